This is an optimization exercise on Yosys and OpenROAD, whose aim is small area, not a production implementation. RTL that was checked went through simulation tests only; none was proved equivalent to the original. The runs stand in the order in which they began. Some may have run side by side, so a run need not build on the results above it, and the first need not be the original design. Not every run is shown, and edits may drop behaviour that the tests do not exercise. For runs 1 to 3, only the layout was checked, not whether the RTL still works. Power and IR drop assume default switching activity.

==> design/flow/design.v <==
module NV_soDLA_CACC_CALC_int8(  
  input         reset,  
  input         nvdla_core_clk,  
  input  [4:0]  cfg_truncate,  
  input  [21:0] in_data,  
  input  [33:0] in_op,  
  input         in_op_valid,  
  input         in_sel,  
  input         in_valid,  
  output [31:0] out_final_data,  
  output        out_final_sat,  
  output        out_final_valid,  
  output [33:0] out_partial_data,  
  output        out_partial_valid  
);
  reg  i_sat_vld;  
  reg [31:0] _RAND_0;
  reg  i_sat_sel;  
  reg [31:0] _RAND_1;
  reg [34:0] i_sum_pd;  
  reg [63:0] _RAND_2;
  wire [21:0] _T_34;  
  wire [33:0] _T_36;  
  wire [33:0] _T_37;  
  wire [33:0] _GEN_5;  
  wire [34:0] _T_38;  
  wire [34:0] _T_39;  
  wire  _GEN_0;  
  wire  i_sum_sign;  
  wire  i_sum_msb;  
  wire  _T_42;  
  wire  _T_43;  
  wire [32:0] _T_47;  
  wire [32:0] _T_48;  
  wire [32:0] i_sat_bits;  
  wire [33:0] i_sat_pd;  
  wire [33:0] i_pre_sft_pd;  
  wire [49:0] _T_57;  
  wire [49:0] _T_58;  
  wire [49:0] i_pre_sft_pd_pack;  
  wire [49:0] _T_59;  
  wire [33:0] i_sft_pd;  
  wire  i_guide;  
  wire [14:0] i_stick;  
  wire [1:0] _T_62;  
  wire [1:0] _T_63;  
  wire  _T_65;  
  wire  _T_66;  
  wire  _T_67;  
  wire  _T_71;  
  wire  _T_72;  
  wire  _T_73;  
  wire [30:0] _T_75;  
  wire  _T_88;  
  wire  _T_91;  
  wire  _T_92;  
  wire  i_point5;  
  wire [31:0] _T_76;  
  wire [31:0] _T_77;  
  wire  _T_79;  
  wire  _T_80;  
  wire  i_sft_need_sat;  
  wire [31:0] i_sft_max;  
  wire [31:0] _T_94;  
  wire [31:0] _GEN_6;  
  wire [32:0] _T_95;  
  wire [31:0] i_pos_pd;  
  wire [31:0] i_final_result;  
  wire  _T_96;  
  wire  i_partial_vld;  
  wire  i_final_vld;  
  reg  _T_99;  
  reg [31:0] _RAND_3;
  reg [33:0] _T_101;  
  reg [63:0] _RAND_4;
  reg  _T_104;  
  reg [31:0] _RAND_5;
  wire  _T_105;  
  reg  _T_108;  
  reg [31:0] _RAND_6;
  reg [31:0] _T_110;  
  reg [31:0] _RAND_7;
  assign _T_34 = $signed(in_data);  
  assign _T_36 = in_op_valid ? in_op : 34'h0;  
  assign _T_37 = $signed(_T_36);  
  assign _GEN_5 = {{12{_T_34[21]}},_T_34};  
  assign _T_38 = $signed(_GEN_5) + $signed(_T_37);  
  assign _T_39 = $unsigned(_T_38);  
  assign _GEN_0 = in_valid ? in_sel : i_sat_sel;  
  assign i_sum_sign = i_sum_pd[34];  
  assign i_sum_msb = i_sum_pd[33];  
  assign _T_42 = i_sum_sign ^ i_sum_msb;  
  assign _T_43 = ~ i_sum_sign;  
  assign _T_47 = _T_43 ? 33'h1ffffffff : 33'h0;  
  assign _T_48 = i_sum_pd[32:0];  
  assign i_sat_bits = _T_42 ? _T_47 : _T_48;  
  assign i_sat_pd = {i_sum_sign,i_sat_bits};  
  assign i_pre_sft_pd = i_sat_sel ? i_sat_pd : 34'h0;  
  assign _T_57 = {i_pre_sft_pd,16'h0};  
  assign _T_58 = $signed(_T_57);  
  assign i_pre_sft_pd_pack = $signed(_T_58) >>> cfg_truncate;  
  assign _T_59 = $unsigned(i_pre_sft_pd_pack);  
  assign i_sft_pd = _T_59[49:16];  
  assign i_guide = _T_59[15];  
  assign i_stick = _T_59[14:0];  
  assign _T_62 = i_sft_pd[32:31];  
  assign _T_63 = ~ _T_62;  
  assign _T_65 = _T_63 == 2'h0;  
  assign _T_66 = ~ _T_65;  
  assign _T_67 = i_sum_sign & _T_66;  
  assign _T_71 = _T_62 != 2'h0;  
  assign _T_72 = _T_43 & _T_71;  
  assign _T_73 = _T_67 | _T_72;  
  assign _T_75 = i_sft_pd[30:0];  
  assign _T_88 = i_sat_sel & i_guide;  
  assign _T_91 = i_stick != 15'h0;  
  assign _T_92 = _T_43 | _T_91;  
  assign i_point5 = _T_88 & _T_92;  
  assign _T_76 = {_T_75,i_point5};  
  assign _T_77 = ~ _T_76;  
  assign _T_79 = _T_77 == 32'h0;  
  assign _T_80 = _T_43 & _T_79;  
  assign i_sft_need_sat = _T_73 | _T_80;  
  assign i_sft_max = i_sum_sign ? 32'h80000000 : 32'h7fffffff;  
  assign _T_94 = i_sft_pd[31:0];  
  assign _GEN_6 = {{31'd0}, i_point5};  
  assign _T_95 = _T_94 + _GEN_6;  
  assign i_pos_pd = _T_94 + _GEN_6;  
  assign i_final_result = i_sft_need_sat ? i_sft_max : i_pos_pd;  
  assign _T_96 = ~ i_sat_sel;  
  assign i_partial_vld = i_sat_vld & _T_96;  
  assign i_final_vld = i_sat_vld & i_sat_sel;  
  assign _T_105 = i_final_vld & i_sft_need_sat;  
  assign out_final_data = _T_110;  
  assign out_final_sat = _T_108;  
  assign out_final_valid = _T_104;  
  assign out_partial_data = _T_101;  
  assign out_partial_valid = _T_99;  
  always @(posedge nvdla_core_clk) begin
    if (reset) begin
      i_sat_vld <= 1'h0;
    end else begin
      i_sat_vld <= in_valid;
    end
    if (reset) begin
      i_sat_sel <= 1'h0;
    end else begin
      if (in_valid) begin
        i_sat_sel <= in_sel;
      end
    end
    if (in_valid) begin
      i_sum_pd <= _T_39;
    end
    if (reset) begin
      _T_99 <= 1'h0;
    end else begin
      _T_99 <= i_partial_vld;
    end
    if (i_partial_vld) begin
      _T_101 <= i_sat_pd;
    end
    if (reset) begin
      _T_104 <= 1'h0;
    end else begin
      _T_104 <= i_final_vld;
    end
    if (reset) begin
      _T_108 <= 1'h0;
    end else begin
      _T_108 <= _T_105;
    end
    if (i_final_vld) begin
      if (i_sft_need_sat) begin
        if (i_sum_sign) begin
          _T_110 <= 32'h80000000;
        end else begin
          _T_110 <= 32'h7fffffff;
        end
      end else begin
        _T_110 <= i_pos_pd;
      end
    end
  end
endmodule
module NV_soDLA_CACC_calculator_for_check(  
  input           nvdla_core_clk,  
  input           nvdla_core_rstn,  
  input  [1087:0] abuf_rd_data,  
  output          abuf_wr_en,  
  output [5:0]    abuf_wr_addr,  
  output [1087:0] abuf_wr_data,  
  output          dlv_valid,  
  output          dlv_mask,  
  output [1023:0] dlv_data,  
  output [1:0]    dlv_pd,  
  input           accu_ctrl_valid,  
  input  [12:0]   accu_ctrl_pd,  
  input           accu_ctrl_ram_valid,  
  input  [4:0]    cfg_truncate,  
  input  [21:0]   mac_a2accu_data0,  
  input  [21:0]   mac_a2accu_data1,  
  input  [21:0]   mac_a2accu_data2,  
  input  [21:0]   mac_a2accu_data3,  
  input  [21:0]   mac_a2accu_data4,  
  input  [21:0]   mac_a2accu_data5,  
  input  [21:0]   mac_a2accu_data6,  
  input  [21:0]   mac_a2accu_data7,  
  input  [21:0]   mac_a2accu_data8,  
  input  [21:0]   mac_a2accu_data9,  
  input  [21:0]   mac_a2accu_data10,  
  input  [21:0]   mac_a2accu_data11,  
  input  [21:0]   mac_a2accu_data12,  
  input  [21:0]   mac_a2accu_data13,  
  input  [21:0]   mac_a2accu_data14,  
  input  [21:0]   mac_a2accu_data15,  
  input  [15:0]   mac_a2accu_mask,  
  input           mac_a2accu_mode, 
  input           mac_a2accu_pvld,  
  input  [21:0]   mac_b2accu_data0,  
  input  [21:0]   mac_b2accu_data1,  
  input  [21:0]   mac_b2accu_data2,  
  input  [21:0]   mac_b2accu_data3,  
  input  [21:0]   mac_b2accu_data4,  
  input  [21:0]   mac_b2accu_data5,  
  input  [21:0]   mac_b2accu_data6,  
  input  [21:0]   mac_b2accu_data7,  
  input  [21:0]   mac_b2accu_data8,  
  input  [21:0]   mac_b2accu_data9,  
  input  [21:0]   mac_b2accu_data10,  
  input  [21:0]   mac_b2accu_data11,  
  input  [21:0]   mac_b2accu_data12,  
  input  [21:0]   mac_b2accu_data13,  
  input  [21:0]   mac_b2accu_data14,  
  input  [21:0]   mac_b2accu_data15,  
  input  [15:0]   mac_b2accu_mask,  
  input           mac_b2accu_mode, 
  input           mac_b2accu_pvld,  
  output [31:0]   dp2reg_sat_count  
);
  wire  NV_soDLA_CACC_CALC_int8_reset;  
  wire  NV_soDLA_CACC_CALC_int8_nvdla_core_clk;  
  wire [4:0] NV_soDLA_CACC_CALC_int8_cfg_truncate;  
  wire [21:0] NV_soDLA_CACC_CALC_int8_in_data;  
  wire [33:0] NV_soDLA_CACC_CALC_int8_in_op;  
  wire  NV_soDLA_CACC_CALC_int8_in_op_valid;  
  wire  NV_soDLA_CACC_CALC_int8_in_sel;  
  wire  NV_soDLA_CACC_CALC_int8_in_valid;  
  wire [31:0] NV_soDLA_CACC_CALC_int8_out_final_data;  
  wire  NV_soDLA_CACC_CALC_int8_out_final_sat;  
  wire  NV_soDLA_CACC_CALC_int8_out_final_valid;  
  wire [33:0] NV_soDLA_CACC_CALC_int8_out_partial_data;  
  wire  NV_soDLA_CACC_CALC_int8_out_partial_valid;  
  wire  NV_soDLA_CACC_CALC_int8_1_reset;  
  wire  NV_soDLA_CACC_CALC_int8_1_nvdla_core_clk;  
  wire [4:0] NV_soDLA_CACC_CALC_int8_1_cfg_truncate;  
  wire [21:0] NV_soDLA_CACC_CALC_int8_1_in_data;  
  wire [33:0] NV_soDLA_CACC_CALC_int8_1_in_op;  
  wire  NV_soDLA_CACC_CALC_int8_1_in_op_valid;  
  wire  NV_soDLA_CACC_CALC_int8_1_in_sel;  
  wire  NV_soDLA_CACC_CALC_int8_1_in_valid;  
  wire [31:0] NV_soDLA_CACC_CALC_int8_1_out_final_data;  
  wire  NV_soDLA_CACC_CALC_int8_1_out_final_sat;  
  wire  NV_soDLA_CACC_CALC_int8_1_out_final_valid;  
  wire [33:0] NV_soDLA_CACC_CALC_int8_1_out_partial_data;  
  wire  NV_soDLA_CACC_CALC_int8_1_out_partial_valid;  
  wire  NV_soDLA_CACC_CALC_int8_2_reset;  
  wire  NV_soDLA_CACC_CALC_int8_2_nvdla_core_clk;  
  wire [4:0] NV_soDLA_CACC_CALC_int8_2_cfg_truncate;  
  wire [21:0] NV_soDLA_CACC_CALC_int8_2_in_data;  
  wire [33:0] NV_soDLA_CACC_CALC_int8_2_in_op;  
  wire  NV_soDLA_CACC_CALC_int8_2_in_op_valid;  
  wire  NV_soDLA_CACC_CALC_int8_2_in_sel;  
  wire  NV_soDLA_CACC_CALC_int8_2_in_valid;  
  wire [31:0] NV_soDLA_CACC_CALC_int8_2_out_final_data;  
  wire  NV_soDLA_CACC_CALC_int8_2_out_final_sat;  
  wire  NV_soDLA_CACC_CALC_int8_2_out_final_valid;  
  wire [33:0] NV_soDLA_CACC_CALC_int8_2_out_partial_data;  
  wire  NV_soDLA_CACC_CALC_int8_2_out_partial_valid;  
  wire  NV_soDLA_CACC_CALC_int8_3_reset;  
  wire  NV_soDLA_CACC_CALC_int8_3_nvdla_core_clk;  
  wire [4:0] NV_soDLA_CACC_CALC_int8_3_cfg_truncate;  
  wire [21:0] NV_soDLA_CACC_CALC_int8_3_in_data;  
  wire [33:0] NV_soDLA_CACC_CALC_int8_3_in_op;  
  wire  NV_soDLA_CACC_CALC_int8_3_in_op_valid;  
  wire  NV_soDLA_CACC_CALC_int8_3_in_sel;  
  wire  NV_soDLA_CACC_CALC_int8_3_in_valid;  
  wire [31:0] NV_soDLA_CACC_CALC_int8_3_out_final_data;  
  wire  NV_soDLA_CACC_CALC_int8_3_out_final_sat;  
  wire  NV_soDLA_CACC_CALC_int8_3_out_final_valid;  
  wire [33:0] NV_soDLA_CACC_CALC_int8_3_out_partial_data;  
  wire  NV_soDLA_CACC_CALC_int8_3_out_partial_valid;  
  wire  NV_soDLA_CACC_CALC_int8_4_reset;  
  wire  NV_soDLA_CACC_CALC_int8_4_nvdla_core_clk;  
  wire [4:0] NV_soDLA_CACC_CALC_int8_4_cfg_truncate;  
  wire [21:0] NV_soDLA_CACC_CALC_int8_4_in_data;  
  wire [33:0] NV_soDLA_CACC_CALC_int8_4_in_op;  
  wire  NV_soDLA_CACC_CALC_int8_4_in_op_valid;  
  wire  NV_soDLA_CACC_CALC_int8_4_in_sel;  
  wire  NV_soDLA_CACC_CALC_int8_4_in_valid;  
  wire [31:0] NV_soDLA_CACC_CALC_int8_4_out_final_data;  
  wire  NV_soDLA_CACC_CALC_int8_4_out_final_sat;  
  wire  NV_soDLA_CACC_CALC_int8_4_out_final_valid;  
  wire [33:0] NV_soDLA_CACC_CALC_int8_4_out_partial_data;  
  wire  NV_soDLA_CACC_CALC_int8_4_out_partial_valid;  
  wire  NV_soDLA_CACC_CALC_int8_5_reset;  
  wire  NV_soDLA_CACC_CALC_int8_5_nvdla_core_clk;  
  wire [4:0] NV_soDLA_CACC_CALC_int8_5_cfg_truncate;  
  wire [21:0] NV_soDLA_CACC_CALC_int8_5_in_data;  
  wire [33:0] NV_soDLA_CACC_CALC_int8_5_in_op;  
  wire  NV_soDLA_CACC_CALC_int8_5_in_op_valid;  
  wire  NV_soDLA_CACC_CALC_int8_5_in_sel;  
  wire  NV_soDLA_CACC_CALC_int8_5_in_valid;  
  wire [31:0] NV_soDLA_CACC_CALC_int8_5_out_final_data;  
  wire  NV_soDLA_CACC_CALC_int8_5_out_final_sat;  
  wire  NV_soDLA_CACC_CALC_int8_5_out_final_valid;  
  wire [33:0] NV_soDLA_CACC_CALC_int8_5_out_partial_data;  
  wire  NV_soDLA_CACC_CALC_int8_5_out_partial_valid;  
  wire  NV_soDLA_CACC_CALC_int8_6_reset;  
  wire  NV_soDLA_CACC_CALC_int8_6_nvdla_core_clk;  
  wire [4:0] NV_soDLA_CACC_CALC_int8_6_cfg_truncate;  
  wire [21:0] NV_soDLA_CACC_CALC_int8_6_in_data;  
  wire [33:0] NV_soDLA_CACC_CALC_int8_6_in_op;  
  wire  NV_soDLA_CACC_CALC_int8_6_in_op_valid;  
  wire  NV_soDLA_CACC_CALC_int8_6_in_sel;  
  wire  NV_soDLA_CACC_CALC_int8_6_in_valid;  
  wire [31:0] NV_soDLA_CACC_CALC_int8_6_out_final_data;  
  wire  NV_soDLA_CACC_CALC_int8_6_out_final_sat;  
  wire  NV_soDLA_CACC_CALC_int8_6_out_final_valid;  
  wire [33:0] NV_soDLA_CACC_CALC_int8_6_out_partial_data;  
  wire  NV_soDLA_CACC_CALC_int8_6_out_partial_valid;  
  wire  NV_soDLA_CACC_CALC_int8_7_reset;  
  wire  NV_soDLA_CACC_CALC_int8_7_nvdla_core_clk;  
  wire [4:0] NV_soDLA_CACC_CALC_int8_7_cfg_truncate;  
  wire [21:0] NV_soDLA_CACC_CALC_int8_7_in_data;  
  wire [33:0] NV_soDLA_CACC_CALC_int8_7_in_op;  
  wire  NV_soDLA_CACC_CALC_int8_7_in_op_valid;  
  wire  NV_soDLA_CACC_CALC_int8_7_in_sel;  
  wire  NV_soDLA_CACC_CALC_int8_7_in_valid;  
  wire [31:0] NV_soDLA_CACC_CALC_int8_7_out_final_data;  
  wire  NV_soDLA_CACC_CALC_int8_7_out_final_sat;  
  wire  NV_soDLA_CACC_CALC_int8_7_out_final_valid;  
  wire [33:0] NV_soDLA_CACC_CALC_int8_7_out_partial_data;  
  wire  NV_soDLA_CACC_CALC_int8_7_out_partial_valid;  
  wire  NV_soDLA_CACC_CALC_int8_8_reset;  
  wire  NV_soDLA_CACC_CALC_int8_8_nvdla_core_clk;  
  wire [4:0] NV_soDLA_CACC_CALC_int8_8_cfg_truncate;  
  wire [21:0] NV_soDLA_CACC_CALC_int8_8_in_data;  
  wire [33:0] NV_soDLA_CACC_CALC_int8_8_in_op;  
  wire  NV_soDLA_CACC_CALC_int8_8_in_op_valid;  
  wire  NV_soDLA_CACC_CALC_int8_8_in_sel;  
  wire  NV_soDLA_CACC_CALC_int8_8_in_valid;  
  wire [31:0] NV_soDLA_CACC_CALC_int8_8_out_final_data;  
  wire  NV_soDLA_CACC_CALC_int8_8_out_final_sat;  
  wire  NV_soDLA_CACC_CALC_int8_8_out_final_valid;  
  wire [33:0] NV_soDLA_CACC_CALC_int8_8_out_partial_data;  
  wire  NV_soDLA_CACC_CALC_int8_8_out_partial_valid;  
  wire  NV_soDLA_CACC_CALC_int8_9_reset;  
  wire  NV_soDLA_CACC_CALC_int8_9_nvdla_core_clk;  
  wire [4:0] NV_soDLA_CACC_CALC_int8_9_cfg_truncate;  
  wire [21:0] NV_soDLA_CACC_CALC_int8_9_in_data;  
  wire [33:0] NV_soDLA_CACC_CALC_int8_9_in_op;  
  wire  NV_soDLA_CACC_CALC_int8_9_in_op_valid;  
  wire  NV_soDLA_CACC_CALC_int8_9_in_sel;  
  wire  NV_soDLA_CACC_CALC_int8_9_in_valid;  
  wire [31:0] NV_soDLA_CACC_CALC_int8_9_out_final_data;  
  wire  NV_soDLA_CACC_CALC_int8_9_out_final_sat;  
  wire  NV_soDLA_CACC_CALC_int8_9_out_final_valid;  
  wire [33:0] NV_soDLA_CACC_CALC_int8_9_out_partial_data;  
  wire  NV_soDLA_CACC_CALC_int8_9_out_partial_valid;  
  wire  NV_soDLA_CACC_CALC_int8_10_reset;  
  wire  NV_soDLA_CACC_CALC_int8_10_nvdla_core_clk;  
  wire [4:0] NV_soDLA_CACC_CALC_int8_10_cfg_truncate;  
  wire [21:0] NV_soDLA_CACC_CALC_int8_10_in_data;  
  wire [33:0] NV_soDLA_CACC_CALC_int8_10_in_op;  
  wire  NV_soDLA_CACC_CALC_int8_10_in_op_valid;  
  wire  NV_soDLA_CACC_CALC_int8_10_in_sel;  
  wire  NV_soDLA_CACC_CALC_int8_10_in_valid;  
  wire [31:0] NV_soDLA_CACC_CALC_int8_10_out_final_data;  
  wire  NV_soDLA_CACC_CALC_int8_10_out_final_sat;  
  wire  NV_soDLA_CACC_CALC_int8_10_out_final_valid;  
  wire [33:0] NV_soDLA_CACC_CALC_int8_10_out_partial_data;  
  wire  NV_soDLA_CACC_CALC_int8_10_out_partial_valid;  
  wire  NV_soDLA_CACC_CALC_int8_11_reset;  
  wire  NV_soDLA_CACC_CALC_int8_11_nvdla_core_clk;  
  wire [4:0] NV_soDLA_CACC_CALC_int8_11_cfg_truncate;  
  wire [21:0] NV_soDLA_CACC_CALC_int8_11_in_data;  
  wire [33:0] NV_soDLA_CACC_CALC_int8_11_in_op;  
  wire  NV_soDLA_CACC_CALC_int8_11_in_op_valid;  
  wire  NV_soDLA_CACC_CALC_int8_11_in_sel;  
  wire  NV_soDLA_CACC_CALC_int8_11_in_valid;  
  wire [31:0] NV_soDLA_CACC_CALC_int8_11_out_final_data;  
  wire  NV_soDLA_CACC_CALC_int8_11_out_final_sat;  
  wire  NV_soDLA_CACC_CALC_int8_11_out_final_valid;  
  wire [33:0] NV_soDLA_CACC_CALC_int8_11_out_partial_data;  
  wire  NV_soDLA_CACC_CALC_int8_11_out_partial_valid;  
  wire  NV_soDLA_CACC_CALC_int8_12_reset;  
  wire  NV_soDLA_CACC_CALC_int8_12_nvdla_core_clk;  
  wire [4:0] NV_soDLA_CACC_CALC_int8_12_cfg_truncate;  
  wire [21:0] NV_soDLA_CACC_CALC_int8_12_in_data;  
  wire [33:0] NV_soDLA_CACC_CALC_int8_12_in_op;  
  wire  NV_soDLA_CACC_CALC_int8_12_in_op_valid;  
  wire  NV_soDLA_CACC_CALC_int8_12_in_sel;  
  wire  NV_soDLA_CACC_CALC_int8_12_in_valid;  
  wire [31:0] NV_soDLA_CACC_CALC_int8_12_out_final_data;  
  wire  NV_soDLA_CACC_CALC_int8_12_out_final_sat;  
  wire  NV_soDLA_CACC_CALC_int8_12_out_final_valid;  
  wire [33:0] NV_soDLA_CACC_CALC_int8_12_out_partial_data;  
  wire  NV_soDLA_CACC_CALC_int8_12_out_partial_valid;  
  wire  NV_soDLA_CACC_CALC_int8_13_reset;  
  wire  NV_soDLA_CACC_CALC_int8_13_nvdla_core_clk;  
  wire [4:0] NV_soDLA_CACC_CALC_int8_13_cfg_truncate;  
  wire [21:0] NV_soDLA_CACC_CALC_int8_13_in_data;  
  wire [33:0] NV_soDLA_CACC_CALC_int8_13_in_op;  
  wire  NV_soDLA_CACC_CALC_int8_13_in_op_valid;  
  wire  NV_soDLA_CACC_CALC_int8_13_in_sel;  
  wire  NV_soDLA_CACC_CALC_int8_13_in_valid;  
  wire [31:0] NV_soDLA_CACC_CALC_int8_13_out_final_data;  
  wire  NV_soDLA_CACC_CALC_int8_13_out_final_sat;  
  wire  NV_soDLA_CACC_CALC_int8_13_out_final_valid;  
  wire [33:0] NV_soDLA_CACC_CALC_int8_13_out_partial_data;  
  wire  NV_soDLA_CACC_CALC_int8_13_out_partial_valid;  
  wire  NV_soDLA_CACC_CALC_int8_14_reset;  
  wire  NV_soDLA_CACC_CALC_int8_14_nvdla_core_clk;  
  wire [4:0] NV_soDLA_CACC_CALC_int8_14_cfg_truncate;  
  wire [21:0] NV_soDLA_CACC_CALC_int8_14_in_data;  
  wire [33:0] NV_soDLA_CACC_CALC_int8_14_in_op;  
  wire  NV_soDLA_CACC_CALC_int8_14_in_op_valid;  
  wire  NV_soDLA_CACC_CALC_int8_14_in_sel;  
  wire  NV_soDLA_CACC_CALC_int8_14_in_valid;  
  wire [31:0] NV_soDLA_CACC_CALC_int8_14_out_final_data;  
  wire  NV_soDLA_CACC_CALC_int8_14_out_final_sat;  
  wire  NV_soDLA_CACC_CALC_int8_14_out_final_valid;  
  wire [33:0] NV_soDLA_CACC_CALC_int8_14_out_partial_data;  
  wire  NV_soDLA_CACC_CALC_int8_14_out_partial_valid;  
  wire  NV_soDLA_CACC_CALC_int8_15_reset;  
  wire  NV_soDLA_CACC_CALC_int8_15_nvdla_core_clk;  
  wire [4:0] NV_soDLA_CACC_CALC_int8_15_cfg_truncate;  
  wire [21:0] NV_soDLA_CACC_CALC_int8_15_in_data;  
  wire [33:0] NV_soDLA_CACC_CALC_int8_15_in_op;  
  wire  NV_soDLA_CACC_CALC_int8_15_in_op_valid;  
  wire  NV_soDLA_CACC_CALC_int8_15_in_sel;  
  wire  NV_soDLA_CACC_CALC_int8_15_in_valid;  
  wire [31:0] NV_soDLA_CACC_CALC_int8_15_out_final_data;  
  wire  NV_soDLA_CACC_CALC_int8_15_out_final_sat;  
  wire  NV_soDLA_CACC_CALC_int8_15_out_final_valid;  
  wire [33:0] NV_soDLA_CACC_CALC_int8_15_out_partial_data;  
  wire  NV_soDLA_CACC_CALC_int8_15_out_partial_valid;  
  wire  NV_soDLA_CACC_CALC_int8_16_reset;  
  wire  NV_soDLA_CACC_CALC_int8_16_nvdla_core_clk;  
  wire [4:0] NV_soDLA_CACC_CALC_int8_16_cfg_truncate;  
  wire [21:0] NV_soDLA_CACC_CALC_int8_16_in_data;  
  wire [33:0] NV_soDLA_CACC_CALC_int8_16_in_op;  
  wire  NV_soDLA_CACC_CALC_int8_16_in_op_valid;  
  wire  NV_soDLA_CACC_CALC_int8_16_in_sel;  
  wire  NV_soDLA_CACC_CALC_int8_16_in_valid;  
  wire [31:0] NV_soDLA_CACC_CALC_int8_16_out_final_data;  
  wire  NV_soDLA_CACC_CALC_int8_16_out_final_sat;  
  wire  NV_soDLA_CACC_CALC_int8_16_out_final_valid;  
  wire [33:0] NV_soDLA_CACC_CALC_int8_16_out_partial_data;  
  wire  NV_soDLA_CACC_CALC_int8_16_out_partial_valid;  
  wire  NV_soDLA_CACC_CALC_int8_17_reset;  
  wire  NV_soDLA_CACC_CALC_int8_17_nvdla_core_clk;  
  wire [4:0] NV_soDLA_CACC_CALC_int8_17_cfg_truncate;  
  wire [21:0] NV_soDLA_CACC_CALC_int8_17_in_data;  
  wire [33:0] NV_soDLA_CACC_CALC_int8_17_in_op;  
  wire  NV_soDLA_CACC_CALC_int8_17_in_op_valid;  
  wire  NV_soDLA_CACC_CALC_int8_17_in_sel;  
  wire  NV_soDLA_CACC_CALC_int8_17_in_valid;  
  wire [31:0] NV_soDLA_CACC_CALC_int8_17_out_final_data;  
  wire  NV_soDLA_CACC_CALC_int8_17_out_final_sat;  
  wire  NV_soDLA_CACC_CALC_int8_17_out_final_valid;  
  wire [33:0] NV_soDLA_CACC_CALC_int8_17_out_partial_data;  
  wire  NV_soDLA_CACC_CALC_int8_17_out_partial_valid;  
  wire  NV_soDLA_CACC_CALC_int8_18_reset;  
  wire  NV_soDLA_CACC_CALC_int8_18_nvdla_core_clk;  
  wire [4:0] NV_soDLA_CACC_CALC_int8_18_cfg_truncate;  
  wire [21:0] NV_soDLA_CACC_CALC_int8_18_in_data;  
  wire [33:0] NV_soDLA_CACC_CALC_int8_18_in_op;  
  wire  NV_soDLA_CACC_CALC_int8_18_in_op_valid;  
  wire  NV_soDLA_CACC_CALC_int8_18_in_sel;  
  wire  NV_soDLA_CACC_CALC_int8_18_in_valid;  
  wire [31:0] NV_soDLA_CACC_CALC_int8_18_out_final_data;  
  wire  NV_soDLA_CACC_CALC_int8_18_out_final_sat;  
  wire  NV_soDLA_CACC_CALC_int8_18_out_final_valid;  
  wire [33:0] NV_soDLA_CACC_CALC_int8_18_out_partial_data;  
  wire  NV_soDLA_CACC_CALC_int8_18_out_partial_valid;  
  wire  NV_soDLA_CACC_CALC_int8_19_reset;  
  wire  NV_soDLA_CACC_CALC_int8_19_nvdla_core_clk;  
  wire [4:0] NV_soDLA_CACC_CALC_int8_19_cfg_truncate;  
  wire [21:0] NV_soDLA_CACC_CALC_int8_19_in_data;  
  wire [33:0] NV_soDLA_CACC_CALC_int8_19_in_op;  
  wire  NV_soDLA_CACC_CALC_int8_19_in_op_valid;  
  wire  NV_soDLA_CACC_CALC_int8_19_in_sel;  
  wire  NV_soDLA_CACC_CALC_int8_19_in_valid;  
  wire [31:0] NV_soDLA_CACC_CALC_int8_19_out_final_data;  
  wire  NV_soDLA_CACC_CALC_int8_19_out_final_sat;  
  wire  NV_soDLA_CACC_CALC_int8_19_out_final_valid;  
  wire [33:0] NV_soDLA_CACC_CALC_int8_19_out_partial_data;  
  wire  NV_soDLA_CACC_CALC_int8_19_out_partial_valid;  
  wire  NV_soDLA_CACC_CALC_int8_20_reset;  
  wire  NV_soDLA_CACC_CALC_int8_20_nvdla_core_clk;  
  wire [4:0] NV_soDLA_CACC_CALC_int8_20_cfg_truncate;  
  wire [21:0] NV_soDLA_CACC_CALC_int8_20_in_data;  
  wire [33:0] NV_soDLA_CACC_CALC_int8_20_in_op;  
  wire  NV_soDLA_CACC_CALC_int8_20_in_op_valid;  
  wire  NV_soDLA_CACC_CALC_int8_20_in_sel;  
  wire  NV_soDLA_CACC_CALC_int8_20_in_valid;  
  wire [31:0] NV_soDLA_CACC_CALC_int8_20_out_final_data;  
  wire  NV_soDLA_CACC_CALC_int8_20_out_final_sat;  
  wire  NV_soDLA_CACC_CALC_int8_20_out_final_valid;  
  wire [33:0] NV_soDLA_CACC_CALC_int8_20_out_partial_data;  
  wire  NV_soDLA_CACC_CALC_int8_20_out_partial_valid;  
  wire  NV_soDLA_CACC_CALC_int8_21_reset;  
  wire  NV_soDLA_CACC_CALC_int8_21_nvdla_core_clk;  
  wire [4:0] NV_soDLA_CACC_CALC_int8_21_cfg_truncate;  
  wire [21:0] NV_soDLA_CACC_CALC_int8_21_in_data;  
  wire [33:0] NV_soDLA_CACC_CALC_int8_21_in_op;  
  wire  NV_soDLA_CACC_CALC_int8_21_in_op_valid;  
  wire  NV_soDLA_CACC_CALC_int8_21_in_sel;  
  wire  NV_soDLA_CACC_CALC_int8_21_in_valid;  
  wire [31:0] NV_soDLA_CACC_CALC_int8_21_out_final_data;  
  wire  NV_soDLA_CACC_CALC_int8_21_out_final_sat;  
  wire  NV_soDLA_CACC_CALC_int8_21_out_final_valid;  
  wire [33:0] NV_soDLA_CACC_CALC_int8_21_out_partial_data;  
  wire  NV_soDLA_CACC_CALC_int8_21_out_partial_valid;  
  wire  NV_soDLA_CACC_CALC_int8_22_reset;  
  wire  NV_soDLA_CACC_CALC_int8_22_nvdla_core_clk;  
  wire [4:0] NV_soDLA_CACC_CALC_int8_22_cfg_truncate;  
  wire [21:0] NV_soDLA_CACC_CALC_int8_22_in_data;  
  wire [33:0] NV_soDLA_CACC_CALC_int8_22_in_op;  
  wire  NV_soDLA_CACC_CALC_int8_22_in_op_valid;  
  wire  NV_soDLA_CACC_CALC_int8_22_in_sel;  
  wire  NV_soDLA_CACC_CALC_int8_22_in_valid;  
  wire [31:0] NV_soDLA_CACC_CALC_int8_22_out_final_data;  
  wire  NV_soDLA_CACC_CALC_int8_22_out_final_sat;  
  wire  NV_soDLA_CACC_CALC_int8_22_out_final_valid;  
  wire [33:0] NV_soDLA_CACC_CALC_int8_22_out_partial_data;  
  wire  NV_soDLA_CACC_CALC_int8_22_out_partial_valid;  
  wire  NV_soDLA_CACC_CALC_int8_23_reset;  
  wire  NV_soDLA_CACC_CALC_int8_23_nvdla_core_clk;  
  wire [4:0] NV_soDLA_CACC_CALC_int8_23_cfg_truncate;  
  wire [21:0] NV_soDLA_CACC_CALC_int8_23_in_data;  
  wire [33:0] NV_soDLA_CACC_CALC_int8_23_in_op;  
  wire  NV_soDLA_CACC_CALC_int8_23_in_op_valid;  
  wire  NV_soDLA_CACC_CALC_int8_23_in_sel;  
  wire  NV_soDLA_CACC_CALC_int8_23_in_valid;  
  wire [31:0] NV_soDLA_CACC_CALC_int8_23_out_final_data;  
  wire  NV_soDLA_CACC_CALC_int8_23_out_final_sat;  
  wire  NV_soDLA_CACC_CALC_int8_23_out_final_valid;  
  wire [33:0] NV_soDLA_CACC_CALC_int8_23_out_partial_data;  
  wire  NV_soDLA_CACC_CALC_int8_23_out_partial_valid;  
  wire  NV_soDLA_CACC_CALC_int8_24_reset;  
  wire  NV_soDLA_CACC_CALC_int8_24_nvdla_core_clk;  
  wire [4:0] NV_soDLA_CACC_CALC_int8_24_cfg_truncate;  
  wire [21:0] NV_soDLA_CACC_CALC_int8_24_in_data;  
  wire [33:0] NV_soDLA_CACC_CALC_int8_24_in_op;  
  wire  NV_soDLA_CACC_CALC_int8_24_in_op_valid;  
  wire  NV_soDLA_CACC_CALC_int8_24_in_sel;  
  wire  NV_soDLA_CACC_CALC_int8_24_in_valid;  
  wire [31:0] NV_soDLA_CACC_CALC_int8_24_out_final_data;  
  wire  NV_soDLA_CACC_CALC_int8_24_out_final_sat;  
  wire  NV_soDLA_CACC_CALC_int8_24_out_final_valid;  
  wire [33:0] NV_soDLA_CACC_CALC_int8_24_out_partial_data;  
  wire  NV_soDLA_CACC_CALC_int8_24_out_partial_valid;  
  wire  NV_soDLA_CACC_CALC_int8_25_reset;  
  wire  NV_soDLA_CACC_CALC_int8_25_nvdla_core_clk;  
  wire [4:0] NV_soDLA_CACC_CALC_int8_25_cfg_truncate;  
  wire [21:0] NV_soDLA_CACC_CALC_int8_25_in_data;  
  wire [33:0] NV_soDLA_CACC_CALC_int8_25_in_op;  
  wire  NV_soDLA_CACC_CALC_int8_25_in_op_valid;  
  wire  NV_soDLA_CACC_CALC_int8_25_in_sel;  
  wire  NV_soDLA_CACC_CALC_int8_25_in_valid;  
  wire [31:0] NV_soDLA_CACC_CALC_int8_25_out_final_data;  
  wire  NV_soDLA_CACC_CALC_int8_25_out_final_sat;  
  wire  NV_soDLA_CACC_CALC_int8_25_out_final_valid;  
  wire [33:0] NV_soDLA_CACC_CALC_int8_25_out_partial_data;  
  wire  NV_soDLA_CACC_CALC_int8_25_out_partial_valid;  
  wire  NV_soDLA_CACC_CALC_int8_26_reset;  
  wire  NV_soDLA_CACC_CALC_int8_26_nvdla_core_clk;  
  wire [4:0] NV_soDLA_CACC_CALC_int8_26_cfg_truncate;  
  wire [21:0] NV_soDLA_CACC_CALC_int8_26_in_data;  
  wire [33:0] NV_soDLA_CACC_CALC_int8_26_in_op;  
  wire  NV_soDLA_CACC_CALC_int8_26_in_op_valid;  
  wire  NV_soDLA_CACC_CALC_int8_26_in_sel;  
  wire  NV_soDLA_CACC_CALC_int8_26_in_valid;  
  wire [31:0] NV_soDLA_CACC_CALC_int8_26_out_final_data;  
  wire  NV_soDLA_CACC_CALC_int8_26_out_final_sat;  
  wire  NV_soDLA_CACC_CALC_int8_26_out_final_valid;  
  wire [33:0] NV_soDLA_CACC_CALC_int8_26_out_partial_data;  
  wire  NV_soDLA_CACC_CALC_int8_26_out_partial_valid;  
  wire  NV_soDLA_CACC_CALC_int8_27_reset;  
  wire  NV_soDLA_CACC_CALC_int8_27_nvdla_core_clk;  
  wire [4:0] NV_soDLA_CACC_CALC_int8_27_cfg_truncate;  
  wire [21:0] NV_soDLA_CACC_CALC_int8_27_in_data;  
  wire [33:0] NV_soDLA_CACC_CALC_int8_27_in_op;  
  wire  NV_soDLA_CACC_CALC_int8_27_in_op_valid;  
  wire  NV_soDLA_CACC_CALC_int8_27_in_sel;  
  wire  NV_soDLA_CACC_CALC_int8_27_in_valid;  
  wire [31:0] NV_soDLA_CACC_CALC_int8_27_out_final_data;  
  wire  NV_soDLA_CACC_CALC_int8_27_out_final_sat;  
  wire  NV_soDLA_CACC_CALC_int8_27_out_final_valid;  
  wire [33:0] NV_soDLA_CACC_CALC_int8_27_out_partial_data;  
  wire  NV_soDLA_CACC_CALC_int8_27_out_partial_valid;  
  wire  NV_soDLA_CACC_CALC_int8_28_reset;  
  wire  NV_soDLA_CACC_CALC_int8_28_nvdla_core_clk;  
  wire [4:0] NV_soDLA_CACC_CALC_int8_28_cfg_truncate;  
  wire [21:0] NV_soDLA_CACC_CALC_int8_28_in_data;  
  wire [33:0] NV_soDLA_CACC_CALC_int8_28_in_op;  
  wire  NV_soDLA_CACC_CALC_int8_28_in_op_valid;  
  wire  NV_soDLA_CACC_CALC_int8_28_in_sel;  
  wire  NV_soDLA_CACC_CALC_int8_28_in_valid;  
  wire [31:0] NV_soDLA_CACC_CALC_int8_28_out_final_data;  
  wire  NV_soDLA_CACC_CALC_int8_28_out_final_sat;  
  wire  NV_soDLA_CACC_CALC_int8_28_out_final_valid;  
  wire [33:0] NV_soDLA_CACC_CALC_int8_28_out_partial_data;  
  wire  NV_soDLA_CACC_CALC_int8_28_out_partial_valid;  
  wire  NV_soDLA_CACC_CALC_int8_29_reset;  
  wire  NV_soDLA_CACC_CALC_int8_29_nvdla_core_clk;  
  wire [4:0] NV_soDLA_CACC_CALC_int8_29_cfg_truncate;  
  wire [21:0] NV_soDLA_CACC_CALC_int8_29_in_data;  
  wire [33:0] NV_soDLA_CACC_CALC_int8_29_in_op;  
  wire  NV_soDLA_CACC_CALC_int8_29_in_op_valid;  
  wire  NV_soDLA_CACC_CALC_int8_29_in_sel;  
  wire  NV_soDLA_CACC_CALC_int8_29_in_valid;  
  wire [31:0] NV_soDLA_CACC_CALC_int8_29_out_final_data;  
  wire  NV_soDLA_CACC_CALC_int8_29_out_final_sat;  
  wire  NV_soDLA_CACC_CALC_int8_29_out_final_valid;  
  wire [33:0] NV_soDLA_CACC_CALC_int8_29_out_partial_data;  
  wire  NV_soDLA_CACC_CALC_int8_29_out_partial_valid;  
  wire  NV_soDLA_CACC_CALC_int8_30_reset;  
  wire  NV_soDLA_CACC_CALC_int8_30_nvdla_core_clk;  
  wire [4:0] NV_soDLA_CACC_CALC_int8_30_cfg_truncate;  
  wire [21:0] NV_soDLA_CACC_CALC_int8_30_in_data;  
  wire [33:0] NV_soDLA_CACC_CALC_int8_30_in_op;  
  wire  NV_soDLA_CACC_CALC_int8_30_in_op_valid;  
  wire  NV_soDLA_CACC_CALC_int8_30_in_sel;  
  wire  NV_soDLA_CACC_CALC_int8_30_in_valid;  
  wire [31:0] NV_soDLA_CACC_CALC_int8_30_out_final_data;  
  wire  NV_soDLA_CACC_CALC_int8_30_out_final_sat;  
  wire  NV_soDLA_CACC_CALC_int8_30_out_final_valid;  
  wire [33:0] NV_soDLA_CACC_CALC_int8_30_out_partial_data;  
  wire  NV_soDLA_CACC_CALC_int8_30_out_partial_valid;  
  wire  NV_soDLA_CACC_CALC_int8_31_reset;  
  wire  NV_soDLA_CACC_CALC_int8_31_nvdla_core_clk;  
  wire [4:0] NV_soDLA_CACC_CALC_int8_31_cfg_truncate;  
  wire [21:0] NV_soDLA_CACC_CALC_int8_31_in_data;  
  wire [33:0] NV_soDLA_CACC_CALC_int8_31_in_op;  
  wire  NV_soDLA_CACC_CALC_int8_31_in_op_valid;  
  wire  NV_soDLA_CACC_CALC_int8_31_in_sel;  
  wire  NV_soDLA_CACC_CALC_int8_31_in_valid;  
  wire [31:0] NV_soDLA_CACC_CALC_int8_31_out_final_data;  
  wire  NV_soDLA_CACC_CALC_int8_31_out_final_sat;  
  wire  NV_soDLA_CACC_CALC_int8_31_out_final_valid;  
  wire [33:0] NV_soDLA_CACC_CALC_int8_31_out_partial_data;  
  wire  NV_soDLA_CACC_CALC_int8_31_out_partial_valid;  
  wire  _T_134;  
  reg [12:0] accu_ctrl_pd_d1;  
  reg [31:0] _RAND_0;
  wire [12:0] _GEN_0;  
  wire  calc_valid_in;  
  reg  _T_209;  
  reg [31:0] _RAND_1;
  reg  _T_211;  
  reg [31:0] _RAND_2;
  reg  calc_valid;  
  reg [31:0] _RAND_3;
  wire [5:0] calc_addr;  
  wire  calc_stripe_end;  
  wire  calc_channel_end;  
  wire  calc_layer_end;  
  wire  calc_in_mask_0;  
  wire  calc_in_mask_16;  
  wire  calc_in_mask_1;  
  wire  calc_in_mask_17;  
  wire  calc_in_mask_2;  
  wire  calc_in_mask_18;  
  wire  calc_in_mask_3;  
  wire  calc_in_mask_19;  
  wire  calc_in_mask_4;  
  wire  calc_in_mask_20;  
  wire  calc_in_mask_5;  
  wire  calc_in_mask_21;  
  wire  calc_in_mask_6;  
  wire  calc_in_mask_22;  
  wire  calc_in_mask_7;  
  wire  calc_in_mask_23;  
  wire  calc_in_mask_8;  
  wire  calc_in_mask_24;  
  wire  calc_in_mask_9;  
  wire  calc_in_mask_25;  
  wire  calc_in_mask_10;  
  wire  calc_in_mask_26;  
  wire  calc_in_mask_11;  
  wire  calc_in_mask_27;  
  wire  calc_in_mask_12;  
  wire  calc_in_mask_28;  
  wire  calc_in_mask_13;  
  wire  calc_in_mask_29;  
  wire  calc_in_mask_14;  
  wire  calc_in_mask_30;  
  wire  calc_in_mask_15;  
  wire  calc_in_mask_31;  
  wire  calc_dlv_valid;  
  wire  _T_425;  
  wire  calc_wr_en;  
  reg  _T_615;  
  reg [31:0] _RAND_4;
  reg  _T_622;  
  reg [31:0] _RAND_5;
  reg  calc_wr_en_out;  
  reg [31:0] _RAND_6;
  reg [5:0] _T_629;  
  reg [31:0] _RAND_7;
  reg [5:0] calc_addr_out;  
  reg [31:0] _RAND_8;
  wire [5:0] _GEN_4;  
  wire [5:0] _GEN_5;  
  reg  _T_636;  
  reg [31:0] _RAND_9;
  reg  calc_dlv_valid_out;  
  reg [31:0] _RAND_10;
  reg  _T_643;  
  reg [31:0] _RAND_11;
  reg  calc_stripe_end_out;  
  reg [31:0] _RAND_12;
  reg  _T_650;  
  reg [31:0] _RAND_13;
  reg  calc_layer_end_out;  
  reg [31:0] _RAND_14;
  wire  _GEN_6;  
  wire  _GEN_7;  
  wire  _GEN_8;  
  wire  _GEN_9;  
  wire  calc_pout_vld_0;  
  wire [33:0] calc_pout_sum_0;  
  wire [33:0] calc_pout_0;  
  wire  calc_pout_vld_1;  
  wire [33:0] calc_pout_sum_1;  
  wire [33:0] calc_pout_1;  
  wire  calc_pout_vld_2;  
  wire [33:0] calc_pout_sum_2;  
  wire [33:0] calc_pout_2;  
  wire  calc_pout_vld_3;  
  wire [33:0] calc_pout_sum_3;  
  wire [33:0] calc_pout_3;  
  wire  calc_pout_vld_4;  
  wire [33:0] calc_pout_sum_4;  
  wire [33:0] calc_pout_4;  
  wire  calc_pout_vld_5;  
  wire [33:0] calc_pout_sum_5;  
  wire [33:0] calc_pout_5;  
  wire  calc_pout_vld_6;  
  wire [33:0] calc_pout_sum_6;  
  wire [33:0] calc_pout_6;  
  wire  calc_pout_vld_7;  
  wire [33:0] calc_pout_sum_7;  
  wire [33:0] calc_pout_7;  
  wire  calc_pout_vld_8;  
  wire [33:0] calc_pout_sum_8;  
  wire [33:0] calc_pout_8;  
  wire  calc_pout_vld_9;  
  wire [33:0] calc_pout_sum_9;  
  wire [33:0] calc_pout_9;  
  wire  calc_pout_vld_10;  
  wire [33:0] calc_pout_sum_10;  
  wire [33:0] calc_pout_10;  
  wire  calc_pout_vld_11;  
  wire [33:0] calc_pout_sum_11;  
  wire [33:0] calc_pout_11;  
  wire  calc_pout_vld_12;  
  wire [33:0] calc_pout_sum_12;  
  wire [33:0] calc_pout_12;  
  wire  calc_pout_vld_13;  
  wire [33:0] calc_pout_sum_13;  
  wire [33:0] calc_pout_13;  
  wire  calc_pout_vld_14;  
  wire [33:0] calc_pout_sum_14;  
  wire [33:0] calc_pout_14;  
  wire  calc_pout_vld_15;  
  wire [33:0] calc_pout_sum_15;  
  wire [33:0] calc_pout_15;  
  wire  calc_pout_vld_16;  
  wire [33:0] calc_pout_sum_16;  
  wire [33:0] calc_pout_16;  
  wire  calc_pout_vld_17;  
  wire [33:0] calc_pout_sum_17;  
  wire [33:0] calc_pout_17;  
  wire  calc_pout_vld_18;  
  wire [33:0] calc_pout_sum_18;  
  wire [33:0] calc_pout_18;  
  wire  calc_pout_vld_19;  
  wire [33:0] calc_pout_sum_19;  
  wire [33:0] calc_pout_19;  
  wire  calc_pout_vld_20;  
  wire [33:0] calc_pout_sum_20;  
  wire [33:0] calc_pout_20;  
  wire  calc_pout_vld_21;  
  wire [33:0] calc_pout_sum_21;  
  wire [33:0] calc_pout_21;  
  wire  calc_pout_vld_22;  
  wire [33:0] calc_pout_sum_22;  
  wire [33:0] calc_pout_22;  
  wire  calc_pout_vld_23;  
  wire [33:0] calc_pout_sum_23;  
  wire [33:0] calc_pout_23;  
  wire  calc_pout_vld_24;  
  wire [33:0] calc_pout_sum_24;  
  wire [33:0] calc_pout_24;  
  wire  calc_pout_vld_25;  
  wire [33:0] calc_pout_sum_25;  
  wire [33:0] calc_pout_25;  
  wire  calc_pout_vld_26;  
  wire [33:0] calc_pout_sum_26;  
  wire [33:0] calc_pout_26;  
  wire  calc_pout_vld_27;  
  wire [33:0] calc_pout_sum_27;  
  wire [33:0] calc_pout_27;  
  wire  calc_pout_vld_28;  
  wire [33:0] calc_pout_sum_28;  
  wire [33:0] calc_pout_28;  
  wire  calc_pout_vld_29;  
  wire [33:0] calc_pout_sum_29;  
  wire [33:0] calc_pout_29;  
  wire  calc_pout_vld_30;  
  wire [33:0] calc_pout_sum_30;  
  wire [33:0] calc_pout_30;  
  wire  calc_pout_vld_31;  
  wire [33:0] calc_pout_sum_31;  
  wire [33:0] calc_pout_31;  
  wire  calc_fout_vld_0;  
  wire [31:0] calc_fout_sum_0;  
  wire [31:0] calc_fout_0;  
  wire  calc_fout_vld_1;  
  wire [31:0] calc_fout_sum_1;  
  wire [31:0] calc_fout_1;  
  wire  calc_fout_vld_2;  
  wire [31:0] calc_fout_sum_2;  
  wire [31:0] calc_fout_2;  
  wire  calc_fout_vld_3;  
  wire [31:0] calc_fout_sum_3;  
  wire [31:0] calc_fout_3;  
  wire  calc_fout_vld_4;  
  wire [31:0] calc_fout_sum_4;  
  wire [31:0] calc_fout_4;  
  wire  calc_fout_vld_5;  
  wire [31:0] calc_fout_sum_5;  
  wire [31:0] calc_fout_5;  
  wire  calc_fout_vld_6;  
  wire [31:0] calc_fout_sum_6;  
  wire [31:0] calc_fout_6;  
  wire  calc_fout_vld_7;  
  wire [31:0] calc_fout_sum_7;  
  wire [31:0] calc_fout_7;  
  wire  calc_fout_vld_8;  
  wire [31:0] calc_fout_sum_8;  
  wire [31:0] calc_fout_8;  
  wire  calc_fout_vld_9;  
  wire [31:0] calc_fout_sum_9;  
  wire [31:0] calc_fout_9;  
  wire  calc_fout_vld_10;  
  wire [31:0] calc_fout_sum_10;  
  wire [31:0] calc_fout_10;  
  wire  calc_fout_vld_11;  
  wire [31:0] calc_fout_sum_11;  
  wire [31:0] calc_fout_11;  
  wire  calc_fout_vld_12;  
  wire [31:0] calc_fout_sum_12;  
  wire [31:0] calc_fout_12;  
  wire  calc_fout_vld_13;  
  wire [31:0] calc_fout_sum_13;  
  wire [31:0] calc_fout_13;  
  wire  calc_fout_vld_14;  
  wire [31:0] calc_fout_sum_14;  
  wire [31:0] calc_fout_14;  
  wire  calc_fout_vld_15;  
  wire [31:0] calc_fout_sum_15;  
  wire [31:0] calc_fout_15;  
  wire  calc_fout_vld_16;  
  wire [31:0] calc_fout_sum_16;  
  wire [31:0] calc_fout_16;  
  wire  calc_fout_vld_17;  
  wire [31:0] calc_fout_sum_17;  
  wire [31:0] calc_fout_17;  
  wire  calc_fout_vld_18;  
  wire [31:0] calc_fout_sum_18;  
  wire [31:0] calc_fout_18;  
  wire  calc_fout_vld_19;  
  wire [31:0] calc_fout_sum_19;  
  wire [31:0] calc_fout_19;  
  wire  calc_fout_vld_20;  
  wire [31:0] calc_fout_sum_20;  
  wire [31:0] calc_fout_20;  
  wire  calc_fout_vld_21;  
  wire [31:0] calc_fout_sum_21;  
  wire [31:0] calc_fout_21;  
  wire  calc_fout_vld_22;  
  wire [31:0] calc_fout_sum_22;  
  wire [31:0] calc_fout_22;  
  wire  calc_fout_vld_23;  
  wire [31:0] calc_fout_sum_23;  
  wire [31:0] calc_fout_23;  
  wire  calc_fout_vld_24;  
  wire [31:0] calc_fout_sum_24;  
  wire [31:0] calc_fout_24;  
  wire  calc_fout_vld_25;  
  wire [31:0] calc_fout_sum_25;  
  wire [31:0] calc_fout_25;  
  wire  calc_fout_vld_26;  
  wire [31:0] calc_fout_sum_26;  
  wire [31:0] calc_fout_26;  
  wire  calc_fout_vld_27;  
  wire [31:0] calc_fout_sum_27;  
  wire [31:0] calc_fout_27;  
  wire  calc_fout_vld_28;  
  wire [31:0] calc_fout_sum_28;  
  wire [31:0] calc_fout_28;  
  wire  calc_fout_vld_29;  
  wire [31:0] calc_fout_sum_29;  
  wire [31:0] calc_fout_29;  
  wire  calc_fout_vld_30;  
  wire [31:0] calc_fout_sum_30;  
  wire [31:0] calc_fout_30;  
  wire  calc_fout_vld_31;  
  wire [31:0] calc_fout_sum_31;  
  wire [31:0] calc_fout_31;  
  reg  _T_793;  
  reg [31:0] _RAND_15;
  reg [5:0] _T_795;  
  reg [31:0] _RAND_16;
  wire [271:0] _T_802;  
  wire [543:0] _T_810;  
  wire [271:0] _T_817;  
  wire [1087:0] _T_826;  
  reg [1087:0] _T_828;  
  reg [1087:0] _RAND_17;
  wire [255:0] _T_835;  
  wire [511:0] _T_843;  
  wire [255:0] _T_850;  
  wire [1023:0] _T_859;  
  reg [1023:0] _T_861;  
  reg [1023:0] _RAND_18;
  reg  _T_864;  
  reg [31:0] _RAND_19;
  reg  _T_867;  
  reg [31:0] _RAND_20;
  reg  dlv_stripe_end;  
  reg [31:0] _RAND_21;
  wire  _GEN_77;  
  reg  dlv_layer_end;  
  reg [31:0] _RAND_22;
  wire  _GEN_78;  
  reg  dlv_sat_vld_d1;  
  reg [31:0] _RAND_23;
  reg  dlv_sat_end_d1;  
  reg [31:0] _RAND_24;
  reg  dlv_sat_bit_d1_0;  
  reg [31:0] _RAND_25;
  reg  dlv_sat_bit_d1_1;  
  reg [31:0] _RAND_26;
  reg  dlv_sat_bit_d1_2;  
  reg [31:0] _RAND_27;
  reg  dlv_sat_bit_d1_3;  
  reg [31:0] _RAND_28;
  reg  dlv_sat_bit_d1_4;  
  reg [31:0] _RAND_29;
  reg  dlv_sat_bit_d1_5;  
  reg [31:0] _RAND_30;
  reg  dlv_sat_bit_d1_6;  
  reg [31:0] _RAND_31;
  reg  dlv_sat_bit_d1_7;  
  reg [31:0] _RAND_32;
  reg  dlv_sat_bit_d1_8;  
  reg [31:0] _RAND_33;
  reg  dlv_sat_bit_d1_9;  
  reg [31:0] _RAND_34;
  reg  dlv_sat_bit_d1_10;  
  reg [31:0] _RAND_35;
  reg  dlv_sat_bit_d1_11;  
  reg [31:0] _RAND_36;
  reg  dlv_sat_bit_d1_12;  
  reg [31:0] _RAND_37;
  reg  dlv_sat_bit_d1_13;  
  reg [31:0] _RAND_38;
  reg  dlv_sat_bit_d1_14;  
  reg [31:0] _RAND_39;
  reg  dlv_sat_bit_d1_15;  
  reg [31:0] _RAND_40;
  reg  dlv_sat_bit_d1_16;  
  reg [31:0] _RAND_41;
  reg  dlv_sat_bit_d1_17;  
  reg [31:0] _RAND_42;
  reg  dlv_sat_bit_d1_18;  
  reg [31:0] _RAND_43;
  reg  dlv_sat_bit_d1_19;  
  reg [31:0] _RAND_44;
  reg  dlv_sat_bit_d1_20;  
  reg [31:0] _RAND_45;
  reg  dlv_sat_bit_d1_21;  
  reg [31:0] _RAND_46;
  reg  dlv_sat_bit_d1_22;  
  reg [31:0] _RAND_47;
  reg  dlv_sat_bit_d1_23;  
  reg [31:0] _RAND_48;
  reg  dlv_sat_bit_d1_24;  
  reg [31:0] _RAND_49;
  reg  dlv_sat_bit_d1_25;  
  reg [31:0] _RAND_50;
  reg  dlv_sat_bit_d1_26;  
  reg [31:0] _RAND_51;
  reg  dlv_sat_bit_d1_27;  
  reg [31:0] _RAND_52;
  reg  dlv_sat_bit_d1_28;  
  reg [31:0] _RAND_53;
  reg  dlv_sat_bit_d1_29;  
  reg [31:0] _RAND_54;
  reg  dlv_sat_bit_d1_30;  
  reg [31:0] _RAND_55;
  reg  dlv_sat_bit_d1_31;  
  reg [31:0] _RAND_56;
  reg  dlv_sat_clr_d1;  
  reg [31:0] _RAND_57;
  wire  dlv_sat_end;  
  wire  _T_1117;  
  wire  _T_1118;  
  wire  dlv_sat_clr;  
  wire  _GEN_79;  
  wire  calc_fout_sat_0;  
  wire  _GEN_80;  
  wire  calc_fout_sat_1;  
  wire  _GEN_81;  
  wire  calc_fout_sat_2;  
  wire  _GEN_82;  
  wire  calc_fout_sat_3;  
  wire  _GEN_83;  
  wire  calc_fout_sat_4;  
  wire  _GEN_84;  
  wire  calc_fout_sat_5;  
  wire  _GEN_85;  
  wire  calc_fout_sat_6;  
  wire  _GEN_86;  
  wire  calc_fout_sat_7;  
  wire  _GEN_87;  
  wire  calc_fout_sat_8;  
  wire  _GEN_88;  
  wire  calc_fout_sat_9;  
  wire  _GEN_89;  
  wire  calc_fout_sat_10;  
  wire  _GEN_90;  
  wire  calc_fout_sat_11;  
  wire  _GEN_91;  
  wire  calc_fout_sat_12;  
  wire  _GEN_92;  
  wire  calc_fout_sat_13;  
  wire  _GEN_93;  
  wire  calc_fout_sat_14;  
  wire  _GEN_94;  
  wire  calc_fout_sat_15;  
  wire  _GEN_95;  
  wire  calc_fout_sat_16;  
  wire  _GEN_96;  
  wire  calc_fout_sat_17;  
  wire  _GEN_97;  
  wire  calc_fout_sat_18;  
  wire  _GEN_98;  
  wire  calc_fout_sat_19;  
  wire  _GEN_99;  
  wire  calc_fout_sat_20;  
  wire  _GEN_100;  
  wire  calc_fout_sat_21;  
  wire  _GEN_101;  
  wire  calc_fout_sat_22;  
  wire  _GEN_102;  
  wire  calc_fout_sat_23;  
  wire  _GEN_103;  
  wire  calc_fout_sat_24;  
  wire  _GEN_104;  
  wire  calc_fout_sat_25;  
  wire  _GEN_105;  
  wire  calc_fout_sat_26;  
  wire  _GEN_106;  
  wire  calc_fout_sat_27;  
  wire  _GEN_107;  
  wire  calc_fout_sat_28;  
  wire  _GEN_108;  
  wire  calc_fout_sat_29;  
  wire  _GEN_109;  
  wire  calc_fout_sat_30;  
  wire  _GEN_110;  
  wire  calc_fout_sat_31;  
  wire  _GEN_111;  
  wire [1:0] _T_1157;  
  wire [1:0] _GEN_113;  
  wire [2:0] _T_1158;  
  wire [2:0] _GEN_114;  
  wire [3:0] _T_1159;  
  wire [3:0] _GEN_115;  
  wire [4:0] _T_1160;  
  wire [4:0] _GEN_116;  
  wire [5:0] _T_1161;  
  wire [5:0] _GEN_117;  
  wire [6:0] _T_1162;  
  wire [6:0] _GEN_118;  
  wire [7:0] _T_1163;  
  wire [7:0] _GEN_119;  
  wire [8:0] _T_1164;  
  wire [8:0] _GEN_120;  
  wire [9:0] _T_1165;  
  wire [9:0] _GEN_121;  
  wire [10:0] _T_1166;  
  wire [10:0] _GEN_122;  
  wire [11:0] _T_1167;  
  wire [11:0] _GEN_123;  
  wire [12:0] _T_1168;  
  wire [12:0] _GEN_124;  
  wire [13:0] _T_1169;  
  wire [13:0] _GEN_125;  
  wire [14:0] _T_1170;  
  wire [14:0] _GEN_126;  
  wire [15:0] _T_1171;  
  wire [15:0] _GEN_127;  
  wire [16:0] _T_1172;  
  wire [16:0] _GEN_128;  
  wire [17:0] _T_1173;  
  wire [17:0] _GEN_129;  
  wire [18:0] _T_1174;  
  wire [18:0] _GEN_130;  
  wire [19:0] _T_1175;  
  wire [19:0] _GEN_131;  
  wire [20:0] _T_1176;  
  wire [20:0] _GEN_132;  
  wire [21:0] _T_1177;  
  wire [21:0] _GEN_133;  
  wire [22:0] _T_1178;  
  wire [22:0] _GEN_134;  
  wire [23:0] _T_1179;  
  wire [23:0] _GEN_135;  
  wire [24:0] _T_1180;  
  wire [24:0] _GEN_136;  
  wire [25:0] _T_1181;  
  wire [25:0] _GEN_137;  
  wire [26:0] _T_1182;  
  wire [26:0] _GEN_138;  
  wire [27:0] _T_1183;  
  wire [27:0] _GEN_139;  
  wire [28:0] _T_1184;  
  wire [28:0] _GEN_140;  
  wire [29:0] _T_1185;  
  wire [29:0] _GEN_141;  
  wire [30:0] _T_1186;  
  wire [30:0] _GEN_142;  
  wire [31:0] sat_sum;  
  reg [31:0] sat_count;  
  reg [31:0] _RAND_58;
  wire [32:0] _T_1189;  
  wire [31:0] sat_count_inc;  
  wire  sat_carry;  
  wire [55:0] _T_1192;  
  wire [31:0] _T_1198;  
  wire [55:0] sat_count_w;  
  wire  _T_1200;  
  wire  _T_1201;  
  wire  sat_reg_en;  
  wire [55:0] _GEN_112;  
  NV_soDLA_CACC_CALC_int8 NV_soDLA_CACC_CALC_int8 (  
    .reset(NV_soDLA_CACC_CALC_int8_reset),
    .nvdla_core_clk(NV_soDLA_CACC_CALC_int8_nvdla_core_clk),
    .cfg_truncate(NV_soDLA_CACC_CALC_int8_cfg_truncate),
    .in_data(NV_soDLA_CACC_CALC_int8_in_data),
    .in_op(NV_soDLA_CACC_CALC_int8_in_op),
    .in_op_valid(NV_soDLA_CACC_CALC_int8_in_op_valid),
    .in_sel(NV_soDLA_CACC_CALC_int8_in_sel),
    .in_valid(NV_soDLA_CACC_CALC_int8_in_valid),
    .out_final_data(NV_soDLA_CACC_CALC_int8_out_final_data),
    .out_final_sat(NV_soDLA_CACC_CALC_int8_out_final_sat),
    .out_final_valid(NV_soDLA_CACC_CALC_int8_out_final_valid),
    .out_partial_data(NV_soDLA_CACC_CALC_int8_out_partial_data),
    .out_partial_valid(NV_soDLA_CACC_CALC_int8_out_partial_valid)
  );
  NV_soDLA_CACC_CALC_int8 NV_soDLA_CACC_CALC_int8_1 (  
    .reset(NV_soDLA_CACC_CALC_int8_1_reset),
    .nvdla_core_clk(NV_soDLA_CACC_CALC_int8_1_nvdla_core_clk),
    .cfg_truncate(NV_soDLA_CACC_CALC_int8_1_cfg_truncate),
    .in_data(NV_soDLA_CACC_CALC_int8_1_in_data),
    .in_op(NV_soDLA_CACC_CALC_int8_1_in_op),
    .in_op_valid(NV_soDLA_CACC_CALC_int8_1_in_op_valid),
    .in_sel(NV_soDLA_CACC_CALC_int8_1_in_sel),
    .in_valid(NV_soDLA_CACC_CALC_int8_1_in_valid),
    .out_final_data(NV_soDLA_CACC_CALC_int8_1_out_final_data),
    .out_final_sat(NV_soDLA_CACC_CALC_int8_1_out_final_sat),
    .out_final_valid(NV_soDLA_CACC_CALC_int8_1_out_final_valid),
    .out_partial_data(NV_soDLA_CACC_CALC_int8_1_out_partial_data),
    .out_partial_valid(NV_soDLA_CACC_CALC_int8_1_out_partial_valid)
  );
  NV_soDLA_CACC_CALC_int8 NV_soDLA_CACC_CALC_int8_2 (  
    .reset(NV_soDLA_CACC_CALC_int8_2_reset),
    .nvdla_core_clk(NV_soDLA_CACC_CALC_int8_2_nvdla_core_clk),
    .cfg_truncate(NV_soDLA_CACC_CALC_int8_2_cfg_truncate),
    .in_data(NV_soDLA_CACC_CALC_int8_2_in_data),
    .in_op(NV_soDLA_CACC_CALC_int8_2_in_op),
    .in_op_valid(NV_soDLA_CACC_CALC_int8_2_in_op_valid),
    .in_sel(NV_soDLA_CACC_CALC_int8_2_in_sel),
    .in_valid(NV_soDLA_CACC_CALC_int8_2_in_valid),
    .out_final_data(NV_soDLA_CACC_CALC_int8_2_out_final_data),
    .out_final_sat(NV_soDLA_CACC_CALC_int8_2_out_final_sat),
    .out_final_valid(NV_soDLA_CACC_CALC_int8_2_out_final_valid),
    .out_partial_data(NV_soDLA_CACC_CALC_int8_2_out_partial_data),
    .out_partial_valid(NV_soDLA_CACC_CALC_int8_2_out_partial_valid)
  );
  NV_soDLA_CACC_CALC_int8 NV_soDLA_CACC_CALC_int8_3 (  
    .reset(NV_soDLA_CACC_CALC_int8_3_reset),
    .nvdla_core_clk(NV_soDLA_CACC_CALC_int8_3_nvdla_core_clk),
    .cfg_truncate(NV_soDLA_CACC_CALC_int8_3_cfg_truncate),
    .in_data(NV_soDLA_CACC_CALC_int8_3_in_data),
    .in_op(NV_soDLA_CACC_CALC_int8_3_in_op),
    .in_op_valid(NV_soDLA_CACC_CALC_int8_3_in_op_valid),
    .in_sel(NV_soDLA_CACC_CALC_int8_3_in_sel),
    .in_valid(NV_soDLA_CACC_CALC_int8_3_in_valid),
    .out_final_data(NV_soDLA_CACC_CALC_int8_3_out_final_data),
    .out_final_sat(NV_soDLA_CACC_CALC_int8_3_out_final_sat),
    .out_final_valid(NV_soDLA_CACC_CALC_int8_3_out_final_valid),
    .out_partial_data(NV_soDLA_CACC_CALC_int8_3_out_partial_data),
    .out_partial_valid(NV_soDLA_CACC_CALC_int8_3_out_partial_valid)
  );
  NV_soDLA_CACC_CALC_int8 NV_soDLA_CACC_CALC_int8_4 (  
    .reset(NV_soDLA_CACC_CALC_int8_4_reset),
    .nvdla_core_clk(NV_soDLA_CACC_CALC_int8_4_nvdla_core_clk),
    .cfg_truncate(NV_soDLA_CACC_CALC_int8_4_cfg_truncate),
    .in_data(NV_soDLA_CACC_CALC_int8_4_in_data),
    .in_op(NV_soDLA_CACC_CALC_int8_4_in_op),
    .in_op_valid(NV_soDLA_CACC_CALC_int8_4_in_op_valid),
    .in_sel(NV_soDLA_CACC_CALC_int8_4_in_sel),
    .in_valid(NV_soDLA_CACC_CALC_int8_4_in_valid),
    .out_final_data(NV_soDLA_CACC_CALC_int8_4_out_final_data),
    .out_final_sat(NV_soDLA_CACC_CALC_int8_4_out_final_sat),
    .out_final_valid(NV_soDLA_CACC_CALC_int8_4_out_final_valid),
    .out_partial_data(NV_soDLA_CACC_CALC_int8_4_out_partial_data),
    .out_partial_valid(NV_soDLA_CACC_CALC_int8_4_out_partial_valid)
  );
  NV_soDLA_CACC_CALC_int8 NV_soDLA_CACC_CALC_int8_5 (  
    .reset(NV_soDLA_CACC_CALC_int8_5_reset),
    .nvdla_core_clk(NV_soDLA_CACC_CALC_int8_5_nvdla_core_clk),
    .cfg_truncate(NV_soDLA_CACC_CALC_int8_5_cfg_truncate),
    .in_data(NV_soDLA_CACC_CALC_int8_5_in_data),
    .in_op(NV_soDLA_CACC_CALC_int8_5_in_op),
    .in_op_valid(NV_soDLA_CACC_CALC_int8_5_in_op_valid),
    .in_sel(NV_soDLA_CACC_CALC_int8_5_in_sel),
    .in_valid(NV_soDLA_CACC_CALC_int8_5_in_valid),
    .out_final_data(NV_soDLA_CACC_CALC_int8_5_out_final_data),
    .out_final_sat(NV_soDLA_CACC_CALC_int8_5_out_final_sat),
    .out_final_valid(NV_soDLA_CACC_CALC_int8_5_out_final_valid),
    .out_partial_data(NV_soDLA_CACC_CALC_int8_5_out_partial_data),
    .out_partial_valid(NV_soDLA_CACC_CALC_int8_5_out_partial_valid)
  );
  NV_soDLA_CACC_CALC_int8 NV_soDLA_CACC_CALC_int8_6 (  
    .reset(NV_soDLA_CACC_CALC_int8_6_reset),
    .nvdla_core_clk(NV_soDLA_CACC_CALC_int8_6_nvdla_core_clk),
    .cfg_truncate(NV_soDLA_CACC_CALC_int8_6_cfg_truncate),
    .in_data(NV_soDLA_CACC_CALC_int8_6_in_data),
    .in_op(NV_soDLA_CACC_CALC_int8_6_in_op),
    .in_op_valid(NV_soDLA_CACC_CALC_int8_6_in_op_valid),
    .in_sel(NV_soDLA_CACC_CALC_int8_6_in_sel),
    .in_valid(NV_soDLA_CACC_CALC_int8_6_in_valid),
    .out_final_data(NV_soDLA_CACC_CALC_int8_6_out_final_data),
    .out_final_sat(NV_soDLA_CACC_CALC_int8_6_out_final_sat),
    .out_final_valid(NV_soDLA_CACC_CALC_int8_6_out_final_valid),
    .out_partial_data(NV_soDLA_CACC_CALC_int8_6_out_partial_data),
    .out_partial_valid(NV_soDLA_CACC_CALC_int8_6_out_partial_valid)
  );
  NV_soDLA_CACC_CALC_int8 NV_soDLA_CACC_CALC_int8_7 (  
    .reset(NV_soDLA_CACC_CALC_int8_7_reset),
    .nvdla_core_clk(NV_soDLA_CACC_CALC_int8_7_nvdla_core_clk),
    .cfg_truncate(NV_soDLA_CACC_CALC_int8_7_cfg_truncate),
    .in_data(NV_soDLA_CACC_CALC_int8_7_in_data),
    .in_op(NV_soDLA_CACC_CALC_int8_7_in_op),
    .in_op_valid(NV_soDLA_CACC_CALC_int8_7_in_op_valid),
    .in_sel(NV_soDLA_CACC_CALC_int8_7_in_sel),
    .in_valid(NV_soDLA_CACC_CALC_int8_7_in_valid),
    .out_final_data(NV_soDLA_CACC_CALC_int8_7_out_final_data),
    .out_final_sat(NV_soDLA_CACC_CALC_int8_7_out_final_sat),
    .out_final_valid(NV_soDLA_CACC_CALC_int8_7_out_final_valid),
    .out_partial_data(NV_soDLA_CACC_CALC_int8_7_out_partial_data),
    .out_partial_valid(NV_soDLA_CACC_CALC_int8_7_out_partial_valid)
  );
  NV_soDLA_CACC_CALC_int8 NV_soDLA_CACC_CALC_int8_8 (  
    .reset(NV_soDLA_CACC_CALC_int8_8_reset),
    .nvdla_core_clk(NV_soDLA_CACC_CALC_int8_8_nvdla_core_clk),
    .cfg_truncate(NV_soDLA_CACC_CALC_int8_8_cfg_truncate),
    .in_data(NV_soDLA_CACC_CALC_int8_8_in_data),
    .in_op(NV_soDLA_CACC_CALC_int8_8_in_op),
    .in_op_valid(NV_soDLA_CACC_CALC_int8_8_in_op_valid),
    .in_sel(NV_soDLA_CACC_CALC_int8_8_in_sel),
    .in_valid(NV_soDLA_CACC_CALC_int8_8_in_valid),
    .out_final_data(NV_soDLA_CACC_CALC_int8_8_out_final_data),
    .out_final_sat(NV_soDLA_CACC_CALC_int8_8_out_final_sat),
    .out_final_valid(NV_soDLA_CACC_CALC_int8_8_out_final_valid),
    .out_partial_data(NV_soDLA_CACC_CALC_int8_8_out_partial_data),
    .out_partial_valid(NV_soDLA_CACC_CALC_int8_8_out_partial_valid)
  );
  NV_soDLA_CACC_CALC_int8 NV_soDLA_CACC_CALC_int8_9 (  
    .reset(NV_soDLA_CACC_CALC_int8_9_reset),
    .nvdla_core_clk(NV_soDLA_CACC_CALC_int8_9_nvdla_core_clk),
    .cfg_truncate(NV_soDLA_CACC_CALC_int8_9_cfg_truncate),
    .in_data(NV_soDLA_CACC_CALC_int8_9_in_data),
    .in_op(NV_soDLA_CACC_CALC_int8_9_in_op),
    .in_op_valid(NV_soDLA_CACC_CALC_int8_9_in_op_valid),
    .in_sel(NV_soDLA_CACC_CALC_int8_9_in_sel),
    .in_valid(NV_soDLA_CACC_CALC_int8_9_in_valid),
    .out_final_data(NV_soDLA_CACC_CALC_int8_9_out_final_data),
    .out_final_sat(NV_soDLA_CACC_CALC_int8_9_out_final_sat),
    .out_final_valid(NV_soDLA_CACC_CALC_int8_9_out_final_valid),
    .out_partial_data(NV_soDLA_CACC_CALC_int8_9_out_partial_data),
    .out_partial_valid(NV_soDLA_CACC_CALC_int8_9_out_partial_valid)
  );
  NV_soDLA_CACC_CALC_int8 NV_soDLA_CACC_CALC_int8_10 (  
    .reset(NV_soDLA_CACC_CALC_int8_10_reset),
    .nvdla_core_clk(NV_soDLA_CACC_CALC_int8_10_nvdla_core_clk),
    .cfg_truncate(NV_soDLA_CACC_CALC_int8_10_cfg_truncate),
    .in_data(NV_soDLA_CACC_CALC_int8_10_in_data),
    .in_op(NV_soDLA_CACC_CALC_int8_10_in_op),
    .in_op_valid(NV_soDLA_CACC_CALC_int8_10_in_op_valid),
    .in_sel(NV_soDLA_CACC_CALC_int8_10_in_sel),
    .in_valid(NV_soDLA_CACC_CALC_int8_10_in_valid),
    .out_final_data(NV_soDLA_CACC_CALC_int8_10_out_final_data),
    .out_final_sat(NV_soDLA_CACC_CALC_int8_10_out_final_sat),
    .out_final_valid(NV_soDLA_CACC_CALC_int8_10_out_final_valid),
    .out_partial_data(NV_soDLA_CACC_CALC_int8_10_out_partial_data),
    .out_partial_valid(NV_soDLA_CACC_CALC_int8_10_out_partial_valid)
  );
  NV_soDLA_CACC_CALC_int8 NV_soDLA_CACC_CALC_int8_11 (  
    .reset(NV_soDLA_CACC_CALC_int8_11_reset),
    .nvdla_core_clk(NV_soDLA_CACC_CALC_int8_11_nvdla_core_clk),
    .cfg_truncate(NV_soDLA_CACC_CALC_int8_11_cfg_truncate),
    .in_data(NV_soDLA_CACC_CALC_int8_11_in_data),
    .in_op(NV_soDLA_CACC_CALC_int8_11_in_op),
    .in_op_valid(NV_soDLA_CACC_CALC_int8_11_in_op_valid),
    .in_sel(NV_soDLA_CACC_CALC_int8_11_in_sel),
    .in_valid(NV_soDLA_CACC_CALC_int8_11_in_valid),
    .out_final_data(NV_soDLA_CACC_CALC_int8_11_out_final_data),
    .out_final_sat(NV_soDLA_CACC_CALC_int8_11_out_final_sat),
    .out_final_valid(NV_soDLA_CACC_CALC_int8_11_out_final_valid),
    .out_partial_data(NV_soDLA_CACC_CALC_int8_11_out_partial_data),
    .out_partial_valid(NV_soDLA_CACC_CALC_int8_11_out_partial_valid)
  );
  NV_soDLA_CACC_CALC_int8 NV_soDLA_CACC_CALC_int8_12 (  
    .reset(NV_soDLA_CACC_CALC_int8_12_reset),
    .nvdla_core_clk(NV_soDLA_CACC_CALC_int8_12_nvdla_core_clk),
    .cfg_truncate(NV_soDLA_CACC_CALC_int8_12_cfg_truncate),
    .in_data(NV_soDLA_CACC_CALC_int8_12_in_data),
    .in_op(NV_soDLA_CACC_CALC_int8_12_in_op),
    .in_op_valid(NV_soDLA_CACC_CALC_int8_12_in_op_valid),
    .in_sel(NV_soDLA_CACC_CALC_int8_12_in_sel),
    .in_valid(NV_soDLA_CACC_CALC_int8_12_in_valid),
    .out_final_data(NV_soDLA_CACC_CALC_int8_12_out_final_data),
    .out_final_sat(NV_soDLA_CACC_CALC_int8_12_out_final_sat),
    .out_final_valid(NV_soDLA_CACC_CALC_int8_12_out_final_valid),
    .out_partial_data(NV_soDLA_CACC_CALC_int8_12_out_partial_data),
    .out_partial_valid(NV_soDLA_CACC_CALC_int8_12_out_partial_valid)
  );
  NV_soDLA_CACC_CALC_int8 NV_soDLA_CACC_CALC_int8_13 (  
    .reset(NV_soDLA_CACC_CALC_int8_13_reset),
    .nvdla_core_clk(NV_soDLA_CACC_CALC_int8_13_nvdla_core_clk),
    .cfg_truncate(NV_soDLA_CACC_CALC_int8_13_cfg_truncate),
    .in_data(NV_soDLA_CACC_CALC_int8_13_in_data),
    .in_op(NV_soDLA_CACC_CALC_int8_13_in_op),
    .in_op_valid(NV_soDLA_CACC_CALC_int8_13_in_op_valid),
    .in_sel(NV_soDLA_CACC_CALC_int8_13_in_sel),
    .in_valid(NV_soDLA_CACC_CALC_int8_13_in_valid),
    .out_final_data(NV_soDLA_CACC_CALC_int8_13_out_final_data),
    .out_final_sat(NV_soDLA_CACC_CALC_int8_13_out_final_sat),
    .out_final_valid(NV_soDLA_CACC_CALC_int8_13_out_final_valid),
    .out_partial_data(NV_soDLA_CACC_CALC_int8_13_out_partial_data),
    .out_partial_valid(NV_soDLA_CACC_CALC_int8_13_out_partial_valid)
  );
  NV_soDLA_CACC_CALC_int8 NV_soDLA_CACC_CALC_int8_14 (  
    .reset(NV_soDLA_CACC_CALC_int8_14_reset),
    .nvdla_core_clk(NV_soDLA_CACC_CALC_int8_14_nvdla_core_clk),
    .cfg_truncate(NV_soDLA_CACC_CALC_int8_14_cfg_truncate),
    .in_data(NV_soDLA_CACC_CALC_int8_14_in_data),
    .in_op(NV_soDLA_CACC_CALC_int8_14_in_op),
    .in_op_valid(NV_soDLA_CACC_CALC_int8_14_in_op_valid),
    .in_sel(NV_soDLA_CACC_CALC_int8_14_in_sel),
    .in_valid(NV_soDLA_CACC_CALC_int8_14_in_valid),
    .out_final_data(NV_soDLA_CACC_CALC_int8_14_out_final_data),
    .out_final_sat(NV_soDLA_CACC_CALC_int8_14_out_final_sat),
    .out_final_valid(NV_soDLA_CACC_CALC_int8_14_out_final_valid),
    .out_partial_data(NV_soDLA_CACC_CALC_int8_14_out_partial_data),
    .out_partial_valid(NV_soDLA_CACC_CALC_int8_14_out_partial_valid)
  );
  NV_soDLA_CACC_CALC_int8 NV_soDLA_CACC_CALC_int8_15 (  
    .reset(NV_soDLA_CACC_CALC_int8_15_reset),
    .nvdla_core_clk(NV_soDLA_CACC_CALC_int8_15_nvdla_core_clk),
    .cfg_truncate(NV_soDLA_CACC_CALC_int8_15_cfg_truncate),
    .in_data(NV_soDLA_CACC_CALC_int8_15_in_data),
    .in_op(NV_soDLA_CACC_CALC_int8_15_in_op),
    .in_op_valid(NV_soDLA_CACC_CALC_int8_15_in_op_valid),
    .in_sel(NV_soDLA_CACC_CALC_int8_15_in_sel),
    .in_valid(NV_soDLA_CACC_CALC_int8_15_in_valid),
    .out_final_data(NV_soDLA_CACC_CALC_int8_15_out_final_data),
    .out_final_sat(NV_soDLA_CACC_CALC_int8_15_out_final_sat),
    .out_final_valid(NV_soDLA_CACC_CALC_int8_15_out_final_valid),
    .out_partial_data(NV_soDLA_CACC_CALC_int8_15_out_partial_data),
    .out_partial_valid(NV_soDLA_CACC_CALC_int8_15_out_partial_valid)
  );
  NV_soDLA_CACC_CALC_int8 NV_soDLA_CACC_CALC_int8_16 (  
    .reset(NV_soDLA_CACC_CALC_int8_16_reset),
    .nvdla_core_clk(NV_soDLA_CACC_CALC_int8_16_nvdla_core_clk),
    .cfg_truncate(NV_soDLA_CACC_CALC_int8_16_cfg_truncate),
    .in_data(NV_soDLA_CACC_CALC_int8_16_in_data),
    .in_op(NV_soDLA_CACC_CALC_int8_16_in_op),
    .in_op_valid(NV_soDLA_CACC_CALC_int8_16_in_op_valid),
    .in_sel(NV_soDLA_CACC_CALC_int8_16_in_sel),
    .in_valid(NV_soDLA_CACC_CALC_int8_16_in_valid),
    .out_final_data(NV_soDLA_CACC_CALC_int8_16_out_final_data),
    .out_final_sat(NV_soDLA_CACC_CALC_int8_16_out_final_sat),
    .out_final_valid(NV_soDLA_CACC_CALC_int8_16_out_final_valid),
    .out_partial_data(NV_soDLA_CACC_CALC_int8_16_out_partial_data),
    .out_partial_valid(NV_soDLA_CACC_CALC_int8_16_out_partial_valid)
  );
  NV_soDLA_CACC_CALC_int8 NV_soDLA_CACC_CALC_int8_17 (  
    .reset(NV_soDLA_CACC_CALC_int8_17_reset),
    .nvdla_core_clk(NV_soDLA_CACC_CALC_int8_17_nvdla_core_clk),
    .cfg_truncate(NV_soDLA_CACC_CALC_int8_17_cfg_truncate),
    .in_data(NV_soDLA_CACC_CALC_int8_17_in_data),
    .in_op(NV_soDLA_CACC_CALC_int8_17_in_op),
    .in_op_valid(NV_soDLA_CACC_CALC_int8_17_in_op_valid),
    .in_sel(NV_soDLA_CACC_CALC_int8_17_in_sel),
    .in_valid(NV_soDLA_CACC_CALC_int8_17_in_valid),
    .out_final_data(NV_soDLA_CACC_CALC_int8_17_out_final_data),
    .out_final_sat(NV_soDLA_CACC_CALC_int8_17_out_final_sat),
    .out_final_valid(NV_soDLA_CACC_CALC_int8_17_out_final_valid),
    .out_partial_data(NV_soDLA_CACC_CALC_int8_17_out_partial_data),
    .out_partial_valid(NV_soDLA_CACC_CALC_int8_17_out_partial_valid)
  );
  NV_soDLA_CACC_CALC_int8 NV_soDLA_CACC_CALC_int8_18 (  
    .reset(NV_soDLA_CACC_CALC_int8_18_reset),
    .nvdla_core_clk(NV_soDLA_CACC_CALC_int8_18_nvdla_core_clk),
    .cfg_truncate(NV_soDLA_CACC_CALC_int8_18_cfg_truncate),
    .in_data(NV_soDLA_CACC_CALC_int8_18_in_data),
    .in_op(NV_soDLA_CACC_CALC_int8_18_in_op),
    .in_op_valid(NV_soDLA_CACC_CALC_int8_18_in_op_valid),
    .in_sel(NV_soDLA_CACC_CALC_int8_18_in_sel),
    .in_valid(NV_soDLA_CACC_CALC_int8_18_in_valid),
    .out_final_data(NV_soDLA_CACC_CALC_int8_18_out_final_data),
    .out_final_sat(NV_soDLA_CACC_CALC_int8_18_out_final_sat),
    .out_final_valid(NV_soDLA_CACC_CALC_int8_18_out_final_valid),
    .out_partial_data(NV_soDLA_CACC_CALC_int8_18_out_partial_data),
    .out_partial_valid(NV_soDLA_CACC_CALC_int8_18_out_partial_valid)
  );
  NV_soDLA_CACC_CALC_int8 NV_soDLA_CACC_CALC_int8_19 (  
    .reset(NV_soDLA_CACC_CALC_int8_19_reset),
    .nvdla_core_clk(NV_soDLA_CACC_CALC_int8_19_nvdla_core_clk),
    .cfg_truncate(NV_soDLA_CACC_CALC_int8_19_cfg_truncate),
    .in_data(NV_soDLA_CACC_CALC_int8_19_in_data),
    .in_op(NV_soDLA_CACC_CALC_int8_19_in_op),
    .in_op_valid(NV_soDLA_CACC_CALC_int8_19_in_op_valid),
    .in_sel(NV_soDLA_CACC_CALC_int8_19_in_sel),
    .in_valid(NV_soDLA_CACC_CALC_int8_19_in_valid),
    .out_final_data(NV_soDLA_CACC_CALC_int8_19_out_final_data),
    .out_final_sat(NV_soDLA_CACC_CALC_int8_19_out_final_sat),
    .out_final_valid(NV_soDLA_CACC_CALC_int8_19_out_final_valid),
    .out_partial_data(NV_soDLA_CACC_CALC_int8_19_out_partial_data),
    .out_partial_valid(NV_soDLA_CACC_CALC_int8_19_out_partial_valid)
  );
  NV_soDLA_CACC_CALC_int8 NV_soDLA_CACC_CALC_int8_20 (  
    .reset(NV_soDLA_CACC_CALC_int8_20_reset),
    .nvdla_core_clk(NV_soDLA_CACC_CALC_int8_20_nvdla_core_clk),
    .cfg_truncate(NV_soDLA_CACC_CALC_int8_20_cfg_truncate),
    .in_data(NV_soDLA_CACC_CALC_int8_20_in_data),
    .in_op(NV_soDLA_CACC_CALC_int8_20_in_op),
    .in_op_valid(NV_soDLA_CACC_CALC_int8_20_in_op_valid),
    .in_sel(NV_soDLA_CACC_CALC_int8_20_in_sel),
    .in_valid(NV_soDLA_CACC_CALC_int8_20_in_valid),
    .out_final_data(NV_soDLA_CACC_CALC_int8_20_out_final_data),
    .out_final_sat(NV_soDLA_CACC_CALC_int8_20_out_final_sat),
    .out_final_valid(NV_soDLA_CACC_CALC_int8_20_out_final_valid),
    .out_partial_data(NV_soDLA_CACC_CALC_int8_20_out_partial_data),
    .out_partial_valid(NV_soDLA_CACC_CALC_int8_20_out_partial_valid)
  );
  NV_soDLA_CACC_CALC_int8 NV_soDLA_CACC_CALC_int8_21 (  
    .reset(NV_soDLA_CACC_CALC_int8_21_reset),
    .nvdla_core_clk(NV_soDLA_CACC_CALC_int8_21_nvdla_core_clk),
    .cfg_truncate(NV_soDLA_CACC_CALC_int8_21_cfg_truncate),
    .in_data(NV_soDLA_CACC_CALC_int8_21_in_data),
    .in_op(NV_soDLA_CACC_CALC_int8_21_in_op),
    .in_op_valid(NV_soDLA_CACC_CALC_int8_21_in_op_valid),
    .in_sel(NV_soDLA_CACC_CALC_int8_21_in_sel),
    .in_valid(NV_soDLA_CACC_CALC_int8_21_in_valid),
    .out_final_data(NV_soDLA_CACC_CALC_int8_21_out_final_data),
    .out_final_sat(NV_soDLA_CACC_CALC_int8_21_out_final_sat),
    .out_final_valid(NV_soDLA_CACC_CALC_int8_21_out_final_valid),
    .out_partial_data(NV_soDLA_CACC_CALC_int8_21_out_partial_data),
    .out_partial_valid(NV_soDLA_CACC_CALC_int8_21_out_partial_valid)
  );
  NV_soDLA_CACC_CALC_int8 NV_soDLA_CACC_CALC_int8_22 (  
    .reset(NV_soDLA_CACC_CALC_int8_22_reset),
    .nvdla_core_clk(NV_soDLA_CACC_CALC_int8_22_nvdla_core_clk),
    .cfg_truncate(NV_soDLA_CACC_CALC_int8_22_cfg_truncate),
    .in_data(NV_soDLA_CACC_CALC_int8_22_in_data),
    .in_op(NV_soDLA_CACC_CALC_int8_22_in_op),
    .in_op_valid(NV_soDLA_CACC_CALC_int8_22_in_op_valid),
    .in_sel(NV_soDLA_CACC_CALC_int8_22_in_sel),
    .in_valid(NV_soDLA_CACC_CALC_int8_22_in_valid),
    .out_final_data(NV_soDLA_CACC_CALC_int8_22_out_final_data),
    .out_final_sat(NV_soDLA_CACC_CALC_int8_22_out_final_sat),
    .out_final_valid(NV_soDLA_CACC_CALC_int8_22_out_final_valid),
    .out_partial_data(NV_soDLA_CACC_CALC_int8_22_out_partial_data),
    .out_partial_valid(NV_soDLA_CACC_CALC_int8_22_out_partial_valid)
  );
  NV_soDLA_CACC_CALC_int8 NV_soDLA_CACC_CALC_int8_23 (  
    .reset(NV_soDLA_CACC_CALC_int8_23_reset),
    .nvdla_core_clk(NV_soDLA_CACC_CALC_int8_23_nvdla_core_clk),
    .cfg_truncate(NV_soDLA_CACC_CALC_int8_23_cfg_truncate),
    .in_data(NV_soDLA_CACC_CALC_int8_23_in_data),
    .in_op(NV_soDLA_CACC_CALC_int8_23_in_op),
    .in_op_valid(NV_soDLA_CACC_CALC_int8_23_in_op_valid),
    .in_sel(NV_soDLA_CACC_CALC_int8_23_in_sel),
    .in_valid(NV_soDLA_CACC_CALC_int8_23_in_valid),
    .out_final_data(NV_soDLA_CACC_CALC_int8_23_out_final_data),
    .out_final_sat(NV_soDLA_CACC_CALC_int8_23_out_final_sat),
    .out_final_valid(NV_soDLA_CACC_CALC_int8_23_out_final_valid),
    .out_partial_data(NV_soDLA_CACC_CALC_int8_23_out_partial_data),
    .out_partial_valid(NV_soDLA_CACC_CALC_int8_23_out_partial_valid)
  );
  NV_soDLA_CACC_CALC_int8 NV_soDLA_CACC_CALC_int8_24 (  
    .reset(NV_soDLA_CACC_CALC_int8_24_reset),
    .nvdla_core_clk(NV_soDLA_CACC_CALC_int8_24_nvdla_core_clk),
    .cfg_truncate(NV_soDLA_CACC_CALC_int8_24_cfg_truncate),
    .in_data(NV_soDLA_CACC_CALC_int8_24_in_data),
    .in_op(NV_soDLA_CACC_CALC_int8_24_in_op),
    .in_op_valid(NV_soDLA_CACC_CALC_int8_24_in_op_valid),
    .in_sel(NV_soDLA_CACC_CALC_int8_24_in_sel),
    .in_valid(NV_soDLA_CACC_CALC_int8_24_in_valid),
    .out_final_data(NV_soDLA_CACC_CALC_int8_24_out_final_data),
    .out_final_sat(NV_soDLA_CACC_CALC_int8_24_out_final_sat),
    .out_final_valid(NV_soDLA_CACC_CALC_int8_24_out_final_valid),
    .out_partial_data(NV_soDLA_CACC_CALC_int8_24_out_partial_data),
    .out_partial_valid(NV_soDLA_CACC_CALC_int8_24_out_partial_valid)
  );
  NV_soDLA_CACC_CALC_int8 NV_soDLA_CACC_CALC_int8_25 (  
    .reset(NV_soDLA_CACC_CALC_int8_25_reset),
    .nvdla_core_clk(NV_soDLA_CACC_CALC_int8_25_nvdla_core_clk),
    .cfg_truncate(NV_soDLA_CACC_CALC_int8_25_cfg_truncate),
    .in_data(NV_soDLA_CACC_CALC_int8_25_in_data),
    .in_op(NV_soDLA_CACC_CALC_int8_25_in_op),
    .in_op_valid(NV_soDLA_CACC_CALC_int8_25_in_op_valid),
    .in_sel(NV_soDLA_CACC_CALC_int8_25_in_sel),
    .in_valid(NV_soDLA_CACC_CALC_int8_25_in_valid),
    .out_final_data(NV_soDLA_CACC_CALC_int8_25_out_final_data),
    .out_final_sat(NV_soDLA_CACC_CALC_int8_25_out_final_sat),
    .out_final_valid(NV_soDLA_CACC_CALC_int8_25_out_final_valid),
    .out_partial_data(NV_soDLA_CACC_CALC_int8_25_out_partial_data),
    .out_partial_valid(NV_soDLA_CACC_CALC_int8_25_out_partial_valid)
  );
  NV_soDLA_CACC_CALC_int8 NV_soDLA_CACC_CALC_int8_26 (  
    .reset(NV_soDLA_CACC_CALC_int8_26_reset),
    .nvdla_core_clk(NV_soDLA_CACC_CALC_int8_26_nvdla_core_clk),
    .cfg_truncate(NV_soDLA_CACC_CALC_int8_26_cfg_truncate),
    .in_data(NV_soDLA_CACC_CALC_int8_26_in_data),
    .in_op(NV_soDLA_CACC_CALC_int8_26_in_op),
    .in_op_valid(NV_soDLA_CACC_CALC_int8_26_in_op_valid),
    .in_sel(NV_soDLA_CACC_CALC_int8_26_in_sel),
    .in_valid(NV_soDLA_CACC_CALC_int8_26_in_valid),
    .out_final_data(NV_soDLA_CACC_CALC_int8_26_out_final_data),
    .out_final_sat(NV_soDLA_CACC_CALC_int8_26_out_final_sat),
    .out_final_valid(NV_soDLA_CACC_CALC_int8_26_out_final_valid),
    .out_partial_data(NV_soDLA_CACC_CALC_int8_26_out_partial_data),
    .out_partial_valid(NV_soDLA_CACC_CALC_int8_26_out_partial_valid)
  );
  NV_soDLA_CACC_CALC_int8 NV_soDLA_CACC_CALC_int8_27 (  
    .reset(NV_soDLA_CACC_CALC_int8_27_reset),
    .nvdla_core_clk(NV_soDLA_CACC_CALC_int8_27_nvdla_core_clk),
    .cfg_truncate(NV_soDLA_CACC_CALC_int8_27_cfg_truncate),
    .in_data(NV_soDLA_CACC_CALC_int8_27_in_data),
    .in_op(NV_soDLA_CACC_CALC_int8_27_in_op),
    .in_op_valid(NV_soDLA_CACC_CALC_int8_27_in_op_valid),
    .in_sel(NV_soDLA_CACC_CALC_int8_27_in_sel),
    .in_valid(NV_soDLA_CACC_CALC_int8_27_in_valid),
    .out_final_data(NV_soDLA_CACC_CALC_int8_27_out_final_data),
    .out_final_sat(NV_soDLA_CACC_CALC_int8_27_out_final_sat),
    .out_final_valid(NV_soDLA_CACC_CALC_int8_27_out_final_valid),
    .out_partial_data(NV_soDLA_CACC_CALC_int8_27_out_partial_data),
    .out_partial_valid(NV_soDLA_CACC_CALC_int8_27_out_partial_valid)
  );
  NV_soDLA_CACC_CALC_int8 NV_soDLA_CACC_CALC_int8_28 (  
    .reset(NV_soDLA_CACC_CALC_int8_28_reset),
    .nvdla_core_clk(NV_soDLA_CACC_CALC_int8_28_nvdla_core_clk),
    .cfg_truncate(NV_soDLA_CACC_CALC_int8_28_cfg_truncate),
    .in_data(NV_soDLA_CACC_CALC_int8_28_in_data),
    .in_op(NV_soDLA_CACC_CALC_int8_28_in_op),
    .in_op_valid(NV_soDLA_CACC_CALC_int8_28_in_op_valid),
    .in_sel(NV_soDLA_CACC_CALC_int8_28_in_sel),
    .in_valid(NV_soDLA_CACC_CALC_int8_28_in_valid),
    .out_final_data(NV_soDLA_CACC_CALC_int8_28_out_final_data),
    .out_final_sat(NV_soDLA_CACC_CALC_int8_28_out_final_sat),
    .out_final_valid(NV_soDLA_CACC_CALC_int8_28_out_final_valid),
    .out_partial_data(NV_soDLA_CACC_CALC_int8_28_out_partial_data),
    .out_partial_valid(NV_soDLA_CACC_CALC_int8_28_out_partial_valid)
  );
  NV_soDLA_CACC_CALC_int8 NV_soDLA_CACC_CALC_int8_29 (  
    .reset(NV_soDLA_CACC_CALC_int8_29_reset),
    .nvdla_core_clk(NV_soDLA_CACC_CALC_int8_29_nvdla_core_clk),
    .cfg_truncate(NV_soDLA_CACC_CALC_int8_29_cfg_truncate),
    .in_data(NV_soDLA_CACC_CALC_int8_29_in_data),
    .in_op(NV_soDLA_CACC_CALC_int8_29_in_op),
    .in_op_valid(NV_soDLA_CACC_CALC_int8_29_in_op_valid),
    .in_sel(NV_soDLA_CACC_CALC_int8_29_in_sel),
    .in_valid(NV_soDLA_CACC_CALC_int8_29_in_valid),
    .out_final_data(NV_soDLA_CACC_CALC_int8_29_out_final_data),
    .out_final_sat(NV_soDLA_CACC_CALC_int8_29_out_final_sat),
    .out_final_valid(NV_soDLA_CACC_CALC_int8_29_out_final_valid),
    .out_partial_data(NV_soDLA_CACC_CALC_int8_29_out_partial_data),
    .out_partial_valid(NV_soDLA_CACC_CALC_int8_29_out_partial_valid)
  );
  NV_soDLA_CACC_CALC_int8 NV_soDLA_CACC_CALC_int8_30 (  
    .reset(NV_soDLA_CACC_CALC_int8_30_reset),
    .nvdla_core_clk(NV_soDLA_CACC_CALC_int8_30_nvdla_core_clk),
    .cfg_truncate(NV_soDLA_CACC_CALC_int8_30_cfg_truncate),
    .in_data(NV_soDLA_CACC_CALC_int8_30_in_data),
    .in_op(NV_soDLA_CACC_CALC_int8_30_in_op),
    .in_op_valid(NV_soDLA_CACC_CALC_int8_30_in_op_valid),
    .in_sel(NV_soDLA_CACC_CALC_int8_30_in_sel),
    .in_valid(NV_soDLA_CACC_CALC_int8_30_in_valid),
    .out_final_data(NV_soDLA_CACC_CALC_int8_30_out_final_data),
    .out_final_sat(NV_soDLA_CACC_CALC_int8_30_out_final_sat),
    .out_final_valid(NV_soDLA_CACC_CALC_int8_30_out_final_valid),
    .out_partial_data(NV_soDLA_CACC_CALC_int8_30_out_partial_data),
    .out_partial_valid(NV_soDLA_CACC_CALC_int8_30_out_partial_valid)
  );
  NV_soDLA_CACC_CALC_int8 NV_soDLA_CACC_CALC_int8_31 (  
    .reset(NV_soDLA_CACC_CALC_int8_31_reset),
    .nvdla_core_clk(NV_soDLA_CACC_CALC_int8_31_nvdla_core_clk),
    .cfg_truncate(NV_soDLA_CACC_CALC_int8_31_cfg_truncate),
    .in_data(NV_soDLA_CACC_CALC_int8_31_in_data),
    .in_op(NV_soDLA_CACC_CALC_int8_31_in_op),
    .in_op_valid(NV_soDLA_CACC_CALC_int8_31_in_op_valid),
    .in_sel(NV_soDLA_CACC_CALC_int8_31_in_sel),
    .in_valid(NV_soDLA_CACC_CALC_int8_31_in_valid),
    .out_final_data(NV_soDLA_CACC_CALC_int8_31_out_final_data),
    .out_final_sat(NV_soDLA_CACC_CALC_int8_31_out_final_sat),
    .out_final_valid(NV_soDLA_CACC_CALC_int8_31_out_final_valid),
    .out_partial_data(NV_soDLA_CACC_CALC_int8_31_out_partial_data),
    .out_partial_valid(NV_soDLA_CACC_CALC_int8_31_out_partial_valid)
  );
  assign _T_134 = nvdla_core_rstn == 1'h0;  
  assign _GEN_0 = accu_ctrl_valid ? accu_ctrl_pd : accu_ctrl_pd_d1;  
  assign calc_valid_in = mac_b2accu_pvld | mac_a2accu_pvld;  
  assign calc_addr = accu_ctrl_pd_d1[5:0];  
  assign calc_stripe_end = accu_ctrl_pd_d1[9];  
  assign calc_channel_end = accu_ctrl_pd_d1[10];  
  assign calc_layer_end = accu_ctrl_pd_d1[11];  
  assign calc_in_mask_0 = mac_a2accu_mask[0];  
  assign calc_in_mask_16 = mac_b2accu_mask[0];  
  assign calc_in_mask_1 = mac_a2accu_mask[1];  
  assign calc_in_mask_17 = mac_b2accu_mask[1];  
  assign calc_in_mask_2 = mac_a2accu_mask[2];  
  assign calc_in_mask_18 = mac_b2accu_mask[2];  
  assign calc_in_mask_3 = mac_a2accu_mask[3];  
  assign calc_in_mask_19 = mac_b2accu_mask[3];  
  assign calc_in_mask_4 = mac_a2accu_mask[4];  
  assign calc_in_mask_20 = mac_b2accu_mask[4];  
  assign calc_in_mask_5 = mac_a2accu_mask[5];  
  assign calc_in_mask_21 = mac_b2accu_mask[5];  
  assign calc_in_mask_6 = mac_a2accu_mask[6];  
  assign calc_in_mask_22 = mac_b2accu_mask[6];  
  assign calc_in_mask_7 = mac_a2accu_mask[7];  
  assign calc_in_mask_23 = mac_b2accu_mask[7];  
  assign calc_in_mask_8 = mac_a2accu_mask[8];  
  assign calc_in_mask_24 = mac_b2accu_mask[8];  
  assign calc_in_mask_9 = mac_a2accu_mask[9];  
  assign calc_in_mask_25 = mac_b2accu_mask[9];  
  assign calc_in_mask_10 = mac_a2accu_mask[10];  
  assign calc_in_mask_26 = mac_b2accu_mask[10];  
  assign calc_in_mask_11 = mac_a2accu_mask[11];  
  assign calc_in_mask_27 = mac_b2accu_mask[11];  
  assign calc_in_mask_12 = mac_a2accu_mask[12];  
  assign calc_in_mask_28 = mac_b2accu_mask[12];  
  assign calc_in_mask_13 = mac_a2accu_mask[13];  
  assign calc_in_mask_29 = mac_b2accu_mask[13];  
  assign calc_in_mask_14 = mac_a2accu_mask[14];  
  assign calc_in_mask_30 = mac_b2accu_mask[14];  
  assign calc_in_mask_15 = mac_a2accu_mask[15];  
  assign calc_in_mask_31 = mac_b2accu_mask[15];  
  assign calc_dlv_valid = calc_valid & calc_channel_end;  
  assign _T_425 = ~ calc_channel_end;  
  assign calc_wr_en = calc_valid & _T_425;  
  assign _GEN_4 = calc_valid ? calc_addr : _T_629;  
  assign _GEN_5 = _T_615 ? _T_629 : calc_addr_out;  
  assign _GEN_6 = calc_dlv_valid ? calc_stripe_end : _T_643;  
  assign _GEN_7 = calc_dlv_valid ? calc_layer_end : _T_650;  
  assign _GEN_8 = _T_636 ? _T_643 : calc_stripe_end_out;  
  assign _GEN_9 = _T_636 ? _T_650 : calc_layer_end_out;  
  assign calc_pout_vld_0 = NV_soDLA_CACC_CALC_int8_out_partial_valid;  
  assign calc_pout_sum_0 = NV_soDLA_CACC_CALC_int8_out_partial_data;  
  assign calc_pout_0 = calc_pout_vld_0 ? calc_pout_sum_0 : 34'h0;  
  assign calc_pout_vld_1 = NV_soDLA_CACC_CALC_int8_1_out_partial_valid;  
  assign calc_pout_sum_1 = NV_soDLA_CACC_CALC_int8_1_out_partial_data;  
  assign calc_pout_1 = calc_pout_vld_1 ? calc_pout_sum_1 : 34'h0;  
  assign calc_pout_vld_2 = NV_soDLA_CACC_CALC_int8_2_out_partial_valid;  
  assign calc_pout_sum_2 = NV_soDLA_CACC_CALC_int8_2_out_partial_data;  
  assign calc_pout_2 = calc_pout_vld_2 ? calc_pout_sum_2 : 34'h0;  
  assign calc_pout_vld_3 = NV_soDLA_CACC_CALC_int8_3_out_partial_valid;  
  assign calc_pout_sum_3 = NV_soDLA_CACC_CALC_int8_3_out_partial_data;  
  assign calc_pout_3 = calc_pout_vld_3 ? calc_pout_sum_3 : 34'h0;  
  assign calc_pout_vld_4 = NV_soDLA_CACC_CALC_int8_4_out_partial_valid;  
  assign calc_pout_sum_4 = NV_soDLA_CACC_CALC_int8_4_out_partial_data;  
  assign calc_pout_4 = calc_pout_vld_4 ? calc_pout_sum_4 : 34'h0;  
  assign calc_pout_vld_5 = NV_soDLA_CACC_CALC_int8_5_out_partial_valid;  
  assign calc_pout_sum_5 = NV_soDLA_CACC_CALC_int8_5_out_partial_data;  
  assign calc_pout_5 = calc_pout_vld_5 ? calc_pout_sum_5 : 34'h0;  
  assign calc_pout_vld_6 = NV_soDLA_CACC_CALC_int8_6_out_partial_valid;  
  assign calc_pout_sum_6 = NV_soDLA_CACC_CALC_int8_6_out_partial_data;  
  assign calc_pout_6 = calc_pout_vld_6 ? calc_pout_sum_6 : 34'h0;  
  assign calc_pout_vld_7 = NV_soDLA_CACC_CALC_int8_7_out_partial_valid;  
  assign calc_pout_sum_7 = NV_soDLA_CACC_CALC_int8_7_out_partial_data;  
  assign calc_pout_7 = calc_pout_vld_7 ? calc_pout_sum_7 : 34'h0;  
  assign calc_pout_vld_8 = NV_soDLA_CACC_CALC_int8_8_out_partial_valid;  
  assign calc_pout_sum_8 = NV_soDLA_CACC_CALC_int8_8_out_partial_data;  
  assign calc_pout_8 = calc_pout_vld_8 ? calc_pout_sum_8 : 34'h0;  
  assign calc_pout_vld_9 = NV_soDLA_CACC_CALC_int8_9_out_partial_valid;  
  assign calc_pout_sum_9 = NV_soDLA_CACC_CALC_int8_9_out_partial_data;  
  assign calc_pout_9 = calc_pout_vld_9 ? calc_pout_sum_9 : 34'h0;  
  assign calc_pout_vld_10 = NV_soDLA_CACC_CALC_int8_10_out_partial_valid;  
  assign calc_pout_sum_10 = NV_soDLA_CACC_CALC_int8_10_out_partial_data;  
  assign calc_pout_10 = calc_pout_vld_10 ? calc_pout_sum_10 : 34'h0;  
  assign calc_pout_vld_11 = NV_soDLA_CACC_CALC_int8_11_out_partial_valid;  
  assign calc_pout_sum_11 = NV_soDLA_CACC_CALC_int8_11_out_partial_data;  
  assign calc_pout_11 = calc_pout_vld_11 ? calc_pout_sum_11 : 34'h0;  
  assign calc_pout_vld_12 = NV_soDLA_CACC_CALC_int8_12_out_partial_valid;  
  assign calc_pout_sum_12 = NV_soDLA_CACC_CALC_int8_12_out_partial_data;  
  assign calc_pout_12 = calc_pout_vld_12 ? calc_pout_sum_12 : 34'h0;  
  assign calc_pout_vld_13 = NV_soDLA_CACC_CALC_int8_13_out_partial_valid;  
  assign calc_pout_sum_13 = NV_soDLA_CACC_CALC_int8_13_out_partial_data;  
  assign calc_pout_13 = calc_pout_vld_13 ? calc_pout_sum_13 : 34'h0;  
  assign calc_pout_vld_14 = NV_soDLA_CACC_CALC_int8_14_out_partial_valid;  
  assign calc_pout_sum_14 = NV_soDLA_CACC_CALC_int8_14_out_partial_data;  
  assign calc_pout_14 = calc_pout_vld_14 ? calc_pout_sum_14 : 34'h0;  
  assign calc_pout_vld_15 = NV_soDLA_CACC_CALC_int8_15_out_partial_valid;  
  assign calc_pout_sum_15 = NV_soDLA_CACC_CALC_int8_15_out_partial_data;  
  assign calc_pout_15 = calc_pout_vld_15 ? calc_pout_sum_15 : 34'h0;  
  assign calc_pout_vld_16 = NV_soDLA_CACC_CALC_int8_16_out_partial_valid;  
  assign calc_pout_sum_16 = NV_soDLA_CACC_CALC_int8_16_out_partial_data;  
  assign calc_pout_16 = calc_pout_vld_16 ? calc_pout_sum_16 : 34'h0;  
  assign calc_pout_vld_17 = NV_soDLA_CACC_CALC_int8_17_out_partial_valid;  
  assign calc_pout_sum_17 = NV_soDLA_CACC_CALC_int8_17_out_partial_data;  
  assign calc_pout_17 = calc_pout_vld_17 ? calc_pout_sum_17 : 34'h0;  
  assign calc_pout_vld_18 = NV_soDLA_CACC_CALC_int8_18_out_partial_valid;  
  assign calc_pout_sum_18 = NV_soDLA_CACC_CALC_int8_18_out_partial_data;  
  assign calc_pout_18 = calc_pout_vld_18 ? calc_pout_sum_18 : 34'h0;  
  assign calc_pout_vld_19 = NV_soDLA_CACC_CALC_int8_19_out_partial_valid;  
  assign calc_pout_sum_19 = NV_soDLA_CACC_CALC_int8_19_out_partial_data;  
  assign calc_pout_19 = calc_pout_vld_19 ? calc_pout_sum_19 : 34'h0;  
  assign calc_pout_vld_20 = NV_soDLA_CACC_CALC_int8_20_out_partial_valid;  
  assign calc_pout_sum_20 = NV_soDLA_CACC_CALC_int8_20_out_partial_data;  
  assign calc_pout_20 = calc_pout_vld_20 ? calc_pout_sum_20 : 34'h0;  
  assign calc_pout_vld_21 = NV_soDLA_CACC_CALC_int8_21_out_partial_valid;  
  assign calc_pout_sum_21 = NV_soDLA_CACC_CALC_int8_21_out_partial_data;  
  assign calc_pout_21 = calc_pout_vld_21 ? calc_pout_sum_21 : 34'h0;  
  assign calc_pout_vld_22 = NV_soDLA_CACC_CALC_int8_22_out_partial_valid;  
  assign calc_pout_sum_22 = NV_soDLA_CACC_CALC_int8_22_out_partial_data;  
  assign calc_pout_22 = calc_pout_vld_22 ? calc_pout_sum_22 : 34'h0;  
  assign calc_pout_vld_23 = NV_soDLA_CACC_CALC_int8_23_out_partial_valid;  
  assign calc_pout_sum_23 = NV_soDLA_CACC_CALC_int8_23_out_partial_data;  
  assign calc_pout_23 = calc_pout_vld_23 ? calc_pout_sum_23 : 34'h0;  
  assign calc_pout_vld_24 = NV_soDLA_CACC_CALC_int8_24_out_partial_valid;  
  assign calc_pout_sum_24 = NV_soDLA_CACC_CALC_int8_24_out_partial_data;  
  assign calc_pout_24 = calc_pout_vld_24 ? calc_pout_sum_24 : 34'h0;  
  assign calc_pout_vld_25 = NV_soDLA_CACC_CALC_int8_25_out_partial_valid;  
  assign calc_pout_sum_25 = NV_soDLA_CACC_CALC_int8_25_out_partial_data;  
  assign calc_pout_25 = calc_pout_vld_25 ? calc_pout_sum_25 : 34'h0;  
  assign calc_pout_vld_26 = NV_soDLA_CACC_CALC_int8_26_out_partial_valid;  
  assign calc_pout_sum_26 = NV_soDLA_CACC_CALC_int8_26_out_partial_data;  
  assign calc_pout_26 = calc_pout_vld_26 ? calc_pout_sum_26 : 34'h0;  
  assign calc_pout_vld_27 = NV_soDLA_CACC_CALC_int8_27_out_partial_valid;  
  assign calc_pout_sum_27 = NV_soDLA_CACC_CALC_int8_27_out_partial_data;  
  assign calc_pout_27 = calc_pout_vld_27 ? calc_pout_sum_27 : 34'h0;  
  assign calc_pout_vld_28 = NV_soDLA_CACC_CALC_int8_28_out_partial_valid;  
  assign calc_pout_sum_28 = NV_soDLA_CACC_CALC_int8_28_out_partial_data;  
  assign calc_pout_28 = calc_pout_vld_28 ? calc_pout_sum_28 : 34'h0;  
  assign calc_pout_vld_29 = NV_soDLA_CACC_CALC_int8_29_out_partial_valid;  
  assign calc_pout_sum_29 = NV_soDLA_CACC_CALC_int8_29_out_partial_data;  
  assign calc_pout_29 = calc_pout_vld_29 ? calc_pout_sum_29 : 34'h0;  
  assign calc_pout_vld_30 = NV_soDLA_CACC_CALC_int8_30_out_partial_valid;  
  assign calc_pout_sum_30 = NV_soDLA_CACC_CALC_int8_30_out_partial_data;  
  assign calc_pout_30 = calc_pout_vld_30 ? calc_pout_sum_30 : 34'h0;  
  assign calc_pout_vld_31 = NV_soDLA_CACC_CALC_int8_31_out_partial_valid;  
  assign calc_pout_sum_31 = NV_soDLA_CACC_CALC_int8_31_out_partial_data;  
  assign calc_pout_31 = calc_pout_vld_31 ? calc_pout_sum_31 : 34'h0;  
  assign calc_fout_vld_0 = NV_soDLA_CACC_CALC_int8_out_final_valid;  
  assign calc_fout_sum_0 = NV_soDLA_CACC_CALC_int8_out_final_data;  
  assign calc_fout_0 = calc_fout_vld_0 ? calc_fout_sum_0 : 32'h0;  
  assign calc_fout_vld_1 = NV_soDLA_CACC_CALC_int8_1_out_final_valid;  
  assign calc_fout_sum_1 = NV_soDLA_CACC_CALC_int8_1_out_final_data;  
  assign calc_fout_1 = calc_fout_vld_1 ? calc_fout_sum_1 : 32'h0;  
  assign calc_fout_vld_2 = NV_soDLA_CACC_CALC_int8_2_out_final_valid;  
  assign calc_fout_sum_2 = NV_soDLA_CACC_CALC_int8_2_out_final_data;  
  assign calc_fout_2 = calc_fout_vld_2 ? calc_fout_sum_2 : 32'h0;  
  assign calc_fout_vld_3 = NV_soDLA_CACC_CALC_int8_3_out_final_valid;  
  assign calc_fout_sum_3 = NV_soDLA_CACC_CALC_int8_3_out_final_data;  
  assign calc_fout_3 = calc_fout_vld_3 ? calc_fout_sum_3 : 32'h0;  
  assign calc_fout_vld_4 = NV_soDLA_CACC_CALC_int8_4_out_final_valid;  
  assign calc_fout_sum_4 = NV_soDLA_CACC_CALC_int8_4_out_final_data;  
  assign calc_fout_4 = calc_fout_vld_4 ? calc_fout_sum_4 : 32'h0;  
  assign calc_fout_vld_5 = NV_soDLA_CACC_CALC_int8_5_out_final_valid;  
  assign calc_fout_sum_5 = NV_soDLA_CACC_CALC_int8_5_out_final_data;  
  assign calc_fout_5 = calc_fout_vld_5 ? calc_fout_sum_5 : 32'h0;  
  assign calc_fout_vld_6 = NV_soDLA_CACC_CALC_int8_6_out_final_valid;  
  assign calc_fout_sum_6 = NV_soDLA_CACC_CALC_int8_6_out_final_data;  
  assign calc_fout_6 = calc_fout_vld_6 ? calc_fout_sum_6 : 32'h0;  
  assign calc_fout_vld_7 = NV_soDLA_CACC_CALC_int8_7_out_final_valid;  
  assign calc_fout_sum_7 = NV_soDLA_CACC_CALC_int8_7_out_final_data;  
  assign calc_fout_7 = calc_fout_vld_7 ? calc_fout_sum_7 : 32'h0;  
  assign calc_fout_vld_8 = NV_soDLA_CACC_CALC_int8_8_out_final_valid;  
  assign calc_fout_sum_8 = NV_soDLA_CACC_CALC_int8_8_out_final_data;  
  assign calc_fout_8 = calc_fout_vld_8 ? calc_fout_sum_8 : 32'h0;  
  assign calc_fout_vld_9 = NV_soDLA_CACC_CALC_int8_9_out_final_valid;  
  assign calc_fout_sum_9 = NV_soDLA_CACC_CALC_int8_9_out_final_data;  
  assign calc_fout_9 = calc_fout_vld_9 ? calc_fout_sum_9 : 32'h0;  
  assign calc_fout_vld_10 = NV_soDLA_CACC_CALC_int8_10_out_final_valid;  
  assign calc_fout_sum_10 = NV_soDLA_CACC_CALC_int8_10_out_final_data;  
  assign calc_fout_10 = calc_fout_vld_10 ? calc_fout_sum_10 : 32'h0;  
  assign calc_fout_vld_11 = NV_soDLA_CACC_CALC_int8_11_out_final_valid;  
  assign calc_fout_sum_11 = NV_soDLA_CACC_CALC_int8_11_out_final_data;  
  assign calc_fout_11 = calc_fout_vld_11 ? calc_fout_sum_11 : 32'h0;  
  assign calc_fout_vld_12 = NV_soDLA_CACC_CALC_int8_12_out_final_valid;  
  assign calc_fout_sum_12 = NV_soDLA_CACC_CALC_int8_12_out_final_data;  
  assign calc_fout_12 = calc_fout_vld_12 ? calc_fout_sum_12 : 32'h0;  
  assign calc_fout_vld_13 = NV_soDLA_CACC_CALC_int8_13_out_final_valid;  
  assign calc_fout_sum_13 = NV_soDLA_CACC_CALC_int8_13_out_final_data;  
  assign calc_fout_13 = calc_fout_vld_13 ? calc_fout_sum_13 : 32'h0;  
  assign calc_fout_vld_14 = NV_soDLA_CACC_CALC_int8_14_out_final_valid;  
  assign calc_fout_sum_14 = NV_soDLA_CACC_CALC_int8_14_out_final_data;  
  assign calc_fout_14 = calc_fout_vld_14 ? calc_fout_sum_14 : 32'h0;  
  assign calc_fout_vld_15 = NV_soDLA_CACC_CALC_int8_15_out_final_valid;  
  assign calc_fout_sum_15 = NV_soDLA_CACC_CALC_int8_15_out_final_data;  
  assign calc_fout_15 = calc_fout_vld_15 ? calc_fout_sum_15 : 32'h0;  
  assign calc_fout_vld_16 = NV_soDLA_CACC_CALC_int8_16_out_final_valid;  
  assign calc_fout_sum_16 = NV_soDLA_CACC_CALC_int8_16_out_final_data;  
  assign calc_fout_16 = calc_fout_vld_16 ? calc_fout_sum_16 : 32'h0;  
  assign calc_fout_vld_17 = NV_soDLA_CACC_CALC_int8_17_out_final_valid;  
  assign calc_fout_sum_17 = NV_soDLA_CACC_CALC_int8_17_out_final_data;  
  assign calc_fout_17 = calc_fout_vld_17 ? calc_fout_sum_17 : 32'h0;  
  assign calc_fout_vld_18 = NV_soDLA_CACC_CALC_int8_18_out_final_valid;  
  assign calc_fout_sum_18 = NV_soDLA_CACC_CALC_int8_18_out_final_data;  
  assign calc_fout_18 = calc_fout_vld_18 ? calc_fout_sum_18 : 32'h0;  
  assign calc_fout_vld_19 = NV_soDLA_CACC_CALC_int8_19_out_final_valid;  
  assign calc_fout_sum_19 = NV_soDLA_CACC_CALC_int8_19_out_final_data;  
  assign calc_fout_19 = calc_fout_vld_19 ? calc_fout_sum_19 : 32'h0;  
  assign calc_fout_vld_20 = NV_soDLA_CACC_CALC_int8_20_out_final_valid;  
  assign calc_fout_sum_20 = NV_soDLA_CACC_CALC_int8_20_out_final_data;  
  assign calc_fout_20 = calc_fout_vld_20 ? calc_fout_sum_20 : 32'h0;  
  assign calc_fout_vld_21 = NV_soDLA_CACC_CALC_int8_21_out_final_valid;  
  assign calc_fout_sum_21 = NV_soDLA_CACC_CALC_int8_21_out_final_data;  
  assign calc_fout_21 = calc_fout_vld_21 ? calc_fout_sum_21 : 32'h0;  
  assign calc_fout_vld_22 = NV_soDLA_CACC_CALC_int8_22_out_final_valid;  
  assign calc_fout_sum_22 = NV_soDLA_CACC_CALC_int8_22_out_final_data;  
  assign calc_fout_22 = calc_fout_vld_22 ? calc_fout_sum_22 : 32'h0;  
  assign calc_fout_vld_23 = NV_soDLA_CACC_CALC_int8_23_out_final_valid;  
  assign calc_fout_sum_23 = NV_soDLA_CACC_CALC_int8_23_out_final_data;  
  assign calc_fout_23 = calc_fout_vld_23 ? calc_fout_sum_23 : 32'h0;  
  assign calc_fout_vld_24 = NV_soDLA_CACC_CALC_int8_24_out_final_valid;  
  assign calc_fout_sum_24 = NV_soDLA_CACC_CALC_int8_24_out_final_data;  
  assign calc_fout_24 = calc_fout_vld_24 ? calc_fout_sum_24 : 32'h0;  
  assign calc_fout_vld_25 = NV_soDLA_CACC_CALC_int8_25_out_final_valid;  
  assign calc_fout_sum_25 = NV_soDLA_CACC_CALC_int8_25_out_final_data;  
  assign calc_fout_25 = calc_fout_vld_25 ? calc_fout_sum_25 : 32'h0;  
  assign calc_fout_vld_26 = NV_soDLA_CACC_CALC_int8_26_out_final_valid;  
  assign calc_fout_sum_26 = NV_soDLA_CACC_CALC_int8_26_out_final_data;  
  assign calc_fout_26 = calc_fout_vld_26 ? calc_fout_sum_26 : 32'h0;  
  assign calc_fout_vld_27 = NV_soDLA_CACC_CALC_int8_27_out_final_valid;  
  assign calc_fout_sum_27 = NV_soDLA_CACC_CALC_int8_27_out_final_data;  
  assign calc_fout_27 = calc_fout_vld_27 ? calc_fout_sum_27 : 32'h0;  
  assign calc_fout_vld_28 = NV_soDLA_CACC_CALC_int8_28_out_final_valid;  
  assign calc_fout_sum_28 = NV_soDLA_CACC_CALC_int8_28_out_final_data;  
  assign calc_fout_28 = calc_fout_vld_28 ? calc_fout_sum_28 : 32'h0;  
  assign calc_fout_vld_29 = NV_soDLA_CACC_CALC_int8_29_out_final_valid;  
  assign calc_fout_sum_29 = NV_soDLA_CACC_CALC_int8_29_out_final_data;  
  assign calc_fout_29 = calc_fout_vld_29 ? calc_fout_sum_29 : 32'h0;  
  assign calc_fout_vld_30 = NV_soDLA_CACC_CALC_int8_30_out_final_valid;  
  assign calc_fout_sum_30 = NV_soDLA_CACC_CALC_int8_30_out_final_data;  
  assign calc_fout_30 = calc_fout_vld_30 ? calc_fout_sum_30 : 32'h0;  
  assign calc_fout_vld_31 = NV_soDLA_CACC_CALC_int8_31_out_final_valid;  
  assign calc_fout_sum_31 = NV_soDLA_CACC_CALC_int8_31_out_final_data;  
  assign calc_fout_31 = calc_fout_vld_31 ? calc_fout_sum_31 : 32'h0;  
  assign _T_802 = {calc_pout_7,calc_pout_6,calc_pout_5,calc_pout_4,calc_pout_3,calc_pout_2,calc_pout_1,calc_pout_0};  
  assign _T_810 = {calc_pout_15,calc_pout_14,calc_pout_13,calc_pout_12,calc_pout_11,calc_pout_10,calc_pout_9,calc_pout_8,_T_802};  
  assign _T_817 = {calc_pout_23,calc_pout_22,calc_pout_21,calc_pout_20,calc_pout_19,calc_pout_18,calc_pout_17,calc_pout_16};  
  assign _T_826 = {calc_pout_31,calc_pout_30,calc_pout_29,calc_pout_28,calc_pout_27,calc_pout_26,calc_pout_25,calc_pout_24,_T_817,_T_810};  
  assign _T_835 = {calc_fout_7,calc_fout_6,calc_fout_5,calc_fout_4,calc_fout_3,calc_fout_2,calc_fout_1,calc_fout_0};  
  assign _T_843 = {calc_fout_15,calc_fout_14,calc_fout_13,calc_fout_12,calc_fout_11,calc_fout_10,calc_fout_9,calc_fout_8,_T_835};  
  assign _T_850 = {calc_fout_23,calc_fout_22,calc_fout_21,calc_fout_20,calc_fout_19,calc_fout_18,calc_fout_17,calc_fout_16};  
  assign _T_859 = {calc_fout_31,calc_fout_30,calc_fout_29,calc_fout_28,calc_fout_27,calc_fout_26,calc_fout_25,calc_fout_24,_T_850,_T_843};  
  assign _GEN_77 = calc_dlv_valid_out ? calc_stripe_end_out : dlv_stripe_end;  
  assign _GEN_78 = calc_dlv_valid_out ? calc_layer_end_out : dlv_layer_end;  
  assign dlv_sat_end = calc_layer_end_out & calc_stripe_end_out;  
  assign _T_1117 = ~ dlv_sat_end;  
  assign _T_1118 = calc_dlv_valid_out & _T_1117;  
  assign dlv_sat_clr = _T_1118 & dlv_sat_end_d1;  
  assign _GEN_79 = calc_dlv_valid_out ? dlv_sat_end : dlv_sat_end_d1;  
  assign calc_fout_sat_0 = NV_soDLA_CACC_CALC_int8_out_final_sat;  
  assign _GEN_80 = calc_dlv_valid_out ? calc_fout_sat_0 : dlv_sat_bit_d1_0;  
  assign calc_fout_sat_1 = NV_soDLA_CACC_CALC_int8_1_out_final_sat;  
  assign _GEN_81 = calc_dlv_valid_out ? calc_fout_sat_1 : dlv_sat_bit_d1_1;  
  assign calc_fout_sat_2 = NV_soDLA_CACC_CALC_int8_2_out_final_sat;  
  assign _GEN_82 = calc_dlv_valid_out ? calc_fout_sat_2 : dlv_sat_bit_d1_2;  
  assign calc_fout_sat_3 = NV_soDLA_CACC_CALC_int8_3_out_final_sat;  
  assign _GEN_83 = calc_dlv_valid_out ? calc_fout_sat_3 : dlv_sat_bit_d1_3;  
  assign calc_fout_sat_4 = NV_soDLA_CACC_CALC_int8_4_out_final_sat;  
  assign _GEN_84 = calc_dlv_valid_out ? calc_fout_sat_4 : dlv_sat_bit_d1_4;  
  assign calc_fout_sat_5 = NV_soDLA_CACC_CALC_int8_5_out_final_sat;  
  assign _GEN_85 = calc_dlv_valid_out ? calc_fout_sat_5 : dlv_sat_bit_d1_5;  
  assign calc_fout_sat_6 = NV_soDLA_CACC_CALC_int8_6_out_final_sat;  
  assign _GEN_86 = calc_dlv_valid_out ? calc_fout_sat_6 : dlv_sat_bit_d1_6;  
  assign calc_fout_sat_7 = NV_soDLA_CACC_CALC_int8_7_out_final_sat;  
  assign _GEN_87 = calc_dlv_valid_out ? calc_fout_sat_7 : dlv_sat_bit_d1_7;  
  assign calc_fout_sat_8 = NV_soDLA_CACC_CALC_int8_8_out_final_sat;  
  assign _GEN_88 = calc_dlv_valid_out ? calc_fout_sat_8 : dlv_sat_bit_d1_8;  
  assign calc_fout_sat_9 = NV_soDLA_CACC_CALC_int8_9_out_final_sat;  
  assign _GEN_89 = calc_dlv_valid_out ? calc_fout_sat_9 : dlv_sat_bit_d1_9;  
  assign calc_fout_sat_10 = NV_soDLA_CACC_CALC_int8_10_out_final_sat;  
  assign _GEN_90 = calc_dlv_valid_out ? calc_fout_sat_10 : dlv_sat_bit_d1_10;  
  assign calc_fout_sat_11 = NV_soDLA_CACC_CALC_int8_11_out_final_sat;  
  assign _GEN_91 = calc_dlv_valid_out ? calc_fout_sat_11 : dlv_sat_bit_d1_11;  
  assign calc_fout_sat_12 = NV_soDLA_CACC_CALC_int8_12_out_final_sat;  
  assign _GEN_92 = calc_dlv_valid_out ? calc_fout_sat_12 : dlv_sat_bit_d1_12;  
  assign calc_fout_sat_13 = NV_soDLA_CACC_CALC_int8_13_out_final_sat;  
  assign _GEN_93 = calc_dlv_valid_out ? calc_fout_sat_13 : dlv_sat_bit_d1_13;  
  assign calc_fout_sat_14 = NV_soDLA_CACC_CALC_int8_14_out_final_sat;  
  assign _GEN_94 = calc_dlv_valid_out ? calc_fout_sat_14 : dlv_sat_bit_d1_14;  
  assign calc_fout_sat_15 = NV_soDLA_CACC_CALC_int8_15_out_final_sat;  
  assign _GEN_95 = calc_dlv_valid_out ? calc_fout_sat_15 : dlv_sat_bit_d1_15;  
  assign calc_fout_sat_16 = NV_soDLA_CACC_CALC_int8_16_out_final_sat;  
  assign _GEN_96 = calc_dlv_valid_out ? calc_fout_sat_16 : dlv_sat_bit_d1_16;  
  assign calc_fout_sat_17 = NV_soDLA_CACC_CALC_int8_17_out_final_sat;  
  assign _GEN_97 = calc_dlv_valid_out ? calc_fout_sat_17 : dlv_sat_bit_d1_17;  
  assign calc_fout_sat_18 = NV_soDLA_CACC_CALC_int8_18_out_final_sat;  
  assign _GEN_98 = calc_dlv_valid_out ? calc_fout_sat_18 : dlv_sat_bit_d1_18;  
  assign calc_fout_sat_19 = NV_soDLA_CACC_CALC_int8_19_out_final_sat;  
  assign _GEN_99 = calc_dlv_valid_out ? calc_fout_sat_19 : dlv_sat_bit_d1_19;  
  assign calc_fout_sat_20 = NV_soDLA_CACC_CALC_int8_20_out_final_sat;  
  assign _GEN_100 = calc_dlv_valid_out ? calc_fout_sat_20 : dlv_sat_bit_d1_20;  
  assign calc_fout_sat_21 = NV_soDLA_CACC_CALC_int8_21_out_final_sat;  
  assign _GEN_101 = calc_dlv_valid_out ? calc_fout_sat_21 : dlv_sat_bit_d1_21;  
  assign calc_fout_sat_22 = NV_soDLA_CACC_CALC_int8_22_out_final_sat;  
  assign _GEN_102 = calc_dlv_valid_out ? calc_fout_sat_22 : dlv_sat_bit_d1_22;  
  assign calc_fout_sat_23 = NV_soDLA_CACC_CALC_int8_23_out_final_sat;  
  assign _GEN_103 = calc_dlv_valid_out ? calc_fout_sat_23 : dlv_sat_bit_d1_23;  
  assign calc_fout_sat_24 = NV_soDLA_CACC_CALC_int8_24_out_final_sat;  
  assign _GEN_104 = calc_dlv_valid_out ? calc_fout_sat_24 : dlv_sat_bit_d1_24;  
  assign calc_fout_sat_25 = NV_soDLA_CACC_CALC_int8_25_out_final_sat;  
  assign _GEN_105 = calc_dlv_valid_out ? calc_fout_sat_25 : dlv_sat_bit_d1_25;  
  assign calc_fout_sat_26 = NV_soDLA_CACC_CALC_int8_26_out_final_sat;  
  assign _GEN_106 = calc_dlv_valid_out ? calc_fout_sat_26 : dlv_sat_bit_d1_26;  
  assign calc_fout_sat_27 = NV_soDLA_CACC_CALC_int8_27_out_final_sat;  
  assign _GEN_107 = calc_dlv_valid_out ? calc_fout_sat_27 : dlv_sat_bit_d1_27;  
  assign calc_fout_sat_28 = NV_soDLA_CACC_CALC_int8_28_out_final_sat;  
  assign _GEN_108 = calc_dlv_valid_out ? calc_fout_sat_28 : dlv_sat_bit_d1_28;  
  assign calc_fout_sat_29 = NV_soDLA_CACC_CALC_int8_29_out_final_sat;  
  assign _GEN_109 = calc_dlv_valid_out ? calc_fout_sat_29 : dlv_sat_bit_d1_29;  
  assign calc_fout_sat_30 = NV_soDLA_CACC_CALC_int8_30_out_final_sat;  
  assign _GEN_110 = calc_dlv_valid_out ? calc_fout_sat_30 : dlv_sat_bit_d1_30;  
  assign calc_fout_sat_31 = NV_soDLA_CACC_CALC_int8_31_out_final_sat;  
  assign _GEN_111 = calc_dlv_valid_out ? calc_fout_sat_31 : dlv_sat_bit_d1_31;  
  assign _T_1157 = dlv_sat_bit_d1_0 + dlv_sat_bit_d1_1;  
  assign _GEN_113 = {{1'd0}, dlv_sat_bit_d1_2};  
  assign _T_1158 = _T_1157 + _GEN_113;  
  assign _GEN_114 = {{2'd0}, dlv_sat_bit_d1_3};  
  assign _T_1159 = _T_1158 + _GEN_114;  
  assign _GEN_115 = {{3'd0}, dlv_sat_bit_d1_4};  
  assign _T_1160 = _T_1159 + _GEN_115;  
  assign _GEN_116 = {{4'd0}, dlv_sat_bit_d1_5};  
  assign _T_1161 = _T_1160 + _GEN_116;  
  assign _GEN_117 = {{5'd0}, dlv_sat_bit_d1_6};  
  assign _T_1162 = _T_1161 + _GEN_117;  
  assign _GEN_118 = {{6'd0}, dlv_sat_bit_d1_7};  
  assign _T_1163 = _T_1162 + _GEN_118;  
  assign _GEN_119 = {{7'd0}, dlv_sat_bit_d1_8};  
  assign _T_1164 = _T_1163 + _GEN_119;  
  assign _GEN_120 = {{8'd0}, dlv_sat_bit_d1_9};  
  assign _T_1165 = _T_1164 + _GEN_120;  
  assign _GEN_121 = {{9'd0}, dlv_sat_bit_d1_10};  
  assign _T_1166 = _T_1165 + _GEN_121;  
  assign _GEN_122 = {{10'd0}, dlv_sat_bit_d1_11};  
  assign _T_1167 = _T_1166 + _GEN_122;  
  assign _GEN_123 = {{11'd0}, dlv_sat_bit_d1_12};  
  assign _T_1168 = _T_1167 + _GEN_123;  
  assign _GEN_124 = {{12'd0}, dlv_sat_bit_d1_13};  
  assign _T_1169 = _T_1168 + _GEN_124;  
  assign _GEN_125 = {{13'd0}, dlv_sat_bit_d1_14};  
  assign _T_1170 = _T_1169 + _GEN_125;  
  assign _GEN_126 = {{14'd0}, dlv_sat_bit_d1_15};  
  assign _T_1171 = _T_1170 + _GEN_126;  
  assign _GEN_127 = {{15'd0}, dlv_sat_bit_d1_16};  
  assign _T_1172 = _T_1171 + _GEN_127;  
  assign _GEN_128 = {{16'd0}, dlv_sat_bit_d1_17};  
  assign _T_1173 = _T_1172 + _GEN_128;  
  assign _GEN_129 = {{17'd0}, dlv_sat_bit_d1_18};  
  assign _T_1174 = _T_1173 + _GEN_129;  
  assign _GEN_130 = {{18'd0}, dlv_sat_bit_d1_19};  
  assign _T_1175 = _T_1174 + _GEN_130;  
  assign _GEN_131 = {{19'd0}, dlv_sat_bit_d1_20};  
  assign _T_1176 = _T_1175 + _GEN_131;  
  assign _GEN_132 = {{20'd0}, dlv_sat_bit_d1_21};  
  assign _T_1177 = _T_1176 + _GEN_132;  
  assign _GEN_133 = {{21'd0}, dlv_sat_bit_d1_22};  
  assign _T_1178 = _T_1177 + _GEN_133;  
  assign _GEN_134 = {{22'd0}, dlv_sat_bit_d1_23};  
  assign _T_1179 = _T_1178 + _GEN_134;  
  assign _GEN_135 = {{23'd0}, dlv_sat_bit_d1_24};  
  assign _T_1180 = _T_1179 + _GEN_135;  
  assign _GEN_136 = {{24'd0}, dlv_sat_bit_d1_25};  
  assign _T_1181 = _T_1180 + _GEN_136;  
  assign _GEN_137 = {{25'd0}, dlv_sat_bit_d1_26};  
  assign _T_1182 = _T_1181 + _GEN_137;  
  assign _GEN_138 = {{26'd0}, dlv_sat_bit_d1_27};  
  assign _T_1183 = _T_1182 + _GEN_138;  
  assign _GEN_139 = {{27'd0}, dlv_sat_bit_d1_28};  
  assign _T_1184 = _T_1183 + _GEN_139;  
  assign _GEN_140 = {{28'd0}, dlv_sat_bit_d1_29};  
  assign _T_1185 = _T_1184 + _GEN_140;  
  assign _GEN_141 = {{29'd0}, dlv_sat_bit_d1_30};  
  assign _T_1186 = _T_1185 + _GEN_141;  
  assign _GEN_142 = {{30'd0}, dlv_sat_bit_d1_31};  
  assign sat_sum = _T_1186 + _GEN_142;  
  assign _T_1189 = sat_count + sat_sum;  
  assign sat_count_inc = _T_1189[31:0];  
  assign sat_carry = _T_1189[32];  
  assign _T_1192 = {24'h0,sat_sum};  
  assign _T_1198 = sat_carry ? 32'hffffffff : sat_count_inc;  
  assign sat_count_w = dlv_sat_clr_d1 ? _T_1192 : {{24'd0}, _T_1198};  
  assign _T_1200 = sat_sum != 32'h0;  
  assign _T_1201 = _T_1200 | dlv_sat_clr_d1;  
  assign sat_reg_en = dlv_sat_vld_d1 & _T_1201;  
  assign _GEN_112 = sat_reg_en ? sat_count_w : {{24'd0}, sat_count};  
  assign abuf_wr_en = _T_793;  
  assign abuf_wr_addr = _T_795;  
  assign abuf_wr_data = _T_828;  
  assign dlv_valid = _T_864;  
  assign dlv_mask = _T_867;  
  assign dlv_data = _T_861;  
  assign dlv_pd = {dlv_layer_end,dlv_stripe_end};  
  assign dp2reg_sat_count = sat_count;  
  assign NV_soDLA_CACC_CALC_int8_reset = nvdla_core_rstn == 1'h0;  
  assign NV_soDLA_CACC_CALC_int8_nvdla_core_clk = nvdla_core_clk;  
  assign NV_soDLA_CACC_CALC_int8_cfg_truncate = cfg_truncate;  
  assign NV_soDLA_CACC_CALC_int8_in_data = mac_a2accu_data0;  
  assign NV_soDLA_CACC_CALC_int8_in_op = abuf_rd_data[33:0];  
  assign NV_soDLA_CACC_CALC_int8_in_op_valid = calc_in_mask_0 & accu_ctrl_ram_valid;  
  assign NV_soDLA_CACC_CALC_int8_in_sel = calc_valid & calc_channel_end;  
  assign NV_soDLA_CACC_CALC_int8_in_valid = mac_a2accu_mask[0];  
  assign NV_soDLA_CACC_CALC_int8_1_reset = nvdla_core_rstn == 1'h0;  
  assign NV_soDLA_CACC_CALC_int8_1_nvdla_core_clk = nvdla_core_clk;  
  assign NV_soDLA_CACC_CALC_int8_1_cfg_truncate = cfg_truncate;  
  assign NV_soDLA_CACC_CALC_int8_1_in_data = mac_a2accu_data1;  
  assign NV_soDLA_CACC_CALC_int8_1_in_op = abuf_rd_data[67:34];  
  assign NV_soDLA_CACC_CALC_int8_1_in_op_valid = calc_in_mask_1 & accu_ctrl_ram_valid;  
  assign NV_soDLA_CACC_CALC_int8_1_in_sel = calc_valid & calc_channel_end;  
  assign NV_soDLA_CACC_CALC_int8_1_in_valid = mac_a2accu_mask[1];  
  assign NV_soDLA_CACC_CALC_int8_2_reset = nvdla_core_rstn == 1'h0;  
  assign NV_soDLA_CACC_CALC_int8_2_nvdla_core_clk = nvdla_core_clk;  
  assign NV_soDLA_CACC_CALC_int8_2_cfg_truncate = cfg_truncate;  
  assign NV_soDLA_CACC_CALC_int8_2_in_data = mac_a2accu_data2;  
  assign NV_soDLA_CACC_CALC_int8_2_in_op = abuf_rd_data[101:68];  
  assign NV_soDLA_CACC_CALC_int8_2_in_op_valid = calc_in_mask_2 & accu_ctrl_ram_valid;  
  assign NV_soDLA_CACC_CALC_int8_2_in_sel = calc_valid & calc_channel_end;  
  assign NV_soDLA_CACC_CALC_int8_2_in_valid = mac_a2accu_mask[2];  
  assign NV_soDLA_CACC_CALC_int8_3_reset = nvdla_core_rstn == 1'h0;  
  assign NV_soDLA_CACC_CALC_int8_3_nvdla_core_clk = nvdla_core_clk;  
  assign NV_soDLA_CACC_CALC_int8_3_cfg_truncate = cfg_truncate;  
  assign NV_soDLA_CACC_CALC_int8_3_in_data = mac_a2accu_data3;  
  assign NV_soDLA_CACC_CALC_int8_3_in_op = abuf_rd_data[135:102];  
  assign NV_soDLA_CACC_CALC_int8_3_in_op_valid = calc_in_mask_3 & accu_ctrl_ram_valid;  
  assign NV_soDLA_CACC_CALC_int8_3_in_sel = calc_valid & calc_channel_end;  
  assign NV_soDLA_CACC_CALC_int8_3_in_valid = mac_a2accu_mask[3];  
  assign NV_soDLA_CACC_CALC_int8_4_reset = nvdla_core_rstn == 1'h0;  
  assign NV_soDLA_CACC_CALC_int8_4_nvdla_core_clk = nvdla_core_clk;  
  assign NV_soDLA_CACC_CALC_int8_4_cfg_truncate = cfg_truncate;  
  assign NV_soDLA_CACC_CALC_int8_4_in_data = mac_a2accu_data4;  
  assign NV_soDLA_CACC_CALC_int8_4_in_op = abuf_rd_data[169:136];  
  assign NV_soDLA_CACC_CALC_int8_4_in_op_valid = calc_in_mask_4 & accu_ctrl_ram_valid;  
  assign NV_soDLA_CACC_CALC_int8_4_in_sel = calc_valid & calc_channel_end;  
  assign NV_soDLA_CACC_CALC_int8_4_in_valid = mac_a2accu_mask[4];  
  assign NV_soDLA_CACC_CALC_int8_5_reset = nvdla_core_rstn == 1'h0;  
  assign NV_soDLA_CACC_CALC_int8_5_nvdla_core_clk = nvdla_core_clk;  
  assign NV_soDLA_CACC_CALC_int8_5_cfg_truncate = cfg_truncate;  
  assign NV_soDLA_CACC_CALC_int8_5_in_data = mac_a2accu_data5;  
  assign NV_soDLA_CACC_CALC_int8_5_in_op = abuf_rd_data[203:170];  
  assign NV_soDLA_CACC_CALC_int8_5_in_op_valid = calc_in_mask_5 & accu_ctrl_ram_valid;  
  assign NV_soDLA_CACC_CALC_int8_5_in_sel = calc_valid & calc_channel_end;  
  assign NV_soDLA_CACC_CALC_int8_5_in_valid = mac_a2accu_mask[5];  
  assign NV_soDLA_CACC_CALC_int8_6_reset = nvdla_core_rstn == 1'h0;  
  assign NV_soDLA_CACC_CALC_int8_6_nvdla_core_clk = nvdla_core_clk;  
  assign NV_soDLA_CACC_CALC_int8_6_cfg_truncate = cfg_truncate;  
  assign NV_soDLA_CACC_CALC_int8_6_in_data = mac_a2accu_data6;  
  assign NV_soDLA_CACC_CALC_int8_6_in_op = abuf_rd_data[237:204];  
  assign NV_soDLA_CACC_CALC_int8_6_in_op_valid = calc_in_mask_6 & accu_ctrl_ram_valid;  
  assign NV_soDLA_CACC_CALC_int8_6_in_sel = calc_valid & calc_channel_end;  
  assign NV_soDLA_CACC_CALC_int8_6_in_valid = mac_a2accu_mask[6];  
  assign NV_soDLA_CACC_CALC_int8_7_reset = nvdla_core_rstn == 1'h0;  
  assign NV_soDLA_CACC_CALC_int8_7_nvdla_core_clk = nvdla_core_clk;  
  assign NV_soDLA_CACC_CALC_int8_7_cfg_truncate = cfg_truncate;  
  assign NV_soDLA_CACC_CALC_int8_7_in_data = mac_a2accu_data7;  
  assign NV_soDLA_CACC_CALC_int8_7_in_op = abuf_rd_data[271:238];  
  assign NV_soDLA_CACC_CALC_int8_7_in_op_valid = calc_in_mask_7 & accu_ctrl_ram_valid;  
  assign NV_soDLA_CACC_CALC_int8_7_in_sel = calc_valid & calc_channel_end;  
  assign NV_soDLA_CACC_CALC_int8_7_in_valid = mac_a2accu_mask[7];  
  assign NV_soDLA_CACC_CALC_int8_8_reset = nvdla_core_rstn == 1'h0;  
  assign NV_soDLA_CACC_CALC_int8_8_nvdla_core_clk = nvdla_core_clk;  
  assign NV_soDLA_CACC_CALC_int8_8_cfg_truncate = cfg_truncate;  
  assign NV_soDLA_CACC_CALC_int8_8_in_data = mac_a2accu_data8;  
  assign NV_soDLA_CACC_CALC_int8_8_in_op = abuf_rd_data[305:272];  
  assign NV_soDLA_CACC_CALC_int8_8_in_op_valid = calc_in_mask_8 & accu_ctrl_ram_valid;  
  assign NV_soDLA_CACC_CALC_int8_8_in_sel = calc_valid & calc_channel_end;  
  assign NV_soDLA_CACC_CALC_int8_8_in_valid = mac_a2accu_mask[8];  
  assign NV_soDLA_CACC_CALC_int8_9_reset = nvdla_core_rstn == 1'h0;  
  assign NV_soDLA_CACC_CALC_int8_9_nvdla_core_clk = nvdla_core_clk;  
  assign NV_soDLA_CACC_CALC_int8_9_cfg_truncate = cfg_truncate;  
  assign NV_soDLA_CACC_CALC_int8_9_in_data = mac_a2accu_data9;  
  assign NV_soDLA_CACC_CALC_int8_9_in_op = abuf_rd_data[339:306];  
  assign NV_soDLA_CACC_CALC_int8_9_in_op_valid = calc_in_mask_9 & accu_ctrl_ram_valid;  
  assign NV_soDLA_CACC_CALC_int8_9_in_sel = calc_valid & calc_channel_end;  
  assign NV_soDLA_CACC_CALC_int8_9_in_valid = mac_a2accu_mask[9];  
  assign NV_soDLA_CACC_CALC_int8_10_reset = nvdla_core_rstn == 1'h0;  
  assign NV_soDLA_CACC_CALC_int8_10_nvdla_core_clk = nvdla_core_clk;  
  assign NV_soDLA_CACC_CALC_int8_10_cfg_truncate = cfg_truncate;  
  assign NV_soDLA_CACC_CALC_int8_10_in_data = mac_a2accu_data10;  
  assign NV_soDLA_CACC_CALC_int8_10_in_op = abuf_rd_data[373:340];  
  assign NV_soDLA_CACC_CALC_int8_10_in_op_valid = calc_in_mask_10 & accu_ctrl_ram_valid;  
  assign NV_soDLA_CACC_CALC_int8_10_in_sel = calc_valid & calc_channel_end;  
  assign NV_soDLA_CACC_CALC_int8_10_in_valid = mac_a2accu_mask[10];  
  assign NV_soDLA_CACC_CALC_int8_11_reset = nvdla_core_rstn == 1'h0;  
  assign NV_soDLA_CACC_CALC_int8_11_nvdla_core_clk = nvdla_core_clk;  
  assign NV_soDLA_CACC_CALC_int8_11_cfg_truncate = cfg_truncate;  
  assign NV_soDLA_CACC_CALC_int8_11_in_data = mac_a2accu_data11;  
  assign NV_soDLA_CACC_CALC_int8_11_in_op = abuf_rd_data[407:374];  
  assign NV_soDLA_CACC_CALC_int8_11_in_op_valid = calc_in_mask_11 & accu_ctrl_ram_valid;  
  assign NV_soDLA_CACC_CALC_int8_11_in_sel = calc_valid & calc_channel_end;  
  assign NV_soDLA_CACC_CALC_int8_11_in_valid = mac_a2accu_mask[11];  
  assign NV_soDLA_CACC_CALC_int8_12_reset = nvdla_core_rstn == 1'h0;  
  assign NV_soDLA_CACC_CALC_int8_12_nvdla_core_clk = nvdla_core_clk;  
  assign NV_soDLA_CACC_CALC_int8_12_cfg_truncate = cfg_truncate;  
  assign NV_soDLA_CACC_CALC_int8_12_in_data = mac_a2accu_data12;  
  assign NV_soDLA_CACC_CALC_int8_12_in_op = abuf_rd_data[441:408];  
  assign NV_soDLA_CACC_CALC_int8_12_in_op_valid = calc_in_mask_12 & accu_ctrl_ram_valid;  
  assign NV_soDLA_CACC_CALC_int8_12_in_sel = calc_valid & calc_channel_end;  
  assign NV_soDLA_CACC_CALC_int8_12_in_valid = mac_a2accu_mask[12];  
  assign NV_soDLA_CACC_CALC_int8_13_reset = nvdla_core_rstn == 1'h0;  
  assign NV_soDLA_CACC_CALC_int8_13_nvdla_core_clk = nvdla_core_clk;  
  assign NV_soDLA_CACC_CALC_int8_13_cfg_truncate = cfg_truncate;  
  assign NV_soDLA_CACC_CALC_int8_13_in_data = mac_a2accu_data13;  
  assign NV_soDLA_CACC_CALC_int8_13_in_op = abuf_rd_data[475:442];  
  assign NV_soDLA_CACC_CALC_int8_13_in_op_valid = calc_in_mask_13 & accu_ctrl_ram_valid;  
  assign NV_soDLA_CACC_CALC_int8_13_in_sel = calc_valid & calc_channel_end;  
  assign NV_soDLA_CACC_CALC_int8_13_in_valid = mac_a2accu_mask[13];  
  assign NV_soDLA_CACC_CALC_int8_14_reset = nvdla_core_rstn == 1'h0;  
  assign NV_soDLA_CACC_CALC_int8_14_nvdla_core_clk = nvdla_core_clk;  
  assign NV_soDLA_CACC_CALC_int8_14_cfg_truncate = cfg_truncate;  
  assign NV_soDLA_CACC_CALC_int8_14_in_data = mac_a2accu_data14;  
  assign NV_soDLA_CACC_CALC_int8_14_in_op = abuf_rd_data[509:476];  
  assign NV_soDLA_CACC_CALC_int8_14_in_op_valid = calc_in_mask_14 & accu_ctrl_ram_valid;  
  assign NV_soDLA_CACC_CALC_int8_14_in_sel = calc_valid & calc_channel_end;  
  assign NV_soDLA_CACC_CALC_int8_14_in_valid = mac_a2accu_mask[14];  
  assign NV_soDLA_CACC_CALC_int8_15_reset = nvdla_core_rstn == 1'h0;  
  assign NV_soDLA_CACC_CALC_int8_15_nvdla_core_clk = nvdla_core_clk;  
  assign NV_soDLA_CACC_CALC_int8_15_cfg_truncate = cfg_truncate;  
  assign NV_soDLA_CACC_CALC_int8_15_in_data = mac_a2accu_data15;  
  assign NV_soDLA_CACC_CALC_int8_15_in_op = abuf_rd_data[543:510];  
  assign NV_soDLA_CACC_CALC_int8_15_in_op_valid = calc_in_mask_15 & accu_ctrl_ram_valid;  
  assign NV_soDLA_CACC_CALC_int8_15_in_sel = calc_valid & calc_channel_end;  
  assign NV_soDLA_CACC_CALC_int8_15_in_valid = mac_a2accu_mask[15];  
  assign NV_soDLA_CACC_CALC_int8_16_reset = nvdla_core_rstn == 1'h0;  
  assign NV_soDLA_CACC_CALC_int8_16_nvdla_core_clk = nvdla_core_clk;  
  assign NV_soDLA_CACC_CALC_int8_16_cfg_truncate = cfg_truncate;  
  assign NV_soDLA_CACC_CALC_int8_16_in_data = mac_b2accu_data0;  
  assign NV_soDLA_CACC_CALC_int8_16_in_op = abuf_rd_data[577:544];  
  assign NV_soDLA_CACC_CALC_int8_16_in_op_valid = calc_in_mask_16 & accu_ctrl_ram_valid;  
  assign NV_soDLA_CACC_CALC_int8_16_in_sel = calc_valid & calc_channel_end;  
  assign NV_soDLA_CACC_CALC_int8_16_in_valid = mac_b2accu_mask[0];  
  assign NV_soDLA_CACC_CALC_int8_17_reset = nvdla_core_rstn == 1'h0;  
  assign NV_soDLA_CACC_CALC_int8_17_nvdla_core_clk = nvdla_core_clk;  
  assign NV_soDLA_CACC_CALC_int8_17_cfg_truncate = cfg_truncate;  
  assign NV_soDLA_CACC_CALC_int8_17_in_data = mac_b2accu_data1;  
  assign NV_soDLA_CACC_CALC_int8_17_in_op = abuf_rd_data[611:578];  
  assign NV_soDLA_CACC_CALC_int8_17_in_op_valid = calc_in_mask_17 & accu_ctrl_ram_valid;  
  assign NV_soDLA_CACC_CALC_int8_17_in_sel = calc_valid & calc_channel_end;  
  assign NV_soDLA_CACC_CALC_int8_17_in_valid = mac_b2accu_mask[1];  
  assign NV_soDLA_CACC_CALC_int8_18_reset = nvdla_core_rstn == 1'h0;  
  assign NV_soDLA_CACC_CALC_int8_18_nvdla_core_clk = nvdla_core_clk;  
  assign NV_soDLA_CACC_CALC_int8_18_cfg_truncate = cfg_truncate;  
  assign NV_soDLA_CACC_CALC_int8_18_in_data = mac_b2accu_data2;  
  assign NV_soDLA_CACC_CALC_int8_18_in_op = abuf_rd_data[645:612];  
  assign NV_soDLA_CACC_CALC_int8_18_in_op_valid = calc_in_mask_18 & accu_ctrl_ram_valid;  
  assign NV_soDLA_CACC_CALC_int8_18_in_sel = calc_valid & calc_channel_end;  
  assign NV_soDLA_CACC_CALC_int8_18_in_valid = mac_b2accu_mask[2];  
  assign NV_soDLA_CACC_CALC_int8_19_reset = nvdla_core_rstn == 1'h0;  
  assign NV_soDLA_CACC_CALC_int8_19_nvdla_core_clk = nvdla_core_clk;  
  assign NV_soDLA_CACC_CALC_int8_19_cfg_truncate = cfg_truncate;  
  assign NV_soDLA_CACC_CALC_int8_19_in_data = mac_b2accu_data3;  
  assign NV_soDLA_CACC_CALC_int8_19_in_op = abuf_rd_data[679:646];  
  assign NV_soDLA_CACC_CALC_int8_19_in_op_valid = calc_in_mask_19 & accu_ctrl_ram_valid;  
  assign NV_soDLA_CACC_CALC_int8_19_in_sel = calc_valid & calc_channel_end;  
  assign NV_soDLA_CACC_CALC_int8_19_in_valid = mac_b2accu_mask[3];  
  assign NV_soDLA_CACC_CALC_int8_20_reset = nvdla_core_rstn == 1'h0;  
  assign NV_soDLA_CACC_CALC_int8_20_nvdla_core_clk = nvdla_core_clk;  
  assign NV_soDLA_CACC_CALC_int8_20_cfg_truncate = cfg_truncate;  
  assign NV_soDLA_CACC_CALC_int8_20_in_data = mac_b2accu_data4;  
  assign NV_soDLA_CACC_CALC_int8_20_in_op = abuf_rd_data[713:680];  
  assign NV_soDLA_CACC_CALC_int8_20_in_op_valid = calc_in_mask_20 & accu_ctrl_ram_valid;  
  assign NV_soDLA_CACC_CALC_int8_20_in_sel = calc_valid & calc_channel_end;  
  assign NV_soDLA_CACC_CALC_int8_20_in_valid = mac_b2accu_mask[4];  
  assign NV_soDLA_CACC_CALC_int8_21_reset = nvdla_core_rstn == 1'h0;  
  assign NV_soDLA_CACC_CALC_int8_21_nvdla_core_clk = nvdla_core_clk;  
  assign NV_soDLA_CACC_CALC_int8_21_cfg_truncate = cfg_truncate;  
  assign NV_soDLA_CACC_CALC_int8_21_in_data = mac_b2accu_data5;  
  assign NV_soDLA_CACC_CALC_int8_21_in_op = abuf_rd_data[747:714];  
  assign NV_soDLA_CACC_CALC_int8_21_in_op_valid = calc_in_mask_21 & accu_ctrl_ram_valid;  
  assign NV_soDLA_CACC_CALC_int8_21_in_sel = calc_valid & calc_channel_end;  
  assign NV_soDLA_CACC_CALC_int8_21_in_valid = mac_b2accu_mask[5];  
  assign NV_soDLA_CACC_CALC_int8_22_reset = nvdla_core_rstn == 1'h0;  
  assign NV_soDLA_CACC_CALC_int8_22_nvdla_core_clk = nvdla_core_clk;  
  assign NV_soDLA_CACC_CALC_int8_22_cfg_truncate = cfg_truncate;  
  assign NV_soDLA_CACC_CALC_int8_22_in_data = mac_b2accu_data6;  
  assign NV_soDLA_CACC_CALC_int8_22_in_op = abuf_rd_data[781:748];  
  assign NV_soDLA_CACC_CALC_int8_22_in_op_valid = calc_in_mask_22 & accu_ctrl_ram_valid;  
  assign NV_soDLA_CACC_CALC_int8_22_in_sel = calc_valid & calc_channel_end;  
  assign NV_soDLA_CACC_CALC_int8_22_in_valid = mac_b2accu_mask[6];  
  assign NV_soDLA_CACC_CALC_int8_23_reset = nvdla_core_rstn == 1'h0;  
  assign NV_soDLA_CACC_CALC_int8_23_nvdla_core_clk = nvdla_core_clk;  
  assign NV_soDLA_CACC_CALC_int8_23_cfg_truncate = cfg_truncate;  
  assign NV_soDLA_CACC_CALC_int8_23_in_data = mac_b2accu_data7;  
  assign NV_soDLA_CACC_CALC_int8_23_in_op = abuf_rd_data[815:782];  
  assign NV_soDLA_CACC_CALC_int8_23_in_op_valid = calc_in_mask_23 & accu_ctrl_ram_valid;  
  assign NV_soDLA_CACC_CALC_int8_23_in_sel = calc_valid & calc_channel_end;  
  assign NV_soDLA_CACC_CALC_int8_23_in_valid = mac_b2accu_mask[7];  
  assign NV_soDLA_CACC_CALC_int8_24_reset = nvdla_core_rstn == 1'h0;  
  assign NV_soDLA_CACC_CALC_int8_24_nvdla_core_clk = nvdla_core_clk;  
  assign NV_soDLA_CACC_CALC_int8_24_cfg_truncate = cfg_truncate;  
  assign NV_soDLA_CACC_CALC_int8_24_in_data = mac_b2accu_data8;  
  assign NV_soDLA_CACC_CALC_int8_24_in_op = abuf_rd_data[849:816];  
  assign NV_soDLA_CACC_CALC_int8_24_in_op_valid = calc_in_mask_24 & accu_ctrl_ram_valid;  
  assign NV_soDLA_CACC_CALC_int8_24_in_sel = calc_valid & calc_channel_end;  
  assign NV_soDLA_CACC_CALC_int8_24_in_valid = mac_b2accu_mask[8];  
  assign NV_soDLA_CACC_CALC_int8_25_reset = nvdla_core_rstn == 1'h0;  
  assign NV_soDLA_CACC_CALC_int8_25_nvdla_core_clk = nvdla_core_clk;  
  assign NV_soDLA_CACC_CALC_int8_25_cfg_truncate = cfg_truncate;  
  assign NV_soDLA_CACC_CALC_int8_25_in_data = mac_b2accu_data9;  
  assign NV_soDLA_CACC_CALC_int8_25_in_op = abuf_rd_data[883:850];  
  assign NV_soDLA_CACC_CALC_int8_25_in_op_valid = calc_in_mask_25 & accu_ctrl_ram_valid;  
  assign NV_soDLA_CACC_CALC_int8_25_in_sel = calc_valid & calc_channel_end;  
  assign NV_soDLA_CACC_CALC_int8_25_in_valid = mac_b2accu_mask[9];  
  assign NV_soDLA_CACC_CALC_int8_26_reset = nvdla_core_rstn == 1'h0;  
  assign NV_soDLA_CACC_CALC_int8_26_nvdla_core_clk = nvdla_core_clk;  
  assign NV_soDLA_CACC_CALC_int8_26_cfg_truncate = cfg_truncate;  
  assign NV_soDLA_CACC_CALC_int8_26_in_data = mac_b2accu_data10;  
  assign NV_soDLA_CACC_CALC_int8_26_in_op = abuf_rd_data[917:884];  
  assign NV_soDLA_CACC_CALC_int8_26_in_op_valid = calc_in_mask_26 & accu_ctrl_ram_valid;  
  assign NV_soDLA_CACC_CALC_int8_26_in_sel = calc_valid & calc_channel_end;  
  assign NV_soDLA_CACC_CALC_int8_26_in_valid = mac_b2accu_mask[10];  
  assign NV_soDLA_CACC_CALC_int8_27_reset = nvdla_core_rstn == 1'h0;  
  assign NV_soDLA_CACC_CALC_int8_27_nvdla_core_clk = nvdla_core_clk;  
  assign NV_soDLA_CACC_CALC_int8_27_cfg_truncate = cfg_truncate;  
  assign NV_soDLA_CACC_CALC_int8_27_in_data = mac_b2accu_data11;  
  assign NV_soDLA_CACC_CALC_int8_27_in_op = abuf_rd_data[951:918];  
  assign NV_soDLA_CACC_CALC_int8_27_in_op_valid = calc_in_mask_27 & accu_ctrl_ram_valid;  
  assign NV_soDLA_CACC_CALC_int8_27_in_sel = calc_valid & calc_channel_end;  
  assign NV_soDLA_CACC_CALC_int8_27_in_valid = mac_b2accu_mask[11];  
  assign NV_soDLA_CACC_CALC_int8_28_reset = nvdla_core_rstn == 1'h0;  
  assign NV_soDLA_CACC_CALC_int8_28_nvdla_core_clk = nvdla_core_clk;  
  assign NV_soDLA_CACC_CALC_int8_28_cfg_truncate = cfg_truncate;  
  assign NV_soDLA_CACC_CALC_int8_28_in_data = mac_b2accu_data12;  
  assign NV_soDLA_CACC_CALC_int8_28_in_op = abuf_rd_data[985:952];  
  assign NV_soDLA_CACC_CALC_int8_28_in_op_valid = calc_in_mask_28 & accu_ctrl_ram_valid;  
  assign NV_soDLA_CACC_CALC_int8_28_in_sel = calc_valid & calc_channel_end;  
  assign NV_soDLA_CACC_CALC_int8_28_in_valid = mac_b2accu_mask[12];  
  assign NV_soDLA_CACC_CALC_int8_29_reset = nvdla_core_rstn == 1'h0;  
  assign NV_soDLA_CACC_CALC_int8_29_nvdla_core_clk = nvdla_core_clk;  
  assign NV_soDLA_CACC_CALC_int8_29_cfg_truncate = cfg_truncate;  
  assign NV_soDLA_CACC_CALC_int8_29_in_data = mac_b2accu_data13;  
  assign NV_soDLA_CACC_CALC_int8_29_in_op = abuf_rd_data[1019:986];  
  assign NV_soDLA_CACC_CALC_int8_29_in_op_valid = calc_in_mask_29 & accu_ctrl_ram_valid;  
  assign NV_soDLA_CACC_CALC_int8_29_in_sel = calc_valid & calc_channel_end;  
  assign NV_soDLA_CACC_CALC_int8_29_in_valid = mac_b2accu_mask[13];  
  assign NV_soDLA_CACC_CALC_int8_30_reset = nvdla_core_rstn == 1'h0;  
  assign NV_soDLA_CACC_CALC_int8_30_nvdla_core_clk = nvdla_core_clk;  
  assign NV_soDLA_CACC_CALC_int8_30_cfg_truncate = cfg_truncate;  
  assign NV_soDLA_CACC_CALC_int8_30_in_data = mac_b2accu_data14;  
  assign NV_soDLA_CACC_CALC_int8_30_in_op = abuf_rd_data[1053:1020];  
  assign NV_soDLA_CACC_CALC_int8_30_in_op_valid = calc_in_mask_30 & accu_ctrl_ram_valid;  
  assign NV_soDLA_CACC_CALC_int8_30_in_sel = calc_valid & calc_channel_end;  
  assign NV_soDLA_CACC_CALC_int8_30_in_valid = mac_b2accu_mask[14];  
  assign NV_soDLA_CACC_CALC_int8_31_reset = nvdla_core_rstn == 1'h0;  
  assign NV_soDLA_CACC_CALC_int8_31_nvdla_core_clk = nvdla_core_clk;  
  assign NV_soDLA_CACC_CALC_int8_31_cfg_truncate = cfg_truncate;  
  assign NV_soDLA_CACC_CALC_int8_31_in_data = mac_b2accu_data15;  
  assign NV_soDLA_CACC_CALC_int8_31_in_op = abuf_rd_data[1087:1054];  
  assign NV_soDLA_CACC_CALC_int8_31_in_op_valid = calc_in_mask_31 & accu_ctrl_ram_valid;  
  assign NV_soDLA_CACC_CALC_int8_31_in_sel = calc_valid & calc_channel_end;  
  assign NV_soDLA_CACC_CALC_int8_31_in_valid = mac_b2accu_mask[15];  
  always @(posedge nvdla_core_clk) begin
    if (_T_134) begin
      accu_ctrl_pd_d1 <= 13'h0;
    end else begin
      if (accu_ctrl_valid) begin
        accu_ctrl_pd_d1 <= accu_ctrl_pd;
      end
    end
    if (_T_134) begin
      _T_209 <= 1'h0;
    end else begin
      _T_209 <= calc_valid_in;
    end
    if (_T_134) begin
      _T_211 <= 1'h0;
    end else begin
      _T_211 <= _T_209;
    end
    if (_T_134) begin
      calc_valid <= 1'h0;
    end else begin
      calc_valid <= _T_211;
    end
    if (_T_134) begin
      _T_615 <= 1'h0;
    end else begin
      _T_615 <= calc_valid;
    end
    if (_T_134) begin
      _T_622 <= 1'h0;
    end else begin
      _T_622 <= calc_wr_en;
    end
    if (_T_134) begin
      calc_wr_en_out <= 1'h0;
    end else begin
      calc_wr_en_out <= _T_622;
    end
    if (_T_134) begin
      _T_629 <= 6'h0;
    end else begin
      if (calc_valid) begin
        _T_629 <= calc_addr;
      end
    end
    if (_T_134) begin
      calc_addr_out <= 6'h0;
    end else begin
      if (_T_615) begin
        calc_addr_out <= _T_629;
      end
    end
    if (_T_134) begin
      _T_636 <= 1'h0;
    end else begin
      _T_636 <= calc_dlv_valid;
    end
    if (_T_134) begin
      calc_dlv_valid_out <= 1'h0;
    end else begin
      calc_dlv_valid_out <= _T_636;
    end
    if (_T_134) begin
      _T_643 <= 1'h0;
    end else begin
      if (calc_dlv_valid) begin
        _T_643 <= calc_stripe_end;
      end
    end
    if (_T_134) begin
      calc_stripe_end_out <= 1'h0;
    end else begin
      if (_T_636) begin
        calc_stripe_end_out <= _T_643;
      end
    end
    if (_T_134) begin
      _T_650 <= 1'h0;
    end else begin
      if (calc_dlv_valid) begin
        _T_650 <= calc_layer_end;
      end
    end
    if (_T_134) begin
      calc_layer_end_out <= 1'h0;
    end else begin
      if (_T_636) begin
        calc_layer_end_out <= _T_650;
      end
    end
    if (_T_134) begin
      _T_793 <= 1'h0;
    end else begin
      _T_793 <= calc_wr_en_out;
    end
    if (calc_wr_en_out) begin
      _T_795 <= calc_addr_out;
    end
    if (calc_wr_en_out) begin
      _T_828 <= _T_826;
    end
    if (calc_dlv_valid_out) begin
      _T_861 <= _T_859;
    end
    if (_T_134) begin
      _T_864 <= 1'h0;
    end else begin
      _T_864 <= calc_dlv_valid_out;
    end
    if (_T_134) begin
      _T_867 <= 1'h0;
    end else begin
      _T_867 <= calc_dlv_valid_out;
    end
    if (_T_134) begin
      dlv_stripe_end <= 1'h0;
    end else begin
      if (calc_dlv_valid_out) begin
        dlv_stripe_end <= calc_stripe_end_out;
      end
    end
    if (_T_134) begin
      dlv_layer_end <= 1'h0;
    end else begin
      if (calc_dlv_valid_out) begin
        dlv_layer_end <= calc_layer_end_out;
      end
    end
    if (_T_134) begin
      dlv_sat_vld_d1 <= 1'h0;
    end else begin
      dlv_sat_vld_d1 <= calc_dlv_valid_out;
    end
    if (_T_134) begin
      dlv_sat_end_d1 <= 1'h1;
    end else begin
      if (calc_dlv_valid_out) begin
        dlv_sat_end_d1 <= dlv_sat_end;
      end
    end
    if (_T_134) begin
      dlv_sat_bit_d1_0 <= 1'h0;
    end else begin
      if (calc_dlv_valid_out) begin
        dlv_sat_bit_d1_0 <= calc_fout_sat_0;
      end
    end
    if (_T_134) begin
      dlv_sat_bit_d1_1 <= 1'h0;
    end else begin
      if (calc_dlv_valid_out) begin
        dlv_sat_bit_d1_1 <= calc_fout_sat_1;
      end
    end
    if (_T_134) begin
      dlv_sat_bit_d1_2 <= 1'h0;
    end else begin
      if (calc_dlv_valid_out) begin
        dlv_sat_bit_d1_2 <= calc_fout_sat_2;
      end
    end
    if (_T_134) begin
      dlv_sat_bit_d1_3 <= 1'h0;
    end else begin
      if (calc_dlv_valid_out) begin
        dlv_sat_bit_d1_3 <= calc_fout_sat_3;
      end
    end
    if (_T_134) begin
      dlv_sat_bit_d1_4 <= 1'h0;
    end else begin
      if (calc_dlv_valid_out) begin
        dlv_sat_bit_d1_4 <= calc_fout_sat_4;
      end
    end
    if (_T_134) begin
      dlv_sat_bit_d1_5 <= 1'h0;
    end else begin
      if (calc_dlv_valid_out) begin
        dlv_sat_bit_d1_5 <= calc_fout_sat_5;
      end
    end
    if (_T_134) begin
      dlv_sat_bit_d1_6 <= 1'h0;
    end else begin
      if (calc_dlv_valid_out) begin
        dlv_sat_bit_d1_6 <= calc_fout_sat_6;
      end
    end
    if (_T_134) begin
      dlv_sat_bit_d1_7 <= 1'h0;
    end else begin
      if (calc_dlv_valid_out) begin
        dlv_sat_bit_d1_7 <= calc_fout_sat_7;
      end
    end
    if (_T_134) begin
      dlv_sat_bit_d1_8 <= 1'h0;
    end else begin
      if (calc_dlv_valid_out) begin
        dlv_sat_bit_d1_8 <= calc_fout_sat_8;
      end
    end
    if (_T_134) begin
      dlv_sat_bit_d1_9 <= 1'h0;
    end else begin
      if (calc_dlv_valid_out) begin
        dlv_sat_bit_d1_9 <= calc_fout_sat_9;
      end
    end
    if (_T_134) begin
      dlv_sat_bit_d1_10 <= 1'h0;
    end else begin
      if (calc_dlv_valid_out) begin
        dlv_sat_bit_d1_10 <= calc_fout_sat_10;
      end
    end
    if (_T_134) begin
      dlv_sat_bit_d1_11 <= 1'h0;
    end else begin
      if (calc_dlv_valid_out) begin
        dlv_sat_bit_d1_11 <= calc_fout_sat_11;
      end
    end
    if (_T_134) begin
      dlv_sat_bit_d1_12 <= 1'h0;
    end else begin
      if (calc_dlv_valid_out) begin
        dlv_sat_bit_d1_12 <= calc_fout_sat_12;
      end
    end
    if (_T_134) begin
      dlv_sat_bit_d1_13 <= 1'h0;
    end else begin
      if (calc_dlv_valid_out) begin
        dlv_sat_bit_d1_13 <= calc_fout_sat_13;
      end
    end
    if (_T_134) begin
      dlv_sat_bit_d1_14 <= 1'h0;
    end else begin
      if (calc_dlv_valid_out) begin
        dlv_sat_bit_d1_14 <= calc_fout_sat_14;
      end
    end
    if (_T_134) begin
      dlv_sat_bit_d1_15 <= 1'h0;
    end else begin
      if (calc_dlv_valid_out) begin
        dlv_sat_bit_d1_15 <= calc_fout_sat_15;
      end
    end
    if (_T_134) begin
      dlv_sat_bit_d1_16 <= 1'h0;
    end else begin
      if (calc_dlv_valid_out) begin
        dlv_sat_bit_d1_16 <= calc_fout_sat_16;
      end
    end
    if (_T_134) begin
      dlv_sat_bit_d1_17 <= 1'h0;
    end else begin
      if (calc_dlv_valid_out) begin
        dlv_sat_bit_d1_17 <= calc_fout_sat_17;
      end
    end
    if (_T_134) begin
      dlv_sat_bit_d1_18 <= 1'h0;
    end else begin
      if (calc_dlv_valid_out) begin
        dlv_sat_bit_d1_18 <= calc_fout_sat_18;
      end
    end
    if (_T_134) begin
      dlv_sat_bit_d1_19 <= 1'h0;
    end else begin
      if (calc_dlv_valid_out) begin
        dlv_sat_bit_d1_19 <= calc_fout_sat_19;
      end
    end
    if (_T_134) begin
      dlv_sat_bit_d1_20 <= 1'h0;
    end else begin
      if (calc_dlv_valid_out) begin
        dlv_sat_bit_d1_20 <= calc_fout_sat_20;
      end
    end
    if (_T_134) begin
      dlv_sat_bit_d1_21 <= 1'h0;
    end else begin
      if (calc_dlv_valid_out) begin
        dlv_sat_bit_d1_21 <= calc_fout_sat_21;
      end
    end
    if (_T_134) begin
      dlv_sat_bit_d1_22 <= 1'h0;
    end else begin
      if (calc_dlv_valid_out) begin
        dlv_sat_bit_d1_22 <= calc_fout_sat_22;
      end
    end
    if (_T_134) begin
      dlv_sat_bit_d1_23 <= 1'h0;
    end else begin
      if (calc_dlv_valid_out) begin
        dlv_sat_bit_d1_23 <= calc_fout_sat_23;
      end
    end
    if (_T_134) begin
      dlv_sat_bit_d1_24 <= 1'h0;
    end else begin
      if (calc_dlv_valid_out) begin
        dlv_sat_bit_d1_24 <= calc_fout_sat_24;
      end
    end
    if (_T_134) begin
      dlv_sat_bit_d1_25 <= 1'h0;
    end else begin
      if (calc_dlv_valid_out) begin
        dlv_sat_bit_d1_25 <= calc_fout_sat_25;
      end
    end
    if (_T_134) begin
      dlv_sat_bit_d1_26 <= 1'h0;
    end else begin
      if (calc_dlv_valid_out) begin
        dlv_sat_bit_d1_26 <= calc_fout_sat_26;
      end
    end
    if (_T_134) begin
      dlv_sat_bit_d1_27 <= 1'h0;
    end else begin
      if (calc_dlv_valid_out) begin
        dlv_sat_bit_d1_27 <= calc_fout_sat_27;
      end
    end
    if (_T_134) begin
      dlv_sat_bit_d1_28 <= 1'h0;
    end else begin
      if (calc_dlv_valid_out) begin
        dlv_sat_bit_d1_28 <= calc_fout_sat_28;
      end
    end
    if (_T_134) begin
      dlv_sat_bit_d1_29 <= 1'h0;
    end else begin
      if (calc_dlv_valid_out) begin
        dlv_sat_bit_d1_29 <= calc_fout_sat_29;
      end
    end
    if (_T_134) begin
      dlv_sat_bit_d1_30 <= 1'h0;
    end else begin
      if (calc_dlv_valid_out) begin
        dlv_sat_bit_d1_30 <= calc_fout_sat_30;
      end
    end
    if (_T_134) begin
      dlv_sat_bit_d1_31 <= 1'h0;
    end else begin
      if (calc_dlv_valid_out) begin
        dlv_sat_bit_d1_31 <= calc_fout_sat_31;
      end
    end
    if (_T_134) begin
      dlv_sat_clr_d1 <= 1'h0;
    end else begin
      dlv_sat_clr_d1 <= dlv_sat_clr;
    end
    if (_T_134) begin
      sat_count <= 32'h0;
    end else begin
      sat_count <= _GEN_112[31:0];
    end
  end
endmodule
==> design/flow/run.sh <==
#!/bin/bash
# synth_recipe.tcl (not shown) runs the flow's synth.tcl, then flattens the netlist and writes it again
# the make line also repeats each setting of config.mk as NAME=value (left out here)
make -C /OpenROAD-flow-scripts/flow DESIGN_CONFIG=/design/flow/config.mk WORK_HOME=/design/flow/orfs CLKGATE_MAP_FILE= SYNTH_SCRIPT=/design/flow/synth_recipe.tcl finish
==> design/flow/config.mk <==
export PLATFORM = sky130hd
export DESIGN_NAME = NV_soDLA_CACC_calculator_for_check
export DESIGN_NICKNAME = NV_soDLA_CACC_calculator_for_check
export VERILOG_FILES = /design/flow/design.v
export SDC_FILE = /design/flow/constraint.sdc
export NUM_CORES = 8
export LEC_CHECK = 0
export CAP_MARGIN = 20
export CORE_AREA = 10 10 1390 1390
export DIE_AREA = 0 0 1400 1400
export PLACE_DENSITY = 0.35
export SLEW_MARGIN = 20
==> design/flow/constraint.sdc <==
create_clock -name core_clock -period 10.0 [get_ports {nvdla_core_clk}]
set_input_delay 2.0000 -clock core_clock [delete_from_list [all_inputs] [get_ports {nvdla_core_clk}]]
set_output_delay 2.0000 -clock core_clock [all_outputs]
set_load 0.01 [all_outputs]
==> flow_summary_export.csv, run 1 <==
group,metric,value,unit
critical_path,crit_arrival,8.74,ns
pwr,p_leak,0.1640,uW
synth,netlist_area,0.3783,mm2
synth,synth_top_area_share,42.47,%
pwr,ir_worst_vdd,0.0001576,V
sta,rsz0062_at_grt,"no",
hold_path,hold_start,"_T_622",
routing,wl,2895000,um
critical_path,cp-start-kind,"flip-flop",
sta,setup_viol,0,
die,rows,507,
critical_path,r2r-start,"NV_soDLA_CACC_CALC_int8_17.i_sum_pd[34]",
sta,finalClockSkew,0.1295,ns
clock_tree,cts_resized,0,
sta,tns,0,ns
routing,vias_per_cell,5.098,
synth,synth_area_leaders,"edfxtp_1, mux4_2, and2_1",
sta,fin_crit_sh,78.50,%
critical_path,critPathKind,"flip-flop to flip-flop",
die,die_width,1400,um
clock_tree,numCtsBuffers,741,
sta,hold_violations,0,
clock_tree,cts_buffer_depth,5,
routing,dr.pass1.iters,7,
global_route,gr-usage-all-layers,28.10,%
synth,syn_avg_cell_area,10.64,um2
synth,netlist_instances,35550,
finish,final_cells,66070,
placed_design,dp_cells,63190,
clock_tree,htreeDepth,6,
die,die_y,1400,um
placed_design,post-dp-hpwl,2427000,um
clock_tree,cts-hold-fix-buffers,0,
synth,yosysMostFrequentCell,"edfxtp_1",
clock_tree,post_cts_buffers,0,
outcome,outcome,"finished clean",
placed_design,gp_congestion,0.9792,
routing,drc,0,
synth,dominantRegCellSynth,"edfxtp_1",
finish,nNetsFinal,41840,
critical_path,r2r_slack,2.15,ns
clock_tree,cts.sinks,5613,
sta,period_needed,7.850,ns
synth,ys_ff_latch,5613,
die,die_area,1.960,mm2
die,pin_count,4005,
global_route,grt_pass1_vias,317300,
routing,drt_iter0_drc,42640,
synth,async_reset_ff_share,0,%
critical_path,worstPathMaxFanout,35,
global_route,grt_max_degree,146,
die,start_util,19.88,%
synth,synth_top_area_cell,"edfxtp_1",
sta,tightest_slew,1.393,ns
critical_path,r2r_end,"NV_soDLA_CACC_CALC_int8_17._T_110[29]",
critical_path,rr_worst_depth,20,
clock_tree,cts_tree,"done",
die,fp.coreArea,1.902,mm2
synth,ys_seq_area_share,43.86,%
pwr,power_density,153.6,mW/mm2
sta,fmaxAchievable,127.4,MHz
hold_path,hold_depth,1,
global_route,grt.overflow.total,0,
clock_tree,cts.clk_slew.worst_paths,0.06,ns
synth,synth-edff-count,5350,
routing,ant_nets,0,
finish,top_register,"_T_828",
hold_path,hp-class,"flip-flop to flip-flop",
sta,slew_viol_final,0,
hold_path,holdPathEnd,"calc_wr_en_out",
synth,yosys-top-cells-count,"edfxtp_1, o21ai_0, and2_1",
clock_tree,clockRootBuffer,"clkbuf_16",
routing,dr_total_vias,336800,
placed_design,numPortBuffers,3998,
finish,largestRegisters,"_T_828 (1088), _T_861 (1024)",
sta,maxSlewHeadroom,6.486,%
clock_tree,clk_latency,1.26,ns
synth,yosysUniqueCellTypes,154,
critical_path,crit_required,10.89,ns
synth,yosys_warnings,2,
finish,layout-drive-gt1-share,10.49,%
global_route,grt_pass1_wl,3621000,um
run,maxCapViolCount,0,
critical_path,cp-end-kind,"flip-flop",
global_route,antenna_found_initial,1086,
finish,area_growth,25.84,%
routing,wl_per_cell,43.82,um
finish,largest_reg_flops,1088,
==> metal layers <==
layer | track usage (%) | share of wire, % | vias to the layer above
met5 | 0 | 0.077 | -
met4 | 17.84 | 7.3 | 340
met3 | 7.650 | 8.4 | 3325
met2 | 41.01 | 42 | 16890
met1 | 36.60 | 42 | 173500
li1 | - | - | 142700
==> where the power goes <==
part / internal, uW / leakage, uW / switching [uW]
clock: 16100 / 0.0120 / 12100
sequential: 27100 / 0.0489 / 2320
combinational: 5500 / 0.103 / 9930
==> stage by stage <==
step           worst slack, ns  power [uW]  instance area [um2]  hold slack, ns  util, %
4_1_cts                  2.124       73460               471800          0.4115    24.80
3_5_place_dp             1.062       44920               446900          0.4170    23.49
3_3_place_gp            0.9063       44930               446500          0.4128    23.47
2_1_floorplan           0.9167       36600               378300          0.4076        -
5_1_grt                  1.775       75390               475000          0.4451    24.97
6_report                 2.150       73110               476000          0.4311    25.02
==> cell type report <==
type                            instances  area [um2]
Fill cell                          201800     1426000
Multi-Input combinational cell      26630      197500
Sequential cell                      5613      166000
Timing Repair Buffer                 5094       49780
Tap cell                            25200       31520
Clock buffer                          890       19290
Clock inverter                        467        5654
Antenna cell                         1492        3734
Inverter                              684        2605
==> kinds of logic (layout without fill, tap and decap cells) <==
kind of cell	Yosys count	after routing	share of synthesized area, %
adder cells (fa/ha/maj)	2463	2463	7.440
AO/OA/AOI/OAI	8667	8667	14.73
multiplexers	2311	2311	9.884
buffers and inverters	3302	7135	4.221
XOR/XNOR	1781	1781	4.124
flip-flops	5613	5613	43.86
other	0	1492	0
AND/OR/NAND/NOR	11410	11410	15.74
==> worst max-delay path, cell delays in order (launching register included) <==
cell	delay [ns]
edfxtp_1	0.42
buf_4	0.30
inv_2	0.55
buf_4	0.52
maj3_1	0.42
nor2_1	0.07
o41ai_1	0.43
nor3_1	0.12
o221ai_1	0.28
a21oi_1	0.14
o41ai_1	0.76
ha_1	0.33
inv_1	0.05
a31oi_1	0.23
o211ai_1	0.26
or3_1	0.49
or4b_2	0.79
nor3_1	0.51
o311a_1	0.23
buf_4	0.30
o21ai_0	0.18
==> cell usage in the layout, fill, tap and decap left out, drive strengths merged, types with 604 or more instances in the layout <==
| cell type | Yosys | routed |
|---|---|---|
| mux2i | 914 | 914 |
| nor3 | 641 | 641 |
| inv | 653 | 703 |
| xnor2 | 1177 | 1177 |
| and3 | 1358 | 1358 |
| edfxtp | 5350 | 5350 |
| buf | 1016 | 1197 |
| diode | 0 | 1492 |
| maj3 | 1241 | 1241 |
| and2 | 2459 | 2459 |
| o21ai | 2671 | 2671 |
| mux4 | 1060 | 1060 |
| clkdlybuf4s50 | 1 | 3894 |
| xor2 | 604 | 604 |
| a21oi | 1927 | 1927 |
| nor2 | 2149 | 2149 |
| nand3 | 723 | 723 |
| ha | 1165 | 1165 |
| clkbuf | 1597 | 893 |
| nand2 | 2375 | 2375 |
==> how the worst max path moves through the flow <==
stage	cells after the start	slack (ns)	endpoint	start
3_3_place_gp	14	0.91	NV_soDLA_CACC_CALC_int8_7._T_110[22]	cfg_truncate[1]
3_5_place_dp	22	1.06	NV_soDLA_CACC_CALC_int8_11._T_110[28]	cfg_truncate[2]
5_1_grt	25	1.77	sat_count[20]	dlv_sat_bit_d1_0
2_1_floorplan	38	0.92	NV_soDLA_CACC_CALC_int8_17._T_110[10]	cfg_truncate[0]
6_report	20	2.15	NV_soDLA_CACC_CALC_int8_17._T_110[29]	NV_soDLA_CACC_CALC_int8_17.i_sum_pd[34]
4_1_cts	25	2.12	sat_count[9]	dlv_sat_bit_d1_0
==> run 2: changes to the inputs <==
==> design/flow/design.v (replaced) <==
module NV_soDLA_CACC_calculator_for_check(
  input           nvdla_core_clk,
  input           nvdla_core_rstn,
  input  [1087:0] abuf_rd_data,
  output          abuf_wr_en,
  output [5:0]    abuf_wr_addr,
  output [1087:0] abuf_wr_data,
  output          dlv_valid,
  output          dlv_mask,
  output [1023:0] dlv_data,
  output [1:0]    dlv_pd,
  input           accu_ctrl_valid,
  input  [12:0]   accu_ctrl_pd,
  input           accu_ctrl_ram_valid,
  input  [4:0]    cfg_truncate,
  input  [21:0]   mac_a2accu_data0,
  input  [21:0]   mac_a2accu_data1,
  input  [21:0]   mac_a2accu_data2,
  input  [21:0]   mac_a2accu_data3,
  input  [21:0]   mac_a2accu_data4,
  input  [21:0]   mac_a2accu_data5,
  input  [21:0]   mac_a2accu_data6,
  input  [21:0]   mac_a2accu_data7,
  input  [21:0]   mac_a2accu_data8,
  input  [21:0]   mac_a2accu_data9,
  input  [21:0]   mac_a2accu_data10,
  input  [21:0]   mac_a2accu_data11,
  input  [21:0]   mac_a2accu_data12,
  input  [21:0]   mac_a2accu_data13,
  input  [21:0]   mac_a2accu_data14,
  input  [21:0]   mac_a2accu_data15,
  input  [15:0]   mac_a2accu_mask,
  input           mac_a2accu_mode,
  input           mac_a2accu_pvld,
  input  [21:0]   mac_b2accu_data0,
  input  [21:0]   mac_b2accu_data1,
  input  [21:0]   mac_b2accu_data2,
  input  [21:0]   mac_b2accu_data3,
  input  [21:0]   mac_b2accu_data4,
  input  [21:0]   mac_b2accu_data5,
  input  [21:0]   mac_b2accu_data6,
  input  [21:0]   mac_b2accu_data7,
  input  [21:0]   mac_b2accu_data8,
  input  [21:0]   mac_b2accu_data9,
  input  [21:0]   mac_b2accu_data10,
  input  [21:0]   mac_b2accu_data11,
  input  [21:0]   mac_b2accu_data12,
  input  [21:0]   mac_b2accu_data13,
  input  [21:0]   mac_b2accu_data14,
  input  [21:0]   mac_b2accu_data15,
  input  [15:0]   mac_b2accu_mask,
  input           mac_b2accu_mode,
  input           mac_b2accu_pvld,
  output [31:0]   dp2reg_sat_count
);
  wire [703:0] in_data = {mac_b2accu_data15,mac_b2accu_data14,mac_b2accu_data13,mac_b2accu_data12,mac_b2accu_data11,mac_b2accu_data10,mac_b2accu_data9,mac_b2accu_data8,mac_b2accu_data7,mac_b2accu_data6,mac_b2accu_data5,mac_b2accu_data4,mac_b2accu_data3,mac_b2accu_data2,mac_b2accu_data1,mac_b2accu_data0,mac_a2accu_data15,mac_a2accu_data14,mac_a2accu_data13,mac_a2accu_data12,mac_a2accu_data11,mac_a2accu_data10,mac_a2accu_data9,mac_a2accu_data8,mac_a2accu_data7,mac_a2accu_data6,mac_a2accu_data5,mac_a2accu_data4,mac_a2accu_data3,mac_a2accu_data2,mac_a2accu_data1,mac_a2accu_data0};
  wire [31:0] in_mask = {mac_b2accu_mask, mac_a2accu_mask};
  wire        rst = ~nvdla_core_rstn;
  reg  [5:0]  ctl_addr;
  reg         ctl_stripe_end, ctl_channel_end, ctl_layer_end;
  always @(posedge nvdla_core_clk) begin
    if (rst) begin
      ctl_addr <= 6'h0; ctl_stripe_end <= 1'b0; ctl_channel_end <= 1'b0; ctl_layer_end <= 1'b0;
    end else if (accu_ctrl_valid) begin
      ctl_addr <= accu_ctrl_pd[5:0];
      ctl_stripe_end <= accu_ctrl_pd[9];
      ctl_channel_end <= accu_ctrl_pd[10];
      ctl_layer_end <= accu_ctrl_pd[11];
    end
  end
  reg v1, v2, calc_valid;
  reg wr1, wr2, wr3, dl1, dl2, dl3;
  always @(posedge nvdla_core_clk) begin
    if (rst) begin
      v1 <= 1'b0; v2 <= 1'b0; calc_valid <= 1'b0;
      wr1 <= 1'b0; wr2 <= 1'b0; wr3 <= 1'b0;
      dl1 <= 1'b0; dl2 <= 1'b0; dl3 <= 1'b0;
    end else begin
      v1 <= mac_a2accu_pvld | mac_b2accu_pvld;
      v2 <= v1;
      calc_valid <= v2;
      wr1 <= calc_valid & ~ctl_channel_end;
      wr2 <= wr1;
      wr3 <= wr2;
      dl1 <= calc_valid & ctl_channel_end;
      dl2 <= dl1;
      dl3 <= dl2;
    end
  end
  reg [5:0] f1, f2, f3;
  always @(posedge nvdla_core_clk) begin
    f1 <= {ctl_addr[5:2], ctl_channel_end ? {ctl_layer_end, ctl_stripe_end} : ctl_addr[1:0]};
    f2 <= f1;
    f3 <= f2;
  end
  reg [4:0] t2, t3;
  always @(posedge nvdla_core_clk) begin
    t2 <= cfg_truncate;
    t3 <= t2;
  end
  reg  [1087:0] r1, r2, r3;
  wire [1087:0] s0;
  wire [1023:0] fdata;
  wire [31:0]   fsat;
  genvar gi;
  generate
    for (gi = 0; gi < 32; gi = gi + 1) begin : lane
      wire        m   = in_mask[gi];
      wire [21:0] d   = m ? in_data[22*gi +: 22] : 22'h0;
      wire [33:0] op  = (m & accu_ctrl_ram_valid) ? abuf_rd_data[34*gi +: 34] : 34'h0;
      wire [34:0] sum = {{13{d[21]}}, d} + {op[33], op};
      assign s0[34*gi +: 34] = (sum[34] ^ sum[33]) ? {sum[34], {33{~sum[34]}}} : sum[33:0];
      wire [33:0] x = r3[34*gi +: 34];
      wire        sg = x[33];
      wire [49:0] pre = $signed({x, 16'h0}) >>> t3;
      wire [33:0] sft = pre[49:16];
      wire        guide = pre[15];
      wire [14:0] stick = pre[14:0];
      wire        p5 = guide & (~sg | (stick != 15'h0));
      wire        ns = (sg & (sft[32:31] != 2'b11)) | (~sg & (sft[32:31] != 2'b00)) |
                       (~sg & ({sft[30:0], p5} == 32'hffffffff));
      wire [31:0] pos = sft[31:0] + {31'h0, p5};
      assign fdata[32*gi +: 32] = ns ? (sg ? 32'h80000000 : 32'h7fffffff) : pos;
      assign fsat[gi] = ns;
    end
  endgenerate
  always @(posedge nvdla_core_clk) begin
    r1 <= s0;
    r2 <= r1;
    r3 <= r2;
  end
  reg        prev_end;
  reg [31:0] sat_count;
  wire       cur_end = f3[1] & f3[0];
  wire       sat_clr = ~cur_end & prev_end;
  reg  [5:0] sat_sum;
  integer k;
  always @(*) begin
    sat_sum = 6'h0;
    for (k = 0; k < 32; k = k + 1) sat_sum = sat_sum + {5'h0, fsat[k]};
  end
  wire [32:0] sat_add = {1'b0, sat_count} + {27'h0, sat_sum};
  always @(posedge nvdla_core_clk) begin
    if (rst) begin
      prev_end <= 1'b1;
      sat_count <= 32'h0;
    end else if (dl3) begin
      prev_end <= cur_end;
      sat_count <= sat_clr ? {26'h0, sat_sum} : (sat_add[32] ? 32'hffffffff : sat_add[31:0]);
    end
  end
  assign abuf_wr_en = wr3;
  assign abuf_wr_addr = f3;
  assign abuf_wr_data = r3;
  assign dlv_valid = dl3;
  assign dlv_mask = dl3;
  assign dlv_data = fdata;
  assign dlv_pd = f3[1:0];
  assign dp2reg_sat_count = sat_count;
endmodule
--- a/design/flow/config.mk
+++ b/design/flow/config.mk
@@ -7,6 +7,6 @@
 export LEC_CHECK = 0
 export CAP_MARGIN = 20
-export CORE_AREA = 10 10 1390 1390
-export DIE_AREA = 0 0 1400 1400
-export PLACE_DENSITY = 0.35
+export CORE_AREA = 10 10 750 750
+export DIE_AREA = 0 0 760 760
+export PLACE_DENSITY = 0.65
 export SLEW_MARGIN = 20
==> run 2 against run 1 <==
  * The flow now stops in I/O pin placement (3_2_place_iop)
  * Synthesized cell count down 22%
  * Area after synthesis decreased by 34%
==> flow_summary_export.csv, run 2 <==
group,metric,value,unit
synth,synth-edff-count,0,
outcome,error_line,"[ERROR PPL-0024] Number of IO pins (4005) exceeds maximum number of available positions (2758). Increase the die perimeter from 3040.00um to 5446.80um.",
synth,async_reset_ff_share,0,%
die,die_y,760,um
synth,netlist_area,0.2506,mm2
synth,synth_top_area_share,26.71,%
synth,synth_area_leaders,"dfxtp_1, mux4_2, ha_1",
synth,yosys_warnings,1,
synth,ys_ff_latch,3343,
die,start_util,45.96,%
synth,yosysUniqueCellTypes,159,
outcome,outcome,"aborted with a tool error",
outcome,lastStage,"I/O pin placement (3_2_place_iop)",
synth,netlist_instances,27900,
die,rows,271,
synth,yosysMostFrequentCell,"dfxtp_1",
die,die_width,760,um
synth,ys_seq_area_share,26.71,%
synth,yosys-top-cells-count,"dfxtp_1, o21ai_0, nand2_1",
synth,synth_top_area_cell,"dfxtp_1",
synth,dominantRegCellSynth,"dfxtp_1",
synth,syn_avg_cell_area,8.980,um2
[run 2: cell types whose count changed after synthesis, moves of 201 or more]
cell,previous run,this run
maj3_1,1239,209
edfxtp_1,5350,0
mux4_2,907,1196
clkbuf_1,1573,850
mux2i_1,914,713
and2_1,2446,868
nor2_1,2148,1611
dfxtp_1,263,3343
[run 2: logic make-up after synthesis]
| group | Yosys count | synth area share, % |
|---|---|---|
| AND/OR/NAND/NOR | 8657 | 17.59 |
| buffers and inverters | 2515 | 5.639 |
| multiplexers | 2606 | 18.15 |
| AO/OA/AOI/OAI | 7520 | 18.41 |
| flip-flops | 3343 | 26.71 |
| adder cells (fa/ha/maj) | 1431 | 7.108 |
| XOR/XNOR | 1830 | 6.397 |
==> run 3: changes to the inputs <==
--- a/design/flow/design.v
+++ b/design/flow/design.v
@@ -99,6 +99,28 @@
     t3 <= t2;
   end
-  reg  [1087:0] r1, r2, r3;
-  wire [1087:0] s0;
+  reg a1s, b1s, c1s, c2s, e1s, e2s;
+  integer ti;
+  always @(*) begin
+    ti = t3;
+    a1s = (ti >= 18); if (a1s) ti = ti - 18;
+    b1s = (ti >= 9);  if (b1s) ti = ti - 9;
+    c1s = (ti >= 3) && (ti < 6);
+    c2s = (ti >= 6);
+    e1s = (ti % 3) == 1;
+    e2s = (ti % 3) == 2;
+  end
+  wire sa0 = ~a1s, sa1 = a1s, sb0 = ~b1s, sb1 = b1s;
+  wire sc0 = ~(c1s | c2s), sc1 = c1s, sc2 = c2s, sc0n = c1s | c2s;
+  wire se0n = e1s | e2s, se1n = ~e1s, se2n = ~e2s;
+  wire st0 = (t3 == 5'd0), st1 = (t3 == 5'd1), st2 = (t3 == 5'd2);
+  wire [29:0] sw;
+  genvar gw;
+  generate for (gw = 0; gw < 30; gw = gw + 1) begin : swin
+    assign sw[gw] = ({1'b0, t3} >= gw + 2) && ({1'b0, t3} <= gw + 16);
+  end endgenerate
+  reg  [1183:0] r1;
+  reg  [1087:0] r2, r3;
+  wire [1183:0] q0;
+  wire [1087:0] q1;
   wire [1023:0] fdata;
   wire [31:0]   fsat;
@@ -106,26 +128,15 @@
   generate
     for (gi = 0; gi < 32; gi = gi + 1) begin : lane
-      wire        m   = in_mask[gi];
-      wire [21:0] d   = m ? in_data[22*gi +: 22] : 22'h0;
-      wire [33:0] op  = (m & accu_ctrl_ram_valid) ? abuf_rd_data[34*gi +: 34] : 34'h0;
-      wire [34:0] sum = {{13{d[21]}}, d} + {op[33], op};
-      assign s0[34*gi +: 34] = (sum[34] ^ sum[33]) ? {sum[34], {33{~sum[34]}}} : sum[33:0];
-      wire [33:0] x = r3[34*gi +: 34];
-      wire        sg = x[33];
-      wire [49:0] pre = $signed({x, 16'h0}) >>> t3;
-      wire [33:0] sft = pre[49:16];
-      wire        guide = pre[15];
-      wire [14:0] stick = pre[14:0];
-      wire        p5 = guide & (~sg | (stick != 15'h0));
-      wire        ns = (sg & (sft[32:31] != 2'b11)) | (~sg & (sft[32:31] != 2'b00)) |
-                       (~sg & ({sft[30:0], p5} == 32'hffffffff));
-      wire [31:0] pos = sft[31:0] + {31'h0, p5};
-      assign fdata[32*gi +: 32] = ns ? (sg ? 32'h80000000 : 32'h7fffffff) : pos;
-      assign fsat[gi] = ns;
+      cacc_lane_in  u_in  (.d(in_data[22*gi +: 22]), .op(abuf_rd_data[34*gi +: 34]), .m(in_mask[gi]),
+                           .mr(in_mask[gi] & accu_ctrl_ram_valid), .q(q0[37*gi +: 37]));
+      cacc_lane_s2  u_s2  (.q(r1[37*gi +: 37]), .y(q1[34*gi +: 34]));
+      cacc_lane_fin u_fin (.x(r3[34*gi +: 34]), .a0(sa0), .a1(sa1), .b0(sb0), .b1(sb1),
+                           .c0(sc0), .c1(sc1), .c2(sc2), .c0n(sc0n), .e0n(se0n), .e1n(se1n), .e2n(se2n),
+                           .t0(st0), .t1(st1), .t2(st2), .w(sw), .f(fdata[32*gi +: 32]), .ns(fsat[gi]));
     end
   endgenerate
   always @(posedge nvdla_core_clk) begin
-    r1 <= s0;
-    r2 <= r1;
+    r1 <= q0;
+    r2 <= q1;
     r3 <= r2;
   end
@@ -159,2 +170,446 @@
   assign dp2reg_sat_count = sat_count;
 endmodule
+module cacc_lane_in (
+  input [21:0] d,
+  input [33:0] op,
+  input m,
+  input mr,
+  output [36:0] q
+);
+  wire [20:0] dn;
+  wire [21:0] on;
+  wire [9:0] cn0;
+  wire [9:0] cn11;
+  k_nand2 u1 (.a(m), .b(d[0]), .y(dn[0]));
+  k_nand2 u2 (.a(m), .b(d[1]), .y(dn[1]));
+  k_nand2 u3 (.a(m), .b(d[2]), .y(dn[2]));
+  k_nand2 u4 (.a(m), .b(d[3]), .y(dn[3]));
+  k_nand2 u5 (.a(m), .b(d[4]), .y(dn[4]));
+  k_nand2 u6 (.a(m), .b(d[5]), .y(dn[5]));
+  k_nand2 u7 (.a(m), .b(d[6]), .y(dn[6]));
+  k_nand2 u8 (.a(m), .b(d[7]), .y(dn[7]));
+  k_nand2 u9 (.a(m), .b(d[8]), .y(dn[8]));
+  k_nand2 u10 (.a(m), .b(d[9]), .y(dn[9]));
+  k_nand2 u11 (.a(m), .b(d[10]), .y(dn[10]));
+  k_nand2 u12 (.a(m), .b(d[11]), .y(dn[11]));
+  k_nand2 u13 (.a(m), .b(d[12]), .y(dn[12]));
+  k_nand2 u14 (.a(m), .b(d[13]), .y(dn[13]));
+  k_nand2 u15 (.a(m), .b(d[14]), .y(dn[14]));
+  k_nand2 u16 (.a(m), .b(d[15]), .y(dn[15]));
+  k_nand2 u17 (.a(m), .b(d[16]), .y(dn[16]));
+  k_nand2 u18 (.a(m), .b(d[17]), .y(dn[17]));
+  k_nand2 u19 (.a(m), .b(d[18]), .y(dn[18]));
+  k_nand2 u20 (.a(m), .b(d[19]), .y(dn[19]));
+  k_nand2 u21 (.a(m), .b(d[20]), .y(dn[20]));
+  k_nand2 u22 (.a(m), .b(d[21]), .y(q[36]));
+  k_nand2 u23 (.a(mr), .b(op[0]), .y(on[0]));
+  k_nand2 u24 (.a(mr), .b(op[1]), .y(on[1]));
+  k_nand2 u25 (.a(mr), .b(op[2]), .y(on[2]));
+  k_nand2 u26 (.a(mr), .b(op[3]), .y(on[3]));
+  k_nand2 u27 (.a(mr), .b(op[4]), .y(on[4]));
+  k_nand2 u28 (.a(mr), .b(op[5]), .y(on[5]));
+  k_nand2 u29 (.a(mr), .b(op[6]), .y(on[6]));
+  k_nand2 u30 (.a(mr), .b(op[7]), .y(on[7]));
+  k_nand2 u31 (.a(mr), .b(op[8]), .y(on[8]));
+  k_nand2 u32 (.a(mr), .b(op[9]), .y(on[9]));
+  k_nand2 u33 (.a(mr), .b(op[10]), .y(on[10]));
+  k_nand2 u34 (.a(mr), .b(op[11]), .y(on[11]));
+  k_nand2 u35 (.a(mr), .b(op[12]), .y(on[12]));
+  k_nand2 u36 (.a(mr), .b(op[13]), .y(on[13]));
+  k_nand2 u37 (.a(mr), .b(op[14]), .y(on[14]));
+  k_nand2 u38 (.a(mr), .b(op[15]), .y(on[15]));
+  k_nand2 u39 (.a(mr), .b(op[16]), .y(on[16]));
+  k_nand2 u40 (.a(mr), .b(op[17]), .y(on[17]));
+  k_nand2 u41 (.a(mr), .b(op[18]), .y(on[18]));
+  k_nand2 u42 (.a(mr), .b(op[19]), .y(on[19]));
+  k_nand2 u43 (.a(mr), .b(op[20]), .y(on[20]));
+  k_nand2 u44 (.a(mr), .b(op[21]), .y(on[21]));
+  k_nand2 u45 (.a(mr), .b(op[22]), .y(q[24]));
+  k_nand2 u46 (.a(mr), .b(op[23]), .y(q[25]));
+  k_nand2 u47 (.a(mr), .b(op[24]), .y(q[26]));
+  k_nand2 u48 (.a(mr), .b(op[25]), .y(q[27]));
+  k_nand2 u49 (.a(mr), .b(op[26]), .y(q[28]));
+  k_nand2 u50 (.a(mr), .b(op[27]), .y(q[29]));
+  k_nand2 u51 (.a(mr), .b(op[28]), .y(q[30]));
+  k_nand2 u52 (.a(mr), .b(op[29]), .y(q[31]));
+  k_nand2 u53 (.a(mr), .b(op[30]), .y(q[32]));
+  k_nand2 u54 (.a(mr), .b(op[31]), .y(q[33]));
+  k_nand2 u55 (.a(mr), .b(op[32]), .y(q[34]));
+  k_nand2 u56 (.a(mr), .b(op[33]), .y(q[35]));
+  k_xnor2 u57 (.a(dn[0]), .b(on[0]), .y(q[0]));
+  k_or2 u58 (.a(dn[0]), .b(on[0]), .y(cn0[0]));
+  k_fa u59 (.a(dn[1]), .b(on[1]), .ci(cn0[0]), .s(q[1]), .co(cn0[1]));
+  k_fa u60 (.a(dn[2]), .b(on[2]), .ci(cn0[1]), .s(q[2]), .co(cn0[2]));
+  k_fa u61 (.a(dn[3]), .b(on[3]), .ci(cn0[2]), .s(q[3]), .co(cn0[3]));
+  k_fa u62 (.a(dn[4]), .b(on[4]), .ci(cn0[3]), .s(q[4]), .co(cn0[4]));
+  k_fa u63 (.a(dn[5]), .b(on[5]), .ci(cn0[4]), .s(q[5]), .co(cn0[5]));
+  k_fa u64 (.a(dn[6]), .b(on[6]), .ci(cn0[5]), .s(q[6]), .co(cn0[6]));
+  k_fa u65 (.a(dn[7]), .b(on[7]), .ci(cn0[6]), .s(q[7]), .co(cn0[7]));
+  k_fa u66 (.a(dn[8]), .b(on[8]), .ci(cn0[7]), .s(q[8]), .co(cn0[8]));
+  k_fa u67 (.a(dn[9]), .b(on[9]), .ci(cn0[8]), .s(q[9]), .co(cn0[9]));
+  k_fa u68 (.a(dn[10]), .b(on[10]), .ci(cn0[9]), .s(q[10]), .co(q[11]));
+  k_xnor2 u69 (.a(dn[11]), .b(on[11]), .y(q[12]));
+  k_or2 u70 (.a(dn[11]), .b(on[11]), .y(cn11[0]));
+  k_fa u71 (.a(dn[12]), .b(on[12]), .ci(cn11[0]), .s(q[13]), .co(cn11[1]));
+  k_fa u72 (.a(dn[13]), .b(on[13]), .ci(cn11[1]), .s(q[14]), .co(cn11[2]));
+  k_fa u73 (.a(dn[14]), .b(on[14]), .ci(cn11[2]), .s(q[15]), .co(cn11[3]));
+  k_fa u74 (.a(dn[15]), .b(on[15]), .ci(cn11[3]), .s(q[16]), .co(cn11[4]));
+  k_fa u75 (.a(dn[16]), .b(on[16]), .ci(cn11[4]), .s(q[17]), .co(cn11[5]));
+  k_fa u76 (.a(dn[17]), .b(on[17]), .ci(cn11[5]), .s(q[18]), .co(cn11[6]));
+  k_fa u77 (.a(dn[18]), .b(on[18]), .ci(cn11[6]), .s(q[19]), .co(cn11[7]));
+  k_fa u78 (.a(dn[19]), .b(on[19]), .ci(cn11[7]), .s(q[20]), .co(cn11[8]));
+  k_fa u79 (.a(dn[20]), .b(on[20]), .ci(cn11[8]), .s(q[21]), .co(cn11[9]));
+  k_fa u80 (.a(q[36]), .b(on[21]), .ci(cn11[9]), .s(q[22]), .co(q[23]));
+endmodule
+module cacc_lane_s2 (
+  input [36:0] q,
+  output [33:0] y
+);
+  wire [11:0] kn;
+  wire [10:0] mn;
+  wire u;
+  wire usn;
+  wire decn;
+  wire [12:0] hn;
+  wire [12:0] hc;
+  wire ovf;
+  wire qs;
+  assign kn[0] = q[11];
+  k_xnor2 u1 (.a(q[12]), .b(kn[0]), .y(mn[0]));
+  k_or2 u2 (.a(q[12]), .b(kn[0]), .y(kn[1]));
+  k_xnor2 u3 (.a(q[13]), .b(kn[1]), .y(mn[1]));
+  k_or2 u4 (.a(q[13]), .b(kn[1]), .y(kn[2]));
+  k_xnor2 u5 (.a(q[14]), .b(kn[2]), .y(mn[2]));
+  k_or2 u6 (.a(q[14]), .b(kn[2]), .y(kn[3]));
+  k_xnor2 u7 (.a(q[15]), .b(kn[3]), .y(mn[3]));
+  k_or2 u8 (.a(q[15]), .b(kn[3]), .y(kn[4]));
+  k_xnor2 u9 (.a(q[16]), .b(kn[4]), .y(mn[4]));
+  k_or2 u10 (.a(q[16]), .b(kn[4]), .y(kn[5]));
+  k_xnor2 u11 (.a(q[17]), .b(kn[5]), .y(mn[5]));
+  k_or2 u12 (.a(q[17]), .b(kn[5]), .y(kn[6]));
+  k_xnor2 u13 (.a(q[18]), .b(kn[6]), .y(mn[6]));
+  k_or2 u14 (.a(q[18]), .b(kn[6]), .y(kn[7]));
+  k_xnor2 u15 (.a(q[19]), .b(kn[7]), .y(mn[7]));
+  k_or2 u16 (.a(q[19]), .b(kn[7]), .y(kn[8]));
+  k_xnor2 u17 (.a(q[20]), .b(kn[8]), .y(mn[8]));
+  k_or2 u18 (.a(q[20]), .b(kn[8]), .y(kn[9]));
+  k_xnor2 u19 (.a(q[21]), .b(kn[9]), .y(mn[9]));
+  k_or2 u20 (.a(q[21]), .b(kn[9]), .y(kn[10]));
+  k_xnor2 u21 (.a(q[22]), .b(kn[10]), .y(mn[10]));
+  k_or2 u22 (.a(q[22]), .b(kn[10]), .y(kn[11]));
+  k_nand2 u23 (.a(q[23]), .b(kn[11]), .y(u));
+  k_xor2 u24 (.a(u), .b(q[36]), .y(usn));
+  k_or2 u25 (.a(u), .b(q[36]), .y(decn));
+  k_xnor2 u26 (.a(q[24]), .b(usn), .y(hn[0]));
+  k_or2 u27 (.a(q[24]), .b(usn), .y(hc[1]));
+  k_fa u28 (.a(q[25]), .b(decn), .ci(hc[1]), .s(hn[1]), .co(hc[2]));
+  k_fa u29 (.a(q[26]), .b(decn), .ci(hc[2]), .s(hn[2]), .co(hc[3]));
+  k_fa u30 (.a(q[27]), .b(decn), .ci(hc[3]), .s(hn[3]), .co(hc[4]));
+  k_fa u31 (.a(q[28]), .b(decn), .ci(hc[4]), .s(hn[4]), .co(hc[5]));
+  k_fa u32 (.a(q[29]), .b(decn), .ci(hc[5]), .s(hn[5]), .co(hc[6]));
+  k_fa u33 (.a(q[30]), .b(decn), .ci(hc[6]), .s(hn[6]), .co(hc[7]));
+  k_fa u34 (.a(q[31]), .b(decn), .ci(hc[7]), .s(hn[7]), .co(hc[8]));
+  k_fa u35 (.a(q[32]), .b(decn), .ci(hc[8]), .s(hn[8]), .co(hc[9]));
+  k_fa u36 (.a(q[33]), .b(decn), .ci(hc[9]), .s(hn[9]), .co(hc[10]));
+  k_fa u37 (.a(q[34]), .b(decn), .ci(hc[10]), .s(hn[10]), .co(hc[11]));
+  k_fa u38 (.a(q[35]), .b(decn), .ci(hc[11]), .s(hn[11]), .co(hc[12]));
+  k_xor3 u39 (.a(q[35]), .b(decn), .c(hc[12]), .y(hn[12]));
+  k_xor2 u40 (.a(hn[12]), .b(hn[11]), .y(ovf));
+  k_nand2 u41 (.a(ovf), .b(hn[12]), .y(qs));
+  k_o21ai u42 (.a1(ovf), .a2(q[0]), .b1(qs), .y(y[0]));
+  k_o21ai u43 (.a1(ovf), .a2(q[1]), .b1(qs), .y(y[1]));
+  k_o21ai u44 (.a1(ovf), .a2(q[2]), .b1(qs), .y(y[2]));
+  k_o21ai u45 (.a1(ovf), .a2(q[3]), .b1(qs), .y(y[3]));
+  k_o21ai u46 (.a1(ovf), .a2(q[4]), .b1(qs), .y(y[4]));
+  k_o21ai u47 (.a1(ovf), .a2(q[5]), .b1(qs), .y(y[5]));
+  k_o21ai u48 (.a1(ovf), .a2(q[6]), .b1(qs), .y(y[6]));
+  k_o21ai u49 (.a1(ovf), .a2(q[7]), .b1(qs), .y(y[7]));
+  k_o21ai u50 (.a1(ovf), .a2(q[8]), .b1(qs), .y(y[8]));
+  k_o21ai u51 (.a1(ovf), .a2(q[9]), .b1(qs), .y(y[9]));
+  k_o21ai u52 (.a1(ovf), .a2(q[10]), .b1(qs), .y(y[10]));
+  k_o21ai u53 (.a1(ovf), .a2(mn[0]), .b1(qs), .y(y[11]));
+  k_o21ai u54 (.a1(ovf), .a2(mn[1]), .b1(qs), .y(y[12]));
+  k_o21ai u55 (.a1(ovf), .a2(mn[2]), .b1(qs), .y(y[13]));
+  k_o21ai u56 (.a1(ovf), .a2(mn[3]), .b1(qs), .y(y[14]));
+  k_o21ai u57 (.a1(ovf), .a2(mn[4]), .b1(qs), .y(y[15]));
+  k_o21ai u58 (.a1(ovf), .a2(mn[5]), .b1(qs), .y(y[16]));
+  k_o21ai u59 (.a1(ovf), .a2(mn[6]), .b1(qs), .y(y[17]));
+  k_o21ai u60 (.a1(ovf), .a2(mn[7]), .b1(qs), .y(y[18]));
+  k_o21ai u61 (.a1(ovf), .a2(mn[8]), .b1(qs), .y(y[19]));
+  k_o21ai u62 (.a1(ovf), .a2(mn[9]), .b1(qs), .y(y[20]));
+  k_o21ai u63 (.a1(ovf), .a2(mn[10]), .b1(qs), .y(y[21]));
+  k_o21ai u64 (.a1(ovf), .a2(hn[0]), .b1(qs), .y(y[22]));
+  k_o21ai u65 (.a1(ovf), .a2(hn[1]), .b1(qs), .y(y[23]));
+  k_o21ai u66 (.a1(ovf), .a2(hn[2]), .b1(qs), .y(y[24]));
+  k_o21ai u67 (.a1(ovf), .a2(hn[3]), .b1(qs), .y(y[25]));
+  k_o21ai u68 (.a1(ovf), .a2(hn[4]), .b1(qs), .y(y[26]));
+  k_o21ai u69 (.a1(ovf), .a2(hn[5]), .b1(qs), .y(y[27]));
+  k_o21ai u70 (.a1(ovf), .a2(hn[6]), .b1(qs), .y(y[28]));
+  k_o21ai u71 (.a1(ovf), .a2(hn[7]), .b1(qs), .y(y[29]));
+  k_o21ai u72 (.a1(ovf), .a2(hn[8]), .b1(qs), .y(y[30]));
+  k_o21ai u73 (.a1(ovf), .a2(hn[9]), .b1(qs), .y(y[31]));
+  k_o21ai u74 (.a1(ovf), .a2(hn[10]), .b1(qs), .y(y[32]));
+  k_inv u75 (.a(hn[12]), .y(y[33]));
+endmodule
+module cacc_lane_fin (
+  input [33:0] x,
+  input a0,
+  input a1,
+  input b0,
+  input b1,
+  input c0,
+  input c1,
+  input c2,
+  input c0n,
+  input e0n,
+  input e1n,
+  input e2n,
+  input t0,
+  input t1,
+  input t2,
+  input [29:0] w,
+  output [31:0] f,
+  output ns
+);
+  wire sn;
+  wire k1;
+  wire k2;
+  wire k3;
+  wire e0g;
+  wire e1g;
+  wire e2g;
+  wire p5;
+  wire cy0;
+  wire nns;
+  wire y31g;
+  wire pk0;
+  wire [34:0] z1n;
+  wire [34:0] z2;
+  wire [34:0] z3n;
+  wire [32:0] y;
+  wire [9:0] sq;
+  wire [2:0] sp;
+  wire [32:0] cy;
+  k_inv u1 (.a(x[33]), .y(sn));
+  k_nand2 u2 (.a(a1), .b(sn), .y(k1));
+  k_nand2 u3 (.a(b1), .b(x[33]), .y(k2));
+  k_or2 u4 (.a(c0), .b(x[33]), .y(k3));
+  k_nand2 u5 (.a(a1), .b(x[17]), .y(z1n[0]));
+  k_o22ai u6 (.a1(a1), .a2(x[0]), .b1(a0), .b2(x[18]), .y(z1n[1]));
+  k_o22ai u7 (.a1(a1), .a2(x[1]), .b1(a0), .b2(x[19]), .y(z1n[2]));
+  k_o22ai u8 (.a1(a1), .a2(x[2]), .b1(a0), .b2(x[20]), .y(z1n[3]));
+  k_o22ai u9 (.a1(a1), .a2(x[3]), .b1(a0), .b2(x[21]), .y(z1n[4]));
+  k_o22ai u10 (.a1(a1), .a2(x[4]), .b1(a0), .b2(x[22]), .y(z1n[5]));
+  k_o22ai u11 (.a1(a1), .a2(x[5]), .b1(a0), .b2(x[23]), .y(z1n[6]));
+  k_o22ai u12 (.a1(a1), .a2(x[6]), .b1(a0), .b2(x[24]), .y(z1n[7]));
+  k_o22ai u13 (.a1(a1), .a2(x[7]), .b1(a0), .b2(x[25]), .y(z1n[8]));
+  k_o22ai u14 (.a1(a1), .a2(x[8]), .b1(a0), .b2(x[26]), .y(z1n[9]));
+  k_o22ai u15 (.a1(a1), .a2(x[9]), .b1(a0), .b2(x[27]), .y(z1n[10]));
+  k_o22ai u16 (.a1(a1), .a2(x[10]), .b1(a0), .b2(x[28]), .y(z1n[11]));
+  k_o22ai u17 (.a1(a1), .a2(x[11]), .b1(a0), .b2(x[29]), .y(z1n[12]));
+  k_o22ai u18 (.a1(a1), .a2(x[12]), .b1(a0), .b2(x[30]), .y(z1n[13]));
+  k_o22ai u19 (.a1(a1), .a2(x[13]), .b1(a0), .b2(x[31]), .y(z1n[14]));
+  k_o22ai u20 (.a1(a1), .a2(x[14]), .b1(a0), .b2(x[32]), .y(z1n[15]));
+  k_o22ai u21 (.a1(a1), .a2(x[15]), .b1(a0), .b2(x[33]), .y(z1n[16]));
+  k_o21ai u22 (.a1(a1), .a2(x[16]), .b1(k1), .y(z1n[17]));
+  k_o21ai u23 (.a1(a1), .a2(x[17]), .b1(k1), .y(z1n[18]));
+  k_o21ai u24 (.a1(a1), .a2(x[18]), .b1(k1), .y(z1n[19]));
+  k_o21ai u25 (.a1(a1), .a2(x[19]), .b1(k1), .y(z1n[20]));
+  k_o21ai u26 (.a1(a1), .a2(x[20]), .b1(k1), .y(z1n[21]));
+  k_o21ai u27 (.a1(a1), .a2(x[21]), .b1(k1), .y(z1n[22]));
+  k_o21ai u28 (.a1(a1), .a2(x[22]), .b1(k1), .y(z1n[23]));
+  k_o21ai u29 (.a1(a1), .a2(x[23]), .b1(k1), .y(z1n[24]));
+  k_o21ai u30 (.a1(a1), .a2(x[24]), .b1(k1), .y(z1n[25]));
+  k_o21ai u31 (.a1(a1), .a2(x[25]), .b1(k1), .y(z1n[26]));
+  k_o21ai u32 (.a1(a1), .a2(x[26]), .b1(k1), .y(z1n[27]));
+  k_o21ai u33 (.a1(a1), .a2(x[27]), .b1(k1), .y(z1n[28]));
+  k_o21ai u34 (.a1(a1), .a2(x[28]), .b1(k1), .y(z1n[29]));
+  k_o21ai u35 (.a1(a1), .a2(x[29]), .b1(k1), .y(z1n[30]));
+  k_o21ai u36 (.a1(a1), .a2(x[30]), .b1(k1), .y(z1n[31]));
+  k_o21ai u37 (.a1(a1), .a2(x[31]), .b1(k1), .y(z1n[32]));
+  k_o21ai u38 (.a1(a1), .a2(x[32]), .b1(k1), .y(z1n[33]));
+  k_o21ai u39 (.a1(a1), .a2(x[33]), .b1(k1), .y(z1n[34]));
+  k_o22ai u40 (.a1(b1), .a2(z1n[0]), .b1(b0), .b2(z1n[9]), .y(z2[0]));
+  k_o22ai u41 (.a1(b1), .a2(z1n[1]), .b1(b0), .b2(z1n[10]), .y(z2[1]));
+  k_o22ai u42 (.a1(b1), .a2(z1n[2]), .b1(b0), .b2(z1n[11]), .y(z2[2]));
+  k_o22ai u43 (.a1(b1), .a2(z1n[3]), .b1(b0), .b2(z1n[12]), .y(z2[3]));
+  k_o22ai u44 (.a1(b1), .a2(z1n[4]), .b1(b0), .b2(z1n[13]), .y(z2[4]));
+  k_o22ai u45 (.a1(b1), .a2(z1n[5]), .b1(b0), .b2(z1n[14]), .y(z2[5]));
+  k_o22ai u46 (.a1(b1), .a2(z1n[6]), .b1(b0), .b2(z1n[15]), .y(z2[6]));
+  k_o22ai u47 (.a1(b1), .a2(z1n[7]), .b1(b0), .b2(z1n[16]), .y(z2[7]));
+  k_o22ai u48 (.a1(b1), .a2(z1n[8]), .b1(b0), .b2(z1n[17]), .y(z2[8]));
+  k_o22ai u49 (.a1(b1), .a2(z1n[9]), .b1(b0), .b2(z1n[18]), .y(z2[9]));
+  k_o22ai u50 (.a1(b1), .a2(z1n[10]), .b1(b0), .b2(z1n[19]), .y(z2[10]));
+  k_o22ai u51 (.a1(b1), .a2(z1n[11]), .b1(b0), .b2(z1n[20]), .y(z2[11]));
+  k_o22ai u52 (.a1(b1), .a2(z1n[12]), .b1(b0), .b2(z1n[21]), .y(z2[12]));
+  k_o22ai u53 (.a1(b1), .a2(z1n[13]), .b1(b0), .b2(z1n[22]), .y(z2[13]));
+  k_o22ai u54 (.a1(b1), .a2(z1n[14]), .b1(b0), .b2(z1n[23]), .y(z2[14]));
+  k_o22ai u55 (.a1(b1), .a2(z1n[15]), .b1(b0), .b2(z1n[24]), .y(z2[15]));
+  k_o22ai u56 (.a1(b1), .a2(z1n[16]), .b1(b0), .b2(z1n[25]), .y(z2[16]));
+  k_o22ai u57 (.a1(b1), .a2(z1n[17]), .b1(b0), .b2(z1n[26]), .y(z2[17]));
+  k_o22ai u58 (.a1(b1), .a2(z1n[18]), .b1(b0), .b2(z1n[27]), .y(z2[18]));
+  k_o22ai u59 (.a1(b1), .a2(z1n[19]), .b1(b0), .b2(z1n[28]), .y(z2[19]));
+  k_o22ai u60 (.a1(b1), .a2(z1n[20]), .b1(b0), .b2(z1n[29]), .y(z2[20]));
+  k_o22ai u61 (.a1(b1), .a2(z1n[21]), .b1(b0), .b2(z1n[30]), .y(z2[21]));
+  k_o22ai u62 (.a1(b1), .a2(z1n[22]), .b1(b0), .b2(z1n[31]), .y(z2[22]));
+  k_o22ai u63 (.a1(b1), .a2(z1n[23]), .b1(b0), .b2(z1n[32]), .y(z2[23]));
+  k_o22ai u64 (.a1(b1), .a2(z1n[24]), .b1(b0), .b2(z1n[33]), .y(z2[24]));
+  k_o22ai u65 (.a1(b1), .a2(z1n[25]), .b1(b0), .b2(z1n[34]), .y(z2[25]));
+  k_o21ai u66 (.a1(b1), .a2(z1n[26]), .b1(k2), .y(z2[26]));
+  k_o21ai u67 (.a1(b1), .a2(z1n[27]), .b1(k2), .y(z2[27]));
+  k_o21ai u68 (.a1(b1), .a2(z1n[28]), .b1(k2), .y(z2[28]));
+  k_o21ai u69 (.a1(b1), .a2(z1n[29]), .b1(k2), .y(z2[29]));
+  k_o21ai u70 (.a1(b1), .a2(z1n[30]), .b1(k2), .y(z2[30]));
+  k_o21ai u71 (.a1(b1), .a2(z1n[31]), .b1(k2), .y(z2[31]));
+  k_o21ai u72 (.a1(b1), .a2(z1n[32]), .b1(k2), .y(z2[32]));
+  k_o21ai u73 (.a1(b1), .a2(z1n[33]), .b1(k2), .y(z2[33]));
+  k_o21ai u74 (.a1(b1), .a2(z1n[34]), .b1(k2), .y(z2[34]));
+  k_a222oi u75 (.a1(c0), .a2(z2[0]), .b1(c1), .b2(z2[3]), .c1(c2), .c2(z2[6]), .y(z3n[0]));
+  k_a222oi u76 (.a1(c0), .a2(z2[1]), .b1(c1), .b2(z2[4]), .c1(c2), .c2(z2[7]), .y(z3n[1]));
+  k_a222oi u77 (.a1(c0), .a2(z2[2]), .b1(c1), .b2(z2[5]), .c1(c2), .c2(z2[8]), .y(z3n[2]));
+  k_a222oi u78 (.a1(c0), .a2(z2[3]), .b1(c1), .b2(z2[6]), .c1(c2), .c2(z2[9]), .y(z3n[3]));
+  k_a222oi u79 (.a1(c0), .a2(z2[4]), .b1(c1), .b2(z2[7]), .c1(c2), .c2(z2[10]), .y(z3n[4]));
+  k_a222oi u80 (.a1(c0), .a2(z2[5]), .b1(c1), .b2(z2[8]), .c1(c2), .c2(z2[11]), .y(z3n[5]));
+  k_a222oi u81 (.a1(c0), .a2(z2[6]), .b1(c1), .b2(z2[9]), .c1(c2), .c2(z2[12]), .y(z3n[6]));
+  k_a222oi u82 (.a1(c0), .a2(z2[7]), .b1(c1), .b2(z2[10]), .c1(c2), .c2(z2[13]), .y(z3n[7]));
+  k_a222oi u83 (.a1(c0), .a2(z2[8]), .b1(c1), .b2(z2[11]), .c1(c2), .c2(z2[14]), .y(z3n[8]));
+  k_a222oi u84 (.a1(c0), .a2(z2[9]), .b1(c1), .b2(z2[12]), .c1(c2), .c2(z2[15]), .y(z3n[9]));
+  k_a222oi u85 (.a1(c0), .a2(z2[10]), .b1(c1), .b2(z2[13]), .c1(c2), .c2(z2[16]), .y(z3n[10]));
+  k_a222oi u86 (.a1(c0), .a2(z2[11]), .b1(c1), .b2(z2[14]), .c1(c2), .c2(z2[17]), .y(z3n[11]));
+  k_a222oi u87 (.a1(c0), .a2(z2[12]), .b1(c1), .b2(z2[15]), .c1(c2), .c2(z2[18]), .y(z3n[12]));
+  k_a222oi u88 (.a1(c0), .a2(z2[13]), .b1(c1), .b2(z2[16]), .c1(c2), .c2(z2[19]), .y(z3n[13]));
+  k_a222oi u89 (.a1(c0), .a2(z2[14]), .b1(c1), .b2(z2[17]), .c1(c2), .c2(z2[20]), .y(z3n[14]));
+  k_a222oi u90 (.a1(c0), .a2(z2[15]), .b1(c1), .b2(z2[18]), .c1(c2), .c2(z2[21]), .y(z3n[15]));
+  k_a222oi u91 (.a1(c0), .a2(z2[16]), .b1(c1), .b2(z2[19]), .c1(c2), .c2(z2[22]), .y(z3n[16]));
+  k_a222oi u92 (.a1(c0), .a2(z2[17]), .b1(c1), .b2(z2[20]), .c1(c2), .c2(z2[23]), .y(z3n[17]));
+  k_a222oi u93 (.a1(c0), .a2(z2[18]), .b1(c1), .b2(z2[21]), .c1(c2), .c2(z2[24]), .y(z3n[18]));
+  k_a222oi u94 (.a1(c0), .a2(z2[19]), .b1(c1), .b2(z2[22]), .c1(c2), .c2(z2[25]), .y(z3n[19]));
+  k_a222oi u95 (.a1(c0), .a2(z2[20]), .b1(c1), .b2(z2[23]), .c1(c2), .c2(z2[26]), .y(z3n[20]));
+  k_a222oi u96 (.a1(c0), .a2(z2[21]), .b1(c1), .b2(z2[24]), .c1(c2), .c2(z2[27]), .y(z3n[21]));
+  k_a222oi u97 (.a1(c0), .a2(z2[22]), .b1(c1), .b2(z2[25]), .c1(c2), .c2(z2[28]), .y(z3n[22]));
+  k_a222oi u98 (.a1(c0), .a2(z2[23]), .b1(c1), .b2(z2[26]), .c1(c2), .c2(z2[29]), .y(z3n[23]));
+  k_a222oi u99 (.a1(c0), .a2(z2[24]), .b1(c1), .b2(z2[27]), .c1(c2), .c2(z2[30]), .y(z3n[24]));
+  k_a222oi u100 (.a1(c0), .a2(z2[25]), .b1(c1), .b2(z2[28]), .c1(c2), .c2(z2[31]), .y(z3n[25]));
+  k_a222oi u101 (.a1(c0), .a2(z2[26]), .b1(c1), .b2(z2[29]), .c1(c2), .c2(z2[32]), .y(z3n[26]));
+  k_a222oi u102 (.a1(c0), .a2(z2[27]), .b1(c1), .b2(z2[30]), .c1(c2), .c2(z2[33]), .y(z3n[27]));
+  k_a222oi u103 (.a1(c0), .a2(z2[28]), .b1(c1), .b2(z2[31]), .c1(c2), .c2(z2[34]), .y(z3n[28]));
+  k_a222oi u104 (.a1(c0), .a2(z2[29]), .b1(c1), .b2(z2[32]), .c1(c2), .c2(x[33]), .y(z3n[29]));
+  k_a222oi u105 (.a1(c0), .a2(z2[30]), .b1(c1), .b2(z2[33]), .c1(c2), .c2(x[33]), .y(z3n[30]));
+  k_a222oi u106 (.a1(c0), .a2(z2[31]), .b1(c1), .b2(z2[34]), .c1(c2), .c2(x[33]), .y(z3n[31]));
+  k_o21ai u107 (.a1(c0n), .a2(z2[32]), .b1(k3), .y(z3n[32]));
+  k_o21ai u108 (.a1(c0n), .a2(z2[33]), .b1(k3), .y(z3n[33]));
+  k_o21ai u109 (.a1(c0n), .a2(z2[34]), .b1(k3), .y(z3n[34]));
+  k_nor2 u110 (.a(e0n), .b(ns), .y(e0g));
+  k_nor2 u111 (.a(e1n), .b(ns), .y(e1g));
+  k_nor2 u112 (.a(e2n), .b(ns), .y(e2g));
+  k_a222oi u113 (.a1(e0g), .a2(z3n[0]), .b1(e1g), .b2(z3n[1]), .c1(e2g), .c2(z3n[2]), .y(y[0]));
+  k_a222oi u114 (.a1(e0g), .a2(z3n[1]), .b1(e1g), .b2(z3n[2]), .c1(e2g), .c2(z3n[3]), .y(y[1]));
+  k_a222oi u115 (.a1(e0g), .a2(z3n[2]), .b1(e1g), .b2(z3n[3]), .c1(e2g), .c2(z3n[4]), .y(y[2]));
+  k_a222oi u116 (.a1(e0g), .a2(z3n[3]), .b1(e1g), .b2(z3n[4]), .c1(e2g), .c2(z3n[5]), .y(y[3]));
+  k_a222oi u117 (.a1(e0g), .a2(z3n[4]), .b1(e1g), .b2(z3n[5]), .c1(e2g), .c2(z3n[6]), .y(y[4]));
+  k_a222oi u118 (.a1(e0g), .a2(z3n[5]), .b1(e1g), .b2(z3n[6]), .c1(e2g), .c2(z3n[7]), .y(y[5]));
+  k_a222oi u119 (.a1(e0g), .a2(z3n[6]), .b1(e1g), .b2(z3n[7]), .c1(e2g), .c2(z3n[8]), .y(y[6]));
+  k_a222oi u120 (.a1(e0g), .a2(z3n[7]), .b1(e1g), .b2(z3n[8]), .c1(e2g), .c2(z3n[9]), .y(y[7]));
+  k_a222oi u121 (.a1(e0g), .a2(z3n[8]), .b1(e1g), .b2(z3n[9]), .c1(e2g), .c2(z3n[10]), .y(y[8]));
+  k_a222oi u122 (.a1(e0g), .a2(z3n[9]), .b1(e1g), .b2(z3n[10]), .c1(e2g), .c2(z3n[11]), .y(y[9]));
+  k_a222oi u123 (.a1(e0g), .a2(z3n[10]), .b1(e1g), .b2(z3n[11]), .c1(e2g), .c2(z3n[12]), .y(y[10]));
+  k_a222oi u124 (.a1(e0g), .a2(z3n[11]), .b1(e1g), .b2(z3n[12]), .c1(e2g), .c2(z3n[13]), .y(y[11]));
+  k_a222oi u125 (.a1(e0g), .a2(z3n[12]), .b1(e1g), .b2(z3n[13]), .c1(e2g), .c2(z3n[14]), .y(y[12]));
+  k_a222oi u126 (.a1(e0g), .a2(z3n[13]), .b1(e1g), .b2(z3n[14]), .c1(e2g), .c2(z3n[15]), .y(y[13]));
+  k_a222oi u127 (.a1(e0g), .a2(z3n[14]), .b1(e1g), .b2(z3n[15]), .c1(e2g), .c2(z3n[16]), .y(y[14]));
+  k_a222oi u128 (.a1(e0g), .a2(z3n[15]), .b1(e1g), .b2(z3n[16]), .c1(e2g), .c2(z3n[17]), .y(y[15]));
+  k_a222oi u129 (.a1(e0g), .a2(z3n[16]), .b1(e1g), .b2(z3n[17]), .c1(e2g), .c2(z3n[18]), .y(y[16]));
+  k_a222oi u130 (.a1(e0g), .a2(z3n[17]), .b1(e1g), .b2(z3n[18]), .c1(e2g), .c2(z3n[19]), .y(y[17]));
+  k_a222oi u131 (.a1(e0g), .a2(z3n[18]), .b1(e1g), .b2(z3n[19]), .c1(e2g), .c2(z3n[20]), .y(y[18]));
+  k_a222oi u132 (.a1(e0g), .a2(z3n[19]), .b1(e1g), .b2(z3n[20]), .c1(e2g), .c2(z3n[21]), .y(y[19]));
+  k_a222oi u133 (.a1(e0g), .a2(z3n[20]), .b1(e1g), .b2(z3n[21]), .c1(e2g), .c2(z3n[22]), .y(y[20]));
+  k_a222oi u134 (.a1(e0g), .a2(z3n[21]), .b1(e1g), .b2(z3n[22]), .c1(e2g), .c2(z3n[23]), .y(y[21]));
+  k_a222oi u135 (.a1(e0g), .a2(z3n[22]), .b1(e1g), .b2(z3n[23]), .c1(e2g), .c2(z3n[24]), .y(y[22]));
+  k_a222oi u136 (.a1(e0g), .a2(z3n[23]), .b1(e1g), .b2(z3n[24]), .c1(e2g), .c2(z3n[25]), .y(y[23]));
+  k_a222oi u137 (.a1(e0g), .a2(z3n[24]), .b1(e1g), .b2(z3n[25]), .c1(e2g), .c2(z3n[26]), .y(y[24]));
+  k_a222oi u138 (.a1(e0g), .a2(z3n[25]), .b1(e1g), .b2(z3n[26]), .c1(e2g), .c2(z3n[27]), .y(y[25]));
+  k_a222oi u139 (.a1(e0g), .a2(z3n[26]), .b1(e1g), .b2(z3n[27]), .c1(e2g), .c2(z3n[28]), .y(y[26]));
+  k_a222oi u140 (.a1(e0g), .a2(z3n[27]), .b1(e1g), .b2(z3n[28]), .c1(e2g), .c2(z3n[29]), .y(y[27]));
+  k_a222oi u141 (.a1(e0g), .a2(z3n[28]), .b1(e1g), .b2(z3n[29]), .c1(e2g), .c2(z3n[30]), .y(y[28]));
+  k_a222oi u142 (.a1(e0g), .a2(z3n[29]), .b1(e1g), .b2(z3n[30]), .c1(e2g), .c2(z3n[31]), .y(y[29]));
+  k_a222oi u143 (.a1(e0g), .a2(z3n[30]), .b1(e1g), .b2(z3n[31]), .c1(e2g), .c2(z3n[32]), .y(y[30]));
+  k_a222oi u144 (.a1(e0g), .a2(z3n[31]), .b1(e1g), .b2(z3n[32]), .c1(e2g), .c2(z3n[33]), .y(y[31]));
+  k_a222oi u145 (.a1(e0g), .a2(z3n[32]), .b1(e1g), .b2(z3n[33]), .c1(e2g), .c2(z3n[34]), .y(y[32]));
+  k_a222oi u146 (.a1(x[0]), .a2(w[0]), .b1(x[1]), .b2(w[1]), .c1(x[2]), .c2(w[2]), .y(sq[0]));
+  k_a222oi u147 (.a1(x[3]), .a2(w[3]), .b1(x[4]), .b2(w[4]), .c1(x[5]), .c2(w[5]), .y(sq[1]));
+  k_a222oi u148 (.a1(x[6]), .a2(w[6]), .b1(x[7]), .b2(w[7]), .c1(x[8]), .c2(w[8]), .y(sq[2]));
+  k_a222oi u149 (.a1(x[9]), .a2(w[9]), .b1(x[10]), .b2(w[10]), .c1(x[11]), .c2(w[11]), .y(sq[3]));
+  k_a222oi u150 (.a1(x[12]), .a2(w[12]), .b1(x[13]), .b2(w[13]), .c1(x[14]), .c2(w[14]), .y(sq[4]));
+  k_a222oi u151 (.a1(x[15]), .a2(w[15]), .b1(x[16]), .b2(w[16]), .c1(x[17]), .c2(w[17]), .y(sq[5]));
+  k_a222oi u152 (.a1(x[18]), .a2(w[18]), .b1(x[19]), .b2(w[19]), .c1(x[20]), .c2(w[20]), .y(sq[6]));
+  k_a222oi u153 (.a1(x[21]), .a2(w[21]), .b1(x[22]), .b2(w[22]), .c1(x[23]), .c2(w[23]), .y(sq[7]));
+  k_a222oi u154 (.a1(x[24]), .a2(w[24]), .b1(x[25]), .b2(w[25]), .c1(x[26]), .c2(w[26]), .y(sq[8]));
+  k_a222oi u155 (.a1(x[27]), .a2(w[27]), .b1(x[28]), .b2(w[28]), .c1(x[29]), .c2(w[29]), .y(sq[9]));
+  k_nand4 u156 (.a(sq[0]), .b(sq[1]), .c(sq[2]), .d(sq[3]), .y(sp[0]));
+  k_nand4 u157 (.a(sq[4]), .b(sq[5]), .c(sq[6]), .d(sq[7]), .y(sp[1]));
+  k_nand3 u158 (.a(sq[8]), .b(sq[9]), .c(x[33]), .y(sp[2]));
+  k_o31a u159 (.a1(sp[0]), .a2(sp[1]), .a3(sp[2]), .b1(y[0]), .y(p5));
+  cacc_lane_fg u160 (.x(x), .t0(t0), .t1(t1), .t2(t2), .p5(p5), .ns(ns), .cy0(cy0));
+  k_inv u161 (.a(ns), .y(nns));
+  assign cy[0] = cy0;
+  k_ha u162 (.a(y[1]), .b(cy[0]), .s(f[0]), .co(cy[1]));
+  k_ha u163 (.a(y[2]), .b(cy[1]), .s(f[1]), .co(cy[2]));
+  k_ha u164 (.a(y[3]), .b(cy[2]), .s(f[2]), .co(cy[3]));
+  k_ha u165 (.a(y[4]), .b(cy[3]), .s(f[3]), .co(cy[4]));
+  k_ha u166 (.a(y[5]), .b(cy[4]), .s(f[4]), .co(cy[5]));
+  k_ha u167 (.a(y[6]), .b(cy[5]), .s(f[5]), .co(cy[6]));
+  k_ha u168 (.a(y[7]), .b(cy[6]), .s(f[6]), .co(cy[7]));
+  k_ha u169 (.a(y[8]), .b(cy[7]), .s(f[7]), .co(cy[8]));
+  k_ha u170 (.a(y[9]), .b(cy[8]), .s(f[8]), .co(cy[9]));
+  k_ha u171 (.a(y[10]), .b(cy[9]), .s(f[9]), .co(cy[10]));
+  k_ha u172 (.a(y[11]), .b(cy[10]), .s(f[10]), .co(cy[11]));
+  k_ha u173 (.a(y[12]), .b(cy[11]), .s(f[11]), .co(cy[12]));
+  k_ha u174 (.a(y[13]), .b(cy[12]), .s(f[12]), .co(cy[13]));
+  k_ha u175 (.a(y[14]), .b(cy[13]), .s(f[13]), .co(cy[14]));
+  k_ha u176 (.a(y[15]), .b(cy[14]), .s(f[14]), .co(cy[15]));
+  k_xor2 u177 (.a(y[16]), .b(cy[15]), .y(f[15]));
+  k_ha u178 (.a(y[17]), .b(cy[16]), .s(f[16]), .co(cy[17]));
+  k_ha u179 (.a(y[18]), .b(cy[17]), .s(f[17]), .co(cy[18]));
+  k_ha u180 (.a(y[19]), .b(cy[18]), .s(f[18]), .co(cy[19]));
+  k_ha u181 (.a(y[20]), .b(cy[19]), .s(f[19]), .co(cy[20]));
+  k_ha u182 (.a(y[21]), .b(cy[20]), .s(f[20]), .co(cy[21]));
+  k_ha u183 (.a(y[22]), .b(cy[21]), .s(f[21]), .co(cy[22]));
+  k_ha u184 (.a(y[23]), .b(cy[22]), .s(f[22]), .co(cy[23]));
+  k_ha u185 (.a(y[24]), .b(cy[23]), .s(f[23]), .co(cy[24]));
+  k_ha u186 (.a(y[25]), .b(cy[24]), .s(f[24]), .co(cy[25]));
+  k_ha u187 (.a(y[26]), .b(cy[25]), .s(f[25]), .co(cy[26]));
+  k_ha u188 (.a(y[27]), .b(cy[26]), .s(f[26]), .co(cy[27]));
+  k_ha u189 (.a(y[28]), .b(cy[27]), .s(f[27]), .co(cy[28]));
+  k_ha u190 (.a(y[29]), .b(cy[28]), .s(f[28]), .co(cy[29]));
+  k_ha u191 (.a(y[30]), .b(cy[29]), .s(f[29]), .co(cy[30]));
+  k_ha u192 (.a(y[31]), .b(cy[30]), .s(f[30]), .co(cy[31]));
+  k_and2 u193 (.a(y[32]), .b(nns), .y(y31g));
+  k_xor2 u194 (.a(y31g), .b(cy[31]), .y(f[31]));
+  cacc_and16 u195 (.a(y[16:1]), .y(pk0));
+  k_and2 u196 (.a(cy0), .b(pk0), .y(cy[16]));
+endmodule
+module cacc_lane_fg (input [33:0] x, input t0, input t1, input t2, input p5, output ns, output cy0);
+  wire s = x[33];
+  wire ovf = (t0 & ~((x[33] == x[32]) & (x[32] == x[31]))) | (t1 & (x[33] ^ x[32]));
+  wire a31 = &x[31:1];
+  wire cc = ~s & ((t1 & a31 & x[0]) | (t2 & a31 & x[32]));
+  assign ns = ovf | cc;
+  assign cy0 = ns ? s : p5;
+endmodule
+module cacc_and16 (input [15:0] a, output y); assign y = &a; endmodule
+module k_inv (input a, output y); assign y = ~a; endmodule
+module k_nand2 (input a, input b, output y); assign y = ~(a & b); endmodule
+module k_nor2 (input a, input b, output y); assign y = ~(a | b); endmodule
+module k_or2 (input a, input b, output y); assign y = a | b; endmodule
+module k_and2 (input a, input b, output y); assign y = a & b; endmodule
+module k_xor2 (input a, input b, output y); assign y = a ^ b; endmodule
+module k_xnor2 (input a, input b, output y); assign y = ~(a ^ b); endmodule
+module k_nand3 (input a, input b, input c, output y); assign y = ~(a & b & c); endmodule
+module k_nand4 (input a, input b, input c, input d, output y); assign y = ~(a & b & c & d); endmodule
+module k_o21ai (input a1, input a2, input b1, output y); assign y = ~((a1 | a2) & b1); endmodule
+module k_o22ai (input a1, input a2, input b1, input b2, output y); assign y = ~((a1 | a2) & (b1 | b2)); endmodule
+module k_o31a (input a1, input a2, input a3, input b1, output y); assign y = (a1 | a2 | a3) & b1; endmodule
+module k_a222oi (input a1, input a2, input b1, input b2, input c1, input c2, output y); assign y = ~((a1 & a2) | (b1 & b2) | (c1 & c2)); endmodule
+module k_ha (input a, input b, output s, output co); assign s = a ^ b; assign co = a & b; endmodule
+module k_fa (input a, input b, input ci, output s, output co); assign s = a ^ b ^ ci; assign co = (a & b) | (ci & (a ^ b)); endmodule
+module k_xor3 (input a, input b, input c, output y); assign y = a ^ b ^ c; endmodule
--- a/design/flow/config.mk
+++ b/design/flow/config.mk
@@ -7,6 +7,7 @@
 export LEC_CHECK = 0
 export CAP_MARGIN = 20
-export CORE_AREA = 10 10 750 750
-export DIE_AREA = 0 0 760 760
-export PLACE_DENSITY = 0.65
+export CORE_AREA = 10 10 1890 250
+export DIE_AREA = 0 0 1900 260
+export PLACE_DENSITY = 0.62
 export SLEW_MARGIN = 20
+export SYNTH_HIERARCHICAL = 1
==> run 3 against run 2 <==
  * The run fails in global routing (5_1_grt)
  * Area after synthesis down 30%
  * Synthesized cell count is 41% lower
==> flow_summary_export.csv, run 3 <==
group,metric,value,unit
synth,async_reset_ff_share,0,%
global_route,grt_pass1_wl,2086000,um
outcome,outcome,"aborted with a tool error",
clock_tree,cts.sinks,3439,
global_route,grt_pass1_vias,206000,
outcome,error_line,"[ERROR GRT-0116] Global routing finished with congestion. Check the congestion regions in the DRC Viewer.",
die,start_util,39.23,%
placed_design,place_area,0.2564,mm2
synth,yosys_warnings,7,
placed_design,gp_congestion,1.513,
die,die_width,1900,um
global_route,grt_max_degree,133,
synth,yosysMostFrequentCell,"dfxtp_1",
die,pin_count,4005,
global_route,gr-usage-all-layers,63.02,%
die,rows,87,
clock_tree,cts_buffer_depth,5,
clock_tree,cts-hold-fix-buffers,0,
synth,yosysUniqueCellTypes,114,
synth,ys_ff_latch,3439,
global_route,grt.overflow.total,164,
synth,dominantRegCellSynth,"dfxtp_1",
synth,yosys-top-cells-count,"dfxtp_1, a222oi_1, nand2_1",
placed_design,numPortBuffers,3998,
die,die_y,260,um
placed_design,place_ws,-8.771,ns
synth,synth_top_area_cell,"dfxtp_1",
outcome,lastStage,"global routing (5_1_grt)",
synth,netlist_area,0.1745,mm2
synth,ys_seq_area_share,39.46,%
synth,synth_top_area_share,39.46,%
clock_tree,numCtsBuffers,225,
synth,synth_area_leaders,"dfxtp_1, a222oi_1, fa_1",
synth,syn_avg_cell_area,10.51,um2
placed_design,post-dp-hpwl,1353000,um
synth,synth-edff-count,0,
clock_tree,clockRootBuffer,"clkbuf_16",
synth,netlist_instances,16600,
clock_tree,htreeDepth,4,
run 3: cell count changes after synthesis, moves of 642 or more:
| cell | previous run | this run |
|---|---|---|
| mux4_2 | 1196 | 0 |
| mux2i_1 | 713 | 17 |
| o22ai_1 | 48 | 1355 |
| xor2_1 | 780 | 138 |
| o21ai_0 | 2472 | 67 |
| fa_1 | 57 | 1017 |
| nor2_1 | 1611 | 300 |
| a222oi_1 | 0 | 2400 |
| and3_1 | 1305 | 24 |
| and2_1 | 868 | 113 |
| clkbuf_1 | 850 | 50 |
| a21oi_1 | 2071 | 91 |
| a21o_1 | 672 | 13 |
| o21ai_1 | 42 | 2023 |
run 3: per-module statistics from Yosys (local to each module, per instance), excerpt:
module,cells inside,flip-flops and latches,times used
cacc_lane_fg,21,0,32
cacc_and16,5,0,32
k_xor3,1,0,32
k_ha,1,0,960
k_a222oi,1,0,2400
k_xnor2,1,0,448
k_xor2,1,0,128
k_o22ai,1,0,1344
k_or2,1,0,512
k_and2,1,0,64
k_nand3,1,0,32
k_nor2,1,0,96
k_inv,1,0,96
k_nand2,1,0,1952
run 3: worst min path at each step:
stage                         end  startpoint  slack, ns
after floorplan             t3[1]       t2[1]       0.31
after global placement    r3[151]     r2[151]       0.31
after detailed placement  r3[209]     r2[209]       0.31
after CTS                 r3[670]     r2[670]       0.27
run 3: logic make-up after synthesis:
kind of cell / share of synthesized area [%]
compound gates: 26.77
buf+inv: 0.5701
xor+xnor: 3.573
mux: 0.1592
simple gates: 10.65
fa+ha+maj: 18.81
flops: 39.46
run 3: layer usage:
metal	track usage, %	GRT overflow
met4	28.49	0
met5	46.14	7
met1	73.65	61
met2	67.31	0
met3	63.02	96
run 3: power by group through the flow:
| stage | clock network (uW) | logic (uW) | registers (uW) |
|---|---|---|---|
| 4_1_cts | 10900 | 107000 | 20300 |
| 3_3_place_gp | 0 | 103000 | 20600 |
| 2_1_floorplan | 0 | 39000 | 19100 |
| 3_5_place_dp | 0 | 103000 | 20600 |
run 3: through the flow:
step	cells	utilization [%]	hold WS (ns)
floorplan	16600	-	0.3095
detailed placement	29870	57.66	0.3121
CTS	30410	60.17	0.2718
global placement	29870	57.65	0.3095
run 3: timing repair:
action / CTS
cloned: 14
setup endpoints to repair: 1056
setup buffers: 124
gates resized for setup: 669
endpoints found under the hold margin: 0
pin swaps: 258
==> run 4: changes to the inputs <==
--- a/design/flow/design.v
+++ b/design/flow/design.v
@@ -99,19 +99,46 @@
     t3 <= t2;
   end
-  reg a1s, b1s, c1s, c2s, e1s, e2s;
-  integer ti;
-  always @(*) begin
-    ti = t3;
-    a1s = (ti >= 18); if (a1s) ti = ti - 18;
-    b1s = (ti >= 9);  if (b1s) ti = ti - 9;
-    c1s = (ti >= 3) && (ti < 6);
-    c2s = (ti >= 6);
-    e1s = (ti % 3) == 1;
-    e2s = (ti % 3) == 2;
+  reg [8:0] dsel;   
+  always @(posedge nvdla_core_clk) begin
+    case (t2)
+      5'd0: dsel <= 9'b001000000;
+      5'd1: dsel <= 9'b010010000;
+      5'd2: dsel <= 9'b100100000;
+      5'd3: dsel <= 9'b000000100;
+      5'd4: dsel <= 9'b000010100;
+      5'd5: dsel <= 9'b000100100;
+      5'd6: dsel <= 9'b000001000;
+      5'd7: dsel <= 9'b000011000;
+      5'd8: dsel <= 9'b000101000;
+      5'd9: dsel <= 9'b000000010;
+      5'd10: dsel <= 9'b000010010;
+      5'd11: dsel <= 9'b000100010;
+      5'd12: dsel <= 9'b000000110;
+      5'd13: dsel <= 9'b000010110;
+      5'd14: dsel <= 9'b000100110;
+      5'd15: dsel <= 9'b000001010;
+      5'd16: dsel <= 9'b000011010;
+      5'd17: dsel <= 9'b000101010;
+      5'd18: dsel <= 9'b000000001;
+      5'd19: dsel <= 9'b000010001;
+      5'd20: dsel <= 9'b000100001;
+      5'd21: dsel <= 9'b000000101;
+      5'd22: dsel <= 9'b000010101;
+      5'd23: dsel <= 9'b000100101;
+      5'd24: dsel <= 9'b000001001;
+      5'd25: dsel <= 9'b000011001;
+      5'd26: dsel <= 9'b000101001;
+      5'd27: dsel <= 9'b000000011;
+      5'd28: dsel <= 9'b000010011;
+      5'd29: dsel <= 9'b000100011;
+      5'd30: dsel <= 9'b000000111;
+      5'd31: dsel <= 9'b000010111;
+    endcase
   end
+  wire a1s = dsel[0], b1s = dsel[1], c1s = dsel[2], c2s = dsel[3], e1s = dsel[4], e2s = dsel[5];
   wire sa0 = ~a1s, sa1 = a1s, sb0 = ~b1s, sb1 = b1s;
   wire sc0 = ~(c1s | c2s), sc1 = c1s, sc2 = c2s, sc0n = c1s | c2s;
   wire se0n = e1s | e2s, se1n = ~e1s, se2n = ~e2s;
-  wire st0 = (t3 == 5'd0), st1 = (t3 == 5'd1), st2 = (t3 == 5'd2);
+  wire st0 = dsel[6], st1 = dsel[7], st2 = dsel[8];
   wire [29:0] sw;
   genvar gw;
@@ -383,5 +410,4 @@
   wire nns;
   wire y31g;
-  wire pk0;
   wire [34:0] z1n;
   wire [34:0] z2;
@@ -391,4 +417,5 @@
   wire [2:0] sp;
   wire [32:0] cy;
+  wire [2:0] pk;
   k_inv u1 (.a(x[33]), .y(sn));
   k_nand2 u2 (.a(a1), .b(sn), .y(k1));
@@ -560,5 +587,5 @@
   k_ha u167 (.a(y[6]), .b(cy[5]), .s(f[5]), .co(cy[6]));
   k_ha u168 (.a(y[7]), .b(cy[6]), .s(f[6]), .co(cy[7]));
-  k_ha u169 (.a(y[8]), .b(cy[7]), .s(f[7]), .co(cy[8]));
+  k_xor2 u169 (.a(y[8]), .b(cy[7]), .y(f[7]));
   k_ha u170 (.a(y[9]), .b(cy[8]), .s(f[8]), .co(cy[9]));
   k_ha u171 (.a(y[10]), .b(cy[9]), .s(f[9]), .co(cy[10]));
@@ -576,5 +603,5 @@
   k_ha u183 (.a(y[22]), .b(cy[21]), .s(f[21]), .co(cy[22]));
   k_ha u184 (.a(y[23]), .b(cy[22]), .s(f[22]), .co(cy[23]));
-  k_ha u185 (.a(y[24]), .b(cy[23]), .s(f[23]), .co(cy[24]));
+  k_xor2 u185 (.a(y[24]), .b(cy[23]), .y(f[23]));
   k_ha u186 (.a(y[25]), .b(cy[24]), .s(f[24]), .co(cy[25]));
   k_ha u187 (.a(y[26]), .b(cy[25]), .s(f[25]), .co(cy[26]));
@@ -586,6 +613,10 @@
   k_and2 u193 (.a(y[32]), .b(nns), .y(y31g));
   k_xor2 u194 (.a(y31g), .b(cy[31]), .y(f[31]));
-  cacc_and16 u195 (.a(y[16:1]), .y(pk0));
-  k_and2 u196 (.a(cy0), .b(pk0), .y(cy[16]));
+  cacc_and8 u195 (.a(y[8:1]), .y(pk[0]));
+  k_and2 u196 (.a(cy[0]), .b(pk[0]), .y(cy[8]));
+  cacc_and8 u197 (.a(y[16:9]), .y(pk[1]));
+  k_and2 u198 (.a(cy[8]), .b(pk[1]), .y(cy[16]));
+  cacc_and8 u199 (.a(y[24:17]), .y(pk[2]));
+  k_and2 u200 (.a(cy[16]), .b(pk[2]), .y(cy[24]));
 endmodule
 module cacc_lane_fg (input [33:0] x, input t0, input t1, input t2, input p5, output ns, output cy0);
@@ -597,5 +628,5 @@
   assign cy0 = ns ? s : p5;
 endmodule
-module cacc_and16 (input [15:0] a, output y); assign y = &a; endmodule
+module cacc_and8 (input [7:0] a, output y); assign y = &a; endmodule
 module k_inv (input a, output y); assign y = ~a; endmodule
 module k_nand2 (input a, input b, output y); assign y = ~(a & b); endmodule
==> design/flow/flow/run.sh (new file) <==
#!/bin/bash
# Layout flow: the standard ORFS flow (standard.sh, unchanged synthesis, floorplan, power grid
# and tap cells), with these changes to how the layout is made:
#  - no timing-driven upsizing at floorplan (the netlist has no wires yet, so it only grows cells)
#  - port buffers use the smallest buffer cell (repair_design upsizes where a port needs more drive)
#  - pins one routing track apart (the default is two), so that a compact die holds all 4005 ports
#  - clock tree: larger sink clusters (25 flip-flops per leaf buffer) and no dummy loads
#  - power/area recovery (downsizing of non-critical cells) after global routing
# Every tool's output goes to a log in this folder (make's output here, each ORFS step's full
# log under orfs/logs/).
set -euo pipefail
W=$(pwd)
EXTRA=(
  "REMOVE_ABC_BUFFERS=1"
  "BUFFER_PORTS_ARGS=-buffer_cell sky130_fd_sc_hd__buf_1"
  "RECOVER_POWER=100"
  "PLACE_PINS_ARGS=-min_distance 1 -min_distance_in_tracks"
  "CTS_ARGS=-sink_clustering_enable -repair_clock_nets -dont_use_dummy_load -sink_clustering_size 25 -sink_clustering_max_diameter 100"
)
bash "$W/standard.sh" "${EXTRA[@]}" finish > "$W/flow_make.log" 2>&1
==> design/flow/standard.sh (new file) <==
#!/bin/bash
# synth_recipe.tcl (not shown) runs the flow's synth.tcl, then flattens the netlist and writes it again
# the make line also repeats each setting of config.mk as NAME=value (left out here)
make -C /OpenROAD-flow-scripts/flow DESIGN_CONFIG=/design/flow/config.mk WORK_HOME=/design/flow/orfs CLKGATE_MAP_FILE= SYNTH_SCRIPT=/design/flow/synth_recipe.tcl "${@:-finish}"
--- a/design/flow/config.mk
+++ b/design/flow/config.mk
@@ -7,7 +7,9 @@
 export LEC_CHECK = 0
 export CAP_MARGIN = 20
-export CORE_AREA = 10 10 1890 250
-export DIE_AREA = 0 0 1900 260
-export PLACE_DENSITY = 0.62
+export CELL_PAD_IN_SITES_DETAIL_PLACEMENT = 1
+export CELL_PAD_IN_SITES_GLOBAL_PLACEMENT = 1
+export CORE_AREA = 10 10 810 810
+export DIE_AREA = 0 0 820 820
+export PLACE_DENSITY = 0.5
 export SLEW_MARGIN = 20
 export SYNTH_HIERARCHICAL = 1
removed: design/flow/run.sh
==> run 4 against run 3 <==
  * The layout now fails its checks (antenna rules, capacitance limit, slew limit)
  * Area after synthesis shrank 2.1%
  * Synthesized cell count shrank 2.7%
==> flow_summary_export.csv, run 4 <==
group,metric,value,unit
finish,nFillCells,73680,
synth,syn_avg_cell_area,10.58,um2
pwr,power_density,248.8,mW/mm2
synth,async_reset_ff_share,0,%
synth,netlist_area,0.1709,mm2
finish,top_register,"r1",
pwr,seqPwrFrac,39.8,%
sta,hold_violations,0,
pwr,ir_worst_vdd,0.0001369,V
routing,vias_per_cell,6.240,
sta,setup_viol,0,
sta,tightest_slew,3.163,ns
clock_tree,cts_buffer_depth,4,
clock_tree,htreeDepth,4,
pwr,comb_power_share,44.5,%
finish,area_growth,21.18,%
critical_path,cpLargestDelayFamily,"simple AND/OR/NAND/NOR gates",
placed_design,place_area,0.2012,mm2
die,rows,293,
hold_path,hp-class,"flip-flop to flip-flop",
die,die_area,0.6724,mm2
critical_path,crit_required,8.00,ns
die,pin_count,4005,
critical_path,cpMostUsedCell,"ha_1",
critical_path,critical_path.slowest_cell,"clkbuf_1",
sta,fin_crit_sh,99.07,%
global_route,gr-usage-all-layers,37.12,%
sta,maxSlewHeadroom,-110.9,%
clock_tree,cts_resized,0,
global_route,grt.overflow.total,0,
clock_tree,cts_tree,"done",
clock_tree,clockRootBuffer,"clkbuf_16",
critical_path,crit_arrival,7.91,ns
synth,yosys_warnings,7,
placed_design,gp_congestion,1.020,
routing,dr_total_vias,185100,
critical_path,worstPathMaxFanout,16,
finish,final_area,0.2071,mm2
critical_path,critPathKind,"flip-flop to output pin",
outcome,so_faults,"antenna rules, capacitance limit, slew limit",
critical_path,slowest_delay,0.85,ns
die,die_width,820,um
clock_tree,cts.clk_slew.worst_paths,0.10,ns
finish,final_cells,29670,
routing,drc,0,
routing,wl_per_cell,44.33,um
synth,synth_top_area_cell,"dfxtp_1",
global_route,grt_pass1_wl,1708000,um
pwr,intPower,26060,uW
clock_tree,cts-hold-fix-buffers,0,
finish,final_common_cell,"dfxtp_1",
routing,drt_iter0_drc,37340,
critical_path,worst-path-buf-inv,2,
die,start_util,26.82,%
sta,period_needed,9.907,ns
placed_design,post-dp-hpwl,1043000,um
clock_tree,post_cts_buffers,0,
pwr,p_leak,0.06982,uW
synth,ys_ff_latch,3448,
placed_design,numPortBuffers,3998,
pwr,p_sw_share,49.41,%
synth,ys_seq_area_share,40.40,%
synth,yosysUniqueCellTypes,69,
finish,nNetsFinal,24510,
routing,wl,1315000,um
placed_design,dp_cells,28940,
finish,largest_reg_flops,1184,
synth,synth_area_leaders,"dfxtp_1, a222oi_1, fa_1",
global_route,grt_max_degree,181,
clock_tree,clk_latency,1.03,ns
finish,layout-drive-gt1-share,3.484,%
clock_tree,numCtsBuffers,191,
global_route,antenna_found_initial,604,
critical_path,cp-end-kind,"output pin",
routing,dr.pass1.iters,17,
critical_path,worstPathCellList,"and2_0 > nand2_1 > nand3_1 > nand2_4 > clkbuf_1 > a222oi_1 > nand4_1 > o31a_1 > a31o_1 > and2_1 > and2_1 > ha_1 > ha_1 > ha_1 > ha_1 > ha_1 > ha_1 > ha_1 > xor2_1 > clkbuf_1",
critical_path,cp-start-kind,"flip-flop",
sta,fmaxAchievable,100.9,MHz
sta,finalClockSkew,0.1250,ns
clock_tree,cts.sinks,3448,
synth,synth-edff-count,0,
routing,ant_nets,2,
synth,yosys-top-cells-count,"dfxtp_1, a222oi_1, nand2_1",
global_route,grt_pass1_vias,177400,
outcome,outcome,"finished with violations",
pwr,power.switching,25460,uW
finish,mostFrequentLayoutCells,"dfxtp_1, buf_1, a222oi_1",
synth,synth_top_area_share,40.40,%
pwr,power.clock.fraction,15.8,%
die,fp.coreArea,0.6372,mm2
finish,largestRegisters,"r1 (1184), r2 (1088), r3 (1088)",
die,die_y,820,um
synth,dominantRegCellSynth,"dfxtp_1",
synth,yosysMostFrequentCell,"dfxtp_1",
synth,netlist_instances,16150,
sta,slew_viol_final,212,
run,maxCapViolCount,11,
run 4: cell types whose count changed after synthesis, moves of 41 or more:
cell,delta
nand2_1,-76
xor2_1,+58
a21oi_1,-71
and2_1,+64
nand4_1,+61
ha_1,-83
o21ai_0,-41
run 4: cell type report:
class                           count  area, um2  area share, %
Multi-Input combinational cell  12470     101900          49.22
Sequential cell                  3448      69050          33.35
Timing Repair Buffer             4418      18680          9.022
Tap cell                         8407      10520          5.080
Clock buffer                      191       4780          2.308
Antenna cell                      535       1339         0.6465
Inverter                          197      777.0         0.3752
run 4: cells by family (layout without fill, tap and decap cells):
family	Yosys count	after routing	synth area share, %
buffers and inverters	230	4806	0.5155
adders and majority gates	1930	1930	18.60
DFF	3448	3448	40.40
and+or+nand+nor	3810	3810	10.48
muxes	16	16	0.09519
other	0	535	0
xor gates and xnor gates	680	680	3.767
AOI/OAI and AO/OA	6035	6035	26.15
run 4: worst paths after layout:
check	from	endpoint	slack [ns]	depth (start not counted)
worst min-delay path	r2[715]	r3[715]	0.24	0
worst min register to register	r2[715]	r3[715]	0.24	0
worst max-delay path	t3[1]	dlv_data[183]	0.09	20
worst max register to register	r1[48]	r2[46]	0.35	29
run 4: modules after synthesis, one instance, submodules excluded, a selection:
module	cell area (um2)	cells inside	flip-flops and latches
k_a222oi	10.01	1	0
k_or2	6.256	1	0
cacc_and8	16.27	3	0
k_nand4	6.256	1	0
k_nor2	3.754	1	0
k_xnor2	8.758	1	0
run 4: routing by layer:
metal | global-route usage (%) | share of wire [%] | wire [um]
met3 | 14.89 | 12 | 154900
met5 | 2.214 | 0.22 | 2872
met4 | 34.98 | 12 | 153200
met1 | 40.54 | 34 | 452600
met2 | 54.41 | 42 | 551600
run 4: metrics by stage:
stage          power [uW]  worst slack [ns]  hold slack (ns)  util [%]   TNS, ns
3_3_place_gp        42390            0.6256           0.3097     31.55         0
3_5_place_dp        42450            0.5529           0.3132     31.57         0
2_1_floorplan       29760            -81.03           0.3096         -         -
6_report            51520           0.09329           0.2399     32.50         0
4_1_cts             50620            0.1761           0.2460     32.32         0
5_1_grt             52810          -0.01119           0.2432     32.41  -0.01119
run 4: power groups by stage:
| stage | Clock [uW] | Combinational (uW) | Sequential [uW] |
|---|---|---|---|
| after floorplan | 0 | 10400 | 19400 |
| after global placement | 0 | 21800 | 20600 |
| after detailed placement | 0 | 21800 | 20600 |
| after CTS | 8340 | 22000 | 20300 |
| after global routing | 8790 | 23400 | 20600 |
| final | 8130 | 22900 | 20500 |
==> run 5: changes to the inputs <==
--- a/design/flow/flow/run.sh
+++ b/design/flow/flow/run.sh
@@ -6,5 +6,4 @@
 #  - pins one routing track apart (the default is two), so that a compact die holds all 4005 ports
 #  - clock tree: larger sink clusters (25 flip-flops per leaf buffer) and no dummy loads
-#  - power/area recovery (downsizing of non-critical cells) after global routing
 # Every tool's output goes to a log in this folder (make's output here, each ORFS step's full
 # log under orfs/logs/).
@@ -14,5 +13,4 @@
   "REMOVE_ABC_BUFFERS=1"
   "BUFFER_PORTS_ARGS=-buffer_cell sky130_fd_sc_hd__buf_1"
-  "RECOVER_POWER=100"
   "PLACE_PINS_ARGS=-min_distance 1 -min_distance_in_tracks"
   "CTS_ARGS=-sink_clustering_enable -repair_clock_nets -dont_use_dummy_load -sink_clustering_size 25 -sink_clustering_max_diameter 100"
==> run 5 against run 4 <==
  * Now clean on timing, DRC and antenna
  * Count of clock-buffer cells in the layout unchanged
  * First-iteration DRC count increased by 0.70%
  * Critical endpoint is now dlv_data[926]
  * Sequential cell count unchanged
  * Area after synthesis unchanged
  * Critical path type unchanged
  * Via count increased by 0.18%
==> flow_summary_export.csv, run 5 <==
group,metric,value,unit
synth,netlist_area,0.1709,mm2
placed_design,gp_congestion,1.020,
critical_path,critPathLaunch,"dsel[0]",
critical_path,r2r-start,"r1[233]",
die,die_area,0.6724,mm2
placed_design,post-dp-hpwl,1043000,um
die,die_width,820,um
placed_design,numPortBuffers,3998,
clock_tree,numCtsBuffers,191,
critical_path,worstPathCellList,"inv_8 > buf_12 > o22ai_1 > o22ai_1 > a222oi_1 > a222oi_1 > nand4_1 > nor2_1 > and2_1 > and2_1 > ha_1 > ha_1 > ha_1 > ha_1 > ha_1 > ha_1 > ha_1 > buf_1",
synth,synth_area_leaders,"dfxtp_1, a222oi_1, fa_1",
routing,dr_total_vias,185500,
sta,tns,0,ns
pwr,p_leak,0.07022,uW
routing,wl_met3,154400,um
synth,netlist_instances,16150,
synth,yosysMostFrequentCell,"dfxtp_1",
critical_path,r2r_end,"r2[206]",
sta,fmaxAchievable,103.0,MHz
synth,yosysUniqueCellTypes,69,
critical_path,rr_worst_depth,30,
finish,layout-drive-gt1-share,3.913,%
synth,yosys-top-cells-count,"dfxtp_1, a222oi_1, nand2_1",
routing,ant_nets,0,
finish,largestRegisters,"r1 (1184), r2 (1088), r3 (1088)",
die,start_util,26.82,%
pwr,ir_worst_vdd,0.0001367,V
clock_tree,cts.clk_slew.worst_paths,0.08,ns
placed_design,dp_cells,28940,
clock_tree,clk_latency,1.01,ns
global_route,grt_pass1_vias,177400,
critical_path,critPathCapture,"dlv_data[926]",
outcome,outcome,"finished clean",
critical_path,critPathKind,"flip-flop to output pin",
global_route,gr-usage-all-layers,37.12,%
synth,synth_top_area_cell,"dfxtp_1",
pwr,p_sw_share,49.44,%
finish,final_area,0.2074,mm2
global_route,grt_pass1_wl,1708000,um
finish,mostFrequentLayoutCells,"buf_1, dfxtp_1, a222oi_1",
clock_tree,cts_buffer_depth,4,
pwr,intPower,26190,uW
synth,synth-edff-count,0,
clock_tree,cts.sinks,3448,
routing,top_layer,"met5",
critical_path,cp-start-kind,"flip-flop",
pwr,seqPwrFrac,39.6,%
sta,fin_crit_sh,97.06,%
finish,nNetsFinal,24510,
die,rows,293,
sta,whs,0.2406,ns
sta,maxSlewHeadroom,9.341,%
synth,async_reset_ff_share,0,%
placed_design,place_ws,0.5529,ns
critical_path,cpMostUsedCell,"ha_1",
synth,synth_top_area_share,40.40,%
sta,tightest_slew,1.365,ns
routing,wl_met1,454600,um
routing,wl,1317000,um
sta,finalWorstSetupSlack,0.2936,ns
finish,nFillCells,73610,
finish,final_common_cell,"buf_1",
die,die_y,820,um
die,pin_count,4005,
synth,ys_ff_latch,3448,
synth,ys_seq_area_share,40.40,%
critical_path,slowest_delay,1.00,ns
die,fp.coreArea,0.6372,mm2
clock_tree,post_cts_buffers,0,
clock_tree,clockRootBuffer,"clkbuf_16",
clock_tree,cts-hold-fix-buffers,0,
run,maxCapViolCount,0,
routing,wl_met2,553200,um
critical_path,critical_path.slowest_cell,"dfxtp_4",
synth,dominantRegCellSynth,"dfxtp_1",
pwr,power.clock.fraction,15.7,%
sta,rsz0062_at_grt,"no",
routing,drt_iter0_drc,37610,
critical_path,cp-end-kind,"output pin",
routing,dr.pass1.iters,20,
pwr,comb_power_share,44.7,%
sta,setup_viol,0,
synth,yosys_warnings,7,
placed_design,place_area,0.2012,mm2
hold_path,hold_depth,0,
critical_path,crit_required,8.00,ns
global_route,grt.overflow.total,0,
critical_path,r2r_slack,0.60,ns
critical_path,crit_arrival,7.71,ns
pwr,power_density,249.7,mW/mm2
sta,slew_viol_final,0,
sta,period_needed,9.706,ns
pwr,power.switching,25610,uW
sta,finalClockSkew,0.1190,ns
synth,syn_avg_cell_area,10.58,um2
routing,drc,0,
global_route,grt_max_degree,181,
global_route,antenna_found_initial,604,
finish,final_cells,29640,
finish,top_register,"r1",
routing,wl_per_cell,44.43,um
sta,hold_violations,0,
hold_path,hp-class,"flip-flop to flip-flop",
finish,area_growth,21.39,%
clock_tree,cts_tree,"done",
clock_tree,cts_resized,0,
routing,vias_per_cell,6.257,
critical_path,worstPathMaxFanout,111,
finish,largest_reg_flops,1184,
clock_tree,htreeDepth,4,
run 5: changes by cell type in the layout (fill, tap and decap cells not counted), sizes merged:
cell / change
buf: +1221
diode: -29
clkbuf: -1221
run 5: power groups by stage:
| stage | Sequential [uW] | Combinational, uW | Clock [uW] |
|---|---|---|---|
| after floorplan | 19400 | 10400 | 0 |
| after global placement | 20600 | 21800 | 0 |
| after detailed placement | 20600 | 21800 | 0 |
| after CTS | 20300 | 22000 | 8340 |
| after global routing | 20600 | 23700 | 8790 |
| final | 20500 | 23200 | 8140 |
run 5: final cells by class:
| class | count | area, um2 | area share (%) |
|---|---|---|---|
| Antenna cell | 506 | 1266 | 0.6104 |
| Clock buffer | 191 | 4780 | 2.304 |
| Inverter | 197 | 777.0 | 0.3746 |
| Multi-Input combinational cell | 12470 | 102000 | 49.17 |
| Sequential cell | 3448 | 69050 | 33.29 |
| Tap cell | 8407 | 10520 | 5.071 |
| Timing Repair Buffer | 4418 | 19040 | 9.181 |
run 5: worst min path at each step:
| stage | start | end | slack, ns |
|---|---|---|---|
| after floorplan | f1[0] | f2[0] | 0.31 |
| after global routing | r2[715] | r3[715] | 0.24 |
| after CTS | r2[715] | r3[715] | 0.25 |
| after global placement | r2[419] | r3[419] | 0.31 |
| after detailed placement | r2[226] | r3[226] | 0.31 |
| final | r2[715] | r3[715] | 0.24 |
run 5: worst max-delay path, delay by kind of cell, from the launching register on:
family / cells / cell delay, ns
AO/OA/AOI/OAI: 4 / 1.87
buffers and inverters: 3 / 1.70
adder cells (fa/ha/maj): 7 / 1.36
flip-flops: 1 / 1.00
AND/OR/NAND/NOR: 4 / 0.70
run 5: cells by family (layout without fill, tap and decap cells):
| kind of cell | Yosys count | after routing | share of synthesized area [%] |
|---|---|---|---|
| adders and majority gates | 1930 | 1930 | 18.60 |
| other | 0 | 506 | 0 |
| AOI/OAI and AO/OA | 6035 | 6035 | 26.15 |
| DFF | 3448 | 3448 | 40.40 |
| and+or+nand+nor | 3810 | 3810 | 10.48 |
| xor gates and xnor gates | 680 | 680 | 3.767 |
| buffers and inverters | 230 | 4806 | 0.5155 |
| muxes | 16 | 16 | 0.09519 |
run 5: metrics by stage:
| stage | total power [uW] | utilization, % |
|---|---|---|
| final | 51790 | 32.56 |
| after global routing | 53030 | 32.48 |
| after CTS | 50620 | 32.32 |
| after detailed placement | 42450 | 31.57 |
| after global placement | 42390 | 31.55 |
| after floorplan | 29760 | - |
run 5: per-module statistics from Yosys, one instance, submodules excluded, a selection:
module | times used | area [um2] | cells inside
k_nor2 | 96 | 3.754 | 1
k_inv | 96 | 3.754 | 1
k_and2 | 128 | 6.256 | 1
k_fa | 992 | 20.02 | 1
k_or2 | 512 | 6.256 | 1
k_ha | 896 | 12.51 | 1
k_o22ai | 1344 | 6.256 | 1
k_nand3 | 32 | 5.005 | 1
k_a222oi | 2400 | 10.01 | 1
cacc_and8 | 96 | 16.27 | 3
k_xor3 | 32 | 23.77 | 1
cacc_lane_fg | 32 | 127.6 | 21
k_o21ai | 2016 | 5.005 | 1
k_nand2 | 1952 | 3.754 | 1
k_xor2 | 192 | 8.758 | 1
run 5: metal layers:
metal,GRT usage [%],vias up
li1,-,75650
met1,40.54,92620
met2,54.41,13200
met3,14.89,3784
met4,34.98,196
met5,2.214,-
==> run 6: changes to the inputs <==
--- a/design/flow/design.v
+++ b/design/flow/design.v
@@ -94,12 +94,12 @@
     f3 <= f2;
   end
-  reg [4:0] t2, t3;
+  reg [4:0] t2;
   always @(posedge nvdla_core_clk) begin
     t2 <= cfg_truncate;
-    t3 <= t2;
   end
   reg [8:0] dsel;   
   always @(posedge nvdla_core_clk) begin
-    case (t2)
+    if (!dl1) dsel <= 9'b0;
+    else case (cfg_truncate)
       5'd0: dsel <= 9'b001000000;
       5'd1: dsel <= 9'b010010000;
@@ -144,10 +144,10 @@
   genvar gw;
   generate for (gw = 0; gw < 30; gw = gw + 1) begin : swin
-    assign sw[gw] = ({1'b0, t3} >= gw + 2) && ({1'b0, t3} <= gw + 16);
+    assign sw[gw] = ({1'b0, t2} >= gw + 2) && ({1'b0, t2} <= gw + 16);
   end endgenerate
   reg  [1183:0] r1;
   reg  [1087:0] r2, r3;
   wire [1183:0] q0;
-  wire [1087:0] q1;
+  wire [1087:0] q1, q2;
   wire [1023:0] fdata;
   wire [31:0]   fsat;
@@ -158,7 +158,9 @@
                            .mr(in_mask[gi] & accu_ctrl_ram_valid), .q(q0[37*gi +: 37]));
       cacc_lane_s2  u_s2  (.q(r1[37*gi +: 37]), .y(q1[34*gi +: 34]));
-      cacc_lane_fin u_fin (.x(r3[34*gi +: 34]), .a0(sa0), .a1(sa1), .b0(sb0), .b1(sb1),
+      cacc_lane_sh  u_sh  (.x(r2[34*gi +: 34]), .dl(dl2), .a0(sa0), .a1(sa1), .b0(sb0), .b1(sb1),
                            .c0(sc0), .c1(sc1), .c2(sc2), .c0n(sc0n), .e0n(se0n), .e1n(se1n), .e2n(se2n),
-                           .t0(st0), .t1(st1), .t2(st2), .w(sw), .f(fdata[32*gi +: 32]), .ns(fsat[gi]));
+                           .t0(st0), .t1(st1), .t2(st2), .w(sw), .q(q2[34*gi +: 34]));
+      cacc_lane_out u_out (.x(r3[34*gi +: 34]), .f(fdata[32*gi +: 32]));
+      assign fsat[gi] = r3[34*gi + 33];
     end
   endgenerate
@@ -166,5 +168,5 @@
     r1 <= q0;
     r2 <= q1;
-    r3 <= r2;
+    r3 <= q2;
   end
   reg        prev_end;
@@ -379,6 +381,7 @@
   k_inv u75 (.a(hn[12]), .y(y[33]));
 endmodule
-module cacc_lane_fin (
+module cacc_lane_sh (
   input [33:0] x,
+  input dl,
   input a0,
   input a1,
@@ -396,6 +399,5 @@
   input t2,
   input [29:0] w,
-  output [31:0] f,
-  output ns
+  output [33:0] q
 );
   wire sn;
@@ -407,7 +409,5 @@
   wire e2g;
   wire p5;
-  wire cy0;
-  wire nns;
-  wire y31g;
+  wire ns;
   wire [34:0] z1n;
   wire [34:0] z2;
@@ -416,6 +416,4 @@
   wire [9:0] sq;
   wire [2:0] sp;
-  wire [32:0] cy;
-  wire [2:0] pk;
   k_inv u1 (.a(x[33]), .y(sn));
   k_nand2 u2 (.a(a1), .b(sn), .y(k1));
@@ -531,36 +529,36 @@
   k_nor2 u112 (.a(e2n), .b(ns), .y(e2g));
   k_a222oi u113 (.a1(e0g), .a2(z3n[0]), .b1(e1g), .b2(z3n[1]), .c1(e2g), .c2(z3n[2]), .y(y[0]));
-  k_a222oi u114 (.a1(e0g), .a2(z3n[1]), .b1(e1g), .b2(z3n[2]), .c1(e2g), .c2(z3n[3]), .y(y[1]));
-  k_a222oi u115 (.a1(e0g), .a2(z3n[2]), .b1(e1g), .b2(z3n[3]), .c1(e2g), .c2(z3n[4]), .y(y[2]));
-  k_a222oi u116 (.a1(e0g), .a2(z3n[3]), .b1(e1g), .b2(z3n[4]), .c1(e2g), .c2(z3n[5]), .y(y[3]));
-  k_a222oi u117 (.a1(e0g), .a2(z3n[4]), .b1(e1g), .b2(z3n[5]), .c1(e2g), .c2(z3n[6]), .y(y[4]));
-  k_a222oi u118 (.a1(e0g), .a2(z3n[5]), .b1(e1g), .b2(z3n[6]), .c1(e2g), .c2(z3n[7]), .y(y[5]));
-  k_a222oi u119 (.a1(e0g), .a2(z3n[6]), .b1(e1g), .b2(z3n[7]), .c1(e2g), .c2(z3n[8]), .y(y[6]));
-  k_a222oi u120 (.a1(e0g), .a2(z3n[7]), .b1(e1g), .b2(z3n[8]), .c1(e2g), .c2(z3n[9]), .y(y[7]));
-  k_a222oi u121 (.a1(e0g), .a2(z3n[8]), .b1(e1g), .b2(z3n[9]), .c1(e2g), .c2(z3n[10]), .y(y[8]));
-  k_a222oi u122 (.a1(e0g), .a2(z3n[9]), .b1(e1g), .b2(z3n[10]), .c1(e2g), .c2(z3n[11]), .y(y[9]));
-  k_a222oi u123 (.a1(e0g), .a2(z3n[10]), .b1(e1g), .b2(z3n[11]), .c1(e2g), .c2(z3n[12]), .y(y[10]));
-  k_a222oi u124 (.a1(e0g), .a2(z3n[11]), .b1(e1g), .b2(z3n[12]), .c1(e2g), .c2(z3n[13]), .y(y[11]));
-  k_a222oi u125 (.a1(e0g), .a2(z3n[12]), .b1(e1g), .b2(z3n[13]), .c1(e2g), .c2(z3n[14]), .y(y[12]));
-  k_a222oi u126 (.a1(e0g), .a2(z3n[13]), .b1(e1g), .b2(z3n[14]), .c1(e2g), .c2(z3n[15]), .y(y[13]));
-  k_a222oi u127 (.a1(e0g), .a2(z3n[14]), .b1(e1g), .b2(z3n[15]), .c1(e2g), .c2(z3n[16]), .y(y[14]));
-  k_a222oi u128 (.a1(e0g), .a2(z3n[15]), .b1(e1g), .b2(z3n[16]), .c1(e2g), .c2(z3n[17]), .y(y[15]));
-  k_a222oi u129 (.a1(e0g), .a2(z3n[16]), .b1(e1g), .b2(z3n[17]), .c1(e2g), .c2(z3n[18]), .y(y[16]));
-  k_a222oi u130 (.a1(e0g), .a2(z3n[17]), .b1(e1g), .b2(z3n[18]), .c1(e2g), .c2(z3n[19]), .y(y[17]));
-  k_a222oi u131 (.a1(e0g), .a2(z3n[18]), .b1(e1g), .b2(z3n[19]), .c1(e2g), .c2(z3n[20]), .y(y[18]));
-  k_a222oi u132 (.a1(e0g), .a2(z3n[19]), .b1(e1g), .b2(z3n[20]), .c1(e2g), .c2(z3n[21]), .y(y[19]));
-  k_a222oi u133 (.a1(e0g), .a2(z3n[20]), .b1(e1g), .b2(z3n[21]), .c1(e2g), .c2(z3n[22]), .y(y[20]));
-  k_a222oi u134 (.a1(e0g), .a2(z3n[21]), .b1(e1g), .b2(z3n[22]), .c1(e2g), .c2(z3n[23]), .y(y[21]));
-  k_a222oi u135 (.a1(e0g), .a2(z3n[22]), .b1(e1g), .b2(z3n[23]), .c1(e2g), .c2(z3n[24]), .y(y[22]));
-  k_a222oi u136 (.a1(e0g), .a2(z3n[23]), .b1(e1g), .b2(z3n[24]), .c1(e2g), .c2(z3n[25]), .y(y[23]));
-  k_a222oi u137 (.a1(e0g), .a2(z3n[24]), .b1(e1g), .b2(z3n[25]), .c1(e2g), .c2(z3n[26]), .y(y[24]));
-  k_a222oi u138 (.a1(e0g), .a2(z3n[25]), .b1(e1g), .b2(z3n[26]), .c1(e2g), .c2(z3n[27]), .y(y[25]));
-  k_a222oi u139 (.a1(e0g), .a2(z3n[26]), .b1(e1g), .b2(z3n[27]), .c1(e2g), .c2(z3n[28]), .y(y[26]));
-  k_a222oi u140 (.a1(e0g), .a2(z3n[27]), .b1(e1g), .b2(z3n[28]), .c1(e2g), .c2(z3n[29]), .y(y[27]));
-  k_a222oi u141 (.a1(e0g), .a2(z3n[28]), .b1(e1g), .b2(z3n[29]), .c1(e2g), .c2(z3n[30]), .y(y[28]));
-  k_a222oi u142 (.a1(e0g), .a2(z3n[29]), .b1(e1g), .b2(z3n[30]), .c1(e2g), .c2(z3n[31]), .y(y[29]));
-  k_a222oi u143 (.a1(e0g), .a2(z3n[30]), .b1(e1g), .b2(z3n[31]), .c1(e2g), .c2(z3n[32]), .y(y[30]));
-  k_a222oi u144 (.a1(e0g), .a2(z3n[31]), .b1(e1g), .b2(z3n[32]), .c1(e2g), .c2(z3n[33]), .y(y[31]));
-  k_a222oi u145 (.a1(e0g), .a2(z3n[32]), .b1(e1g), .b2(z3n[33]), .c1(e2g), .c2(z3n[34]), .y(y[32]));
+  k_a222oi u114 (.a1(e0g), .a2(z3n[1]), .b1(e1g), .b2(z3n[2]), .c1(e2g), .c2(z3n[3]), .y(q[0]));
+  k_a222oi u115 (.a1(e0g), .a2(z3n[2]), .b1(e1g), .b2(z3n[3]), .c1(e2g), .c2(z3n[4]), .y(q[1]));
+  k_a222oi u116 (.a1(e0g), .a2(z3n[3]), .b1(e1g), .b2(z3n[4]), .c1(e2g), .c2(z3n[5]), .y(q[2]));
+  k_a222oi u117 (.a1(e0g), .a2(z3n[4]), .b1(e1g), .b2(z3n[5]), .c1(e2g), .c2(z3n[6]), .y(q[3]));
+  k_a222oi u118 (.a1(e0g), .a2(z3n[5]), .b1(e1g), .b2(z3n[6]), .c1(e2g), .c2(z3n[7]), .y(q[4]));
+  k_a222oi u119 (.a1(e0g), .a2(z3n[6]), .b1(e1g), .b2(z3n[7]), .c1(e2g), .c2(z3n[8]), .y(q[5]));
+  k_a222oi u120 (.a1(e0g), .a2(z3n[7]), .b1(e1g), .b2(z3n[8]), .c1(e2g), .c2(z3n[9]), .y(q[6]));
+  k_a222oi u121 (.a1(e0g), .a2(z3n[8]), .b1(e1g), .b2(z3n[9]), .c1(e2g), .c2(z3n[10]), .y(q[7]));
+  k_a222oi u122 (.a1(e0g), .a2(z3n[9]), .b1(e1g), .b2(z3n[10]), .c1(e2g), .c2(z3n[11]), .y(q[8]));
+  k_a222oi u123 (.a1(e0g), .a2(z3n[10]), .b1(e1g), .b2(z3n[11]), .c1(e2g), .c2(z3n[12]), .y(q[9]));
+  k_a222oi u124 (.a1(e0g), .a2(z3n[11]), .b1(e1g), .b2(z3n[12]), .c1(e2g), .c2(z3n[13]), .y(q[10]));
+  k_a222oi u125 (.a1(e0g), .a2(z3n[12]), .b1(e1g), .b2(z3n[13]), .c1(e2g), .c2(z3n[14]), .y(q[11]));
+  k_a222oi u126 (.a1(e0g), .a2(z3n[13]), .b1(e1g), .b2(z3n[14]), .c1(e2g), .c2(z3n[15]), .y(q[12]));
+  k_a222oi u127 (.a1(e0g), .a2(z3n[14]), .b1(e1g), .b2(z3n[15]), .c1(e2g), .c2(z3n[16]), .y(q[13]));
+  k_a222oi u128 (.a1(e0g), .a2(z3n[15]), .b1(e1g), .b2(z3n[16]), .c1(e2g), .c2(z3n[17]), .y(q[14]));
+  k_a222oi u129 (.a1(e0g), .a2(z3n[16]), .b1(e1g), .b2(z3n[17]), .c1(e2g), .c2(z3n[18]), .y(q[15]));
+  k_a222oi u130 (.a1(e0g), .a2(z3n[17]), .b1(e1g), .b2(z3n[18]), .c1(e2g), .c2(z3n[19]), .y(q[16]));
+  k_a222oi u131 (.a1(e0g), .a2(z3n[18]), .b1(e1g), .b2(z3n[19]), .c1(e2g), .c2(z3n[20]), .y(q[17]));
+  k_a222oi u132 (.a1(e0g), .a2(z3n[19]), .b1(e1g), .b2(z3n[20]), .c1(e2g), .c2(z3n[21]), .y(q[18]));
+  k_a222oi u133 (.a1(e0g), .a2(z3n[20]), .b1(e1g), .b2(z3n[21]), .c1(e2g), .c2(z3n[22]), .y(q[19]));
+  k_a222oi u134 (.a1(e0g), .a2(z3n[21]), .b1(e1g), .b2(z3n[22]), .c1(e2g), .c2(z3n[23]), .y(q[20]));
+  k_a222oi u135 (.a1(e0g), .a2(z3n[22]), .b1(e1g), .b2(z3n[23]), .c1(e2g), .c2(z3n[24]), .y(q[21]));
+  k_a222oi u136 (.a1(e0g), .a2(z3n[23]), .b1(e1g), .b2(z3n[24]), .c1(e2g), .c2(z3n[25]), .y(q[22]));
+  k_a222oi u137 (.a1(e0g), .a2(z3n[24]), .b1(e1g), .b2(z3n[25]), .c1(e2g), .c2(z3n[26]), .y(q[23]));
+  k_a222oi u138 (.a1(e0g), .a2(z3n[25]), .b1(e1g), .b2(z3n[26]), .c1(e2g), .c2(z3n[27]), .y(q[24]));
+  k_a222oi u139 (.a1(e0g), .a2(z3n[26]), .b1(e1g), .b2(z3n[27]), .c1(e2g), .c2(z3n[28]), .y(q[25]));
+  k_a222oi u140 (.a1(e0g), .a2(z3n[27]), .b1(e1g), .b2(z3n[28]), .c1(e2g), .c2(z3n[29]), .y(q[26]));
+  k_a222oi u141 (.a1(e0g), .a2(z3n[28]), .b1(e1g), .b2(z3n[29]), .c1(e2g), .c2(z3n[30]), .y(q[27]));
+  k_a222oi u142 (.a1(e0g), .a2(z3n[29]), .b1(e1g), .b2(z3n[30]), .c1(e2g), .c2(z3n[31]), .y(q[28]));
+  k_a222oi u143 (.a1(e0g), .a2(z3n[30]), .b1(e1g), .b2(z3n[31]), .c1(e2g), .c2(z3n[32]), .y(q[29]));
+  k_a222oi u144 (.a1(e0g), .a2(z3n[31]), .b1(e1g), .b2(z3n[32]), .c1(e2g), .c2(z3n[33]), .y(q[30]));
+  k_a222oi u145 (.a1(e0g), .a2(z3n[32]), .b1(e1g), .b2(z3n[33]), .c1(e2g), .c2(z3n[34]), .y(q[31]));
   k_a222oi u146 (.a1(x[0]), .a2(w[0]), .b1(x[1]), .b2(w[1]), .c1(x[2]), .c2(w[2]), .y(sq[0]));
   k_a222oi u147 (.a1(x[3]), .a2(w[3]), .b1(x[4]), .b2(w[4]), .c1(x[5]), .c2(w[5]), .y(sq[1]));
@@ -577,48 +575,53 @@
   k_nand3 u158 (.a(sq[8]), .b(sq[9]), .c(x[33]), .y(sp[2]));
   k_o31a u159 (.a1(sp[0]), .a2(sp[1]), .a3(sp[2]), .b1(y[0]), .y(p5));
-  cacc_lane_fg u160 (.x(x), .t0(t0), .t1(t1), .t2(t2), .p5(p5), .ns(ns), .cy0(cy0));
-  k_inv u161 (.a(ns), .y(nns));
-  assign cy[0] = cy0;
-  k_ha u162 (.a(y[1]), .b(cy[0]), .s(f[0]), .co(cy[1]));
-  k_ha u163 (.a(y[2]), .b(cy[1]), .s(f[1]), .co(cy[2]));
-  k_ha u164 (.a(y[3]), .b(cy[2]), .s(f[2]), .co(cy[3]));
-  k_ha u165 (.a(y[4]), .b(cy[3]), .s(f[3]), .co(cy[4]));
-  k_ha u166 (.a(y[5]), .b(cy[4]), .s(f[4]), .co(cy[5]));
-  k_ha u167 (.a(y[6]), .b(cy[5]), .s(f[5]), .co(cy[6]));
-  k_ha u168 (.a(y[7]), .b(cy[6]), .s(f[6]), .co(cy[7]));
-  k_xor2 u169 (.a(y[8]), .b(cy[7]), .y(f[7]));
-  k_ha u170 (.a(y[9]), .b(cy[8]), .s(f[8]), .co(cy[9]));
-  k_ha u171 (.a(y[10]), .b(cy[9]), .s(f[9]), .co(cy[10]));
-  k_ha u172 (.a(y[11]), .b(cy[10]), .s(f[10]), .co(cy[11]));
-  k_ha u173 (.a(y[12]), .b(cy[11]), .s(f[11]), .co(cy[12]));
-  k_ha u174 (.a(y[13]), .b(cy[12]), .s(f[12]), .co(cy[13]));
-  k_ha u175 (.a(y[14]), .b(cy[13]), .s(f[13]), .co(cy[14]));
-  k_ha u176 (.a(y[15]), .b(cy[14]), .s(f[14]), .co(cy[15]));
-  k_xor2 u177 (.a(y[16]), .b(cy[15]), .y(f[15]));
-  k_ha u178 (.a(y[17]), .b(cy[16]), .s(f[16]), .co(cy[17]));
-  k_ha u179 (.a(y[18]), .b(cy[17]), .s(f[17]), .co(cy[18]));
-  k_ha u180 (.a(y[19]), .b(cy[18]), .s(f[18]), .co(cy[19]));
-  k_ha u181 (.a(y[20]), .b(cy[19]), .s(f[19]), .co(cy[20]));
-  k_ha u182 (.a(y[21]), .b(cy[20]), .s(f[20]), .co(cy[21]));
-  k_ha u183 (.a(y[22]), .b(cy[21]), .s(f[21]), .co(cy[22]));
-  k_ha u184 (.a(y[23]), .b(cy[22]), .s(f[22]), .co(cy[23]));
-  k_xor2 u185 (.a(y[24]), .b(cy[23]), .y(f[23]));
-  k_ha u186 (.a(y[25]), .b(cy[24]), .s(f[24]), .co(cy[25]));
-  k_ha u187 (.a(y[26]), .b(cy[25]), .s(f[25]), .co(cy[26]));
-  k_ha u188 (.a(y[27]), .b(cy[26]), .s(f[26]), .co(cy[27]));
-  k_ha u189 (.a(y[28]), .b(cy[27]), .s(f[27]), .co(cy[28]));
-  k_ha u190 (.a(y[29]), .b(cy[28]), .s(f[28]), .co(cy[29]));
-  k_ha u191 (.a(y[30]), .b(cy[29]), .s(f[29]), .co(cy[30]));
-  k_ha u192 (.a(y[31]), .b(cy[30]), .s(f[30]), .co(cy[31]));
-  k_and2 u193 (.a(y[32]), .b(nns), .y(y31g));
-  k_xor2 u194 (.a(y31g), .b(cy[31]), .y(f[31]));
-  cacc_and8 u195 (.a(y[8:1]), .y(pk[0]));
-  k_and2 u196 (.a(cy[0]), .b(pk[0]), .y(cy[8]));
-  cacc_and8 u197 (.a(y[16:9]), .y(pk[1]));
-  k_and2 u198 (.a(cy[8]), .b(pk[1]), .y(cy[16]));
-  cacc_and8 u199 (.a(y[24:17]), .y(pk[2]));
-  k_and2 u200 (.a(cy[16]), .b(pk[2]), .y(cy[24]));
+  cacc_lane_fg u160 (.x(x), .dl(dl), .t0(t0), .t1(t1), .t2(t2), .p5(p5), .ns(ns), .q32(q[32]), .q33(q[33]));
+endmodule
+module cacc_lane_out (
+  input [33:0] x,
+  output [31:0] f
+);
+  wire [32:0] cy;
+  wire pk0;
+  wire nns;
+  wire y31g;
+  assign cy[0] = x[32];
+  k_inv u1 (.a(x[33]), .y(nns));
+  k_ha u2 (.a(x[0]), .b(cy[0]), .s(f[0]), .co(cy[1]));
+  k_ha u3 (.a(x[1]), .b(cy[1]), .s(f[1]), .co(cy[2]));
+  k_ha u4 (.a(x[2]), .b(cy[2]), .s(f[2]), .co(cy[3]));
+  k_ha u5 (.a(x[3]), .b(cy[3]), .s(f[3]), .co(cy[4]));
+  k_ha u6 (.a(x[4]), .b(cy[4]), .s(f[4]), .co(cy[5]));
+  k_ha u7 (.a(x[5]), .b(cy[5]), .s(f[5]), .co(cy[6]));
+  k_ha u8 (.a(x[6]), .b(cy[6]), .s(f[6]), .co(cy[7]));
+  k_ha u9 (.a(x[7]), .b(cy[7]), .s(f[7]), .co(cy[8]));
+  k_ha u10 (.a(x[8]), .b(cy[8]), .s(f[8]), .co(cy[9]));
+  k_ha u11 (.a(x[9]), .b(cy[9]), .s(f[9]), .co(cy[10]));
+  k_ha u12 (.a(x[10]), .b(cy[10]), .s(f[10]), .co(cy[11]));
+  k_ha u13 (.a(x[11]), .b(cy[11]), .s(f[11]), .co(cy[12]));
+  k_ha u14 (.a(x[12]), .b(cy[12]), .s(f[12]), .co(cy[13]));
+  k_ha u15 (.a(x[13]), .b(cy[13]), .s(f[13]), .co(cy[14]));
+  k_ha u16 (.a(x[14]), .b(cy[14]), .s(f[14]), .co(cy[15]));
+  k_xor2 u17 (.a(x[15]), .b(cy[15]), .y(f[15]));
+  k_ha u18 (.a(x[16]), .b(cy[16]), .s(f[16]), .co(cy[17]));
+  k_ha u19 (.a(x[17]), .b(cy[17]), .s(f[17]), .co(cy[18]));
+  k_ha u20 (.a(x[18]), .b(cy[18]), .s(f[18]), .co(cy[19]));
+  k_ha u21 (.a(x[19]), .b(cy[19]), .s(f[19]), .co(cy[20]));
+  k_ha u22 (.a(x[20]), .b(cy[20]), .s(f[20]), .co(cy[21]));
+  k_ha u23 (.a(x[21]), .b(cy[21]), .s(f[21]), .co(cy[22]));
+  k_ha u24 (.a(x[22]), .b(cy[22]), .s(f[22]), .co(cy[23]));
+  k_ha u25 (.a(x[23]), .b(cy[23]), .s(f[23]), .co(cy[24]));
+  k_ha u26 (.a(x[24]), .b(cy[24]), .s(f[24]), .co(cy[25]));
+  k_ha u27 (.a(x[25]), .b(cy[25]), .s(f[25]), .co(cy[26]));
+  k_ha u28 (.a(x[26]), .b(cy[26]), .s(f[26]), .co(cy[27]));
+  k_ha u29 (.a(x[27]), .b(cy[27]), .s(f[27]), .co(cy[28]));
+  k_ha u30 (.a(x[28]), .b(cy[28]), .s(f[28]), .co(cy[29]));
+  k_ha u31 (.a(x[29]), .b(cy[29]), .s(f[29]), .co(cy[30]));
+  k_ha u32 (.a(x[30]), .b(cy[30]), .s(f[30]), .co(cy[31]));
+  k_and2 u33 (.a(x[31]), .b(nns), .y(y31g));
+  k_xor2 u34 (.a(y31g), .b(cy[31]), .y(f[31]));
+  cacc_and16 u35 (.a(x[15:0]), .y(pk0));
+  k_and2 u36 (.a(x[32]), .b(pk0), .y(cy[16]));
 endmodule
-module cacc_lane_fg (input [33:0] x, input t0, input t1, input t2, input p5, output ns, output cy0);
+module cacc_lane_fg (input [33:0] x, input dl, input t0, input t1, input t2, input p5, output ns, output q32, output q33);
   wire s = x[33];
   wire ovf = (t0 & ~((x[33] == x[32]) & (x[32] == x[31]))) | (t1 & (x[33] ^ x[32]));
@@ -626,7 +629,8 @@
   wire cc = ~s & ((t1 & a31 & x[0]) | (t2 & a31 & x[32]));
   assign ns = ovf | cc;
-  assign cy0 = ns ? s : p5;
+  assign q32 = dl ? (ns ? s : p5) : x[32];
+  assign q33 = dl ? ns : x[33];
 endmodule
-module cacc_and8 (input [7:0] a, output y); assign y = &a; endmodule
+module cacc_and16 (input [15:0] a, output y); assign y = &a; endmodule
 module k_inv (input a, output y); assign y = ~a; endmodule
 module k_nand2 (input a, input b, output y); assign y = ~(a & b); endmodule
==> run 6 against run 5 <==
  * Synthesized cell count shrank 0.53%
  * The flow now stops in global routing (5_1_grt)
  * Area after synthesis grew 0.41%
==> flow_summary_export.csv, run 6 <==
group,metric,value,unit
synth,synth-compound-area-share,26.23,%
placed_design,post-dp-hpwl,921800,um
synth,synth-edff-count,0,
synth,synth_fa_ha_area_share,18.99,%
global_route,grt_pass1_wl,1538000,um
outcome,error_line,"[ERROR GRT-0116] Global routing finished with congestion. Check the congestion regions in the DRC Viewer.",
clock_tree,cts.sinks,3443,
clock_tree,numCtsBuffers,191,
synth,synth_simple_gate_area_share,10.42,%
die,die_y,820,um
die,rows,293,
synth,yosysUniqueCellTypes,64,
clock_tree,htreeDepth,4,
synth,netlist_area,0.1716,mm2
placed_design,dp_cells,28780,
synth,synth_top_area_cell,"dfxtp_1",
global_route,gr-usage-all-layers,32.63,%
synth,synth-xor-area-share,3.425,%
clock_tree,cts_buffer_depth,4,
synth,synth_mux_area_share,0.2640,%
synth,syn_avg_cell_area,10.68,um2
synth,dominantRegCellSynth,"dfxtp_1",
synth,synth_area_leaders,"dfxtp_1, a222oi_1, fa_1",
clock_tree,post_cts_buffers,0,
synth,ys_seq_area_share,40.17,%
die,die_width,820,um
global_route,grt.overflow.total,25,
clock_tree,cts_resized,0,
placed_design,numPortBuffers,3998,
outcome,lastStage,"global routing (5_1_grt)",
synth,async_reset_ff_share,0,%
die,start_util,26.93,%
synth,yosys-top-cells-count,"dfxtp_1, a222oi_1, o21ai_1",
global_route,grt_max_degree,174,
global_route,grt_pass1_vias,185700,
synth,yosysMostFrequentCell,"dfxtp_1",
outcome,outcome,"aborted with a tool error",
synth,synth_top_area_share,40.17,%
clock_tree,cts-hold-fix-buffers,0,
synth,synth_top_family_by_area,"compound AO/OA/AOI/OAI gates",
synth,netlist_instances,16060,
synth,ys_ff_latch,3443,
clock_tree,clockRootBuffer,"clkbuf_16",
synth,yosys_warnings,7,
placed_design,gp_congestion,0.9844,
die,pin_count,4005,
==> run 6: power by group through the flow <==
stage | Sequential, uW | Clock, uW | Combinational, uW
4_1_cts | 21600 | 8420 | 17200
3_5_place_dp | 21900 | 0 | 17000
3_3_place_gp | 22000 | 0 | 16900
2_1_floorplan | 19500 | 0 | 9970
==> run 6: cells by family after synthesis <==
| kind of cell | Yosys count |
|---|---|
| compound gates | 6134 |
| xor+xnor | 616 |
| fa+ha+maj | 1994 |
| buf+inv | 224 |
| flops | 3443 |
| mux | 45 |
| simple gates | 3607 |
==> run 6: worst max path at each step <==
stage	start	to	cells after the start
floorplan	dsel[1]	r3[100]	7
global placement	r1[936]	r2[882]	31
detailed placement	r1[751]	r2[694]	30
CTS	r1[936]	r2[861]	31
==> run 6: per-module statistics from Yosys, one instance, submodules excluded, a selection <==
module | times used | cell area, um2
NV_soDLA_CACC_calculator_for_check | 1 | 72280
cacc_lane_fg | 32 | 168.9
k_a222oi | 2400 | 10.01
k_and2 | 64 | 6.256
k_nand2 | 1952 | 3.754
k_nand3 | 32 | 5.005
k_nand4 | 64 | 6.256
k_nor2 | 96 | 3.754
k_or2 | 512 | 6.256
==> run 6: through the flow <==
| stage | setup slack [ns] | hold slack (ns) | total power, uW | cell area, um2 |
|---|---|---|---|---|
| 3_3_place_gp | 0.9852 | 0.3100 | 38910 | 200700 |
| 4_1_cts | 0.8511 | 0.3221 | 47230 | 205500 |
| 3_5_place_dp | 0.8424 | 0.3138 | 38960 | 200800 |
| 2_1_floorplan | -77.52 | 0.3096 | 29470 | 171400 |
==> run 6: layer usage <==
metal | track usage (%) | overflow
met1 | 37.28 | 0
met2 | 50.30 | 18
met3 | 9.705 | 0
met4 | 26.76 | 7
met5 | 1.604 | 0
==> run 7: changes to the inputs <==
--- a/design/flow/flow/run.sh
+++ b/design/flow/flow/run.sh
@@ -6,4 +6,6 @@
 #  - pins one routing track apart (the default is two), so that a compact die holds all 4005 ports
 #  - clock tree: larger sink clusters (25 flip-flops per leaf buffer) and no dummy loads
+#  - global routing may finish with a little overflow (detailed routing clears it), and
+#    more rounds of antenna repair after detailed routing
 # Every tool's output goes to a log in this folder (make's output here, each ORFS step's full
 # log under orfs/logs/).
@@ -14,4 +16,6 @@
   "BUFFER_PORTS_ARGS=-buffer_cell sky130_fd_sc_hd__buf_1"
   "PLACE_PINS_ARGS=-min_distance 1 -min_distance_in_tracks"
+  "GLOBAL_ROUTE_ARGS=-congestion_iterations 100 -congestion_report_iter_step 5 -verbose -allow_congestion"
+  "MAX_REPAIR_ANTENNAS_ITER_DRT=10"
   "CTS_ARGS=-sink_clustering_enable -repair_clock_nets -dont_use_dummy_load -sink_clustering_size 25 -sink_clustering_max_diameter 100"
 )
==> run 7 against run 6 <==
  * The flow again stops in global routing (5_1_grt)
  * Synthesized cell count unchanged
  * Area after synthesis unchanged
==> flow_summary_export.csv, run 7 <==
group,metric,value,unit
synth,ys_ff_latch,3443,
die,pin_count,4005,
synth,netlist_instances,16060,
global_route,grt_max_degree,174,
synth,synth_area_leaders,"dfxtp_1, a222oi_1, fa_1",
synth,ys_seq_area_share,40.17,%
clock_tree,post_cts_buffers,0,
die,start_util,26.93,%
global_route,gr-usage-all-layers,32.84,%
die,die_y,820,um
clock_tree,htreeDepth,4,
global_route,grt.overflow.total,19,
synth,yosys_warnings,7,
synth,synth_top_area_share,40.17,%
clock_tree,cts.sinks,3443,
clock_tree,cts_buffer_depth,4,
synth,yosys-top-cells-count,"dfxtp_1, a222oi_1, o21ai_1",
synth,netlist_area,0.1716,mm2
clock_tree,cts-hold-fix-buffers,0,
outcome,lastStage,"global routing (5_1_grt)",
synth,syn_avg_cell_area,10.68,um2
clock_tree,cts_resized,0,
synth,synth_top_area_cell,"dfxtp_1",
synth,dominantRegCellSynth,"dfxtp_1",
synth,synth-edff-count,0,
die,rows,293,
outcome,outcome,"aborted with a tool error",
clock_tree,clockRootBuffer,"clkbuf_16",
clock_tree,numCtsBuffers,191,
placed_design,post-dp-hpwl,921800,um
placed_design,gp_congestion,0.9844,
synth,yosysUniqueCellTypes,64,
outcome,error_line,"[ERROR GRT-0232] Routing congestion too high. Check the congestion heatmap in the GUI.",
die,die_width,820,um
synth,yosysMostFrequentCell,"dfxtp_1",
synth,async_reset_ff_share,0,%
placed_design,numPortBuffers,3998,
placed_design,place_area,0.2008,mm2
run 7: cell counts after synthesis:
No cell type changed its count.
run 7: worst max-delay path by stage:
stage / cells past startpoint / slack, ns / endpoint / start
after detailed placement: 30 / 0.84 / r2[694] / r1[751]
after global placement: 31 / 0.99 / r2[882] / r1[936]
after CTS: 31 / 0.85 / r2[861] / r1[936]
after floorplan: 7 / -77.52 / r3[100] / dsel[1]
run 7: routing by layer:
metal,track usage [%],GRT overflow
met5,1.975,1
met4,26.36,6
met3,10.03,1
met2,50.47,11
met1,37.68,0
run 7: metrics by stage:
| stage | util [%] | setup slack (ns) | power (uW) | std cells |
|---|---|---|---|---|
| after floorplan | - | -77.52 | 29470 | 16030 |
| after global placement | 31.50 | 0.9852 | 38910 | 28780 |
| after detailed placement | 31.51 | 0.8424 | 38960 | 28780 |
| after CTS | 32.26 | 0.8511 | 47230 | 28970 |
run 7: power by group through the flow:
stage	sequential, uW	clock [uW]	combinational [uW]
floorplan	19500	0	9970
global placement	22000	0	16900
detailed placement	21900	0	17000
CTS	21600	8420	17200
run 7: per-module statistics from Yosys, one instance, submodules excluded, excerpt:
module                              flip-flops and latches  cells inside  area [um2]  copies in the design
NV_soDLA_CACC_calculator_for_check                    3443          3967       72280                     1
cacc_and16                                               0             5       37.54                    32
k_a222oi                                                 0             1       10.01                  2400
k_and2                                                   0             1       6.256                    64
k_fa                                                     0             1       20.02                   992
k_ha                                                     0             1       12.51                   960
k_nand2                                                  0             1       3.754                  1952
k_nor2                                                   0             1       3.754                    96
k_o31a                                                   0             1       8.758                    32
k_or2                                                    0             1       6.256                   512
k_xor2                                                   0             1       8.758                   128
k_xor3                                                   0             1       23.77                    32
run 7: cell families after synthesis:
family	count (synthesis)	synth area share, %
AO/OA/AOI/OAI	6134	26.23
XOR/XNOR	616	3.425
adder cells (fa/ha/maj)	1994	18.99
buffers and inverters	224	0.4974
flip-flops	3443	40.17
multiplexers	45	0.2640
AND/OR/NAND/NOR	3607	10.42
==> run 8: changes to the inputs <==
==> design/flow/design.v: back to that of run 4 <==
--- a/design/flow/config.mk
+++ b/design/flow/config.mk
@@ -9,7 +9,7 @@
 export CELL_PAD_IN_SITES_DETAIL_PLACEMENT = 1
 export CELL_PAD_IN_SITES_GLOBAL_PLACEMENT = 1
-export CORE_AREA = 10 10 810 810
-export DIE_AREA = 0 0 820 820
-export PLACE_DENSITY = 0.5
+export CORE_AREA = 10 10 730 730
+export DIE_AREA = 0 0 740 740
+export PLACE_DENSITY = 0.55
 export SLEW_MARGIN = 20
 export SYNTH_HIERARCHICAL = 1
==> run 8 against run 7 <==
  * The run now finishes clean
  * Synthesized cell count is 0.54% higher
  * Area after synthesis is 0.40% lower
==> flow_summary_export.csv, run 8 <==
group,metric,value,unit
critical_path,slowest_delay,0.71,ns
synth,yosys_warnings,7,
synth,netlist_area,0.1709,mm2
clock_tree,clk_latency,0.99,ns
critical_path,crit_required,8.00,ns
synth,synth_top_area_cell,"dfxtp_1",
critical_path,cp-end-kind,"output pin",
critical_path,crit_arrival,7.81,ns
sta,fin_crit_sh,98.10,%
die,fp.coreArea,0.5166,mm2
finish,largest_reg_flops,1184,
die,rows,264,
clock_tree,cts.sinks,3448,
sta,finalClockSkew,0.1223,ns
synth,synth_top_family_by_area,"compound AO/OA/AOI/OAI gates",
sta,setup_viol,0,
pwr,power,52290,uW
synth,synth_top_area_share,40.40,%
synth,synth-compound-area-share,26.15,%
finish,final_area,0.2049,mm2
synth,synth-xor-area-share,3.767,%
synth,async_reset_ff_share,0,%
hold_path,hp-class,"flip-flop to flip-flop",
synth,synth_fa_ha_area_share,18.60,%
synth,syn_avg_cell_area,10.58,um2
synth,synth-edff-count,0,
routing,wl,1344000,um
synth,synth_mux_area_share,0.09519,%
finish,layout-drive-gt1-share,3.966,%
finish,nNetsFinal,24460,
sta,fmaxAchievable,101.9,MHz
critical_path,critical_path.slowest_cell,"dfxtp_2",
synth,yosys-top-cells-count,"dfxtp_1, a222oi_1, nand2_1",
synth,synth_area_leaders,"dfxtp_1, a222oi_1, fa_1",
critical_path,cpLargestDelayFamily,"simple AND/OR/NAND/NOR gates",
run,maxCapViolCount,0,
synth,ys_seq_area_share,40.40,%
global_route,grt.overflow.total,0,
finish,final_common_cell,"buf_1",
clock_tree,cts.clk_slew.worst_paths,0.10,ns
finish,largestRegisters,"r1 (1184), r2 (1088), r3 (1088)",
sta,tns,0,ns
sta,finalWorstSetupSlack,0.1898,ns
die,start_util,33.08,%
critical_path,worstPathCellList,"inv_1 > nor2_4 > and3_4 > nor2_4 > buf_4 > a222oi_1 > nand4_1 > o31a_1 > a31o_1 > and2_1 > and2_1 > and2_1 > ha_1 > ha_1 > ha_1 > ha_1 > ha_1 > ha_1 > ha_1 > xor2_2 > buf_1",
pwr,p_leak,0.06999,uW
sta,rsz0062_at_grt,"no",
synth,yosysUniqueCellTypes,69,
critical_path,worstPathMaxFanout,18,
synth,dominantRegCellSynth,"dfxtp_1",
global_route,antenna_found_initial,729,
finish,top_register,"r1",
synth,synth_simple_gate_area_share,10.48,%
routing,dr_total_vias,189600,
sta,hold_violations,0,
pwr,power_density,255.2,mW/mm2
die,pin_count,4005,
critical_path,critPathKind,"flip-flop to output pin",
critical_path,cp-start-kind,"flip-flop",
placed_design,post-dp-hpwl,1031000,um
global_route,grt_pass1_wl,1742000,um
die,die_area,0.5476,mm2
sta,period_needed,9.810,ns
routing,wl_per_cell,47.78,um
routing,vias_per_cell,6.740,
placed_design,place_area,0.1986,mm2
sta,whs,0.2399,ns
routing,dr.pass1.iters,17,
clock_tree,htreeDepth,4,
global_route,grt_max_degree,183,
finish,mostFrequentLayoutCells,"buf_1, dfxtp_1, a222oi_1",
sta,maxSlewHeadroom,3.898,%
pwr,ir_worst_vdd,0.0001599,V
routing,drt_iter0_drc,39610,
die,die_width,740,um
placed_design,numPortBuffers,3998,
global_route,gr-usage-all-layers,46.83,%
die,die_y,740,um
clock_tree,numCtsBuffers,182,
synth,ys_ff_latch,3448,
synth,yosysMostFrequentCell,"dfxtp_1",
clock_tree,clockRootBuffer,"clkbuf_16",
critical_path,worst-path-buf-inv,3,
routing,drc,0,
finish,area_growth,19.91,%
placed_design,place_ws,0.6759,ns
routing,ant_nets,0,
placed_design,gp_congestion,1.088,
clock_tree,cts-hold-fix-buffers,0,
clock_tree,cts_tree,"done",
clock_tree,cts_buffer_depth,4,
global_route,grt_pass1_vias,178100,
outcome,outcome,"finished clean",
synth,netlist_instances,16150,
sta,slew_viol_final,0,
sta,tightest_slew,1.447,ns
critical_path,cpMostUsedCell,"ha_1",
run 8: worst paths after layout:
kind              cells past startpoint             to  startpoint  slack, ns
setup / recovery                     21  dlv_data[895]       t3[4]       0.19
hold / removal                        0       r3[1033]    r2[1033]       0.24
hold reg to reg                       0       r3[1033]    r2[1033]       0.24
setup reg to reg                     24  sat_count[23]     dsel[6]       0.64
run 8: power by group:
part	leakage [uW]	internal (uW)	switching (uW)
registers	0.0289	16700	3640
logic	0.0388	6070	18000
clock network	0.00225	3240	4650
total	0.0700	26000	26300
run 8: logic make-up (layout without fill, tap and decap cells):
kind of cell    Yosys count  count (layout)
compound gates         6035            6035
simple gates           3810            3810
flops                  3448            3448
fa+ha+maj              1930            1930
xor+xnor                680             680
buf+inv                 230            4755
mux                      16              16
other cells               0             539
run 8: worst register-to-register path, cell delays in order, from the launching register on:
cell and delay, ns:
dfxtp_4 0.77, a211oi_1 0.20, a311o_1 0.40, nand2_1 0.31
inv_1 0.40, fa_1 1.10, fa_1 0.57, fa_1 0.54
fa_1 0.45, fa_1 0.54, fa_1 0.41, inv_1 0.06
ha_1 0.16, inv_1 0.06, fa_1 0.40, nand2b_1 0.17
a21oi_1 0.16, xor2_1 0.46, ha_1 0.41, a211o_1 0.35
o21bai_1 0.30, buf_4 0.25, and3_1 0.19, a41o_1 0.27
a221oi_2 0.28
run 8: final cells by class:
type                       instances  area (um2)
antenna                          539        1349
timing repair buffer            4376       18420
inverter                         197       777.0
tap                             6916        8653
sequential                      3448       69050
multi-input combinational      12470      102100
fill                           59860      311700
clock buffer                     182        4554
run 8: routing by layer:
metal  share of wire [%]  GRT usage (%)  vias up  wire length, um
met5                0.30          4.950        -             4014
met4                  13          48.32      246           170400
met3                  13          23.41     4645           179000
met2                  42          67.14    14930           558900
met1                  32          47.71    94160           431600
li1                    -              -    75620                -
run 8: repair_timing:
item | 4_1_cts | 5_1_grt
gates resized for setup | 1 | 0
setup buffers | 0 | 0
endpoints found under the setup margin | 9 | 0
run 8: per-module statistics from Yosys (local to each module, per instance), a selection:
module / flip-flops and latches / copies in the design
k_nand4: 0 / 64
cacc_lane_fg: 0 / 32
k_xor3: 0 / 32
k_xnor2: 0 / 448
k_ha: 0 / 896
k_xor2: 0 / 192
k_nor2: 0 / 96
NV_soDLA_CACC_calculator_for_check: 3448 / 1
k_a222oi: 0 / 2400
run 8: metrics by stage:
stage                     std cells  util, %
after global placement        27400    38.42
final                         28130    39.66
after detailed placement      27410    38.44
after CTS                     27590    39.32
after floorplan               16120        -
after global routing          27930    39.57
==> run 9: changes to the inputs <==
--- a/design/flow/design.v
+++ b/design/flow/design.v
@@ -403,7 +403,4 @@
   wire k2;
   wire k3;
-  wire e0g;
-  wire e1g;
-  wire e2g;
   wire p5;
   wire cy0;
@@ -414,4 +411,10 @@
   wire [34:0] z3n;
   wire [32:0] y;
+  wire e0ga;
+  wire e1ga;
+  wire e2ga;
+  wire e0gb;
+  wire e1gb;
+  wire e2gb;
   wire [9:0] sq;
   wire [2:0] sp;
@@ -527,96 +530,99 @@
   k_o21ai u108 (.a1(c0n), .a2(z2[33]), .b1(k3), .y(z3n[33]));
   k_o21ai u109 (.a1(c0n), .a2(z2[34]), .b1(k3), .y(z3n[34]));
-  k_nor2 u110 (.a(e0n), .b(ns), .y(e0g));
-  k_nor2 u111 (.a(e1n), .b(ns), .y(e1g));
-  k_nor2 u112 (.a(e2n), .b(ns), .y(e2g));
-  k_a222oi u113 (.a1(e0g), .a2(z3n[0]), .b1(e1g), .b2(z3n[1]), .c1(e2g), .c2(z3n[2]), .y(y[0]));
-  k_a222oi u114 (.a1(e0g), .a2(z3n[1]), .b1(e1g), .b2(z3n[2]), .c1(e2g), .c2(z3n[3]), .y(y[1]));
-  k_a222oi u115 (.a1(e0g), .a2(z3n[2]), .b1(e1g), .b2(z3n[3]), .c1(e2g), .c2(z3n[4]), .y(y[2]));
-  k_a222oi u116 (.a1(e0g), .a2(z3n[3]), .b1(e1g), .b2(z3n[4]), .c1(e2g), .c2(z3n[5]), .y(y[3]));
-  k_a222oi u117 (.a1(e0g), .a2(z3n[4]), .b1(e1g), .b2(z3n[5]), .c1(e2g), .c2(z3n[6]), .y(y[4]));
-  k_a222oi u118 (.a1(e0g), .a2(z3n[5]), .b1(e1g), .b2(z3n[6]), .c1(e2g), .c2(z3n[7]), .y(y[5]));
-  k_a222oi u119 (.a1(e0g), .a2(z3n[6]), .b1(e1g), .b2(z3n[7]), .c1(e2g), .c2(z3n[8]), .y(y[6]));
-  k_a222oi u120 (.a1(e0g), .a2(z3n[7]), .b1(e1g), .b2(z3n[8]), .c1(e2g), .c2(z3n[9]), .y(y[7]));
-  k_a222oi u121 (.a1(e0g), .a2(z3n[8]), .b1(e1g), .b2(z3n[9]), .c1(e2g), .c2(z3n[10]), .y(y[8]));
-  k_a222oi u122 (.a1(e0g), .a2(z3n[9]), .b1(e1g), .b2(z3n[10]), .c1(e2g), .c2(z3n[11]), .y(y[9]));
-  k_a222oi u123 (.a1(e0g), .a2(z3n[10]), .b1(e1g), .b2(z3n[11]), .c1(e2g), .c2(z3n[12]), .y(y[10]));
-  k_a222oi u124 (.a1(e0g), .a2(z3n[11]), .b1(e1g), .b2(z3n[12]), .c1(e2g), .c2(z3n[13]), .y(y[11]));
-  k_a222oi u125 (.a1(e0g), .a2(z3n[12]), .b1(e1g), .b2(z3n[13]), .c1(e2g), .c2(z3n[14]), .y(y[12]));
-  k_a222oi u126 (.a1(e0g), .a2(z3n[13]), .b1(e1g), .b2(z3n[14]), .c1(e2g), .c2(z3n[15]), .y(y[13]));
-  k_a222oi u127 (.a1(e0g), .a2(z3n[14]), .b1(e1g), .b2(z3n[15]), .c1(e2g), .c2(z3n[16]), .y(y[14]));
-  k_a222oi u128 (.a1(e0g), .a2(z3n[15]), .b1(e1g), .b2(z3n[16]), .c1(e2g), .c2(z3n[17]), .y(y[15]));
-  k_a222oi u129 (.a1(e0g), .a2(z3n[16]), .b1(e1g), .b2(z3n[17]), .c1(e2g), .c2(z3n[18]), .y(y[16]));
-  k_a222oi u130 (.a1(e0g), .a2(z3n[17]), .b1(e1g), .b2(z3n[18]), .c1(e2g), .c2(z3n[19]), .y(y[17]));
-  k_a222oi u131 (.a1(e0g), .a2(z3n[18]), .b1(e1g), .b2(z3n[19]), .c1(e2g), .c2(z3n[20]), .y(y[18]));
-  k_a222oi u132 (.a1(e0g), .a2(z3n[19]), .b1(e1g), .b2(z3n[20]), .c1(e2g), .c2(z3n[21]), .y(y[19]));
-  k_a222oi u133 (.a1(e0g), .a2(z3n[20]), .b1(e1g), .b2(z3n[21]), .c1(e2g), .c2(z3n[22]), .y(y[20]));
-  k_a222oi u134 (.a1(e0g), .a2(z3n[21]), .b1(e1g), .b2(z3n[22]), .c1(e2g), .c2(z3n[23]), .y(y[21]));
-  k_a222oi u135 (.a1(e0g), .a2(z3n[22]), .b1(e1g), .b2(z3n[23]), .c1(e2g), .c2(z3n[24]), .y(y[22]));
-  k_a222oi u136 (.a1(e0g), .a2(z3n[23]), .b1(e1g), .b2(z3n[24]), .c1(e2g), .c2(z3n[25]), .y(y[23]));
-  k_a222oi u137 (.a1(e0g), .a2(z3n[24]), .b1(e1g), .b2(z3n[25]), .c1(e2g), .c2(z3n[26]), .y(y[24]));
-  k_a222oi u138 (.a1(e0g), .a2(z3n[25]), .b1(e1g), .b2(z3n[26]), .c1(e2g), .c2(z3n[27]), .y(y[25]));
-  k_a222oi u139 (.a1(e0g), .a2(z3n[26]), .b1(e1g), .b2(z3n[27]), .c1(e2g), .c2(z3n[28]), .y(y[26]));
-  k_a222oi u140 (.a1(e0g), .a2(z3n[27]), .b1(e1g), .b2(z3n[28]), .c1(e2g), .c2(z3n[29]), .y(y[27]));
-  k_a222oi u141 (.a1(e0g), .a2(z3n[28]), .b1(e1g), .b2(z3n[29]), .c1(e2g), .c2(z3n[30]), .y(y[28]));
-  k_a222oi u142 (.a1(e0g), .a2(z3n[29]), .b1(e1g), .b2(z3n[30]), .c1(e2g), .c2(z3n[31]), .y(y[29]));
-  k_a222oi u143 (.a1(e0g), .a2(z3n[30]), .b1(e1g), .b2(z3n[31]), .c1(e2g), .c2(z3n[32]), .y(y[30]));
-  k_a222oi u144 (.a1(e0g), .a2(z3n[31]), .b1(e1g), .b2(z3n[32]), .c1(e2g), .c2(z3n[33]), .y(y[31]));
-  k_a222oi u145 (.a1(e0g), .a2(z3n[32]), .b1(e1g), .b2(z3n[33]), .c1(e2g), .c2(z3n[34]), .y(y[32]));
-  k_a222oi u146 (.a1(x[0]), .a2(w[0]), .b1(x[1]), .b2(w[1]), .c1(x[2]), .c2(w[2]), .y(sq[0]));
-  k_a222oi u147 (.a1(x[3]), .a2(w[3]), .b1(x[4]), .b2(w[4]), .c1(x[5]), .c2(w[5]), .y(sq[1]));
-  k_a222oi u148 (.a1(x[6]), .a2(w[6]), .b1(x[7]), .b2(w[7]), .c1(x[8]), .c2(w[8]), .y(sq[2]));
-  k_a222oi u149 (.a1(x[9]), .a2(w[9]), .b1(x[10]), .b2(w[10]), .c1(x[11]), .c2(w[11]), .y(sq[3]));
-  k_a222oi u150 (.a1(x[12]), .a2(w[12]), .b1(x[13]), .b2(w[13]), .c1(x[14]), .c2(w[14]), .y(sq[4]));
-  k_a222oi u151 (.a1(x[15]), .a2(w[15]), .b1(x[16]), .b2(w[16]), .c1(x[17]), .c2(w[17]), .y(sq[5]));
-  k_a222oi u152 (.a1(x[18]), .a2(w[18]), .b1(x[19]), .b2(w[19]), .c1(x[20]), .c2(w[20]), .y(sq[6]));
-  k_a222oi u153 (.a1(x[21]), .a2(w[21]), .b1(x[22]), .b2(w[22]), .c1(x[23]), .c2(w[23]), .y(sq[7]));
-  k_a222oi u154 (.a1(x[24]), .a2(w[24]), .b1(x[25]), .b2(w[25]), .c1(x[26]), .c2(w[26]), .y(sq[8]));
-  k_a222oi u155 (.a1(x[27]), .a2(w[27]), .b1(x[28]), .b2(w[28]), .c1(x[29]), .c2(w[29]), .y(sq[9]));
-  k_nand4 u156 (.a(sq[0]), .b(sq[1]), .c(sq[2]), .d(sq[3]), .y(sp[0]));
-  k_nand4 u157 (.a(sq[4]), .b(sq[5]), .c(sq[6]), .d(sq[7]), .y(sp[1]));
-  k_nand3 u158 (.a(sq[8]), .b(sq[9]), .c(x[33]), .y(sp[2]));
-  k_o31a u159 (.a1(sp[0]), .a2(sp[1]), .a3(sp[2]), .b1(y[0]), .y(p5));
-  cacc_lane_fg u160 (.x(x), .t0(t0), .t1(t1), .t2(t2), .p5(p5), .ns(ns), .cy0(cy0));
-  k_inv u161 (.a(ns), .y(nns));
+  k_nor2 u110 (.a(e0n), .b(ns), .y(e0ga));
+  k_nor2 u111 (.a(e1n), .b(ns), .y(e1ga));
+  k_nor2 u112 (.a(e2n), .b(ns), .y(e2ga));
+  k_nor2 u113 (.a(e0n), .b(ns), .y(e0gb));
+  k_nor2 u114 (.a(e1n), .b(ns), .y(e1gb));
+  k_nor2 u115 (.a(e2n), .b(ns), .y(e2gb));
+  k_a222oi u116 (.a1(e0ga), .a2(z3n[0]), .b1(e1ga), .b2(z3n[1]), .c1(e2ga), .c2(z3n[2]), .y(y[0]));
+  k_a222oi u117 (.a1(e0ga), .a2(z3n[1]), .b1(e1ga), .b2(z3n[2]), .c1(e2ga), .c2(z3n[3]), .y(y[1]));
+  k_a222oi u118 (.a1(e0ga), .a2(z3n[2]), .b1(e1ga), .b2(z3n[3]), .c1(e2ga), .c2(z3n[4]), .y(y[2]));
+  k_a222oi u119 (.a1(e0ga), .a2(z3n[3]), .b1(e1ga), .b2(z3n[4]), .c1(e2ga), .c2(z3n[5]), .y(y[3]));
+  k_a222oi u120 (.a1(e0ga), .a2(z3n[4]), .b1(e1ga), .b2(z3n[5]), .c1(e2ga), .c2(z3n[6]), .y(y[4]));
+  k_a222oi u121 (.a1(e0ga), .a2(z3n[5]), .b1(e1ga), .b2(z3n[6]), .c1(e2ga), .c2(z3n[7]), .y(y[5]));
+  k_a222oi u122 (.a1(e0ga), .a2(z3n[6]), .b1(e1ga), .b2(z3n[7]), .c1(e2ga), .c2(z3n[8]), .y(y[6]));
+  k_a222oi u123 (.a1(e0ga), .a2(z3n[7]), .b1(e1ga), .b2(z3n[8]), .c1(e2ga), .c2(z3n[9]), .y(y[7]));
+  k_a222oi u124 (.a1(e0ga), .a2(z3n[8]), .b1(e1ga), .b2(z3n[9]), .c1(e2ga), .c2(z3n[10]), .y(y[8]));
+  k_a222oi u125 (.a1(e0ga), .a2(z3n[9]), .b1(e1ga), .b2(z3n[10]), .c1(e2ga), .c2(z3n[11]), .y(y[9]));
+  k_a222oi u126 (.a1(e0ga), .a2(z3n[10]), .b1(e1ga), .b2(z3n[11]), .c1(e2ga), .c2(z3n[12]), .y(y[10]));
+  k_a222oi u127 (.a1(e0ga), .a2(z3n[11]), .b1(e1ga), .b2(z3n[12]), .c1(e2ga), .c2(z3n[13]), .y(y[11]));
+  k_a222oi u128 (.a1(e0ga), .a2(z3n[12]), .b1(e1ga), .b2(z3n[13]), .c1(e2ga), .c2(z3n[14]), .y(y[12]));
+  k_a222oi u129 (.a1(e0ga), .a2(z3n[13]), .b1(e1ga), .b2(z3n[14]), .c1(e2ga), .c2(z3n[15]), .y(y[13]));
+  k_a222oi u130 (.a1(e0ga), .a2(z3n[14]), .b1(e1ga), .b2(z3n[15]), .c1(e2ga), .c2(z3n[16]), .y(y[14]));
+  k_a222oi u131 (.a1(e0ga), .a2(z3n[15]), .b1(e1ga), .b2(z3n[16]), .c1(e2ga), .c2(z3n[17]), .y(y[15]));
+  k_a222oi u132 (.a1(e0ga), .a2(z3n[16]), .b1(e1ga), .b2(z3n[17]), .c1(e2ga), .c2(z3n[18]), .y(y[16]));
+  k_a222oi u133 (.a1(e0gb), .a2(z3n[17]), .b1(e1gb), .b2(z3n[18]), .c1(e2gb), .c2(z3n[19]), .y(y[17]));
+  k_a222oi u134 (.a1(e0gb), .a2(z3n[18]), .b1(e1gb), .b2(z3n[19]), .c1(e2gb), .c2(z3n[20]), .y(y[18]));
+  k_a222oi u135 (.a1(e0gb), .a2(z3n[19]), .b1(e1gb), .b2(z3n[20]), .c1(e2gb), .c2(z3n[21]), .y(y[19]));
+  k_a222oi u136 (.a1(e0gb), .a2(z3n[20]), .b1(e1gb), .b2(z3n[21]), .c1(e2gb), .c2(z3n[22]), .y(y[20]));
+  k_a222oi u137 (.a1(e0gb), .a2(z3n[21]), .b1(e1gb), .b2(z3n[22]), .c1(e2gb), .c2(z3n[23]), .y(y[21]));
+  k_a222oi u138 (.a1(e0gb), .a2(z3n[22]), .b1(e1gb), .b2(z3n[23]), .c1(e2gb), .c2(z3n[24]), .y(y[22]));
+  k_a222oi u139 (.a1(e0gb), .a2(z3n[23]), .b1(e1gb), .b2(z3n[24]), .c1(e2gb), .c2(z3n[25]), .y(y[23]));
+  k_a222oi u140 (.a1(e0gb), .a2(z3n[24]), .b1(e1gb), .b2(z3n[25]), .c1(e2gb), .c2(z3n[26]), .y(y[24]));
+  k_a222oi u141 (.a1(e0gb), .a2(z3n[25]), .b1(e1gb), .b2(z3n[26]), .c1(e2gb), .c2(z3n[27]), .y(y[25]));
+  k_a222oi u142 (.a1(e0gb), .a2(z3n[26]), .b1(e1gb), .b2(z3n[27]), .c1(e2gb), .c2(z3n[28]), .y(y[26]));
+  k_a222oi u143 (.a1(e0gb), .a2(z3n[27]), .b1(e1gb), .b2(z3n[28]), .c1(e2gb), .c2(z3n[29]), .y(y[27]));
+  k_a222oi u144 (.a1(e0gb), .a2(z3n[28]), .b1(e1gb), .b2(z3n[29]), .c1(e2gb), .c2(z3n[30]), .y(y[28]));
+  k_a222oi u145 (.a1(e0gb), .a2(z3n[29]), .b1(e1gb), .b2(z3n[30]), .c1(e2gb), .c2(z3n[31]), .y(y[29]));
+  k_a222oi u146 (.a1(e0gb), .a2(z3n[30]), .b1(e1gb), .b2(z3n[31]), .c1(e2gb), .c2(z3n[32]), .y(y[30]));
+  k_a222oi u147 (.a1(e0gb), .a2(z3n[31]), .b1(e1gb), .b2(z3n[32]), .c1(e2gb), .c2(z3n[33]), .y(y[31]));
+  k_a222oi u148 (.a1(e0gb), .a2(z3n[32]), .b1(e1gb), .b2(z3n[33]), .c1(e2gb), .c2(z3n[34]), .y(y[32]));
+  k_a222oi u149 (.a1(x[0]), .a2(w[0]), .b1(x[1]), .b2(w[1]), .c1(x[2]), .c2(w[2]), .y(sq[0]));
+  k_a222oi u150 (.a1(x[3]), .a2(w[3]), .b1(x[4]), .b2(w[4]), .c1(x[5]), .c2(w[5]), .y(sq[1]));
+  k_a222oi u151 (.a1(x[6]), .a2(w[6]), .b1(x[7]), .b2(w[7]), .c1(x[8]), .c2(w[8]), .y(sq[2]));
+  k_a222oi u152 (.a1(x[9]), .a2(w[9]), .b1(x[10]), .b2(w[10]), .c1(x[11]), .c2(w[11]), .y(sq[3]));
+  k_a222oi u153 (.a1(x[12]), .a2(w[12]), .b1(x[13]), .b2(w[13]), .c1(x[14]), .c2(w[14]), .y(sq[4]));
+  k_a222oi u154 (.a1(x[15]), .a2(w[15]), .b1(x[16]), .b2(w[16]), .c1(x[17]), .c2(w[17]), .y(sq[5]));
+  k_a222oi u155 (.a1(x[18]), .a2(w[18]), .b1(x[19]), .b2(w[19]), .c1(x[20]), .c2(w[20]), .y(sq[6]));
+  k_a222oi u156 (.a1(x[21]), .a2(w[21]), .b1(x[22]), .b2(w[22]), .c1(x[23]), .c2(w[23]), .y(sq[7]));
+  k_a222oi u157 (.a1(x[24]), .a2(w[24]), .b1(x[25]), .b2(w[25]), .c1(x[26]), .c2(w[26]), .y(sq[8]));
+  k_a222oi u158 (.a1(x[27]), .a2(w[27]), .b1(x[28]), .b2(w[28]), .c1(x[29]), .c2(w[29]), .y(sq[9]));
+  k_nand4 u159 (.a(sq[0]), .b(sq[1]), .c(sq[2]), .d(sq[3]), .y(sp[0]));
+  k_nand4 u160 (.a(sq[4]), .b(sq[5]), .c(sq[6]), .d(sq[7]), .y(sp[1]));
+  k_nand3 u161 (.a(sq[8]), .b(sq[9]), .c(x[33]), .y(sp[2]));
+  k_o31a u162 (.a1(sp[0]), .a2(sp[1]), .a3(sp[2]), .b1(y[0]), .y(p5));
+  cacc_lane_fg u163 (.x(x), .t0(t0), .t1(t1), .t2(t2), .p5(p5), .ns(ns), .cy0(cy0));
+  k_inv u164 (.a(ns), .y(nns));
   assign cy[0] = cy0;
-  k_ha u162 (.a(y[1]), .b(cy[0]), .s(f[0]), .co(cy[1]));
-  k_ha u163 (.a(y[2]), .b(cy[1]), .s(f[1]), .co(cy[2]));
-  k_ha u164 (.a(y[3]), .b(cy[2]), .s(f[2]), .co(cy[3]));
-  k_ha u165 (.a(y[4]), .b(cy[3]), .s(f[3]), .co(cy[4]));
-  k_ha u166 (.a(y[5]), .b(cy[4]), .s(f[4]), .co(cy[5]));
-  k_ha u167 (.a(y[6]), .b(cy[5]), .s(f[5]), .co(cy[6]));
-  k_ha u168 (.a(y[7]), .b(cy[6]), .s(f[6]), .co(cy[7]));
-  k_xor2 u169 (.a(y[8]), .b(cy[7]), .y(f[7]));
-  k_ha u170 (.a(y[9]), .b(cy[8]), .s(f[8]), .co(cy[9]));
-  k_ha u171 (.a(y[10]), .b(cy[9]), .s(f[9]), .co(cy[10]));
-  k_ha u172 (.a(y[11]), .b(cy[10]), .s(f[10]), .co(cy[11]));
-  k_ha u173 (.a(y[12]), .b(cy[11]), .s(f[11]), .co(cy[12]));
-  k_ha u174 (.a(y[13]), .b(cy[12]), .s(f[12]), .co(cy[13]));
-  k_ha u175 (.a(y[14]), .b(cy[13]), .s(f[13]), .co(cy[14]));
-  k_ha u176 (.a(y[15]), .b(cy[14]), .s(f[14]), .co(cy[15]));
-  k_xor2 u177 (.a(y[16]), .b(cy[15]), .y(f[15]));
-  k_ha u178 (.a(y[17]), .b(cy[16]), .s(f[16]), .co(cy[17]));
-  k_ha u179 (.a(y[18]), .b(cy[17]), .s(f[17]), .co(cy[18]));
-  k_ha u180 (.a(y[19]), .b(cy[18]), .s(f[18]), .co(cy[19]));
-  k_ha u181 (.a(y[20]), .b(cy[19]), .s(f[19]), .co(cy[20]));
-  k_ha u182 (.a(y[21]), .b(cy[20]), .s(f[20]), .co(cy[21]));
-  k_ha u183 (.a(y[22]), .b(cy[21]), .s(f[21]), .co(cy[22]));
-  k_ha u184 (.a(y[23]), .b(cy[22]), .s(f[22]), .co(cy[23]));
-  k_xor2 u185 (.a(y[24]), .b(cy[23]), .y(f[23]));
-  k_ha u186 (.a(y[25]), .b(cy[24]), .s(f[24]), .co(cy[25]));
-  k_ha u187 (.a(y[26]), .b(cy[25]), .s(f[25]), .co(cy[26]));
-  k_ha u188 (.a(y[27]), .b(cy[26]), .s(f[26]), .co(cy[27]));
-  k_ha u189 (.a(y[28]), .b(cy[27]), .s(f[27]), .co(cy[28]));
-  k_ha u190 (.a(y[29]), .b(cy[28]), .s(f[28]), .co(cy[29]));
-  k_ha u191 (.a(y[30]), .b(cy[29]), .s(f[29]), .co(cy[30]));
-  k_ha u192 (.a(y[31]), .b(cy[30]), .s(f[30]), .co(cy[31]));
-  k_and2 u193 (.a(y[32]), .b(nns), .y(y31g));
-  k_xor2 u194 (.a(y31g), .b(cy[31]), .y(f[31]));
-  cacc_and8 u195 (.a(y[8:1]), .y(pk[0]));
-  k_and2 u196 (.a(cy[0]), .b(pk[0]), .y(cy[8]));
-  cacc_and8 u197 (.a(y[16:9]), .y(pk[1]));
-  k_and2 u198 (.a(cy[8]), .b(pk[1]), .y(cy[16]));
-  cacc_and8 u199 (.a(y[24:17]), .y(pk[2]));
-  k_and2 u200 (.a(cy[16]), .b(pk[2]), .y(cy[24]));
+  k_ha u165 (.a(y[1]), .b(cy[0]), .s(f[0]), .co(cy[1]));
+  k_ha u166 (.a(y[2]), .b(cy[1]), .s(f[1]), .co(cy[2]));
+  k_ha u167 (.a(y[3]), .b(cy[2]), .s(f[2]), .co(cy[3]));
+  k_ha u168 (.a(y[4]), .b(cy[3]), .s(f[3]), .co(cy[4]));
+  k_ha u169 (.a(y[5]), .b(cy[4]), .s(f[4]), .co(cy[5]));
+  k_ha u170 (.a(y[6]), .b(cy[5]), .s(f[5]), .co(cy[6]));
+  k_ha u171 (.a(y[7]), .b(cy[6]), .s(f[6]), .co(cy[7]));
+  k_xor2 u172 (.a(y[8]), .b(cy[7]), .y(f[7]));
+  k_ha u173 (.a(y[9]), .b(cy[8]), .s(f[8]), .co(cy[9]));
+  k_ha u174 (.a(y[10]), .b(cy[9]), .s(f[9]), .co(cy[10]));
+  k_ha u175 (.a(y[11]), .b(cy[10]), .s(f[10]), .co(cy[11]));
+  k_ha u176 (.a(y[12]), .b(cy[11]), .s(f[11]), .co(cy[12]));
+  k_ha u177 (.a(y[13]), .b(cy[12]), .s(f[12]), .co(cy[13]));
+  k_ha u178 (.a(y[14]), .b(cy[13]), .s(f[13]), .co(cy[14]));
+  k_ha u179 (.a(y[15]), .b(cy[14]), .s(f[14]), .co(cy[15]));
+  k_xor2 u180 (.a(y[16]), .b(cy[15]), .y(f[15]));
+  k_ha u181 (.a(y[17]), .b(cy[16]), .s(f[16]), .co(cy[17]));
+  k_ha u182 (.a(y[18]), .b(cy[17]), .s(f[17]), .co(cy[18]));
+  k_ha u183 (.a(y[19]), .b(cy[18]), .s(f[18]), .co(cy[19]));
+  k_ha u184 (.a(y[20]), .b(cy[19]), .s(f[19]), .co(cy[20]));
+  k_ha u185 (.a(y[21]), .b(cy[20]), .s(f[20]), .co(cy[21]));
+  k_ha u186 (.a(y[22]), .b(cy[21]), .s(f[21]), .co(cy[22]));
+  k_ha u187 (.a(y[23]), .b(cy[22]), .s(f[22]), .co(cy[23]));
+  k_xor2 u188 (.a(y[24]), .b(cy[23]), .y(f[23]));
+  k_ha u189 (.a(y[25]), .b(cy[24]), .s(f[24]), .co(cy[25]));
+  k_ha u190 (.a(y[26]), .b(cy[25]), .s(f[25]), .co(cy[26]));
+  k_ha u191 (.a(y[27]), .b(cy[26]), .s(f[26]), .co(cy[27]));
+  k_ha u192 (.a(y[28]), .b(cy[27]), .s(f[27]), .co(cy[28]));
+  k_ha u193 (.a(y[29]), .b(cy[28]), .s(f[28]), .co(cy[29]));
+  k_ha u194 (.a(y[30]), .b(cy[29]), .s(f[29]), .co(cy[30]));
+  k_ha u195 (.a(y[31]), .b(cy[30]), .s(f[30]), .co(cy[31]));
+  k_and2 u196 (.a(y[32]), .b(nns), .y(y31g));
+  k_xor2 u197 (.a(y31g), .b(cy[31]), .y(f[31]));
+  cacc_and8 u198 (.a(y[8:1]), .y(pk[0]));
+  k_and2 u199 (.a(cy[0]), .b(pk[0]), .y(cy[8]));
+  cacc_and8 u200 (.a(y[16:9]), .y(pk[1]));
+  k_and2 u201 (.a(cy[8]), .b(pk[1]), .y(cy[16]));
+  cacc_and8 u202 (.a(y[24:17]), .y(pk[2]));
+  k_and2 u203 (.a(cy[16]), .b(pk[2]), .y(cy[24]));
 endmodule
 module cacc_lane_fg (input [33:0] x, input t0, input t1, input t2, input p5, output ns, output cy0);
==> run 9 against run 8 <==
  * Global-route usage is 0.87 points lower
  * Non-clock buffer count is 1 higher
  * Sequential share of layout area hardly changed
  * First-iteration DRC count is 4.1% higher
  * Critical path depth stayed put
  * Register-to-register slack better by 0.02 ns
  * Count of clock-buffer cells in the layout is 4 higher
  * Sequential power hardly changed
  * Critical path type unchanged
  * Cell area is 0.13% lower
  * Via count is 0.29% lower
==> flow_summary_export.csv, run 9 <==
group,metric,value,unit
outcome,outcome,"finished clean",
critical_path,cp-start-kind,"flip-flop",
finish,mostFrequentLayoutCells,"buf_1, dfxtp_1, a222oi_1",
critical_path,rr_worst_depth,25,
sta,tightest_slew,1.413,ns
clock_tree,cts_buffer_depth,4,
synth,synth_area_leaders,"dfxtp_1, a222oi_1, fa_1",
critical_path,critical_path.slowest_cell,"buf_1",
critical_path,crit_cells,21,
die,pin_count,4005,
sta,period_needed,9.712,ns
synth,synth-edff-count,0,
finish,largest_reg_flops,1184,
clock_tree,cts_tree,"done",
clock_tree,clockRootBuffer,"clkbuf_16",
critical_path,r2r-start,"dsel[7]",
finish,layout-drive-gt1-share,3.480,%
routing,wl,1322000,um
die,die_width,740,um
sta,fmaxAchievable,103.0,MHz
global_route,grt_max_degree,184,
clock_tree,cts.clk_slew.worst_paths,0.10,ns
critical_path,cp-end-kind,"output pin",
critical_path,critPathCapture,"dlv_data[919]",
critical_path,critPathKind,"flip-flop to output pin",
global_route,antenna_found_initial,545,
routing,drt_iter0_drc,41250,
routing,ant_nets,0,
synth,syn_avg_cell_area,10.54,um2
clock_tree,cts.sinks,3448,
clock_tree,numCtsBuffers,186,
placed_design,place_ws,0.7029,ns
placed_design,numPortBuffers,3998,
placed_design,place_area,0.1988,mm2
sta,slew_viol_final,0,
clock_tree,clk_latency,1.02,ns
global_route,use_met1,48.26,%
synth,yosys_warnings,7,
critical_path,worstPathCellList,"buf_12 > buf_4 > a22oi_1 > nor3_1 > nand3_1 > nand2_1 > nor2_1 > a222oi_1 > o31a_1 > a31o_1 > and2_1 > and2_1 > ha_1 > ha_1 > ha_1 > ha_1 > ha_1 > ha_1 > ha_1 > xor2_1 > buf_1",
clock_tree,cts_resized,0,
synth,async_reset_ff_share,0,%
finish,top_register,"r1",
clock_tree,cts-hold-fix-buffers,0,
placed_design,post-dp-hpwl,1018000,um
global_route,grt_use_met2,64.57,%
run,maxCapViolCount,0,
synth,synth_top_area_share,40.31,%
critical_path,crit_arrival,7.71,ns
pwr,power,52520,uW
synth,ys_ff_latch,3448,
global_route,busiest_layer,"met2",
die,fp.coreArea,0.5166,mm2
synth,netlist_instances,16250,
synth,synth_top_area_cell,"dfxtp_1",
pwr,power_density,256.7,mW/mm2
global_route,gr-usage-all-layers,45.97,%
clock_tree,htreeDepth,4,
global_route,grt_pass1_vias,177900,
sta,maxSlewHeadroom,6.159,%
finish,final_area,0.2046,mm2
pwr,p_leak,0.07026,uW
sta,finalWorstSetupSlack,0.2881,ns
routing,vias_per_cell,6.734,
finish,final_common_cell,"buf_1",
critical_path,slowest_delay,1.00,ns
global_route,gr-usage-met3,23.39,%
critical_path,cpMostUsedCell,"ha_1",
sta,rsz0062_at_grt,"no",
die,die_y,740,um
clock_tree,post_cts_buffers,0,
placed_design,gp_congestion,1.085,
synth,yosysUniqueCellTypes,69,
sta,fin_crit_sh,97.12,%
finish,largestRegisters,"r1 (1184), r2 (1088), r3 (1088)",
routing,drc,0,
synth,dominantRegCellSynth,"dfxtp_1",
die,start_util,33.15,%
sta,hold_violations,0,
routing,dr_total_vias,189100,
synth,yosysMostFrequentCell,"dfxtp_1",
critical_path,cpLargestDelayFamily,"buffers and inverters",
finish,nNetsFinal,24560,
synth,netlist_area,0.1712,mm2
critical_path,worstPathMaxFanout,20,
hold_path,hp-class,"flip-flop to flip-flop",
critical_path,critPathLaunch,"dsel[7]",
sta,setup_viol,0,
finish,area_growth,19.50,%
synth,ys_seq_area_share,40.31,%
die,die_area,0.5476,mm2
sta,tns,0,ns
synth,yosys-top-cells-count,"dfxtp_1, a222oi_1, nand2_1",
global_route,grt_pass1_wl,1720000,um
sta,finalClockSkew,0.1209,ns
die,rows,264,
finish,fin_util,39.61,%
critical_path,crit_required,8.00,ns
pwr,ir_worst_vdd,0.0001361,V
routing,dr.pass1.iters,22,
critical_path,r2r_slack,0.66,ns
routing,wl_per_cell,47.10,um
global_route,grt.overflow.total,0,
critical_path,worst-path-buf-inv,3,
critical_path,r2r_end,"sat_count[22]",
==> run 9: cell count changes after synthesis <==
cell	before	now
nor2_1	336	432
==> run 9: area by class of cell <==
| cell class | count | area, um2 |
|---|---|---|
| antenna | 384 | 960.9 |
| inverter | 197 | 774.5 |
| multi-input combinational | 12570 | 101900 |
| sequential | 3448 | 69050 |
| timing repair buffer | 4377 | 18620 |
| fill | 59920 | 312000 |
| tap | 6916 | 8653 |
| clock buffer | 186 | 4654 |
==> run 9: per-module statistics from Yosys, one instance, submodules excluded, a selection <==
| module | cells inside | area [um2] | flops+latches | times used |
|---|---|---|---|---|
| k_or2 | 1 | 6.256 | 0 | 512 |
| cacc_and8 | 3 | 16.27 | 0 | 96 |
| k_o21ai | 1 | 5.005 | 0 | 2016 |
| k_and2 | 1 | 6.256 | 0 | 128 |
| k_xor3 | 1 | 23.77 | 0 | 32 |
| k_fa | 1 | 20.02 | 0 | 992 |
| k_ha | 1 | 12.51 | 0 | 896 |
| k_o22ai | 1 | 6.256 | 0 | 1344 |
| NV_soDLA_CACC_calculator_for_check | 3957 | 72380 | 3448 | 1 |
| cacc_lane_fg | 21 | 127.6 | 0 | 32 |
| k_a222oi | 1 | 10.01 | 0 | 2400 |
| k_inv | 1 | 3.754 | 0 | 96 |
==> run 9: power breakdown <==
part | switching, uW | leakage (uW) | total [uW] | internal, uW
Sequential | 3770 | 0.0289 | 20400 | 16700
Combinational | 18100 | 0.0390 | 24100 | 6030
Clock | 4680 | 0.00229 | 7980 | 3310
Total | 26500 | 0.0703 | 52500 | 26000
==> run 9: worst min path at each step <==
stage,from,to,slack [ns],cells past startpoint
6_report,r2[685],r3[685],0.27,0
5_1_grt,r2[685],r3[685],0.27,0
4_1_cts,r2[685],r3[685],0.26,0
3_5_place_dp,f2[0],f3[0],0.31,0
3_3_place_gp,r2[989],r3[989],0.31,0
2_1_floorplan,f1[0],f2[0],0.31,0
==> run 9: per-layer routing <==
| metal | vias to the layer above | wire length (um) |
|---|---|---|
| met4 | 202 | 165400 |
| met1 | 93630 | 436200 |
| met5 | - | 3345 |
| met2 | 14960 | 535200 |
| met3 | 4447 | 182200 |
| li1 | 75820 | - |
==> run 9: metrics by stage <==
step | hold slack (ns) | instances
finish | 0.2667 | 28080
global route | 0.2715 | 27900
CTS | 0.2553 | 27680
detailed placement | 0.3132 | 27500
global placement | 0.3096 | 27490
floorplan | 0.3096 | 16210
==> run 9: cell families after synthesis <==
logic type | count (synthesis) | synth area share (%)
AOI/OAI and AO/OA | 6035 | 26.09
and+or+nand+nor | 3906 | 10.67
DFF | 3448 | 40.31
adders and majority gates | 1930 | 18.56
xor gates and xnor gates | 680 | 3.759
buffers and inverters | 230 | 0.5144
muxes | 16 | 0.09499
==> run 9: worst reg2reg max path, cell delays in order (launching register included) <==
cell and delay [ns]:
dfxtp_4 0.97, a22oi_1 0.26, nor3_1 0.23, nand3_1 0.14, nand2_1 0.40, inv_1 0.34, fa_1 1.02, fa_1 0.57
fa_1 0.53, fa_1 0.44, fa_1 0.53, fa_1 0.41, inv_1 0.06, ha_1 0.16, inv_1 0.06, fa_1 0.39
nand2b_1 0.16, a21oi_1 0.17, xor2_1 0.18, buf_4 0.25, ha_1 0.34, a211o_1 0.36, a31oi_1 0.32, nor2_1 0.30
a2111oi_0 0.49, a211oi_1 0.13
==> run 10: changes to the inputs <==
==> design/flow/design.v: back to that of run 6 <==
==> run 10 against run 9 <==
  * The flow now stops in global routing (5_1_grt)
  * Area after synthesis up 0.20%
  * Synthesized cell count down 1.1%
==> flow_summary_export.csv, run 10 <==
group,metric,value,unit
synth,yosysUniqueCellTypes,64,
synth,netlist_area,0.1716,mm2
global_route,gr-usage-all-layers,41.80,%
outcome,error_line,"[ERROR GRT-0232] Routing congestion too high. Check the congestion heatmap in the GUI.",
die,start_util,33.21,%
die,die_width,740,um
clock_tree,htreeDepth,4,
synth,synth_area_leaders,"dfxtp_1, a222oi_1, fa_1",
outcome,outcome,"aborted with a tool error",
clock_tree,post_cts_buffers,0,
die,die_y,740,um
clock_tree,cts_buffer_depth,4,
clock_tree,cts.sinks,3443,
synth,synth_top_area_cell,"dfxtp_1",
die,pin_count,4005,
synth,yosysMostFrequentCell,"dfxtp_1",
synth,synth_top_area_share,40.17,%
die,rows,264,
synth,ys_seq_area_share,40.17,%
synth,netlist_instances,16060,
synth,yosys_warnings,7,
synth,dominantRegCellSynth,"dfxtp_1",
global_route,grt.overflow.total,87,
synth,synth-edff-count,0,
synth,yosys-top-cells-count,"dfxtp_1, a222oi_1, o21ai_1",
placed_design,numPortBuffers,3998,
synth,syn_avg_cell_area,10.68,um2
placed_design,gp_congestion,1.019,
clock_tree,numCtsBuffers,184,
synth,ys_ff_latch,3443,
clock_tree,cts-hold-fix-buffers,0,
global_route,grt_max_degree,168,
clock_tree,clockRootBuffer,"clkbuf_16",
placed_design,post-dp-hpwl,904600,um
outcome,lastStage,"global routing (5_1_grt)",
clock_tree,cts_resized,0,
synth,async_reset_ff_share,0,%
## run 10: worst max path at each step
stage	from	depth (start not counted)	slack [ns]	endpoint
floorplan	dsel[1]	7	-77.52	r3[100]
global placement	r1[233]	29	0.83	r2[214]
detailed placement	r1[233]	29	0.72	r2[205]
CTS	r1[233]	29	0.66	r2[226]
## run 10: cells by family after synthesis
family | after synthesis | synth area share (%)
compound gates | 6134 | 26.23
fa+ha+maj | 1994 | 18.99
xor+xnor | 616 | 3.425
flops | 3443 | 40.17
mux | 45 | 0.2640
buf+inv | 224 | 0.4974
simple gates | 3607 | 10.42
## run 10: Yosys stat by module (local to each module, per instance), a selection
module / times used / area (um2)
k_and2: 64 / 6.256
cacc_lane_fg: 32 / 168.9
k_o21ai: 2016 / 5.005
k_ha: 960 / 12.51
cacc_and16: 32 / 37.54
k_o22ai: 1344 / 6.256
k_or2: 512 / 6.256
k_nor2: 96 / 3.754
k_xor3: 32 / 23.77
k_nand3: 32 / 5.005
k_nand4: 64 / 6.256
k_a222oi: 2400 / 10.01
k_inv: 96 / 3.754
## run 10: stage by stage
| stage | total power, uW | hold WS, ns | setup slack (ns) | instances | instance area [um2] |
|---|---|---|---|---|---|
| floorplan | 29470 | 0.3096 | -77.52 | 16030 | 171400 |
| global placement | 38690 | 0.3101 | 0.8324 | 27280 | 198700 |
| detailed placement | 38770 | 0.3147 | 0.7248 | 27280 | 198700 |
| CTS | 46720 | 0.3316 | 0.6616 | 27460 | 203300 |
## run 10: power by group through the flow
stage / sequential [uW] / clock (uW) / combinational (uW)
after floorplan: 19500 / 0 / 9970
after global placement: 22000 / 0 / 16700
after detailed placement: 22000 / 0 / 16800
after CTS: 21700 / 8120 / 16900
## run 10: per-layer routing
metal,track usage [%],GRT overflow
met3,14.74,0
met2,62.81,65
met5,4.811,0
met1,47.69,4
met4,33.64,18

port drivers added, routing unchanged:
No port has a modelled driver above. Below, the same layouts with a new extraction and two added sets of constraints. Step 1 assumes that a clkbuf_16 drives the clock port and a buf_2 every other input. Step 2, shift: input delay + t, output delay - t, t = (earliest + latest rising clock arrival at the registers) / 2. This alone moves slack from input paths to output paths. Slacks: ideal / step 1 / step 2; pairs: ideal / step 1.
run | t, ns | slack for setup (ns) | latest minus earliest clock arrival (ns) | worst slew at a driven data input, ns | pins driven straight from the clock port
run 1 | 1.377 | 2.150 / 2.134 / 0.757 | 0.166 / 0.167 | 0.70 | 1
run 4 | 1.110 | 0.093 / -0.051 / -0.907 | 0.153 / 0.152 | 0.59 | 1
run 5 | 1.093 | 0.294 / 0.148 / 0.595 | 0.158 / 0.157 | 0.68 | 1
run 8 | 1.062 | 0.190 / 0.048 / 0.638 | 0.151 / 0.152 | 0.75 | 1
run 9 | 1.103 | 0.288 / 0.142 / 0.662 | 0.143 / 0.142 | 0.73 | 1
The setup slack of run 1, which loses most, moves by -0.016 ns with the drivers and by -1.393 ns with both steps.
